Background: an optimization exercise with open tools, aiming at small area. Do not read the settings as production practice. Where RTL was checked, it was by simulation tests only, not by an equivalence proof against the original. Order is by start time. A run may have started before the one above it ended, and the first run may already hold edits. Not every run is shown, and edits may drop behaviour that the tests do not exercise. For runs 12, 15, 19, 24 and 29, only the layout was checked, not whether the RTL still works.

**flow/design.v**
```verilog
`timescale 1ns / 1ps
`default_nettype none
module cordic #(
    parameter INPUT_DATA_WIDTH = 16,
    parameter ITERATIONS = 16
)(
    input wire i_clk,
    input wire i_resetn,
    input wire signed [INPUT_DATA_WIDTH - 1:0] i_xIn,
    input wire signed [INPUT_DATA_WIDTH - 1:0] i_yIn,
    input wire signed [31:0] i_angle,
    output reg signed [INPUT_DATA_WIDTH:0] o_xOut, 
    output reg signed [INPUT_DATA_WIDTH:0] o_yOut
);
localparam ANGLE_WIDTH = 32;  
reg signed [INPUT_DATA_WIDTH:0] r_x [ITERATIONS:0];
reg signed [INPUT_DATA_WIDTH:0] r_y [ITERATIONS:0];
reg signed [ANGLE_WIDTH - 1:0] r_angleErrors [ITERATIONS:0];
wire signed[30:0] w_cordicAngles [ANGLE_WIDTH - 1:0];
assign w_cordicAngles[00] = 32'b00100000000000000000000000000000;
assign w_cordicAngles[01] = 32'b00010010111001000000010100011110;
assign w_cordicAngles[02] = 32'b00001001111110110011100001011011;
assign w_cordicAngles[03] = 32'b00000101000100010001000111010100;
assign w_cordicAngles[04] = 32'b00000010100010110000110101000011;
assign w_cordicAngles[05] = 32'b00000001010001011101011111100001;
assign w_cordicAngles[06] = 32'b00000000101000101111011000011110;
assign w_cordicAngles[07] = 32'b00000000010100010111110001010101;
assign w_cordicAngles[08] = 32'b00000000001010001011111001010011;
assign w_cordicAngles[09] = 32'b00000000000101000101111100101111;
assign w_cordicAngles[10] = 32'b00000000000010100010111110011000;
assign w_cordicAngles[11] = 32'b00000000000001010001011111001100;
assign w_cordicAngles[12] = 32'b00000000000000101000101111100110;
assign w_cordicAngles[13] = 32'b00000000000000010100010111110011;
assign w_cordicAngles[14] = 32'b00000000000000001010001011111010;
assign w_cordicAngles[15] = 32'b00000000000000000101000101111101;
assign w_cordicAngles[16] = 32'b00000000000000000010100010111110;
assign w_cordicAngles[17] = 32'b00000000000000000001010001011111;
assign w_cordicAngles[18] = 32'b00000000000000000000101000110000;
assign w_cordicAngles[19] = 32'b00000000000000000000010100011000;
assign w_cordicAngles[20] = 32'b00000000000000000000001010001100;
assign w_cordicAngles[21] = 32'b00000000000000000000000101000110;
assign w_cordicAngles[22] = 32'b00000000000000000000000010100011;
assign w_cordicAngles[23] = 32'b00000000000000000000000001010001;
assign w_cordicAngles[24] = 32'b00000000000000000000000000101001;
assign w_cordicAngles[25] = 32'b00000000000000000000000000010100;
assign w_cordicAngles[26] = 32'b00000000000000000000000000001010;
assign w_cordicAngles[27] = 32'b00000000000000000000000000000101;
assign w_cordicAngles[28] = 32'b00000000000000000000000000000011;
assign w_cordicAngles[29] = 32'b00000000000000000000000000000001;
assign w_cordicAngles[30] = 32'b00000000000000000000000000000001;
always @(posedge i_clk or negedge i_resetn) begin
    if(~i_resetn) begin
        r_x[0] <= 0;
        r_y[0] <= 0;
        r_angleErrors[0] <= 0;
    end else begin
        case(i_angle[ANGLE_WIDTH - 1 -: 2])
            2'b00: begin
                r_x[0] <= i_xIn;
                r_y[0] <= i_yIn;
                r_angleErrors[0] <= i_angle;
            end
            2'b11: begin
                r_x[0] <= i_xIn;
                r_y[0] <= i_yIn;
                r_angleErrors[0] <= i_angle;
            end  
            2'b01: begin
                r_x[0] <= -i_yIn;
                r_y[0] <= i_xIn;
                r_angleErrors[0] <= {2'b00, i_angle[ANGLE_WIDTH - 3:0]};
            end
            2'b10: begin
                r_x[0] <= i_yIn;
                r_y[0] <= -i_xIn; 
                r_angleErrors[0] <= {2'b11, i_angle[ANGLE_WIDTH - 3:0]};
            end
        endcase
    end
end
genvar i;
generate
    for(i = 0; i < ITERATIONS; i = i + 1) begin
        always @(posedge i_clk) begin
            if(r_angleErrors[i] > 0) begin
                r_x[i+1] <= r_x[i] - (r_y[i] >>> i);
                r_y[i+1] <= r_y[i] + (r_x[i] >>> i);
                r_angleErrors[i+1] <= r_angleErrors[i] - w_cordicAngles[i];
            end else begin
                r_x[i+1] <= r_x[i] + (r_y[i] >>> i);
                r_y[i+1] <= r_y[i] - (r_x[i] >>> i);
                r_angleErrors[i+1] <= r_angleErrors[i] + w_cordicAngles[i];
            end
        end
    end
endgenerate
always @(posedge i_clk) begin
    o_xOut <= r_x[ITERATIONS];
    o_yOut <= r_y[ITERATIONS];
end
endmodule
```
**flow/run.sh**
```bash
#!/bin/bash
# synth_recipe.tcl (not shown) runs the flow's synth.tcl, then flattens the netlist and writes it again
# the make line also repeats each setting of config.mk as NAME=value (left out here)
make -C /OpenROAD-flow-scripts/flow DESIGN_CONFIG=/design/flow/config.mk WORK_HOME=/design/flow/orfs CLKGATE_MAP_FILE= SYNTH_SCRIPT=/design/flow/synth_recipe.tcl finish
```
**flow/config.mk**
```make
export PLATFORM = sky130hd
export DESIGN_NAME = cordic
export DESIGN_NICKNAME = cordic
export VERILOG_FILES = /design/flow/design.v
export SDC_FILE = /design/flow/constraint.sdc
export NUM_CORES = 4
export LEC_CHECK = 0
export CAP_MARGIN = 20
export CORE_MARGIN = 2
export CORE_UTILIZATION = 40
export SLEW_MARGIN = 20
```
**flow/constraint.sdc**
```tcl
create_clock -name core_clock -period 5.5 [get_ports {i_clk}]
set_input_delay 1.1000 -clock core_clock [delete_from_list [all_inputs] [get_ports {i_clk}]]
set_output_delay 1.1000 -clock core_clock [all_outputs]
set_load 0.01 [all_outputs]
```
==> impl_table.tex, run 1 <==
\begin{tabular}{lr}
\hline
Metric & Value \\
\hline
\multicolumn{2}{l}{\textbf{Timing}} \\
Fin crit period & $\sim$5000 ps \\
RSZ-0062 raised after global routing & false \\
Final TNS setup & 0 ps \\
Max-slew violation total from the final report & 0 \\
Endpoints failing setup & 0 \\
Count of final hold-check violations & 0 \\
Fraction of the cycle the final worst path needs & around 90\% \\
Final worst setup slack & between 500 and 600 ps \\
Worst slew margin relative to its limit & 36.65\% \\
Max Clock Freq & just over 200 MHz \\
Maximum clock skew at final layout & about 43 ps \\
Slew at the pin closest to its max-slew limit & $\sim$950 ps \\
\multicolumn{2}{l}{\textbf{Synthesis}} \\
Number of standard cells after synthesis & around 8800 \\
Simple-gate area share of the yosys netlist & between 15 and 20\% \\
Warnings from Yosys & 4 \\
Distinct cell type count of the synthesized netlist & approximately 110 \\
Share of flip-flops with an asynchronous set or reset after synthesis & between 5 and 6\% \\
Number of enable flip-flop cells after synthesis & 0 \\
Synth area leader & dfxtp\_1 \\
Number of synthesized register bits & $\sim$1100 \\
Synthesized-area fraction occupied by ao, oa, aoi and oai cells & 19.72\% \\
Primary FF master, synth & dfxtp\_1 \\
Largest cells by area after synthesis & dfxtp\_1 28\%, ha\_1 16\%, xnor2\_1 8.8\% \\
Multiplexer fraction of the synthesized cell area & less than 1\% \\
Share of synthesized area occupied by flip-flops and latches & between 30 and 40\% \\
Post-Syn Nets & a little under 10000 \\
Xor-xnor portion of the synthesized cell area & 11.78\% \\
Dominant combinational cell family by area after synthesis & compound AO/OA/AOI/OAI gates \\
Adder-cell area share of the yosys netlist & 17.13\% \\
Mapped Avg Cell Area & around 8.6 sq um \\
Fraction of post-synthesis cell area in the top cell type by area & 28.08\% \\
Cell area after synthesis & between 70000 and 80000 sq um \\
\multicolumn{2}{l}{\textbf{Final layout}} \\
Number of diodes added for antenna fixing & 0 \\
Nets & between 9000 and 10000 \\
Leading cell types in the layout, fill and taps excluded & 1057 x dfxtp\_1, 954 x ha\_1, 753 x xnor2\_1 \\
Syn-to-layout area delta & 11.29\% \\
Ratio of cells with drive above 1 in the final layout & 4.052\% \\
Commonest non-fill, non-tap cell in the layout & dfxtp\_1 \\
\multicolumn{2}{l}{\textbf{Route}} \\
Top Metal Used & met4 \\
Drt first pass iters & 6 \\
Routed length per placed instance & approximately 15 um \\
M1 WL & $\sim$78 mm \\
Total via count in the routed design & between 60000 and 70000 \\
Routed met3 length & a little over 5 mm \\
Via density per instance & $\sim$5.3 \\
Drt initial violations & 2842 \\
Met2 WL & roughly 87 mm \\
Count of antenna-violating nets left after detailed routing & 0 \\
Total routed wirelength & between 150 and 200 mm \\
Total DRC errors in the routed layout & 0 \\
\multicolumn{2}{l}{\textbf{Clock tree}} \\
Max H-tree Level & 4 \\
CTS tree & built \\
Root cell of the clock tree & clkbuf\_16 \\
TritonCTS buffer count & approximately 130 \\
Later-pin clock latency in the skew report & roughly 800 ps \\
Post-CTS setup buffers & 0 \\
Clock edge transition at the registers on the reported setup and hold paths & 60 ps \\
Buffer levels on the longest clock path & 3 \\
TritonCTS sink count & $\sim$1100 \\
Quantity of hold-fixing buffers added after cts & 0 \\
\multicolumn{2}{l}{\textbf{Worst hold path}} \\
Hold crit path type & register to register \\
\multicolumn{2}{l}{\textbf{Floorplanning}} \\
Core region area & $\sim$190000 sq um \\
Die span in x & 438.0 um \\
Die area & roughly 190000 sq um \\
Die boundary height & roughly 440 um \\
Number of top-level design ports & 100 \\
Std-Cell Rows & approximately 160 \\
Effective utilization at floorplan & a little over 40\% \\
\multicolumn{2}{l}{\textbf{Job}} \\
Max-cap violations & 0 \\
\multicolumn{2}{l}{\textbf{GRT}} \\
Number of antenna violations at the first check in global routing & 0 \\
Tot GR Track Use & between 10\% and 20\% \\
Via count of the first global-routing pass & 59830 \\
First-pass GRT wire length & slightly below 300 mm \\
Pin count of the biggest net entering global routing & 67 \\
Global route overflow & 0 \\
\multicolumn{2}{l}{\textbf{Worst setup path}} \\
Category of the worst setup path capture point & register \\
Class of the most critical setup path & register to register \\
Startpoint type of the worst setup path & register \\
Highest net fanout along the worst path & 18 \\
Data arrival time of the critical path & 5640 ps \\
Data required time at the worst endpoint & roughly 6200 ps \\
\multicolumn{2}{l}{\textbf{Run status}} \\
Status & no timing/DRC/antenna violations \\
\multicolumn{2}{l}{\textbf{Place}} \\
Post-placement worst setup slack & roughly 560 ps \\
Buffers added on ports & around 100 \\
DP HPWL & roughly 140 mm \\
Final estimated routing congestion in global placement & between 0.8 and 0.9 \\
\hline
\end{tabular}
==> sequential cells by signal (all words and copies together) (netlist names) <==
| signal | count |
|---|---|
| o_xOut | 17 |
| o_yOut | 17 |
| r_angleErrors | 512 |
| r_x | 288 |
| r_y | 289 |
==> kinds of logic after synthesis <==
kind of cell / count (synthesis)
XOR/XNOR: 1010
AO/OA/AOI/OAI: 2291
flip-flops: 1123
AND/OR/NAND/NOR: 2498
multiplexers: 42
buffers and inverters: 796
adder cells (fa/ha/maj): 1004
==> path summary, 6_finish.rpt <==
kind | startpoint | to | slack (ps) | depth (start not counted)
max | r_angleErrors[5][0] | r_angleErrors[6][30] | 550 | 17
min | r_x[16][9] | o_xOut[9] | 320 | 0
max reg2reg | r_angleErrors[5][0] | r_angleErrors[6][30] | 550 | 17
min reg2reg | r_x[16][9] | o_xOut[9] | 320 | 0
max in group asynchronous | i_resetn | r_angleErrors[0][17] | 4430 | 2
min in group asynchronous | i_resetn | r_y[0][16] | 520 | 2
==> metal layers <==
metal	track usage, %	vias up
met5	0	-
met4	5.534	0
met3	2.190	257
met2	32.73	869
met1	21.55	28280
li1	-	31670
==> through the flow <==
stage                     utilization [%]  hold WS (ps)  cell area, sq um  instances
after floorplan                         -         309.6             75360       8764
after global placement              42.28         311.8             79230      11260
after detailed placement            42.28         312.1             79230      11260
after CTS                           44.75         325.7             83860      11500
after global routing                44.75         329.4             83860      11500
final                               44.75         324.5             83860      11500
==> repair_timing <==
| action | in CTS | in global routing |
|---|---|---|
| gates resized for setup | 0 | 1 |
| endpoints found under the hold margin | 0 | 0 |
| endpoints found under the setup margin | 0 | 1 |
==> cells in the mapped netlist, drive strengths merged (25+ instances only) <==
cell and instances:
a21o 252, o41ai 37, nand2b 97, a311oi 29
mux2i 34, inv 642, o211ai 41, a31oi 70
and3 138, o21a 110, nor2b 104, xor2 255
or3 146, nand3b 25, xnor2 753, a211oi 108
o21bai 91, a21boi 58, or2 32, nand3 230
dfrtp 66, a21oi 635, clkbuf 108, dfxtp 1057
a211o 28, nor3 239, buf 40, nor2 616
o21ai 498, nor4 156, ha 954, fa 47
o31ai 110, and2 58, nand4 54, nand2 531
o2111ai 25
==> area by class of cell <==
class,count,area (sq um)
Clock buffer,178,3751
Multi-Input combinational cell,6845,49510
Sequential cell,1123,22810
Timing Repair Buffer,148,1354
Fill cell,18460,103500
Tap cell,2495,3122
Inverter,648,2435
Clock inverter,65,882.1
==> worst max-delay path: stages, from the launching register on <==
cell and delay, ps:
dfxtp_1 360, nor4_1 430, nand4_1 300, nor2_1 310, or2_2 180, inv_1 60, buf_4 210, fa_1 420
a21o_1 170, a21oi_1 270, o21a_1 180, o31ai_1 150, a311oi_1 510, o211ai_1 240, o41ai_2 390, o21ai_1 170
o41ai_1 350, xnor2_1 160
Power of run 1 is left out: the tool's default activity adds up to more than one toggle a clock period on the data nets, which glitch-free logic cannot reach.
==> run 2, diff against run 1 <==
==> flow/design.v (replaced) <==
`timescale 1ns / 1ps
`default_nettype none
module cordic #(
    parameter INPUT_DATA_WIDTH = 16,
    parameter ITERATIONS = 16
)(
    input wire i_clk,
    input wire i_resetn,
    input wire signed [INPUT_DATA_WIDTH - 1:0] i_xIn,
    input wire signed [INPUT_DATA_WIDTH - 1:0] i_yIn,
    input wire signed [31:0] i_angle,
    output reg signed [INPUT_DATA_WIDTH:0] o_xOut,
    output reg signed [INPUT_DATA_WIDTH:0] o_yOut
);
reg signed [15:0] r_xin, r_yin;
reg [31:0] r_ang;
always @(posedge i_clk or negedge i_resetn)
    if (~i_resetn) begin r_xin <= 0; r_yin <= 0; end
    else begin r_xin <= i_xIn; r_yin <= i_yIn; end
always @(posedge i_clk) r_ang <= i_angle;
wire [1:0] q = r_ang[31:30];
wire signed [16:0] xs = r_xin, ys = r_yin;
wire signed [16:0] x0 = (q == 2'b01) ? -ys : (q == 2'b10) ? ys : xs;
wire signed [16:0] y0 = (q == 2'b01) ? xs : (q == 2'b10) ? -xs : ys;
wire signed [30:0] a0 = {q[1], r_ang[29:0]};
reg signed [16:0] r_x1, r_y1;
reg signed [30:0] r_a1;
reg signed [16:0] r_x2, r_y2;
reg signed [29:0] r_a2;
reg signed [16:0] r_x3, r_y3;
reg signed [28:0] r_a3;
reg signed [16:0] r_x4, r_y4;
reg signed [27:0] r_a4;
reg signed [16:0] r_x5, r_y5;
reg signed [26:0] r_a5;
reg signed [16:0] r_x6, r_y6;
reg signed [25:0] r_a6;
reg signed [16:0] r_x7, r_y7;
reg signed [24:0] r_a7;
reg signed [16:0] r_x8, r_y8;
reg signed [23:0] r_a8;
reg signed [16:0] r_x9, r_y9;
reg signed [22:0] r_a9;
reg signed [16:0] r_x10, r_y10;
reg signed [21:0] r_a10;
reg signed [16:0] r_x11, r_y11;
reg signed [20:0] r_a11;
reg signed [16:0] r_x12, r_y12;
reg signed [19:0] r_a12;
reg signed [16:0] r_x13, r_y13;
reg signed [18:0] r_a13;
reg signed [16:0] r_x14, r_y14;
reg signed [17:0] r_a14;
reg signed [16:0] r_x15, r_y15;
reg signed [16:0] r_a15;
reg signed [16:0] r_x16, r_y16;
wire d0 = (a0 > 0);
always @(posedge i_clk) begin
    r_x1 <= d0 ? x0 - (y0 >>> 0) : x0 + (y0 >>> 0);
    r_y1 <= d0 ? y0 + (x0 >>> 0) : y0 - (x0 >>> 0);
    r_a1 <= d0 ? a0 - 31'sd536870912 : a0 + 31'sd536870912;
end
wire d1 = (r_a1 > 0);
always @(posedge i_clk) begin
    r_x2 <= d1 ? r_x1 - (r_y1 >>> 1) : r_x1 + (r_y1 >>> 1);
    r_y2 <= d1 ? r_y1 + (r_x1 >>> 1) : r_y1 - (r_x1 >>> 1);
    r_a2 <= d1 ? r_a1 - 31'sd316933406 : r_a1 + 31'sd316933406;
end
wire d2 = (r_a2 > 0);
always @(posedge i_clk) begin
    r_x3 <= d2 ? r_x2 - (r_y2 >>> 2) : r_x2 + (r_y2 >>> 2);
    r_y3 <= d2 ? r_y2 + (r_x2 >>> 2) : r_y2 - (r_x2 >>> 2);
    r_a3 <= d2 ? r_a2 - 30'sd167458907 : r_a2 + 30'sd167458907;
end
wire d3 = (r_a3 > 0);
always @(posedge i_clk) begin
    r_x4 <= d3 ? r_x3 - (r_y3 >>> 3) : r_x3 + (r_y3 >>> 3);
    r_y4 <= d3 ? r_y3 + (r_x3 >>> 3) : r_y3 - (r_x3 >>> 3);
    r_a4 <= d3 ? r_a3 - 29'sd85004756 : r_a3 + 29'sd85004756;
end
wire d4 = (r_a4 > 0);
always @(posedge i_clk) begin
    r_x5 <= d4 ? r_x4 - (r_y4 >>> 4) : r_x4 + (r_y4 >>> 4);
    r_y5 <= d4 ? r_y4 + (r_x4 >>> 4) : r_y4 - (r_x4 >>> 4);
    r_a5 <= d4 ? r_a4 - 28'sd42667331 : r_a4 + 28'sd42667331;
end
wire d5 = (r_a5 > 0);
always @(posedge i_clk) begin
    r_x6 <= d5 ? r_x5 - (r_y5 >>> 5) : r_x5 + (r_y5 >>> 5);
    r_y6 <= d5 ? r_y5 + (r_x5 >>> 5) : r_y5 - (r_x5 >>> 5);
    r_a6 <= d5 ? r_a5 - 27'sd21354465 : r_a5 + 27'sd21354465;
end
wire d6 = (r_a6 > 0);
always @(posedge i_clk) begin
    r_x7 <= d6 ? r_x6 - (r_y6 >>> 6) : r_x6 + (r_y6 >>> 6);
    r_y7 <= d6 ? r_y6 + (r_x6 >>> 6) : r_y6 - (r_x6 >>> 6);
    r_a7 <= d6 ? r_a6 - 26'sd10679838 : r_a6 + 26'sd10679838;
end
wire d7 = (r_a7 > 0);
always @(posedge i_clk) begin
    r_x8 <= d7 ? r_x7 - (r_y7 >>> 7) : r_x7 + (r_y7 >>> 7);
    r_y8 <= d7 ? r_y7 + (r_x7 >>> 7) : r_y7 - (r_x7 >>> 7);
    r_a8 <= d7 ? r_a7 - 25'sd5340245 : r_a7 + 25'sd5340245;
end
wire d8 = (r_a8 > 0);
always @(posedge i_clk) begin
    r_x9 <= d8 ? r_x8 - (r_y8 >>> 8) : r_x8 + (r_y8 >>> 8);
    r_y9 <= d8 ? r_y8 + (r_x8 >>> 8) : r_y8 - (r_x8 >>> 8);
    r_a9 <= d8 ? r_a8 - 24'sd2670163 : r_a8 + 24'sd2670163;
end
wire d9 = (r_a9 > 0);
always @(posedge i_clk) begin
    r_x10 <= d9 ? r_x9 - (r_y9 >>> 9) : r_x9 + (r_y9 >>> 9);
    r_y10 <= d9 ? r_y9 + (r_x9 >>> 9) : r_y9 - (r_x9 >>> 9);
    r_a10 <= d9 ? r_a9 - 23'sd1335087 : r_a9 + 23'sd1335087;
end
wire d10 = (r_a10 > 0);
always @(posedge i_clk) begin
    r_x11 <= d10 ? r_x10 - (r_y10 >>> 10) : r_x10 + (r_y10 >>> 10);
    r_y11 <= d10 ? r_y10 + (r_x10 >>> 10) : r_y10 - (r_x10 >>> 10);
    r_a11 <= d10 ? r_a10 - 22'sd667544 : r_a10 + 22'sd667544;
end
wire d11 = (r_a11 > 0);
always @(posedge i_clk) begin
    r_x12 <= d11 ? r_x11 - (r_y11 >>> 11) : r_x11 + (r_y11 >>> 11);
    r_y12 <= d11 ? r_y11 + (r_x11 >>> 11) : r_y11 - (r_x11 >>> 11);
    r_a12 <= d11 ? r_a11 - 21'sd333772 : r_a11 + 21'sd333772;
end
wire d12 = (r_a12 > 0);
always @(posedge i_clk) begin
    r_x13 <= d12 ? r_x12 - (r_y12 >>> 12) : r_x12 + (r_y12 >>> 12);
    r_y13 <= d12 ? r_y12 + (r_x12 >>> 12) : r_y12 - (r_x12 >>> 12);
    r_a13 <= d12 ? r_a12 - 20'sd166886 : r_a12 + 20'sd166886;
end
wire d13 = (r_a13 > 0);
always @(posedge i_clk) begin
    r_x14 <= d13 ? r_x13 - (r_y13 >>> 13) : r_x13 + (r_y13 >>> 13);
    r_y14 <= d13 ? r_y13 + (r_x13 >>> 13) : r_y13 - (r_x13 >>> 13);
    r_a14 <= d13 ? r_a13 - 19'sd83443 : r_a13 + 19'sd83443;
end
wire d14 = (r_a14 > 0);
always @(posedge i_clk) begin
    r_x15 <= d14 ? r_x14 - (r_y14 >>> 14) : r_x14 + (r_y14 >>> 14);
    r_y15 <= d14 ? r_y14 + (r_x14 >>> 14) : r_y14 - (r_x14 >>> 14);
    r_a15 <= d14 ? r_a14 - 18'sd41722 : r_a14 + 18'sd41722;
end
wire d15 = (r_a15 > 0);
always @(posedge i_clk) begin
    r_x16 <= d15 ? r_x15 - (r_y15 >>> 15) : r_x15 + (r_y15 >>> 15);
    r_y16 <= d15 ? r_y15 + (r_x15 >>> 15) : r_y15 - (r_x15 >>> 15);
end
always @(posedge i_clk) begin o_xOut <= r_x16; o_yOut <= r_y16; end
endmodule
==> run 2 against run 1 <==
Effect of this change:
- synthesized cell count fell by 12%
- flip-flop and latch count decreased by 122
- via count is 12% lower
- fmax rose by 0.74%
- sequential share of layout area rose by 0.059 points
- critical path type unchanged
- critical endpoint is now r_a6[24]
- highest routed layer unchanged
==> impl_table.tex, run 2 <==
\begin{tabular}{lr}
\hline
Metric & Value \\
\hline
\multicolumn{2}{l}{\textbf{Run status}} \\
Status & no timing/DRC/antenna violations (unchanged) \\
\multicolumn{2}{l}{\textbf{Worst setup path}} \\
Delay of the slowest cell on the worst path & 600 ps (was 510 ps) \\
Slowest library cell on the worst path & dfxtp\_1 (was a311oi\_1) \\
Ordered list of cells on the worst path & nor4\_1 > and4\_1 > a21oi\_4 > clkinv\_1 > xnor2\_1 > ha\_1 > nor2\_1 > nand2\_1 > a2111oi\_4 > o31ai\_2 > o41a\_1 > o21ai\_1 > o31ai\_1 > a221o\_1 > a311oi\_1 > xnor2\_1 (was nor4\_1 > nand4\_1 > nor2\_1 > or2\_2 > inv\_1 > buf\_4 > fa\_1 > a21o\_1 > a21oi\_1 > o21a\_1 > o31ai\_1 > a311oi\_1 > o211ai\_1 > o41ai\_2 > o21ai\_1 > o41ai\_1 > xnor2\_1) \\
CP dominant cell by count & xnor2\_1 \\
Data required time at the worst endpoint & 6170 ps (was 6190 ps) \\
Class of the most critical setup path & register to register (unchanged) \\
Data arrival time of the critical path & 5590 ps (was 5640 ps) \\
Highest net fanout along the worst path & 15 (was 18) \\
Category of the worst setup path capture point & register (unchanged) \\
Startpoint type of the worst setup path & register (unchanged) \\
\multicolumn{2}{l}{\textbf{Place}} \\
Final estimated routing congestion in global placement & 0.8801 (was 0.8628) \\
Post-placement worst setup slack & 656.5 ps (was 561.8 ps) \\
DP HPWL & 122.1 mm (was 139.6 mm) \\
Buffers added on ports & 99 (unchanged) \\
Total placed cells including tap cells & 9922 (was 11260) \\
\multicolumn{2}{l}{\textbf{Synthesis}} \\
Warnings from Yosys & 1 (was 4) \\
Cell area after synthesis & 66340 sq um (was 75360 sq um) \\
Largest cells by area after synthesis & dfxtp\_1 29\%, ha\_1 16\%, xnor2\_1 8.7\% (was dfxtp\_1 28\%, ha\_1 16\%, xnor2\_1 8.8\%) \\
Synth area leader & dfxtp\_1 (unchanged) \\
Mapped Avg Cell Area & 8.598 sq um (about the same) \\
Number of standard cells after synthesis & 7716 (was 8764) \\
Number of synthesized register bits & 1001 (was 1123) \\
Most frequent cells after synthesis & 969 x dfxtp\_1, 859 x ha\_1, 659 x xnor2\_1 (was 1057 x dfxtp\_1, 954 x ha\_1, 753 x xnor2\_1) \\
Post-Syn Nets & 8687 (was 9831) \\
Number of enable flip-flop cells after synthesis & 0 (unchanged) \\
Share of synthesized area occupied by flip-flops and latches & 30.45\% (was 30.27\%) \\
Primary FF master, synth & dfxtp\_1 (unchanged) \\
Share of flip-flops with an asynchronous set or reset after synthesis & 3.197\% (was 5.877\%) \\
Distinct cell type count of the synthesized netlist & 96 (was 108) \\
Fraction of post-synthesis cell area in the top cell type by area & 29.24\% (was 28.08\%) \\
Cell with the most instances after synthesis & dfxtp\_1 (unchanged) \\
\multicolumn{2}{l}{\textbf{Timing}} \\
Count of final hold-check violations & 0 (unchanged) \\
Final worst setup slack & 584.7 ps (was 548.2 ps) \\
Endpoints failing setup & 0 (unchanged) \\
Max Clock Freq & 203.4 MHz (was 201.9 MHz) \\
Slew at the pin closest to its max-slew limit & 1062 ps (was 950.2 ps) \\
Final TNS setup & 0 ps (unchanged) \\
Fin crit period & 4915 ps (was 4952 ps) \\
Worst slew margin relative to its limit & 29.17\% (was 36.65\%) \\
Max-slew violation total from the final report & 0 (unchanged) \\
Maximum clock skew at final layout & 44.78 ps (was 42.69 ps) \\
Fraction of the cycle the final worst path needs & 89.37\% (was 90.03\%) \\
RSZ-0062 raised after global routing & false (unchanged) \\
\multicolumn{2}{l}{\textbf{Route}} \\
Total routed wirelength & 153.0 mm (was 175.0 mm) \\
Count of antenna-violating nets left after detailed routing & 0 (unchanged) \\
Total DRC errors in the routed layout & 0 (unchanged) \\
Total via count in the routed design & 53680 (was 61070) \\
Via density per instance & 5.295 (was 5.310) \\
Routed length per placed instance & 15.09 um (was 15.22 um) \\
Drt initial violations & 2686 (was 2842) \\
Drt first pass iters & 8 (was 6) \\
\multicolumn{2}{l}{\textbf{Floorplanning}} \\
Die area & 169100 sq um (was 191900 sq um) \\
Die boundary height & 411.2 um (was 438.0 um) \\
Effective utilization at floorplan & 40.25\% (was 40.21\%) \\
Die span in x & 411.2 um (was 438.0 um) \\
Number of top-level design ports & 100 (unchanged) \\
Core region area & 164800 sq um (was 187400 sq um) \\
Std-Cell Rows & 149 (was 159) \\
\multicolumn{2}{l}{\textbf{Final layout}} \\
Ratio of cells with drive above 1 in the final layout & 4.302\% (was 4.052\%) \\
Number of diodes added for antenna fixing & 0 (unchanged) \\
Leading cell types in the layout, fill and taps excluded & 967 x dfxtp\_1, 859 x ha\_1, 659 x xnor2\_1 (was 1057 x dfxtp\_1, 954 x ha\_1, 753 x xnor2\_1) \\
Post-layout util & 44.97\% (was 44.75\%) \\
Number of flip-flops in the largest register & 32 (was 512) \\
Nets & 8821 (was 9967) \\
Commonest non-fill, non-tap cell in the layout & dfxtp\_1 (unchanged) \\
Area of combinational cells with multiple inputs & 43430 sq um (was 49510 sq um) \\
Final std cells w/o fill & 10140 (was 11500) \\
Filler cell count in the final layout & 16140 (was 18460) \\
Syn-to-layout area delta & 11.71\% (was 11.29\%) \\
Sequential cell area & 20200 sq um (was 22810 sq um) \\
Largest registers ranked by flip-flop count & r\_ang: 32 flops, r\_a1: 31 flops, r\_a2: 30 flops (was r\_angleErrors: 512 flops, r\_y: 289 flops, r\_x: 288 flops) \\
Register with the highest flop count & r\_ang (was r\_angleErrors) \\
\multicolumn{2}{l}{\textbf{GRT}} \\
Via count of the first global-routing pass & 52420 (was 59830) \\
Number of antenna violations at the first check in global routing & 0 (unchanged) \\
First-pass GRT wire length & 254.1 mm (was 290.6 mm) \\
Global route overflow & 0 (unchanged) \\
Tot GR Track Use & 17.74\% (was 17.86\%) \\
Pin count of the biggest net entering global routing & 66 (was 67) \\
\multicolumn{2}{l}{\textbf{Clock tree}} \\
Root cell of the clock tree & clkbuf\_16 (unchanged) \\
CTS tree & built (unchanged) \\
Post-CTS setup buffers & 0 (unchanged) \\
TritonCTS sink count & 1001 (was 1123) \\
Later-pin clock latency in the skew report & 760 ps (was 780 ps) \\
Clock edge transition at the registers on the reported setup and hold paths & 60 ps (about the same) \\
Post\_cts resized & 0 (unchanged) \\
Quantity of hold-fixing buffers added after cts & 0 (unchanged) \\
Buffer levels on the longest clock path & 3 (unchanged) \\
Max H-tree Level & 3 (was 4) \\
TritonCTS buffer count & 115 (was 134) \\
\multicolumn{2}{l}{\textbf{Job}} \\
Max-cap violations & 0 (unchanged) \\
\multicolumn{2}{l}{\textbf{Worst hold path}} \\
Hold crit path type & register to register (unchanged) \\
\hline
\end{tabular}
-- run 2: cell types whose count changed in the layout (fill, tap and decap cells not counted), sizes merged, moves of 39 or more --
cell / change
nor4: -40
ha: -95
dfxtp: -88
a21oi: -93
xnor2: -94
a21o: -51
o21ai: -75
inv: -39
nand2: -64
clkbuf: -40
-- run 2: cell families (layout without fill, tap and decap cells) --
group / count (synthesis) / in the layout / share of synthesized area, %
AOI/OAI and AO/OA: 1922 / 1922 / 18.73
xor gates and xnor gates: 911 / 911 / 12.07
adders and majority gates: 912 / 912 / 17.69
buffers and inverters: 736 / 969 / 4.196
DFF: 1001 / 1001 / 30.45
muxes: 44 / 44 / 0.7355
and+or+nand+nor: 2190 / 2190 / 16.12
-- run 2: path summary, 6_finish.rpt --
path                          start         to  slack, ps  cells after the start
max                         r_a5[8]   r_a6[24]        580                     16
min                        r_y16[3]  o_yOut[3]        320                      0
max reg2reg                 r_a5[8]   r_a6[24]        580                     16
min reg2reg                r_y16[3]  o_yOut[3]        320                      0
max in group asynchronous  i_resetn   r_xin[0]       4460                      2
min in group asynchronous  i_resetn  r_xin[15]        730                      2
-- run 2: critical path, delay by kind of cell (launching register included) --
family                     cells  cell delay [ps]
AOI/OAI and AO/OA              8             2380
xor gates and xnor gates       2              420
DFF                            1              600
and+or+nand+nor                4              680
adders and majority gates      1              240
buffers and inverters          1              510
-- run 2: stage by stage --
step	hold slack [ps]	area, sq um
global route	327.8	74110
floorplan	309.6	66340
finish	324.6	74110
global placement	310.7	69970
detailed placement	312.1	69970
CTS	325.1	74110
-- run 2: layout make-up --
type | instances | share of cell area (%)
clock buffers | 138 | 4.189
clock inverters | 78 | 1.395
inverters | 612 | 3.100
multi-input cells | 5979 | 58.60
flip-flops and latches | 1001 | 27.26
well taps | 2189 | 3.696
repair buffers | 141 | 1.763
-- run 2: layer usage --
metal  wire length (um)  GRT usage, %
met1              66560         20.82
met2              78050         33.48
met3               4696         2.314
met4               3652         4.724
met5                  0             0
Power of run 2 is left out for the same reason.
## Run 3: large edit since run 2, in outline
flow/design.v: 153 -> 2468 lines; modules unchanged: 0
  cordic: edited, 151 -> 2466 lines, shown in part
==> module cordic, changes in run 3, first 50 of 2591 lines <==
@@ -11,141 +11,2456 @@
     output reg signed [INPUT_DATA_WIDTH:0] o_yOut
 );
-reg signed [15:0] r_xin, r_yin;
-reg [31:0] r_ang;
+wire [1:0] q = i_angle[31:30];
+wire signed [16:0] xs = i_xIn, ys = i_yIn;
+wire signed [16:0] w_xpre = (q == 2'b01) ? -ys : (q == 2'b10) ? ys : xs;
+wire signed [16:0] w_ypre = (q == 2'b01) ? xs : (q == 2'b10) ? -xs : ys;
+wire w_nz29 = |i_angle[28:0];
+wire w_d0 = ~q[1] & (i_angle[29] | w_nz29);
+wire [1:0] w_t = {q[1], i_angle[29]};
+wire [1:0] w_t1 = w_d0 ? w_t - 2'd1 : w_t + 2'd1;
+wire w_d1 = (w_t1 == 2'b01) | ((w_t1 == 2'b00) & w_nz29);
+reg signed [16:0] r_x0, r_y0;
+reg [30:0] r_a1;
+reg r_d0, r_d1;
 always @(posedge i_clk or negedge i_resetn)
-    if (~i_resetn) begin r_xin <= 0; r_yin <= 0; end
-    else begin r_xin <= i_xIn; r_yin <= i_yIn; end
-always @(posedge i_clk) r_ang <= i_angle;
-wire [1:0] q = r_ang[31:30];
-wire signed [16:0] xs = r_xin, ys = r_yin;
-wire signed [16:0] x0 = (q == 2'b01) ? -ys : (q == 2'b10) ? ys : xs;
-wire signed [16:0] y0 = (q == 2'b01) ? xs : (q == 2'b10) ? -xs : ys;
-wire signed [30:0] a0 = {q[1], r_ang[29:0]};
-reg signed [16:0] r_x1, r_y1;
-reg signed [30:0] r_a1;
-reg signed [16:0] r_x2, r_y2;
-reg signed [29:0] r_a2;
-reg signed [16:0] r_x3, r_y3;
-reg signed [28:0] r_a3;
-reg signed [16:0] r_x4, r_y4;
-reg signed [27:0] r_a4;
-reg signed [16:0] r_x5, r_y5;
-reg signed [26:0] r_a5;
-reg signed [16:0] r_x6, r_y6;
-reg signed [25:0] r_a6;
-reg signed [16:0] r_x7, r_y7;
-reg signed [24:0] r_a7;
-reg signed [16:0] r_x8, r_y8;
-reg signed [23:0] r_a8;
-reg signed [16:0] r_x9, r_y9;
-reg signed [22:0] r_a9;
-reg signed [16:0] r_x10, r_y10;
-reg signed [21:0] r_a10;
-reg signed [16:0] r_x11, r_y11;
-reg signed [20:0] r_a11;
-reg signed [16:0] r_x12, r_y12;
-reg signed [19:0] r_a12;
==> run 3 against run 2 <==
Effect of this change:
- clock skew is 20 ps lower
- non-clock buffer count is 1 lower
- still clean
- via count is 52% lower
- design area is 24% lower
- cell count is 40% lower
- critical path depth is 2 lower
- worst hold slack better by 23 ps
- fmax is 2.2% lower
- flip-flop and latch count is 30 lower
- worst setup slack worse by 110 ps
- largest cell class unchanged
==> impl_table.tex, run 3 <==
\begin{tabular}{lr}
\hline
Metric & Value \\
\hline
\multicolumn{2}{l}{\textbf{Run status}} \\
Status & no timing/DRC/antenna violations (unchanged) \\
\multicolumn{2}{l}{\textbf{Synthesis}} \\
Number of synthesized register bits & 971 (was 1001) \\
Number of standard cells after synthesis & 4185 (was 7716) \\
Share of synthesized area occupied by flip-flops and latches & 39.35\% (was 30.45\%) \\
Multiplexer fraction of the synthesized cell area & 0.9164\% (was 0.7356\%) \\
Cell with the most instances after synthesis & dfxtp\_1 (unchanged) \\
Fraction of post-synthesis cell area in the top cell type by area & 37.64\% (was 29.24\%) \\
Mapped Avg Cell Area & 11.91 sq um (was 8.598 sq um) \\
Number of enable flip-flop cells after synthesis & 0 (unchanged) \\
Dominant combinational cell family by area after synthesis & adder cells (was compound AO/OA/AOI/OAI gates) \\
Share of flip-flops with an asynchronous set or reset after synthesis & 3.502\% (was 3.197\%) \\
Warnings from Yosys & 1 (unchanged) \\
Largest cells by area after synthesis & dfxtp\_1 38\%, fa\_1 26\%, xnor2\_1 8.6\% (was dfxtp\_1 29\%, ha\_1 16\%, xnor2\_1 8.7\%) \\
Most frequent cells after synthesis & 937 x dfxtp\_1, 691 x inv\_1, 658 x fa\_1 (was 969 x dfxtp\_1, 859 x ha\_1, 659 x xnor2\_1) \\
Synthesized-area fraction occupied by ao, oa, aoi and oai cells & 2.305\% (was 18.73\%) \\
Simple-gate area share of the yosys netlist & 5.961\% (was 16.12\%) \\
Xor-xnor portion of the synthesized cell area & 14.22\% (was 12.07\%) \\
Synth area leader & dfxtp\_1 (unchanged) \\
Cell area after synthesis & 49830 sq um (was 66340 sq um) \\
Adder-cell area share of the yosys netlist & 31.46\% (was 17.69\%) \\
Post-Syn Nets & 5109 (was 8687) \\
Primary FF master, synth & dfxtp\_1 (unchanged) \\
Distinct cell type count of the synthesized netlist & 75 (was 96) \\
\multicolumn{2}{l}{\textbf{Worst setup path}} \\
Class of the most critical setup path & register to register (unchanged) \\
CP dominant cell by count & fa\_1 (was xnor2\_1) \\
Category of the worst setup path capture point & register (unchanged) \\
Startpoint type of the worst setup path & register (unchanged) \\
Flop-to-flop setup slack & 470 ps (was 580 ps) \\
Ordered list of cells on the worst path & mux2\_2 > fa\_1 > fa\_1 > fa\_1 > fa\_1 > fa\_1 > fa\_1 > fa\_1 > inv\_1 > fa\_1 > nand3\_1 > or3\_1 > nor4\_1 > xnor2\_1 (was nor4\_1 > and4\_1 > a21oi\_4 > clkinv\_1 > xnor2\_1 > ha\_1 > nor2\_1 > nand2\_1 > a2111oi\_4 > o31ai\_2 > o41a\_1 > o21ai\_1 > o31ai\_1 > a221o\_1 > a311oi\_1 > xnor2\_1) \\
Slowest library cell on the worst path & fa\_1 (was dfxtp\_1) \\
Reg-to-reg endpoint & r\_yn16[16] (was r\_a6[24]) \\
Delay of the slowest cell on the worst path & 440 ps (was 600 ps) \\
Data required time at the worst endpoint & 6070 ps (was 6170 ps) \\
Data arrival time of the critical path & 5590 ps (about the same) \\
Start point of the critical path & r\_xn15[15] (was r\_a5[8]) \\
Worst reg2reg path depth & 14 (was 16) \\
Highest net fanout along the worst path & 5 (was 15) \\
Critical register-to-register path startpoint & r\_xn15[15] (was r\_a5[8]) \\
\multicolumn{2}{l}{\textbf{Route}} \\
Via density per instance & 4.243 (was 5.295) \\
Routed length per placed instance & 11.45 um (was 15.09 um) \\
Drt first pass iters & 4 (was 8) \\
Total routed wirelength & 69.58 mm (was 153.0 mm) \\
Drt initial violations & 701 (was 2686) \\
Total via count in the routed design & 25790 (was 53680) \\
Count of antenna-violating nets left after detailed routing & 0 (unchanged) \\
Total DRC errors in the routed layout & 0 (unchanged) \\
\multicolumn{2}{l}{\textbf{Floorplanning}} \\
Effective utilization at floorplan & 40.31\% (was 40.25\%) \\
Std-Cell Rows & 129 (was 149) \\
Die boundary height & 357.0 um (was 411.2 um) \\
Die area & 127400 sq um (was 169100 sq um) \\
Number of top-level design ports & 100 (unchanged) \\
Core region area & 123600 sq um (was 164800 sq um) \\
Die span in x & 357.0 um (was 411.2 um) \\
\multicolumn{2}{l}{\textbf{Place}} \\
DP HPWL & 56.93 mm (was 122.1 mm) \\
Buffers added on ports & 99 (unchanged) \\
Final estimated routing congestion in global placement & 0.8543 (was 0.8801) \\
\multicolumn{2}{l}{\textbf{Clock tree}} \\
Post\_cts resized & 0 (unchanged) \\
Clock edge transition at the registers on the reported setup and hold paths & 60 ps (about the same) \\
TritonCTS buffer count & 104 (was 115) \\
Buffer levels on the longest clock path & 3 (unchanged) \\
Quantity of hold-fixing buffers added after cts & 0 (unchanged) \\
Max H-tree Level & 3 (unchanged) \\
CTS tree & built (unchanged) \\
Root cell of the clock tree & clkbuf\_16 (unchanged) \\
TritonCTS sink count & 971 (was 1001) \\
Later-pin clock latency in the skew report & 690 ps (was 760 ps) \\
Post-CTS setup buffers & 0 (unchanged) \\
\multicolumn{2}{l}{\textbf{Final layout}} \\
Syn-to-layout area delta & 13.75\% (was 11.71\%) \\
Nets & 5278 (was 8821) \\
Largest registers ranked by flip-flop count & r\_a1: 30 flops, r\_bn2: 30 flops, r\_bn3: 29 flops (was r\_ang: 32 flops, r\_a1: 31 flops, r\_a2: 30 flops) \\
Number of diodes added for antenna fixing & 0 (unchanged) \\
Leading cell types in the layout, fill and taps excluded & 934 x dfxtp\_1, 691 x inv\_1, 658 x fa\_1 (was 967 x dfxtp\_1, 859 x ha\_1, 659 x xnor2\_1) \\
Commonest non-fill, non-tap cell in the layout & dfxtp\_1 (unchanged) \\
Filler cell count in the final layout & 11410 (was 16140) \\
Ratio of cells with drive above 1 in the final layout & 6.146\% (was 4.302\%) \\
\multicolumn{2}{l}{\textbf{Worst hold path}} \\
Hold Path Sink & o\_xOut[2] (was o\_yOut[3]) \\
Hold crit path type & register to register (unchanged) \\
Hold path startpoint & r\_xn16[2] (was r\_y16[3]) \\
Worst hold stages & 1 (was 0) \\
\multicolumn{2}{l}{\textbf{GRT}} \\
Tot GR Track Use & 11.72\% (was 17.74\%) \\
Global route overflow & 0 (unchanged) \\
Via count of the first global-routing pass & 27950 (was 52420) \\
Number of antenna violations at the first check in global routing & 0 (unchanged) \\
First-pass GRT wire length & 123.4 mm (was 254.1 mm) \\
Pin count of the biggest net entering global routing & 54 (was 66) \\
\multicolumn{2}{l}{\textbf{Timing}} \\
Maximum clock skew at final layout & 25.26 ps (was 44.78 ps) \\
Final TNS setup & 0 ps (unchanged) \\
Max-slew violation total from the final report & 0 (unchanged) \\
Slew at the pin closest to its max-slew limit & 1014 ps (was 1062 ps) \\
Max Clock Freq & 198.9 MHz (was 203.4 MHz) \\
RSZ-0062 raised after global routing & false (unchanged) \\
Worst slew margin relative to its limit & 32.37\% (was 29.17\%) \\
Fraction of the cycle the final worst path needs & 91.41\% (was 89.37\%) \\
Count of final hold-check violations & 0 (unchanged) \\
Endpoints failing setup & 0 (unchanged) \\
Fin crit period & 5027 ps (was 4915 ps) \\
\multicolumn{2}{l}{\textbf{Job}} \\
Max-cap violations & 0 (unchanged) \\
\hline
\end{tabular}
[run 3: cells by family (layout without fill, tap and decap cells)]
family,after synthesis,after routing
compound gates,174,174
xor+xnor,809,809
fa+ha+maj,858,858
buf+inv,769,1026
flops,971,971
mux,43,43
simple gates,561,561
[run 3: critical path: cells and delay by family, from the launching register on]
kind,cells,cell delay (ps)
XOR/XNOR,1,120
multiplexers,1,370
adder cells (fa/ha/maj),8,3160
AND/OR/NAND/NOR,3,790
flip-flops,1,390
buffers and inverters,1,90
[run 3: area by class of cell]
cell class / instances / area [sq um] / share of cell area, %
Clock inverter: 33 / 568.0 / 1.002
Sequential cell: 971 / 19610 / 34.60
Multi-Input combinational cell: 2445 / 27340 / 48.24
Timing Repair Buffer: 140 / 1294 / 2.282
Inverter: 692 / 2597 / 4.582
Clock buffer: 161 / 3219 / 5.680
Tap cell: 1637 / 2048 / 3.613
[run 3: per-stage QoR]
step / util [%] / hold WS, ps / std cells / cell area, sq um / worst slack [ps]
after floorplan: - / 309.6 / 4185 / 49830 / 164.2
after global placement: 42.78 / 339.5 / 5885 / 52900 / 409.1
after global routing: 45.85 / 366.9 / 6079 / 56680 / 143.2
final: 45.85 / 347.4 / 6079 / 56680 / 472.7
after detailed placement: 42.78 / 340.8 / 5885 / 52900 / 388.0
after CTS: 45.85 / 354.2 / 6079 / 56680 / 389.4
[run 3: how the worst max path moves through the flow]
| stage | depth (start not counted) | slack (ps) | endpoint |
|---|---|---|---|
| finish | 14 | 470 | r_yn16[16] |
| CTS | 14 | 390 | r_yn16[16] |
| detailed placement | 14 | 390 | r_yn16[16] |
| floorplan | 18 | 160 | r_xn3[16] |
| global route | 14 | 140 | r_yn16[16] |
| global placement | 14 | 410 | r_yn16[16] |
[run 3: routing by layer]
metal | track usage (%) | share of wire (%) | vias up | routed length [um]
met1 | 11.19 | 37 | 12140 | 25450
li1 | - | - | 13190 | -
met3 | 2.434 | 3.5 | 159 | 2464
met5 | 0 | 0 | - | 0
met4 | 4.580 | 3.5 | 0 | 2457
met2 | 23.90 | 56 | 302 | 39210
Power of run 3 is left out for the same reason.
==> run 4, diff against run 3 <==
--- a/flow/config.mk
+++ b/flow/config.mk
@@ -8,4 +8,5 @@
 export CAP_MARGIN = 20
 export CORE_MARGIN = 2
-export CORE_UTILIZATION = 40
+export CORE_UTILIZATION = 55
+export CTS_BUF_LIST = sky130_fd_sc_hd__clkbuf_8
 export SLEW_MARGIN = 20
==> run 4 against run 3 <==
Effect of this change:
- still clean
- synthesized area did not move
- worst setup slack got worse by 40 ps
- first-iteration DRC count rose by 6.6%
- core utilization rose by 16 points
- die area down 27%
- register-to-register slack got worse by 40 ps
- cell count shrank 5.7%
- critical path type unchanged
- flip-flop and latch count unchanged
- sequential share of layout area is 0.50 points higher
- non-clock buffer count increased by 6
- via count up 2.2%
==> impl_table.tex, run 4 <==
\begin{tabular}{lr}
\hline
Metric & Value \\
\hline
\multicolumn{2}{l}{\textbf{Worst hold path}} \\
Hold crit path type & register to register (unchanged) \\
\multicolumn{2}{l}{\textbf{Final layout}} \\
Largest registers ranked by flip-flop count & r\_a1: 30 flops, r\_bn2: 30 flops, r\_bn3: 29 flops (unchanged) \\
Post-route standard cell area excluding fillers & 55880 sq um (was 56680 sq um) \\
Commonest non-fill, non-tap cell in the layout & dfxtp\_1 (unchanged) \\
Final std cells w/o fill & 5735 (was 6079) \\
Area of combinational cells with multiple inputs & 27340 sq um (unchanged) \\
Syn-to-layout area delta & 12.13\% (was 13.75\%) \\
Ratio of cells with drive above 1 in the final layout & 7.679\% (was 6.146\%) \\
Nets & 5349 (was 5278) \\
Filler cell count in the final layout & 7321 (was 11410) \\
Leading cell types in the layout, fill and taps excluded & 934 x dfxtp\_1, 749 x inv\_1, 658 x fa\_1 (was 934 x dfxtp\_1, 691 x inv\_1, 658 x fa\_1) \\
Sequential cell area & 19610 sq um (unchanged) \\
\multicolumn{2}{l}{\textbf{Job}} \\
Max-cap violations & 0 (unchanged) \\
\multicolumn{2}{l}{\textbf{Synthesis}} \\
Xor-xnor portion of the synthesized cell area & 14.22\% (unchanged) \\
Share of synthesized area occupied by flip-flops and latches & 39.35\% (unchanged) \\
Cell with the most instances after synthesis & dfxtp\_1 (unchanged) \\
Fraction of post-synthesis cell area in the top cell type by area & 37.64\% (unchanged) \\
Synthesized-area fraction occupied by ao, oa, aoi and oai cells & 2.305\% (unchanged) \\
Dominant combinational cell family by area after synthesis & adder cells (unchanged) \\
Share of flip-flops with an asynchronous set or reset after synthesis & 3.502\% (unchanged) \\
Warnings from Yosys & 1 (unchanged) \\
Post-Syn Nets & 5109 (unchanged) \\
Most frequent cells after synthesis & 937 x dfxtp\_1, 691 x inv\_1, 658 x fa\_1 (unchanged) \\
Synth area leader & dfxtp\_1 (unchanged) \\
Number of enable flip-flop cells after synthesis & 0 (unchanged) \\
Multiplexer fraction of the synthesized cell area & 0.9164\% (unchanged) \\
Mapped Avg Cell Area & 11.91 sq um (unchanged) \\
Cell area after synthesis & 49830 sq um (unchanged) \\
Simple-gate area share of the yosys netlist & 5.961\% (unchanged) \\
Adder-cell area share of the yosys netlist & 31.46\% (unchanged) \\
Number of standard cells after synthesis & 4185 (unchanged) \\
Distinct cell type count of the synthesized netlist & 75 (unchanged) \\
Primary FF master, synth & dfxtp\_1 (unchanged) \\
Largest cells by area after synthesis & dfxtp\_1 38\%, fa\_1 26\%, xnor2\_1 8.6\% (unchanged) \\
Number of synthesized register bits & 971 (unchanged) \\
\multicolumn{2}{l}{\textbf{Place}} \\
Placed cell area & 52360 sq um (was 52900 sq um) \\
Buffers added on ports & 99 (unchanged) \\
DP HPWL & 61.16 mm (was 56.93 mm) \\
Total placed cells including tap cells & 5430 (was 5885) \\
Final estimated routing congestion in global placement & 0.8032 (was 0.8543) \\
\multicolumn{2}{l}{\textbf{Clock tree}} \\
CTS tree & built (unchanged) \\
Later-pin clock latency in the skew report & 830 ps (was 690 ps) \\
Post-CTS setup buffers & 0 (unchanged) \\
Post\_cts resized & 0 (unchanged) \\
Quantity of hold-fixing buffers added after cts & 0 (unchanged) \\
Clock edge transition at the registers on the reported setup and hold paths & 60 ps (about the same) \\
TritonCTS sink count & 971 (unchanged) \\
Max H-tree Level & 4 (was 3) \\
Buffer levels on the longest clock path & 3 (unchanged) \\
TritonCTS buffer count & 169 (was 104) \\
Root cell of the clock tree & clkbuf\_8 (was clkbuf\_16) \\
\multicolumn{2}{l}{\textbf{Timing}} \\
Endpoints failing setup & 0 (unchanged) \\
Slew at the pin closest to its max-slew limit & 1025 ps (was 1014 ps) \\
Max-slew violation total from the final report & 0 (unchanged) \\
RSZ-0062 raised after global routing & false (unchanged) \\
Worst hold margin & 352.6 ps (was 347.4 ps) \\
Max Clock Freq & 197.4 MHz (was 198.9 MHz) \\
Maximum clock skew at final layout & 35.45 ps (was 25.26 ps) \\
Final TNS setup & 0 ps (unchanged) \\
Count of final hold-check violations & 0 (unchanged) \\
Fraction of the cycle the final worst path needs & 92.13\% (was 91.41\%) \\
Fin crit period & 5067 ps (was 5027 ps) \\
Worst slew margin relative to its limit & 31.04\% (was 32.37\%) \\
\multicolumn{2}{l}{\textbf{Worst setup path}} \\
Data arrival time of the critical path & 5780 ps (was 5590 ps) \\
Category of the worst setup path capture point & register (unchanged) \\
Data required time at the worst endpoint & 6210 ps (was 6070 ps) \\
Class of the most critical setup path & register to register (unchanged) \\
Startpoint type of the worst setup path & register (unchanged) \\
Highest net fanout along the worst path & 5 (unchanged) \\
\multicolumn{2}{l}{\textbf{Route}} \\
Total via count in the routed design & 26350 (was 25790) \\
Met2 WL & 40.04 mm (was 39.21 mm) \\
Total routed wirelength & 75.55 mm (was 69.58 mm) \\
Total DRC errors in the routed layout & 0 (unchanged) \\
Top Metal Used & met4 (unchanged) \\
Via density per instance & 4.594 (was 4.243) \\
M1 WL & 30.92 mm (was 25.45 mm) \\
Drt initial violations & 747 (was 701) \\
Drt first pass iters & 5 (was 4) \\
Count of antenna-violating nets left after detailed routing & 0 (unchanged) \\
Routed met3 length & 2.757 mm (was 2.464 mm) \\
Routed length per placed instance & 13.17 um (was 11.45 um) \\
\multicolumn{2}{l}{\textbf{Floorplanning}} \\
Die area & 93030 sq um (was 127400 sq um) \\
Die boundary height & 305.0 um (was 357.0 um) \\
Effective utilization at floorplan & 55.45\% (was 40.31\%) \\
Die span in x & 305.0 um (was 357.0 um) \\
Core region area & 89870 sq um (was 123600 sq um) \\
Number of top-level design ports & 100 (unchanged) \\
Std-Cell Rows & 110 (was 129) \\
\multicolumn{2}{l}{\textbf{GRT}} \\
First-pass GRT wire length & 133.2 mm (was 123.4 mm) \\
Number of antenna violations at the first check in global routing & 1 (was 0) \\
Pin count of the biggest net entering global routing & 54 (unchanged) \\
Via count of the first global-routing pass & 28600 (was 27950) \\
Global route overflow & 0 (unchanged) \\
Tot GR Track Use & 17.73\% (was 11.72\%) \\
\multicolumn{2}{l}{\textbf{Run status}} \\
Status & no timing/DRC/antenna violations (unchanged) \\
\hline
\end{tabular}
[run 4: cell counts after synthesis]
Identical to the previous run, type by type.
[run 4: area by class of cell]
cell class,count,area share [%]
Inverter,692,4.649
Antenna cell,1,0.004478
Sequential cell,971,35.10
Multi-Input combinational cell,2445,48.94
Clock inverter,91,1.035
Timing Repair Buffer,146,2.396
Tap cell,1176,2.633
Clock buffer,213,5.247
[run 4: final timing paths]
kind	cells after the start	endpoint	start	slack, ps
setup / recovery	14	r_yn16[16]	r_xn15[15]	430
hold / removal	1	o_yOut[8]	r_yn16[8]	350
setup reg to reg	14	r_yn16[16]	r_xn15[15]	430
hold reg to reg	1	o_yOut[8]	r_yn16[8]	350
max in group asynchronous	2	r_y0[4]	i_resetn	4470
min in group asynchronous	2	r_y0[15]	i_resetn	690
[run 4: layer usage]
layer / vias up / GRT usage (%)
li1: 13310 / -
met1: 12540 / 19.94
met2: 347 / 33.31
met3: 151 / 3.428
met4: 0 / 6.010
met5: - / 0
[run 4: cell families after synthesis]
family / count (synthesis)
AND/OR/NAND/NOR: 561
AO/OA/AOI/OAI: 174
adder cells (fa/ha/maj): 858
multiplexers: 43
XOR/XNOR: 809
flip-flops: 971
buffers and inverters: 769
[run 4: stage by stage]
step	utilization [%]	setup slack, ps
5_1_grt	62.17	109.4
3_5_place_dp	58.26	399.4
6_report	62.17	433.0
3_3_place_gp	58.26	424.7
4_1_cts	62.17	385.3
2_1_floorplan	-	164.2
[run 4: worst max-delay path, stage by stage (launching register included)]
cell and delay, ps:
dfxtp_1 400, mux2_2 370, fa_1 420, fa_1 430, fa_1 420, fa_1 430
fa_1 450, fa_1 430, fa_1 400, inv_1 90, fa_1 200, nand3_1 120
or3_1 420, nor4_1 260, xnor2_1 110
Power of run 4 is left out for the same reason.
==> run 5, diff against run 4 <==
--- a/flow/config.mk
+++ b/flow/config.mk
@@ -8,5 +8,5 @@
 export CAP_MARGIN = 20
 export CORE_MARGIN = 2
-export CORE_UTILIZATION = 55
-export CTS_BUF_LIST = sky130_fd_sc_hd__clkbuf_8
+export CORE_UTILIZATION = 65
+export CTS_BUF_LIST = sky130_fd_sc_hd__clkbuf_4
 export SLEW_MARGIN = 20
==> run 5 against run 4 <==
Effect of this change:
- still clean on timing, DRC and antenna
- fmax shrank 0.69%
- clock-buffer cell count grew 174
- global-route usage grew 3.1 points
- first-iteration DRC count grew 9.9%
- cell count is essentially flat
- non-clock buffer count shrank 2
- highest routed layer unchanged
==> impl_table.tex, run 5 <==
\begin{tabular}{lr}
\hline
Metric & Value \\
\hline
\multicolumn{2}{l}{\textbf{Synthesis}} \\
Number of synthesized register bits & 971 (unchanged) \\
Share of synthesized area occupied by flip-flops and latches & 39.35\% (unchanged) \\
Number of standard cells after synthesis & 4185 (unchanged) \\
Number of enable flip-flop cells after synthesis & 0 (unchanged) \\
Synth area leader & dfxtp\_1 (unchanged) \\
Primary FF master, synth & dfxtp\_1 (unchanged) \\
Warnings from Yosys & 1 (unchanged) \\
Distinct cell type count of the synthesized netlist & 75 (unchanged) \\
Largest cells by area after synthesis & dfxtp\_1 38\%, fa\_1 26\%, xnor2\_1 8.6\% (unchanged) \\
Share of flip-flops with an asynchronous set or reset after synthesis & 3.502\% (unchanged) \\
Fraction of post-synthesis cell area in the top cell type by area & 37.64\% (unchanged) \\
Mapped Avg Cell Area & 11.91 sq um (unchanged) \\
Most frequent cells after synthesis & 937 x dfxtp\_1, 691 x inv\_1, 658 x fa\_1 (unchanged) \\
Cell area after synthesis & 49830 sq um (unchanged) \\
Cell with the most instances after synthesis & dfxtp\_1 (unchanged) \\
Post-Syn Nets & 5109 (unchanged) \\
\multicolumn{2}{l}{\textbf{Place}} \\
DP HPWL & 59.74 mm (was 61.16 mm) \\
Final estimated routing congestion in global placement & 0.8277 (was 0.8032) \\
Buffers added on ports & 99 (unchanged) \\
\multicolumn{2}{l}{\textbf{Timing}} \\
Max-slew violation total from the final report & 0 (unchanged) \\
RSZ-0062 raised after global routing & false (unchanged) \\
Endpoints failing setup & 0 (unchanged) \\
Fin crit period & 5102 ps (was 5067 ps) \\
Maximum clock skew at final layout & 92.87 ps (was 35.45 ps) \\
Worst slew margin relative to its limit & 30.35\% (was 31.04\%) \\
Max Clock Freq & 196.0 MHz (was 197.4 MHz) \\
Count of final hold-check violations & 0 (unchanged) \\
Fraction of the cycle the final worst path needs & 92.77\% (was 92.13\%) \\
Slew at the pin closest to its max-slew limit & 1045 ps (was 1025 ps) \\
Final TNS setup & 0 ps (unchanged) \\
\multicolumn{2}{l}{\textbf{Worst setup path}} \\
Data arrival time of the critical path & 6010 ps (was 5780 ps) \\
Slowest library cell on the worst path & fa\_1 (unchanged) \\
Critical register-to-register path startpoint & r\_xn15[15] (unchanged) \\
Class of the most critical setup path & register to register (unchanged) \\
Data required time at the worst endpoint & 6400 ps (was 6210 ps) \\
Delay of the slowest cell on the worst path & 450 ps (about the same) \\
CP dominant cell by count & fa\_1 (unchanged) \\
Highest net fanout along the worst path & 5 (unchanged) \\
Category of the worst setup path capture point & register (unchanged) \\
Ordered list of cells on the worst path & mux2\_2 > fa\_1 > fa\_1 > fa\_1 > fa\_1 > fa\_1 > fa\_1 > fa\_1 > inv\_1 > fa\_1 > nand3\_1 > or3\_1 > nor4\_1 > xnor2\_1 (unchanged) \\
Startpoint type of the worst setup path & register (unchanged) \\
Number of buffers and inverters on the critical path & 1 (unchanged) \\
Gate family responsible for the most delay along the worst path & adder cells (unchanged) \\
Start point of the critical path & r\_xn15[15] (unchanged) \\
\multicolumn{2}{l}{\textbf{Final layout}} \\
Sequential cell area & 19610 sq um (unchanged) \\
Largest registers ranked by flip-flop count & r\_a1: 30 flops, r\_bn2: 30 flops, r\_bn3: 29 flops (unchanged) \\
Area of combinational cells with multiple inputs & 27340 sq um (unchanged) \\
Filler cell count in the final layout & 5566 (was 7321) \\
Leading cell types in the layout, fill and taps excluded & 934 x dfxtp\_1, 691 x inv\_1, 658 x fa\_1 (was 934 x dfxtp\_1, 749 x inv\_1, 658 x fa\_1) \\
Syn-to-layout area delta & 11.36\% (was 12.13\%) \\
Ratio of cells with drive above 1 in the final layout & 10.88\% (was 7.679\%) \\
Nets & 5455 (was 5349) \\
Commonest non-fill, non-tap cell in the layout & dfxtp\_1 (unchanged) \\
\multicolumn{2}{l}{\textbf{Floorplanning}} \\
Die boundary height & 280.9 um (was 305.0 um) \\
Core region area & 75950 sq um (was 89870 sq um) \\
Std-Cell Rows & 101 (was 110) \\
Die span in x & 280.9 um (was 305.0 um) \\
Die area & 78900 sq um (was 93030 sq um) \\
Number of top-level design ports & 100 (unchanged) \\
Effective utilization at floorplan & 65.61\% (was 55.45\%) \\
\multicolumn{2}{l}{\textbf{Worst hold path}} \\
Hold crit path type & register to register (unchanged) \\
Hold path startpoint & r\_yn16[0] (was r\_yn16[8]) \\
\multicolumn{2}{l}{\textbf{Clock tree}} \\
Root cell of the clock tree & clkbuf\_4 (was clkbuf\_8) \\
TritonCTS sink count & 971 (unchanged) \\
Buffer levels on the longest clock path & 4 (was 3) \\
TritonCTS buffer count & 277 (was 169) \\
Quantity of hold-fixing buffers added after cts & 0 (unchanged) \\
Later-pin clock latency in the skew report & 1050 ps (was 830 ps) \\
Max H-tree Level & 5 (was 4) \\
Post-CTS setup buffers & 0 (unchanged) \\
Post\_cts resized & 0 (unchanged) \\
CTS tree & built (unchanged) \\
Clock edge transition at the registers on the reported setup and hold paths & 70 ps (was 60 ps) \\
\multicolumn{2}{l}{\textbf{Route}} \\
Routed length per placed instance & 12.97 um (was 13.17 um) \\
Total routed wirelength & 74.33 mm (was 75.55 mm) \\
Count of antenna-violating nets left after detailed routing & 0 (unchanged) \\
Drt initial violations & 821 (was 747) \\
Total via count in the routed design & 27240 (was 26350) \\
Drt first pass iters & 4 (was 5) \\
Via density per instance & 4.753 (was 4.594) \\
Total DRC errors in the routed layout & 0 (unchanged) \\
\multicolumn{2}{l}{\textbf{GRT}} \\
Number of antenna violations at the first check in global routing & 2 (was 1) \\
Tot GR Track Use & 20.83\% (was 17.73\%) \\
Via count of the first global-routing pass & 29530 (was 28600) \\
Pin count of the biggest net entering global routing & 54 (unchanged) \\
First-pass GRT wire length & 132.6 mm (was 133.2 mm) \\
Global route overflow & 0 (unchanged) \\
\multicolumn{2}{l}{\textbf{Run status}} \\
Status & no timing/DRC/antenna violations (unchanged) \\
\multicolumn{2}{l}{\textbf{Job}} \\
Max-cap violations & 0 (unchanged) \\
\hline
\end{tabular}
-- run 5: cell count changes in the layout (fill, tap and decap cells not counted), sizes merged --
| cell | change |
|---|---|
| clkbuf | +174 |
| bufinv | +3 |
| inv | -62 |
| clkinv | +27 |
| clkinvlp | -2 |
| buf | -2 |
| diode | +4 |
-- run 5: logic make-up after synthesis --
| kind of cell | count (synthesis) | synth area share, % |
|---|---|---|
| buffers and inverters | 769 | 5.795 |
| AND/OR/NAND/NOR | 561 | 5.961 |
| flip-flops | 971 | 39.35 |
| AO/OA/AOI/OAI | 174 | 2.305 |
| XOR/XNOR | 809 | 14.22 |
| adder cells (fa/ha/maj) | 858 | 31.46 |
| multiplexers | 43 | 0.9164 |
-- run 5: path summary, 6_finish.rpt --
kind	end	cells after the start	slack, ps
min in group asynchronous	r_x0[16]	2	470
worst min-delay path	o_yOut[0]	1	330
worst max-delay path	r_yn16[16]	14	400
worst max register to register	r_yn16[16]	14	400
worst min register to register	o_yOut[0]	1	330
max in group asynchronous	r_y0[6]	2	4640
-- run 5: routing by layer --
metal,vias to the layer above,track usage (%),wire (um)
met3,157,3.940,2475
li1,13660,-,-
met5,-,0,0
met2,383,38.65,39790
met1,13040,23.49,30210
met4,0,8.350,1859
-- run 5: area by class of cell --
type / instances / area share [%]
Tap cell: 1030 / 2.322
Sequential cell: 971 / 35.34
Multi-Input combinational cell: 2445 / 49.27
Clock buffer: 387 / 5.235
Clock inverter: 57 / 0.7373
Antenna cell: 5 / 0.02255
Timing Repair Buffer: 144 / 2.385
Inverter: 692 / 4.681
-- run 5: stage by stage --
stage               hold WS (ps)  instance area (sq um)  util (%)  cells  setup WS [ps]
floorplan                  309.6                  49830         -   4185          164.2
global placement           338.0                  52170     68.69   5282          409.6
detailed placement         341.5                  52170     68.69   5282          389.2
CTS                        341.1                  55480     73.05   5726          338.8
global route               362.1                  55490     73.07   5731          38.99
finish                     334.7                  55490     73.07   5731          397.9
Power of run 5 is left out for the same reason.
==> run 6, diff against run 5 <==
--- a/flow/config.mk
+++ b/flow/config.mk
@@ -8,5 +8,6 @@
 export CAP_MARGIN = 20
 export CORE_MARGIN = 2
-export CORE_UTILIZATION = 65
-export CTS_BUF_LIST = sky130_fd_sc_hd__clkbuf_4
+export CORE_UTILIZATION = 60
+export CTS_CLUSTER_DIAMETER = 60
+export CTS_CLUSTER_SIZE = 20
 export SLEW_MARGIN = 20
==> run 6 against run 5 <==
Effect of this change:
- highest routed layer unchanged
- first-iteration DRC count decreased by 19%
- via count down 4.5%
- worst hold slack gained 23 ps
- flip-flop and latch count stayed put
- critical path depth stayed put
- clock skew is 73 ps lower
- still clean
- critical path type unchanged
==> impl_table.tex, run 6 <==
\begin{tabular}{lr}
\hline
Metric & Value \\
\hline
\multicolumn{2}{l}{\textbf{Synthesis}} \\
Cell area after synthesis & 49830 sq um (unchanged) \\
Most frequent cells after synthesis & 937 x dfxtp\_1, 691 x inv\_1, 658 x fa\_1 (unchanged) \\
Cell with the most instances after synthesis & dfxtp\_1 (unchanged) \\
Post-Syn Nets & 5109 (unchanged) \\
Number of enable flip-flop cells after synthesis & 0 (unchanged) \\
Largest cells by area after synthesis & dfxtp\_1 38\%, fa\_1 26\%, xnor2\_1 8.6\% (unchanged) \\
Share of flip-flops with an asynchronous set or reset after synthesis & 3.502\% (unchanged) \\
Mapped Avg Cell Area & 11.91 sq um (unchanged) \\
Share of synthesized area occupied by flip-flops and latches & 39.35\% (unchanged) \\
Synth area leader & dfxtp\_1 (unchanged) \\
Primary FF master, synth & dfxtp\_1 (unchanged) \\
Distinct cell type count of the synthesized netlist & 75 (unchanged) \\
Number of synthesized register bits & 971 (unchanged) \\
Fraction of post-synthesis cell area in the top cell type by area & 37.64\% (unchanged) \\
Number of standard cells after synthesis & 4185 (unchanged) \\
Warnings from Yosys & 1 (unchanged) \\
\multicolumn{2}{l}{\textbf{Route}} \\
Routed length per placed instance & 13.58 um (was 12.97 um) \\
Drt initial violations & 664 (was 821) \\
Total routed wirelength & 74.16 mm (was 74.33 mm) \\
Via density per instance & 4.763 (was 4.753) \\
Drt first pass iters & 5 (was 4) \\
Count of antenna-violating nets left after detailed routing & 0 (unchanged) \\
Total via count in the routed design & 26010 (was 27240) \\
Total DRC errors in the routed layout & 0 (unchanged) \\
\multicolumn{2}{l}{\textbf{Floorplanning}} \\
Std-Cell Rows & 105 (was 101) \\
Effective utilization at floorplan & 60.69\% (was 65.61\%) \\
Die area & 85380 sq um (was 78900 sq um) \\
Die boundary height & 292.2 um (was 280.9 um) \\
Core region area & 82110 sq um (was 75950 sq um) \\
Number of top-level design ports & 100 (unchanged) \\
Die span in x & 292.2 um (was 280.9 um) \\
\multicolumn{2}{l}{\textbf{GRT}} \\
Global route overflow & 0 (unchanged) \\
Number of antenna violations at the first check in global routing & 0 (was 2) \\
Tot GR Track Use & 18.89\% (was 20.83\%) \\
Via count of the first global-routing pass & 27820 (was 29530) \\
First-pass GRT wire length & 130.4 mm (was 132.6 mm) \\
Pin count of the biggest net entering global routing & 44 (was 54) \\
\multicolumn{2}{l}{\textbf{Timing}} \\
Final worst setup slack & 415.2 ps (was 397.9 ps) \\
Max-slew violation total from the final report & 0 (unchanged) \\
Worst slew margin relative to its limit & 30.75\% (was 30.35\%) \\
RSZ-0062 raised after global routing & false (unchanged) \\
Count of final hold-check violations & 0 (unchanged) \\
Max Clock Freq & 196.7 MHz (was 196.0 MHz) \\
Slew at the pin closest to its max-slew limit & 1029 ps (was 1045 ps) \\
Fin crit period & 5085 ps (was 5102 ps) \\
Endpoints failing setup & 0 (unchanged) \\
Maximum clock skew at final layout & 19.78 ps (was 92.87 ps) \\
Fraction of the cycle the final worst path needs & 92.45\% (was 92.77\%) \\
Final TNS setup & 0 ps (unchanged) \\
\multicolumn{2}{l}{\textbf{Final layout}} \\
Largest registers ranked by flip-flop count & r\_a1: 30 flops, r\_bn2: 30 flops, r\_bn3: 29 flops (unchanged) \\
Leading cell types in the layout, fill and taps excluded & 934 x dfxtp\_1, 691 x inv\_1, 658 x fa\_1 (unchanged) \\
Sequential cell area & 19610 sq um (unchanged) \\
Number of diodes added for antenna fixing & 0 (was 5) \\
Filler cell count in the final layout & 6407 (was 5566) \\
Commonest non-fill, non-tap cell in the layout & dfxtp\_1 (unchanged) \\
Area of combinational cells with multiple inputs & 27340 sq um (unchanged) \\
Syn-to-layout area delta & 10.20\% (was 11.36\%) \\
Nets & 5256 (was 5455) \\
Ratio of cells with drive above 1 in the final layout & 5.376\% (was 10.88\%) \\
\multicolumn{2}{l}{\textbf{Worst hold path}} \\
Hold crit path type & register to register (unchanged) \\
Worst hold stages & 1 (unchanged) \\
Hold path startpoint & r\_yn16[7] (was r\_yn16[0]) \\
Hold Path Sink & o\_yOut[7] (was o\_yOut[0]) \\
\multicolumn{2}{l}{\textbf{Worst setup path}} \\
Flop-to-flop setup slack & 420 ps (was 400 ps) \\
Highest net fanout along the worst path & 5 (unchanged) \\
Start point of the critical path & r\_xn15[15] (unchanged) \\
Critical register-to-register path startpoint & r\_xn15[15] (unchanged) \\
Startpoint type of the worst setup path & register (unchanged) \\
Reg-to-reg endpoint & r\_yn16[16] (unchanged) \\
Worst reg2reg path depth & 14 (unchanged) \\
Data required time at the worst endpoint & 6000 ps (was 6400 ps) \\
Data arrival time of the critical path & 5590 ps (was 6010 ps) \\
Category of the worst setup path capture point & register (unchanged) \\
Class of the most critical setup path & register to register (unchanged) \\
\multicolumn{2}{l}{\textbf{Clock tree}} \\
TritonCTS sink count & 971 (unchanged) \\
Buffer levels on the longest clock path & 3 (was 4) \\
Post-CTS setup buffers & 0 (unchanged) \\
Root cell of the clock tree & clkbuf\_16 (was clkbuf\_4) \\
Clock edge transition at the registers on the reported setup and hold paths & 80 ps (was 70 ps) \\
Quantity of hold-fixing buffers added after cts & 0 (unchanged) \\
Later-pin clock latency in the skew report & 620 ps (was 1050 ps) \\
CTS tree & built (unchanged) \\
Max H-tree Level & 3 (was 5) \\
Post\_cts resized & 0 (unchanged) \\
TritonCTS buffer count & 77 (was 277) \\
\multicolumn{2}{l}{\textbf{Job}} \\
Max-cap violations & 0 (unchanged) \\
\multicolumn{2}{l}{\textbf{Place}} \\
Post-placement worst setup slack & 381.1 ps (was 389.2 ps) \\
Buffers added on ports & 99 (unchanged) \\
DP HPWL & 61.34 mm (was 59.74 mm) \\
Final estimated routing congestion in global placement & 0.8305 (was 0.8277) \\
\multicolumn{2}{l}{\textbf{Run status}} \\
Status & no timing/DRC/antenna violations (unchanged) \\
\hline
\end{tabular}
[run 6: changes by cell type in the layout (fill, tap and decap cells not counted), moves of 2 or more]
cell,change
clkbuf_4,-387
clkbuf_16,+81
clkinv_1,-35
inv_8,+11
inv_6,+8
clkinv_8,+6
inv_2,-6
diode_2,-5
clkbuf_1,+4
clkinv_4,+4
clkinvlp_4,+4
clkbuf_8,+2
clkinv_2,-2
inv_4,+2
[run 6: critical path, cell delays in order, from the launching register on]
cell     delay [ps]
dfxtp_1         410
mux2_2          370
fa_1            430
fa_1            440
fa_1            440
fa_1            430
fa_1            420
fa_1            450
fa_1            400
inv_1            80
fa_1            200
nand3_1         120
or3_1           410
nor4_1          260
xnor2_1         110
[run 6: cell type report]
type,instances,share of cell area [%]
clock buffer,87,3.769
clock inverter,50,1.130
inverter,692,4.730
multi-input combinational,2445,49.79
sequential,971,35.72
tap,1070,2.438
timing repair buffer,145,2.424
[run 6: worst max path at each step]
stage	endpoint	depth (start not counted)	slack [ps]
2_1_floorplan	r_xn3[16]	18	160
3_3_place_gp	r_yn16[16]	14	430
3_5_place_dp	r_yn16[16]	14	380
4_1_cts	r_yn16[16]	14	350
5_1_grt	r_yn16[16]	14	80
6_report	r_yn16[16]	14	420
[run 6: stage by stage]
stage	instance area, sq um	cells	util [%]	hold slack, ps
3_3_place_gp	52220	5323	63.60	338.3
5_1_grt	54910	5460	66.88	369.7
3_5_place_dp	52220	5323	63.60	341.5
6_report	54910	5460	66.88	357.5
4_1_cts	54910	5460	66.88	359.6
2_1_floorplan	49830	4185	-	309.6
[run 6: routing by layer]
metal	GRT usage, %	up-vias	wire length, um
li1	-	13100	-
met1	21.98	12510	30210
met2	36.03	281	39600
met3	2.991	120	2591
met4	4.664	0	1760
met5	0	-	0
[run 6: cell families after synthesis]
group	count (synthesis)	synth area share, %
muxes	43	0.9164
adders and majority gates	858	31.46
and+or+nand+nor	561	5.961
xor gates and xnor gates	809	14.22
DFF	971	39.35
AOI/OAI and AO/OA	174	2.305
buffers and inverters	769	5.795
Power of run 6 is left out for the same reason.
==> run 7, diff against run 6 <==
--- a/flow/config.mk
+++ b/flow/config.mk
@@ -9,5 +9,5 @@
 export CORE_MARGIN = 2
 export CORE_UTILIZATION = 60
-export CTS_CLUSTER_DIAMETER = 60
-export CTS_CLUSTER_SIZE = 20
+export CTS_CLUSTER_DIAMETER = 80
+export CTS_CLUSTER_SIZE = 25
 export SLEW_MARGIN = 20
==> run 7 against run 6 <==
Effect of this change:
- clock-buffer cell count down 31
- clock skew rose by 6.4 ps
- flip-flop and latch count unchanged
- design area is 1.9% lower
- worst setup slack got worse by 11 ps
- fmax is 0.21% lower
- critical endpoint unchanged
- sequential share of layout area grew 0.69 points
- largest cell class unchanged
- cell count shrank 1.1%
- synthesized cell count unchanged
==> impl_table.tex, run 7 <==
\begin{tabular}{lr}
\hline
Metric & Value \\
\hline
\multicolumn{2}{l}{\textbf{Floorplanning}} \\
Die span in x & 292.2 um (unchanged) \\
Number of top-level design ports & 100 (unchanged) \\
Die boundary height & 292.2 um (unchanged) \\
Die area & 85380 sq um (unchanged) \\
Core region area & 82110 sq um (unchanged) \\
Std-Cell Rows & 105 (unchanged) \\
Effective utilization at floorplan & 60.69\% (unchanged) \\
\multicolumn{2}{l}{\textbf{Clock tree}} \\
Clock edge transition at the registers on the reported setup and hold paths & 90 ps (was 80 ps) \\
CTS tree & built (unchanged) \\
Buffer levels on the longest clock path & 3 (unchanged) \\
TritonCTS sink count & 971 (unchanged) \\
Later-pin clock latency in the skew report & 640 ps (was 620 ps) \\
Post\_cts resized & 0 (unchanged) \\
Max H-tree Level & 2 (was 3) \\
Root cell of the clock tree & clkbuf\_16 (unchanged) \\
Post-CTS setup buffers & 0 (unchanged) \\
TritonCTS buffer count & 49 (was 77) \\
Quantity of hold-fixing buffers added after cts & 0 (unchanged) \\
\multicolumn{2}{l}{\textbf{Timing}} \\
Final TNS setup & 0 ps (unchanged) \\
Max-slew violation total from the final report & 0 (unchanged) \\
Fraction of the cycle the final worst path needs & 92.65\% (was 92.45\%) \\
Max Clock Freq & 196.2 MHz (was 196.7 MHz) \\
Count of final hold-check violations & 0 (unchanged) \\
RSZ-0062 raised after global routing & false (unchanged) \\
Fin crit period & 5096 ps (was 5085 ps) \\
Endpoints failing setup & 0 (unchanged) \\
Slew at the pin closest to its max-slew limit & 1007 ps (was 1029 ps) \\
Maximum clock skew at final layout & 26.20 ps (was 19.78 ps) \\
Worst slew margin relative to its limit & 32.25\% (was 30.75\%) \\
\multicolumn{2}{l}{\textbf{Synthesis}} \\
Primary FF master, synth & dfxtp\_1 (unchanged) \\
Synth area leader & dfxtp\_1 (unchanged) \\
Most frequent cells after synthesis & 937 x dfxtp\_1, 691 x inv\_1, 658 x fa\_1 (unchanged) \\
Number of synthesized register bits & 971 (unchanged) \\
Cell with the most instances after synthesis & dfxtp\_1 (unchanged) \\
Share of synthesized area occupied by flip-flops and latches & 39.35\% (unchanged) \\
Cell area after synthesis & 49830 sq um (unchanged) \\
Mapped Avg Cell Area & 11.91 sq um (unchanged) \\
Share of flip-flops with an asynchronous set or reset after synthesis & 3.502\% (unchanged) \\
Fraction of post-synthesis cell area in the top cell type by area & 37.64\% (unchanged) \\
Distinct cell type count of the synthesized netlist & 75 (unchanged) \\
Number of enable flip-flop cells after synthesis & 0 (unchanged) \\
Warnings from Yosys & 1 (unchanged) \\
Number of standard cells after synthesis & 4185 (unchanged) \\
Largest cells by area after synthesis & dfxtp\_1 38\%, fa\_1 26\%, xnor2\_1 8.6\% (unchanged) \\
Post-Syn Nets & 5109 (unchanged) \\
\multicolumn{2}{l}{\textbf{Route}} \\
Count of antenna-violating nets left after detailed routing & 0 (unchanged) \\
Via density per instance & 4.755 (was 4.763) \\
Total DRC errors in the routed layout & 0 (unchanged) \\
Drt initial violations & 675 (was 664) \\
Routed length per placed instance & 13.56 um (was 13.58 um) \\
Total routed wirelength & 73.22 mm (was 74.16 mm) \\
Drt first pass iters & 5 (unchanged) \\
Total via count in the routed design & 25670 (was 26010) \\
\multicolumn{2}{l}{\textbf{Final layout}} \\
Area of combinational cells with multiple inputs & 27340 sq um (unchanged) \\
Number of diodes added for antenna fixing & 0 (unchanged) \\
Ratio of cells with drive above 1 in the final layout & 4.067\% (was 5.376\%) \\
Leading cell types in the layout, fill and taps excluded & 934 x dfxtp\_1, 691 x inv\_1, 658 x fa\_1 (unchanged) \\
Sequential cell area & 19610 sq um (unchanged) \\
Largest registers ranked by flip-flop count & r\_a1: 30 flops, r\_bn2: 30 flops, r\_bn3: 29 flops (unchanged) \\
Nets & 5228 (was 5256) \\
Syn-to-layout area delta & 8.095\% (was 10.20\%) \\
Filler cell count in the final layout & 6531 (was 6407) \\
Commonest non-fill, non-tap cell in the layout & dfxtp\_1 (unchanged) \\
\multicolumn{2}{l}{\textbf{Job}} \\
Max-cap violations & 0 (unchanged) \\
\multicolumn{2}{l}{\textbf{GRT}} \\
Tot GR Track Use & 18.56\% (was 18.89\%) \\
Global route overflow & 0 (unchanged) \\
First-pass GRT wire length & 128.8 mm (was 130.4 mm) \\
Via count of the first global-routing pass & 27320 (was 27820) \\
Pin count of the biggest net entering global routing & 44 (unchanged) \\
Number of antenna violations at the first check in global routing & 0 (unchanged) \\
\multicolumn{2}{l}{\textbf{Worst setup path}} \\
Critical register-to-register path startpoint & r\_xn15[15] (unchanged) \\
Reg-to-reg endpoint & r\_yn16[16] (unchanged) \\
Highest net fanout along the worst path & 5 (unchanged) \\
Slowest library cell on the worst path & fa\_1 (unchanged) \\
CP dominant cell by count & fa\_1 (unchanged) \\
Worst reg2reg path depth & 14 (unchanged) \\
Ordered list of cells on the worst path & mux2\_2 > fa\_1 > fa\_1 > fa\_1 > fa\_1 > fa\_1 > fa\_1 > fa\_1 > inv\_1 > fa\_1 > nand3\_1 > or3\_1 > nor4\_1 > xnor2\_1 (unchanged) \\
Startpoint type of the worst setup path & register (unchanged) \\
Delay of the slowest cell on the worst path & 450 ps (about the same) \\
Data arrival time of the critical path & 5610 ps (was 5590 ps) \\
Class of the most critical setup path & register to register (unchanged) \\
Data required time at the worst endpoint & 6020 ps (was 6000 ps) \\
Flop-to-flop setup slack & 400 ps (was 420 ps) \\
Category of the worst setup path capture point & register (unchanged) \\
\multicolumn{2}{l}{\textbf{Place}} \\
Final estimated routing congestion in global placement & 0.8305 (unchanged) \\
DP HPWL & 61.34 mm (unchanged) \\
Buffers added on ports & 99 (unchanged) \\
\multicolumn{2}{l}{\textbf{Worst hold path}} \\
Hold Path Sink & o\_yOut[14] (was o\_yOut[7]) \\
Worst hold stages & 1 (unchanged) \\
Hold path startpoint & r\_yn16[14] (was r\_yn16[7]) \\
Hold crit path type & register to register (unchanged) \\
\multicolumn{2}{l}{\textbf{Run status}} \\
Status & no timing/DRC/antenna violations (unchanged) \\
\hline
\end{tabular}
==> run 7: logic make-up after synthesis <==
logic type      after synthesis  synth area share (%)
flops                       971                 39.35
fa+ha+maj                   858                 31.46
xor+xnor                    809                 14.22
buf+inv                     769                 5.795
simple gates                561                 5.961
compound gates              174                 2.305
mux                          43                0.9164
==> run 7: worst max path at each step <==
stage                           from          to  cells past startpoint
after floorplan                r_dd2   r_xn3[16]                     18
after global placement    r_xn15[15]  r_yn16[16]                     14
after detailed placement  r_xn15[15]  r_yn16[16]                     14
after CTS                 r_xn15[15]  r_yn16[16]                     14
after global routing      r_xn15[15]  r_yn16[16]                     14
final                     r_xn15[15]  r_yn16[16]                     14
==> run 7: critical path, delay by kind of cell (launching register included) <==
kind	cells	cell delay, ps
xor gates and xnor gates	1	110
muxes	1	370
DFF	1	410
adders and majority gates	8	3220
buffers and inverters	1	80
and+or+nand+nor	3	790
==> run 7: layer usage <==
| layer | vias to the layer above | GRT usage (%) | wire length [um] |
|---|---|---|---|
| met5 | - | 0 | 0 |
| met4 | 0 | 4.174 | 1447 |
| li1 | 12990 | - | - |
| met3 | 83 | 2.154 | 2090 |
| met2 | 233 | 35.69 | 39210 |
| met1 | 12360 | 22.06 | 30470 |
==> run 7: stage by stage <==
step	cell area, sq um	setup slack, ps	utilization, %	hold slack (ps)	cells
global route	53870	66.23	65.60	370.7	5398
finish	53870	404.3	65.60	356.7	5398
CTS	53870	338.6	65.60	360.0	5398
floorplan	49830	164.2	-	309.6	4185
detailed placement	52220	381.1	63.60	341.5	5323
global placement	52220	427.7	63.60	338.3	5323
==> run 7: layout make-up <==
| cell class | instances | share of cell area, % |
|---|---|---|
| Clock buffer | 56 | 2.460 |
| Clock inverter | 19 | 0.5900 |
| Inverter | 692 | 4.822 |
| Multi-Input combinational cell | 2445 | 50.76 |
| Sequential cell | 971 | 36.41 |
| Tap cell | 1070 | 2.485 |
| Timing Repair Buffer | 145 | 2.471 |
Power of run 7 is left out for the same reason.
--- run 8: outline of the changes from run 7 ---
flow/design.v: 2468 -> 2101 lines; modules unchanged: 0
  cordic: edited, 2466 -> 2099 lines, shown in part
==> module cordic, changes in run 8, first 24 of 2828 lines <==
@@ -41,8 +41,7 @@
 wire ax0_c8; assign ax0_s[7] = r_x0[7] ^ (r_y0[7] ^ r_d0) ^ ax0_c7; assign ax0_c8 = (r_x0[7] & (r_y0[7] ^ r_d0)) | (r_x0[7] & ax0_c7) | ((r_y0[7] ^ r_d0) & ax0_c7);
 wire ax0_c9; assign ax0_s[8] = r_x0[8] ^ (r_y0[8] ^ r_d0) ^ ax0_c8; assign ax0_c9 = (r_x0[8] & (r_y0[8] ^ r_d0)) | (r_x0[8] & ax0_c8) | ((r_y0[8] ^ r_d0) & ax0_c8);
-wire ax0_t9;
-wire ax0_l10; assign ax0_t9 = r_x0[9] ^ (r_y0[9] ^ r_d0); assign ax0_l10 = r_x0[9] & (r_y0[9] ^ r_d0);
+wire ax0_c10; assign ax0_s[9] = r_x0[9] ^ (r_y0[9] ^ r_d0) ^ ax0_c9; assign ax0_c10 = (r_x0[9] & (r_y0[9] ^ r_d0)) | (r_x0[9] & ax0_c9) | ((r_y0[9] ^ r_d0) & ax0_c9);
 wire ax0_t10;
-wire ax0_l11; assign ax0_t10 = r_x0[10] ^ (r_y0[10] ^ r_d0) ^ ax0_l10; assign ax0_l11 = (r_x0[10] & (r_y0[10] ^ r_d0)) | (r_x0[10] & ax0_l10) | ((r_y0[10] ^ r_d0) & ax0_l10);
+wire ax0_l11; assign ax0_t10 = r_x0[10] ^ (r_y0[10] ^ r_d0); assign ax0_l11 = r_x0[10] & (r_y0[10] ^ r_d0);
 wire ax0_t11;
 wire ax0_l12; assign ax0_t11 = r_x0[11] ^ (r_y0[11] ^ r_d0) ^ ax0_l11; assign ax0_l12 = (r_x0[11] & (r_y0[11] ^ r_d0)) | (r_x0[11] & ax0_l11) | ((r_y0[11] ^ r_d0) & ax0_l11);
@@ -56,19 +55,17 @@
 wire ax0_l16; assign ax0_t15 = r_x0[15] ^ (r_y0[15] ^ r_d0) ^ ax0_l15; assign ax0_l16 = (r_x0[15] & (r_y0[15] ^ r_d0)) | (r_x0[15] & ax0_l15) | ((r_y0[15] ^ r_d0) & ax0_l15);
 wire ax0_t16 = r_x0[16] ^ (r_y0[16] ^ r_d0) ^ ax0_l16;
-assign ax0_s[9] = ax0_t9 ^ ax0_c9;
-wire ax0_p10 = ax0_t9;
-assign ax0_s[10] = ax0_t10 ^ (ax0_c9 & ax0_p10);
-wire ax0_p11 = ax0_t10 & ax0_p10;
-assign ax0_s[11] = ax0_t11 ^ (ax0_c9 & ax0_p11);
+assign ax0_s[10] = ax0_t10 ^ ax0_c10;
+wire ax0_p11 = ax0_t10;
+assign ax0_s[11] = ax0_t11 ^ (ax0_c10 & ax0_p11);
 wire ax0_p12 = ax0_t11 & ax0_p11;
-assign ax0_s[12] = ax0_t12 ^ (ax0_c9 & ax0_p12);
==> run 8 against run 7 <==
Effect of this change:
- design area down 5.2%
- flip-flop and latch count is 15 lower
- via count is 0.42% lower
==> impl_table.tex, run 8 <==
\begin{tabular}{lr}
\hline
Metric & Value \\
\hline
\multicolumn{2}{l}{\textbf{Final layout}} \\
Syn-to-layout area delta & 8.138\% (was 8.095\%) \\
Nets & 4859 (was 5228) \\
Number of diodes added for antenna fixing & 0 (unchanged) \\
Commonest non-fill, non-tap cell in the layout & dfxtp\_1 (unchanged) \\
Post-layout util & 65.69\% (was 65.60\%) \\
Filler cell count in the final layout & 5948 (was 6531) \\
Largest registers ranked by flip-flop count & r\_a1: 30 flops, r\_bn2: 30 flops, r\_bn3: 29 flops (unchanged) \\
Ratio of cells with drive above 1 in the final layout & 4.987\% (was 4.067\%) \\
Leading cell types in the layout, fill and taps excluded & 914 x dfxtp\_1, 585 x fa\_1, 582 x inv\_1 (was 934 x dfxtp\_1, 691 x inv\_1, 658 x fa\_1) \\
\multicolumn{2}{l}{\textbf{Timing}} \\
Fin crit period & 5337 ps (was 5096 ps) \\
Worst slew margin relative to its limit & 27.36\% (was 32.25\%) \\
Endpoints failing setup & 0 (unchanged) \\
Max Clock Freq & 187.4 MHz (was 196.2 MHz) \\
RSZ-0062 raised after global routing & false (unchanged) \\
Fraction of the cycle the final worst path needs & 97.03\% (was 92.65\%) \\
Slew at the pin closest to its max-slew limit & 1082 ps (was 1007 ps) \\
Maximum clock skew at final layout & 28.46 ps (was 26.20 ps) \\
Final TNS setup & 0 ps (unchanged) \\
Worst hold margin & 356.5 ps (was 356.7 ps) \\
Max-slew violation total from the final report & 0 (unchanged) \\
Count of final hold-check violations & 0 (unchanged) \\
\multicolumn{2}{l}{\textbf{Synthesis}} \\
Number of synthesized register bits & 956 (was 971) \\
Distinct cell type count of the synthesized netlist & 77 (was 75) \\
Multiplexer fraction of the synthesized cell area & 1.460\% (was 0.9164\%) \\
Fraction of post-synthesis cell area in the top cell type by area & 39.09\% (was 37.64\%) \\
Cell area after synthesis & 47220 sq um (was 49830 sq um) \\
Simple-gate area share of the yosys netlist & 7.619\% (was 5.961\%) \\
Most frequent cells after synthesis & 922 x dfxtp\_1, 586 x fa\_1, 583 x inv\_1 (was 937 x dfxtp\_1, 691 x inv\_1, 658 x fa\_1) \\
Cell with the most instances after synthesis & dfxtp\_1 (unchanged) \\
Warnings from Yosys & 1 (unchanged) \\
Xor-xnor portion of the synthesized cell area & 14.51\% (was 14.22\%) \\
Mapped Avg Cell Area & 11.86 sq um (was 11.91 sq um) \\
Primary FF master, synth & dfxtp\_1 (unchanged) \\
Synth area leader & dfxtp\_1 (unchanged) \\
Largest cells by area after synthesis & dfxtp\_1 39\%, fa\_1 25\%, xnor2\_1 8.8\% (was dfxtp\_1 38\%, fa\_1 26\%, xnor2\_1 8.6\%) \\
Synthesized-area fraction occupied by ao, oa, aoi and oai cells & 2.639\% (was 2.305\%) \\
Adder-cell area share of the yosys netlist & 27.52\% (was 31.46\%) \\
Post-Syn Nets & 4735 (was 5109) \\
Number of enable flip-flop cells after synthesis & 0 (unchanged) \\
Share of synthesized area occupied by flip-flops and latches & 40.89\% (was 39.35\%) \\
Number of standard cells after synthesis & 3982 (was 4185) \\
Dominant combinational cell family by area after synthesis & adder cells (unchanged) \\
Share of flip-flops with an asynchronous set or reset after synthesis & 3.556\% (was 3.502\%) \\
\multicolumn{2}{l}{\textbf{Clock tree}} \\
Buffer levels on the longest clock path & 3 (unchanged) \\
CTS tree & built (unchanged) \\
Later-pin clock latency in the skew report & 630 ps (was 640 ps) \\
Max H-tree Level & 2 (unchanged) \\
TritonCTS sink count & 956 (was 971) \\
Clock edge transition at the registers on the reported setup and hold paths & 100 ps (was 90 ps) \\
Root cell of the clock tree & clkbuf\_16 (unchanged) \\
Post-CTS setup buffers & 0 (unchanged) \\
TritonCTS buffer count & 47 (was 49) \\
\multicolumn{2}{l}{\textbf{Route}} \\
Drt first pass iters & 5 (unchanged) \\
Total routed wirelength & 76.58 mm (was 73.22 mm) \\
Via density per instance & 4.943 (was 4.755) \\
Drt initial violations & 757 (was 675) \\
Total via count in the routed design & 25560 (was 25670) \\
Count of antenna-violating nets left after detailed routing & 0 (unchanged) \\
Total DRC errors in the routed layout & 0 (unchanged) \\
Routed length per placed instance & 14.81 um (was 13.56 um) \\
\multicolumn{2}{l}{\textbf{Worst setup path}} \\
CP dominant cell by count & fa\_1 (unchanged) \\
Ordered list of cells on the worst path & mux2\_2 > fa\_1 > fa\_1 > fa\_1 > fa\_1 > fa\_1 > fa\_1 > fa\_1 > fa\_1 > buf\_4 > or2\_2 > or3\_1 > o22ai\_1 > xor2\_1 (was mux2\_2 > fa\_1 > fa\_1 > fa\_1 > fa\_1 > fa\_1 > fa\_1 > fa\_1 > inv\_1 > fa\_1 > nand3\_1 > or3\_1 > nor4\_1 > xnor2\_1) \\
Delay of the slowest cell on the worst path & 450 ps (about the same) \\
Class of the most critical setup path & register to register (unchanged) \\
Slowest library cell on the worst path & fa\_1 (unchanged) \\
Data required time at the worst endpoint & 6060 ps (was 6020 ps) \\
Data arrival time of the critical path & 5900 ps (was 5610 ps) \\
Startpoint type of the worst setup path & register (unchanged) \\
Highest net fanout along the worst path & 5 (unchanged) \\
Worst reg2reg path depth & 14 (unchanged) \\
Category of the worst setup path capture point & register (unchanged) \\
\multicolumn{2}{l}{\textbf{Place}} \\
Final estimated routing congestion in global placement & 0.8881 (was 0.8305) \\
Buffers added on ports & 99 (unchanged) \\
DP HPWL & 62.74 mm (was 61.34 mm) \\
\multicolumn{2}{l}{\textbf{Run status}} \\
Status & no timing/DRC/antenna violations (unchanged) \\
\multicolumn{2}{l}{\textbf{GRT}} \\
Tot GR Track Use & 19.90\% (was 18.56\%) \\
Pin count of the biggest net entering global routing & 58 (was 44) \\
Number of antenna violations at the first check in global routing & 0 (unchanged) \\
First-pass GRT wire length & 132.8 mm (was 128.8 mm) \\
Global route overflow & 0 (unchanged) \\
Via count of the first global-routing pass & 27810 (was 27320) \\
\multicolumn{2}{l}{\textbf{Floorplanning}} \\
Std-Cell Rows & 102 (was 105) \\
Die span in x & 284.5 um (was 292.2 um) \\
Number of top-level design ports & 100 (unchanged) \\
Die boundary height & 284.5 um (was 292.2 um) \\
Die area & 80950 sq um (was 85380 sq um) \\
Effective utilization at floorplan & 60.75\% (was 60.69\%) \\
Core region area & 77720 sq um (was 82110 sq um) \\
\multicolumn{2}{l}{\textbf{Worst hold path}} \\
Worst hold stages & 0 (was 1) \\
Hold crit path type & register to register (unchanged) \\
\multicolumn{2}{l}{\textbf{Job}} \\
Max-cap violations & 0 (unchanged) \\
\hline
\end{tabular}
run 8: changes by cell type after synthesis, sizes merged, moves of 21 or more:
cell	previous run	this run
ha	200	101
fa	658	586
nand2b	55	28
and3	11	49
mux2i	22	43
inv	692	583
run 8: kinds of logic (layout without fill, tap and decap cells):
family / Yosys count / in the layout
flip-flops: 956 / 956
XOR/XNOR: 778 / 778
adder cells (fa/ha/maj): 687 / 687
buffers and inverters: 659 / 808
AND/OR/NAND/NOR: 637 / 637
AO/OA/AOI/OAI: 199 / 199
multiplexers: 66 / 66
run 8: final cells by class:
cell class / instances / area (sq um) / share of cell area, %
Tap cell: 1040 / 1301 / 2.549
Timing Repair Buffer: 151 / 1375 / 2.693
Clock inverter: 18 / 212.7 / 0.4166
Inverter: 583 / 2192 / 4.293
Sequential cell: 956 / 19320 / 37.84
Clock buffer: 56 / 1251 / 2.451
Multi-Input combinational cell: 2367 / 25410 / 49.76
run 8: through the flow:
stage / worst slack, ps / instance area [sq um] / std cells
floorplan: 11.81 / 47220 / 3982
global placement: 214.2 / 49560 / 5097
detailed placement: 159.0 / 49560 / 5097
CTS: 116.2 / 51030 / 5171
global route: 9.651 / 51060 / 5171
finish: 163.1 / 51060 / 5171
run 8: final timing paths:
| kind | from | to | slack, ps |
|---|---|---|---|
| setup reg to reg | r_xn14[14] | r_yn15[12] | 160 |
| max in group asynchronous | i_resetn | r_x0[14] | 4320 |
| setup / recovery | r_xn14[14] | r_yn15[12] | 160 |
| hold / removal | r_t15_0 | r_t15_13 | 360 |
| min in group asynchronous | i_resetn | r_x0[4] | 880 |
| hold reg to reg | r_t15_0 | r_t15_13 | 360 |
run 8: routing by layer:
metal  track usage [%]  wire length (um)  vias up
met5                 0                 0        -
met4             4.816              1632        0
met3             2.247              1769       97
met2             39.27             43290      266
met1             22.62             29890    12620
li1                  -                 -    12570
run 8: repair_timing:
action                                 4_1_cts  5_1_grt
hold buffers                                 0        0
endpoints found under the hold margin        0        0
setup endpoints to repair                    0        8
gates resized for setup                      0        7
run 8: critical path, delay by kind of cell (launching register included):
kind	cells	cell delay (ps)
adder cells (fa/ha/maj)	8	3440
AND/OR/NAND/NOR	2	620
flip-flops	1	350
multiplexers	1	350
AO/OA/AOI/OAI	1	180
buffers and inverters	1	170
XOR/XNOR	1	160
Power of run 8 is left out for the same reason.
==> run 9, diff against run 8 <==
==> flow/design.v: back to that of run 3 <==
--- a/flow/config.mk
+++ b/flow/config.mk
@@ -9,5 +9,5 @@
 export CORE_MARGIN = 2
 export CORE_UTILIZATION = 60
-export CTS_CLUSTER_DIAMETER = 80
-export CTS_CLUSTER_SIZE = 25
+export CTS_CLUSTER_DIAMETER = 100
+export CTS_CLUSTER_SIZE = 32
 export SLEW_MARGIN = 20
==> run 9 against run 8 <==
Effect of this change:
- clock skew grew 0.75 ps
- core utilization shrank 0.68 points
- highest routed layer unchanged
- clock-buffer cell count shrank 10
- register-to-register slack gained 250 ps
- cell count grew 4.0%
- die area grew 5.5%
- fmax grew 4.9%
==> impl_table.tex, run 9 <==
\begin{tabular}{lr}
\hline
Metric & Value \\
\hline
\multicolumn{2}{l}{\textbf{Run status}} \\
Status & no timing/DRC/antenna violations (unchanged) \\
\multicolumn{2}{l}{\textbf{Worst setup path}} \\
Startpoint type of the worst setup path & register (unchanged) \\
Data arrival time of the critical path & 5630 ps (was 5900 ps) \\
Category of the worst setup path capture point & register (unchanged) \\
Worst reg2reg path depth & 15 (was 14) \\
Critical register-to-register path startpoint & r\_dd15 (was r\_xn14[14]) \\
Data required time at the worst endpoint & 6050 ps (was 6060 ps) \\
Worst setup path end & r\_xn16[15] (was r\_yn15[12]) \\
Highest net fanout along the worst path & 5 (unchanged) \\
Flop-to-flop setup slack & 410 ps (was 160 ps) \\
Class of the most critical setup path & register to register (unchanged) \\
Start point of the critical path & r\_dd15 (was r\_xn14[14]) \\
Reg-to-reg endpoint & r\_xn16[15] (was r\_yn15[12]) \\
\multicolumn{2}{l}{\textbf{Final layout}} \\
Ratio of cells with drive above 1 in the final layout & 3.597\% (was 4.987\%) \\
Number of diodes added for antenna fixing & 0 (unchanged) \\
Commonest non-fill, non-tap cell in the layout & dfxtp\_1 (unchanged) \\
Nets & 5217 (was 4859) \\
Leading cell types in the layout, fill and taps excluded & 934 x dfxtp\_1, 691 x inv\_1, 658 x fa\_1 (was 914 x dfxtp\_1, 585 x fa\_1, 582 x inv\_1) \\
Final std cells w/o fill & 5379 (was 5171) \\
Syn-to-layout area delta & 7.121\% (was 8.138\%) \\
Largest registers ranked by flip-flop count & r\_a1: 30 flops, r\_bn2: 30 flops, r\_bn3: 29 flops (unchanged) \\
\multicolumn{2}{l}{\textbf{Timing}} \\
Max Clock Freq & 196.6 MHz (was 187.4 MHz) \\
Endpoints failing setup & 0 (unchanged) \\
RSZ-0062 raised after global routing & false (unchanged) \\
Final TNS setup & 0 ps (unchanged) \\
Worst slew margin relative to its limit & 34.16\% (was 27.36\%) \\
Fin crit period & 5085 ps (was 5337 ps) \\
Count of final hold-check violations & 0 (unchanged) \\
Max-slew violation total from the final report & 0 (unchanged) \\
Fraction of the cycle the final worst path needs & 92.46\% (was 97.03\%) \\
Slew at the pin closest to its max-slew limit & 978.5 ps (was 1082 ps) \\
Maximum clock skew at final layout & 29.20 ps (was 28.46 ps) \\
\multicolumn{2}{l}{\textbf{Clock tree}} \\
Max H-tree Level & 2 (unchanged) \\
Post\_cts resized & 0 (unchanged) \\
CTS tree & built (unchanged) \\
Buffer levels on the longest clock path & 3 (unchanged) \\
Later-pin clock latency in the skew report & 620 ps (was 630 ps) \\
Post-CTS setup buffers & 0 (unchanged) \\
TritonCTS buffer count & 38 (was 47) \\
TritonCTS sink count & 971 (was 956) \\
Clock edge transition at the registers on the reported setup and hold paths & 110 ps (was 100 ps) \\
Root cell of the clock tree & clkbuf\_16 (unchanged) \\
Quantity of hold-fixing buffers added after cts & 0 (unchanged) \\
\multicolumn{2}{l}{\textbf{GRT}} \\
First-pass GRT wire length & 128.0 mm (was 132.8 mm) \\
Global route overflow & 0 (unchanged) \\
Pin count of the biggest net entering global routing & 44 (was 58) \\
Tot GR Track Use & 18.44\% (was 19.90\%) \\
Number of antenna violations at the first check in global routing & 0 (unchanged) \\
Via count of the first global-routing pass & 27200 (was 27810) \\
\multicolumn{2}{l}{\textbf{Synthesis}} \\
Post-Syn Nets & 5109 (was 4735) \\
Distinct cell type count of the synthesized netlist & 75 (was 77) \\
Dominant combinational cell family by area after synthesis & adder cells (unchanged) \\
Multiplexer fraction of the synthesized cell area & 0.9164\% (was 1.460\%) \\
Largest cells by area after synthesis & dfxtp\_1 38\%, fa\_1 26\%, xnor2\_1 8.6\% (was dfxtp\_1 39\%, fa\_1 25\%, xnor2\_1 8.8\%) \\
Share of synthesized area occupied by flip-flops and latches & 39.35\% (was 40.89\%) \\
Synth area leader & dfxtp\_1 (unchanged) \\
Simple-gate area share of the yosys netlist & 5.961\% (was 7.619\%) \\
Xor-xnor portion of the synthesized cell area & 14.22\% (was 14.51\%) \\
Warnings from Yosys & 1 (unchanged) \\
Adder-cell area share of the yosys netlist & 31.46\% (was 27.52\%) \\
Cell with the most instances after synthesis & dfxtp\_1 (unchanged) \\
Number of standard cells after synthesis & 4185 (was 3982) \\
Number of enable flip-flop cells after synthesis & 0 (unchanged) \\
Most frequent cells after synthesis & 937 x dfxtp\_1, 691 x inv\_1, 658 x fa\_1 (was 922 x dfxtp\_1, 586 x fa\_1, 583 x inv\_1) \\
Cell area after synthesis & 49830 sq um (was 47220 sq um) \\
Synthesized-area fraction occupied by ao, oa, aoi and oai cells & 2.305\% (was 2.639\%) \\
Mapped Avg Cell Area & 11.91 sq um (was 11.86 sq um) \\
Number of synthesized register bits & 971 (was 956) \\
Primary FF master, synth & dfxtp\_1 (unchanged) \\
Fraction of post-synthesis cell area in the top cell type by area & 37.64\% (was 39.09\%) \\
Share of flip-flops with an asynchronous set or reset after synthesis & 3.502\% (was 3.556\%) \\
\multicolumn{2}{l}{\textbf{Route}} \\
Total routed wirelength & 72.78 mm (was 76.58 mm) \\
Total via count in the routed design & 25620 (was 25560) \\
Total DRC errors in the routed layout & 0 (unchanged) \\
Drt first pass iters & 5 (unchanged) \\
Via density per instance & 4.762 (was 4.943) \\
Drt initial violations & 779 (was 757) \\
Count of antenna-violating nets left after detailed routing & 0 (unchanged) \\
Routed length per placed instance & 13.53 um (was 14.81 um) \\
\multicolumn{2}{l}{\textbf{Job}} \\
Max-cap violations & 0 (unchanged) \\
\multicolumn{2}{l}{\textbf{Floorplanning}} \\
Core region area & 82110 sq um (was 77720 sq um) \\
Std-Cell Rows & 105 (was 102) \\
Die span in x & 292.2 um (was 284.5 um) \\
Die boundary height & 292.2 um (was 284.5 um) \\
Effective utilization at floorplan & 60.69\% (was 60.75\%) \\
Die area & 85380 sq um (was 80950 sq um) \\
Number of top-level design ports & 100 (unchanged) \\
\multicolumn{2}{l}{\textbf{Place}} \\
Final estimated routing congestion in global placement & 0.8305 (was 0.8881) \\
DP HPWL & 61.34 mm (was 62.74 mm) \\
Total placed cells including tap cells & 5323 (was 5097) \\
Buffers added on ports & 99 (unchanged) \\
\multicolumn{2}{l}{\textbf{Worst hold path}} \\
Hold crit path type & register to register (unchanged) \\
\hline
\end{tabular}
==> run 9: changes by cell type in the layout (fill, tap and decap cells not counted), sizes merged, moves of 15 or more <==
cell / delta
o21ai: +16
xor2: +17
fa: +72
ha: +99
mux2i: -21
nand2: -18
dfxtp: +15
inv: +107
and3: -38
nor2: +16
nand2b: +27
==> run 9: final cells by class <==
type	count	area, sq um
tap	1070	1339
clock buffer	46	1055
fill	6585	28730
timing repair buffer	145	1331
sequential	971	19610
clock inverter	10	102.6
inverter	692	2597
multi-input combinational	2445	27340
==> run 9: routing by layer <==
metal  global-route usage, %  share of wire, %  vias to the layer above
met4                   3.860               1.8                        0
met3                   2.055               2.7                       67
met1                   22.01                42                    12380
met2                   35.55                54                      220
met5                       0                 0                        -
li1                        -                 -                    12950
==> run 9: worst max-delay path, stage by stage (launching register included) <==
cell and delay [ps]:
dfxtp_1 370, xnor2_1 460, inv_1 170, fa_1 460, fa_1 410, fa_1 390, fa_1 390, fa_1 400
fa_1 390, fa_1 360, inv_1 80, fa_1 180, nand3_1 120, or3_1 410, nor3_1 270, xor2_1 170
==> run 9: cells by family after synthesis <==
family,count (synthesis)
mux,43
compound gates,174
buf+inv,769
fa+ha+maj,858
xor+xnor,809
simple gates,561
flops,971
==> run 9: how the worst min path moves through the flow <==
stage / depth (start not counted) / start / endpoint / slack [ps]
CTS: 0 / r_a1[0] / r_bn2[0] / 350
global placement: 1 / r_xn16[9] / o_xOut[9] / 340
global route: 0 / r_a1[0] / r_bn2[0] / 350
floorplan: 0 / r_bn15[16] / r_dd15 / 310
detailed placement: 1 / r_yn16[7] / o_yOut[7] / 340
finish: 0 / r_a1[0] / r_bn2[0] / 360
==> run 9: stage by stage <==
step | hold WS, ps | utilization (%) | cell area, sq um | worst slack, ps
after floorplan | 309.6 | - | 49830 | 164.2
after global placement | 338.3 | 63.60 | 52220 | 427.7
after detailed placement | 341.5 | 63.60 | 52220 | 381.1
after CTS | 353.7 | 65.01 | 53380 | 352.4
after global routing | 351.5 | 65.01 | 53380 | 96.21
final | 356.9 | 65.01 | 53380 | 414.6
Power of run 9 is left out for the same reason.
==> run 10, diff against run 9 <==
--- a/flow/config.mk
+++ b/flow/config.mk
@@ -9,5 +9,6 @@
 export CORE_MARGIN = 2
 export CORE_UTILIZATION = 60
-export CTS_CLUSTER_DIAMETER = 100
-export CTS_CLUSTER_SIZE = 32
+export CTS_CLUSTER_DIAMETER = 90
+export CTS_CLUSTER_SIZE = 28
+export GPL_TIMING_DRIVEN = 0
 export SLEW_MARGIN = 20
==> run 10 against run 9 <==
Effect of this change:
- still clean
- clock skew about the same
- global-route usage about the same
- critical path depth up 3
- synthesized area unchanged
- clock-buffer cell count up 3
- die area unchanged
- synthesized cell count unchanged
- design area up 0.62%
- via count up 0.59%
- worst hold slack worse by 22 ps
- cell count up 0.54%
- critical path type unchanged
==> impl_table.tex, run 10 <==
\begin{tabular}{lr}
\hline
Metric & Value \\
\hline
\multicolumn{2}{l}{\textbf{Timing}} \\
RSZ-0062 raised after global routing & false (unchanged) \\
Endpoints failing setup & 0 (unchanged) \\
Maximum clock skew at final layout & 29.06 ps (was 29.20 ps) \\
Slew at the pin closest to its max-slew limit & 996.4 ps (was 978.5 ps) \\
Max Clock Freq & 189.7 MHz (was 196.6 MHz) \\
Fraction of the cycle the final worst path needs & 95.83\% (was 92.46\%) \\
Worst slew margin relative to its limit & 33.49\% (was 34.16\%) \\
Max-slew violation total from the final report & 0 (unchanged) \\
Count of final hold-check violations & 0 (unchanged) \\
Fin crit period & 5271 ps (was 5085 ps) \\
\multicolumn{2}{l}{\textbf{Worst setup path}} \\
Number of buffers and inverters on the critical path & 5 (was 2) \\
Flop-to-flop setup slack & 230 ps (was 410 ps) \\
Category of the worst setup path capture point & register (unchanged) \\
Slowest library cell on the worst path & dfxtp\_1 (was xnor2\_1) \\
Startpoint type of the worst setup path & register (unchanged) \\
Worst reg2reg path depth & 18 (was 15) \\
Reg-to-reg endpoint & r\_xn3[15] (was r\_xn16[15]) \\
Data arrival time of the critical path & 5820 ps (was 5630 ps) \\
Critical register-to-register path startpoint & r\_dd2 (was r\_dd15) \\
Highest net fanout along the worst path & 10 (was 5) \\
CP dominant cell by count & fa\_1 (unchanged) \\
Class of the most critical setup path & register to register (unchanged) \\
Ordered list of cells on the worst path & clkbuf\_1 > buf\_6 > clkbuf\_8 > mux2i\_1 > fa\_1 > fa\_1 > fa\_1 > fa\_1 > fa\_1 > fa\_1 > fa\_1 > inv\_1 > fa\_1 > nand3\_1 > or3\_1 > clkbuf\_1 > nor3\_2 > xor2\_1 (was xnor2\_1 > inv\_1 > fa\_1 > fa\_1 > fa\_1 > fa\_1 > fa\_1 > fa\_1 > fa\_1 > inv\_1 > fa\_1 > nand3\_1 > or3\_1 > nor3\_1 > xor2\_1) \\
Data required time at the worst endpoint & 6050 ps (about the same) \\
Gate family responsible for the most delay along the worst path & adder cells (unchanged) \\
Delay of the slowest cell on the worst path & 430 ps (was 460 ps) \\
\multicolumn{2}{l}{\textbf{Floorplanning}} \\
Die span in x & 292.2 um (unchanged) \\
Effective utilization at floorplan & 60.69\% (unchanged) \\
Number of top-level design ports & 100 (unchanged) \\
Die area & 85380 sq um (unchanged) \\
Core region area & 82110 sq um (unchanged) \\
Die boundary height & 292.2 um (unchanged) \\
Std-Cell Rows & 105 (unchanged) \\
\multicolumn{2}{l}{\textbf{GRT}} \\
First-pass GRT wire length & 127.4 mm (was 128.0 mm) \\
Global route overflow & 0 (unchanged) \\
Number of antenna violations at the first check in global routing & 0 (unchanged) \\
M1 GR Usage & 19.36\% (was 22.01\%) \\
Grt met2 use & 38.22\% (was 35.55\%) \\
Tot GR Track Use & 18.42\% (was 18.44\%) \\
Layer carrying the most global-route usage & met2 (unchanged) \\
Global-route met3 utilization & 1.971\% (was 2.055\%) \\
Via count of the first global-routing pass & 27280 (was 27200) \\
Pin count of the biggest net entering global routing & 35 (was 44) \\
\multicolumn{2}{l}{\textbf{Final layout}} \\
Nets & 5246 (was 5217) \\
Area of combinational cells with multiple inputs & 27480 sq um (was 27340 sq um) \\
Number of diodes added for antenna fixing & 0 (unchanged) \\
Sequential cell area & 19650 sq um (was 19610 sq um) \\
Largest registers ranked by flip-flop count & r\_a1: 30 flops, r\_bn2: 30 flops, r\_bn3: 29 flops (unchanged) \\
Syn-to-layout area delta & 7.788\% (was 7.121\%) \\
Commonest non-fill, non-tap cell in the layout & dfxtp\_1 (unchanged) \\
Final std cells w/o fill & 5408 (was 5379) \\
Filler cell count in the final layout & 6476 (was 6585) \\
Ratio of cells with drive above 1 in the final layout & 4.172\% (was 3.597\%) \\
Leading cell types in the layout, fill and taps excluded & 918 x dfxtp\_1, 687 x inv\_1, 658 x fa\_1 (was 934 x dfxtp\_1, 691 x inv\_1, 658 x fa\_1) \\
\multicolumn{2}{l}{\textbf{Clock tree}} \\
TritonCTS sink count & 971 (unchanged) \\
Clock edge transition at the registers on the reported setup and hold paths & 100 ps (was 110 ps) \\
Later-pin clock latency in the skew report & 620 ps (about the same) \\
Root cell of the clock tree & clkbuf\_16 (unchanged) \\
Buffer levels on the longest clock path & 3 (unchanged) \\
TritonCTS buffer count & 43 (was 38) \\
CTS tree & built (unchanged) \\
Max H-tree Level & 2 (unchanged) \\
\multicolumn{2}{l}{\textbf{Route}} \\
Count of antenna-violating nets left after detailed routing & 0 (unchanged) \\
Total routed wirelength & 72.98 mm (was 72.78 mm) \\
Drt initial violations & 614 (was 779) \\
Via density per instance & 4.765 (was 4.762) \\
Total via count in the routed design & 25770 (was 25620) \\
Drt first pass iters & 4 (was 5) \\
Routed length per placed instance & 13.49 um (was 13.53 um) \\
Total DRC errors in the routed layout & 0 (unchanged) \\
\multicolumn{2}{l}{\textbf{Synthesis}} \\
Largest cells by area after synthesis & dfxtp\_1 38\%, fa\_1 26\%, xnor2\_1 8.6\% (unchanged) \\
Number of enable flip-flop cells after synthesis & 0 (unchanged) \\
Cell area after synthesis & 49830 sq um (unchanged) \\
Primary FF master, synth & dfxtp\_1 (unchanged) \\
Warnings from Yosys & 1 (unchanged) \\
Share of flip-flops with an asynchronous set or reset after synthesis & 3.502\% (unchanged) \\
Mapped Avg Cell Area & 11.91 sq um (unchanged) \\
Share of synthesized area occupied by flip-flops and latches & 39.35\% (unchanged) \\
Distinct cell type count of the synthesized netlist & 75 (unchanged) \\
Post-Syn Nets & 5109 (unchanged) \\
Most frequent cells after synthesis & 937 x dfxtp\_1, 691 x inv\_1, 658 x fa\_1 (unchanged) \\
Synth area leader & dfxtp\_1 (unchanged) \\
Number of standard cells after synthesis & 4185 (unchanged) \\
Fraction of post-synthesis cell area in the top cell type by area & 37.64\% (unchanged) \\
Cell with the most instances after synthesis & dfxtp\_1 (unchanged) \\
Number of synthesized register bits & 971 (unchanged) \\
\multicolumn{2}{l}{\textbf{Run status}} \\
Status & no timing/DRC/antenna violations (unchanged) \\
\multicolumn{2}{l}{\textbf{Worst hold path}} \\
Hold crit path type & register to register (unchanged) \\
Worst hold stages & 0 (unchanged) \\
Hold path startpoint & r\_bn15[16] (was r\_a1[0]) \\
Hold Path Sink & r\_dd15 (was r\_bn2[0]) \\
\multicolumn{2}{l}{\textbf{Job}} \\
Max-cap violations & 0 (unchanged) \\
\multicolumn{2}{l}{\textbf{Place}} \\
Total placed cells including tap cells & 5353 (was 5323) \\
Buffers added on ports & 95 (was 99) \\
DP HPWL & 60.71 mm (was 61.34 mm) \\
Final estimated routing congestion in global placement & 0.8272 (was 0.8305) \\
\hline
\end{tabular}
[run 10: changes by cell type in the layout (fill, tap and decap cells not counted), moves of 6 or more]
| cell | previous run | this run |
|---|---|---|
| clkbuf_1 | 4 | 44 |
| buf_4 | 46 | 7 |
| dfxtp_1 | 934 | 918 |
| dfxtp_2 | 3 | 14 |
| clkbuf_4 | 0 | 8 |
| xor2_1 | 318 | 311 |
| xor2_2 | 1 | 7 |
[run 10: stage by stage]
stage,setup slack (ps),util [%],hold WS (ps),instance area (sq um),TNS (ps)
floorplan,164.2,-,309.6,49830,0
global placement,-799.1,63.48,322.0,52120,-32140
detailed placement,-827.7,63.57,316.1,52200,-35900
CTS,4.034,65.27,340.3,53590,0
global route,1.824,65.42,348.3,53710,0
finish,229.2,65.42,334.7,53710,0
[run 10: cells by family after synthesis]
family / after synthesis / synth area share, %
multiplexers: 43 / 0.9164
flip-flops: 971 / 39.35
buffers and inverters: 769 / 5.795
adder cells (fa/ha/maj): 858 / 31.46
AND/OR/NAND/NOR: 561 / 5.961
XOR/XNOR: 809 / 14.22
AO/OA/AOI/OAI: 174 / 2.305
[run 10: per-layer routing]
metal / part of all wire (%) / vias to the layer above
met5: 0 / -
met4: 2.4 / 0
met3: 2.5 / 84
met2: 58 / 226
met1: 38 / 12420
li1: - / 13030
[run 10: area by class of cell]
type / count / share of cell area, %
Buffer: 66 / 0.5870
Clock buffer: 49 / 2.143
Clock inverter: 12 / 0.2469
Inverter: 692 / 4.866
Multi-Input combinational cell: 2445 / 51.16
Sequential cell: 971 / 36.57
Tap cell: 1070 / 2.492
Timing Repair Buffer: 103 / 1.926
[run 10: repair_timing]
item	CTS	global route
pin swaps	1	0
resized for setup	41	33
buffers inserted	4	1
endpoints found under the setup margin	124	77
hold buffers	0	0
[run 10: how the worst max path moves through the flow]
stage           start    endpoint  slack (ps)  depth (start not counted)
6_report        r_dd2   r_xn3[15]         230                         18
5_1_grt        r_dd10  r_xn11[16]           2                         16
4_1_cts         r_dd4   r_yn5[16]           4                         16
3_5_place_dp    r_dd2   r_xn3[16]        -830                         18
3_3_place_gp    r_dd2   r_xn3[16]        -800                         18
2_1_floorplan   r_dd2   r_xn3[16]         160                         18
[run 10: worst register-to-register path: cells and delay by family, from the launching register on]
| family | cells | cell delay [ps] |
|---|---|---|
| mux | 1 | 110 |
| simple gates | 3 | 640 |
| buf+inv | 5 | 920 |
| fa+ha+maj | 8 | 2980 |
| xor+xnor | 1 | 160 |
| flops | 1 | 430 |
Power of run 10 is left out for the same reason.
## Run 11: large edit since run 10, in outline
flow/design.v: 2468 -> 2590 lines; modules unchanged: 0
  cordic: edited, 2466 -> 2588 lines, shown in part
==> module cordic, changes in run 11, first 24 of 3416 lines <==
@@ -41,8 +41,7 @@
 wire ax0_c8; assign ax0_s[7] = r_x0[7] ^ (r_y0[7] ^ r_d0) ^ ax0_c7; assign ax0_c8 = (r_x0[7] & (r_y0[7] ^ r_d0)) | (r_x0[7] & ax0_c7) | ((r_y0[7] ^ r_d0) & ax0_c7);
 wire ax0_c9; assign ax0_s[8] = r_x0[8] ^ (r_y0[8] ^ r_d0) ^ ax0_c8; assign ax0_c9 = (r_x0[8] & (r_y0[8] ^ r_d0)) | (r_x0[8] & ax0_c8) | ((r_y0[8] ^ r_d0) & ax0_c8);
-wire ax0_t9;
-wire ax0_l10; assign ax0_t9 = r_x0[9] ^ (r_y0[9] ^ r_d0); assign ax0_l10 = r_x0[9] & (r_y0[9] ^ r_d0);
+wire ax0_c10; assign ax0_s[9] = r_x0[9] ^ (r_y0[9] ^ r_d0) ^ ax0_c9; assign ax0_c10 = (r_x0[9] & (r_y0[9] ^ r_d0)) | (r_x0[9] & ax0_c9) | ((r_y0[9] ^ r_d0) & ax0_c9);
 wire ax0_t10;
-wire ax0_l11; assign ax0_t10 = r_x0[10] ^ (r_y0[10] ^ r_d0) ^ ax0_l10; assign ax0_l11 = (r_x0[10] & (r_y0[10] ^ r_d0)) | (r_x0[10] & ax0_l10) | ((r_y0[10] ^ r_d0) & ax0_l10);
+wire ax0_l11; assign ax0_t10 = r_x0[10] ^ (r_y0[10] ^ r_d0); assign ax0_l11 = r_x0[10] & (r_y0[10] ^ r_d0);
 wire ax0_t11;
 wire ax0_l12; assign ax0_t11 = r_x0[11] ^ (r_y0[11] ^ r_d0) ^ ax0_l11; assign ax0_l12 = (r_x0[11] & (r_y0[11] ^ r_d0)) | (r_x0[11] & ax0_l11) | ((r_y0[11] ^ r_d0) & ax0_l11);
@@ -56,19 +55,17 @@
 wire ax0_l16; assign ax0_t15 = r_x0[15] ^ (r_y0[15] ^ r_d0) ^ ax0_l15; assign ax0_l16 = (r_x0[15] & (r_y0[15] ^ r_d0)) | (r_x0[15] & ax0_l15) | ((r_y0[15] ^ r_d0) & ax0_l15);
 wire ax0_t16 = r_x0[16] ^ (r_y0[16] ^ r_d0) ^ ax0_l16;
-assign ax0_s[9] = ax0_t9 ^ ax0_c9;
-wire ax0_p10 = ax0_t9;
-assign ax0_s[10] = ax0_t10 ^ (ax0_c9 & ax0_p10);
-wire ax0_p11 = ax0_t10 & ax0_p10;
-assign ax0_s[11] = ax0_t11 ^ (ax0_c9 & ax0_p11);
+assign ax0_s[10] = ax0_t10 ^ ax0_c10;
+wire ax0_p11 = ax0_t10;
+assign ax0_s[11] = ax0_t11 ^ (ax0_c10 & ax0_p11);
 wire ax0_p12 = ax0_t11 & ax0_p11;
-assign ax0_s[12] = ax0_t12 ^ (ax0_c9 & ax0_p12);
--- a/flow/config.mk
+++ b/flow/config.mk
@@ -11,4 +11,3 @@
 export CTS_CLUSTER_DIAMETER = 90
 export CTS_CLUSTER_SIZE = 28
-export GPL_TIMING_DRIVEN = 0
 export SLEW_MARGIN = 20
==> run 11 against run 10 <==
Effect of this change:
- still clean on timing, DRC and antenna
- synthesized cell count shrank 3.9%
- routed wire length is 7.9% higher
- clock skew up 1.9 ps
- global-route usage is 2.6 points higher
- via count decreased by 0.20%
- design area fell by 6.9%
==> impl_table.tex, run 11 <==
\begin{tabular}{lr}
\hline
Metric & Value \\
\hline
\multicolumn{2}{l}{\textbf{Synthesis}} \\
Cell with the most instances after synthesis & dfxtp\_1 (unchanged) \\
Share of flip-flops with an asynchronous set or reset after synthesis & 3.680\% (was 3.502\%) \\
Primary FF master, synth & dfxtp\_1 (unchanged) \\
Number of synthesized register bits & 924 (was 971) \\
Post-Syn Nets & 4736 (was 5109) \\
Mapped Avg Cell Area & 11.49 sq um (was 11.91 sq um) \\
Synth area leader & dfxtp\_1 (unchanged) \\
Number of enable flip-flop cells after synthesis & 0 (unchanged) \\
Most frequent cells after synthesis & 890 x dfxtp\_1, 556 x fa\_1, 542 x inv\_1 (was 937 x dfxtp\_1, 691 x inv\_1, 658 x fa\_1) \\
Share of synthesized area occupied by flip-flops and latches & 40.41\% (was 39.35\%) \\
Number of standard cells after synthesis & 4022 (was 4185) \\
Warnings from Yosys & 1 (unchanged) \\
Cell area after synthesis & 46190 sq um (was 49830 sq um) \\
Fraction of post-synthesis cell area in the top cell type by area & 38.57\% (was 37.64\%) \\
Distinct cell type count of the synthesized netlist & 79 (was 75) \\
Largest cells by area after synthesis & dfxtp\_1 39\%, fa\_1 24\%, xnor2\_1 9.2\% (was dfxtp\_1 38\%, fa\_1 26\%, xnor2\_1 8.6\%) \\
\multicolumn{2}{l}{\textbf{Final layout}} \\
Nets & 4836 (was 5246) \\
Commonest non-fill, non-tap cell in the layout & dfxtp\_1 (unchanged) \\
Filler cell count in the final layout & 5872 (was 6476) \\
Post-layout util & 65.71\% (was 65.42\%) \\
Area of combinational cells with multiple inputs & 25130 sq um (was 27480 sq um) \\
Ratio of cells with drive above 1 in the final layout & 5.338\% (was 4.172\%) \\
Largest registers ranked by flip-flop count & r\_a1: 30 flops, r\_bn2: 30 flops, r\_bn3: 29 flops (unchanged) \\
Syn-to-layout area delta & 8.213\% (was 7.788\%) \\
Sequential cell area & 18690 sq um (was 19650 sq um) \\
Leading cell types in the layout, fill and taps excluded & 877 x dfxtp\_1, 546 x fa\_1, 541 x inv\_1 (was 918 x dfxtp\_1, 687 x inv\_1, 658 x fa\_1) \\
\multicolumn{2}{l}{\textbf{Timing}} \\
RSZ-0062 raised after global routing & false (unchanged) \\
Maximum clock skew at final layout & 30.94 ps (was 29.06 ps) \\
Worst slew margin relative to its limit & 36.90\% (was 33.49\%) \\
Slew at the pin closest to its max-slew limit & 939.7 ps (was 996.4 ps) \\
Fraction of the cycle the final worst path needs & 95.68\% (was 95.83\%) \\
Final TNS setup & 0 ps (unchanged) \\
Count of final hold-check violations & 0 (unchanged) \\
Max Clock Freq & 190.0 MHz (was 189.7 MHz) \\
Max-slew violation total from the final report & 0 (unchanged) \\
Endpoints failing setup & 0 (unchanged) \\
Fin crit period & 5262 ps (was 5271 ps) \\
\multicolumn{2}{l}{\textbf{Worst setup path}} \\
Ordered list of cells on the worst path & mux2\_2 > fa\_1 > fa\_1 > fa\_1 > fa\_1 > fa\_1 > fa\_1 > fa\_1 > fa\_1 > or3\_1 > a21boi\_0 > o21ai\_0 > xnor2\_1 (was clkbuf\_1 > buf\_6 > clkbuf\_8 > mux2i\_1 > fa\_1 > fa\_1 > fa\_1 > fa\_1 > fa\_1 > fa\_1 > fa\_1 > inv\_1 > fa\_1 > nand3\_1 > or3\_1 > clkbuf\_1 > nor3\_2 > xor2\_1) \\
Startpoint type of the worst setup path & register (unchanged) \\
Data arrival time of the critical path & 5760 ps (was 5820 ps) \\
Gate family responsible for the most delay along the worst path & adder cells (unchanged) \\
Number of buffers and inverters on the critical path & 0 (was 5) \\
Class of the most critical setup path & register to register (unchanged) \\
CP dominant cell by count & fa\_1 (unchanged) \\
Category of the worst setup path capture point & register (unchanged) \\
Highest net fanout along the worst path & 5 (was 10) \\
Slowest library cell on the worst path & fa\_1 (was dfxtp\_1) \\
Delay of the slowest cell on the worst path & 460 ps (was 430 ps) \\
Data required time at the worst endpoint & 6000 ps (was 6050 ps) \\
\multicolumn{2}{l}{\textbf{Worst hold path}} \\
Hold crit path type & register to register (unchanged) \\
\multicolumn{2}{l}{\textbf{Clock tree}} \\
Root cell of the clock tree & clkbuf\_16 (unchanged) \\
Clock edge transition at the registers on the reported setup and hold paths & 100 ps (about the same) \\
Later-pin clock latency in the skew report & 610 ps (was 620 ps) \\
Max H-tree Level & 2 (unchanged) \\
TritonCTS buffer count & 42 (was 43) \\
CTS tree & built (unchanged) \\
TritonCTS sink count & 924 (was 971) \\
Buffer levels on the longest clock path & 3 (unchanged) \\
\multicolumn{2}{l}{\textbf{Route}} \\
Drt initial violations & 1041 (was 614) \\
Total routed wirelength & 78.73 mm (was 72.98 mm) \\
Total DRC errors in the routed layout & 0 (unchanged) \\
Drt first pass iters & 7 (was 4) \\
Routed length per placed instance & 15.22 um (was 13.49 um) \\
Count of antenna-violating nets left after detailed routing & 0 (unchanged) \\
Via density per instance & 4.972 (was 4.765) \\
Total via count in the routed design & 25720 (was 25770) \\
\multicolumn{2}{l}{\textbf{Floorplanning}} \\
Number of top-level design ports & 100 (unchanged) \\
Die span in x & 281.5 um (was 292.2 um) \\
Die area & 79220 sq um (was 85380 sq um) \\
Die boundary height & 281.5 um (was 292.2 um) \\
Std-Cell Rows & 101 (was 105) \\
Effective utilization at floorplan & 60.72\% (was 60.69\%) \\
Core region area & 76080 sq um (was 82110 sq um) \\
\multicolumn{2}{l}{\textbf{Job}} \\
Max-cap violations & 0 (unchanged) \\
\multicolumn{2}{l}{\textbf{Run status}} \\
Status & no timing/DRC/antenna violations (unchanged) \\
\multicolumn{2}{l}{\textbf{GRT}} \\
Global route overflow & 0 (unchanged) \\
Via count of the first global-routing pass & 28030 (was 27280) \\
Pin count of the biggest net entering global routing & 69 (was 35) \\
Number of antenna violations at the first check in global routing & 4 (was 0) \\
First-pass GRT wire length & 135.0 mm (was 127.4 mm) \\
Tot GR Track Use & 20.98\% (was 18.42\%) \\
\multicolumn{2}{l}{\textbf{Place}} \\
DP HPWL & 63.75 mm (was 60.71 mm) \\
Final estimated routing congestion in global placement & 0.8659 (was 0.8272) \\
Buffers added on ports & 99 (was 95) \\
\hline
\end{tabular}
## run 11: cell type report
cell class                 count  area share [%]
inverter                     542           4.077
timing repair buffer         167           3.004
sequential                   924           37.39
clock inverter                12          0.4080
antenna                        2         0.01001
tap                         1030           2.578
clock buffer                  50           2.268
multi-input combinational   2445           50.27
## run 11: worst register-to-register path, delay by kind of cell, from the launching register on
kind,cells,cell delay [ps]
AOI/OAI and AO/OA,2,560
and+or+nand+nor,1,360
adders and majority gates,8,3240
DFF,1,450
muxes,1,380
xor gates and xnor gates,1,160
## run 11: metal layers
| metal | vias up | track usage, % | share of wire (%) |
|---|---|---|---|
| met2 | 326 | 39.50 | 52 |
| li1 | 12730 | - | - |
| met1 | 12550 | 25.84 | 43 |
| met4 | 4 | 4.201 | 1.8 |
| met5 | - | 0 | 0.032 |
| met3 | 101 | 2.502 | 3.2 |
## run 11: cells by family (layout without fill, tap and decap cells)
logic type,after synthesis,in the layout,share of synthesized area (%)
and+or+nand+nor,671,671,7.500
adders and majority gates,648,648,26.59
xor gates and xnor gates,765,765,14.50
DFF,924,924,40.41
AOI/OAI and AO/OA,295,295,4.085
other,0,2,0
muxes,66,66,1.506
buffers and inverters,653,771,5.404
## run 11: path summary, 6_finish.rpt
| path | cells after the start | startpoint | slack [ps] | to |
|---|---|---|---|---|
| worst max register to register | 13 | r_xn13[13] | 240 | r_yn14[16] |
| worst min-delay path | 0 | r_t15_0 | 310 | r_t15_11 |
| max in group asynchronous | 2 | i_resetn | 4310 | r_y0[3] |
| worst min register to register | 0 | r_t15_0 | 310 | r_t15_11 |
| min in group asynchronous | 2 | i_resetn | 880 | r_y0[11] |
| worst max-delay path | 13 | r_xn13[13] | 240 | r_yn14[16] |
## run 11: timing repair
item                       4_1_cts  5_1_grt
gates resized for setup          0       23
hold buffers                     0        0
setup buffers                    0       15
setup endpoints to repair        0       23
## run 11: per-stage QoR
step / setup WS (ps) / cell area (sq um) / instances / hold slack (ps)
final: 237.8 / 49990 / 5172 / 312.2
after global routing: 0.4969 / 49990 / 5172 / 313.1
after CTS: 35.42 / 49790 / 5155 / 312.1
after detailed placement: 71.76 / 48450 / 5093 / 312.1
after global placement: 210.0 / 48450 / 5093 / 313.4
after floorplan: 20.06 / 46230 / 4022 / 309.6
Power of run 11 is left out for the same reason.
--- run 12: outline of the changes from run 11 ---
flow/design.v: 2590 -> 2460 lines; modules unchanged: 0
  cordic: edited, 2588 -> 2458 lines, shown in part
==> module cordic, changes in run 12, first 34 of 1196 lines <==
@@ -226,5 +226,4 @@
 wire ax1_t15;
 wire ax1_l16; assign ax1_t15 = r_x1[15] ^ (r_y1[16] ^ r_dd1) ^ ax1_l15; assign ax1_l16 = (r_x1[15] & (r_y1[16] ^ r_dd1)) | (r_x1[15] & ax1_l15) | ((r_y1[16] ^ r_dd1) & ax1_l15);
-wire ax1_t16 = r_x1[16] ^ (r_y1[16] ^ r_dd1) ^ ax1_l16;
 assign ax1_s[10] = ax1_t10 ^ ax1_c10;
 wire ax1_p11 = ax1_t10;
@@ -239,5 +238,7 @@
 assign ax1_s[15] = ax1_t15 ^ (ax1_c10 & ax1_p15);
 wire ax1_p16 = ax1_t15 & ax1_p15;
-assign ax1_s[16] = ax1_t16 ^ (ax1_c10 & ax1_p16);
+wire ax1_co16 = ax1_l16 | (ax1_c10 & ax1_p16);
+wire ax1_x16 = (r_y1[16] ^ r_dd1) ^ ax1_co16;
+assign ax1_s[16] = r_x1[16] ^ ax1_x16;
 wire [16:0] ay1_s;
 wire ay1_c1; assign ay1_s[0] = r_y1[0] ^ (r_x1[1] ^ ~r_dd1) ^ ~r_dd1; assign ay1_c1 = (r_y1[0] & (r_x1[1] ^ ~r_dd1)) | (r_y1[0] & ~r_dd1) | ((r_x1[1] ^ ~r_dd1) & ~r_dd1);
@@ -263,5 +264,4 @@
 wire ay1_t15;
 wire ay1_l16; assign ay1_t15 = r_y1[15] ^ (r_x1[16] ^ ~r_dd1) ^ ay1_l15; assign ay1_l16 = (r_y1[15] & (r_x1[16] ^ ~r_dd1)) | (r_y1[15] & ay1_l15) | ((r_x1[16] ^ ~r_dd1) & ay1_l15);
-wire ay1_t16 = r_y1[16] ^ (r_x1[16] ^ ~r_dd1) ^ ay1_l16;
 assign ay1_s[10] = ay1_t10 ^ ay1_c10;
 wire ay1_p11 = ay1_t10;
@@ -276,5 +276,7 @@
 assign ay1_s[15] = ay1_t15 ^ (ay1_c10 & ay1_p15);
 wire ay1_p16 = ay1_t15 & ay1_p15;
-assign ay1_s[16] = ay1_t16 ^ (ay1_c10 & ay1_p16);
+wire ay1_co16 = ay1_l16 | (ay1_c10 & ay1_p16);
+wire ay1_x16 = (r_x1[16] ^ ~r_dd1) ^ ay1_co16;
+assign ay1_s[16] = r_y1[16] ^ ay1_x16;
 reg [16:0] r_xn2, r_yn2;   
 wire [16:0] r_x2 = ~r_xn2, r_y2 = ~r_yn2;
@@ -393,7 +395,4 @@
 wire ax2_t14;
 wire ax2_l15; assign ax2_t14 = r_x2[14] ^ (r_y2[16] ^ r_dd2) ^ ax2_l14; assign ax2_l15 = (r_x2[14] & (r_y2[16] ^ r_dd2)) | (r_x2[14] & ax2_l14) | ((r_y2[16] ^ r_dd2) & ax2_l14);
-wire ax2_t15;
==> run 12 against run 11 <==
Effect of this change:
- synthesized cell count fell by 2.3%
- synthesized area down 1.9%
- clock-buffer cell count is the same
- design area decreased by 0.60%
- register-to-register slack got worse by 80 ps
- via count decreased by 1.4%
- global-route usage shrank 0.071 points
- routed wire length is 0.89% lower
- cell count down 2.4%
- worst setup slack worse by 83 ps
- die area shrank 1.9%
- core utilization increased by 0.92 points
- largest cell class unchanged
==> impl_table.tex, run 12 <==
\begin{tabular}{lr}
\hline
Metric & Value \\
\hline
\multicolumn{2}{l}{\textbf{Job}} \\
Max-cap violations & 0 (unchanged) \\
\multicolumn{2}{l}{\textbf{Synthesis}} \\
Distinct cell type count of the synthesized netlist & 96 (was 79) \\
Share of flip-flops with an asynchronous set or reset after synthesis & 3.680\% (unchanged) \\
Primary FF master, synth & dfxtp\_1 (unchanged) \\
Warnings from Yosys & 1 (unchanged) \\
Post-Syn Nets & 4608 (was 4736) \\
Number of synthesized register bits & 924 (unchanged) \\
Multiplexer fraction of the synthesized cell area & 1.511\% (was 1.506\%) \\
Largest cells by area after synthesis & dfxtp\_1 39\%, fa\_1 24\%, xnor2\_1 9.1\% (was dfxtp\_1 39\%, fa\_1 24\%, xnor2\_1 9.2\%) \\
Cell with the most instances after synthesis & dfxtp\_1 (unchanged) \\
Number of enable flip-flop cells after synthesis & 0 (unchanged) \\
Xor-xnor portion of the synthesized cell area & 14.38\% (was 14.50\%) \\
Cell area after synthesis & 45300 sq um (was 46190 sq um) \\
Synth area leader & dfxtp\_1 (unchanged) \\
Most frequent cells after synthesis & 890 x dfxtp\_1, 541 x fa\_1, 530 x inv\_1 (was 890 x dfxtp\_1, 556 x fa\_1, 542 x inv\_1) \\
Simple-gate area share of the yosys netlist & 7.261\% (was 7.500\%) \\
Synthesized-area fraction occupied by ao, oa, aoi and oai cells & 4.187\% (was 4.085\%) \\
Adder-cell area share of the yosys netlist & 25.92\% (was 26.59\%) \\
Share of synthesized area occupied by flip-flops and latches & 41.21\% (was 40.41\%) \\
Dominant combinational cell family by area after synthesis & adder cells (unchanged) \\
Mapped Avg Cell Area & 11.53 sq um (was 11.49 sq um) \\
Number of standard cells after synthesis & 3928 (was 4022) \\
Fraction of post-synthesis cell area in the top cell type by area & 39.33\% (was 38.57\%) \\
\multicolumn{2}{l}{\textbf{Timing}} \\
RSZ-0062 raised after global routing & true (was false) \\
Final worst setup slack & 154.8 ps (was 237.8 ps) \\
Slew at the pin closest to its max-slew limit & 1128 ps (was 939.7 ps) \\
Count of final hold-check violations & 0 (unchanged) \\
Maximum clock skew at final layout & 30.58 ps (was 30.94 ps) \\
Worst hold margin & 326.3 ps (was 312.2 ps) \\
Worst slew margin relative to its limit & 24.56\% (was 36.90\%) \\
Endpoints failing setup & 0 (unchanged) \\
Max-slew violation total from the final report & 0 (unchanged) \\
Fraction of the cycle the final worst path needs & 97.18\% (was 95.68\%) \\
Fin crit period & 5345 ps (was 5262 ps) \\
Max Clock Freq & 187.1 MHz (was 190.0 MHz) \\
\multicolumn{2}{l}{\textbf{Route}} \\
Drt initial violations & 940 (was 1041) \\
Routed length per placed instance & 15.46 um (was 15.22 um) \\
Count of antenna-violating nets left after detailed routing & 0 (unchanged) \\
Via density per instance & 5.022 (was 4.972) \\
Total via count in the routed design & 25350 (was 25720) \\
Total routed wirelength & 78.03 mm (was 78.73 mm) \\
Drt first pass iters & 5 (was 7) \\
Total DRC errors in the routed layout & 0 (unchanged) \\
\multicolumn{2}{l}{\textbf{Floorplanning}} \\
Core region area & 74570 sq um (was 76080 sq um) \\
Std-Cell Rows & 100 (was 101) \\
Die span in x & 278.8 um (was 281.5 um) \\
Die boundary height & 278.8 um (was 281.5 um) \\
Number of top-level design ports & 100 (unchanged) \\
Die area & 77720 sq um (was 79220 sq um) \\
Effective utilization at floorplan & 60.75\% (was 60.72\%) \\
\multicolumn{2}{l}{\textbf{Clock tree}} \\
Max H-tree Level & 2 (unchanged) \\
Root cell of the clock tree & clkbuf\_16 (unchanged) \\
CTS tree & built (unchanged) \\
TritonCTS buffer count & 40 (was 42) \\
Quantity of hold-fixing buffers added after cts & 0 (unchanged) \\
Later-pin clock latency in the skew report & 600 ps (was 610 ps) \\
Clock edge transition at the registers on the reported setup and hold paths & 100 ps (about the same) \\
TritonCTS sink count & 924 (unchanged) \\
Buffer levels on the longest clock path & 3 (unchanged) \\
\multicolumn{2}{l}{\textbf{Worst setup path}} \\
Worst reg2reg path depth & 15 (was 13) \\
Startpoint type of the worst setup path & register (unchanged) \\
Worst setup path end & r\_xn15[15] (was r\_yn14[16]) \\
Category of the worst setup path capture point & register (unchanged) \\
Data required time at the worst endpoint & 6040 ps (was 6000 ps) \\
Highest net fanout along the worst path & 5 (unchanged) \\
Start point of the critical path & r\_dd14 (was r\_xn13[13]) \\
Flop-to-flop setup slack & 150 ps (was 240 ps) \\
Reg-to-reg endpoint & r\_xn15[15] (was r\_yn14[16]) \\
Data arrival time of the critical path & 5890 ps (was 5760 ps) \\
Critical register-to-register path startpoint & r\_dd14 (was r\_xn13[13]) \\
Class of the most critical setup path & register to register (unchanged) \\
\multicolumn{2}{l}{\textbf{Place}} \\
DP HPWL & 63.50 mm (was 63.75 mm) \\
Post-placement worst setup slack & -52.82 ps (was 71.76 ps) \\
Placed cell area & 47850 sq um (was 48450 sq um) \\
Final estimated routing congestion in global placement & 0.8476 (was 0.8659) \\
Buffers added on ports & 99 (unchanged) \\
\multicolumn{2}{l}{\textbf{Run status}} \\
Status & no timing/DRC/antenna violations (unchanged) \\
\multicolumn{2}{l}{\textbf{GRT}} \\
Global route overflow & 0 (unchanged) \\
Number of antenna violations at the first check in global routing & 10 (was 4) \\
Via count of the first global-routing pass & 27390 (was 28030) \\
Pin count of the biggest net entering global routing & 57 (was 69) \\
First-pass GRT wire length & 131.8 mm (was 135.0 mm) \\
Tot GR Track Use & 20.91\% (was 20.98\%) \\
\multicolumn{2}{l}{\textbf{Final layout}} \\
Post-layout util & 66.63\% (was 65.71\%) \\
Ratio of cells with drive above 1 in the final layout & 9.720\% (was 5.338\%) \\
Nets & 4739 (was 4836) \\
Largest registers ranked by flip-flop count & r\_a1: 30 flops, r\_bn2: 30 flops, r\_bn3: 29 flops (unchanged) \\
Filler cell count in the final layout & 5719 (was 5872) \\
Post-route standard cell area excluding fillers & 49690 sq um (was 49990 sq um) \\
Leading cell types in the layout, fill and taps excluded & 851 x dfxtp\_1, 523 x inv\_1, 494 x fa\_1 (was 877 x dfxtp\_1, 546 x fa\_1, 541 x inv\_1) \\
Commonest non-fill, non-tap cell in the layout & dfxtp\_1 (unchanged) \\
Syn-to-layout area delta & 9.674\% (was 8.213\%) \\
\multicolumn{2}{l}{\textbf{Worst hold path}} \\
Hold crit path type & register to register (unchanged) \\
\hline
\end{tabular}
-- run 12: repair_timing --
| item | 4_1_cts | 5_1_grt |
|---|---|---|
| setup buffers | 0 | 9 |
| endpoints found under the setup margin | 13 | 89 |
| gates resized for setup | 12 | 155 |
| pin swaps | 2 | 22 |
-- run 12: worst min-delay path by stage --
stage / start / endpoint / slack, ps / depth (start not counted)
global placement: r_t15_12 / r_t15_13 / 310 / 0
floorplan: r_t12_0 / r_dd12 / 310 / 0
global route: r_t15_0 / r_t15_11 / 340 / 0
CTS: r_t15_0 / r_t15_11 / 330 / 0
detailed placement: r_t14_11 / r_t14_12 / 310 / 0
finish: r_t15_0 / r_t15_11 / 330 / 0
-- run 12: cell families after synthesis --
family / after synthesis
AO/OA/AOI/OAI: 289
XOR/XNOR: 743
adder cells (fa/ha/maj): 614
buffers and inverters: 652
flip-flops: 924
multiplexers: 65
AND/OR/NAND/NOR: 641
-- run 12: area by class of cell --
cell class,count,area [sq um],share of cell area [%]
flip-flops and latches,924,18740,37.71
repair buffers,209,1834,3.692
clock inverters,7,72.57,0.1461
well taps,969,1212,2.440
diodes,4,10.01,0.02015
inverters,532,2003,4.032
multi-input cells,2352,24700,49.71
clock buffers,50,1121,2.256
-- run 12: layer usage --
metal	vias up	global-route usage, %	share of wire, %
li1	12460	-	-
met5	-	0	0.047
met3	114	3.121	3.5
met1	12460	23.34	39
met2	314	40.93	55
met4	6	5.735	2.6
-- run 12: critical path, cell delays in order (launching register included) --
cell and delay, ps:
dfxtp_2 360, xor2_1 200, fa_1 440, fa_1 420, fa_1 400, fa_1 390
fa_1 400, fa_1 390, fa_1 390, fa_1 420, fa_2 390, or3_1 410
nor4_2 240, a41oi_2 110, nor2_1 170, xor2_1 140
-- run 12: metrics by stage --
stage	cells	TNS, ps
CTS	5034	0
global route	5046	-332.1
floorplan	3928	-94.48
finish	5047	0
detailed placement	4977	-247.9
global placement	4977	0
Power of run 12 is left out for the same reason.
==> run 13, diff against run 12 <==
--- a/flow/design.v
+++ b/flow/design.v
@@ -620,11 +620,16 @@
 wire aa4_c8; assign aa4_s[7] = r_b4[7] ^ w_d4 ^ aa4_c7; assign aa4_c8 = (r_b4[7] & w_d4) | (r_b4[7] & aa4_c7) | (w_d4 & aa4_c7);
 wire aa4_c9; assign aa4_s[8] = r_b4[8] ^ ~w_d4 ^ aa4_c8; assign aa4_c9 = (r_b4[8] & ~w_d4) | (r_b4[8] & aa4_c8) | (~w_d4 & aa4_c8);
-wire aa4_c10; assign aa4_s[9] = r_b4[9] ^ w_d4 ^ aa4_c9; assign aa4_c10 = (r_b4[9] & w_d4) | (r_b4[9] & aa4_c9) | (w_d4 & aa4_c9);
-wire aa4_c11; assign aa4_s[10] = r_b4[10] ^ ~w_d4 ^ aa4_c10; assign aa4_c11 = (r_b4[10] & ~w_d4) | (r_b4[10] & aa4_c10) | (~w_d4 & aa4_c10);
-wire aa4_c12; assign aa4_s[11] = r_b4[11] ^ ~w_d4 ^ aa4_c11; assign aa4_c12 = (r_b4[11] & ~w_d4) | (r_b4[11] & aa4_c11) | (~w_d4 & aa4_c11);
-wire aa4_c13; assign aa4_s[12] = r_b4[12] ^ w_d4 ^ aa4_c12; assign aa4_c13 = (r_b4[12] & w_d4) | (r_b4[12] & aa4_c12) | (w_d4 & aa4_c12);
-wire aa4_c14; assign aa4_s[13] = r_b4[13] ^ w_d4 ^ aa4_c13; assign aa4_c14 = (r_b4[13] & w_d4) | (r_b4[13] & aa4_c13) | (w_d4 & aa4_c13);
+wire aa4_t9;
+wire aa4_l10; assign aa4_t9 = r_b4[9] ^ w_d4; assign aa4_l10 = r_b4[9] & w_d4;
+wire aa4_t10;
+wire aa4_l11; assign aa4_t10 = r_b4[10] ^ ~w_d4 ^ aa4_l10; assign aa4_l11 = (r_b4[10] & ~w_d4) | (r_b4[10] & aa4_l10) | (~w_d4 & aa4_l10);
+wire aa4_t11;
+wire aa4_l12; assign aa4_t11 = r_b4[11] ^ ~w_d4 ^ aa4_l11; assign aa4_l12 = (r_b4[11] & ~w_d4) | (r_b4[11] & aa4_l11) | (~w_d4 & aa4_l11);
+wire aa4_t12;
+wire aa4_l13; assign aa4_t12 = r_b4[12] ^ w_d4 ^ aa4_l12; assign aa4_l13 = (r_b4[12] & w_d4) | (r_b4[12] & aa4_l12) | (w_d4 & aa4_l12);
+wire aa4_t13;
+wire aa4_l14; assign aa4_t13 = r_b4[13] ^ w_d4 ^ aa4_l13; assign aa4_l14 = (r_b4[13] & w_d4) | (r_b4[13] & aa4_l13) | (w_d4 & aa4_l13);
 wire aa4_t14;
-wire aa4_l15; assign aa4_t14 = r_b4[14] ^ w_d4; assign aa4_l15 = r_b4[14] & w_d4;
+wire aa4_l15; assign aa4_t14 = r_b4[14] ^ w_d4 ^ aa4_l14; assign aa4_l15 = (r_b4[14] & w_d4) | (r_b4[14] & aa4_l14) | (w_d4 & aa4_l14);
 wire aa4_t15;
 wire aa4_l16; assign aa4_t15 = r_b4[15] ^ w_d4 ^ aa4_l15; assign aa4_l16 = (r_b4[15] & w_d4) | (r_b4[15] & aa4_l15) | (w_d4 & aa4_l15);
@@ -633,6 +638,25 @@
 wire aa4_t17;
 wire aa4_l18; assign aa4_t17 = r_b4[17] ^ ~w_d4 ^ aa4_l17; assign aa4_l18 = (r_b4[17] & ~w_d4) | (r_b4[17] & aa4_l17) | (~w_d4 & aa4_l17);
+assign aa4_s[9] = aa4_t9 ^ aa4_c9;
+wire aa4_p10 = aa4_t9;
+assign aa4_s[10] = aa4_t10 ^ (aa4_c9 & aa4_p10);
+wire aa4_p11 = aa4_t10 & aa4_p10;
+assign aa4_s[11] = aa4_t11 ^ (aa4_c9 & aa4_p11);
+wire aa4_p12 = aa4_t11 & aa4_p11;
+assign aa4_s[12] = aa4_t12 ^ (aa4_c9 & aa4_p12);
+wire aa4_p13 = aa4_t12 & aa4_p12;
+assign aa4_s[13] = aa4_t13 ^ (aa4_c9 & aa4_p13);
+wire aa4_p14 = aa4_t13 & aa4_p13;
+assign aa4_s[14] = aa4_t14 ^ (aa4_c9 & aa4_p14);
+wire aa4_p15 = aa4_t14 & aa4_p14;
+assign aa4_s[15] = aa4_t15 ^ (aa4_c9 & aa4_p15);
+wire aa4_p16 = aa4_t15 & aa4_p15;
+assign aa4_s[16] = aa4_t16 ^ (aa4_c9 & aa4_p16);
+wire aa4_p17 = aa4_t16 & aa4_p16;
+assign aa4_s[17] = aa4_t17 ^ (aa4_c9 & aa4_p17);
+wire aa4_p18 = aa4_t17 & aa4_p17;
+wire aa4_co18 = aa4_l18 | (aa4_c9 & aa4_p18);
 wire aa4_t18;
-wire aa4_l19; assign aa4_t18 = r_b4[18] ^ w_d4 ^ aa4_l18; assign aa4_l19 = (r_b4[18] & w_d4) | (r_b4[18] & aa4_l18) | (w_d4 & aa4_l18);
+wire aa4_l19; assign aa4_t18 = r_b4[18] ^ w_d4; assign aa4_l19 = r_b4[18] & w_d4;
 wire aa4_t19;
 wire aa4_l20; assign aa4_t19 = r_b4[19] ^ ~w_d4 ^ aa4_l19; assign aa4_l20 = (r_b4[19] & ~w_d4) | (r_b4[19] & aa4_l19) | (~w_d4 & aa4_l19);
@@ -650,29 +674,21 @@
 wire aa4_l26; assign aa4_t25 = r_b4[25] ^ ~w_d4 ^ aa4_l25; assign aa4_l26 = (r_b4[25] & ~w_d4) | (r_b4[25] & aa4_l25) | (~w_d4 & aa4_l25);
 wire aa4_t26 = r_b4[26] ^ w_d4 ^ aa4_l26;
-assign aa4_s[14] = aa4_t14 ^ aa4_c14;
-wire aa4_p15 = aa4_t14;
-assign aa4_s[15] = aa4_t15 ^ (aa4_c14 & aa4_p15);
-wire aa4_p16 = aa4_t15 & aa4_p15;
-assign aa4_s[16] = aa4_t16 ^ (aa4_c14 & aa4_p16);
-wire aa4_p17 = aa4_t16 & aa4_p16;
-assign aa4_s[17] = aa4_t17 ^ (aa4_c14 & aa4_p17);
-wire aa4_p18 = aa4_t17 & aa4_p17;
-assign aa4_s[18] = aa4_t18 ^ (aa4_c14 & aa4_p18);
-wire aa4_p19 = aa4_t18 & aa4_p18;
-assign aa4_s[19] = aa4_t19 ^ (aa4_c14 & aa4_p19);
+assign aa4_s[18] = aa4_t18 ^ aa4_co18;
+wire aa4_p19 = aa4_t18;
+assign aa4_s[19] = aa4_t19 ^ (aa4_co18 & aa4_p19);
 wire aa4_p20 = aa4_t19 & aa4_p19;
-assign aa4_s[20] = aa4_t20 ^ (aa4_c14 & aa4_p20);
+assign aa4_s[20] = aa4_t20 ^ (aa4_co18 & aa4_p20);
 wire aa4_p21 = aa4_t20 & aa4_p20;
-assign aa4_s[21] = aa4_t21 ^ (aa4_c14 & aa4_p21);
+assign aa4_s[21] = aa4_t21 ^ (aa4_co18 & aa4_p21);
 wire aa4_p22 = aa4_t21 & aa4_p21;
-assign aa4_s[22] = aa4_t22 ^ (aa4_c14 & aa4_p22);
+assign aa4_s[22] = aa4_t22 ^ (aa4_co18 & aa4_p22);
 wire aa4_p23 = aa4_t22 & aa4_p22;
-assign aa4_s[23] = aa4_t23 ^ (aa4_c14 & aa4_p23);
+assign aa4_s[23] = aa4_t23 ^ (aa4_co18 & aa4_p23);
 wire aa4_p24 = aa4_t23 & aa4_p23;
-assign aa4_s[24] = aa4_t24 ^ (aa4_c14 & aa4_p24);
+assign aa4_s[24] = aa4_t24 ^ (aa4_co18 & aa4_p24);
 wire aa4_p25 = aa4_t24 & aa4_p24;
-assign aa4_s[25] = aa4_t25 ^ (aa4_c14 & aa4_p25);
+assign aa4_s[25] = aa4_t25 ^ (aa4_co18 & aa4_p25);
 wire aa4_p26 = aa4_t25 & aa4_p25;
-assign aa4_s[26] = aa4_t26 ^ (aa4_c14 & aa4_p26);
+assign aa4_s[26] = aa4_t26 ^ (aa4_co18 & aa4_p26);
 reg [26:0] r_bn5;   
 wire [26:0] r_b5 = ~r_bn5;
@@ -758,10 +774,14 @@
 wire aa5_c8; assign aa5_s[7] = r_b5[7] ^ ~w_d5 ^ aa5_c7; assign aa5_c8 = (r_b5[7] & ~w_d5) | (r_b5[7] & aa5_c7) | (~w_d5 & aa5_c7);
 wire aa5_c9; assign aa5_s[8] = r_b5[8] ^ ~w_d5 ^ aa5_c8; assign aa5_c9 = (r_b5[8] & ~w_d5) | (r_b5[8] & aa5_c8) | (~w_d5 & aa5_c8);
-wire aa5_c10; assign aa5_s[9] = r_b5[9] ^ ~w_d5 ^ aa5_c9; assign aa5_c10 = (r_b5[9] & ~w_d5) | (r_b5[9] & aa5_c9) | (~w_d5 & aa5_c9);
-wire aa5_c11; assign aa5_s[10] = r_b5[10] ^ ~w_d5 ^ aa5_c10; assign aa5_c11 = (r_b5[10] & ~w_d5) | (r_b5[10] & aa5_c10) | (~w_d5 & aa5_c10);
-wire aa5_c12; assign aa5_s[11] = r_b5[11] ^ w_d5 ^ aa5_c11; assign aa5_c12 = (r_b5[11] & w_d5) | (r_b5[11] & aa5_c11) | (w_d5 & aa5_c11);
-wire aa5_c13; assign aa5_s[12] = r_b5[12] ^ ~w_d5 ^ aa5_c12; assign aa5_c13 = (r_b5[12] & ~w_d5) | (r_b5[12] & aa5_c12) | (~w_d5 & aa5_c12);
+wire aa5_t9;
+wire aa5_l10; assign aa5_t9 = r_b5[9] ^ ~w_d5; assign aa5_l10 = r_b5[9] & ~w_d5;
+wire aa5_t10;
+wire aa5_l11; assign aa5_t10 = r_b5[10] ^ ~w_d5 ^ aa5_l10; assign aa5_l11 = (r_b5[10] & ~w_d5) | (r_b5[10] & aa5_l10) | (~w_d5 & aa5_l10);
+wire aa5_t11;
+wire aa5_l12; assign aa5_t11 = r_b5[11] ^ w_d5 ^ aa5_l11; assign aa5_l12 = (r_b5[11] & w_d5) | (r_b5[11] & aa5_l11) | (w_d5 & aa5_l11);
+wire aa5_t12;
+wire aa5_l13; assign aa5_t12 = r_b5[12] ^ ~w_d5 ^ aa5_l12; assign aa5_l13 = (r_b5[12] & ~w_d5) | (r_b5[12] & aa5_l12) | (~w_d5 & aa5_l12);
 wire aa5_t13;
-wire aa5_l14; assign aa5_t13 = r_b5[13] ^ w_d5; assign aa5_l14 = r_b5[13] & w_d5;
+wire aa5_l14; assign aa5_t13 = r_b5[13] ^ w_d5 ^ aa5_l13; assign aa5_l14 = (r_b5[13] & w_d5) | (r_b5[13] & aa5_l13) | (w_d5 & aa5_l13);
 wire aa5_t14;
 wire aa5_l15; assign aa5_t14 = r_b5[14] ^ ~w_d5 ^ aa5_l14; assign aa5_l15 = (r_b5[14] & ~w_d5) | (r_b5[14] & aa5_l14) | (~w_d5 & aa5_l14);
@@ -772,6 +792,25 @@
 wire aa5_t17;
 wire aa5_l18; assign aa5_t17 = r_b5[17] ^ w_d5 ^ aa5_l17; assign aa5_l18 = (r_b5[17] & w_d5) | (r_b5[17] & aa5_l17) | (w_d5 & aa5_l17);
+assign aa5_s[9] = aa5_t9 ^ aa5_c9;
+wire aa5_p10 = aa5_t9;
+assign aa5_s[10] = aa5_t10 ^ (aa5_c9 & aa5_p10);
+wire aa5_p11 = aa5_t10 & aa5_p10;
+assign aa5_s[11] = aa5_t11 ^ (aa5_c9 & aa5_p11);
+wire aa5_p12 = aa5_t11 & aa5_p11;
+assign aa5_s[12] = aa5_t12 ^ (aa5_c9 & aa5_p12);
+wire aa5_p13 = aa5_t12 & aa5_p12;
+assign aa5_s[13] = aa5_t13 ^ (aa5_c9 & aa5_p13);
+wire aa5_p14 = aa5_t13 & aa5_p13;
+assign aa5_s[14] = aa5_t14 ^ (aa5_c9 & aa5_p14);
+wire aa5_p15 = aa5_t14 & aa5_p14;
+assign aa5_s[15] = aa5_t15 ^ (aa5_c9 & aa5_p15);
+wire aa5_p16 = aa5_t15 & aa5_p15;
+assign aa5_s[16] = aa5_t16 ^ (aa5_c9 & aa5_p16);
+wire aa5_p17 = aa5_t16 & aa5_p16;
+assign aa5_s[17] = aa5_t17 ^ (aa5_c9 & aa5_p17);
+wire aa5_p18 = aa5_t17 & aa5_p17;
+wire aa5_co18 = aa5_l18 | (aa5_c9 & aa5_p18);
 wire aa5_t18;
-wire aa5_l19; assign aa5_t18 = r_b5[18] ^ ~w_d5 ^ aa5_l18; assign aa5_l19 = (r_b5[18] & ~w_d5) | (r_b5[18] & aa5_l18) | (~w_d5 & aa5_l18);
+wire aa5_l19; assign aa5_t18 = r_b5[18] ^ ~w_d5; assign aa5_l19 = r_b5[18] & ~w_d5;
 wire aa5_t19;
 wire aa5_l20; assign aa5_t19 = r_b5[19] ^ w_d5 ^ aa5_l19; assign aa5_l20 = (r_b5[19] & w_d5) | (r_b5[19] & aa5_l19) | (w_d5 & aa5_l19);
@@ -787,29 +826,19 @@
 wire aa5_l25; assign aa5_t24 = r_b5[24] ^ ~w_d5 ^ aa5_l24; assign aa5_l25 = (r_b5[24] & ~w_d5) | (r_b5[24] & aa5_l24) | (~w_d5 & aa5_l24);
 wire aa5_t25 = r_b5[25] ^ w_d5 ^ aa5_l25;
-assign aa5_s[13] = aa5_t13 ^ aa5_c13;
-wire aa5_p14 = aa5_t13;
-assign aa5_s[14] = aa5_t14 ^ (aa5_c13 & aa5_p14);
-wire aa5_p15 = aa5_t14 & aa5_p14;
-assign aa5_s[15] = aa5_t15 ^ (aa5_c13 & aa5_p15);
-wire aa5_p16 = aa5_t15 & aa5_p15;
-assign aa5_s[16] = aa5_t16 ^ (aa5_c13 & aa5_p16);
-wire aa5_p17 = aa5_t16 & aa5_p16;
-assign aa5_s[17] = aa5_t17 ^ (aa5_c13 & aa5_p17);
-wire aa5_p18 = aa5_t17 & aa5_p17;
-assign aa5_s[18] = aa5_t18 ^ (aa5_c13 & aa5_p18);
-wire aa5_p19 = aa5_t18 & aa5_p18;
-assign aa5_s[19] = aa5_t19 ^ (aa5_c13 & aa5_p19);
+assign aa5_s[18] = aa5_t18 ^ aa5_co18;
+wire aa5_p19 = aa5_t18;
+assign aa5_s[19] = aa5_t19 ^ (aa5_co18 & aa5_p19);
 wire aa5_p20 = aa5_t19 & aa5_p19;
-assign aa5_s[20] = aa5_t20 ^ (aa5_c13 & aa5_p20);
+assign aa5_s[20] = aa5_t20 ^ (aa5_co18 & aa5_p20);
 wire aa5_p21 = aa5_t20 & aa5_p20;
-assign aa5_s[21] = aa5_t21 ^ (aa5_c13 & aa5_p21);
+assign aa5_s[21] = aa5_t21 ^ (aa5_co18 & aa5_p21);
 wire aa5_p22 = aa5_t21 & aa5_p21;
-assign aa5_s[22] = aa5_t22 ^ (aa5_c13 & aa5_p22);
+assign aa5_s[22] = aa5_t22 ^ (aa5_co18 & aa5_p22);
 wire aa5_p23 = aa5_t22 & aa5_p22;
-assign aa5_s[23] = aa5_t23 ^ (aa5_c13 & aa5_p23);
+assign aa5_s[23] = aa5_t23 ^ (aa5_co18 & aa5_p23);
 wire aa5_p24 = aa5_t23 & aa5_p23;
-assign aa5_s[24] = aa5_t24 ^ (aa5_c13 & aa5_p24);
+assign aa5_s[24] = aa5_t24 ^ (aa5_co18 & aa5_p24);
 wire aa5_p25 = aa5_t24 & aa5_p24;
-assign aa5_s[25] = aa5_t25 ^ (aa5_c13 & aa5_p25);
+assign aa5_s[25] = aa5_t25 ^ (aa5_co18 & aa5_p25);
 reg [25:0] r_bn6;   
 wire [25:0] r_b6 = ~r_bn6;
@@ -891,10 +920,14 @@
 wire aa6_c8; assign aa6_s[7] = r_b6[7] ^ w_d6 ^ aa6_c7; assign aa6_c8 = (r_b6[7] & w_d6) | (r_b6[7] & aa6_c7) | (w_d6 & aa6_c7);
 wire aa6_c9; assign aa6_s[8] = r_b6[8] ^ w_d6 ^ aa6_c8; assign aa6_c9 = (r_b6[8] & w_d6) | (r_b6[8] & aa6_c8) | (w_d6 & aa6_c8);
-wire aa6_c10; assign aa6_s[9] = r_b6[9] ^ ~w_d6 ^ aa6_c9; assign aa6_c10 = (r_b6[9] & ~w_d6) | (r_b6[9] & aa6_c9) | (~w_d6 & aa6_c9);
-wire aa6_c11; assign aa6_s[10] = r_b6[10] ^ ~w_d6 ^ aa6_c10; assign aa6_c11 = (r_b6[10] & ~w_d6) | (r_b6[10] & aa6_c10) | (~w_d6 & aa6_c10);
-wire aa6_c12; assign aa6_s[11] = r_b6[11] ^ w_d6 ^ aa6_c11; assign aa6_c12 = (r_b6[11] & w_d6) | (r_b6[11] & aa6_c11) | (w_d6 & aa6_c11);
-wire aa6_c13; assign aa6_s[12] = r_b6[12] ^ ~w_d6 ^ aa6_c12; assign aa6_c13 = (r_b6[12] & ~w_d6) | (r_b6[12] & aa6_c12) | (~w_d6 & aa6_c12);
+wire aa6_t9;
+wire aa6_l10; assign aa6_t9 = r_b6[9] ^ ~w_d6; assign aa6_l10 = r_b6[9] & ~w_d6;
+wire aa6_t10;
+wire aa6_l11; assign aa6_t10 = r_b6[10] ^ ~w_d6 ^ aa6_l10; assign aa6_l11 = (r_b6[10] & ~w_d6) | (r_b6[10] & aa6_l10) | (~w_d6 & aa6_l10);
+wire aa6_t11;
+wire aa6_l12; assign aa6_t11 = r_b6[11] ^ w_d6 ^ aa6_l11; assign aa6_l12 = (r_b6[11] & w_d6) | (r_b6[11] & aa6_l11) | (w_d6 & aa6_l11);
+wire aa6_t12;
+wire aa6_l13; assign aa6_t12 = r_b6[12] ^ ~w_d6 ^ aa6_l12; assign aa6_l13 = (r_b6[12] & ~w_d6) | (r_b6[12] & aa6_l12) | (~w_d6 & aa6_l12);
 wire aa6_t13;
-wire aa6_l14; assign aa6_t13 = r_b6[13] ^ ~w_d6; assign aa6_l14 = r_b6[13] & ~w_d6;
+wire aa6_l14; assign aa6_t13 = r_b6[13] ^ ~w_d6 ^ aa6_l13; assign aa6_l14 = (r_b6[13] & ~w_d6) | (r_b6[13] & aa6_l13) | (~w_d6 & aa6_l13);
 wire aa6_t14;
 wire aa6_l15; assign aa6_t14 = r_b6[14] ^ ~w_d6 ^ aa6_l14; assign aa6_l15 = (r_b6[14] & ~w_d6) | (r_b6[14] & aa6_l14) | (~w_d6 & aa6_l14);
@@ -903,6 +936,23 @@
 wire aa6_t16;
 wire aa6_l17; assign aa6_t16 = r_b6[16] ^ w_d6 ^ aa6_l16; assign aa6_l17 = (r_b6[16] & w_d6) | (r_b6[16] & aa6_l16) | (w_d6 & aa6_l16);
+assign aa6_s[9] = aa6_t9 ^ aa6_c9;
+wire aa6_p10 = aa6_t9;
+assign aa6_s[10] = aa6_t10 ^ (aa6_c9 & aa6_p10);
+wire aa6_p11 = aa6_t10 & aa6_p10;
+assign aa6_s[11] = aa6_t11 ^ (aa6_c9 & aa6_p11);
+wire aa6_p12 = aa6_t11 & aa6_p11;
+assign aa6_s[12] = aa6_t12 ^ (aa6_c9 & aa6_p12);
+wire aa6_p13 = aa6_t12 & aa6_p12;
+assign aa6_s[13] = aa6_t13 ^ (aa6_c9 & aa6_p13);
+wire aa6_p14 = aa6_t13 & aa6_p13;
+assign aa6_s[14] = aa6_t14 ^ (aa6_c9 & aa6_p14);
+wire aa6_p15 = aa6_t14 & aa6_p14;
+assign aa6_s[15] = aa6_t15 ^ (aa6_c9 & aa6_p15);
+wire aa6_p16 = aa6_t15 & aa6_p15;
+assign aa6_s[16] = aa6_t16 ^ (aa6_c9 & aa6_p16);
+wire aa6_p17 = aa6_t16 & aa6_p16;
+wire aa6_co17 = aa6_l17 | (aa6_c9 & aa6_p17);
 wire aa6_t17;
-wire aa6_l18; assign aa6_t17 = r_b6[17] ^ ~w_d6 ^ aa6_l17; assign aa6_l18 = (r_b6[17] & ~w_d6) | (r_b6[17] & aa6_l17) | (~w_d6 & aa6_l17);
+wire aa6_l18; assign aa6_t17 = r_b6[17] ^ ~w_d6; assign aa6_l18 = r_b6[17] & ~w_d6;
 wire aa6_t18;
 wire aa6_l19; assign aa6_t18 = r_b6[18] ^ w_d6 ^ aa6_l18; assign aa6_l19 = (r_b6[18] & w_d6) | (r_b6[18] & aa6_l18) | (w_d6 & aa6_l18);
@@ -918,27 +968,19 @@
 wire aa6_l24; assign aa6_t23 = r_b6[23] ^ ~w_d6 ^ aa6_l23; assign aa6_l24 = (r_b6[23] & ~w_d6) | (r_b6[23] & aa6_l23) | (~w_d6 & aa6_l23);
 wire aa6_t24 = r_b6[24] ^ w_d6 ^ aa6_l24;
-assign aa6_s[13] = aa6_t13 ^ aa6_c13;
-wire aa6_p14 = aa6_t13;
-assign aa6_s[14] = aa6_t14 ^ (aa6_c13 & aa6_p14);
-wire aa6_p15 = aa6_t14 & aa6_p14;
-assign aa6_s[15] = aa6_t15 ^ (aa6_c13 & aa6_p15);
-wire aa6_p16 = aa6_t15 & aa6_p15;
-assign aa6_s[16] = aa6_t16 ^ (aa6_c13 & aa6_p16);
-wire aa6_p17 = aa6_t16 & aa6_p16;
-assign aa6_s[17] = aa6_t17 ^ (aa6_c13 & aa6_p17);
-wire aa6_p18 = aa6_t17 & aa6_p17;
-assign aa6_s[18] = aa6_t18 ^ (aa6_c13 & aa6_p18);
+assign aa6_s[17] = aa6_t17 ^ aa6_co17;
+wire aa6_p18 = aa6_t17;
+assign aa6_s[18] = aa6_t18 ^ (aa6_co17 & aa6_p18);
 wire aa6_p19 = aa6_t18 & aa6_p18;
-assign aa6_s[19] = aa6_t19 ^ (aa6_c13 & aa6_p19);
+assign aa6_s[19] = aa6_t19 ^ (aa6_co17 & aa6_p19);
 wire aa6_p20 = aa6_t19 & aa6_p19;
-assign aa6_s[20] = aa6_t20 ^ (aa6_c13 & aa6_p20);
+assign aa6_s[20] = aa6_t20 ^ (aa6_co17 & aa6_p20);
 wire aa6_p21 = aa6_t20 & aa6_p20;
-assign aa6_s[21] = aa6_t21 ^ (aa6_c13 & aa6_p21);
+assign aa6_s[21] = aa6_t21 ^ (aa6_co17 & aa6_p21);
 wire aa6_p22 = aa6_t21 & aa6_p21;
-assign aa6_s[22] = aa6_t22 ^ (aa6_c13 & aa6_p22);
+assign aa6_s[22] = aa6_t22 ^ (aa6_co17 & aa6_p22);
 wire aa6_p23 = aa6_t22 & aa6_p22;
-assign aa6_s[23] = aa6_t23 ^ (aa6_c13 & aa6_p23);
+assign aa6_s[23] = aa6_t23 ^ (aa6_co17 & aa6_p23);
 wire aa6_p24 = aa6_t23 & aa6_p23;
-assign aa6_s[24] = aa6_t24 ^ (aa6_c13 & aa6_p24);
+assign aa6_s[24] = aa6_t24 ^ (aa6_co17 & aa6_p24);
 reg [24:0] r_bn7;   
 wire [24:0] r_b7 = ~r_bn7;
==> flow/flow/run.sh (new file) <==
#!/bin/bash
set -euo pipefail
export BUFFER_PORTS_ARGS="-buffer_cell sky130_fd_sc_hd__buf_1"
bash standard.sh > standard_flow.log 2>&1
==> flow/standard.sh (new file) <==
#!/bin/bash
# synth_recipe.tcl (not shown) runs the flow's synth.tcl, then flattens the netlist and writes it again
# the make line also repeats each setting of config.mk as NAME=value (left out here)
make -C /OpenROAD-flow-scripts/flow DESIGN_CONFIG=/design/flow/config.mk WORK_HOME=/design/flow/orfs CLKGATE_MAP_FILE= SYNTH_SCRIPT=/design/flow/synth_recipe.tcl "${@:-finish}"
removed: flow/run.sh
==> run 13 against run 12 <==
Effect of this change:
- still clean
- first-iteration DRC count is 3.0% higher
- non-clock buffer count is 26 lower
- clock-buffer cell count down 4
==> impl_table.tex, run 13 <==
\begin{tabular}{lr}
\hline
Metric & Value \\
\hline
\multicolumn{2}{l}{\textbf{Run status}} \\
Status & no timing/DRC/antenna violations (unchanged) \\
\multicolumn{2}{l}{\textbf{Worst setup path}} \\
CP dominant cell by count & fa\_1 (unchanged) \\
Ordered list of cells on the worst path & mux2\_2 > fa\_1 > fa\_1 > fa\_1 > fa\_1 > fa\_1 > fa\_1 > fa\_1 > fa\_1 > fa\_1 > or4\_1 > nand2\_1 > o21ai\_0 > xnor2\_1 (was xor2\_1 > fa\_1 > fa\_1 > fa\_1 > fa\_1 > fa\_1 > fa\_1 > fa\_1 > fa\_1 > fa\_2 > or3\_1 > nor4\_2 > a41oi\_2 > nor2\_1 > xor2\_1) \\
Delay of the slowest cell on the worst path & 510 ps (was 440 ps) \\
Highest net fanout along the worst path & 4 (was 5) \\
Data required time at the worst endpoint & 6000 ps (was 6040 ps) \\
Startpoint type of the worst setup path & register (unchanged) \\
Class of the most critical setup path & register to register (unchanged) \\
Category of the worst setup path capture point & register (unchanged) \\
Data arrival time of the critical path & 5820 ps (was 5890 ps) \\
Slowest library cell on the worst path & or4\_1 (was fa\_1) \\
\multicolumn{2}{l}{\textbf{Final layout}} \\
Area of combinational cells with multiple inputs & 24680 sq um (was 24700 sq um) \\
Ratio of cells with drive above 1 in the final layout & 6.137\% (was 9.720\%) \\
Syn-to-layout area delta & 6.593\% (was 9.674\%) \\
Post-layout util & 64.46\% (was 66.63\%) \\
Leading cell types in the layout, fill and taps excluded & 876 x dfxtp\_1, 532 x fa\_1, 529 x inv\_1 (was 851 x dfxtp\_1, 523 x inv\_1, 494 x fa\_1) \\
Commonest non-fill, non-tap cell in the layout & dfxtp\_1 (unchanged) \\
Sequential cell area & 18690 sq um (was 18740 sq um) \\
Largest registers ranked by flip-flop count & r\_a1: 30 flops, r\_bn2: 30 flops, r\_bn3: 29 flops (unchanged) \\
Filler cell count in the final layout & 6139 (was 5719) \\
Nets & 4808 (was 4739) \\
\multicolumn{2}{l}{\textbf{Clock tree}} \\
Later-pin clock latency in the skew report & 600 ps (about the same) \\
Buffer levels on the longest clock path & 3 (unchanged) \\
Clock edge transition at the registers on the reported setup and hold paths & 100 ps (about the same) \\
TritonCTS buffer count & 41 (was 40) \\
TritonCTS sink count & 924 (unchanged) \\
Root cell of the clock tree & clkbuf\_16 (unchanged) \\
CTS tree & built (unchanged) \\
Max H-tree Level & 2 (unchanged) \\
\multicolumn{2}{l}{\textbf{Place}} \\
DP HPWL & 60.18 mm (was 63.50 mm) \\
Buffers added on ports & 99 (unchanged) \\
Final estimated routing congestion in global placement & 0.8577 (was 0.8476) \\
\multicolumn{2}{l}{\textbf{Route}} \\
Count of antenna-violating nets left after detailed routing & 0 (unchanged) \\
Drt first pass iters & 6 (was 5) \\
Via density per instance & 4.955 (was 5.022) \\
Total DRC errors in the routed layout & 0 (unchanged) \\
Total via count in the routed design & 25370 (was 25350) \\
Total routed wirelength & 73.87 mm (was 78.03 mm) \\
Routed length per placed instance & 14.43 um (was 15.46 um) \\
Drt initial violations & 968 (was 940) \\
\multicolumn{2}{l}{\textbf{Synthesis}} \\
Fraction of post-synthesis cell area in the top cell type by area & 38.92\% (was 39.33\%) \\
Share of flip-flops with an asynchronous set or reset after synthesis & 3.680\% (unchanged) \\
Distinct cell type count of the synthesized netlist & 90 (was 96) \\
Largest cells by area after synthesis & dfxtp\_1 39\%, fa\_1 24\%, xnor2\_1 9.3\% (was dfxtp\_1 39\%, fa\_1 24\%, xnor2\_1 9.1\%) \\
Primary FF master, synth & dfxtp\_1 (unchanged) \\
Synth area leader & dfxtp\_1 (unchanged) \\
Warnings from Yosys & 1 (unchanged) \\
Post-Syn Nets & 4712 (was 4608) \\
Mapped Avg Cell Area & 11.36 sq um (was 11.53 sq um) \\
Cell area after synthesis & 45780 sq um (was 45300 sq um) \\
Most frequent cells after synthesis & 890 x dfxtp\_1, 538 x fa\_1, 530 x inv\_1 (was 890 x dfxtp\_1, 541 x fa\_1, 530 x inv\_1) \\
Number of enable flip-flop cells after synthesis & 0 (unchanged) \\
Share of synthesized area occupied by flip-flops and latches & 40.78\% (was 41.21\%) \\
Number of synthesized register bits & 924 (unchanged) \\
Cell with the most instances after synthesis & dfxtp\_1 (unchanged) \\
Number of standard cells after synthesis & 4028 (was 3928) \\
\multicolumn{2}{l}{\textbf{GRT}} \\
First-pass GRT wire length & 125.7 mm (was 131.8 mm) \\
Number of antenna violations at the first check in global routing & 5 (was 10) \\
Pin count of the biggest net entering global routing & 57 (unchanged) \\
Via count of the first global-routing pass & 25880 (was 27390) \\
Global route overflow & 0 (unchanged) \\
Tot GR Track Use & 19.85\% (was 20.91\%) \\
\multicolumn{2}{l}{\textbf{Timing}} \\
Fraction of the cycle the final worst path needs & 96.67\% (was 97.18\%) \\
Endpoints failing setup & 0 (unchanged) \\
Worst slew margin relative to its limit & 34.11\% (was 24.56\%) \\
Slew at the pin closest to its max-slew limit & 988.4 ps (was 1128 ps) \\
Count of final hold-check violations & 0 (unchanged) \\
Maximum clock skew at final layout & 25.88 ps (was 30.58 ps) \\
Max Clock Freq & 188.1 MHz (was 187.1 MHz) \\
Max-slew violation total from the final report & 0 (unchanged) \\
Fin crit period & 5317 ps (was 5345 ps) \\
\multicolumn{2}{l}{\textbf{Floorplanning}} \\
Die span in x & 280.2 um (was 278.8 um) \\
Std-Cell Rows & 101 (was 100) \\
Die boundary height & 280.2 um (was 278.8 um) \\
Core region area & 75700 sq um (was 74570 sq um) \\
Number of top-level design ports & 100 (unchanged) \\
Die area & 78520 sq um (was 77720 sq um) \\
Effective utilization at floorplan & 60.47\% (was 60.75\%) \\
\multicolumn{2}{l}{\textbf{Worst hold path}} \\
Hold crit path type & register to register (unchanged) \\
\multicolumn{2}{l}{\textbf{Job}} \\
Max-cap violations & 0 (unchanged) \\
\hline
\end{tabular}
run 13: metal layers:
| metal | track usage, % | vias up | share of wire (%) |
|---|---|---|---|
| met1 | 23.52 | 12160 | 41 |
| li1 | - | 12770 | - |
| met5 | 0 | - | 0.050 |
| met2 | 37.63 | 310 | 53 |
| met4 | 5.156 | 6 | 2.6 |
| met3 | 2.648 | 119 | 3.0 |
run 13: kinds of logic (layout without fill, tap and decap cells):
kind of cell               count (synthesis)  in the layout  synth area share, %
DFF                                      924            924                40.78
xor gates and xnor gates                 734            734                14.04
and+or+nand+nor                          712            712                8.052
buffers and inverters                    660            771                5.543
adders and majority gates                618            618                25.71
AOI/OAI and AO/OA                        318            318                4.442
muxes                                     62             62                1.424
other                                      0              2                    0
run 13: timing repair:
item	4_1_cts	5_1_grt
buffers inserted	0	1
endpoints found under the setup margin	0	35
endpoints found under the hold margin	0	0
gates resized for setup	0	33
hold buffers	0	0
run 13: worst paths after layout:
check / start / end / slack (ps) / cells past startpoint
setup / recovery: r_xn12[12] / r_yn13[14] / 180 / 14
setup reg to reg: r_xn12[12] / r_yn13[14] / 180 / 14
min in group asynchronous: i_resetn / r_x0[10] / 580 / 1
hold reg to reg: r_t15_12 / r_t15_13 / 330 / 0
max in group asynchronous: i_resetn / r_y0[11] / 4420 / 1
hold / removal: r_t15_12 / r_t15_13 / 330 / 0
run 13: worst max-delay path, delay by kind of cell, from the launching register on:
kind	cells	cell delay [ps]
xor gates and xnor gates	1	130
adders and majority gates	9	3600
DFF	1	350
and+or+nand+nor	2	670
AOI/OAI and AO/OA	1	120
muxes	1	350
run 13: area by class of cell:
type / count / area share (%)
repair buffers: 183 / 2.077
well taps: 978 / 2.508
diodes: 2 / 0.01026
flip-flops and latches: 924 / 38.30
clock inverters: 12 / 0.2385
clock buffers: 46 / 2.203
multi-input cells: 2444 / 50.58
inverters: 530 / 4.085
run 13: per-stage QoR:
stage          cells  worst slack (ps)  hold WS [ps]  TNS, ps  instance area [sq um]
2_1_floorplan   4028             19.52         309.6        0                  45810
3_3_place_gp    5058             137.7         310.6        0                  47470
3_5_place_dp    5058             65.95         312.1        0                  47470
4_1_cts         5116             22.90         334.0        0                  48660
5_1_grt         5118            -17.88         337.6   -26.23                  48790
6_report        5119             183.0         326.5        0                  48790
Power of run 13 is left out for the same reason.
==> run 14, diff against run 13 <==
==> flow/run.sh (new file) <==
#!/bin/bash
# synth_recipe.tcl (not shown) runs the flow's synth.tcl, then flattens the netlist and writes it again
# the make line also repeats each setting of config.mk as NAME=value (left out here)
make -C /OpenROAD-flow-scripts/flow DESIGN_CONFIG=/design/flow/config.mk WORK_HOME=/design/flow/orfs CLKGATE_MAP_FILE= SYNTH_SCRIPT=/design/flow/synth_recipe.tcl finish
removed: flow/flow/run.sh
removed: flow/standard.sh
==> run 14 against run 13 <==
Effect of this change:
- first-iteration DRC count rose by 15%
- clock skew is 0.85 ps higher
- fmax rose by 0.40%
- sequential share of layout area decreased by 0.52 points
- clock-buffer cell count fell by 2
- global-route usage up 0.18 points
- flip-flop and latch count stayed put
- largest cell class unchanged
- via count grew 0.16%
- worst setup slack improved by 21 ps
==> impl_table.tex, run 14 <==
\begin{tabular}{lr}
\hline
Metric & Value \\
\hline
\multicolumn{2}{l}{\textbf{Clock tree}} \\
Later-pin clock latency in the skew report & 620 ps (was 600 ps) \\
Clock edge transition at the registers on the reported setup and hold paths & 100 ps (about the same) \\
Root cell of the clock tree & clkbuf\_16 (unchanged) \\
Quantity of hold-fixing buffers added after cts & 0 (unchanged) \\
Max H-tree Level & 2 (unchanged) \\
TritonCTS sink count & 924 (unchanged) \\
Buffer levels on the longest clock path & 3 (unchanged) \\
CTS tree & built (unchanged) \\
TritonCTS buffer count & 40 (was 41) \\
\multicolumn{2}{l}{\textbf{Route}} \\
Drt initial violations & 1110 (was 968) \\
Drt first pass iters & 5 (was 6) \\
Routed length per placed instance & 14.42 um (was 14.43 um) \\
Total via count in the routed design & 25410 (was 25370) \\
Count of antenna-violating nets left after detailed routing & 0 (unchanged) \\
Total DRC errors in the routed layout & 0 (unchanged) \\
Via density per instance & 4.957 (was 4.955) \\
Total routed wirelength & 73.91 mm (was 73.87 mm) \\
\multicolumn{2}{l}{\textbf{Worst setup path}} \\
Highest net fanout along the worst path & 12 (was 4) \\
Number of buffers and inverters on the critical path & 2 (was 0) \\
Gate family responsible for the most delay along the worst path & adder cells (unchanged) \\
Category of the worst setup path capture point & register (unchanged) \\
Ordered list of cells on the worst path & buf\_4 > xor2\_1 > fa\_1 > fa\_1 > fa\_1 > fa\_1 > fa\_1 > fa\_1 > fa\_1 > fa\_1 > fa\_1 > inv\_1 > nor2\_1 > and3\_1 > o21ai\_0 > xnor2\_1 (was mux2\_2 > fa\_1 > fa\_1 > fa\_1 > fa\_1 > fa\_1 > fa\_1 > fa\_1 > fa\_1 > fa\_1 > or4\_1 > nand2\_1 > o21ai\_0 > xnor2\_1) \\
Data required time at the worst endpoint & 6050 ps (was 6000 ps) \\
Data arrival time of the critical path & 5850 ps (was 5820 ps) \\
Class of the most critical setup path & register to register (unchanged) \\
CP dominant cell by count & fa\_1 (unchanged) \\
Slowest library cell on the worst path & fa\_1 (was or4\_1) \\
Startpoint type of the worst setup path & register (unchanged) \\
Delay of the slowest cell on the worst path & 430 ps (was 510 ps) \\
\multicolumn{2}{l}{\textbf{Final layout}} \\
Commonest non-fill, non-tap cell in the layout & dfxtp\_1 (unchanged) \\
Ratio of cells with drive above 1 in the final layout & 6.347\% (was 6.137\%) \\
Area of combinational cells with multiple inputs & 24730 sq um (was 24680 sq um) \\
Leading cell types in the layout, fill and taps excluded & 873 x dfxtp\_1, 531 x fa\_1, 529 x inv\_1 (was 876 x dfxtp\_1, 532 x fa\_1, 529 x inv\_1) \\
Nets & 4815 (was 4808) \\
Largest registers ranked by flip-flop count & r\_a1: 30 flops, r\_bn2: 30 flops, r\_bn3: 29 flops (unchanged) \\
Filler cell count in the final layout & 6050 (was 6139) \\
Post-layout util & 65.37\% (was 64.46\%) \\
Syn-to-layout area delta & 8.102\% (was 6.593\%) \\
Sequential cell area & 18690 sq um (about the same) \\
\multicolumn{2}{l}{\textbf{GRT}} \\
Tot GR Track Use & 20.03\% (was 19.85\%) \\
Global route overflow & 0 (unchanged) \\
Number of antenna violations at the first check in global routing & 5 (unchanged) \\
Via count of the first global-routing pass & 26390 (was 25880) \\
Pin count of the biggest net entering global routing & 57 (unchanged) \\
First-pass GRT wire length & 126.8 mm (was 125.7 mm) \\
\multicolumn{2}{l}{\textbf{Synthesis}} \\
Largest cells by area after synthesis & dfxtp\_1 39\%, fa\_1 24\%, xnor2\_1 9.3\% (unchanged) \\
Most frequent cells after synthesis & 890 x dfxtp\_1, 538 x fa\_1, 530 x inv\_1 (unchanged) \\
Cell area after synthesis & 45780 sq um (unchanged) \\
Post-Syn Nets & 4712 (unchanged) \\
Number of standard cells after synthesis & 4028 (unchanged) \\
Primary FF master, synth & dfxtp\_1 (unchanged) \\
Cell with the most instances after synthesis & dfxtp\_1 (unchanged) \\
Number of enable flip-flop cells after synthesis & 0 (unchanged) \\
Warnings from Yosys & 1 (unchanged) \\
Distinct cell type count of the synthesized netlist & 90 (unchanged) \\
Fraction of post-synthesis cell area in the top cell type by area & 38.92\% (unchanged) \\
Synth area leader & dfxtp\_1 (unchanged) \\
Share of flip-flops with an asynchronous set or reset after synthesis & 3.680\% (unchanged) \\
Number of synthesized register bits & 924 (unchanged) \\
Mapped Avg Cell Area & 11.36 sq um (unchanged) \\
Share of synthesized area occupied by flip-flops and latches & 40.78\% (unchanged) \\
\multicolumn{2}{l}{\textbf{Timing}} \\
Endpoints failing setup & 0 (unchanged) \\
Max Clock Freq & 188.8 MHz (was 188.1 MHz) \\
Fraction of the cycle the final worst path needs & 96.29\% (was 96.67\%) \\
Count of final hold-check violations & 0 (unchanged) \\
Max-slew violation total from the final report & 0 (unchanged) \\
Slew at the pin closest to its max-slew limit & 896.2 ps (was 988.4 ps) \\
Worst slew margin relative to its limit & 40.25\% (was 34.11\%) \\
Maximum clock skew at final layout & 26.73 ps (was 25.88 ps) \\
Fin crit period & 5296 ps (was 5317 ps) \\
\multicolumn{2}{l}{\textbf{Floorplanning}} \\
Core region area & 75700 sq um (unchanged) \\
Std-Cell Rows & 101 (unchanged) \\
Number of top-level design ports & 100 (unchanged) \\
Die area & 78520 sq um (unchanged) \\
Die span in x & 280.2 um (unchanged) \\
Effective utilization at floorplan & 60.47\% (unchanged) \\
Die boundary height & 280.2 um (unchanged) \\
\multicolumn{2}{l}{\textbf{Run status}} \\
Status & no timing/DRC/antenna violations (unchanged) \\
\multicolumn{2}{l}{\textbf{Place}} \\
Buffers added on ports & 99 (unchanged) \\
DP HPWL & 60.28 mm (was 60.18 mm) \\
Final estimated routing congestion in global placement & 0.8736 (was 0.8577) \\
\multicolumn{2}{l}{\textbf{Job}} \\
Max-cap violations & 0 (unchanged) \\
\multicolumn{2}{l}{\textbf{Worst hold path}} \\
Hold crit path type & register to register (unchanged) \\
\hline
\end{tabular}
-- run 14: per-stage QoR --
stage	hold slack (ps)	instances	setup slack, ps	setup TNS [ps]	cell area (sq um)
floorplan	309.6	4028	19.52	0	45810
global placement	310.0	5064	158.4	0	48160
detailed placement	312.1	5064	95.31	0	48160
CTS	334.8	5119	61.04	0	49290
global route	343.6	5123	-8.708	-8.708	49480
finish	333.7	5125	204.2	0	49490
-- run 14: path summary, 6_finish.rpt --
| path | startpoint | to | slack, ps | depth (start not counted) |
|---|---|---|---|---|
| setup / recovery | r_dd10 | r_xn11[16] | 200 | 16 |
| setup reg to reg | r_dd10 | r_xn11[16] | 200 | 16 |
| hold reg to reg | r_t15_11 | r_t15_12 | 330 | 0 |
| hold / removal | r_t15_11 | r_t15_12 | 330 | 0 |
| min in group asynchronous | i_resetn | r_y0[15] | 880 | 2 |
| max in group asynchronous | i_resetn | r_x0[0] | 4310 | 2 |
-- run 14: layout make-up --
class,instances,area share [%]
repair buffers,191,3.469
clock buffers,44,2.096
clock inverters,11,0.1770
diodes,3,0.01517
inverters,530,4.028
well taps,978,2.473
flip-flops and latches,924,37.78
multi-input cells,2444,49.96
-- run 14: worst register-to-register path: cells and delay by family, from the launching register on --
family | cells | cell delay (ps)
XOR/XNOR | 2 | 280
adder cells (fa/ha/maj) | 9 | 3630
AO/OA/AOI/OAI | 1 | 330
AND/OR/NAND/NOR | 2 | 280
flip-flops | 1 | 380
buffers and inverters | 2 | 330
-- run 14: what timing repair did --
| action | CTS | global route |
|---|---|---|
| buffers inserted | 0 | 3 |
| setup endpoints to repair | 0 | 40 |
| resized for setup | 0 | 44 |
| endpoints found under the hold margin | 0 | 0 |
-- run 14: logic make-up (layout without fill, tap and decap cells) --
kind of cell | Yosys count | after routing | synth area share, %
mux | 62 | 62 | 1.424
buf+inv | 660 | 776 | 5.543
compound gates | 318 | 318 | 4.442
simple gates | 712 | 712 | 8.052
fa+ha+maj | 618 | 618 | 25.71
other cells | 0 | 3 | 0
xor+xnor | 734 | 734 | 14.04
flops | 924 | 924 | 40.78
-- run 14: routing by layer --
metal | track usage (%) | share of wire (%) | up-vias
li1 | - | - | 12790
met1 | 23.45 | 41 | 12160
met2 | 37.48 | 52 | 321
met3 | 3.056 | 3.3 | 133
met4 | 6.280 | 3.2 | 6
met5 | 0 | 0.062 | -
Power of run 14 is left out for the same reason.
## Run 15: large edit since run 14, in outline
flow/design.v: 2502 -> 2487 lines; modules unchanged: 0
  cordic: edited, 2500 -> 2485 lines, shown in part
==> module cordic as of run 15, first 36 of 2485 lines <==
module cordic #(
    parameter INPUT_DATA_WIDTH = 16,
    parameter ITERATIONS = 16
)(
    input wire i_clk,
    input wire i_resetn,
    input wire signed [INPUT_DATA_WIDTH - 1:0] i_xIn,
    input wire signed [INPUT_DATA_WIDTH - 1:0] i_yIn,
    input wire signed [31:0] i_angle,
    output reg signed [INPUT_DATA_WIDTH:0] o_xOut,
    output reg signed [INPUT_DATA_WIDTH:0] o_yOut
);
wire [1:0] q = i_angle[31:30];
wire signed [16:0] xs = i_xIn, ys = i_yIn;
wire signed [16:0] w_xpre = (q == 2'b01) ? -ys : (q == 2'b10) ? ys : xs;
wire signed [16:0] w_ypre = (q == 2'b01) ? xs : (q == 2'b10) ? -xs : ys;
wire w_nz29 = |i_angle[28:0];
wire w_d0 = ~q[1] & (i_angle[29] | w_nz29);
wire [1:0] w_t = {q[1], i_angle[29]};
wire [1:0] w_t1 = w_d0 ? w_t - 2'd1 : w_t + 2'd1;
wire w_d1 = (w_t1 == 2'b01) | ((w_t1 == 2'b00) & w_nz29);
reg signed [16:0] r_x0, r_y0;
reg [30:0] r_a1;
reg r_d0, r_d1;
always @(posedge i_clk or negedge i_resetn)
    if (~i_resetn) begin r_x0 <= 17'sd0; r_y0 <= 17'sd0; end
    else begin r_x0 <= w_xpre; r_y0 <= w_ypre; end
always @(posedge i_clk) begin
    r_a1 <= {w_t1, i_angle[28:0]};
    r_d0 <= w_d0;
    r_d1 <= w_d1;
end
wire [16:0] ax0_s;
wire ax0_c1; assign ax0_s[0] = r_x0[0] ^ (r_y0[0] ^ r_d0) ^ r_d0; assign ax0_c1 = (r_x0[0] & (r_y0[0] ^ r_d0)) | (r_x0[0] & r_d0) | ((r_y0[0] ^ r_d0) & r_d0);
wire ax0_c2; assign ax0_s[1] = r_x0[1] ^ (r_y0[1] ^ r_d0) ^ ax0_c1; assign ax0_c2 = (r_x0[1] & (r_y0[1] ^ r_d0)) | (r_x0[1] & ax0_c1) | ((r_y0[1] ^ r_d0) & ax0_c1);
wire ax0_c3; assign ax0_s[2] = r_x0[2] ^ (r_y0[2] ^ r_d0) ^ ax0_c2; assign ax0_c3 = (r_x0[2] & (r_y0[2] ^ r_d0)) | (r_x0[2] & ax0_c2) | ((r_y0[2] ^ r_d0) & ax0_c2);
==> run 15 against run 14 <==
Effect of this change:
- now fails the layout checks on negative setup slack
- design area shrank 8.6%
- routed wire length grew 1.7%
- worst setup slack lost 260 ps
- critical path type unchanged
==> impl_table.tex, run 15 <==
\begin{tabular}{lr}
\hline
Metric & Value \\
\hline
\multicolumn{2}{l}{\textbf{Worst setup path}} \\
Reg-to-reg endpoint & r\_bn5[26] (was r\_xn11[16]) \\
Class of the most critical setup path & register to register (unchanged) \\
Data arrival time of the critical path & 6070 ps (was 5850 ps) \\
Critical register-to-register path startpoint & r\_bn3[2] (was r\_dd10) \\
Delay of the slowest cell on the worst path & 460 ps (was 430 ps) \\
Start point of the critical path & r\_bn3[2] (was r\_dd10) \\
Category of the worst setup path capture point & register (unchanged) \\
Ordered list of cells on the worst path & o21ai\_2 > a21oi\_2 > o41ai\_2 > a21oi\_1 > o41ai\_2 > a21o\_1 > o2111ai\_2 > inv\_4 > ha\_4 > inv\_2 > fa\_2 > fa\_2 > fa\_2 > fa\_2 > fa\_2 > fa\_2 > o41ai\_4 > and3\_4 > nand2\_4 > nor4\_4 > a21oi\_2 > nor4\_2 > nor2b\_2 > xnor2\_1 (was buf\_4 > xor2\_1 > fa\_1 > fa\_1 > fa\_1 > fa\_1 > fa\_1 > fa\_1 > fa\_1 > fa\_1 > fa\_1 > inv\_1 > nor2\_1 > and3\_1 > o21ai\_0 > xnor2\_1) \\
Flop-to-flop setup slack & -50 ps (was 200 ps) \\
Worst setup path end & r\_bn5[26] (was r\_xn11[16]) \\
Slowest library cell on the worst path & fa\_2 (was fa\_1) \\
Worst reg2reg path depth & 24 (was 16) \\
CP dominant cell by count & fa\_2 (was fa\_1) \\
Gate family responsible for the most delay along the worst path & adder cells (unchanged) \\
Data required time at the worst endpoint & 6020 ps (was 6050 ps) \\
Highest net fanout along the worst path & 3 (was 12) \\
Startpoint type of the worst setup path & register (unchanged) \\
Number of buffers and inverters on the critical path & 2 (unchanged) \\
Total number of cells along the worst setup path & 24 (was 16) \\
\multicolumn{2}{l}{\textbf{Timing}} \\
RSZ-0062 raised after global routing & true \\
Max-slew violation total from the final report & 0 (unchanged) \\
Max Clock Freq & 180.1 MHz (was 188.8 MHz) \\
Maximum clock skew at final layout & 18.13 ps (was 26.73 ps) \\
Worst slew margin relative to its limit & 29.64\% (was 40.25\%) \\
Endpoints failing setup & 2 (was 0) \\
Fraction of the cycle the final worst path needs & 100.9\% (was 96.29\%) \\
Slew at the pin closest to its max-slew limit & 1055 ps (was 896.2 ps) \\
Final worst setup slack & -52.04 ps (was 204.2 ps) \\
Final TNS setup & -89.49 ps (was 0 ps) \\
Count of final hold-check violations & 0 (unchanged) \\
Fin crit period & 5552 ps (was 5296 ps) \\
\multicolumn{2}{l}{\textbf{Synthesis}} \\
Number of enable flip-flop cells after synthesis & 0 (unchanged) \\
Fraction of post-synthesis cell area in the top cell type by area & 40.49\% (was 38.92\%) \\
Number of standard cells after synthesis & 3525 (was 4028) \\
Mapped Avg Cell Area & 11.37 sq um (was 11.36 sq um) \\
Most frequent cells after synthesis & 811 x dfxtp\_1, 426 x fa\_1, 414 x xnor2\_1 (was 890 x dfxtp\_1, 538 x fa\_1, 530 x inv\_1) \\
Synth area leader & dfxtp\_1 (unchanged) \\
Warnings from Yosys & 1 (unchanged) \\
Cell with the most instances after synthesis & dfxtp\_1 (unchanged) \\
Distinct cell type count of the synthesized netlist & 66 (was 90) \\
Number of synthesized register bits & 845 (was 924) \\
Largest cells by area after synthesis & dfxtp\_1 40\%, fa\_1 21\%, xnor2\_1 9.0\% (was dfxtp\_1 39\%, fa\_1 24\%, xnor2\_1 9.3\%) \\
Share of flip-flops with an asynchronous set or reset after synthesis & 4.024\% (was 3.680\%) \\
Cell area after synthesis & 40090 sq um (was 45780 sq um) \\
Share of synthesized area occupied by flip-flops and latches & 42.62\% (was 40.78\%) \\
Primary FF master, synth & dfxtp\_1 (unchanged) \\
Post-Syn Nets & 4073 (was 4712) \\
\multicolumn{2}{l}{\textbf{Clock tree}} \\
TritonCTS sink count & 845 (was 924) \\
Buffer levels on the longest clock path & 3 (unchanged) \\
Quantity of hold-fixing buffers added after cts & 0 (unchanged) \\
TritonCTS buffer count & 37 (was 40) \\
Clock edge transition at the registers on the reported setup and hold paths & 100 ps (about the same) \\
Root cell of the clock tree & clkbuf\_16 (unchanged) \\
CTS tree & built (unchanged) \\
Later-pin clock latency in the skew report & 600 ps (was 620 ps) \\
Max H-tree Level & 2 (unchanged) \\
\multicolumn{2}{l}{\textbf{Run status}} \\
Layout check faults & negative setup slack \\
Status & failed layout checks (was no timing/DRC/antenna violations) \\
\multicolumn{2}{l}{\textbf{Route}} \\
Count of antenna-violating nets left after detailed routing & 0 (unchanged) \\
Drt initial violations & 828 (was 1110) \\
Via density per instance & 5.176 (was 4.957) \\
Drt first pass iters & 5 (unchanged) \\
Total DRC errors in the routed layout & 0 (unchanged) \\
Total routed wirelength & 75.17 mm (was 73.91 mm) \\
Routed length per placed instance & 16.31 um (was 14.42 um) \\
Total via count in the routed design & 23850 (was 25410) \\
\multicolumn{2}{l}{\textbf{GRT}} \\
First-pass GRT wire length & 125.8 mm (was 126.8 mm) \\
Via count of the first global-routing pass & 25670 (was 26390) \\
Tot GR Track Use & 22.38\% (was 20.03\%) \\
Global route overflow & 0 (unchanged) \\
Pin count of the biggest net entering global routing & 72 (was 57) \\
Number of antenna violations at the first check in global routing & 0 (was 5) \\
\multicolumn{2}{l}{\textbf{Floorplanning}} \\
Effective utilization at floorplan & 60.77\% (was 60.47\%) \\
Std-Cell Rows & 94 (was 101) \\
Number of top-level design ports & 100 (unchanged) \\
Core region area & 65980 sq um (was 75700 sq um) \\
Die boundary height & 262.5 um (was 280.2 um) \\
Die span in x & 262.5 um (was 280.2 um) \\
Die area & 68910 sq um (was 78520 sq um) \\
\multicolumn{2}{l}{\textbf{Final layout}} \\
Nets & 4280 (was 4815) \\
Number of flip-flops in the largest register & 31 \\
Number of diodes added for antenna fixing & 0 (was 3) \\
Register with the highest flop count & r\_a1 \\
Syn-to-layout area delta & 12.82\% (was 8.102\%) \\
Ratio of cells with drive above 1 in the final layout & 13.51\% (was 6.347\%) \\
Largest registers ranked by flip-flop count & r\_a1: 31 flops, r\_bn3: 29 flops, r\_bn5: 27 flops (was r\_a1: 30 flops, r\_bn2: 30 flops, r\_bn3: 29 flops) \\
Post-layout util & 68.56\% (was 65.37\%) \\
Commonest non-fill, non-tap cell in the layout & dfxtp\_1 (unchanged) \\
Leading cell types in the layout, fill and taps excluded & 767 x dfxtp\_1, 413 x xnor2\_1, 348 x fa\_1 (was 873 x dfxtp\_1, 531 x fa\_1, 529 x inv\_1) \\
\multicolumn{2}{l}{\textbf{Place}} \\
Final estimated routing congestion in global placement & 0.8827 (was 0.8736) \\
DP HPWL & 60.16 mm (was 60.28 mm) \\
Buffers added on ports & 99 (unchanged) \\
\multicolumn{2}{l}{\textbf{Worst hold path}} \\
Hold crit path type & register to register (unchanged) \\
\multicolumn{2}{l}{\textbf{Job}} \\
Max-cap violations & 0 (unchanged) \\
\hline
\end{tabular}
==> run 15: area by class of cell <==
class	count	area [sq um]
clock buffers	43	1021
clock inverters	8	67.56
fillers	4753	20740
inverters	337	1280
multi-input cells	2224	22210
flip-flops and latches	845	17150
well taps	864	1081
repair buffers	287	2426
==> run 15: through the flow <==
| step | instances | hold slack (ps) | worst slack, ps | instance area, sq um |
|---|---|---|---|---|
| after detailed placement | 4530 | 312.1 | -177.6 | 43120 |
| final | 4608 | 329.8 | -52.04 | 45240 |
| after global placement | 4530 | 311.0 | -90.01 | 43120 |
| after CTS | 4590 | 332.9 | -106.2 | 44410 |
| after floorplan | 3525 | 309.5 | -356.4 | 40350 |
| after global routing | 4608 | 336.4 | -367.4 | 45240 |
==> run 15: cells by family after synthesis <==
| logic type | synth area share (%) |
|---|---|
| flops | 42.62 |
| xor+xnor | 14.59 |
| simple gates | 8.273 |
| fa+ha+maj | 23.07 |
| buf+inv | 4.294 |
| compound gates | 5.427 |
| mux | 1.732 |
==> run 15: worst min path at each step <==
stage                         start   endpoint  slack (ps)  cells past startpoint
after floorplan           r_dl15_14  r_dl15_15         310                      0
after global placement    r_dl12_11  r_dl12_12         310                      0
after detailed placement   r_dl11_7   r_dl11_8         310                      0
after CTS                  r_dl11_7   r_dl11_8         330                      0
after global routing          r_t13   r_dl13_7         340                      0
final                       r_dl7_6    r_dl7_7         330                      0
==> run 15: timing repair <==
item | in CTS | in global routing
endpoints found under the setup margin | 34 | 89
setup buffers | 9 | 18
pin swaps | 10 | 53
gates resized for setup | 37 | 199
==> run 15: metal layers <==
layer / vias to the layer above / routed length (um) / global-route usage [%]
met5: - / 0 / 0
met4: 0 / 2773 / 8.093
met3: 146 / 2176 / 2.849
met2: 324 / 41050 / 43.13
met1: 11650 / 29170 / 25.11
li1: 11740 / - / -
Power of run 15 is left out for the same reason.
==> run 16, diff against run 15 <==
--- a/flow/design.v
+++ b/flow/design.v
@@ -182,8 +182,21 @@
 wire aa1_c3; assign aa1_s[2] = r_a1[2] ^ (r_d1 ? (w_d2 ? 1'b1 : 1'b1) : (w_d2 ? 1'b0 : 1'b0)) ^ aa1_c2; assign aa1_c3 = (r_a1[2] & (r_d1 ? (w_d2 ? 1'b1 : 1'b1) : (w_d2 ? 1'b0 : 1'b0))) | (r_a1[2] & aa1_c2) | ((r_d1 ? (w_d2 ? 1'b1 : 1'b1) : (w_d2 ? 1'b0 : 1'b0)) & aa1_c2);
 wire aa1_c4; assign aa1_s[3] = r_a1[3] ^ (r_d1 ? (w_d2 ? 1'b0 : 1'b1) : (w_d2 ? 1'b0 : 1'b1)) ^ aa1_c3; assign aa1_c4 = (r_a1[3] & (r_d1 ? (w_d2 ? 1'b0 : 1'b1) : (w_d2 ? 1'b0 : 1'b1))) | (r_a1[3] & aa1_c3) | ((r_d1 ? (w_d2 ? 1'b0 : 1'b1) : (w_d2 ? 1'b0 : 1'b1)) & aa1_c3);
-wire aa1_c5; assign aa1_s[4] = r_a1[4] ^ (r_d1 ? (w_d2 ? 1'b0 : 1'b1) : (w_d2 ? 1'b0 : 1'b1)) ^ aa1_c4; assign aa1_c5 = (r_a1[4] & (r_d1 ? (w_d2 ? 1'b0 : 1'b1) : (w_d2 ? 1'b0 : 1'b1))) | (r_a1[4] & aa1_c4) | ((r_d1 ? (w_d2 ? 1'b0 : 1'b1) : (w_d2 ? 1'b0 : 1'b1)) & aa1_c4);
-wire aa1_c6; assign aa1_s[5] = r_a1[5] ^ (r_d1 ? (w_d2 ? 1'b0 : 1'b1) : (w_d2 ? 1'b0 : 1'b1)) ^ aa1_c5; assign aa1_c6 = (r_a1[5] & (r_d1 ? (w_d2 ? 1'b0 : 1'b1) : (w_d2 ? 1'b0 : 1'b1))) | (r_a1[5] & aa1_c5) | ((r_d1 ? (w_d2 ? 1'b0 : 1'b1) : (w_d2 ? 1'b0 : 1'b1)) & aa1_c5);
-wire aa1_c7; assign aa1_s[6] = r_a1[6] ^ (r_d1 ? (w_d2 ? 1'b0 : 1'b0) : (w_d2 ? 1'b1 : 1'b1)) ^ aa1_c6; assign aa1_c7 = (r_a1[6] & (r_d1 ? (w_d2 ? 1'b0 : 1'b0) : (w_d2 ? 1'b1 : 1'b1))) | (r_a1[6] & aa1_c6) | ((r_d1 ? (w_d2 ? 1'b0 : 1'b0) : (w_d2 ? 1'b1 : 1'b1)) & aa1_c6);
-wire aa1_c8; assign aa1_s[7] = r_a1[7] ^ (r_d1 ? (w_d2 ? 1'b1 : 1'b0) : (w_d2 ? 1'b1 : 1'b0)) ^ aa1_c7; assign aa1_c8 = (r_a1[7] & (r_d1 ? (w_d2 ? 1'b1 : 1'b0) : (w_d2 ? 1'b1 : 1'b0))) | (r_a1[7] & aa1_c7) | ((r_d1 ? (w_d2 ? 1'b1 : 1'b0) : (w_d2 ? 1'b1 : 1'b0)) & aa1_c7);
+wire aa1_t4;
+wire aa1_l5; assign aa1_t4 = r_a1[4] ^ (r_d1 ? (w_d2 ? 1'b0 : 1'b1) : (w_d2 ? 1'b0 : 1'b1)); assign aa1_l5 = r_a1[4] & (r_d1 ? (w_d2 ? 1'b0 : 1'b1) : (w_d2 ? 1'b0 : 1'b1));
+wire aa1_t5;
+wire aa1_l6; assign aa1_t5 = r_a1[5] ^ (r_d1 ? (w_d2 ? 1'b0 : 1'b1) : (w_d2 ? 1'b0 : 1'b1)) ^ aa1_l5; assign aa1_l6 = (r_a1[5] & (r_d1 ? (w_d2 ? 1'b0 : 1'b1) : (w_d2 ? 1'b0 : 1'b1))) | (r_a1[5] & aa1_l5) | ((r_d1 ? (w_d2 ? 1'b0 : 1'b1) : (w_d2 ? 1'b0 : 1'b1)) & aa1_l5);
+wire aa1_t6;
+wire aa1_l7; assign aa1_t6 = r_a1[6] ^ (r_d1 ? (w_d2 ? 1'b0 : 1'b0) : (w_d2 ? 1'b1 : 1'b1)) ^ aa1_l6; assign aa1_l7 = (r_a1[6] & (r_d1 ? (w_d2 ? 1'b0 : 1'b0) : (w_d2 ? 1'b1 : 1'b1))) | (r_a1[6] & aa1_l6) | ((r_d1 ? (w_d2 ? 1'b0 : 1'b0) : (w_d2 ? 1'b1 : 1'b1)) & aa1_l6);
+wire aa1_t7;
+wire aa1_l8; assign aa1_t7 = r_a1[7] ^ (r_d1 ? (w_d2 ? 1'b1 : 1'b0) : (w_d2 ? 1'b1 : 1'b0)) ^ aa1_l7; assign aa1_l8 = (r_a1[7] & (r_d1 ? (w_d2 ? 1'b1 : 1'b0) : (w_d2 ? 1'b1 : 1'b0))) | (r_a1[7] & aa1_l7) | ((r_d1 ? (w_d2 ? 1'b1 : 1'b0) : (w_d2 ? 1'b1 : 1'b0)) & aa1_l7);
+assign aa1_s[4] = aa1_t4 ^ aa1_c4;
+wire aa1_p5 = aa1_t4;
+assign aa1_s[5] = aa1_t5 ^ (aa1_c4 & aa1_p5);
+wire aa1_p6 = aa1_t5 & aa1_p5;
+assign aa1_s[6] = aa1_t6 ^ (aa1_c4 & aa1_p6);
+wire aa1_p7 = aa1_t6 & aa1_p6;
+assign aa1_s[7] = aa1_t7 ^ (aa1_c4 & aa1_p7);
+wire aa1_p8 = aa1_t7 & aa1_p7;
+wire aa1_co8 = aa1_l8 | (aa1_c4 & aa1_p8);
 wire aa1_t8;
 wire aa1_l9; assign aa1_t8 = r_a1[8] ^ (r_d1 ? (w_d2 ? 1'b0 : 1'b1) : (w_d2 ? 1'b0 : 1'b1)); assign aa1_l9 = r_a1[8] & (r_d1 ? (w_d2 ? 1'b0 : 1'b1) : (w_d2 ? 1'b0 : 1'b1));
@@ -194,29 +207,32 @@
 wire aa1_t11;
 wire aa1_l12; assign aa1_t11 = r_a1[11] ^ (r_d1 ? (w_d2 ? 1'b0 : 1'b0) : (w_d2 ? 1'b1 : 1'b1)) ^ aa1_l11; assign aa1_l12 = (r_a1[11] & (r_d1 ? (w_d2 ? 1'b0 : 1'b0) : (w_d2 ? 1'b1 : 1'b1))) | (r_a1[11] & aa1_l11) | ((r_d1 ? (w_d2 ? 1'b0 : 1'b0) : (w_d2 ? 1'b1 : 1'b1)) & aa1_l11);
+assign aa1_s[8] = aa1_t8 ^ aa1_co8;
+wire aa1_p9 = aa1_t8;
+assign aa1_s[9] = aa1_t9 ^ (aa1_co8 & aa1_p9);
+wire aa1_p10 = aa1_t9 & aa1_p9;
+assign aa1_s[10] = aa1_t10 ^ (aa1_co8 & aa1_p10);
+wire aa1_p11 = aa1_t10 & aa1_p10;
+assign aa1_s[11] = aa1_t11 ^ (aa1_co8 & aa1_p11);
+wire aa1_p12 = aa1_t11 & aa1_p11;
+wire aa1_co12 = aa1_l12 | (aa1_co8 & aa1_p12);
 wire aa1_t12;
-wire aa1_l13; assign aa1_t12 = r_a1[12] ^ (r_d1 ? (w_d2 ? 1'b0 : 1'b1) : (w_d2 ? 1'b0 : 1'b1)) ^ aa1_l12; assign aa1_l13 = (r_a1[12] & (r_d1 ? (w_d2 ? 1'b0 : 1'b1) : (w_d2 ? 1'b0 : 1'b1))) | (r_a1[12] & aa1_l12) | ((r_d1 ? (w_d2 ? 1'b0 : 1'b1) : (w_d2 ? 1'b0 : 1'b1)) & aa1_l12);
+wire aa1_l13; assign aa1_t12 = r_a1[12] ^ (r_d1 ? (w_d2 ? 1'b0 : 1'b1) : (w_d2 ? 1'b0 : 1'b1)); assign aa1_l13 = r_a1[12] & (r_d1 ? (w_d2 ? 1'b0 : 1'b1) : (w_d2 ? 1'b0 : 1'b1));
 wire aa1_t13;
 wire aa1_l14; assign aa1_t13 = r_a1[13] ^ (r_d1 ? (w_d2 ? 1'b0 : 1'b1) : (w_d2 ? 1'b0 : 1'b1)) ^ aa1_l13; assign aa1_l14 = (r_a1[13] & (r_d1 ? (w_d2 ? 1'b0 : 1'b1) : (w_d2 ? 1'b0 : 1'b1))) | (r_a1[13] & aa1_l13) | ((r_d1 ? (w_d2 ? 1'b0 : 1'b1) : (w_d2 ? 1'b0 : 1'b1)) & aa1_l13);
 wire aa1_t14;
 wire aa1_l15; assign aa1_t14 = r_a1[14] ^ (r_d1 ? (w_d2 ? 1'b1 : 1'b0) : (w_d2 ? 1'b1 : 1'b0)) ^ aa1_l14; assign aa1_l15 = (r_a1[14] & (r_d1 ? (w_d2 ? 1'b1 : 1'b0) : (w_d2 ? 1'b1 : 1'b0))) | (r_a1[14] & aa1_l14) | ((r_d1 ? (w_d2 ? 1'b1 : 1'b0) : (w_d2 ? 1'b1 : 1'b0)) & aa1_l14);
-assign aa1_s[8] = aa1_t8 ^ aa1_c8;
-wire aa1_p9 = aa1_t8;
-assign aa1_s[9] = aa1_t9 ^ (aa1_c8 & aa1_p9);
-wire aa1_p10 = aa1_t9 & aa1_p9;
-assign aa1_s[10] = aa1_t10 ^ (aa1_c8 & aa1_p10);
-wire aa1_p11 = aa1_t10 & aa1_p10;
-assign aa1_s[11] = aa1_t11 ^ (aa1_c8 & aa1_p11);
-wire aa1_p12 = aa1_t11 & aa1_p11;
-assign aa1_s[12] = aa1_t12 ^ (aa1_c8 & aa1_p12);
-wire aa1_p13 = aa1_t12 & aa1_p12;
-assign aa1_s[13] = aa1_t13 ^ (aa1_c8 & aa1_p13);
+wire aa1_t15;
+wire aa1_l16; assign aa1_t15 = r_a1[15] ^ (r_d1 ? (w_d2 ? 1'b1 : 1'b0) : (w_d2 ? 1'b1 : 1'b0)) ^ aa1_l15; assign aa1_l16 = (r_a1[15] & (r_d1 ? (w_d2 ? 1'b1 : 1'b0) : (w_d2 ? 1'b1 : 1'b0))) | (r_a1[15] & aa1_l15) | ((r_d1 ? (w_d2 ? 1'b1 : 1'b0) : (w_d2 ? 1'b1 : 1'b0)) & aa1_l15);
+assign aa1_s[12] = aa1_t12 ^ aa1_co12;
+wire aa1_p13 = aa1_t12;
+assign aa1_s[13] = aa1_t13 ^ (aa1_co12 & aa1_p13);
 wire aa1_p14 = aa1_t13 & aa1_p13;
-assign aa1_s[14] = aa1_t14 ^ (aa1_c8 & aa1_p14);
+assign aa1_s[14] = aa1_t14 ^ (aa1_co12 & aa1_p14);
 wire aa1_p15 = aa1_t14 & aa1_p14;
-wire aa1_co15 = aa1_l15 | (aa1_c8 & aa1_p15);
-wire aa1_t15;
-wire aa1_l16; assign aa1_t15 = r_a1[15] ^ (r_d1 ? (w_d2 ? 1'b1 : 1'b0) : (w_d2 ? 1'b1 : 1'b0)); assign aa1_l16 = r_a1[15] & (r_d1 ? (w_d2 ? 1'b1 : 1'b0) : (w_d2 ? 1'b1 : 1'b0));
+assign aa1_s[15] = aa1_t15 ^ (aa1_co12 & aa1_p15);
+wire aa1_p16 = aa1_t15 & aa1_p15;
+wire aa1_co16 = aa1_l16 | (aa1_co12 & aa1_p16);
 wire aa1_t16;
-wire aa1_l17; assign aa1_t16 = r_a1[16] ^ (r_d1 ? (w_d2 ? 1'b0 : 1'b1) : (w_d2 ? 1'b0 : 1'b1)) ^ aa1_l16; assign aa1_l17 = (r_a1[16] & (r_d1 ? (w_d2 ? 1'b0 : 1'b1) : (w_d2 ? 1'b0 : 1'b1))) | (r_a1[16] & aa1_l16) | ((r_d1 ? (w_d2 ? 1'b0 : 1'b1) : (w_d2 ? 1'b0 : 1'b1)) & aa1_l16);
+wire aa1_l17; assign aa1_t16 = r_a1[16] ^ (r_d1 ? (w_d2 ? 1'b0 : 1'b1) : (w_d2 ? 1'b0 : 1'b1)); assign aa1_l17 = r_a1[16] & (r_d1 ? (w_d2 ? 1'b0 : 1'b1) : (w_d2 ? 1'b0 : 1'b1));
 wire aa1_t17;
 wire aa1_l18; assign aa1_t17 = r_a1[17] ^ (r_d1 ? (w_d2 ? 1'b0 : 1'b1) : (w_d2 ? 1'b0 : 1'b1)) ^ aa1_l17; assign aa1_l18 = (r_a1[17] & (r_d1 ? (w_d2 ? 1'b0 : 1'b1) : (w_d2 ? 1'b0 : 1'b1))) | (r_a1[17] & aa1_l17) | ((r_d1 ? (w_d2 ? 1'b0 : 1'b1) : (w_d2 ? 1'b0 : 1'b1)) & aa1_l17);
@@ -225,49 +241,49 @@
 wire aa1_t19;
 wire aa1_l20; assign aa1_t19 = r_a1[19] ^ (r_d1 ? (w_d2 ? 1'b0 : 1'b0) : (w_d2 ? 1'b1 : 1'b1)) ^ aa1_l19; assign aa1_l20 = (r_a1[19] & (r_d1 ? (w_d2 ? 1'b0 : 1'b0) : (w_d2 ? 1'b1 : 1'b1))) | (r_a1[19] & aa1_l19) | ((r_d1 ? (w_d2 ? 1'b0 : 1'b0) : (w_d2 ? 1'b1 : 1'b1)) & aa1_l19);
-wire aa1_t20;
-wire aa1_l21; assign aa1_t20 = r_a1[20] ^ (r_d1 ? (w_d2 ? 1'b0 : 1'b1) : (w_d2 ? 1'b0 : 1'b1)) ^ aa1_l20; assign aa1_l21 = (r_a1[20] & (r_d1 ? (w_d2 ? 1'b0 : 1'b1) : (w_d2 ? 1'b0 : 1'b1))) | (r_a1[20] & aa1_l20) | ((r_d1 ? (w_d2 ? 1'b0 : 1'b1) : (w_d2 ? 1'b0 : 1'b1)) & aa1_l20);
-wire aa1_t21;
-wire aa1_l22; assign aa1_t21 = r_a1[21] ^ (r_d1 ? (w_d2 ? 1'b1 : 1'b0) : (w_d2 ? 1'b1 : 1'b0)) ^ aa1_l21; assign aa1_l22 = (r_a1[21] & (r_d1 ? (w_d2 ? 1'b1 : 1'b0) : (w_d2 ? 1'b1 : 1'b0))) | (r_a1[21] & aa1_l21) | ((r_d1 ? (w_d2 ? 1'b1 : 1'b0) : (w_d2 ? 1'b1 : 1'b0)) & aa1_l21);
-assign aa1_s[15] = aa1_t15 ^ aa1_co15;
-wire aa1_p16 = aa1_t15;
-assign aa1_s[16] = aa1_t16 ^ (aa1_co15 & aa1_p16);
-wire aa1_p17 = aa1_t16 & aa1_p16;
-assign aa1_s[17] = aa1_t17 ^ (aa1_co15 & aa1_p17);
+assign aa1_s[16] = aa1_t16 ^ aa1_co16;
+wire aa1_p17 = aa1_t16;
+assign aa1_s[17] = aa1_t17 ^ (aa1_co16 & aa1_p17);
 wire aa1_p18 = aa1_t17 & aa1_p17;
-assign aa1_s[18] = aa1_t18 ^ (aa1_co15 & aa1_p18);
+assign aa1_s[18] = aa1_t18 ^ (aa1_co16 & aa1_p18);
 wire aa1_p19 = aa1_t18 & aa1_p18;
-assign aa1_s[19] = aa1_t19 ^ (aa1_co15 & aa1_p19);
+assign aa1_s[19] = aa1_t19 ^ (aa1_co16 & aa1_p19);
 wire aa1_p20 = aa1_t19 & aa1_p19;
-assign aa1_s[20] = aa1_t20 ^ (aa1_co15 & aa1_p20);
-wire aa1_p21 = aa1_t20 & aa1_p20;
-assign aa1_s[21] = aa1_t21 ^ (aa1_co15 & aa1_p21);
-wire aa1_p22 = aa1_t21 & aa1_p21;
-wire aa1_co22 = aa1_l22 | (aa1_co15 & aa1_p22);
+wire aa1_co20 = aa1_l20 | (aa1_co16 & aa1_p20);
+wire aa1_t20;
+wire aa1_l21; assign aa1_t20 = r_a1[20] ^ (r_d1 ? (w_d2 ? 1'b0 : 1'b1) : (w_d2 ? 1'b0 : 1'b1)); assign aa1_l21 = r_a1[20] & (r_d1 ? (w_d2 ? 1'b0 : 1'b1) : (w_d2 ? 1'b0 : 1'b1));
+wire aa1_t21;
+wire aa1_l22; assign aa1_t21 = r_a1[21] ^ (r_d1 ? (w_d2 ? 1'b1 : 1'b0) : (w_d2 ? 1'b1 : 1'b0)) ^ aa1_l21; assign aa1_l22 = (r_a1[21] & (r_d1 ? (w_d2 ? 1'b1 : 1'b0) : (w_d2 ? 1'b1 : 1'b0))) | (r_a1[21] & aa1_l21) | ((r_d1 ? (w_d2 ? 1'b1 : 1'b0) : (w_d2 ? 1'b1 : 1'b0)) & aa1_l21);
 wire aa1_t22;
-wire aa1_l23; assign aa1_t22 = r_a1[22] ^ (r_d1 ? (w_d2 ? 1'b0 : 1'b0) : (w_d2 ? 1'b1 : 1'b1)); assign aa1_l23 = r_a1[22] & (r_d1 ? (w_d2 ? 1'b0 : 1'b0) : (w_d2 ? 1'b1 : 1'b1));
+wire aa1_l23; assign aa1_t22 = r_a1[22] ^ (r_d1 ? (w_d2 ? 1'b0 : 1'b0) : (w_d2 ? 1'b1 : 1'b1)) ^ aa1_l22; assign aa1_l23 = (r_a1[22] & (r_d1 ? (w_d2 ? 1'b0 : 1'b0) : (w_d2 ? 1'b1 : 1'b1))) | (r_a1[22] & aa1_l22) | ((r_d1 ? (w_d2 ? 1'b0 : 1'b0) : (w_d2 ? 1'b1 : 1'b1)) & aa1_l22);
+assign aa1_s[20] = aa1_t20 ^ aa1_co20;
+wire aa1_p21 = aa1_t20;
+assign aa1_s[21] = aa1_t21 ^ (aa1_co20 & aa1_p21);
+wire aa1_p22 = aa1_t21 & aa1_p21;
+assign aa1_s[22] = aa1_t22 ^ (aa1_co20 & aa1_p22);
+wire aa1_p23 = aa1_t22 & aa1_p22;
+wire aa1_co23 = aa1_l23 | (aa1_co20 & aa1_p23);
 wire aa1_t23;
-wire aa1_l24; assign aa1_t23 = r_a1[23] ^ (r_d1 ? (w_d2 ? 1'b0 : 1'b0) : (w_d2 ? 1'b1 : 1'b1)) ^ aa1_l23; assign aa1_l24 = (r_a1[23] & (r_d1 ? (w_d2 ? 1'b0 : 1'b0) : (w_d2 ? 1'b1 : 1'b1))) | (r_a1[23] & aa1_l23) | ((r_d1 ? (w_d2 ? 1'b0 : 1'b0) : (w_d2 ? 1'b1 : 1'b1)) & aa1_l23);
+wire aa1_l24; assign aa1_t23 = r_a1[23] ^ (r_d1 ? (w_d2 ? 1'b0 : 1'b0) : (w_d2 ? 1'b1 : 1'b1)); assign aa1_l24 = r_a1[23] & (r_d1 ? (w_d2 ? 1'b0 : 1'b0) : (w_d2 ? 1'b1 : 1'b1));
 wire aa1_t24;
 wire aa1_l25; assign aa1_t24 = r_a1[24] ^ (r_d1 ? (w_d2 ? 1'b1 : 1'b1) : (w_d2 ? 1'b0 : 1'b0)) ^ aa1_l24; assign aa1_l25 = (r_a1[24] & (r_d1 ? (w_d2 ? 1'b1 : 1'b1) : (w_d2 ? 1'b0 : 1'b0))) | (r_a1[24] & aa1_l24) | ((r_d1 ? (w_d2 ? 1'b1 : 1'b1) : (w_d2 ? 1'b0 : 1'b0)) & aa1_l24);
 wire aa1_t25;
 wire aa1_l26; assign aa1_t25 = r_a1[25] ^ (r_d1 ? (w_d2 ? 1'b1 : 1'b1) : (w_d2 ? 1'b0 : 1'b0)) ^ aa1_l25; assign aa1_l26 = (r_a1[25] & (r_d1 ? (w_d2 ? 1'b1 : 1'b1) : (w_d2 ? 1'b0 : 1'b0))) | (r_a1[25] & aa1_l25) | ((r_d1 ? (w_d2 ? 1'b1 : 1'b1) : (w_d2 ? 1'b0 : 1'b0)) & aa1_l25);
+assign aa1_s[23] = aa1_t23 ^ aa1_co23;
+wire aa1_p24 = aa1_t23;
+assign aa1_s[24] = aa1_t24 ^ (aa1_co23 & aa1_p24);
+wire aa1_p25 = aa1_t24 & aa1_p24;
+assign aa1_s[25] = aa1_t25 ^ (aa1_co23 & aa1_p25);
+wire aa1_p26 = aa1_t25 & aa1_p25;
+wire aa1_co26 = aa1_l26 | (aa1_co23 & aa1_p26);
 wire aa1_t26;
-wire aa1_l27; assign aa1_t26 = r_a1[26] ^ (r_d1 ? (w_d2 ? 1'b0 : 1'b1) : (w_d2 ? 1'b0 : 1'b1)) ^ aa1_l26; assign aa1_l27 = (r_a1[26] & (r_d1 ? (w_d2 ? 1'b0 : 1'b1) : (w_d2 ? 1'b0 : 1'b1))) | (r_a1[26] & aa1_l26) | ((r_d1 ? (w_d2 ? 1'b0 : 1'b1) : (w_d2 ? 1'b0 : 1'b1)) & aa1_l26);
+wire aa1_l27; assign aa1_t26 = r_a1[26] ^ (r_d1 ? (w_d2 ? 1'b0 : 1'b1) : (w_d2 ? 1'b0 : 1'b1)); assign aa1_l27 = r_a1[26] & (r_d1 ? (w_d2 ? 1'b0 : 1'b1) : (w_d2 ? 1'b0 : 1'b1));
 wire aa1_t27;
 wire aa1_l28; assign aa1_t27 = r_a1[27] ^ (r_d1 ? (w_d2 ? 1'b0 : 1'b0) : (w_d2 ? 1'b1 : 1'b1)) ^ aa1_l27; assign aa1_l28 = (r_a1[27] & (r_d1 ? (w_d2 ? 1'b0 : 1'b0) : (w_d2 ? 1'b1 : 1'b1))) | (r_a1[27] & aa1_l27) | ((r_d1 ? (w_d2 ? 1'b0 : 1'b0) : (w_d2 ? 1'b1 : 1'b1)) & aa1_l27);
 wire aa1_t28 = r_a1[28] ^ (r_d1 ? (w_d2 ? 1'b0 : 1'b1) : (w_d2 ? 1'b0 : 1'b1)) ^ aa1_l28;
-assign aa1_s[22] = aa1_t22 ^ aa1_co22;
-wire aa1_p23 = aa1_t22;
-assign aa1_s[23] = aa1_t23 ^ (aa1_co22 & aa1_p23);
-wire aa1_p24 = aa1_t23 & aa1_p23;
-assign aa1_s[24] = aa1_t24 ^ (aa1_co22 & aa1_p24);
-wire aa1_p25 = aa1_t24 & aa1_p24;
-assign aa1_s[25] = aa1_t25 ^ (aa1_co22 & aa1_p25);
-wire aa1_p26 = aa1_t25 & aa1_p25;
-assign aa1_s[26] = aa1_t26 ^ (aa1_co22 & aa1_p26);
-wire aa1_p27 = aa1_t26 & aa1_p26;
-assign aa1_s[27] = aa1_t27 ^ (aa1_co22 & aa1_p27);
+assign aa1_s[26] = aa1_t26 ^ aa1_co26;
+wire aa1_p27 = aa1_t26;
+assign aa1_s[27] = aa1_t27 ^ (aa1_co26 & aa1_p27);
 wire aa1_p28 = aa1_t27 & aa1_p27;
-assign aa1_s[28] = aa1_t28 ^ (aa1_co22 & aa1_p28);
+assign aa1_s[28] = aa1_t28 ^ (aa1_co26 & aa1_p28);
 reg r_d2; always @(posedge i_clk) r_d2 <= w_d2;
 reg [28:0] r_bn3;   
@@ -419,11 +435,23 @@
 wire aa2_c3; assign aa2_s[2] = r_b3[2] ^ (w_d3 ? (w_d4 ? 1'b0 : 1'b1) : (w_d4 ? 1'b0 : 1'b1)) ^ aa2_c2; assign aa2_c3 = (r_b3[2] & (w_d3 ? (w_d4 ? 1'b0 : 1'b1) : (w_d4 ? 1'b0 : 1'b1))) | (r_b3[2] & aa2_c2) | ((w_d3 ? (w_d4 ? 1'b0 : 1'b1) : (w_d4 ? 1'b0 : 1'b1)) & aa2_c2);
 wire aa2_c4; assign aa2_s[3] = r_b3[3] ^ (w_d3 ? (w_d4 ? 1'b1 : 1'b1) : (w_d4 ? 1'b0 : 1'b0)) ^ aa2_c3; assign aa2_c4 = (r_b3[3] & (w_d3 ? (w_d4 ? 1'b1 : 1'b1) : (w_d4 ? 1'b0 : 1'b0))) | (r_b3[3] & aa2_c3) | ((w_d3 ? (w_d4 ? 1'b1 : 1'b1) : (w_d4 ? 1'b0 : 1'b0)) & aa2_c3);
-wire aa2_c5; assign aa2_s[4] = r_b3[4] ^ (w_d3 ? (w_d4 ? 1'b0 : 1'b0) : (w_d4 ? 1'b1 : 1'b1)) ^ aa2_c4; assign aa2_c5 = (r_b3[4] & (w_d3 ? (w_d4 ? 1'b0 : 1'b0) : (w_d4 ? 1'b1 : 1'b1))) | (r_b3[4] & aa2_c4) | ((w_d3 ? (w_d4 ? 1'b0 : 1'b0) : (w_d4 ? 1'b1 : 1'b1)) & aa2_c4);
-wire aa2_c6; assign aa2_s[5] = r_b3[5] ^ (w_d3 ? (w_d4 ? 1'b1 : 1'b1) : (w_d4 ? 1'b0 : 1'b0)) ^ aa2_c5; assign aa2_c6 = (r_b3[5] & (w_d3 ? (w_d4 ? 1'b1 : 1'b1) : (w_d4 ? 1'b0 : 1'b0))) | (r_b3[5] & aa2_c5) | ((w_d3 ? (w_d4 ? 1'b1 : 1'b1) : (w_d4 ? 1'b0 : 1'b0)) & aa2_c5);
-wire aa2_c7; assign aa2_s[6] = r_b3[6] ^ (w_d3 ? (w_d4 ? 1'b1 : 1'b1) : (w_d4 ? 1'b0 : 1'b0)) ^ aa2_c6; assign aa2_c7 = (r_b3[6] & (w_d3 ? (w_d4 ? 1'b1 : 1'b1) : (w_d4 ? 1'b0 : 1'b0))) | (r_b3[6] & aa2_c6) | ((w_d3 ? (w_d4 ? 1'b1 : 1'b1) : (w_d4 ? 1'b0 : 1'b0)) & aa2_c6);
+wire aa2_t4;
+wire aa2_l5; assign aa2_t4 = r_b3[4] ^ (w_d3 ? (w_d4 ? 1'b0 : 1'b0) : (w_d4 ? 1'b1 : 1'b1)); assign aa2_l5 = r_b3[4] & (w_d3 ? (w_d4 ? 1'b0 : 1'b0) : (w_d4 ? 1'b1 : 1'b1));
+wire aa2_t5;
+wire aa2_l6; assign aa2_t5 = r_b3[5] ^ (w_d3 ? (w_d4 ? 1'b1 : 1'b1) : (w_d4 ? 1'b0 : 1'b0)) ^ aa2_l5; assign aa2_l6 = (r_b3[5] & (w_d3 ? (w_d4 ? 1'b1 : 1'b1) : (w_d4 ? 1'b0 : 1'b0))) | (r_b3[5] & aa2_l5) | ((w_d3 ? (w_d4 ? 1'b1 : 1'b1) : (w_d4 ? 1'b0 : 1'b0)) & aa2_l5);
+wire aa2_t6;
+wire aa2_l7; assign aa2_t6 = r_b3[6] ^ (w_d3 ? (w_d4 ? 1'b1 : 1'b1) : (w_d4 ? 1'b0 : 1'b0)) ^ aa2_l6; assign aa2_l7 = (r_b3[6] & (w_d3 ? (w_d4 ? 1'b1 : 1'b1) : (w_d4 ? 1'b0 : 1'b0))) | (r_b3[6] & aa2_l6) | ((w_d3 ? (w_d4 ? 1'b1 : 1'b1) : (w_d4 ? 1'b0 : 1'b0)) & aa2_l6);
 wire aa2_t7;
-wire aa2_l8; assign aa2_t7 = r_b3[7] ^ (w_d3 ? (w_d4 ? 1'b1 : 1'b0) : (w_d4 ? 1'b1 : 1'b0)); assign aa2_l8 = r_b3[7] & (w_d3 ? (w_d4 ? 1'b1 : 1'b0) : (w_d4 ? 1'b1 : 1'b0));
+wire aa2_l8; assign aa2_t7 = r_b3[7] ^ (w_d3 ? (w_d4 ? 1'b1 : 1'b0) : (w_d4 ? 1'b1 : 1'b0)) ^ aa2_l7; assign aa2_l8 = (r_b3[7] & (w_d3 ? (w_d4 ? 1'b1 : 1'b0) : (w_d4 ? 1'b1 : 1'b0))) | (r_b3[7] & aa2_l7) | ((w_d3 ? (w_d4 ? 1'b1 : 1'b0) : (w_d4 ? 1'b1 : 1'b0)) & aa2_l7);
+assign aa2_s[4] = aa2_t4 ^ aa2_c4;
+wire aa2_p5 = aa2_t4;
+assign aa2_s[5] = aa2_t5 ^ (aa2_c4 & aa2_p5);
+wire aa2_p6 = aa2_t5 & aa2_p5;
+assign aa2_s[6] = aa2_t6 ^ (aa2_c4 & aa2_p6);
+wire aa2_p7 = aa2_t6 & aa2_p6;
+assign aa2_s[7] = aa2_t7 ^ (aa2_c4 & aa2_p7);
+wire aa2_p8 = aa2_t7 & aa2_p7;
+wire aa2_co8 = aa2_l8 | (aa2_c4 & aa2_p8);
 wire aa2_t8;
-wire aa2_l9; assign aa2_t8 = r_b3[8] ^ (w_d3 ? (w_d4 ? 1'b0 : 1'b1) : (w_d4 ? 1'b0 : 1'b1)) ^ aa2_l8; assign aa2_l9 = (r_b3[8] & (w_d3 ? (w_d4 ? 1'b0 : 1'b1) : (w_d4 ? 1'b0 : 1'b1))) | (r_b3[8] & aa2_l8) | ((w_d3 ? (w_d4 ? 1'b0 : 1'b1) : (w_d4 ? 1'b0 : 1'b1)) & aa2_l8);
+wire aa2_l9; assign aa2_t8 = r_b3[8] ^ (w_d3 ? (w_d4 ? 1'b0 : 1'b1) : (w_d4 ? 1'b0 : 1'b1)); assign aa2_l9 = r_b3[8] & (w_d3 ? (w_d4 ? 1'b0 : 1'b1) : (w_d4 ? 1'b0 : 1'b1));
 wire aa2_t9;
 wire aa2_l10; assign aa2_t9 = r_b3[9] ^ (w_d3 ? (w_d4 ? 1'b0 : 1'b1) : (w_d4 ? 1'b0 : 1'b1)) ^ aa2_l9; assign aa2_l10 = (r_b3[9] & (w_d3 ? (w_d4 ? 1'b0 : 1'b1) : (w_d4 ? 1'b0 : 1'b1))) | (r_b3[9] & aa2_l9) | ((w_d3 ? (w_d4 ? 1'b0 : 1'b1) : (w_d4 ? 1'b0 : 1'b1)) & aa2_l9);
@@ -432,29 +460,32 @@
 wire aa2_t11;
 wire aa2_l12; assign aa2_t11 = r_b3[11] ^ (w_d3 ? (w_d4 ? 1'b0 : 1'b1) : (w_d4 ? 1'b0 : 1'b1)) ^ aa2_l11; assign aa2_l12 = (r_b3[11] & (w_d3 ? (w_d4 ? 1'b0 : 1'b1) : (w_d4 ? 1'b0 : 1'b1))) | (r_b3[11] & aa2_l11) | ((w_d3 ? (w_d4 ? 1'b0 : 1'b1) : (w_d4 ? 1'b0 : 1'b1)) & aa2_l11);
-wire aa2_t12;
-wire aa2_l13; assign aa2_t12 = r_b3[12] ^ (w_d3 ? (w_d4 ? 1'b0 : 1'b1) : (w_d4 ? 1'b0 : 1'b1)) ^ aa2_l12; assign aa2_l13 = (r_b3[12] & (w_d3 ? (w_d4 ? 1'b0 : 1'b1) : (w_d4 ? 1'b0 : 1'b1))) | (r_b3[12] & aa2_l12) | ((w_d3 ? (w_d4 ? 1'b0 : 1'b1) : (w_d4 ? 1'b0 : 1'b1)) & aa2_l12);
-wire aa2_t13;
-wire aa2_l14; assign aa2_t13 = r_b3[13] ^ (w_d3 ? (w_d4 ? 1'b1 : 1'b1) : (w_d4 ? 1'b0 : 1'b0)) ^ aa2_l13; assign aa2_l14 = (r_b3[13] & (w_d3 ? (w_d4 ? 1'b1 : 1'b1) : (w_d4 ? 1'b0 : 1'b0))) | (r_b3[13] & aa2_l13) | ((w_d3 ? (w_d4 ? 1'b1 : 1'b1) : (w_d4 ? 1'b0 : 1'b0)) & aa2_l13);
-assign aa2_s[7] = aa2_t7 ^ aa2_c7;
-wire aa2_p8 = aa2_t7;
-assign aa2_s[8] = aa2_t8 ^ (aa2_c7 & aa2_p8);
-wire aa2_p9 = aa2_t8 & aa2_p8;
-assign aa2_s[9] = aa2_t9 ^ (aa2_c7 & aa2_p9);
+assign aa2_s[8] = aa2_t8 ^ aa2_co8;
+wire aa2_p9 = aa2_t8;
+assign aa2_s[9] = aa2_t9 ^ (aa2_co8 & aa2_p9);
 wire aa2_p10 = aa2_t9 & aa2_p9;
-assign aa2_s[10] = aa2_t10 ^ (aa2_c7 & aa2_p10);
+assign aa2_s[10] = aa2_t10 ^ (aa2_co8 & aa2_p10);
 wire aa2_p11 = aa2_t10 & aa2_p10;
-assign aa2_s[11] = aa2_t11 ^ (aa2_c7 & aa2_p11);
+assign aa2_s[11] = aa2_t11 ^ (aa2_co8 & aa2_p11);
 wire aa2_p12 = aa2_t11 & aa2_p11;
-assign aa2_s[12] = aa2_t12 ^ (aa2_c7 & aa2_p12);
-wire aa2_p13 = aa2_t12 & aa2_p12;
-assign aa2_s[13] = aa2_t13 ^ (aa2_c7 & aa2_p13);
-wire aa2_p14 = aa2_t13 & aa2_p13;
-wire aa2_co14 = aa2_l14 | (aa2_c7 & aa2_p14);
+wire aa2_co12 = aa2_l12 | (aa2_co8 & aa2_p12);
+wire aa2_t12;
+wire aa2_l13; assign aa2_t12 = r_b3[12] ^ (w_d3 ? (w_d4 ? 1'b0 : 1'b1) : (w_d4 ? 1'b0 : 1'b1)); assign aa2_l13 = r_b3[12] & (w_d3 ? (w_d4 ? 1'b0 : 1'b1) : (w_d4 ? 1'b0 : 1'b1));
+wire aa2_t13;
+wire aa2_l14; assign aa2_t13 = r_b3[13] ^ (w_d3 ? (w_d4 ? 1'b1 : 1'b1) : (w_d4 ? 1'b0 : 1'b0)) ^ aa2_l13; assign aa2_l14 = (r_b3[13] & (w_d3 ? (w_d4 ? 1'b1 : 1'b1) : (w_d4 ? 1'b0 : 1'b0))) | (r_b3[13] & aa2_l13) | ((w_d3 ? (w_d4 ? 1'b1 : 1'b1) : (w_d4 ? 1'b0 : 1'b0)) & aa2_l13);
 wire aa2_t14;
-wire aa2_l15; assign aa2_t14 = r_b3[14] ^ (w_d3 ? (w_d4 ? 1'b1 : 1'b1) : (w_d4 ? 1'b0 : 1'b0)); assign aa2_l15 = r_b3[14] & (w_d3 ? (w_d4 ? 1'b1 : 1'b1) : (w_d4 ? 1'b0 : 1'b0));
+wire aa2_l15; assign aa2_t14 = r_b3[14] ^ (w_d3 ? (w_d4 ? 1'b1 : 1'b1) : (w_d4 ? 1'b0 : 1'b0)) ^ aa2_l14; assign aa2_l15 = (r_b3[14] & (w_d3 ? (w_d4 ? 1'b1 : 1'b1) : (w_d4 ? 1'b0 : 1'b0))) | (r_b3[14] & aa2_l14) | ((w_d3 ? (w_d4 ? 1'b1 : 1'b1) : (w_d4 ? 1'b0 : 1'b0)) & aa2_l14);
 wire aa2_t15;
 wire aa2_l16; assign aa2_t15 = r_b3[15] ^ (w_d3 ? (w_d4 ? 1'b1 : 1'b1) : (w_d4 ? 1'b0 : 1'b0)) ^ aa2_l15; assign aa2_l16 = (r_b3[15] & (w_d3 ? (w_d4 ? 1'b1 : 1'b1) : (w_d4 ? 1'b0 : 1'b0))) | (r_b3[15] & aa2_l15) | ((w_d3 ? (w_d4 ? 1'b1 : 1'b1) : (w_d4 ? 1'b0 : 1'b0)) & aa2_l15);
+assign aa2_s[12] = aa2_t12 ^ aa2_co12;
+wire aa2_p13 = aa2_t12;
+assign aa2_s[13] = aa2_t13 ^ (aa2_co12 & aa2_p13);
+wire aa2_p14 = aa2_t13 & aa2_p13;
+assign aa2_s[14] = aa2_t14 ^ (aa2_co12 & aa2_p14);
+wire aa2_p15 = aa2_t14 & aa2_p14;
+assign aa2_s[15] = aa2_t15 ^ (aa2_co12 & aa2_p15);
+wire aa2_p16 = aa2_t15 & aa2_p15;
+wire aa2_co16 = aa2_l16 | (aa2_co12 & aa2_p16);
 wire aa2_t16;
-wire aa2_l17; assign aa2_t16 = r_b3[16] ^ (w_d3 ? (w_d4 ? 1'b1 : 1'b1) : (w_d4 ? 1'b0 : 1'b0)) ^ aa2_l16; assign aa2_l17 = (r_b3[16] & (w_d3 ? (w_d4 ? 1'b1 : 1'b1) : (w_d4 ? 1'b0 : 1'b0))) | (r_b3[16] & aa2_l16) | ((w_d3 ? (w_d4 ? 1'b1 : 1'b1) : (w_d4 ? 1'b0 : 1'b0)) & aa2_l16);
+wire aa2_l17; assign aa2_t16 = r_b3[16] ^ (w_d3 ? (w_d4 ? 1'b1 : 1'b1) : (w_d4 ? 1'b0 : 1'b0)); assign aa2_l17 = r_b3[16] & (w_d3 ? (w_d4 ? 1'b1 : 1'b1) : (w_d4 ? 1'b0 : 1'b0));
 wire aa2_t17;
 wire aa2_l18; assign aa2_t17 = r_b3[17] ^ (w_d3 ? (w_d4 ? 1'b1 : 1'b0) : (w_d4 ? 1'b1 : 1'b0)) ^ aa2_l17; assign aa2_l18 = (r_b3[17] & (w_d3 ? (w_d4 ? 1'b1 : 1'b0) : (w_d4 ? 1'b1 : 1'b0))) | (r_b3[17] & aa2_l17) | ((w_d3 ? (w_d4 ? 1'b1 : 1'b0) : (w_d4 ? 1'b1 : 1'b0)) & aa2_l17);
@@ -463,43 +494,40 @@
 wire aa2_t19;
 wire aa2_l20; assign aa2_t19 = r_b3[19] ^ (w_d3 ? (w_d4 ? 1'b0 : 1'b1) : (w_d4 ? 1'b0 : 1'b1)) ^ aa2_l19; assign aa2_l20 = (r_b3[19] & (w_d3 ? (w_d4 ? 1'b0 : 1'b1) : (w_d4 ? 1'b0 : 1'b1))) | (r_b3[19] & aa2_l19) | ((w_d3 ? (w_d4 ? 1'b0 : 1'b1) : (w_d4 ? 1'b0 : 1'b1)) & aa2_l19);
-wire aa2_t20;
-wire aa2_l21; assign aa2_t20 = r_b3[20] ^ (w_d3 ? (w_d4 ? 1'b0 : 1'b1) : (w_d4 ? 1'b0 : 1'b1)) ^ aa2_l20; assign aa2_l21 = (r_b3[20] & (w_d3 ? (w_d4 ? 1'b0 : 1'b1) : (w_d4 ? 1'b0 : 1'b1))) | (r_b3[20] & aa2_l20) | ((w_d3 ? (w_d4 ? 1'b0 : 1'b1) : (w_d4 ? 1'b0 : 1'b1)) & aa2_l20);
-assign aa2_s[14] = aa2_t14 ^ aa2_co14;
-wire aa2_p15 = aa2_t14;
-assign aa2_s[15] = aa2_t15 ^ (aa2_co14 & aa2_p15);
-wire aa2_p16 = aa2_t15 & aa2_p15;
-assign aa2_s[16] = aa2_t16 ^ (aa2_co14 & aa2_p16);
-wire aa2_p17 = aa2_t16 & aa2_p16;
-assign aa2_s[17] = aa2_t17 ^ (aa2_co14 & aa2_p17);
+assign aa2_s[16] = aa2_t16 ^ aa2_co16;
+wire aa2_p17 = aa2_t16;
+assign aa2_s[17] = aa2_t17 ^ (aa2_co16 & aa2_p17);
 wire aa2_p18 = aa2_t17 & aa2_p17;
-assign aa2_s[18] = aa2_t18 ^ (aa2_co14 & aa2_p18);
+assign aa2_s[18] = aa2_t18 ^ (aa2_co16 & aa2_p18);
 wire aa2_p19 = aa2_t18 & aa2_p18;
-assign aa2_s[19] = aa2_t19 ^ (aa2_co14 & aa2_p19);
+assign aa2_s[19] = aa2_t19 ^ (aa2_co16 & aa2_p19);
 wire aa2_p20 = aa2_t19 & aa2_p19;
-assign aa2_s[20] = aa2_t20 ^ (aa2_co14 & aa2_p20);
-wire aa2_p21 = aa2_t20 & aa2_p20;
-wire aa2_co21 = aa2_l21 | (aa2_co14 & aa2_p21);
+wire aa2_co20 = aa2_l20 | (aa2_co16 & aa2_p20);
+wire aa2_t20;
+wire aa2_l21; assign aa2_t20 = r_b3[20] ^ (w_d3 ? (w_d4 ? 1'b0 : 1'b1) : (w_d4 ? 1'b0 : 1'b1)); assign aa2_l21 = r_b3[20] & (w_d3 ? (w_d4 ? 1'b0 : 1'b1) : (w_d4 ? 1'b0 : 1'b1));
 wire aa2_t21;
-wire aa2_l22; assign aa2_t21 = r_b3[21] ^ (w_d3 ? (w_d4 ? 1'b1 : 1'b1) : (w_d4 ? 1'b0 : 1'b0)); assign aa2_l22 = r_b3[21] & (w_d3 ? (w_d4 ? 1'b1 : 1'b1) : (w_d4 ? 1'b0 : 1'b0));
+wire aa2_l22; assign aa2_t21 = r_b3[21] ^ (w_d3 ? (w_d4 ? 1'b1 : 1'b1) : (w_d4 ? 1'b0 : 1'b0)) ^ aa2_l21; assign aa2_l22 = (r_b3[21] & (w_d3 ? (w_d4 ? 1'b1 : 1'b1) : (w_d4 ? 1'b0 : 1'b0))) | (r_b3[21] & aa2_l21) | ((w_d3 ? (w_d4 ? 1'b1 : 1'b1) : (w_d4 ? 1'b0 : 1'b0)) & aa2_l21);
 wire aa2_t22;
 wire aa2_l23; assign aa2_t22 = r_b3[22] ^ (w_d3 ? (w_d4 ? 1'b1 : 1'b1) : (w_d4 ? 1'b0 : 1'b0)) ^ aa2_l22; assign aa2_l23 = (r_b3[22] & (w_d3 ? (w_d4 ? 1'b1 : 1'b1) : (w_d4 ? 1'b0 : 1'b0))) | (r_b3[22] & aa2_l22) | ((w_d3 ? (w_d4 ? 1'b1 : 1'b1) : (w_d4 ? 1'b0 : 1'b0)) & aa2_l22);
 wire aa2_t23;
 wire aa2_l24; assign aa2_t23 = r_b3[23] ^ (w_d3 ? (w_d4 ? 1'b0 : 1'b0) : (w_d4 ? 1'b1 : 1'b1)) ^ aa2_l23; assign aa2_l24 = (r_b3[23] & (w_d3 ? (w_d4 ? 1'b0 : 1'b0) : (w_d4 ? 1'b1 : 1'b1))) | (r_b3[23] & aa2_l23) | ((w_d3 ? (w_d4 ? 1'b0 : 1'b0) : (w_d4 ? 1'b1 : 1'b1)) & aa2_l23);
+assign aa2_s[20] = aa2_t20 ^ aa2_co20;
+wire aa2_p21 = aa2_t20;
+assign aa2_s[21] = aa2_t21 ^ (aa2_co20 & aa2_p21);
+wire aa2_p22 = aa2_t21 & aa2_p21;
+assign aa2_s[22] = aa2_t22 ^ (aa2_co20 & aa2_p22);
+wire aa2_p23 = aa2_t22 & aa2_p22;
+assign aa2_s[23] = aa2_t23 ^ (aa2_co20 & aa2_p23);
+wire aa2_p24 = aa2_t23 & aa2_p23;
+wire aa2_co24 = aa2_l24 | (aa2_co20 & aa2_p24);
 wire aa2_t24;
-wire aa2_l25; assign aa2_t24 = r_b3[24] ^ (w_d3 ? (w_d4 ? 1'b0 : 1'b1) : (w_d4 ? 1'b0 : 1'b1)) ^ aa2_l24; assign aa2_l25 = (r_b3[24] & (w_d3 ? (w_d4 ? 1'b0 : 1'b1) : (w_d4 ? 1'b0 : 1'b1))) | (r_b3[24] & aa2_l24) | ((w_d3 ? (w_d4 ? 1'b0 : 1'b1) : (w_d4 ? 1'b0 : 1'b1)) & aa2_l24);
+wire aa2_l25; assign aa2_t24 = r_b3[24] ^ (w_d3 ? (w_d4 ? 1'b0 : 1'b1) : (w_d4 ? 1'b0 : 1'b1)); assign aa2_l25 = r_b3[24] & (w_d3 ? (w_d4 ? 1'b0 : 1'b1) : (w_d4 ? 1'b0 : 1'b1));
 wire aa2_t25;
 wire aa2_l26; assign aa2_t25 = r_b3[25] ^ (w_d3 ? (w_d4 ? 1'b0 : 1'b0) : (w_d4 ? 1'b1 : 1'b1)) ^ aa2_l25; assign aa2_l26 = (r_b3[25] & (w_d3 ? (w_d4 ? 1'b0 : 1'b0) : (w_d4 ? 1'b1 : 1'b1))) | (r_b3[25] & aa2_l25) | ((w_d3 ? (w_d4 ? 1'b0 : 1'b0) : (w_d4 ? 1'b1 : 1'b1)) & aa2_l25);
 wire aa2_t26 = r_b3[26] ^ (w_d3 ? (w_d4 ? 1'b0 : 1'b1) : (w_d4 ? 1'b0 : 1'b1)) ^ aa2_l26;
-assign aa2_s[21] = aa2_t21 ^ aa2_co21;
-wire aa2_p22 = aa2_t21;
-assign aa2_s[22] = aa2_t22 ^ (aa2_co21 & aa2_p22);
-wire aa2_p23 = aa2_t22 & aa2_p22;
-assign aa2_s[23] = aa2_t23 ^ (aa2_co21 & aa2_p23);
-wire aa2_p24 = aa2_t23 & aa2_p23;
-assign aa2_s[24] = aa2_t24 ^ (aa2_co21 & aa2_p24);
-wire aa2_p25 = aa2_t24 & aa2_p24;
-assign aa2_s[25] = aa2_t25 ^ (aa2_co21 & aa2_p25);
+assign aa2_s[24] = aa2_t24 ^ aa2_co24;
+wire aa2_p25 = aa2_t24;
+assign aa2_s[25] = aa2_t25 ^ (aa2_co24 & aa2_p25);
 wire aa2_p26 = aa2_t25 & aa2_p25;
-assign aa2_s[26] = aa2_t26 ^ (aa2_co21 & aa2_p26);
+assign aa2_s[26] = aa2_t26 ^ (aa2_co24 & aa2_p26);
 reg r_d4; always @(posedge i_clk) r_d4 <= w_d4;
 reg [26:0] r_bn5;   
@@ -648,17 +676,40 @@
 wire aa3_c3; assign aa3_s[2] = r_b5[2] ^ (w_d5 ? (w_d6 ? 1'b0 : 1'b1) : (w_d6 ? 1'b0 : 1'b1)) ^ aa3_c2; assign aa3_c3 = (r_b5[2] & (w_d5 ? (w_d6 ? 1'b0 : 1'b1) : (w_d6 ? 1'b0 : 1'b1))) | (r_b5[2] & aa3_c2) | ((w_d5 ? (w_d6 ? 1'b0 : 1'b1) : (w_d6 ? 1'b0 : 1'b1)) & aa3_c2);
 wire aa3_c4; assign aa3_s[3] = r_b5[3] ^ (w_d5 ? (w_d6 ? 1'b0 : 1'b1) : (w_d6 ? 1'b0 : 1'b1)) ^ aa3_c3; assign aa3_c4 = (r_b5[3] & (w_d5 ? (w_d6 ? 1'b0 : 1'b1) : (w_d6 ? 1'b0 : 1'b1))) | (r_b5[3] & aa3_c3) | ((w_d5 ? (w_d6 ? 1'b0 : 1'b1) : (w_d6 ? 1'b0 : 1'b1)) & aa3_c3);
-wire aa3_c5; assign aa3_s[4] = r_b5[4] ^ (w_d5 ? (w_d6 ? 1'b0 : 1'b1) : (w_d6 ? 1'b0 : 1'b1)) ^ aa3_c4; assign aa3_c5 = (r_b5[4] & (w_d5 ? (w_d6 ? 1'b0 : 1'b1) : (w_d6 ? 1'b0 : 1'b1))) | (r_b5[4] & aa3_c4) | ((w_d5 ? (w_d6 ? 1'b0 : 1'b1) : (w_d6 ? 1'b0 : 1'b1)) & aa3_c4);
-wire aa3_c6; assign aa3_s[5] = r_b5[5] ^ (w_d5 ? (w_d6 ? 1'b0 : 1'b1) : (w_d6 ? 1'b0 : 1'b1)) ^ aa3_c5; assign aa3_c6 = (r_b5[5] & (w_d5 ? (w_d6 ? 1'b0 : 1'b1) : (w_d6 ? 1'b0 : 1'b1))) | (r_b5[5] & aa3_c5) | ((w_d5 ? (w_d6 ? 1'b0 : 1'b1) : (w_d6 ? 1'b0 : 1'b1)) & aa3_c5);
-wire aa3_c7; assign aa3_s[6] = r_b5[6] ^ (w_d5 ? (w_d6 ? 1'b0 : 1'b0) : (w_d6 ? 1'b1 : 1'b1)) ^ aa3_c6; assign aa3_c7 = (r_b5[6] & (w_d5 ? (w_d6 ? 1'b0 : 1'b0) : (w_d6 ? 1'b1 : 1'b1))) | (r_b5[6] & aa3_c6) | ((w_d5 ? (w_d6 ? 1'b0 : 1'b0) : (w_d6 ? 1'b1 : 1'b1)) & aa3_c6);
-wire aa3_c8; assign aa3_s[7] = r_b5[7] ^ (w_d5 ? (w_d6 ? 1'b0 : 1'b0) : (w_d6 ? 1'b1 : 1'b1)) ^ aa3_c7; assign aa3_c8 = (r_b5[7] & (w_d5 ? (w_d6 ? 1'b0 : 1'b0) : (w_d6 ? 1'b1 : 1'b1))) | (r_b5[7] & aa3_c7) | ((w_d5 ? (w_d6 ? 1'b0 : 1'b0) : (w_d6 ? 1'b1 : 1'b1)) & aa3_c7);
-wire aa3_c9; assign aa3_s[8] = r_b5[8] ^ (w_d5 ? (w_d6 ? 1'b0 : 1'b0) : (w_d6 ? 1'b1 : 1'b1)) ^ aa3_c8; assign aa3_c9 = (r_b5[8] & (w_d5 ? (w_d6 ? 1'b0 : 1'b0) : (w_d6 ? 1'b1 : 1'b1))) | (r_b5[8] & aa3_c8) | ((w_d5 ? (w_d6 ? 1'b0 : 1'b0) : (w_d6 ? 1'b1 : 1'b1)) & aa3_c8);
+wire aa3_t4;
+wire aa3_l5; assign aa3_t4 = r_b5[4] ^ (w_d5 ? (w_d6 ? 1'b0 : 1'b1) : (w_d6 ? 1'b0 : 1'b1)); assign aa3_l5 = r_b5[4] & (w_d5 ? (w_d6 ? 1'b0 : 1'b1) : (w_d6 ? 1'b0 : 1'b1));
+wire aa3_t5;
+wire aa3_l6; assign aa3_t5 = r_b5[5] ^ (w_d5 ? (w_d6 ? 1'b0 : 1'b1) : (w_d6 ? 1'b0 : 1'b1)) ^ aa3_l5; assign aa3_l6 = (r_b5[5] & (w_d5 ? (w_d6 ? 1'b0 : 1'b1) : (w_d6 ? 1'b0 : 1'b1))) | (r_b5[5] & aa3_l5) | ((w_d5 ? (w_d6 ? 1'b0 : 1'b1) : (w_d6 ? 1'b0 : 1'b1)) & aa3_l5);
+wire aa3_t6;
+wire aa3_l7; assign aa3_t6 = r_b5[6] ^ (w_d5 ? (w_d6 ? 1'b0 : 1'b0) : (w_d6 ? 1'b1 : 1'b1)) ^ aa3_l6; assign aa3_l7 = (r_b5[6] & (w_d5 ? (w_d6 ? 1'b0 : 1'b0) : (w_d6 ? 1'b1 : 1'b1))) | (r_b5[6] & aa3_l6) | ((w_d5 ? (w_d6 ? 1'b0 : 1'b0) : (w_d6 ? 1'b1 : 1'b1)) & aa3_l6);
+wire aa3_t7;
+wire aa3_l8; assign aa3_t7 = r_b5[7] ^ (w_d5 ? (w_d6 ? 1'b0 : 1'b0) : (w_d6 ? 1'b1 : 1'b1)) ^ aa3_l7; assign aa3_l8 = (r_b5[7] & (w_d5 ? (w_d6 ? 1'b0 : 1'b0) : (w_d6 ? 1'b1 : 1'b1))) | (r_b5[7] & aa3_l7) | ((w_d5 ? (w_d6 ? 1'b0 : 1'b0) : (w_d6 ? 1'b1 : 1'b1)) & aa3_l7);
+assign aa3_s[4] = aa3_t4 ^ aa3_c4;
+wire aa3_p5 = aa3_t4;
+assign aa3_s[5] = aa3_t5 ^ (aa3_c4 & aa3_p5);
+wire aa3_p6 = aa3_t5 & aa3_p5;
+assign aa3_s[6] = aa3_t6 ^ (aa3_c4 & aa3_p6);
+wire aa3_p7 = aa3_t6 & aa3_p6;
+assign aa3_s[7] = aa3_t7 ^ (aa3_c4 & aa3_p7);
+wire aa3_p8 = aa3_t7 & aa3_p7;
+wire aa3_co8 = aa3_l8 | (aa3_c4 & aa3_p8);
+wire aa3_t8;
+wire aa3_l9; assign aa3_t8 = r_b5[8] ^ (w_d5 ? (w_d6 ? 1'b0 : 1'b0) : (w_d6 ? 1'b1 : 1'b1)); assign aa3_l9 = r_b5[8] & (w_d5 ? (w_d6 ? 1'b0 : 1'b0) : (w_d6 ? 1'b1 : 1'b1));
 wire aa3_t9;
-wire aa3_l10; assign aa3_t9 = r_b5[9] ^ (w_d5 ? (w_d6 ? 1'b1 : 1'b1) : (w_d6 ? 1'b0 : 1'b0)); assign aa3_l10 = r_b5[9] & (w_d5 ? (w_d6 ? 1'b1 : 1'b1) : (w_d6 ? 1'b0 : 1'b0));
+wire aa3_l10; assign aa3_t9 = r_b5[9] ^ (w_d5 ? (w_d6 ? 1'b1 : 1'b1) : (w_d6 ? 1'b0 : 1'b0)) ^ aa3_l9; assign aa3_l10 = (r_b5[9] & (w_d5 ? (w_d6 ? 1'b1 : 1'b1) : (w_d6 ? 1'b0 : 1'b0))) | (r_b5[9] & aa3_l9) | ((w_d5 ? (w_d6 ? 1'b1 : 1'b1) : (w_d6 ? 1'b0 : 1'b0)) & aa3_l9);
 wire aa3_t10;
 wire aa3_l11; assign aa3_t10 = r_b5[10] ^ (w_d5 ? (w_d6 ? 1'b0 : 1'b1) : (w_d6 ? 1'b0 : 1'b1)) ^ aa3_l10; assign aa3_l11 = (r_b5[10] & (w_d5 ? (w_d6 ? 1'b0 : 1'b1) : (w_d6 ? 1'b0 : 1'b1))) | (r_b5[10] & aa3_l10) | ((w_d5 ? (w_d6 ? 1'b0 : 1'b1) : (w_d6 ? 1'b0 : 1'b1)) & aa3_l10);
 wire aa3_t11;
 wire aa3_l12; assign aa3_t11 = r_b5[11] ^ (w_d5 ? (w_d6 ? 1'b0 : 1'b1) : (w_d6 ? 1'b0 : 1'b1)) ^ aa3_l11; assign aa3_l12 = (r_b5[11] & (w_d5 ? (w_d6 ? 1'b0 : 1'b1) : (w_d6 ? 1'b0 : 1'b1))) | (r_b5[11] & aa3_l11) | ((w_d5 ? (w_d6 ? 1'b0 : 1'b1) : (w_d6 ? 1'b0 : 1'b1)) & aa3_l11);
+assign aa3_s[8] = aa3_t8 ^ aa3_co8;
+wire aa3_p9 = aa3_t8;
+assign aa3_s[9] = aa3_t9 ^ (aa3_co8 & aa3_p9);
+wire aa3_p10 = aa3_t9 & aa3_p9;
+assign aa3_s[10] = aa3_t10 ^ (aa3_co8 & aa3_p10);
+wire aa3_p11 = aa3_t10 & aa3_p10;
+assign aa3_s[11] = aa3_t11 ^ (aa3_co8 & aa3_p11);
+wire aa3_p12 = aa3_t11 & aa3_p11;
+wire aa3_co12 = aa3_l12 | (aa3_co8 & aa3_p12);
 wire aa3_t12;
-wire aa3_l13; assign aa3_t12 = r_b5[12] ^ (w_d5 ? (w_d6 ? 1'b1 : 1'b1) : (w_d6 ? 1'b0 : 1'b0)) ^ aa3_l12; assign aa3_l13 = (r_b5[12] & (w_d5 ? (w_d6 ? 1'b1 : 1'b1) : (w_d6 ? 1'b0 : 1'b0))) | (r_b5[12] & aa3_l12) | ((w_d5 ? (w_d6 ? 1'b1 : 1'b1) : (w_d6 ? 1'b0 : 1'b0)) & aa3_l12);
+wire aa3_l13; assign aa3_t12 = r_b5[12] ^ (w_d5 ? (w_d6 ? 1'b1 : 1'b1) : (w_d6 ? 1'b0 : 1'b0)); assign aa3_l13 = r_b5[12] & (w_d5 ? (w_d6 ? 1'b1 : 1'b1) : (w_d6 ? 1'b0 : 1'b0));
 wire aa3_t13;
 wire aa3_l14; assign aa3_t13 = r_b5[13] ^ (w_d5 ? (w_d6 ? 1'b1 : 1'b0) : (w_d6 ? 1'b1 : 1'b0)) ^ aa3_l13; assign aa3_l14 = (r_b5[13] & (w_d5 ? (w_d6 ? 1'b1 : 1'b0) : (w_d6 ? 1'b1 : 1'b0))) | (r_b5[13] & aa3_l13) | ((w_d5 ? (w_d6 ? 1'b1 : 1'b0) : (w_d6 ? 1'b1 : 1'b0)) & aa3_l13);
@@ -667,53 +718,49 @@
 wire aa3_t15;
 wire aa3_l16; assign aa3_t15 = r_b5[15] ^ (w_d5 ? (w_d6 ? 1'b0 : 1'b0) : (w_d6 ? 1'b1 : 1'b1)) ^ aa3_l15; assign aa3_l16 = (r_b5[15] & (w_d5 ? (w_d6 ? 1'b0 : 1'b0) : (w_d6 ? 1'b1 : 1'b1))) | (r_b5[15] & aa3_l15) | ((w_d5 ? (w_d6 ? 1'b0 : 1'b0) : (w_d6 ? 1'b1 : 1'b1)) & aa3_l15);
-wire aa3_t16;
-wire aa3_l17; assign aa3_t16 = r_b5[16] ^ (w_d5 ? (w_d6 ? 1'b1 : 1'b1) : (w_d6 ? 1'b0 : 1'b0)) ^ aa3_l16; assign aa3_l17 = (r_b5[16] & (w_d5 ? (w_d6 ? 1'b1 : 1'b1) : (w_d6 ? 1'b0 : 1'b0))) | (r_b5[16] & aa3_l16) | ((w_d5 ? (w_d6 ? 1'b1 : 1'b1) : (w_d6 ? 1'b0 : 1'b0)) & aa3_l16);
-assign aa3_s[9] = aa3_t9 ^ aa3_c9;
-wire aa3_p10 = aa3_t9;
-assign aa3_s[10] = aa3_t10 ^ (aa3_c9 & aa3_p10);
-wire aa3_p11 = aa3_t10 & aa3_p10;
-assign aa3_s[11] = aa3_t11 ^ (aa3_c9 & aa3_p11);
-wire aa3_p12 = aa3_t11 & aa3_p11;
-assign aa3_s[12] = aa3_t12 ^ (aa3_c9 & aa3_p12);
-wire aa3_p13 = aa3_t12 & aa3_p12;
-assign aa3_s[13] = aa3_t13 ^ (aa3_c9 & aa3_p13);
+assign aa3_s[12] = aa3_t12 ^ aa3_co12;
+wire aa3_p13 = aa3_t12;
+assign aa3_s[13] = aa3_t13 ^ (aa3_co12 & aa3_p13);
 wire aa3_p14 = aa3_t13 & aa3_p13;
-assign aa3_s[14] = aa3_t14 ^ (aa3_c9 & aa3_p14);
+assign aa3_s[14] = aa3_t14 ^ (aa3_co12 & aa3_p14);
 wire aa3_p15 = aa3_t14 & aa3_p14;
-assign aa3_s[15] = aa3_t15 ^ (aa3_c9 & aa3_p15);
+assign aa3_s[15] = aa3_t15 ^ (aa3_co12 & aa3_p15);
 wire aa3_p16 = aa3_t15 & aa3_p15;
-assign aa3_s[16] = aa3_t16 ^ (aa3_c9 & aa3_p16);
-wire aa3_p17 = aa3_t16 & aa3_p16;
-wire aa3_co17 = aa3_l17 | (aa3_c9 & aa3_p17);
+wire aa3_co16 = aa3_l16 | (aa3_co12 & aa3_p16);
+wire aa3_t16;
+wire aa3_l17; assign aa3_t16 = r_b5[16] ^ (w_d5 ? (w_d6 ? 1'b1 : 1'b1) : (w_d6 ? 1'b0 : 1'b0)); assign aa3_l17 = r_b5[16] & (w_d5 ? (w_d6 ? 1'b1 : 1'b1) : (w_d6 ? 1'b0 : 1'b0));
 wire aa3_t17;
-wire aa3_l18; assign aa3_t17 = r_b5[17] ^ (w_d5 ? (w_d6 ? 1'b1 : 1'b0) : (w_d6 ? 1'b1 : 1'b0)); assign aa3_l18 = r_b5[17] & (w_d5 ? (w_d6 ? 1'b1 : 1'b0) : (w_d6 ? 1'b1 : 1'b0));
+wire aa3_l18; assign aa3_t17 = r_b5[17] ^ (w_d5 ? (w_d6 ? 1'b1 : 1'b0) : (w_d6 ? 1'b1 : 1'b0)) ^ aa3_l17; assign aa3_l18 = (r_b5[17] & (w_d5 ? (w_d6 ? 1'b1 : 1'b0) : (w_d6 ? 1'b1 : 1'b0))) | (r_b5[17] & aa3_l17) | ((w_d5 ? (w_d6 ? 1'b1 : 1'b0) : (w_d6 ? 1'b1 : 1'b0)) & aa3_l17);
 wire aa3_t18;
 wire aa3_l19; assign aa3_t18 = r_b5[18] ^ (w_d5 ? (w_d6 ? 1'b1 : 1'b1) : (w_d6 ? 1'b0 : 1'b0)) ^ aa3_l18; assign aa3_l19 = (r_b5[18] & (w_d5 ? (w_d6 ? 1'b1 : 1'b1) : (w_d6 ? 1'b0 : 1'b0))) | (r_b5[18] & aa3_l18) | ((w_d5 ? (w_d6 ? 1'b1 : 1'b1) : (w_d6 ? 1'b0 : 1'b0)) & aa3_l18);
+assign aa3_s[16] = aa3_t16 ^ aa3_co16;
+wire aa3_p17 = aa3_t16;
+assign aa3_s[17] = aa3_t17 ^ (aa3_co16 & aa3_p17);
+wire aa3_p18 = aa3_t17 & aa3_p17;
+assign aa3_s[18] = aa3_t18 ^ (aa3_co16 & aa3_p18);
+wire aa3_p19 = aa3_t18 & aa3_p18;
+wire aa3_co19 = aa3_l19 | (aa3_co16 & aa3_p19);
 wire aa3_t19;
-wire aa3_l20; assign aa3_t19 = r_b5[19] ^ (w_d5 ? (w_d6 ? 1'b0 : 1'b1) : (w_d6 ? 1'b0 : 1'b1)) ^ aa3_l19; assign aa3_l20 = (r_b5[19] & (w_d5 ? (w_d6 ? 1'b0 : 1'b1) : (w_d6 ? 1'b0 : 1'b1))) | (r_b5[19] & aa3_l19) | ((w_d5 ? (w_d6 ? 1'b0 : 1'b1) : (w_d6 ? 1'b0 : 1'b1)) & aa3_l19);
+wire aa3_l20; assign aa3_t19 = r_b5[19] ^ (w_d5 ? (w_d6 ? 1'b0 : 1'b1) : (w_d6 ? 1'b0 : 1'b1)); assign aa3_l20 = r_b5[19] & (w_d5 ? (w_d6 ? 1'b0 : 1'b1) : (w_d6 ? 1'b0 : 1'b1));
 wire aa3_t20;
 wire aa3_l21; assign aa3_t20 = r_b5[20] ^ (w_d5 ? (w_d6 ? 1'b1 : 1'b1) : (w_d6 ? 1'b0 : 1'b0)) ^ aa3_l20; assign aa3_l21 = (r_b5[20] & (w_d5 ? (w_d6 ? 1'b1 : 1'b1) : (w_d6 ? 1'b0 : 1'b0))) | (r_b5[20] & aa3_l20) | ((w_d5 ? (w_d6 ? 1'b1 : 1'b1) : (w_d6 ? 1'b0 : 1'b0)) & aa3_l20);
 wire aa3_t21;
 wire aa3_l22; assign aa3_t21 = r_b5[21] ^ (w_d5 ? (w_d6 ? 1'b0 : 1'b0) : (w_d6 ? 1'b1 : 1'b1)) ^ aa3_l21; assign aa3_l22 = (r_b5[21] & (w_d5 ? (w_d6 ? 1'b0 : 1'b0) : (w_d6 ? 1'b1 : 1'b1))) | (r_b5[21] & aa3_l21) | ((w_d5 ? (w_d6 ? 1'b0 : 1'b0) : (w_d6 ? 1'b1 : 1'b1)) & aa3_l21);
+assign aa3_s[19] = aa3_t19 ^ aa3_co19;
+wire aa3_p20 = aa3_t19;
+assign aa3_s[20] = aa3_t20 ^ (aa3_co19 & aa3_p20);
+wire aa3_p21 = aa3_t20 & aa3_p20;
+assign aa3_s[21] = aa3_t21 ^ (aa3_co19 & aa3_p21);
+wire aa3_p22 = aa3_t21 & aa3_p21;
+wire aa3_co22 = aa3_l22 | (aa3_co19 & aa3_p22);
 wire aa3_t22;
-wire aa3_l23; assign aa3_t22 = r_b5[22] ^ (w_d5 ? (w_d6 ? 1'b0 : 1'b1) : (w_d6 ? 1'b0 : 1'b1)) ^ aa3_l22; assign aa3_l23 = (r_b5[22] & (w_d5 ? (w_d6 ? 1'b0 : 1'b1) : (w_d6 ? 1'b0 : 1'b1))) | (r_b5[22] & aa3_l22) | ((w_d5 ? (w_d6 ? 1'b0 : 1'b1) : (w_d6 ? 1'b0 : 1'b1)) & aa3_l22);
+wire aa3_l23; assign aa3_t22 = r_b5[22] ^ (w_d5 ? (w_d6 ? 1'b0 : 1'b1) : (w_d6 ? 1'b0 : 1'b1)); assign aa3_l23 = r_b5[22] & (w_d5 ? (w_d6 ? 1'b0 : 1'b1) : (w_d6 ? 1'b0 : 1'b1));
 wire aa3_t23;
 wire aa3_l24; assign aa3_t23 = r_b5[23] ^ (w_d5 ? (w_d6 ? 1'b0 : 1'b0) : (w_d6 ? 1'b1 : 1'b1)) ^ aa3_l23; assign aa3_l24 = (r_b5[23] & (w_d5 ? (w_d6 ? 1'b0 : 1'b0) : (w_d6 ? 1'b1 : 1'b1))) | (r_b5[23] & aa3_l23) | ((w_d5 ? (w_d6 ? 1'b0 : 1'b0) : (w_d6 ? 1'b1 : 1'b1)) & aa3_l23);
 wire aa3_t24 = r_b5[24] ^ (w_d5 ? (w_d6 ? 1'b0 : 1'b1) : (w_d6 ? 1'b0 : 1'b1)) ^ aa3_l24;
-assign aa3_s[17] = aa3_t17 ^ aa3_co17;
-wire aa3_p18 = aa3_t17;
-assign aa3_s[18] = aa3_t18 ^ (aa3_co17 & aa3_p18);
-wire aa3_p19 = aa3_t18 & aa3_p18;
-assign aa3_s[19] = aa3_t19 ^ (aa3_co17 & aa3_p19);
-wire aa3_p20 = aa3_t19 & aa3_p19;
-assign aa3_s[20] = aa3_t20 ^ (aa3_co17 & aa3_p20);
-wire aa3_p21 = aa3_t20 & aa3_p20;
-assign aa3_s[21] = aa3_t21 ^ (aa3_co17 & aa3_p21);
-wire aa3_p22 = aa3_t21 & aa3_p21;
-assign aa3_s[22] = aa3_t22 ^ (aa3_co17 & aa3_p22);
-wire aa3_p23 = aa3_t22 & aa3_p22;
-assign aa3_s[23] = aa3_t23 ^ (aa3_co17 & aa3_p23);
+assign aa3_s[22] = aa3_t22 ^ aa3_co22;
+wire aa3_p23 = aa3_t22;
+assign aa3_s[23] = aa3_t23 ^ (aa3_co22 & aa3_p23);
 wire aa3_p24 = aa3_t23 & aa3_p23;
-assign aa3_s[24] = aa3_t24 ^ (aa3_co17 & aa3_p24);
+assign aa3_s[24] = aa3_t24 ^ (aa3_co22 & aa3_p24);
 reg r_d6; always @(posedge i_clk) r_d6 <= w_d6;
 reg [24:0] r_bn7;   
@@ -855,8 +902,21 @@
 wire aa4_c3; assign aa4_s[2] = r_b7[2] ^ (w_d7 ? (w_d8 ? 1'b0 : 1'b1) : (w_d8 ? 1'b0 : 1'b0)) ^ aa4_c2; assign aa4_c3 = (r_b7[2] & (w_d7 ? (w_d8 ? 1'b0 : 1'b1) : (w_d8 ? 1'b0 : 1'b0))) | (r_b7[2] & aa4_c2) | ((w_d7 ? (w_d8 ? 1'b0 : 1'b1) : (w_d8 ? 1'b0 : 1'b0)) & aa4_c2);
 wire aa4_c4; assign aa4_s[3] = r_b7[3] ^ (w_d7 ? (w_d8 ? 1'b1 : 1'b1) : (w_d8 ? 1'b0 : 1'b1)) ^ aa4_c3; assign aa4_c4 = (r_b7[3] & (w_d7 ? (w_d8 ? 1'b1 : 1'b1) : (w_d8 ? 1'b0 : 1'b1))) | (r_b7[3] & aa4_c3) | ((w_d7 ? (w_d8 ? 1'b1 : 1'b1) : (w_d8 ? 1'b0 : 1'b1)) & aa4_c3);
-wire aa4_c5; assign aa4_s[4] = r_b7[4] ^ (w_d7 ? (w_d8 ? 1'b1 : 1'b1) : (w_d8 ? 1'b0 : 1'b0)) ^ aa4_c4; assign aa4_c5 = (r_b7[4] & (w_d7 ? (w_d8 ? 1'b1 : 1'b1) : (w_d8 ? 1'b0 : 1'b0))) | (r_b7[4] & aa4_c4) | ((w_d7 ? (w_d8 ? 1'b1 : 1'b1) : (w_d8 ? 1'b0 : 1'b0)) & aa4_c4);
-wire aa4_c6; assign aa4_s[5] = r_b7[5] ^ (w_d7 ? (w_d8 ? 1'b0 : 1'b1) : (w_d8 ? 1'b0 : 1'b1)) ^ aa4_c5; assign aa4_c6 = (r_b7[5] & (w_d7 ? (w_d8 ? 1'b0 : 1'b1) : (w_d8 ? 1'b0 : 1'b1))) | (r_b7[5] & aa4_c5) | ((w_d7 ? (w_d8 ? 1'b0 : 1'b1) : (w_d8 ? 1'b0 : 1'b1)) & aa4_c5);
-wire aa4_c7; assign aa4_s[6] = r_b7[6] ^ (w_d7 ? (w_d8 ? 1'b1 : 1'b1) : (w_d8 ? 1'b0 : 1'b0)) ^ aa4_c6; assign aa4_c7 = (r_b7[6] & (w_d7 ? (w_d8 ? 1'b1 : 1'b1) : (w_d8 ? 1'b0 : 1'b0))) | (r_b7[6] & aa4_c6) | ((w_d7 ? (w_d8 ? 1'b1 : 1'b1) : (w_d8 ? 1'b0 : 1'b0)) & aa4_c6);
-wire aa4_c8; assign aa4_s[7] = r_b7[7] ^ (w_d7 ? (w_d8 ? 1'b0 : 1'b1) : (w_d8 ? 1'b0 : 1'b1)) ^ aa4_c7; assign aa4_c8 = (r_b7[7] & (w_d7 ? (w_d8 ? 1'b0 : 1'b1) : (w_d8 ? 1'b0 : 1'b1))) | (r_b7[7] & aa4_c7) | ((w_d7 ? (w_d8 ? 1'b0 : 1'b1) : (w_d8 ? 1'b0 : 1'b1)) & aa4_c7);
+wire aa4_t4;
+wire aa4_l5; assign aa4_t4 = r_b7[4] ^ (w_d7 ? (w_d8 ? 1'b1 : 1'b1) : (w_d8 ? 1'b0 : 1'b0)); assign aa4_l5 = r_b7[4] & (w_d7 ? (w_d8 ? 1'b1 : 1'b1) : (w_d8 ? 1'b0 : 1'b0));
+wire aa4_t5;
+wire aa4_l6; assign aa4_t5 = r_b7[5] ^ (w_d7 ? (w_d8 ? 1'b0 : 1'b1) : (w_d8 ? 1'b0 : 1'b1)) ^ aa4_l5; assign aa4_l6 = (r_b7[5] & (w_d7 ? (w_d8 ? 1'b0 : 1'b1) : (w_d8 ? 1'b0 : 1'b1))) | (r_b7[5] & aa4_l5) | ((w_d7 ? (w_d8 ? 1'b0 : 1'b1) : (w_d8 ? 1'b0 : 1'b1)) & aa4_l5);
+wire aa4_t6;
+wire aa4_l7; assign aa4_t6 = r_b7[6] ^ (w_d7 ? (w_d8 ? 1'b1 : 1'b1) : (w_d8 ? 1'b0 : 1'b0)) ^ aa4_l6; assign aa4_l7 = (r_b7[6] & (w_d7 ? (w_d8 ? 1'b1 : 1'b1) : (w_d8 ? 1'b0 : 1'b0))) | (r_b7[6] & aa4_l6) | ((w_d7 ? (w_d8 ? 1'b1 : 1'b1) : (w_d8 ? 1'b0 : 1'b0)) & aa4_l6);
+wire aa4_t7;
+wire aa4_l8; assign aa4_t7 = r_b7[7] ^ (w_d7 ? (w_d8 ? 1'b0 : 1'b1) : (w_d8 ? 1'b0 : 1'b1)) ^ aa4_l7; assign aa4_l8 = (r_b7[7] & (w_d7 ? (w_d8 ? 1'b0 : 1'b1) : (w_d8 ? 1'b0 : 1'b1))) | (r_b7[7] & aa4_l7) | ((w_d7 ? (w_d8 ? 1'b0 : 1'b1) : (w_d8 ? 1'b0 : 1'b1)) & aa4_l7);
+assign aa4_s[4] = aa4_t4 ^ aa4_c4;
+wire aa4_p5 = aa4_t4;
+assign aa4_s[5] = aa4_t5 ^ (aa4_c4 & aa4_p5);
+wire aa4_p6 = aa4_t5 & aa4_p5;
+assign aa4_s[6] = aa4_t6 ^ (aa4_c4 & aa4_p6);
+wire aa4_p7 = aa4_t6 & aa4_p6;
+assign aa4_s[7] = aa4_t7 ^ (aa4_c4 & aa4_p7);
+wire aa4_p8 = aa4_t7 & aa4_p7;
+wire aa4_co8 = aa4_l8 | (aa4_c4 & aa4_p8);
 wire aa4_t8;
 wire aa4_l9; assign aa4_t8 = r_b7[8] ^ (w_d7 ? (w_d8 ? 1'b1 : 1'b1) : (w_d8 ? 1'b0 : 1'b0)); assign aa4_l9 = r_b7[8] & (w_d7 ? (w_d8 ? 1'b1 : 1'b1) : (w_d8 ? 1'b0 : 1'b0));
@@ -867,6 +927,15 @@
 wire aa4_t11;
 wire aa4_l12; assign aa4_t11 = r_b7[11] ^ (w_d7 ? (w_d8 ? 1'b0 : 1'b0) : (w_d8 ? 1'b1 : 1'b1)) ^ aa4_l11; assign aa4_l12 = (r_b7[11] & (w_d7 ? (w_d8 ? 1'b0 : 1'b0) : (w_d8 ? 1'b1 : 1'b1))) | (r_b7[11] & aa4_l11) | ((w_d7 ? (w_d8 ? 1'b0 : 1'b0) : (w_d8 ? 1'b1 : 1'b1)) & aa4_l11);
+assign aa4_s[8] = aa4_t8 ^ aa4_co8;
+wire aa4_p9 = aa4_t8;
+assign aa4_s[9] = aa4_t9 ^ (aa4_co8 & aa4_p9);
+wire aa4_p10 = aa4_t9 & aa4_p9;
+assign aa4_s[10] = aa4_t10 ^ (aa4_co8 & aa4_p10);
+wire aa4_p11 = aa4_t10 & aa4_p10;
+assign aa4_s[11] = aa4_t11 ^ (aa4_co8 & aa4_p11);
+wire aa4_p12 = aa4_t11 & aa4_p11;
+wire aa4_co12 = aa4_l12 | (aa4_co8 & aa4_p12);
 wire aa4_t12;
-wire aa4_l13; assign aa4_t12 = r_b7[12] ^ (w_d7 ? (w_d8 ? 1'b0 : 1'b0) : (w_d8 ? 1'b1 : 1'b1)) ^ aa4_l12; assign aa4_l13 = (r_b7[12] & (w_d7 ? (w_d8 ? 1'b0 : 1'b0) : (w_d8 ? 1'b1 : 1'b1))) | (r_b7[12] & aa4_l12) | ((w_d7 ? (w_d8 ? 1'b0 : 1'b0) : (w_d8 ? 1'b1 : 1'b1)) & aa4_l12);
+wire aa4_l13; assign aa4_t12 = r_b7[12] ^ (w_d7 ? (w_d8 ? 1'b0 : 1'b0) : (w_d8 ? 1'b1 : 1'b1)); assign aa4_l13 = r_b7[12] & (w_d7 ? (w_d8 ? 1'b0 : 1'b0) : (w_d8 ? 1'b1 : 1'b1));
 wire aa4_t13;
 wire aa4_l14; assign aa4_t13 = r_b7[13] ^ (w_d7 ? (w_d8 ? 1'b0 : 1'b0) : (w_d8 ? 1'b1 : 1'b1)) ^ aa4_l13; assign aa4_l14 = (r_b7[13] & (w_d7 ? (w_d8 ? 1'b0 : 1'b0) : (w_d8 ? 1'b1 : 1'b1))) | (r_b7[13] & aa4_l13) | ((w_d7 ? (w_d8 ? 1'b0 : 1'b0) : (w_d8 ? 1'b1 : 1'b1)) & aa4_l13);
@@ -875,21 +944,13 @@
 wire aa4_t15;
 wire aa4_l16; assign aa4_t15 = r_b7[15] ^ (w_d7 ? (w_d8 ? 1'b1 : 1'b0) : (w_d8 ? 1'b1 : 1'b0)) ^ aa4_l15; assign aa4_l16 = (r_b7[15] & (w_d7 ? (w_d8 ? 1'b1 : 1'b0) : (w_d8 ? 1'b1 : 1'b0))) | (r_b7[15] & aa4_l15) | ((w_d7 ? (w_d8 ? 1'b1 : 1'b0) : (w_d8 ? 1'b1 : 1'b0)) & aa4_l15);
-assign aa4_s[8] = aa4_t8 ^ aa4_c8;
-wire aa4_p9 = aa4_t8;
-assign aa4_s[9] = aa4_t9 ^ (aa4_c8 & aa4_p9);
-wire aa4_p10 = aa4_t9 & aa4_p9;
-assign aa4_s[10] = aa4_t10 ^ (aa4_c8 & aa4_p10);
-wire aa4_p11 = aa4_t10 & aa4_p10;
-assign aa4_s[11] = aa4_t11 ^ (aa4_c8 & aa4_p11);
-wire aa4_p12 = aa4_t11 & aa4_p11;
-assign aa4_s[12] = aa4_t12 ^ (aa4_c8 & aa4_p12);
-wire aa4_p13 = aa4_t12 & aa4_p12;
-assign aa4_s[13] = aa4_t13 ^ (aa4_c8 & aa4_p13);
+assign aa4_s[12] = aa4_t12 ^ aa4_co12;
+wire aa4_p13 = aa4_t12;
+assign aa4_s[13] = aa4_t13 ^ (aa4_co12 & aa4_p13);
 wire aa4_p14 = aa4_t13 & aa4_p13;
-assign aa4_s[14] = aa4_t14 ^ (aa4_c8 & aa4_p14);
+assign aa4_s[14] = aa4_t14 ^ (aa4_co12 & aa4_p14);
 wire aa4_p15 = aa4_t14 & aa4_p14;
-assign aa4_s[15] = aa4_t15 ^ (aa4_c8 & aa4_p15);
+assign aa4_s[15] = aa4_t15 ^ (aa4_co12 & aa4_p15);
 wire aa4_p16 = aa4_t15 & aa4_p15;
-wire aa4_co16 = aa4_l16 | (aa4_c8 & aa4_p16);
+wire aa4_co16 = aa4_l16 | (aa4_co12 & aa4_p16);
 wire aa4_t16;
 wire aa4_l17; assign aa4_t16 = r_b7[16] ^ (w_d7 ? (w_d8 ? 1'b1 : 1'b1) : (w_d8 ? 1'b0 : 1'b0)); assign aa4_l17 = r_b7[16] & (w_d7 ? (w_d8 ? 1'b1 : 1'b1) : (w_d8 ? 1'b0 : 1'b0));
@@ -900,9 +961,4 @@
 wire aa4_t19;
 wire aa4_l20; assign aa4_t19 = r_b7[19] ^ (w_d7 ? (w_d8 ? 1'b0 : 1'b0) : (w_d8 ? 1'b1 : 1'b1)) ^ aa4_l19; assign aa4_l20 = (r_b7[19] & (w_d7 ? (w_d8 ? 1'b0 : 1'b0) : (w_d8 ? 1'b1 : 1'b1))) | (r_b7[19] & aa4_l19) | ((w_d7 ? (w_d8 ? 1'b0 : 1'b0) : (w_d8 ? 1'b1 : 1'b1)) & aa4_l19);
-wire aa4_t20;
-wire aa4_l21; assign aa4_t20 = r_b7[20] ^ (w_d7 ? (w_d8 ? 1'b0 : 1'b1) : (w_d8 ? 1'b0 : 1'b1)) ^ aa4_l20; assign aa4_l21 = (r_b7[20] & (w_d7 ? (w_d8 ? 1'b0 : 1'b1) : (w_d8 ? 1'b0 : 1'b1))) | (r_b7[20] & aa4_l20) | ((w_d7 ? (w_d8 ? 1'b0 : 1'b1) : (w_d8 ? 1'b0 : 1'b1)) & aa4_l20);
-wire aa4_t21;
-wire aa4_l22; assign aa4_t21 = r_b7[21] ^ (w_d7 ? (w_d8 ? 1'b0 : 1'b0) : (w_d8 ? 1'b1 : 1'b1)) ^ aa4_l21; assign aa4_l22 = (r_b7[21] & (w_d7 ? (w_d8 ? 1'b0 : 1'b0) : (w_d8 ? 1'b1 : 1'b1))) | (r_b7[21] & aa4_l21) | ((w_d7 ? (w_d8 ? 1'b0 : 1'b0) : (w_d8 ? 1'b1 : 1'b1)) & aa4_l21);
-wire aa4_t22 = r_b7[22] ^ (w_d7 ? (w_d8 ? 1'b0 : 1'b1) : (w_d8 ? 1'b0 : 1'b1)) ^ aa4_l22;
 assign aa4_s[16] = aa4_t16 ^ aa4_co16;
 wire aa4_p17 = aa4_t16;
@@ -913,9 +969,15 @@
 assign aa4_s[19] = aa4_t19 ^ (aa4_co16 & aa4_p19);
 wire aa4_p20 = aa4_t19 & aa4_p19;
-assign aa4_s[20] = aa4_t20 ^ (aa4_co16 & aa4_p20);
-wire aa4_p21 = aa4_t20 & aa4_p20;
-assign aa4_s[21] = aa4_t21 ^ (aa4_co16 & aa4_p21);
+wire aa4_co20 = aa4_l20 | (aa4_co16 & aa4_p20);
+wire aa4_t20;
+wire aa4_l21; assign aa4_t20 = r_b7[20] ^ (w_d7 ? (w_d8 ? 1'b0 : 1'b1) : (w_d8 ? 1'b0 : 1'b1)); assign aa4_l21 = r_b7[20] & (w_d7 ? (w_d8 ? 1'b0 : 1'b1) : (w_d8 ? 1'b0 : 1'b1));
+wire aa4_t21;
+wire aa4_l22; assign aa4_t21 = r_b7[21] ^ (w_d7 ? (w_d8 ? 1'b0 : 1'b0) : (w_d8 ? 1'b1 : 1'b1)) ^ aa4_l21; assign aa4_l22 = (r_b7[21] & (w_d7 ? (w_d8 ? 1'b0 : 1'b0) : (w_d8 ? 1'b1 : 1'b1))) | (r_b7[21] & aa4_l21) | ((w_d7 ? (w_d8 ? 1'b0 : 1'b0) : (w_d8 ? 1'b1 : 1'b1)) & aa4_l21);
+wire aa4_t22 = r_b7[22] ^ (w_d7 ? (w_d8 ? 1'b0 : 1'b1) : (w_d8 ? 1'b0 : 1'b1)) ^ aa4_l22;
+assign aa4_s[20] = aa4_t20 ^ aa4_co20;
+wire aa4_p21 = aa4_t20;
+assign aa4_s[21] = aa4_t21 ^ (aa4_co20 & aa4_p21);
 wire aa4_p22 = aa4_t21 & aa4_p21;
-assign aa4_s[22] = aa4_t22 ^ (aa4_co16 & aa4_p22);
+assign aa4_s[22] = aa4_t22 ^ (aa4_co20 & aa4_p22);
 reg r_d8; always @(posedge i_clk) r_d8 <= w_d8;
 reg [22:0] r_bn9;   
@@ -1050,11 +1112,23 @@
 wire aa5_c3; assign aa5_s[2] = r_b9[2] ^ (w_d9 ? (w_d10 ? 1'b0 : 1'b0) : (w_d10 ? 1'b1 : 1'b1)) ^ aa5_c2; assign aa5_c3 = (r_b9[2] & (w_d9 ? (w_d10 ? 1'b0 : 1'b0) : (w_d10 ? 1'b1 : 1'b1))) | (r_b9[2] & aa5_c2) | ((w_d9 ? (w_d10 ? 1'b0 : 1'b0) : (w_d10 ? 1'b1 : 1'b1)) & aa5_c2);
 wire aa5_c4; assign aa5_s[3] = r_b9[3] ^ (w_d9 ? (w_d10 ? 1'b1 : 1'b1) : (w_d10 ? 1'b0 : 1'b0)) ^ aa5_c3; assign aa5_c4 = (r_b9[3] & (w_d9 ? (w_d10 ? 1'b1 : 1'b1) : (w_d10 ? 1'b0 : 1'b0))) | (r_b9[3] & aa5_c3) | ((w_d9 ? (w_d10 ? 1'b1 : 1'b1) : (w_d10 ? 1'b0 : 1'b0)) & aa5_c3);
-wire aa5_c5; assign aa5_s[4] = r_b9[4] ^ (w_d9 ? (w_d10 ? 1'b1 : 1'b0) : (w_d10 ? 1'b1 : 1'b0)) ^ aa5_c4; assign aa5_c5 = (r_b9[4] & (w_d9 ? (w_d10 ? 1'b1 : 1'b0) : (w_d10 ? 1'b1 : 1'b0))) | (r_b9[4] & aa5_c4) | ((w_d9 ? (w_d10 ? 1'b1 : 1'b0) : (w_d10 ? 1'b1 : 1'b0)) & aa5_c4);
-wire aa5_c6; assign aa5_s[5] = r_b9[5] ^ (w_d9 ? (w_d10 ? 1'b1 : 1'b1) : (w_d10 ? 1'b0 : 1'b0)) ^ aa5_c5; assign aa5_c6 = (r_b9[5] & (w_d9 ? (w_d10 ? 1'b1 : 1'b1) : (w_d10 ? 1'b0 : 1'b0))) | (r_b9[5] & aa5_c5) | ((w_d9 ? (w_d10 ? 1'b1 : 1'b1) : (w_d10 ? 1'b0 : 1'b0)) & aa5_c5);
-wire aa5_c7; assign aa5_s[6] = r_b9[6] ^ (w_d9 ? (w_d10 ? 1'b0 : 1'b1) : (w_d10 ? 1'b0 : 1'b1)) ^ aa5_c6; assign aa5_c7 = (r_b9[6] & (w_d9 ? (w_d10 ? 1'b0 : 1'b1) : (w_d10 ? 1'b0 : 1'b1))) | (r_b9[6] & aa5_c6) | ((w_d9 ? (w_d10 ? 1'b0 : 1'b1) : (w_d10 ? 1'b0 : 1'b1)) & aa5_c6);
+wire aa5_t4;
+wire aa5_l5; assign aa5_t4 = r_b9[4] ^ (w_d9 ? (w_d10 ? 1'b1 : 1'b0) : (w_d10 ? 1'b1 : 1'b0)); assign aa5_l5 = r_b9[4] & (w_d9 ? (w_d10 ? 1'b1 : 1'b0) : (w_d10 ? 1'b1 : 1'b0));
+wire aa5_t5;
+wire aa5_l6; assign aa5_t5 = r_b9[5] ^ (w_d9 ? (w_d10 ? 1'b1 : 1'b1) : (w_d10 ? 1'b0 : 1'b0)) ^ aa5_l5; assign aa5_l6 = (r_b9[5] & (w_d9 ? (w_d10 ? 1'b1 : 1'b1) : (w_d10 ? 1'b0 : 1'b0))) | (r_b9[5] & aa5_l5) | ((w_d9 ? (w_d10 ? 1'b1 : 1'b1) : (w_d10 ? 1'b0 : 1'b0)) & aa5_l5);
+wire aa5_t6;
+wire aa5_l7; assign aa5_t6 = r_b9[6] ^ (w_d9 ? (w_d10 ? 1'b0 : 1'b1) : (w_d10 ? 1'b0 : 1'b1)) ^ aa5_l6; assign aa5_l7 = (r_b9[6] & (w_d9 ? (w_d10 ? 1'b0 : 1'b1) : (w_d10 ? 1'b0 : 1'b1))) | (r_b9[6] & aa5_l6) | ((w_d9 ? (w_d10 ? 1'b0 : 1'b1) : (w_d10 ? 1'b0 : 1'b1)) & aa5_l6);
 wire aa5_t7;
-wire aa5_l8; assign aa5_t7 = r_b9[7] ^ (w_d9 ? (w_d10 ? 1'b0 : 1'b0) : (w_d10 ? 1'b1 : 1'b1)); assign aa5_l8 = r_b9[7] & (w_d9 ? (w_d10 ? 1'b0 : 1'b0) : (w_d10 ? 1'b1 : 1'b1));
+wire aa5_l8; assign aa5_t7 = r_b9[7] ^ (w_d9 ? (w_d10 ? 1'b0 : 1'b0) : (w_d10 ? 1'b1 : 1'b1)) ^ aa5_l7; assign aa5_l8 = (r_b9[7] & (w_d9 ? (w_d10 ? 1'b0 : 1'b0) : (w_d10 ? 1'b1 : 1'b1))) | (r_b9[7] & aa5_l7) | ((w_d9 ? (w_d10 ? 1'b0 : 1'b0) : (w_d10 ? 1'b1 : 1'b1)) & aa5_l7);
+assign aa5_s[4] = aa5_t4 ^ aa5_c4;
+wire aa5_p5 = aa5_t4;
+assign aa5_s[5] = aa5_t5 ^ (aa5_c4 & aa5_p5);
+wire aa5_p6 = aa5_t5 & aa5_p5;
+assign aa5_s[6] = aa5_t6 ^ (aa5_c4 & aa5_p6);
+wire aa5_p7 = aa5_t6 & aa5_p6;
+assign aa5_s[7] = aa5_t7 ^ (aa5_c4 & aa5_p7);
+wire aa5_p8 = aa5_t7 & aa5_p7;
+wire aa5_co8 = aa5_l8 | (aa5_c4 & aa5_p8);
 wire aa5_t8;
-wire aa5_l9; assign aa5_t8 = r_b9[8] ^ (w_d9 ? (w_d10 ? 1'b1 : 1'b0) : (w_d10 ? 1'b1 : 1'b0)) ^ aa5_l8; assign aa5_l9 = (r_b9[8] & (w_d9 ? (w_d10 ? 1'b1 : 1'b0) : (w_d10 ? 1'b1 : 1'b0))) | (r_b9[8] & aa5_l8) | ((w_d9 ? (w_d10 ? 1'b1 : 1'b0) : (w_d10 ? 1'b1 : 1'b0)) & aa5_l8);
+wire aa5_l9; assign aa5_t8 = r_b9[8] ^ (w_d9 ? (w_d10 ? 1'b1 : 1'b0) : (w_d10 ? 1'b1 : 1'b0)); assign aa5_l9 = r_b9[8] & (w_d9 ? (w_d10 ? 1'b1 : 1'b0) : (w_d10 ? 1'b1 : 1'b0));
 wire aa5_t9;
 wire aa5_l10; assign aa5_t9 = r_b9[9] ^ (w_d9 ? (w_d10 ? 1'b0 : 1'b0) : (w_d10 ? 1'b1 : 1'b1)) ^ aa5_l9; assign aa5_l10 = (r_b9[9] & (w_d9 ? (w_d10 ? 1'b0 : 1'b0) : (w_d10 ? 1'b1 : 1'b1))) | (r_b9[9] & aa5_l9) | ((w_d9 ? (w_d10 ? 1'b0 : 1'b0) : (w_d10 ? 1'b1 : 1'b1)) & aa5_l9);
@@ -1063,49 +1137,49 @@
 wire aa5_t11;
 wire aa5_l12; assign aa5_t11 = r_b9[11] ^ (w_d9 ? (w_d10 ? 1'b0 : 1'b0) : (w_d10 ? 1'b1 : 1'b1)) ^ aa5_l11; assign aa5_l12 = (r_b9[11] & (w_d9 ? (w_d10 ? 1'b0 : 1'b0) : (w_d10 ? 1'b1 : 1'b1))) | (r_b9[11] & aa5_l11) | ((w_d9 ? (w_d10 ? 1'b0 : 1'b0) : (w_d10 ? 1'b1 : 1'b1)) & aa5_l11);
-wire aa5_t12;
-wire aa5_l13; assign aa5_t12 = r_b9[12] ^ (w_d9 ? (w_d10 ? 1'b1 : 1'b1) : (w_d10 ? 1'b0 : 1'b0)) ^ aa5_l12; assign aa5_l13 = (r_b9[12] & (w_d9 ? (w_d10 ? 1'b1 : 1'b1) : (w_d10 ? 1'b0 : 1'b0))) | (r_b9[12] & aa5_l12) | ((w_d9 ? (w_d10 ? 1'b1 : 1'b1) : (w_d10 ? 1'b0 : 1'b0)) & aa5_l12);
-wire aa5_t13;
-wire aa5_l14; assign aa5_t13 = r_b9[13] ^ (w_d9 ? (w_d10 ? 1'b1 : 1'b0) : (w_d10 ? 1'b1 : 1'b0)) ^ aa5_l13; assign aa5_l14 = (r_b9[13] & (w_d9 ? (w_d10 ? 1'b1 : 1'b0) : (w_d10 ? 1'b1 : 1'b0))) | (r_b9[13] & aa5_l13) | ((w_d9 ? (w_d10 ? 1'b1 : 1'b0) : (w_d10 ? 1'b1 : 1'b0)) & aa5_l13);
-assign aa5_s[7] = aa5_t7 ^ aa5_c7;
-wire aa5_p8 = aa5_t7;
-assign aa5_s[8] = aa5_t8 ^ (aa5_c7 & aa5_p8);
-wire aa5_p9 = aa5_t8 & aa5_p8;
-assign aa5_s[9] = aa5_t9 ^ (aa5_c7 & aa5_p9);
+assign aa5_s[8] = aa5_t8 ^ aa5_co8;
+wire aa5_p9 = aa5_t8;
+assign aa5_s[9] = aa5_t9 ^ (aa5_co8 & aa5_p9);
 wire aa5_p10 = aa5_t9 & aa5_p9;
-assign aa5_s[10] = aa5_t10 ^ (aa5_c7 & aa5_p10);
+assign aa5_s[10] = aa5_t10 ^ (aa5_co8 & aa5_p10);
 wire aa5_p11 = aa5_t10 & aa5_p10;
-assign aa5_s[11] = aa5_t11 ^ (aa5_c7 & aa5_p11);
+assign aa5_s[11] = aa5_t11 ^ (aa5_co8 & aa5_p11);
 wire aa5_p12 = aa5_t11 & aa5_p11;
-assign aa5_s[12] = aa5_t12 ^ (aa5_c7 & aa5_p12);
-wire aa5_p13 = aa5_t12 & aa5_p12;
-assign aa5_s[13] = aa5_t13 ^ (aa5_c7 & aa5_p13);
-wire aa5_p14 = aa5_t13 & aa5_p13;
-wire aa5_co14 = aa5_l14 | (aa5_c7 & aa5_p14);
+wire aa5_co12 = aa5_l12 | (aa5_co8 & aa5_p12);
+wire aa5_t12;
+wire aa5_l13; assign aa5_t12 = r_b9[12] ^ (w_d9 ? (w_d10 ? 1'b1 : 1'b1) : (w_d10 ? 1'b0 : 1'b0)); assign aa5_l13 = r_b9[12] & (w_d9 ? (w_d10 ? 1'b1 : 1'b1) : (w_d10 ? 1'b0 : 1'b0));
+wire aa5_t13;
+wire aa5_l14; assign aa5_t13 = r_b9[13] ^ (w_d9 ? (w_d10 ? 1'b1 : 1'b0) : (w_d10 ? 1'b1 : 1'b0)) ^ aa5_l13; assign aa5_l14 = (r_b9[13] & (w_d9 ? (w_d10 ? 1'b1 : 1'b0) : (w_d10 ? 1'b1 : 1'b0))) | (r_b9[13] & aa5_l13) | ((w_d9 ? (w_d10 ? 1'b1 : 1'b0) : (w_d10 ? 1'b1 : 1'b0)) & aa5_l13);
 wire aa5_t14;
-wire aa5_l15; assign aa5_t14 = r_b9[14] ^ (w_d9 ? (w_d10 ? 1'b1 : 1'b1) : (w_d10 ? 1'b0 : 1'b0)); assign aa5_l15 = r_b9[14] & (w_d9 ? (w_d10 ? 1'b1 : 1'b1) : (w_d10 ? 1'b0 : 1'b0));
+wire aa5_l15; assign aa5_t14 = r_b9[14] ^ (w_d9 ? (w_d10 ? 1'b1 : 1'b1) : (w_d10 ? 1'b0 : 1'b0)) ^ aa5_l14; assign aa5_l15 = (r_b9[14] & (w_d9 ? (w_d10 ? 1'b1 : 1'b1) : (w_d10 ? 1'b0 : 1'b0))) | (r_b9[14] & aa5_l14) | ((w_d9 ? (w_d10 ? 1'b1 : 1'b1) : (w_d10 ? 1'b0 : 1'b0)) & aa5_l14);
+assign aa5_s[12] = aa5_t12 ^ aa5_co12;
+wire aa5_p13 = aa5_t12;
+assign aa5_s[13] = aa5_t13 ^ (aa5_co12 & aa5_p13);
+wire aa5_p14 = aa5_t13 & aa5_p13;
+assign aa5_s[14] = aa5_t14 ^ (aa5_co12 & aa5_p14);
+wire aa5_p15 = aa5_t14 & aa5_p14;
+wire aa5_co15 = aa5_l15 | (aa5_co12 & aa5_p15);
 wire aa5_t15;
-wire aa5_l16; assign aa5_t15 = r_b9[15] ^ (w_d9 ? (w_d10 ? 1'b0 : 1'b1) : (w_d10 ? 1'b0 : 1'b1)) ^ aa5_l15; assign aa5_l16 = (r_b9[15] & (w_d9 ? (w_d10 ? 1'b0 : 1'b1) : (w_d10 ? 1'b0 : 1'b1))) | (r_b9[15] & aa5_l15) | ((w_d9 ? (w_d10 ? 1'b0 : 1'b1) : (w_d10 ? 1'b0 : 1'b1)) & aa5_l15);
+wire aa5_l16; assign aa5_t15 = r_b9[15] ^ (w_d9 ? (w_d10 ? 1'b0 : 1'b1) : (w_d10 ? 1'b0 : 1'b1)); assign aa5_l16 = r_b9[15] & (w_d9 ? (w_d10 ? 1'b0 : 1'b1) : (w_d10 ? 1'b0 : 1'b1));
 wire aa5_t16;
 wire aa5_l17; assign aa5_t16 = r_b9[16] ^ (w_d9 ? (w_d10 ? 1'b1 : 1'b1) : (w_d10 ? 1'b0 : 1'b0)) ^ aa5_l16; assign aa5_l17 = (r_b9[16] & (w_d9 ? (w_d10 ? 1'b1 : 1'b1) : (w_d10 ? 1'b0 : 1'b0))) | (r_b9[16] & aa5_l16) | ((w_d9 ? (w_d10 ? 1'b1 : 1'b1) : (w_d10 ? 1'b0 : 1'b0)) & aa5_l16);
 wire aa5_t17;
 wire aa5_l18; assign aa5_t17 = r_b9[17] ^ (w_d9 ? (w_d10 ? 1'b0 : 1'b0) : (w_d10 ? 1'b1 : 1'b1)) ^ aa5_l17; assign aa5_l18 = (r_b9[17] & (w_d9 ? (w_d10 ? 1'b0 : 1'b0) : (w_d10 ? 1'b1 : 1'b1))) | (r_b9[17] & aa5_l17) | ((w_d9 ? (w_d10 ? 1'b0 : 1'b0) : (w_d10 ? 1'b1 : 1'b1)) & aa5_l17);
+assign aa5_s[15] = aa5_t15 ^ aa5_co15;
+wire aa5_p16 = aa5_t15;
+assign aa5_s[16] = aa5_t16 ^ (aa5_co15 & aa5_p16);
+wire aa5_p17 = aa5_t16 & aa5_p16;
+assign aa5_s[17] = aa5_t17 ^ (aa5_co15 & aa5_p17);
+wire aa5_p18 = aa5_t17 & aa5_p17;
+wire aa5_co18 = aa5_l18 | (aa5_co15 & aa5_p18);
 wire aa5_t18;
-wire aa5_l19; assign aa5_t18 = r_b9[18] ^ (w_d9 ? (w_d10 ? 1'b0 : 1'b1) : (w_d10 ? 1'b0 : 1'b1)) ^ aa5_l18; assign aa5_l19 = (r_b9[18] & (w_d9 ? (w_d10 ? 1'b0 : 1'b1) : (w_d10 ? 1'b0 : 1'b1))) | (r_b9[18] & aa5_l18) | ((w_d9 ? (w_d10 ? 1'b0 : 1'b1) : (w_d10 ? 1'b0 : 1'b1)) & aa5_l18);
+wire aa5_l19; assign aa5_t18 = r_b9[18] ^ (w_d9 ? (w_d10 ? 1'b0 : 1'b1) : (w_d10 ? 1'b0 : 1'b1)); assign aa5_l19 = r_b9[18] & (w_d9 ? (w_d10 ? 1'b0 : 1'b1) : (w_d10 ? 1'b0 : 1'b1));
 wire aa5_t19;
 wire aa5_l20; assign aa5_t19 = r_b9[19] ^ (w_d9 ? (w_d10 ? 1'b0 : 1'b0) : (w_d10 ? 1'b1 : 1'b1)) ^ aa5_l19; assign aa5_l20 = (r_b9[19] & (w_d9 ? (w_d10 ? 1'b0 : 1'b0) : (w_d10 ? 1'b1 : 1'b1))) | (r_b9[19] & aa5_l19) | ((w_d9 ? (w_d10 ? 1'b0 : 1'b0) : (w_d10 ? 1'b1 : 1'b1)) & aa5_l19);
 wire aa5_t20 = r_b9[20] ^ (w_d9 ? (w_d10 ? 1'b0 : 1'b1) : (w_d10 ? 1'b0 : 1'b1)) ^ aa5_l20;
-assign aa5_s[14] = aa5_t14 ^ aa5_co14;
-wire aa5_p15 = aa5_t14;
-assign aa5_s[15] = aa5_t15 ^ (aa5_co14 & aa5_p15);
-wire aa5_p16 = aa5_t15 & aa5_p15;
-assign aa5_s[16] = aa5_t16 ^ (aa5_co14 & aa5_p16);
-wire aa5_p17 = aa5_t16 & aa5_p16;
-assign aa5_s[17] = aa5_t17 ^ (aa5_co14 & aa5_p17);
-wire aa5_p18 = aa5_t17 & aa5_p17;
-assign aa5_s[18] = aa5_t18 ^ (aa5_co14 & aa5_p18);
-wire aa5_p19 = aa5_t18 & aa5_p18;
-assign aa5_s[19] = aa5_t19 ^ (aa5_co14 & aa5_p19);
+assign aa5_s[18] = aa5_t18 ^ aa5_co18;
+wire aa5_p19 = aa5_t18;
+assign aa5_s[19] = aa5_t19 ^ (aa5_co18 & aa5_p19);
 wire aa5_p20 = aa5_t19 & aa5_p19;
-assign aa5_s[20] = aa5_t20 ^ (aa5_co14 & aa5_p20);
+assign aa5_s[20] = aa5_t20 ^ (aa5_co18 & aa5_p20);
 reg r_d10; always @(posedge i_clk) r_d10 <= w_d10;
 reg [20:0] r_bn11;   
==> run 16 against run 15 <==
Effect of this change:
- now clean on timing, DRC and antenna
- register-to-register slack better by 200 ps
- cell count is 0.69% lower
- routed wire length is 2.8% higher
- fmax grew 3.7%
- global-route usage grew 0.23 points
- synthesized cell count grew 1.8%
- via count is 1.0% higher
- synthesized area rose by 1.5%
- largest cell class unchanged
- highest routed layer unchanged
==> impl_table.tex, run 16 <==
\begin{tabular}{lr}
\hline
Metric & Value \\
\hline
\multicolumn{2}{l}{\textbf{Run status}} \\
Status & no timing/DRC/antenna violations (was failed layout checks) \\
\multicolumn{2}{l}{\textbf{Synthesis}} \\
Distinct cell type count of the synthesized netlist & 88 (was 66) \\
Number of enable flip-flop cells after synthesis & 0 (unchanged) \\
Number of synthesized register bits & 845 (unchanged) \\
Warnings from Yosys & 1 (unchanged) \\
Fraction of post-synthesis cell area in the top cell type by area & 39.88\% (was 40.49\%) \\
Most frequent cells after synthesis & 811 x dfxtp\_1, 410 x xnor2\_1, 408 x fa\_1 (was 811 x dfxtp\_1, 426 x fa\_1, 414 x xnor2\_1) \\
Synth area leader & dfxtp\_1 (unchanged) \\
Primary FF master, synth & dfxtp\_1 (unchanged) \\
Share of flip-flops with an asynchronous set or reset after synthesis & 4.024\% (unchanged) \\
Cell area after synthesis & 40710 sq um (was 40090 sq um) \\
Number of standard cells after synthesis & 3590 (was 3525) \\
Cell with the most instances after synthesis & dfxtp\_1 (unchanged) \\
Mapped Avg Cell Area & 11.34 sq um (was 11.37 sq um) \\
Largest cells by area after synthesis & dfxtp\_1 40\%, fa\_1 20\%, xnor2\_1 8.8\% (was dfxtp\_1 40\%, fa\_1 21\%, xnor2\_1 9.0\%) \\
Share of synthesized area occupied by flip-flops and latches & 41.97\% (was 42.62\%) \\
Post-Syn Nets & 4159 (was 4073) \\
\multicolumn{2}{l}{\textbf{Route}} \\
Total via count in the routed design & 24100 (was 23850) \\
Drt initial violations & 1135 (was 828) \\
Count of antenna-violating nets left after detailed routing & 0 (unchanged) \\
Via density per instance & 5.267 (was 5.176) \\
Total routed wirelength & 77.27 mm (was 75.17 mm) \\
Routed length per placed instance & 16.89 um (was 16.31 um) \\
Drt first pass iters & 5 (unchanged) \\
Total DRC errors in the routed layout & 0 (unchanged) \\
\multicolumn{2}{l}{\textbf{Final layout}} \\
Leading cell types in the layout, fill and taps excluded & 783 x dfxtp\_1, 408 x xnor2\_1, 373 x inv\_1, 373 x fa\_1, 263 x xor2\_1 (was 767 x dfxtp\_1, 413 x xnor2\_1, 348 x fa\_1) \\
Number of diodes added for antenna fixing & 0 (unchanged) \\
Syn-to-layout area delta & 9.263\% (was 12.82\%) \\
Commonest non-fill, non-tap cell in the layout & dfxtp\_1 (unchanged) \\
Register with the highest flop count & r\_a1 (unchanged) \\
Largest registers ranked by flip-flop count & r\_a1: 31 flops, r\_bn3: 29 flops, r\_bn5: 27 flops (unchanged) \\
Filler cell count in the final layout & 5158 (was 4753) \\
Sequential cell area & 17120 sq um (was 17150 sq um) \\
Area of combinational cells with multiple inputs & 22140 sq um (was 22210 sq um) \\
Ratio of cells with drive above 1 in the final layout & 8.183\% (was 13.51\%) \\
Nets & 4262 (was 4280) \\
Number of flip-flops in the largest register & 31 (unchanged) \\
\multicolumn{2}{l}{\textbf{GRT}} \\
Global route overflow & 0 (unchanged) \\
Via count of the first global-routing pass & 25480 (was 25670) \\
Number of antenna violations at the first check in global routing & 0 (unchanged) \\
Pin count of the biggest net entering global routing & 71 (was 72) \\
Tot GR Track Use & 22.61\% (was 22.38\%) \\
First-pass GRT wire length & 129.0 mm (was 125.8 mm) \\
\multicolumn{2}{l}{\textbf{Job}} \\
Max-cap violations & 0 (unchanged) \\
\multicolumn{2}{l}{\textbf{Clock tree}} \\
Buffer levels on the longest clock path & 3 (unchanged) \\
CTS tree & built (unchanged) \\
Root cell of the clock tree & clkbuf\_16 (unchanged) \\
Max H-tree Level & 2 (unchanged) \\
Later-pin clock latency in the skew report & 600 ps (about the same) \\
TritonCTS sink count & 845 (unchanged) \\
TritonCTS buffer count & 37 (unchanged) \\
Clock edge transition at the registers on the reported setup and hold paths & 100 ps (about the same) \\
\multicolumn{2}{l}{\textbf{Worst setup path}} \\
Ordered list of cells on the worst path & mux2\_2 > fa\_1 > fa\_1 > fa\_1 > fa\_1 > fa\_1 > fa\_2 > fa\_1 > fa\_1 > inv\_1 > fa\_2 > nand3\_1 > or2\_2 > o31ai\_1 > buf\_4 > nor2\_1 > a21oi\_2 > xnor2\_1 (was o21ai\_2 > a21oi\_2 > o41ai\_2 > a21oi\_1 > o41ai\_2 > a21o\_1 > o2111ai\_2 > inv\_4 > ha\_4 > inv\_2 > fa\_2 > fa\_2 > fa\_2 > fa\_2 > fa\_2 > fa\_2 > o41ai\_4 > and3\_4 > nand2\_4 > nor4\_4 > a21oi\_2 > nor4\_2 > nor2b\_2 > xnor2\_1) \\
Number of buffers and inverters on the critical path & 2 (unchanged) \\
Flop-to-flop setup slack & 150 ps (was -50 ps) \\
Worst reg2reg path depth & 18 (was 24) \\
Total number of cells along the worst setup path & 18 (was 24) \\
Delay of the slowest cell on the worst path & 410 ps (was 460 ps) \\
Critical register-to-register path startpoint & r\_xn2[2] (was r\_bn3[2]) \\
Reg-to-reg endpoint & r\_yn3[16] (was r\_bn5[26]) \\
Highest net fanout along the worst path & 3 (unchanged) \\
Gate family responsible for the most delay along the worst path & adder cells (unchanged) \\
Slowest library cell on the worst path & fa\_1 (was fa\_2) \\
Class of the most critical setup path & register to register (unchanged) \\
Category of the worst setup path capture point & register (unchanged) \\
Startpoint type of the worst setup path & register (unchanged) \\
Data arrival time of the critical path & 5880 ps (was 6070 ps) \\
Start point of the critical path & r\_xn2[2] (was r\_bn3[2]) \\
CP dominant cell by count & fa\_1 (was fa\_2) \\
Data required time at the worst endpoint & 6020 ps (about the same) \\
Worst setup path end & r\_yn3[16] (was r\_bn5[26]) \\
\multicolumn{2}{l}{\textbf{Floorplanning}} \\
Std-Cell Rows & 95 (was 94) \\
Die span in x & 264.5 um (was 262.5 um) \\
Core region area & 67160 sq um (was 65980 sq um) \\
Die boundary height & 264.5 um (was 262.5 um) \\
Effective utilization at floorplan & 60.62\% (was 60.77\%) \\
Number of top-level design ports & 100 (unchanged) \\
Die area & 69960 sq um (was 68910 sq um) \\
\multicolumn{2}{l}{\textbf{Timing}} \\
Worst hold margin & 328.1 ps (was 329.8 ps) \\
Max-slew violation total from the final report & 0 (unchanged) \\
Fin crit period & 5352 ps (was 5552 ps) \\
Maximum clock skew at final layout & 21.05 ps (was 18.13 ps) \\
Fraction of the cycle the final worst path needs & 97.30\% (was 100.9\%) \\
Worst slew margin relative to its limit & 32.39\% (was 29.64\%) \\
Slew at the pin closest to its max-slew limit & 1014 ps (was 1055 ps) \\
Max Clock Freq & 186.9 MHz (was 180.1 MHz) \\
Count of final hold-check violations & 0 (unchanged) \\
Final TNS setup & 0 ps (was -89.49 ps) \\
Endpoints failing setup & 0 (was 2) \\
\multicolumn{2}{l}{\textbf{Place}} \\
DP HPWL & 61.22 mm (was 60.16 mm) \\
Buffers added on ports & 99 (unchanged) \\
Final estimated routing congestion in global placement & 0.8906 (was 0.8827) \\
\multicolumn{2}{l}{\textbf{Worst hold path}} \\
Hold crit path type & register to register (unchanged) \\
\hline
\end{tabular}
-- run 16: stage by stage --
step	utilization, %	area [sq um]	setup WS [ps]	std cells
2_1_floorplan	-	40800	-47.21	3590
3_3_place_gp	63.92	42920	114.0	4521
3_5_place_dp	63.92	42920	-30.45	4521
4_1_cts	65.55	44020	0.2593	4570
5_1_grt	66.24	44490	-47.50	4576
6_report	66.24	44490	148.3	4576
-- run 16: final cells by class --
cell class | count | area share (%)
Clock buffer | 44 | 2.259
Inverter | 376 | 3.178
Sequential cell | 845 | 38.49
Clock inverter | 5 | 0.1406
Timing Repair Buffer | 187 | 3.707
Tap cell | 873 | 2.455
Multi-Input combinational cell | 2246 | 49.77
-- run 16: metal layers --
metal / vias up / GRT usage [%] / share of wire, %
met5: - / 0 / 0
met4: 0 / 4.714 / 1.8
met3: 92 / 2.239 / 2.9
met2: 379 / 40.43 / 51
met1: 11880 / 29.93 / 45
li1: 11750 / - / -
-- run 16: logic make-up (layout without fill, tap and decap cells) --
group	count (synthesis)	after routing	synth area share, %
xor gates and xnor gates	675	675	14.55
adders and majority gates	503	503	22.98
muxes	64	64	1.653
AOI/OAI and AO/OA	377	377	6.140
and+or+nand+nor	627	627	7.959
DFF	845	845	41.97
buffers and inverters	499	612	4.745
-- run 16: how the worst min path moves through the flow --
stage | start | endpoint | cells past startpoint
floorplan | r_dl10_9 | r_dl10_10 | 0
global placement | r_dl12_7 | r_dl12_8 | 0
detailed placement | r_t14 | r_dl14_7 | 0
CTS | r_t15 | r_dl15_7 | 0
global route | r_dl10_7 | r_dl10_8 | 0
finish | r_t15 | r_dl15_7 | 0
-- run 16: repair_timing --
item	CTS	global route
endpoints found under the setup margin	6	67
endpoints found under the hold margin	0	0
buffers inserted	0	6
pin swaps	1	19
resized for setup	8	118
gates cloned	0	0
hold buffers	0	0
Power of run 16 is left out for the same reason.
==> run 17, diff against run 16 <==
==> flow/flow/run.sh (new file) <==
#!/bin/bash
# The standard layout (standard.sh: standard synthesis and the ORFS flow), with one change:
# the buffers that placement puts on the input and output ports are the smallest buffer cell,
# sky130_fd_sc_hd__buf_1, instead of the flow's default choice. The make output (every tool's
# output, in order) goes to standard_flow.log here; ORFS keeps each step's own log under orfs/logs.
set -euo pipefail
export BUFFER_PORTS_ARGS="-buffer_cell sky130_fd_sc_hd__buf_1"
bash standard.sh > standard_flow.log 2>&1
==> flow/standard.sh (new file) <==
#!/bin/bash
# synth_recipe.tcl (not shown) runs the flow's synth.tcl, then flattens the netlist and writes it again
# the make line also repeats each setting of config.mk as NAME=value (left out here)
make -C /OpenROAD-flow-scripts/flow DESIGN_CONFIG=/design/flow/config.mk WORK_HOME=/design/flow/orfs CLKGATE_MAP_FILE= SYNTH_SCRIPT=/design/flow/synth_recipe.tcl "${@:-finish}"
removed: flow/run.sh
==> run 17 against run 16 <==
Effect of this change:
- still clean on timing, DRC and antenna
- clock skew up 20 ps
- register-to-register slack lost 20 ps
- routed wire length shrank 1.5%
- synthesized cell count unchanged
- via count shrank 0.31%
- largest cell class unchanged
- fmax down 0.37%
- global-route usage fell by 0.42 points
- core utilization fell by 0.89 points
==> impl_table.tex, run 17 <==
\begin{tabular}{lr}
\hline
Metric & Value \\
\hline
\multicolumn{2}{l}{\textbf{Worst setup path}} \\
Data required time at the worst endpoint & 6040 ps (was 6020 ps) \\
Number of buffers and inverters on the critical path & 0 (was 2) \\
Gate family responsible for the most delay along the worst path & adder cells (unchanged) \\
Delay of the slowest cell on the worst path & 430 ps (was 410 ps) \\
Flop-to-flop setup slack & 130 ps (was 150 ps) \\
Data arrival time of the critical path & 5910 ps (was 5880 ps) \\
Class of the most critical setup path & register to register (unchanged) \\
Startpoint type of the worst setup path & register (unchanged) \\
Slowest library cell on the worst path & fa\_1 (unchanged) \\
CP dominant cell by count & fa\_1 (unchanged) \\
Worst reg2reg path depth & 15 (was 18) \\
Category of the worst setup path capture point & register (unchanged) \\
Reg-to-reg endpoint & r\_xn15[16] (was r\_yn3[16]) \\
Ordered list of cells on the worst path & xor2\_1 > fa\_1 > fa\_1 > fa\_1 > fa\_1 > fa\_1 > fa\_1 > fa\_1 > fa\_1 > fa\_2 > or3\_1 > nor4\_2 > a41oi\_2 > a21oi\_2 > xor2\_1 (was mux2\_2 > fa\_1 > fa\_1 > fa\_1 > fa\_1 > fa\_1 > fa\_2 > fa\_1 > fa\_1 > inv\_1 > fa\_2 > nand3\_1 > or2\_2 > o31ai\_1 > buf\_4 > nor2\_1 > a21oi\_2 > xnor2\_1) \\
Highest net fanout along the worst path & 6 (was 3) \\
Critical register-to-register path startpoint & r\_dl14\_14 (was r\_xn2[2]) \\
\multicolumn{2}{l}{\textbf{Synthesis}} \\
Primary FF master, synth & dfxtp\_1 (unchanged) \\
Distinct cell type count of the synthesized netlist & 88 (unchanged) \\
Number of enable flip-flop cells after synthesis & 0 (unchanged) \\
Fraction of post-synthesis cell area in the top cell type by area & 39.88\% (unchanged) \\
Share of synthesized area occupied by flip-flops and latches & 41.97\% (unchanged) \\
Cell area after synthesis & 40710 sq um (unchanged) \\
Cell with the most instances after synthesis & dfxtp\_1 (unchanged) \\
Number of standard cells after synthesis & 3590 (unchanged) \\
Mapped Avg Cell Area & 11.34 sq um (unchanged) \\
Number of synthesized register bits & 845 (unchanged) \\
Largest cells by area after synthesis & dfxtp\_1 40\%, fa\_1 20\%, xnor2\_1 8.8\% (unchanged) \\
Share of flip-flops with an asynchronous set or reset after synthesis & 4.024\% (unchanged) \\
Synth area leader & dfxtp\_1 (unchanged) \\
Most frequent cells after synthesis & 811 x dfxtp\_1, 410 x xnor2\_1, 408 x fa\_1 (unchanged) \\
Post-Syn Nets & 4159 (unchanged) \\
Warnings from Yosys & 1 (unchanged) \\
\multicolumn{2}{l}{\textbf{Route}} \\
Total DRC errors in the routed layout & 0 (unchanged) \\
Total via count in the routed design & 24030 (was 24100) \\
Routed length per placed instance & 16.62 um (was 16.89 um) \\
Via density per instance & 5.246 (was 5.267) \\
Count of antenna-violating nets left after detailed routing & 0 (unchanged) \\
Total routed wirelength & 76.12 mm (was 77.27 mm) \\
Drt initial violations & 1130 (was 1135) \\
Drt first pass iters & 5 (unchanged) \\
\multicolumn{2}{l}{\textbf{Floorplanning}} \\
Die span in x & 264.5 um (unchanged) \\
Effective utilization at floorplan & 60.62\% (unchanged) \\
Die boundary height & 264.5 um (unchanged) \\
Core region area & 67160 sq um (unchanged) \\
Std-Cell Rows & 95 (unchanged) \\
Die area & 69960 sq um (unchanged) \\
Number of top-level design ports & 100 (unchanged) \\
\multicolumn{2}{l}{\textbf{Place}} \\
DP HPWL & 60.71 mm (was 61.22 mm) \\
Final estimated routing congestion in global placement & 0.9153 (was 0.8906) \\
Buffers added on ports & 99 (unchanged) \\
Total placed cells including tap cells & 4521 (unchanged) \\
\multicolumn{2}{l}{\textbf{Timing}} \\
Fin crit period & 5371 ps (was 5352 ps) \\
Maximum clock skew at final layout & 41.33 ps (was 21.05 ps) \\
Fraction of the cycle the final worst path needs & 97.66\% (was 97.30\%) \\
Max Clock Freq & 186.2 MHz (was 186.9 MHz) \\
Endpoints failing setup & 0 (unchanged) \\
Max-slew violation total from the final report & 0 (unchanged) \\
Worst hold margin & 325.8 ps (was 328.1 ps) \\
Worst slew margin relative to its limit & 28.67\% (was 32.39\%) \\
Slew at the pin closest to its max-slew limit & 1066 ps (was 1014 ps) \\
Final TNS setup & 0 ps (unchanged) \\
Count of final hold-check violations & 0 (unchanged) \\
\multicolumn{2}{l}{\textbf{Final layout}} \\
Post-layout util & 65.35\% (was 66.24\%) \\
Final std cells w/o fill & 4580 (was 4576) \\
Number of diodes added for antenna fixing & 0 (unchanged) \\
Syn-to-layout area delta & 7.794\% (was 9.263\%) \\
Nets & 4261 (was 4262) \\
Leading cell types in the layout, fill and taps excluded & 784 x dfxtp\_1, 409 x xnor2\_1, 374 x fa\_1 (was 783 x dfxtp\_1, 408 x xnor2\_1, 373 x inv\_1, 373 x fa\_1, 263 x xor2\_1) \\
Register with the highest flop count & r\_a1 (unchanged) \\
Filler cell count in the final layout & 5209 (was 5158) \\
Number of flip-flops in the largest register & 31 (unchanged) \\
Largest registers ranked by flip-flop count & r\_a1: 31 flops, r\_bn3: 29 flops, r\_bn5: 27 flops (unchanged) \\
Ratio of cells with drive above 1 in the final layout & 8.282\% (was 8.183\%) \\
Commonest non-fill, non-tap cell in the layout & dfxtp\_1 (unchanged) \\
\multicolumn{2}{l}{\textbf{Worst hold path}} \\
Worst hold stages & 0 (unchanged) \\
Hold path startpoint & r\_dl13\_11 (was r\_t15) \\
Hold crit path type & register to register (unchanged) \\
Hold Path Sink & r\_dl13\_12 (was r\_dl15\_7) \\
\multicolumn{2}{l}{\textbf{Clock tree}} \\
Max H-tree Level & 2 (unchanged) \\
Clock edge transition at the registers on the reported setup and hold paths & 100 ps (about the same) \\
CTS tree & built (unchanged) \\
Buffer levels on the longest clock path & 3 (unchanged) \\
TritonCTS buffer count & 38 (was 37) \\
Later-pin clock latency in the skew report & 610 ps (was 600 ps) \\
Root cell of the clock tree & clkbuf\_16 (unchanged) \\
TritonCTS sink count & 845 (unchanged) \\
\multicolumn{2}{l}{\textbf{GRT}} \\
Via count of the first global-routing pass & 25040 (was 25480) \\
Global route overflow & 0 (unchanged) \\
Tot GR Track Use & 22.18\% (was 22.61\%) \\
Number of antenna violations at the first check in global routing & 0 (unchanged) \\
First-pass GRT wire length & 126.4 mm (was 129.0 mm) \\
Pin count of the biggest net entering global routing & 71 (unchanged) \\
\multicolumn{2}{l}{\textbf{Run status}} \\
Status & no timing/DRC/antenna violations (unchanged) \\
\multicolumn{2}{l}{\textbf{Job}} \\
Max-cap violations & 0 (unchanged) \\
\hline
\end{tabular}
run 17: what timing repair did:
| action | in CTS | in global routing |
|---|---|---|
| setup endpoints to repair | 9 | 67 |
| gates resized for setup | 8 | 116 |
| buffers inserted | 0 | 4 |
| pin swaps | 1 | 16 |
| endpoints found under the hold margin | 0 | 0 |
| hold buffers | 0 | 0 |
run 17: final cells by class:
cell class                      instances  area [sq um]  share of cell area [%]
Multi-Input combinational cell       2246         22090                   50.33
Sequential cell                       845         17130                   39.03
Inverter                              376          1414                   3.222
Tap cell                              873          1092                   2.489
Timing Repair Buffer                  185          1032                   2.352
Clock buffer                           42         997.2                   2.272
Clock inverter                         13         132.6                  0.3022
run 17: cells by family after synthesis:
group	after synthesis	share of synthesized area [%]
DFF	845	41.97
xor gates and xnor gates	675	14.55
and+or+nand+nor	627	7.959
adders and majority gates	503	22.98
buffers and inverters	499	4.745
AOI/OAI and AO/OA	377	6.140
muxes	64	1.653
run 17: how the worst max path moves through the flow:
stage / start / to / slack (ps) / depth (start not counted)
2_1_floorplan: r_dl6_6 / r_yn7[16] / -50 / 20
3_3_place_gp: r_dl10_10 / r_yn11[16] / 110 / 15
3_5_place_dp: r_dl13_13 / r_xn14[15] / -40 / 15
4_1_cts: r_dl14_14 / r_xn15[16] / 10 / 15
5_1_grt: r_dl14_14 / r_xn15[16] / -90 / 15
6_report: r_dl14_14 / r_xn15[16] / 130 / 15
run 17: metrics by stage:
step | area [sq um] | setup slack, ps
after floorplan | 40800 | -47.21
after global placement | 42320 | 107.4
after detailed placement | 42320 | -40.61
after CTS | 43490 | 13.69
after global routing | 43890 | -92.15
final | 43890 | 128.6
run 17: worst reg2reg max path, stage by stage (launching register included):
cell and delay [ps]:
dfxtp_2 370, xor2_1 210, fa_1 430, fa_1 400, fa_1 390, fa_1 390, fa_1 400, fa_1 390
fa_1 390, fa_1 390, fa_2 390, or3_1 430, nor4_2 240, a41oi_2 130, a21oi_2 200, xor2_1 140
run 17: per-layer routing:
metal / up-vias / GRT usage (%) / share of wire (%)
li1: 11760 / - / -
met1: 11780 / 29.13 / 44
met2: 392 / 39.42 / 51
met3: 100 / 2.620 / 3.6
met4: 0 / 5.052 / 1.9
met5: - / 0 / 0
Power of run 17 is left out for the same reason.
==> run 18: too many edits to list; what changed since run 17 <==
flow/design.v: 2561 -> 2260 lines; modules unchanged: 0
  cordic: edited, 2559 -> 2258 lines, shown in part
==> module cordic, changes in run 18, first 50 of 2442 lines <==
@@ -174,18 +174,150 @@
 wire ge2_c32 = (r_a1[30] & ge2_c31);
 wire ge2 = ~(r_a1[30] ^ ge2_c32);
-wire w_d2 = r_d1 ? ge1 : ge2;
-wire [28:0] aa1_s;
+wire w_m1_1_r = r_d1 ? ge1 : ge2;
+wire w_d2 = w_m1_1_r;
+reg r_d2; always @(posedge i_clk) r_d2 <= w_d2;
+wire ge3_c2 = r_a1[1];
+wire ge3_c3 = (r_a1[2] | ge3_c2);
+wire ge3_c4 = (r_a1[3] & ge3_c3);
+wire ge3_c5 = (r_a1[4] & ge3_c4);
+wire ge3_c6 = (r_a1[5] & ge3_c5);
+wire ge3_c7 = (r_a1[6] & ge3_c6);
+wire ge3_c8 = (r_a1[7] | ge3_c7);
+wire ge3_c9 = (r_a1[8] & ge3_c8);
+wire ge3_c10 = (r_a1[9] | ge3_c9);
+wire ge3_c11 = (r_a1[10] & ge3_c10);
+wire ge3_c12 = (r_a1[11] & ge3_c11);
+wire ge3_c13 = (r_a1[12] & ge3_c12);
+wire ge3_c14 = (r_a1[13] & ge3_c13);
+wire ge3_c15 = (r_a1[14] | ge3_c14);
+wire ge3_c16 = (r_a1[15] | ge3_c15);
+wire ge3_c17 = (r_a1[16] & ge3_c16);
+wire ge3_c18 = (r_a1[17] & ge3_c17);
+wire ge3_c19 = (r_a1[18] & ge3_c18);
+wire ge3_c20 = (r_a1[19] & ge3_c19);
+wire ge3_c21 = (r_a1[20] & ge3_c20);
+wire ge3_c22 = (r_a1[21] | ge3_c21);
+wire ge3_c23 = (r_a1[22] & ge3_c22);
+wire ge3_c24 = (r_a1[23] & ge3_c23);
+wire ge3_c25 = (r_a1[24] | ge3_c24);
+wire ge3_c26 = (r_a1[25] | ge3_c25);
+wire ge3_c27 = (r_a1[26] & ge3_c26);
+wire ge3_c28 = (r_a1[27] & ge3_c27);
+wire ge3_c29 = (r_a1[28] & ge3_c28);
+wire ge3_c30 = (r_a1[29] | ge3_c29);
+wire ge3_c31 = (r_a1[30] | ge3_c30);
+wire ge3_c32 = (r_a1[30] | ge3_c31);
+wire ge3 = ~(~r_a1[30] ^ ge3_c32);
+wire ge4_c3 = r_a1[2];
+wire ge4_c4 = (r_a1[3] | ge4_c3);
+wire ge4_c5 = (r_a1[4] | ge4_c4);
+wire ge4_c6 = (r_a1[5] | ge4_c5);
+wire ge4_c7 = (r_a1[6] & ge4_c6);
+wire ge4_c8 = (r_a1[7] & ge4_c7);
+wire ge4_c9 = (r_a1[8] | ge4_c8);
+wire ge4_c10 = (r_a1[9] | ge4_c9);
+wire ge4_c11 = (r_a1[10] & ge4_c10);
+wire ge4_c12 = (r_a1[11] & ge4_c11);
==> run 18 against run 17 <==
Effect of this change:
- die area shrank 3.4%
- highest routed layer unchanged
- via count shrank 4.0%
- critical endpoint is now r_yn12[16]
- core utilization grew 0.73 points
==> impl_table.tex, run 18 <==
\begin{tabular}{lr}
\hline
Metric & Value \\
\hline
\multicolumn{2}{l}{\textbf{Final layout}} \\
Final std cells w/o fill & 4439 (was 4580) \\
Sequential cell area & 16810 sq um (was 17130 sq um) \\
Number of diodes added for antenna fixing & 0 (unchanged) \\
Commonest non-fill, non-tap cell in the layout & dfxtp\_1 (unchanged) \\
Filler cell count in the final layout & 4940 (was 5209) \\
Leading cell types in the layout, fill and taps excluded & 768 x dfxtp\_1, 393 x xnor2\_1, 346 x fa\_1 (was 784 x dfxtp\_1, 409 x xnor2\_1, 374 x fa\_1) \\
Nets & 4121 (was 4261) \\
Largest registers ranked by flip-flop count & r\_a1: 31 flops, r\_bn4: 28 flops, r\_bn7: 25 flops (was r\_a1: 31 flops, r\_bn3: 29 flops, r\_bn5: 27 flops) \\
Ratio of cells with drive above 1 in the final layout & 9.096\% (was 8.282\%) \\
Register with the highest flop count & r\_a1 (unchanged) \\
Number of flip-flops in the largest register & 31 (unchanged) \\
Area of combinational cells with multiple inputs & 21280 sq um (was 22090 sq um) \\
Syn-to-layout area delta & 8.517\% (was 7.794\%) \\
\multicolumn{2}{l}{\textbf{Clock tree}} \\
Root cell of the clock tree & clkbuf\_16 (unchanged) \\
Clock edge transition at the registers on the reported setup and hold paths & 100 ps (about the same) \\
CTS tree & built (unchanged) \\
TritonCTS sink count & 829 (was 845) \\
Buffer levels on the longest clock path & 3 (unchanged) \\
Max H-tree Level & 2 (unchanged) \\
TritonCTS buffer count & 38 (unchanged) \\
Later-pin clock latency in the skew report & 610 ps (about the same) \\
Quantity of hold-fixing buffers added after cts & 0 (unchanged) \\
\multicolumn{2}{l}{\textbf{Synthesis}} \\
Warnings from Yosys & 1 (unchanged) \\
Primary FF master, synth & dfxtp\_1 (unchanged) \\
Post-Syn Nets & 3984 (was 4159) \\
Number of enable flip-flop cells after synthesis & 0 (unchanged) \\
Most frequent cells after synthesis & 795 x dfxtp\_1, 394 x xnor2\_1, 386 x fa\_1 (was 811 x dfxtp\_1, 410 x xnor2\_1, 408 x fa\_1) \\
Share of flip-flops with an asynchronous set or reset after synthesis & 4.101\% (was 4.024\%) \\
Largest cells by area after synthesis & dfxtp\_1 40\%, fa\_1 20\%, xnor2\_1 8.8\% (unchanged) \\
Share of synthesized area occupied by flip-flops and latches & 42.63\% (was 41.97\%) \\
Cell area after synthesis & 39330 sq um (was 40710 sq um) \\
Number of synthesized register bits & 829 (was 845) \\
Cell with the most instances after synthesis & dfxtp\_1 (unchanged) \\
Number of standard cells after synthesis & 3433 (was 3590) \\
Distinct cell type count of the synthesized netlist & 88 (unchanged) \\
Fraction of post-synthesis cell area in the top cell type by area & 40.47\% (was 39.88\%) \\
Synth area leader & dfxtp\_1 (unchanged) \\
Mapped Avg Cell Area & 11.46 sq um (was 11.34 sq um) \\
\multicolumn{2}{l}{\textbf{Floorplanning}} \\
Core region area & 64580 sq um (was 67160 sq um) \\
Effective utilization at floorplan & 60.89\% (was 60.62\%) \\
Std-Cell Rows & 93 (was 95) \\
Die area & 67610 sq um (was 69960 sq um) \\
Number of top-level design ports & 100 (unchanged) \\
Die boundary height & 260.0 um (was 264.5 um) \\
Die span in x & 260.0 um (was 264.5 um) \\
\multicolumn{2}{l}{\textbf{GRT}} \\
Via count of the first global-routing pass & 24380 (was 25040) \\
First-pass GRT wire length & 123.8 mm (was 126.4 mm) \\
Global route overflow & 0 (unchanged) \\
Number of antenna violations at the first check in global routing & 0 (unchanged) \\
Pin count of the biggest net entering global routing & 69 (was 71) \\
Tot GR Track Use & 22.82\% (was 22.18\%) \\
\multicolumn{2}{l}{\textbf{Timing}} \\
Max-slew violation total from the final report & 0 (unchanged) \\
Maximum clock skew at final layout & 28.18 ps (was 41.33 ps) \\
Max Clock Freq & 186.2 MHz (about the same) \\
Count of final hold-check violations & 0 (unchanged) \\
Final worst setup slack & 130.8 ps (was 128.6 ps) \\
Endpoints failing setup & 0 (unchanged) \\
Fraction of the cycle the final worst path needs & 97.62\% (was 97.66\%) \\
Worst slew margin relative to its limit & 33.30\% (was 28.67\%) \\
Fin crit period & 5369 ps (was 5371 ps) \\
Slew at the pin closest to its max-slew limit & 1000 ps (was 1066 ps) \\
\multicolumn{2}{l}{\textbf{Route}} \\
Via density per instance & 5.194 (was 5.246) \\
Total routed wirelength & 74.59 mm (was 76.12 mm) \\
Total via count in the routed design & 23060 (was 24030) \\
Total DRC errors in the routed layout & 0 (unchanged) \\
Routed length per placed instance & 16.80 um (was 16.62 um) \\
Count of antenna-violating nets left after detailed routing & 0 (unchanged) \\
Drt first pass iters & 5 (unchanged) \\
Drt initial violations & 854 (was 1130) \\
\multicolumn{2}{l}{\textbf{Worst setup path}} \\
Highest net fanout along the worst path & 3 (was 6) \\
Startpoint type of the worst setup path & register (unchanged) \\
Ordered list of cells on the worst path & mux2\_2 > fa\_1 > fa\_2 > fa\_2 > fa\_1 > fa\_2 > fa\_1 > fa\_2 > fa\_2 > fa\_2 > or3\_4 > nor4\_4 > a41oi\_2 > nor2\_2 > nand2\_1 > xnor2\_1 (was xor2\_1 > fa\_1 > fa\_1 > fa\_1 > fa\_1 > fa\_1 > fa\_1 > fa\_1 > fa\_1 > fa\_2 > or3\_1 > nor4\_2 > a41oi\_2 > a21oi\_2 > xor2\_1) \\
Class of the most critical setup path & register to register (unchanged) \\
Category of the worst setup path capture point & register (unchanged) \\
Worst reg2reg path depth & 16 (was 15) \\
CP dominant cell by count & fa\_2 (was fa\_1) \\
Slowest library cell on the worst path & fa\_2 (was fa\_1) \\
Data arrival time of the critical path & 5890 ps (was 5910 ps) \\
Data required time at the worst endpoint & 6020 ps (was 6040 ps) \\
Delay of the slowest cell on the worst path & 430 ps (about the same) \\
\multicolumn{2}{l}{\textbf{Place}} \\
Final estimated routing congestion in global placement & 0.8854 (was 0.9153) \\
Buffers added on ports & 99 (unchanged) \\
DP HPWL & 60.32 mm (was 60.71 mm) \\
Post-placement worst setup slack & -67.12 ps (was -40.61 ps) \\
Total placed cells including tap cells & 4383 (was 4521) \\
\multicolumn{2}{l}{\textbf{Worst hold path}} \\
Worst hold stages & 0 (unchanged) \\
Hold crit path type & register to register (unchanged) \\
\multicolumn{2}{l}{\textbf{Run status}} \\
Status & no timing/DRC/antenna violations (unchanged) \\
\multicolumn{2}{l}{\textbf{Job}} \\
Max-cap violations & 0 (unchanged) \\
\hline
\end{tabular}
==> run 18: changes by cell type in the layout (fill, tap and decap cells not counted), moves of 16 or more <==
| cell | before | now |
|---|---|---|
| dfxtp_1 | 784 | 768 |
| fa_1 | 374 | 346 |
| inv_1 | 373 | 338 |
| nor2_1 | 152 | 170 |
| o21ai_0 | 74 | 56 |
| xnor2_1 | 409 | 393 |
==> run 18: final cells by class <==
cell class	instances	share of cell area, %
sequential	829	39.39
clock inverter	12	0.3460
inverter	341	2.999
tap	855	2.507
timing repair buffer	187	2.507
clock buffer	42	2.387
multi-input combinational	2173	49.86
==> run 18: logic make-up (layout without fill, tap and decap cells) <==
| kind of cell | count (synthesis) | in the layout | synth area share [%] |
|---|---|---|---|
| AOI/OAI and AO/OA | 356 | 356 | 6.064 |
| DFF | 829 | 829 | 42.63 |
| xor gates and xnor gates | 656 | 656 | 14.73 |
| muxes | 64 | 64 | 1.715 |
| adders and majority gates | 485 | 485 | 22.80 |
| and+or+nand+nor | 612 | 612 | 7.865 |
| buffers and inverters | 431 | 582 | 4.187 |
==> run 18: through the flow <==
step	util [%]	setup TNS, ps	hold slack, ps	area [sq um]
after floorplan	-	-27.49	309.6	39360
after global placement	63.59	0	311.0	41060
after detailed placement	63.59	-123.0	312.1	41060
after CTS	65.43	0	334.0	42260
after global routing	66.08	-87.73	333.1	42670
final	66.08	0	330.8	42670
==> run 18: critical path, delay by kind of cell (launching register included) <==
| family | cells | cell delay (ps) |
|---|---|---|
| adder cells (fa/ha/maj) | 9 | 3420 |
| AND/OR/NAND/NOR | 4 | 940 |
| flip-flops | 1 | 350 |
| multiplexers | 1 | 340 |
| XOR/XNOR | 1 | 170 |
| AO/OA/AOI/OAI | 1 | 90 |
==> run 18: final timing paths <==
kind / end / slack, ps / from
setup / recovery: r_yn12[16] / 130 / r_xn11[11]
hold / removal: r_dl12_7 / 330 / r_dl12_6
max in group asynchronous: r_y0[3] / 4460 / i_resetn
min in group asynchronous: r_y0[12] / 570 / i_resetn
setup reg to reg: r_yn12[16] / 130 / r_xn11[11]
hold reg to reg: r_dl12_7 / 330 / r_dl12_6
==> run 18: what timing repair did <==
action	4_1_cts	5_1_grt
setup buffers	0	1
resized for setup	10	115
pin swaps	2	19
cloned	0	1
endpoints found under the setup margin	8	79
==> run 18: layer usage <==
metal  up-vias  GRT usage (%)  part of all wire, %  routed length (um)
li1      11350              -                    -                   -
met1     11310          28.78                   43               31910
met2       311          42.18                   53               39310
met3        88          2.290                  2.6                1952
met4         0          5.077                  1.9                1419
met5         -              0                    0                   0
Power of run 18 is left out for the same reason.
==> run 19, diff against run 18 <==
--- a/flow/design.v
+++ b/flow/design.v
@@ -314,104 +314,99 @@
 wire aa1_c3; assign aa1_s[2] = r_a1[2] ^ (r_d1 ? 1'b0 : 1'b1) ^ aa1_c2; assign aa1_c3 = (r_a1[2] & (r_d1 ? 1'b0 : 1'b1)) | (r_a1[2] & aa1_c2) | ((r_d1 ? 1'b0 : 1'b1) & aa1_c2);
 wire aa1_c4; assign aa1_s[3] = r_a1[3] ^ (r_d1 ? (w_d2 ? (w_d3 ? 1'b0 : 1'b1) : (w_d3 ? 1'b1 : 1'b0)) : (w_d2 ? (w_d3 ? 1'b1 : 1'b0) : (w_d3 ? 1'b0 : 1'b1))) ^ aa1_c3; assign aa1_c4 = (r_a1[3] & (r_d1 ? (w_d2 ? (w_d3 ? 1'b0 : 1'b1) : (w_d3 ? 1'b1 : 1'b0)) : (w_d2 ? (w_d3 ? 1'b1 : 1'b0) : (w_d3 ? 1'b0 : 1'b1)))) | (r_a1[3] & aa1_c3) | ((r_d1 ? (w_d2 ? (w_d3 ? 1'b0 : 1'b1) : (w_d3 ? 1'b1 : 1'b0)) : (w_d2 ? (w_d3 ? 1'b1 : 1'b0) : (w_d3 ? 1'b0 : 1'b1))) & aa1_c3);
-wire aa1_t4;
-wire aa1_l5; assign aa1_t4 = r_a1[4] ^ (r_d1 ? (w_d2 ? 1'b1 : (w_d3 ? 1'b0 : 1'b1)) : (w_d2 ? (w_d3 ? 1'b0 : 1'b1) : 1'b0)); assign aa1_l5 = r_a1[4] & (r_d1 ? (w_d2 ? 1'b1 : (w_d3 ? 1'b0 : 1'b1)) : (w_d2 ? (w_d3 ? 1'b0 : 1'b1) : 1'b0));
+wire aa1_c5; assign aa1_s[4] = r_a1[4] ^ (r_d1 ? (w_d2 ? 1'b1 : (w_d3 ? 1'b0 : 1'b1)) : (w_d2 ? (w_d3 ? 1'b0 : 1'b1) : 1'b0)) ^ aa1_c4; assign aa1_c5 = (r_a1[4] & (r_d1 ? (w_d2 ? 1'b1 : (w_d3 ? 1'b0 : 1'b1)) : (w_d2 ? (w_d3 ? 1'b0 : 1'b1) : 1'b0))) | (r_a1[4] & aa1_c4) | ((r_d1 ? (w_d2 ? 1'b1 : (w_d3 ? 1'b0 : 1'b1)) : (w_d2 ? (w_d3 ? 1'b0 : 1'b1) : 1'b0)) & aa1_c4);
 wire aa1_t5;
-wire aa1_l6; assign aa1_t5 = r_a1[5] ^ (w_d3 ? 1'b1 : 1'b0) ^ aa1_l5; assign aa1_l6 = (r_a1[5] & (w_d3 ? 1'b1 : 1'b0)) | (r_a1[5] & aa1_l5) | ((w_d3 ? 1'b1 : 1'b0) & aa1_l5);
+wire aa1_l6; assign aa1_t5 = r_a1[5] ^ (w_d3 ? 1'b1 : 1'b0); assign aa1_l6 = r_a1[5] & (w_d3 ? 1'b1 : 1'b0);
 wire aa1_t6;
 wire aa1_l7; assign aa1_t6 = r_a1[6] ^ (r_d1 ? (w_d2 ? (w_d3 ? 1'b0 : 1'b1) : (w_d3 ? 1'b1 : 1'b0)) : (w_d2 ? (w_d3 ? 1'b1 : 1'b0) : (w_d3 ? 1'b0 : 1'b1))) ^ aa1_l6; assign aa1_l7 = (r_a1[6] & (r_d1 ? (w_d2 ? (w_d3 ? 1'b0 : 1'b1) : (w_d3 ? 1'b1 : 1'b0)) : (w_d2 ? (w_d3 ? 1'b1 : 1'b0) : (w_d3 ? 1'b0 : 1'b1)))) | (r_a1[6] & aa1_l6) | ((r_d1 ? (w_d2 ? (w_d3 ? 1'b0 : 1'b1) : (w_d3 ? 1'b1 : 1'b0)) : (w_d2 ? (w_d3 ? 1'b1 : 1'b0) : (w_d3 ? 1'b0 : 1'b1))) & aa1_l6);
 wire aa1_t7;
 wire aa1_l8; assign aa1_t7 = r_a1[7] ^ (r_d1 ? (w_d2 ? (w_d3 ? 1'b1 : 1'b0) : 1'b0) : (w_d2 ? 1'b1 : (w_d3 ? 1'b1 : 1'b0))) ^ aa1_l7; assign aa1_l8 = (r_a1[7] & (r_d1 ? (w_d2 ? (w_d3 ? 1'b1 : 1'b0) : 1'b0) : (w_d2 ? 1'b1 : (w_d3 ? 1'b1 : 1'b0)))) | (r_a1[7] & aa1_l7) | ((r_d1 ? (w_d2 ? (w_d3 ? 1'b1 : 1'b0) : 1'b0) : (w_d2 ? 1'b1 : (w_d3 ? 1'b1 : 1'b0))) & aa1_l7);
-assign aa1_s[4] = aa1_t4 ^ aa1_c4;
-wire aa1_p5 = aa1_t4;
-assign aa1_s[5] = aa1_t5 ^ (aa1_c4 & aa1_p5);
-wire aa1_p6 = aa1_t5 & aa1_p5;
-assign aa1_s[6] = aa1_t6 ^ (aa1_c4 & aa1_p6);
-wire aa1_p7 = aa1_t6 & aa1_p6;
-assign aa1_s[7] = aa1_t7 ^ (aa1_c4 & aa1_p7);
-wire aa1_p8 = aa1_t7 & aa1_p7;
-wire aa1_co8 = aa1_l8 | (aa1_c4 & aa1_p8);
 wire aa1_t8;
-wire aa1_l9; assign aa1_t8 = r_a1[8] ^ (w_d2 ? 1'b0 : 1'b1); assign aa1_l9 = r_a1[8] & (w_d2 ? 1'b0 : 1'b1);
+wire aa1_l9; assign aa1_t8 = r_a1[8] ^ (w_d2 ? 1'b0 : 1'b1) ^ aa1_l8; assign aa1_l9 = (r_a1[8] & (w_d2 ? 1'b0 : 1'b1)) | (r_a1[8] & aa1_l8) | ((w_d2 ? 1'b0 : 1'b1) & aa1_l8);
 wire aa1_t9;
 wire aa1_l10; assign aa1_t9 = r_a1[9] ^ (r_d1 ? 1'b0 : 1'b1) ^ aa1_l9; assign aa1_l10 = (r_a1[9] & (r_d1 ? 1'b0 : 1'b1)) | (r_a1[9] & aa1_l9) | ((r_d1 ? 1'b0 : 1'b1) & aa1_l9);
+assign aa1_s[5] = aa1_t5 ^ aa1_c5;
+wire aa1_p6 = aa1_t5;
+assign aa1_s[6] = aa1_t6 ^ (aa1_c5 & aa1_p6);
+wire aa1_p7 = aa1_t6 & aa1_p6;
+assign aa1_s[7] = aa1_t7 ^ (aa1_c5 & aa1_p7);
+wire aa1_p8 = aa1_t7 & aa1_p7;
+assign aa1_s[8] = aa1_t8 ^ (aa1_c5 & aa1_p8);
+wire aa1_p9 = aa1_t8 & aa1_p8;
+assign aa1_s[9] = aa1_t9 ^ (aa1_c5 & aa1_p9);
+wire aa1_p10 = aa1_t9 & aa1_p9;
+wire aa1_co10 = aa1_l10 | (aa1_c5 & aa1_p10);
 wire aa1_t10;
-wire aa1_l11; assign aa1_t10 = r_a1[10] ^ (w_d3 ? 1'b0 : 1'b1) ^ aa1_l10; assign aa1_l11 = (r_a1[10] & (w_d3 ? 1'b0 : 1'b1)) | (r_a1[10] & aa1_l10) | ((w_d3 ? 1'b0 : 1'b1) & aa1_l10);
+wire aa1_l11; assign aa1_t10 = r_a1[10] ^ (w_d3 ? 1'b0 : 1'b1); assign aa1_l11 = r_a1[10] & (w_d3 ? 1'b0 : 1'b1);
 wire aa1_t11;
 wire aa1_l12; assign aa1_t11 = r_a1[11] ^ (r_d1 ? 1'b0 : 1'b1) ^ aa1_l11; assign aa1_l12 = (r_a1[11] & (r_d1 ? 1'b0 : 1'b1)) | (r_a1[11] & aa1_l11) | ((r_d1 ? 1'b0 : 1'b1) & aa1_l11);
-assign aa1_s[8] = aa1_t8 ^ aa1_co8;
-wire aa1_p9 = aa1_t8;
-assign aa1_s[9] = aa1_t9 ^ (aa1_co8 & aa1_p9);
-wire aa1_p10 = aa1_t9 & aa1_p9;
-assign aa1_s[10] = aa1_t10 ^ (aa1_co8 & aa1_p10);
-wire aa1_p11 = aa1_t10 & aa1_p10;
-assign aa1_s[11] = aa1_t11 ^ (aa1_co8 & aa1_p11);
-wire aa1_p12 = aa1_t11 & aa1_p11;
-wire aa1_co12 = aa1_l12 | (aa1_co8 & aa1_p12);
 wire aa1_t12;
-wire aa1_l13; assign aa1_t12 = r_a1[12] ^ (w_d2 ? 1'b1 : 1'b0); assign aa1_l13 = r_a1[12] & (w_d2 ? 1'b1 : 1'b0);
+wire aa1_l13; assign aa1_t12 = r_a1[12] ^ (w_d2 ? 1'b1 : 1'b0) ^ aa1_l12; assign aa1_l13 = (r_a1[12] & (w_d2 ? 1'b1 : 1'b0)) | (r_a1[12] & aa1_l12) | ((w_d2 ? 1'b1 : 1'b0) & aa1_l12);
 wire aa1_t13;
 wire aa1_l14; assign aa1_t13 = r_a1[13] ^ (w_d3 ? 1'b1 : 1'b0) ^ aa1_l13; assign aa1_l14 = (r_a1[13] & (w_d3 ? 1'b1 : 1'b0)) | (r_a1[13] & aa1_l13) | ((w_d3 ? 1'b1 : 1'b0) & aa1_l13);
 wire aa1_t14;
 wire aa1_l15; assign aa1_t14 = r_a1[14] ^ (w_d3 ? 1'b0 : 1'b1) ^ aa1_l14; assign aa1_l15 = (r_a1[14] & (w_d3 ? 1'b0 : 1'b1)) | (r_a1[14] & aa1_l14) | ((w_d3 ? 1'b0 : 1'b1) & aa1_l14);
-wire aa1_t15;
-wire aa1_l16; assign aa1_t15 = r_a1[15] ^ (w_d2 ? 1'b1 : 1'b0) ^ aa1_l15; assign aa1_l16 = (r_a1[15] & (w_d2 ? 1'b1 : 1'b0)) | (r_a1[15] & aa1_l15) | ((w_d2 ? 1'b1 : 1'b0) & aa1_l15);
-assign aa1_s[12] = aa1_t12 ^ aa1_co12;
-wire aa1_p13 = aa1_t12;
-assign aa1_s[13] = aa1_t13 ^ (aa1_co12 & aa1_p13);
+assign aa1_s[10] = aa1_t10 ^ aa1_co10;
+wire aa1_p11 = aa1_t10;
+assign aa1_s[11] = aa1_t11 ^ (aa1_co10 & aa1_p11);
+wire aa1_p12 = aa1_t11 & aa1_p11;
+assign aa1_s[12] = aa1_t12 ^ (aa1_co10 & aa1_p12);
+wire aa1_p13 = aa1_t12 & aa1_p12;
+assign aa1_s[13] = aa1_t13 ^ (aa1_co10 & aa1_p13);
 wire aa1_p14 = aa1_t13 & aa1_p13;
-assign aa1_s[14] = aa1_t14 ^ (aa1_co12 & aa1_p14);
+assign aa1_s[14] = aa1_t14 ^ (aa1_co10 & aa1_p14);
 wire aa1_p15 = aa1_t14 & aa1_p14;
-assign aa1_s[15] = aa1_t15 ^ (aa1_co12 & aa1_p15);
-wire aa1_p16 = aa1_t15 & aa1_p15;
-wire aa1_co16 = aa1_l16 | (aa1_co12 & aa1_p16);
+wire aa1_co15 = aa1_l15 | (aa1_co10 & aa1_p15);
+wire aa1_t15;
+wire aa1_l16; assign aa1_t15 = r_a1[15] ^ (w_d2 ? 1'b1 : 1'b0); assign aa1_l16 = r_a1[15] & (w_d2 ? 1'b1 : 1'b0);
 wire aa1_t16;
-wire aa1_l17; assign aa1_t16 = r_a1[16] ^ (w_d2 ? 1'b1 : 1'b0); assign aa1_l17 = r_a1[16] & (w_d2 ? 1'b1 : 1'b0);
+wire aa1_l17; assign aa1_t16 = r_a1[16] ^ (w_d2 ? 1'b1 : 1'b0) ^ aa1_l16; assign aa1_l17 = (r_a1[16] & (w_d2 ? 1'b1 : 1'b0)) | (r_a1[16] & aa1_l16) | ((w_d2 ? 1'b1 : 1'b0) & aa1_l16);
 wire aa1_t17;
 wire aa1_l18; assign aa1_t17 = r_a1[17] ^ (w_d3 ? 1'b1 : 1'b0) ^ aa1_l17; assign aa1_l18 = (r_a1[17] & (w_d3 ? 1'b1 : 1'b0)) | (r_a1[17] & aa1_l17) | ((w_d3 ? 1'b1 : 1'b0) & aa1_l17);
 wire aa1_t18;
 wire aa1_l19; assign aa1_t18 = r_a1[18] ^ (w_d3 ? 1'b1 : 1'b0) ^ aa1_l18; assign aa1_l19 = (r_a1[18] & (w_d3 ? 1'b1 : 1'b0)) | (r_a1[18] & aa1_l18) | ((w_d3 ? 1'b1 : 1'b0) & aa1_l18);
-assign aa1_s[16] = aa1_t16 ^ aa1_co16;
-wire aa1_p17 = aa1_t16;
-assign aa1_s[17] = aa1_t17 ^ (aa1_co16 & aa1_p17);
+wire aa1_t19;
+wire aa1_l20; assign aa1_t19 = r_a1[19] ^ (r_d1 ? (w_d2 ? (w_d3 ? 1'b1 : 1'b0) : (w_d3 ? 1'b0 : 1'b1)) : (w_d2 ? (w_d3 ? 1'b0 : 1'b1) : (w_d3 ? 1'b1 : 1'b0))) ^ aa1_l19; assign aa1_l20 = (r_a1[19] & (r_d1 ? (w_d2 ? (w_d3 ? 1'b1 : 1'b0) : (w_d3 ? 1'b0 : 1'b1)) : (w_d2 ? (w_d3 ? 1'b0 : 1'b1) : (w_d3 ? 1'b1 : 1'b0)))) | (r_a1[19] & aa1_l19) | ((r_d1 ? (w_d2 ? (w_d3 ? 1'b1 : 1'b0) : (w_d3 ? 1'b0 : 1'b1)) : (w_d2 ? (w_d3 ? 1'b0 : 1'b1) : (w_d3 ? 1'b1 : 1'b0))) & aa1_l19);
+assign aa1_s[15] = aa1_t15 ^ aa1_co15;
+wire aa1_p16 = aa1_t15;
+assign aa1_s[16] = aa1_t16 ^ (aa1_co15 & aa1_p16);
+wire aa1_p17 = aa1_t16 & aa1_p16;
+assign aa1_s[17] = aa1_t17 ^ (aa1_co15 & aa1_p17);
 wire aa1_p18 = aa1_t17 & aa1_p17;
-assign aa1_s[18] = aa1_t18 ^ (aa1_co16 & aa1_p18);
+assign aa1_s[18] = aa1_t18 ^ (aa1_co15 & aa1_p18);
 wire aa1_p19 = aa1_t18 & aa1_p18;
-wire aa1_co19 = aa1_l19 | (aa1_co16 & aa1_p19);
-wire aa1_t19;
-wire aa1_l20; assign aa1_t19 = r_a1[19] ^ (r_d1 ? (w_d2 ? (w_d3 ? 1'b1 : 1'b0) : (w_d3 ? 1'b0 : 1'b1)) : (w_d2 ? (w_d3 ? 1'b0 : 1'b1) : (w_d3 ? 1'b1 : 1'b0))); assign aa1_l20 = r_a1[19] & (r_d1 ? (w_d2 ? (w_d3 ? 1'b1 : 1'b0) : (w_d3 ? 1'b0 : 1'b1)) : (w_d2 ? (w_d3 ? 1'b0 : 1'b1) : (w_d3 ? 1'b1 : 1'b0)));
+assign aa1_s[19] = aa1_t19 ^ (aa1_co15 & aa1_p19);
+wire aa1_p20 = aa1_t19 & aa1_p19;
+wire aa1_co20 = aa1_l20 | (aa1_co15 & aa1_p20);
 wire aa1_t20;
-wire aa1_l21; assign aa1_t20 = r_a1[20] ^ (r_d1 ? (w_d2 ? (w_d3 ? 1'b0 : 1'b1) : 1'b0) : (w_d2 ? 1'b1 : (w_d3 ? 1'b0 : 1'b1))) ^ aa1_l20; assign aa1_l21 = (r_a1[20] & (r_d1 ? (w_d2 ? (w_d3 ? 1'b0 : 1'b1) : 1'b0) : (w_d2 ? 1'b1 : (w_d3 ? 1'b0 : 1'b1)))) | (r_a1[20] & aa1_l20) | ((r_d1 ? (w_d2 ? (w_d3 ? 1'b0 : 1'b1) : 1'b0) : (w_d2 ? 1'b1 : (w_d3 ? 1'b0 : 1'b1))) & aa1_l20);
+wire aa1_l21; assign aa1_t20 = r_a1[20] ^ (r_d1 ? (w_d2 ? (w_d3 ? 1'b0 : 1'b1) : 1'b0) : (w_d2 ? 1'b1 : (w_d3 ? 1'b0 : 1'b1))); assign aa1_l21 = r_a1[20] & (r_d1 ? (w_d2 ? (w_d3 ? 1'b0 : 1'b1) : 1'b0) : (w_d2 ? 1'b1 : (w_d3 ? 1'b0 : 1'b1)));
 wire aa1_t21;
 wire aa1_l22; assign aa1_t21 = r_a1[21] ^ (w_d3 ? 1'b0 : 1'b1) ^ aa1_l21; assign aa1_l22 = (r_a1[21] & (w_d3 ? 1'b0 : 1'b1)) | (r_a1[21] & aa1_l21) | ((w_d3 ? 1'b0 : 1'b1) & aa1_l21);
-assign aa1_s[19] = aa1_t19 ^ aa1_co19;
-wire aa1_p20 = aa1_t19;
-assign aa1_s[20] = aa1_t20 ^ (aa1_co19 & aa1_p20);
-wire aa1_p21 = aa1_t20 & aa1_p20;
-assign aa1_s[21] = aa1_t21 ^ (aa1_co19 & aa1_p21);
-wire aa1_p22 = aa1_t21 & aa1_p21;
-wire aa1_co22 = aa1_l22 | (aa1_co19 & aa1_p22);
 wire aa1_t22;
-wire aa1_l23; assign aa1_t22 = r_a1[22] ^ (r_d1 ? 1'b0 : 1'b1); assign aa1_l23 = r_a1[22] & (r_d1 ? 1'b0 : 1'b1);
+wire aa1_l23; assign aa1_t22 = r_a1[22] ^ (r_d1 ? 1'b0 : 1'b1) ^ aa1_l22; assign aa1_l23 = (r_a1[22] & (r_d1 ? 1'b0 : 1'b1)) | (r_a1[22] & aa1_l22) | ((r_d1 ? 1'b0 : 1'b1) & aa1_l22);
 wire aa1_t23;
 wire aa1_l24; assign aa1_t23 = r_a1[23] ^ (r_d1 ? 1'b0 : 1'b1) ^ aa1_l23; assign aa1_l24 = (r_a1[23] & (r_d1 ? 1'b0 : 1'b1)) | (r_a1[23] & aa1_l23) | ((r_d1 ? 1'b0 : 1'b1) & aa1_l23);
-wire aa1_t24;
-wire aa1_l25; assign aa1_t24 = r_a1[24] ^ (r_d1 ? 1'b0 : 1'b1) ^ aa1_l24; assign aa1_l25 = (r_a1[24] & (r_d1 ? 1'b0 : 1'b1)) | (r_a1[24] & aa1_l24) | ((r_d1 ? 1'b0 : 1'b1) & aa1_l24);
-assign aa1_s[22] = aa1_t22 ^ aa1_co22;
-wire aa1_p23 = aa1_t22;
-assign aa1_s[23] = aa1_t23 ^ (aa1_co22 & aa1_p23);
+assign aa1_s[20] = aa1_t20 ^ aa1_co20;
+wire aa1_p21 = aa1_t20;
+assign aa1_s[21] = aa1_t21 ^ (aa1_co20 & aa1_p21);
+wire aa1_p22 = aa1_t21 & aa1_p21;
+assign aa1_s[22] = aa1_t22 ^ (aa1_co20 & aa1_p22);
+wire aa1_p23 = aa1_t22 & aa1_p22;
+assign aa1_s[23] = aa1_t23 ^ (aa1_co20 & aa1_p23);
 wire aa1_p24 = aa1_t23 & aa1_p23;
-assign aa1_s[24] = aa1_t24 ^ (aa1_co22 & aa1_p24);
-wire aa1_p25 = aa1_t24 & aa1_p24;
-wire aa1_co25 = aa1_l25 | (aa1_co22 & aa1_p25);
+wire aa1_co24 = aa1_l24 | (aa1_co20 & aa1_p24);
+wire aa1_t24;
+wire aa1_l25; assign aa1_t24 = r_a1[24] ^ (r_d1 ? 1'b0 : 1'b1); assign aa1_l25 = r_a1[24] & (r_d1 ? 1'b0 : 1'b1);
 wire aa1_t25;
-wire aa1_l26; assign aa1_t25 = r_a1[25] ^ (w_d3 ? 1'b1 : 1'b0); assign aa1_l26 = r_a1[25] & (w_d3 ? 1'b1 : 1'b0);
+wire aa1_l26; assign aa1_t25 = r_a1[25] ^ (w_d3 ? 1'b1 : 1'b0) ^ aa1_l25; assign aa1_l26 = (r_a1[25] & (w_d3 ? 1'b1 : 1'b0)) | (r_a1[25] & aa1_l25) | ((w_d3 ? 1'b1 : 1'b0) & aa1_l25);
 wire aa1_t26;
 wire aa1_l27; assign aa1_t26 = r_a1[26] ^ (r_d1 ? (w_d2 ? (w_d3 ? 1'b1 : 1'b0) : (w_d3 ? 1'b0 : 1'b1)) : (w_d2 ? (w_d3 ? 1'b0 : 1'b1) : (w_d3 ? 1'b1 : 1'b0))) ^ aa1_l26; assign aa1_l27 = (r_a1[26] & (r_d1 ? (w_d2 ? (w_d3 ? 1'b1 : 1'b0) : (w_d3 ? 1'b0 : 1'b1)) : (w_d2 ? (w_d3 ? 1'b0 : 1'b1) : (w_d3 ? 1'b1 : 1'b0)))) | (r_a1[26] & aa1_l26) | ((r_d1 ? (w_d2 ? (w_d3 ? 1'b1 : 1'b0) : (w_d3 ? 1'b0 : 1'b1)) : (w_d2 ? (w_d3 ? 1'b0 : 1'b1) : (w_d3 ? 1'b1 : 1'b0))) & aa1_l26);
 wire aa1_t27 = r_a1[27] ^ (r_d1 ? (w_d2 ? 1'b1 : (w_d3 ? 1'b0 : 1'b1)) : (w_d2 ? (w_d3 ? 1'b0 : 1'b1) : 1'b0)) ^ aa1_l27;
-assign aa1_s[25] = aa1_t25 ^ aa1_co25;
-wire aa1_p26 = aa1_t25;
-assign aa1_s[26] = aa1_t26 ^ (aa1_co25 & aa1_p26);
+assign aa1_s[24] = aa1_t24 ^ aa1_co24;
+wire aa1_p25 = aa1_t24;
+assign aa1_s[25] = aa1_t25 ^ (aa1_co24 & aa1_p25);
+wire aa1_p26 = aa1_t25 & aa1_p25;
+assign aa1_s[26] = aa1_t26 ^ (aa1_co24 & aa1_p26);
 wire aa1_p27 = aa1_t26 & aa1_p26;
-assign aa1_s[27] = aa1_t27 ^ (aa1_co25 & aa1_p27);
+assign aa1_s[27] = aa1_t27 ^ (aa1_co24 & aa1_p27);
 reg [27:0] r_bn4;   
 wire [27:0] r_b4 = ~r_bn4;
@@ -685,43 +680,39 @@
 wire aa2_c3; assign aa2_s[2] = r_b4[2] ^ (w_d4 ? (w_d5 ? (w_d6 ? 1'b1 : 1'b0) : (w_d6 ? 1'b0 : 1'b1)) : (w_d6 ? 1'b1 : 1'b0)) ^ aa2_c2; assign aa2_c3 = (r_b4[2] & (w_d4 ? (w_d5 ? (w_d6 ? 1'b1 : 1'b0) : (w_d6 ? 1'b0 : 1'b1)) : (w_d6 ? 1'b1 : 1'b0))) | (r_b4[2] & aa2_c2) | ((w_d4 ? (w_d5 ? (w_d6 ? 1'b1 : 1'b0) : (w_d6 ? 1'b0 : 1'b1)) : (w_d6 ? 1'b1 : 1'b0)) & aa2_c2);
 wire aa2_c4; assign aa2_s[3] = r_b4[3] ^ (w_d4 ? (w_d5 ? 1'b1 : (w_d6 ? 1'b0 : 1'b1)) : 1'b0) ^ aa2_c3; assign aa2_c4 = (r_b4[3] & (w_d4 ? (w_d5 ? 1'b1 : (w_d6 ? 1'b0 : 1'b1)) : 1'b0)) | (r_b4[3] & aa2_c3) | ((w_d4 ? (w_d5 ? 1'b1 : (w_d6 ? 1'b0 : 1'b1)) : 1'b0) & aa2_c3);
-wire aa2_t4;
-wire aa2_l5; assign aa2_t4 = r_b4[4] ^ (w_d4 ? (w_d5 ? 1'b1 : (w_d6 ? 1'b0 : 1'b1)) : 1'b0); assign aa2_l5 = r_b4[4] & (w_d4 ? (w_d5 ? 1'b1 : (w_d6 ? 1'b0 : 1'b1)) : 1'b0);
+wire aa2_c5; assign aa2_s[4] = r_b4[4] ^ (w_d4 ? (w_d5 ? 1'b1 : (w_d6 ? 1'b0 : 1'b1)) : 1'b0) ^ aa2_c4; assign aa2_c5 = (r_b4[4] & (w_d4 ? (w_d5 ? 1'b1 : (w_d6 ? 1'b0 : 1'b1)) : 1'b0)) | (r_b4[4] & aa2_c4) | ((w_d4 ? (w_d5 ? 1'b1 : (w_d6 ? 1'b0 : 1'b1)) : 1'b0) & aa2_c4);
 wire aa2_t5;
-wire aa2_l6; assign aa2_t5 = r_b4[5] ^ (w_d4 ? (w_d5 ? 1'b1 : (w_d6 ? 1'b0 : 1'b1)) : 1'b0) ^ aa2_l5; assign aa2_l6 = (r_b4[5] & (w_d4 ? (w_d5 ? 1'b1 : (w_d6 ? 1'b0 : 1'b1)) : 1'b0)) | (r_b4[5] & aa2_l5) | ((w_d4 ? (w_d5 ? 1'b1 : (w_d6 ? 1'b0 : 1'b1)) : 1'b0) & aa2_l5);
+wire aa2_l6; assign aa2_t5 = r_b4[5] ^ (w_d4 ? (w_d5 ? 1'b1 : (w_d6 ? 1'b0 : 1'b1)) : 1'b0); assign aa2_l6 = r_b4[5] & (w_d4 ? (w_d5 ? 1'b1 : (w_d6 ? 1'b0 : 1'b1)) : 1'b0);
 wire aa2_t6;
 wire aa2_l7; assign aa2_t6 = r_b4[6] ^ (w_d4 ? (w_d5 ? (w_d6 ? 1'b0 : 1'b1) : 1'b0) : (w_d5 ? (w_d6 ? 1'b1 : 1'b0) : (w_d6 ? 1'b0 : 1'b1))) ^ aa2_l6; assign aa2_l7 = (r_b4[6] & (w_d4 ? (w_d5 ? (w_d6 ? 1'b0 : 1'b1) : 1'b0) : (w_d5 ? (w_d6 ? 1'b1 : 1'b0) : (w_d6 ? 1'b0 : 1'b1)))) | (r_b4[6] & aa2_l6) | ((w_d4 ? (w_d5 ? (w_d6 ? 1'b0 : 1'b1) : 1'b0) : (w_d5 ? (w_d6 ? 1'b1 : 1'b0) : (w_d6 ? 1'b0 : 1'b1))) & aa2_l6);
-assign aa2_s[4] = aa2_t4 ^ aa2_c4;
-wire aa2_p5 = aa2_t4;
-assign aa2_s[5] = aa2_t5 ^ (aa2_c4 & aa2_p5);
-wire aa2_p6 = aa2_t5 & aa2_p5;
-assign aa2_s[6] = aa2_t6 ^ (aa2_c4 & aa2_p6);
-wire aa2_p7 = aa2_t6 & aa2_p6;
-wire aa2_co7 = aa2_l7 | (aa2_c4 & aa2_p7);
 wire aa2_t7;
-wire aa2_l8; assign aa2_t7 = r_b4[7] ^ (w_d4 ? 1'b1 : (w_d5 ? (w_d6 ? 1'b0 : 1'b1) : 1'b0)); assign aa2_l8 = r_b4[7] & (w_d4 ? 1'b1 : (w_d5 ? (w_d6 ? 1'b0 : 1'b1) : 1'b0));
+wire aa2_l8; assign aa2_t7 = r_b4[7] ^ (w_d4 ? 1'b1 : (w_d5 ? (w_d6 ? 1'b0 : 1'b1) : 1'b0)) ^ aa2_l7; assign aa2_l8 = (r_b4[7] & (w_d4 ? 1'b1 : (w_d5 ? (w_d6 ? 1'b0 : 1'b1) : 1'b0))) | (r_b4[7] & aa2_l7) | ((w_d4 ? 1'b1 : (w_d5 ? (w_d6 ? 1'b0 : 1'b1) : 1'b0)) & aa2_l7);
 wire aa2_t8;
 wire aa2_l9; assign aa2_t8 = r_b4[8] ^ (w_d4 ? 1'b0 : 1'b1) ^ aa2_l8; assign aa2_l9 = (r_b4[8] & (w_d4 ? 1'b0 : 1'b1)) | (r_b4[8] & aa2_l8) | ((w_d4 ? 1'b0 : 1'b1) & aa2_l8);
-wire aa2_t9;
-wire aa2_l10; assign aa2_t9 = r_b4[9] ^ (w_d4 ? 1'b0 : 1'b1) ^ aa2_l9; assign aa2_l10 = (r_b4[9] & (w_d4 ? 1'b0 : 1'b1)) | (r_b4[9] & aa2_l9) | ((w_d4 ? 1'b0 : 1'b1) & aa2_l9);
-assign aa2_s[7] = aa2_t7 ^ aa2_co7;
-wire aa2_p8 = aa2_t7;
-assign aa2_s[8] = aa2_t8 ^ (aa2_co7 & aa2_p8);
+assign aa2_s[5] = aa2_t5 ^ aa2_c5;
+wire aa2_p6 = aa2_t5;
+assign aa2_s[6] = aa2_t6 ^ (aa2_c5 & aa2_p6);
+wire aa2_p7 = aa2_t6 & aa2_p6;
+assign aa2_s[7] = aa2_t7 ^ (aa2_c5 & aa2_p7);
+wire aa2_p8 = aa2_t7 & aa2_p7;
+assign aa2_s[8] = aa2_t8 ^ (aa2_c5 & aa2_p8);
 wire aa2_p9 = aa2_t8 & aa2_p8;
-assign aa2_s[9] = aa2_t9 ^ (aa2_co7 & aa2_p9);
-wire aa2_p10 = aa2_t9 & aa2_p9;
-wire aa2_co10 = aa2_l10 | (aa2_co7 & aa2_p10);
+wire aa2_co9 = aa2_l9 | (aa2_c5 & aa2_p9);
+wire aa2_t9;
+wire aa2_l10; assign aa2_t9 = r_b4[9] ^ (w_d4 ? 1'b0 : 1'b1); assign aa2_l10 = r_b4[9] & (w_d4 ? 1'b0 : 1'b1);
 wire aa2_t10;
-wire aa2_l11; assign aa2_t10 = r_b4[10] ^ (w_d6 ? 1'b1 : 1'b0); assign aa2_l11 = r_b4[10] & (w_d6 ? 1'b1 : 1'b0);
+wire aa2_l11; assign aa2_t10 = r_b4[10] ^ (w_d6 ? 1'b1 : 1'b0) ^ aa2_l10; assign aa2_l11 = (r_b4[10] & (w_d6 ? 1'b1 : 1'b0)) | (r_b4[10] & aa2_l10) | ((w_d6 ? 1'b1 : 1'b0) & aa2_l10);
 wire aa2_t11;
 wire aa2_l12; assign aa2_t11 = r_b4[11] ^ (w_d4 ? 1'b0 : 1'b1) ^ aa2_l11; assign aa2_l12 = (r_b4[11] & (w_d4 ? 1'b0 : 1'b1)) | (r_b4[11] & aa2_l11) | ((w_d4 ? 1'b0 : 1'b1) & aa2_l11);
 wire aa2_t12;
 wire aa2_l13; assign aa2_t12 = r_b4[12] ^ (w_d4 ? (w_d5 ? (w_d6 ? 1'b0 : 1'b1) : (w_d6 ? 1'b1 : 1'b0)) : (w_d5 ? (w_d6 ? 1'b1 : 1'b0) : (w_d6 ? 1'b0 : 1'b1))) ^ aa2_l12; assign aa2_l13 = (r_b4[12] & (w_d4 ? (w_d5 ? (w_d6 ? 1'b0 : 1'b1) : (w_d6 ? 1'b1 : 1'b0)) : (w_d5 ? (w_d6 ? 1'b1 : 1'b0) : (w_d6 ? 1'b0 : 1'b1)))) | (r_b4[12] & aa2_l12) | ((w_d4 ? (w_d5 ? (w_d6 ? 1'b0 : 1'b1) : (w_d6 ? 1'b1 : 1'b0)) : (w_d5 ? (w_d6 ? 1'b1 : 1'b0) : (w_d6 ? 1'b0 : 1'b1))) & aa2_l12);
-assign aa2_s[10] = aa2_t10 ^ aa2_co10;
-wire aa2_p11 = aa2_t10;
-assign aa2_s[11] = aa2_t11 ^ (aa2_co10 & aa2_p11);
+assign aa2_s[9] = aa2_t9 ^ aa2_co9;
+wire aa2_p10 = aa2_t9;
+assign aa2_s[10] = aa2_t10 ^ (aa2_co9 & aa2_p10);
+wire aa2_p11 = aa2_t10 & aa2_p10;
+assign aa2_s[11] = aa2_t11 ^ (aa2_co9 & aa2_p11);
 wire aa2_p12 = aa2_t11 & aa2_p11;
-assign aa2_s[12] = aa2_t12 ^ (aa2_co10 & aa2_p12);
+assign aa2_s[12] = aa2_t12 ^ (aa2_co9 & aa2_p12);
 wire aa2_p13 = aa2_t12 & aa2_p12;
-wire aa2_co13 = aa2_l13 | (aa2_co10 & aa2_p13);
+wire aa2_co13 = aa2_l13 | (aa2_co9 & aa2_p13);
 wire aa2_t13;
 wire aa2_l14; assign aa2_t13 = r_b4[13] ^ (w_d4 ? (w_d5 ? (w_d6 ? 1'b1 : 1'b0) : 1'b0) : (w_d5 ? 1'b1 : (w_d6 ? 1'b1 : 1'b0))); assign aa2_l14 = r_b4[13] & (w_d4 ? (w_d5 ? (w_d6 ? 1'b1 : 1'b0) : 1'b0) : (w_d5 ? 1'b1 : (w_d6 ? 1'b1 : 1'b0)));
@@ -730,4 +721,6 @@
 wire aa2_t15;
 wire aa2_l16; assign aa2_t15 = r_b4[15] ^ (w_d5 ? 1'b0 : 1'b1) ^ aa2_l15; assign aa2_l16 = (r_b4[15] & (w_d5 ? 1'b0 : 1'b1)) | (r_b4[15] & aa2_l15) | ((w_d5 ? 1'b0 : 1'b1) & aa2_l15);
+wire aa2_t16;
+wire aa2_l17; assign aa2_t16 = r_b4[16] ^ (w_d5 ? 1'b0 : 1'b1) ^ aa2_l16; assign aa2_l17 = (r_b4[16] & (w_d5 ? 1'b0 : 1'b1)) | (r_b4[16] & aa2_l16) | ((w_d5 ? 1'b0 : 1'b1) & aa2_l16);
 assign aa2_s[13] = aa2_t13 ^ aa2_co13;
 wire aa2_p14 = aa2_t13;
@@ -736,41 +729,38 @@
 assign aa2_s[15] = aa2_t15 ^ (aa2_co13 & aa2_p15);
 wire aa2_p16 = aa2_t15 & aa2_p15;
-wire aa2_co16 = aa2_l16 | (aa2_co13 & aa2_p16);
-wire aa2_t16;
-wire aa2_l17; assign aa2_t16 = r_b4[16] ^ (w_d5 ? 1'b0 : 1'b1); assign aa2_l17 = r_b4[16] & (w_d5 ? 1'b0 : 1'b1);
+assign aa2_s[16] = aa2_t16 ^ (aa2_co13 & aa2_p16);
+wire aa2_p17 = aa2_t16 & aa2_p16;
+wire aa2_co17 = aa2_l17 | (aa2_co13 & aa2_p17);
 wire aa2_t17;
-wire aa2_l18; assign aa2_t17 = r_b4[17] ^ (w_d4 ? (w_d5 ? (w_d6 ? 1'b0 : 1'b1) : (w_d6 ? 1'b1 : 1'b0)) : (w_d5 ? (w_d6 ? 1'b1 : 1'b0) : (w_d6 ? 1'b0 : 1'b1))) ^ aa2_l17; assign aa2_l18 = (r_b4[17] & (w_d4 ? (w_d5 ? (w_d6 ? 1'b0 : 1'b1) : (w_d6 ? 1'b1 : 1'b0)) : (w_d5 ? (w_d6 ? 1'b1 : 1'b0) : (w_d6 ? 1'b0 : 1'b1)))) | (r_b4[17] & aa2_l17) | ((w_d4 ? (w_d5 ? (w_d6 ? 1'b0 : 1'b1) : (w_d6 ? 1'b1 : 1'b0)) : (w_d5 ? (w_d6 ? 1'b1 : 1'b0) : (w_d6 ? 1'b0 : 1'b1))) & aa2_l17);
+wire aa2_l18; assign aa2_t17 = r_b4[17] ^ (w_d4 ? (w_d5 ? (w_d6 ? 1'b0 : 1'b1) : (w_d6 ? 1'b1 : 1'b0)) : (w_d5 ? (w_d6 ? 1'b1 : 1'b0) : (w_d6 ? 1'b0 : 1'b1))); assign aa2_l18 = r_b4[17] & (w_d4 ? (w_d5 ? (w_d6 ? 1'b0 : 1'b1) : (w_d6 ? 1'b1 : 1'b0)) : (w_d5 ? (w_d6 ? 1'b1 : 1'b0) : (w_d6 ? 1'b0 : 1'b1)));
 wire aa2_t18;
 wire aa2_l19; assign aa2_t18 = r_b4[18] ^ (w_d4 ? (w_d5 ? (w_d6 ? 1'b1 : 1'b0) : 1'b1) : (w_d5 ? 1'b0 : (w_d6 ? 1'b1 : 1'b0))) ^ aa2_l18; assign aa2_l19 = (r_b4[18] & (w_d4 ? (w_d5 ? (w_d6 ? 1'b1 : 1'b0) : 1'b1) : (w_d5 ? 1'b0 : (w_d6 ? 1'b1 : 1'b0)))) | (r_b4[18] & aa2_l18) | ((w_d4 ? (w_d5 ? (w_d6 ? 1'b1 : 1'b0) : 1'b1) : (w_d5 ? 1'b0 : (w_d6 ? 1'b1 : 1'b0))) & aa2_l18);
-assign aa2_s[16] = aa2_t16 ^ aa2_co16;
-wire aa2_p17 = aa2_t16;
-assign aa2_s[17] = aa2_t17 ^ (aa2_co16 & aa2_p17);
-wire aa2_p18 = aa2_t17 & aa2_p17;
-assign aa2_s[18] = aa2_t18 ^ (aa2_co16 & aa2_p18);
-wire aa2_p19 = aa2_t18 & aa2_p18;
-wire aa2_co19 = aa2_l19 | (aa2_co16 & aa2_p19);
 wire aa2_t19;
-wire aa2_l20; assign aa2_t19 = r_b4[19] ^ (w_d4 ? (w_d5 ? (w_d6 ? 1'b1 : 1'b0) : (w_d6 ? 1'b0 : 1'b1)) : (w_d5 ? (w_d6 ? 1'b0 : 1'b1) : (w_d6 ? 1'b1 : 1'b0))); assign aa2_l20 = r_b4[19] & (w_d4 ? (w_d5 ? (w_d6 ? 1'b1 : 1'b0) : (w_d6 ? 1'b0 : 1'b1)) : (w_d5 ? (w_d6 ? 1'b0 : 1'b1) : (w_d6 ? 1'b1 : 1'b0)));
+wire aa2_l20; assign aa2_t19 = r_b4[19] ^ (w_d4 ? (w_d5 ? (w_d6 ? 1'b1 : 1'b0) : (w_d6 ? 1'b0 : 1'b1)) : (w_d5 ? (w_d6 ? 1'b0 : 1'b1) : (w_d6 ? 1'b1 : 1'b0))) ^ aa2_l19; assign aa2_l20 = (r_b4[19] & (w_d4 ? (w_d5 ? (w_d6 ? 1'b1 : 1'b0) : (w_d6 ? 1'b0 : 1'b1)) : (w_d5 ? (w_d6 ? 1'b0 : 1'b1) : (w_d6 ? 1'b1 : 1'b0)))) | (r_b4[19] & aa2_l19) | ((w_d4 ? (w_d5 ? (w_d6 ? 1'b1 : 1'b0) : (w_d6 ? 1'b0 : 1'b1)) : (w_d5 ? (w_d6 ? 1'b0 : 1'b1) : (w_d6 ? 1'b1 : 1'b0))) & aa2_l19);
 wire aa2_t20;
 wire aa2_l21; assign aa2_t20 = r_b4[20] ^ (w_d4 ? (w_d5 ? (w_d6 ? 1'b0 : 1'b1) : 1'b1) : (w_d5 ? 1'b0 : (w_d6 ? 1'b0 : 1'b1))) ^ aa2_l20; assign aa2_l21 = (r_b4[20] & (w_d4 ? (w_d5 ? (w_d6 ? 1'b0 : 1'b1) : 1'b1) : (w_d5 ? 1'b0 : (w_d6 ? 1'b0 : 1'b1)))) | (r_b4[20] & aa2_l20) | ((w_d4 ? (w_d5 ? (w_d6 ? 1'b0 : 1'b1) : 1'b1) : (w_d5 ? 1'b0 : (w_d6 ? 1'b0 : 1'b1))) & aa2_l20);
-wire aa2_t21;
-wire aa2_l22; assign aa2_t21 = r_b4[21] ^ (w_d4 ? 1'b0 : 1'b1) ^ aa2_l21; assign aa2_l22 = (r_b4[21] & (w_d4 ? 1'b0 : 1'b1)) | (r_b4[21] & aa2_l21) | ((w_d4 ? 1'b0 : 1'b1) & aa2_l21);
-assign aa2_s[19] = aa2_t19 ^ aa2_co19;
-wire aa2_p20 = aa2_t19;
-assign aa2_s[20] = aa2_t20 ^ (aa2_co19 & aa2_p20);
+assign aa2_s[17] = aa2_t17 ^ aa2_co17;
+wire aa2_p18 = aa2_t17;
+assign aa2_s[18] = aa2_t18 ^ (aa2_co17 & aa2_p18);
+wire aa2_p19 = aa2_t18 & aa2_p18;
+assign aa2_s[19] = aa2_t19 ^ (aa2_co17 & aa2_p19);
+wire aa2_p20 = aa2_t19 & aa2_p19;
+assign aa2_s[20] = aa2_t20 ^ (aa2_co17 & aa2_p20);
 wire aa2_p21 = aa2_t20 & aa2_p20;
-assign aa2_s[21] = aa2_t21 ^ (aa2_co19 & aa2_p21);
-wire aa2_p22 = aa2_t21 & aa2_p21;
-wire aa2_co22 = aa2_l22 | (aa2_co19 & aa2_p22);
+wire aa2_co21 = aa2_l21 | (aa2_co17 & aa2_p21);
+wire aa2_t21;
+wire aa2_l22; assign aa2_t21 = r_b4[21] ^ (w_d4 ? 1'b0 : 1'b1); assign aa2_l22 = r_b4[21] & (w_d4 ? 1'b0 : 1'b1);
 wire aa2_t22;
-wire aa2_l23; assign aa2_t22 = r_b4[22] ^ (w_d6 ? 1'b0 : 1'b1); assign aa2_l23 = r_b4[22] & (w_d6 ? 1'b0 : 1'b1);
+wire aa2_l23; assign aa2_t22 = r_b4[22] ^ (w_d6 ? 1'b0 : 1'b1) ^ aa2_l22; assign aa2_l23 = (r_b4[22] & (w_d6 ? 1'b0 : 1'b1)) | (r_b4[22] & aa2_l22) | ((w_d6 ? 1'b0 : 1'b1) & aa2_l22);
 wire aa2_t23;
 wire aa2_l24; assign aa2_t23 = r_b4[23] ^ (w_d5 ? 1'b1 : 1'b0) ^ aa2_l23; assign aa2_l24 = (r_b4[23] & (w_d5 ? 1'b1 : 1'b0)) | (r_b4[23] & aa2_l23) | ((w_d5 ? 1'b1 : 1'b0) & aa2_l23);
 wire aa2_t24 = r_b4[24] ^ (w_d4 ? (w_d5 ? (w_d6 ? 1'b1 : 1'b0) : (w_d6 ? 1'b0 : 1'b1)) : (w_d5 ? (w_d6 ? 1'b0 : 1'b1) : (w_d6 ? 1'b1 : 1'b0))) ^ aa2_l24;
-assign aa2_s[22] = aa2_t22 ^ aa2_co22;
-wire aa2_p23 = aa2_t22;
-assign aa2_s[23] = aa2_t23 ^ (aa2_co22 & aa2_p23);
+assign aa2_s[21] = aa2_t21 ^ aa2_co21;
+wire aa2_p22 = aa2_t21;
+assign aa2_s[22] = aa2_t22 ^ (aa2_co21 & aa2_p22);
+wire aa2_p23 = aa2_t22 & aa2_p22;
+assign aa2_s[23] = aa2_t23 ^ (aa2_co21 & aa2_p23);
 wire aa2_p24 = aa2_t23 & aa2_p23;
-assign aa2_s[24] = aa2_t24 ^ (aa2_co22 & aa2_p24);
+assign aa2_s[24] = aa2_t24 ^ (aa2_co21 & aa2_p24);
 reg [24:0] r_bn7;   
 wire [24:0] r_b7 = ~r_bn7;
@@ -1022,30 +1012,26 @@
 wire aa3_c3; assign aa3_s[2] = r_b7[2] ^ (w_d7 ? (w_d8 ? (w_d9 ? 1'b0 : 1'b1) : 1'b1) : (w_d8 ? 1'b0 : (w_d9 ? 1'b0 : 1'b1))) ^ aa3_c2; assign aa3_c3 = (r_b7[2] & (w_d7 ? (w_d8 ? (w_d9 ? 1'b0 : 1'b1) : 1'b1) : (w_d8 ? 1'b0 : (w_d9 ? 1'b0 : 1'b1)))) | (r_b7[2] & aa3_c2) | ((w_d7 ? (w_d8 ? (w_d9 ? 1'b0 : 1'b1) : 1'b1) : (w_d8 ? 1'b0 : (w_d9 ? 1'b0 : 1'b1))) & aa3_c2);
 wire aa3_c4; assign aa3_s[3] = r_b7[3] ^ (w_d7 ? (w_d8 ? (w_d9 ? 1'b1 : 1'b0) : 1'b1) : (w_d8 ? 1'b0 : (w_d9 ? 1'b1 : 1'b0))) ^ aa3_c3; assign aa3_c4 = (r_b7[3] & (w_d7 ? (w_d8 ? (w_d9 ? 1'b1 : 1'b0) : 1'b1) : (w_d8 ? 1'b0 : (w_d9 ? 1'b1 : 1'b0)))) | (r_b7[3] & aa3_c3) | ((w_d7 ? (w_d8 ? (w_d9 ? 1'b1 : 1'b0) : 1'b1) : (w_d8 ? 1'b0 : (w_d9 ? 1'b1 : 1'b0))) & aa3_c3);
-wire aa3_t4;
-wire aa3_l5; assign aa3_t4 = r_b7[4] ^ (w_d7 ? 1'b0 : 1'b1); assign aa3_l5 = r_b7[4] & (w_d7 ? 1'b0 : 1'b1);
+wire aa3_c5; assign aa3_s[4] = r_b7[4] ^ (w_d7 ? 1'b0 : 1'b1) ^ aa3_c4; assign aa3_c5 = (r_b7[4] & (w_d7 ? 1'b0 : 1'b1)) | (r_b7[4] & aa3_c4) | ((w_d7 ? 1'b0 : 1'b1) & aa3_c4);
 wire aa3_t5;
-wire aa3_l6; assign aa3_t5 = r_b7[5] ^ (w_d7 ? (w_d8 ? (w_d9 ? 1'b1 : 1'b0) : (w_d9 ? 1'b0 : 1'b1)) : (w_d8 ? (w_d9 ? 1'b0 : 1'b1) : (w_d9 ? 1'b1 : 1'b0))) ^ aa3_l5; assign aa3_l6 = (r_b7[5] & (w_d7 ? (w_d8 ? (w_d9 ? 1'b1 : 1'b0) : (w_d9 ? 1'b0 : 1'b1)) : (w_d8 ? (w_d9 ? 1'b0 : 1'b1) : (w_d9 ? 1'b1 : 1'b0)))) | (r_b7[5] & aa3_l5) | ((w_d7 ? (w_d8 ? (w_d9 ? 1'b1 : 1'b0) : (w_d9 ? 1'b0 : 1'b1)) : (w_d8 ? (w_d9 ? 1'b0 : 1'b1) : (w_d9 ? 1'b1 : 1'b0))) & aa3_l5);
+wire aa3_l6; assign aa3_t5 = r_b7[5] ^ (w_d7 ? (w_d8 ? (w_d9 ? 1'b1 : 1'b0) : (w_d9 ? 1'b0 : 1'b1)) : (w_d8 ? (w_d9 ? 1'b0 : 1'b1) : (w_d9 ? 1'b1 : 1'b0))); assign aa3_l6 = r_b7[5] & (w_d7 ? (w_d8 ? (w_d9 ? 1'b1 : 1'b0) : (w_d9 ? 1'b0 : 1'b1)) : (w_d8 ? (w_d9 ? 1'b0 : 1'b1) : (w_d9 ? 1'b1 : 1'b0)));
 wire aa3_t6;
 wire aa3_l7; assign aa3_t6 = r_b7[6] ^ (w_d7 ? (w_d8 ? 1'b0 : (w_d9 ? 1'b1 : 1'b0)) : (w_d8 ? (w_d9 ? 1'b1 : 1'b0) : 1'b1)) ^ aa3_l6; assign aa3_l7 = (r_b7[6] & (w_d7 ? (w_d8 ? 1'b0 : (w_d9 ? 1'b1 : 1'b0)) : (w_d8 ? (w_d9 ? 1'b1 : 1'b0) : 1'b1))) | (r_b7[6] & aa3_l6) | ((w_d7 ? (w_d8 ? 1'b0 : (w_d9 ? 1'b1 : 1'b0)) : (w_d8 ? (w_d9 ? 1'b1 : 1'b0) : 1'b1)) & aa3_l6);
-assign aa3_s[4] = aa3_t4 ^ aa3_c4;
-wire aa3_p5 = aa3_t4;
-assign aa3_s[5] = aa3_t5 ^ (aa3_c4 & aa3_p5);
-wire aa3_p6 = aa3_t5 & aa3_p5;
-assign aa3_s[6] = aa3_t6 ^ (aa3_c4 & aa3_p6);
-wire aa3_p7 = aa3_t6 & aa3_p6;
-wire aa3_co7 = aa3_l7 | (aa3_c4 & aa3_p7);
 wire aa3_t7;
-wire aa3_l8; assign aa3_t7 = r_b7[7] ^ (w_d7 ? (w_d8 ? (w_d9 ? 1'b0 : 1'b1) : (w_d9 ? 1'b1 : 1'b0)) : (w_d8 ? (w_d9 ? 1'b1 : 1'b0) : (w_d9 ? 1'b0 : 1'b1))); assign aa3_l8 = r_b7[7] & (w_d7 ? (w_d8 ? (w_d9 ? 1'b0 : 1'b1) : (w_d9 ? 1'b1 : 1'b0)) : (w_d8 ? (w_d9 ? 1'b1 : 1'b0) : (w_d9 ? 1'b0 : 1'b1)));
+wire aa3_l8; assign aa3_t7 = r_b7[7] ^ (w_d7 ? (w_d8 ? (w_d9 ? 1'b0 : 1'b1) : (w_d9 ? 1'b1 : 1'b0)) : (w_d8 ? (w_d9 ? 1'b1 : 1'b0) : (w_d9 ? 1'b0 : 1'b1))) ^ aa3_l7; assign aa3_l8 = (r_b7[7] & (w_d7 ? (w_d8 ? (w_d9 ? 1'b0 : 1'b1) : (w_d9 ? 1'b1 : 1'b0)) : (w_d8 ? (w_d9 ? 1'b1 : 1'b0) : (w_d9 ? 1'b0 : 1'b1)))) | (r_b7[7] & aa3_l7) | ((w_d7 ? (w_d8 ? (w_d9 ? 1'b0 : 1'b1) : (w_d9 ? 1'b1 : 1'b0)) : (w_d8 ? (w_d9 ? 1'b1 : 1'b0) : (w_d9 ? 1'b0 : 1'b1))) & aa3_l7);
 wire aa3_t8;
 wire aa3_l9; assign aa3_t8 = r_b7[8] ^ (w_d7 ? (w_d8 ? 1'b0 : (w_d9 ? 1'b0 : 1'b1)) : (w_d8 ? (w_d9 ? 1'b0 : 1'b1) : 1'b1)) ^ aa3_l8; assign aa3_l9 = (r_b7[8] & (w_d7 ? (w_d8 ? 1'b0 : (w_d9 ? 1'b0 : 1'b1)) : (w_d8 ? (w_d9 ? 1'b0 : 1'b1) : 1'b1))) | (r_b7[8] & aa3_l8) | ((w_d7 ? (w_d8 ? 1'b0 : (w_d9 ? 1'b0 : 1'b1)) : (w_d8 ? (w_d9 ? 1'b0 : 1'b1) : 1'b1)) & aa3_l8);
 wire aa3_t9;
 wire aa3_l10; assign aa3_t9 = r_b7[9] ^ (w_d9 ? 1'b1 : 1'b0) ^ aa3_l9; assign aa3_l10 = (r_b7[9] & (w_d9 ? 1'b1 : 1'b0)) | (r_b7[9] & aa3_l9) | ((w_d9 ? 1'b1 : 1'b0) & aa3_l9);
-assign aa3_s[7] = aa3_t7 ^ aa3_co7;
-wire aa3_p8 = aa3_t7;
-assign aa3_s[8] = aa3_t8 ^ (aa3_co7 & aa3_p8);
+assign aa3_s[5] = aa3_t5 ^ aa3_c5;
+wire aa3_p6 = aa3_t5;
+assign aa3_s[6] = aa3_t6 ^ (aa3_c5 & aa3_p6);
+wire aa3_p7 = aa3_t6 & aa3_p6;
+assign aa3_s[7] = aa3_t7 ^ (aa3_c5 & aa3_p7);
+wire aa3_p8 = aa3_t7 & aa3_p7;
+assign aa3_s[8] = aa3_t8 ^ (aa3_c5 & aa3_p8);
 wire aa3_p9 = aa3_t8 & aa3_p8;
-assign aa3_s[9] = aa3_t9 ^ (aa3_co7 & aa3_p9);
+assign aa3_s[9] = aa3_t9 ^ (aa3_c5 & aa3_p9);
 wire aa3_p10 = aa3_t9 & aa3_p9;
-wire aa3_co10 = aa3_l10 | (aa3_co7 & aa3_p10);
+wire aa3_co10 = aa3_l10 | (aa3_c5 & aa3_p10);
 wire aa3_t10;
 wire aa3_l11; assign aa3_t10 = r_b7[10] ^ (w_d8 ? 1'b1 : 1'b0); assign aa3_l11 = r_b7[10] & (w_d8 ? 1'b1 : 1'b0);
@@ -1054,4 +1040,6 @@
 wire aa3_t12;
 wire aa3_l13; assign aa3_t12 = r_b7[12] ^ (w_d7 ? 1'b0 : 1'b1) ^ aa3_l12; assign aa3_l13 = (r_b7[12] & (w_d7 ? 1'b0 : 1'b1)) | (r_b7[12] & aa3_l12) | ((w_d7 ? 1'b0 : 1'b1) & aa3_l12);
+wire aa3_t13;
+wire aa3_l14; assign aa3_t13 = r_b7[13] ^ (w_d7 ? 1'b1 : 1'b0) ^ aa3_l13; assign aa3_l14 = (r_b7[13] & (w_d7 ? 1'b1 : 1'b0)) | (r_b7[13] & aa3_l13) | ((w_d7 ? 1'b1 : 1'b0) & aa3_l13);
 assign aa3_s[10] = aa3_t10 ^ aa3_co10;
 wire aa3_p11 = aa3_t10;
@@ -1060,41 +1048,38 @@
 assign aa3_s[12] = aa3_t12 ^ (aa3_co10 & aa3_p12);
 wire aa3_p13 = aa3_t12 & aa3_p12;
-wire aa3_co13 = aa3_l13 | (aa3_co10 & aa3_p13);
-wire aa3_t13;
-wire aa3_l14; assign aa3_t13 = r_b7[13] ^ (w_d7 ? 1'b1 : 1'b0); assign aa3_l14 = r_b7[13] & (w_d7 ? 1'b1 : 1'b0);
+assign aa3_s[13] = aa3_t13 ^ (aa3_co10 & aa3_p13);
+wire aa3_p14 = aa3_t13 & aa3_p13;
+wire aa3_co14 = aa3_l14 | (aa3_co10 & aa3_p14);
 wire aa3_t14;
-wire aa3_l15; assign aa3_t14 = r_b7[14] ^ (w_d9 ? 1'b1 : 1'b0) ^ aa3_l14; assign aa3_l15 = (r_b7[14] & (w_d9 ? 1'b1 : 1'b0)) | (r_b7[14] & aa3_l14) | ((w_d9 ? 1'b1 : 1'b0) & aa3_l14);
+wire aa3_l15; assign aa3_t14 = r_b7[14] ^ (w_d9 ? 1'b1 : 1'b0); assign aa3_l15 = r_b7[14] & (w_d9 ? 1'b1 : 1'b0);
 wire aa3_t15;
 wire aa3_l16; assign aa3_t15 = r_b7[15] ^ (w_d8 ? 1'b0 : 1'b1) ^ aa3_l15; assign aa3_l16 = (r_b7[15] & (w_d8 ? 1'b0 : 1'b1)) | (r_b7[15] & aa3_l15) | ((w_d8 ? 1'b0 : 1'b1) & aa3_l15);
-assign aa3_s[13] = aa3_t13 ^ aa3_co13;
-wire aa3_p14 = aa3_t13;
-assign aa3_s[14] = aa3_t14 ^ (aa3_co13 & aa3_p14);
-wire aa3_p15 = aa3_t14 & aa3_p14;
-assign aa3_s[15] = aa3_t15 ^ (aa3_co13 & aa3_p15);
-wire aa3_p16 = aa3_t15 & aa3_p15;
-wire aa3_co16 = aa3_l16 | (aa3_co13 & aa3_p16);
 wire aa3_t16;
-wire aa3_l17; assign aa3_t16 = r_b7[16] ^ (w_d7 ? (w_d8 ? (w_d9 ? 1'b1 : 1'b0) : (w_d9 ? 1'b0 : 1'b1)) : (w_d8 ? (w_d9 ? 1'b0 : 1'b1) : (w_d9 ? 1'b1 : 1'b0))); assign aa3_l17 = r_b7[16] & (w_d7 ? (w_d8 ? (w_d9 ? 1'b1 : 1'b0) : (w_d9 ? 1'b0 : 1'b1)) : (w_d8 ? (w_d9 ? 1'b0 : 1'b1) : (w_d9 ? 1'b1 : 1'b0)));
+wire aa3_l17; assign aa3_t16 = r_b7[16] ^ (w_d7 ? (w_d8 ? (w_d9 ? 1'b1 : 1'b0) : (w_d9 ? 1'b0 : 1'b1)) : (w_d8 ? (w_d9 ? 1'b0 : 1'b1) : (w_d9 ? 1'b1 : 1'b0))) ^ aa3_l16; assign aa3_l17 = (r_b7[16] & (w_d7 ? (w_d8 ? (w_d9 ? 1'b1 : 1'b0) : (w_d9 ? 1'b0 : 1'b1)) : (w_d8 ? (w_d9 ? 1'b0 : 1'b1) : (w_d9 ? 1'b1 : 1'b0)))) | (r_b7[16] & aa3_l16) | ((w_d7 ? (w_d8 ? (w_d9 ? 1'b1 : 1'b0) : (w_d9 ? 1'b0 : 1'b1)) : (w_d8 ? (w_d9 ? 1'b0 : 1'b1) : (w_d9 ? 1'b1 : 1'b0))) & aa3_l16);
 wire aa3_t17;
 wire aa3_l18; assign aa3_t17 = r_b7[17] ^ (w_d7 ? (w_d8 ? (w_d9 ? 1'b0 : 1'b1) : 1'b1) : (w_d8 ? 1'b0 : (w_d9 ? 1'b0 : 1'b1))) ^ aa3_l17; assign aa3_l18 = (r_b7[17] & (w_d7 ? (w_d8 ? (w_d9 ? 1'b0 : 1'b1) : 1'b1) : (w_d8 ? 1'b0 : (w_d9 ? 1'b0 : 1'b1)))) | (r_b7[17] & aa3_l17) | ((w_d7 ? (w_d8 ? (w_d9 ? 1'b0 : 1'b1) : 1'b1) : (w_d8 ? 1'b0 : (w_d9 ? 1'b0 : 1'b1))) & aa3_l17);
-wire aa3_t18;
-wire aa3_l19; assign aa3_t18 = r_b7[18] ^ (w_d7 ? 1'b0 : 1'b1) ^ aa3_l18; assign aa3_l19 = (r_b7[18] & (w_d7 ? 1'b0 : 1'b1)) | (r_b7[18] & aa3_l18) | ((w_d7 ? 1'b0 : 1'b1) & aa3_l18);
-assign aa3_s[16] = aa3_t16 ^ aa3_co16;
-wire aa3_p17 = aa3_t16;
-assign aa3_s[17] = aa3_t17 ^ (aa3_co16 & aa3_p17);
+assign aa3_s[14] = aa3_t14 ^ aa3_co14;
+wire aa3_p15 = aa3_t14;
+assign aa3_s[15] = aa3_t15 ^ (aa3_co14 & aa3_p15);
+wire aa3_p16 = aa3_t15 & aa3_p15;
+assign aa3_s[16] = aa3_t16 ^ (aa3_co14 & aa3_p16);
+wire aa3_p17 = aa3_t16 & aa3_p16;
+assign aa3_s[17] = aa3_t17 ^ (aa3_co14 & aa3_p17);
 wire aa3_p18 = aa3_t17 & aa3_p17;
-assign aa3_s[18] = aa3_t18 ^ (aa3_co16 & aa3_p18);
-wire aa3_p19 = aa3_t18 & aa3_p18;
-wire aa3_co19 = aa3_l19 | (aa3_co16 & aa3_p19);
+wire aa3_co18 = aa3_l18 | (aa3_co14 & aa3_p18);
+wire aa3_t18;
+wire aa3_l19; assign aa3_t18 = r_b7[18] ^ (w_d7 ? 1'b0 : 1'b1); assign aa3_l19 = r_b7[18] & (w_d7 ? 1'b0 : 1'b1);
 wire aa3_t19;
-wire aa3_l20; assign aa3_t19 = r_b7[19] ^ (w_d9 ? 1'b0 : 1'b1); assign aa3_l20 = r_b7[19] & (w_d9 ? 1'b0 : 1'b1);
+wire aa3_l20; assign aa3_t19 = r_b7[19] ^ (w_d9 ? 1'b0 : 1'b1) ^ aa3_l19; assign aa3_l20 = (r_b7[19] & (w_d9 ? 1'b0 : 1'b1)) | (r_b7[19] & aa3_l19) | ((w_d9 ? 1'b0 : 1'b1) & aa3_l19);
 wire aa3_t20;
 wire aa3_l21; assign aa3_t20 = r_b7[20] ^ (w_d8 ? 1'b1 : 1'b0) ^ aa3_l20; assign aa3_l21 = (r_b7[20] & (w_d8 ? 1'b1 : 1'b0)) | (r_b7[20] & aa3_l20) | ((w_d8 ? 1'b1 : 1'b0) & aa3_l20);
 wire aa3_t21 = r_b7[21] ^ (w_d7 ? (w_d8 ? (w_d9 ? 1'b1 : 1'b0) : (w_d9 ? 1'b0 : 1'b1)) : (w_d8 ? (w_d9 ? 1'b0 : 1'b1) : (w_d9 ? 1'b1 : 1'b0))) ^ aa3_l21;
-assign aa3_s[19] = aa3_t19 ^ aa3_co19;
-wire aa3_p20 = aa3_t19;
-assign aa3_s[20] = aa3_t20 ^ (aa3_co19 & aa3_p20);
+assign aa3_s[18] = aa3_t18 ^ aa3_co18;
+wire aa3_p19 = aa3_t18;
+assign aa3_s[19] = aa3_t19 ^ (aa3_co18 & aa3_p19);
+wire aa3_p20 = aa3_t19 & aa3_p19;
+assign aa3_s[20] = aa3_t20 ^ (aa3_co18 & aa3_p20);
 wire aa3_p21 = aa3_t20 & aa3_p20;
-assign aa3_s[21] = aa3_t21 ^ (aa3_co19 & aa3_p21);
+assign aa3_s[21] = aa3_t21 ^ (aa3_co18 & aa3_p21);
 reg [21:0] r_bn10;   
 wire [21:0] r_b10 = ~r_bn10;
@@ -1326,4 +1311,6 @@
 wire aa4_t6;
 wire aa4_l7; assign aa4_t6 = r_b10[6] ^ (w_d10 ? (w_d11 ? 1'b0 : (w_d12 ? 1'b1 : 1'b0)) : (w_d11 ? (w_d12 ? 1'b1 : 1'b0) : 1'b1)) ^ aa4_l6; assign aa4_l7 = (r_b10[6] & (w_d10 ? (w_d11 ? 1'b0 : (w_d12 ? 1'b1 : 1'b0)) : (w_d11 ? (w_d12 ? 1'b1 : 1'b0) : 1'b1))) | (r_b10[6] & aa4_l6) | ((w_d10 ? (w_d11 ? 1'b0 : (w_d12 ? 1'b1 : 1'b0)) : (w_d11 ? (w_d12 ? 1'b1 : 1'b0) : 1'b1)) & aa4_l6);
+wire aa4_t7;
+wire aa4_l8; assign aa4_t7 = r_b10[7] ^ (w_d11 ? 1'b1 : 1'b0) ^ aa4_l7; assign aa4_l8 = (r_b10[7] & (w_d11 ? 1'b1 : 1'b0)) | (r_b10[7] & aa4_l7) | ((w_d11 ? 1'b1 : 1'b0) & aa4_l7);
 assign aa4_s[4] = aa4_t4 ^ aa4_c4;
 wire aa4_p5 = aa4_t4;
@@ -1332,44 +1319,41 @@
 assign aa4_s[6] = aa4_t6 ^ (aa4_c4 & aa4_p6);
 wire aa4_p7 = aa4_t6 & aa4_p6;
-wire aa4_co7 = aa4_l7 | (aa4_c4 & aa4_p7);
-wire aa4_t7;
-wire aa4_l8; assign aa4_t7 = r_b10[7] ^ (w_d11 ? 1'b1 : 1'b0); assign aa4_l8 = r_b10[7] & (w_d11 ? 1'b1 : 1'b0);
+assign aa4_s[7] = aa4_t7 ^ (aa4_c4 & aa4_p7);
+wire aa4_p8 = aa4_t7 & aa4_p7;
+wire aa4_co8 = aa4_l8 | (aa4_c4 & aa4_p8);
 wire aa4_t8;
-wire aa4_l9; assign aa4_t8 = r_b10[8] ^ (w_d10 ? 1'b0 : 1'b1) ^ aa4_l8; assign aa4_l9 = (r_b10[8] & (w_d10 ? 1'b0 : 1'b1)) | (r_b10[8] & aa4_l8) | ((w_d10 ? 1'b0 : 1'b1) & aa4_l8);
+wire aa4_l9; assign aa4_t8 = r_b10[8] ^ (w_d10 ? 1'b0 : 1'b1); assign aa4_l9 = r_b10[8] & (w_d10 ? 1'b0 : 1'b1);
 wire aa4_t9;
 wire aa4_l10; assign aa4_t9 = r_b10[9] ^ (w_d10 ? 1'b0 : 1'b1) ^ aa4_l9; assign aa4_l10 = (r_b10[9] & (w_d10 ? 1'b0 : 1'b1)) | (r_b10[9] & aa4_l9) | ((w_d10 ? 1'b0 : 1'b1) & aa4_l9);
-assign aa4_s[7] = aa4_t7 ^ aa4_co7;
-wire aa4_p8 = aa4_t7;
-assign aa4_s[8] = aa4_t8 ^ (aa4_co7 & aa4_p8);
-wire aa4_p9 = aa4_t8 & aa4_p8;
-assign aa4_s[9] = aa4_t9 ^ (aa4_co7 & aa4_p9);
-wire aa4_p10 = aa4_t9 & aa4_p9;
-wire aa4_co10 = aa4_l10 | (aa4_co7 & aa4_p10);
 wire aa4_t10;
-wire aa4_l11; assign aa4_t10 = r_b10[10] ^ (w_d10 ? 1'b1 : 1'b0); assign aa4_l11 = r_b10[10] & (w_d10 ? 1'b1 : 1'b0);
+wire aa4_l11; assign aa4_t10 = r_b10[10] ^ (w_d10 ? 1'b1 : 1'b0) ^ aa4_l10; assign aa4_l11 = (r_b10[10] & (w_d10 ? 1'b1 : 1'b0)) | (r_b10[10] & aa4_l10) | ((w_d10 ? 1'b1 : 1'b0) & aa4_l10);
 wire aa4_t11;
 wire aa4_l12; assign aa4_t11 = r_b10[11] ^ (w_d12 ? 1'b1 : 1'b0) ^ aa4_l11; assign aa4_l12 = (r_b10[11] & (w_d12 ? 1'b1 : 1'b0)) | (r_b10[11] & aa4_l11) | ((w_d12 ? 1'b1 : 1'b0) & aa4_l11);
-wire aa4_t12;
-wire aa4_l13; assign aa4_t12 = r_b10[12] ^ (w_d11 ? 1'b0 : 1'b1) ^ aa4_l12; assign aa4_l13 = (r_b10[12] & (w_d11 ? 1'b0 : 1'b1)) | (r_b10[12] & aa4_l12) | ((w_d11 ? 1'b0 : 1'b1) & aa4_l12);
-assign aa4_s[10] = aa4_t10 ^ aa4_co10;
-wire aa4_p11 = aa4_t10;
-assign aa4_s[11] = aa4_t11 ^ (aa4_co10 & aa4_p11);
+assign aa4_s[8] = aa4_t8 ^ aa4_co8;
+wire aa4_p9 = aa4_t8;
+assign aa4_s[9] = aa4_t9 ^ (aa4_co8 & aa4_p9);
+wire aa4_p10 = aa4_t9 & aa4_p9;
+assign aa4_s[10] = aa4_t10 ^ (aa4_co8 & aa4_p10);
+wire aa4_p11 = aa4_t10 & aa4_p10;
+assign aa4_s[11] = aa4_t11 ^ (aa4_co8 & aa4_p11);
 wire aa4_p12 = aa4_t11 & aa4_p11;
-assign aa4_s[12] = aa4_t12 ^ (aa4_co10 & aa4_p12);
-wire aa4_p13 = aa4_t12 & aa4_p12;
-wire aa4_co13 = aa4_l13 | (aa4_co10 & aa4_p13);
+wire aa4_co12 = aa4_l12 | (aa4_co8 & aa4_p12);
+wire aa4_t12;
+wire aa4_l13; assign aa4_t12 = r_b10[12] ^ (w_d11 ? 1'b0 : 1'b1); assign aa4_l13 = r_b10[12] & (w_d11 ? 1'b0 : 1'b1);
 wire aa4_t13;
-wire aa4_l14; assign aa4_t13 = r_b10[13] ^ (w_d10 ? (w_d11 ? (w_d12 ? 1'b1 : 1'b0) : (w_d12 ? 1'b0 : 1'b1)) : (w_d11 ? (w_d12 ? 1'b0 : 1'b1) : (w_d12 ? 1'b1 : 1'b0))); assign aa4_l14 = r_b10[13] & (w_d10 ? (w_d11 ? (w_d12 ? 1'b1 : 1'b0) : (w_d12 ? 1'b0 : 1'b1)) : (w_d11 ? (w_d12 ? 1'b0 : 1'b1) : (w_d12 ? 1'b1 : 1'b0)));
+wire aa4_l14; assign aa4_t13 = r_b10[13] ^ (w_d10 ? (w_d11 ? (w_d12 ? 1'b1 : 1'b0) : (w_d12 ? 1'b0 : 1'b1)) : (w_d11 ? (w_d12 ? 1'b0 : 1'b1) : (w_d12 ? 1'b1 : 1'b0))) ^ aa4_l13; assign aa4_l14 = (r_b10[13] & (w_d10 ? (w_d11 ? (w_d12 ? 1'b1 : 1'b0) : (w_d12 ? 1'b0 : 1'b1)) : (w_d11 ? (w_d12 ? 1'b0 : 1'b1) : (w_d12 ? 1'b1 : 1'b0)))) | (r_b10[13] & aa4_l13) | ((w_d10 ? (w_d11 ? (w_d12 ? 1'b1 : 1'b0) : (w_d12 ? 1'b0 : 1'b1)) : (w_d11 ? (w_d12 ? 1'b0 : 1'b1) : (w_d12 ? 1'b1 : 1'b0))) & aa4_l13);
 wire aa4_t14;
 wire aa4_l15; assign aa4_t14 = r_b10[14] ^ (w_d10 ? (w_d11 ? (w_d12 ? 1'b0 : 1'b1) : 1'b1) : (w_d11 ? 1'b0 : (w_d12 ? 1'b0 : 1'b1))) ^ aa4_l14; assign aa4_l15 = (r_b10[14] & (w_d10 ? (w_d11 ? (w_d12 ? 1'b0 : 1'b1) : 1'b1) : (w_d11 ? 1'b0 : (w_d12 ? 1'b0 : 1'b1)))) | (r_b10[14] & aa4_l14) | ((w_d10 ? (w_d11 ? (w_d12 ? 1'b0 : 1'b1) : 1'b1) : (w_d11 ? 1'b0 : (w_d12 ? 1'b0 : 1'b1))) & aa4_l14);
 wire aa4_t15;
 wire aa4_l16; assign aa4_t15 = r_b10[15] ^ (w_d10 ? 1'b0 : 1'b1) ^ aa4_l15; assign aa4_l16 = (r_b10[15] & (w_d10 ? 1'b0 : 1'b1)) | (r_b10[15] & aa4_l15) | ((w_d10 ? 1'b0 : 1'b1) & aa4_l15);
-assign aa4_s[13] = aa4_t13 ^ aa4_co13;
-wire aa4_p14 = aa4_t13;
-assign aa4_s[14] = aa4_t14 ^ (aa4_co13 & aa4_p14);
+assign aa4_s[12] = aa4_t12 ^ aa4_co12;
+wire aa4_p13 = aa4_t12;
+assign aa4_s[13] = aa4_t13 ^ (aa4_co12 & aa4_p13);
+wire aa4_p14 = aa4_t13 & aa4_p13;
+assign aa4_s[14] = aa4_t14 ^ (aa4_co12 & aa4_p14);
 wire aa4_p15 = aa4_t14 & aa4_p14;
-assign aa4_s[15] = aa4_t15 ^ (aa4_co13 & aa4_p15);
+assign aa4_s[15] = aa4_t15 ^ (aa4_co12 & aa4_p15);
 wire aa4_p16 = aa4_t15 & aa4_p15;
-wire aa4_co16 = aa4_l16 | (aa4_co13 & aa4_p16);
+wire aa4_co16 = aa4_l16 | (aa4_co12 & aa4_p16);
 wire aa4_t16;
 wire aa4_l17; assign aa4_t16 = r_b10[16] ^ (w_d12 ? 1'b0 : 1'b1); assign aa4_l17 = r_b10[16] & (w_d12 ? 1'b0 : 1'b1);
==> run 19 against run 18 <==
Effect of this change:
- still clean
- sequential share of layout area down 0.25 points
- worst hold slack got worse by 5.3 ps
- clock-buffer cell count increased by 2
- register-to-register slack better by 30 ps
- critical path depth fell by 2
- global-route usage down 0.069 points
- first-iteration DRC count is 31% higher
- cell count grew 0.45%
- flip-flop and latch count is the same
==> impl_table.tex, run 19 <==
\begin{tabular}{lr}
\hline
Metric & Value \\
\hline
\multicolumn{2}{l}{\textbf{Run status}} \\
Status & no timing/DRC/antenna violations (unchanged) \\
\multicolumn{2}{l}{\textbf{Place}} \\
DP HPWL & 60.04 mm (was 60.32 mm) \\
Buffers added on ports & 99 (unchanged) \\
Placed cell area & 41110 sq um (was 41060 sq um) \\
Final estimated routing congestion in global placement & 0.9171 (was 0.8854) \\
Total placed cells including tap cells & 4392 (was 4383) \\
\multicolumn{2}{l}{\textbf{Route}} \\
Via density per instance & 5.286 (was 5.194) \\
Total DRC errors in the routed layout & 0 (unchanged) \\
Total via count in the routed design & 23570 (was 23060) \\
Count of antenna-violating nets left after detailed routing & 0 (unchanged) \\
Total routed wirelength & 75.23 mm (was 74.59 mm) \\
Drt initial violations & 1123 (was 854) \\
Drt first pass iters & 8 (was 5) \\
Routed length per placed instance & 16.87 um (was 16.80 um) \\
\multicolumn{2}{l}{\textbf{Timing}} \\
Worst slew margin relative to its limit & 31.48\% (was 33.30\%) \\
Endpoints failing setup & 0 (unchanged) \\
Count of final hold-check violations & 0 (unchanged) \\
Max-slew violation total from the final report & 0 (unchanged) \\
Worst hold margin & 325.5 ps (was 330.8 ps) \\
Maximum clock skew at final layout & 36.01 ps (was 28.18 ps) \\
Slew at the pin closest to its max-slew limit & 1024 ps (was 1000 ps) \\
Final TNS setup & 0 ps (unchanged) \\
Max Clock Freq & 187.4 MHz (was 186.2 MHz) \\
Fin crit period & 5335 ps (was 5369 ps) \\
Fraction of the cycle the final worst path needs & 97.01\% (was 97.62\%) \\
\multicolumn{2}{l}{\textbf{Synthesis}} \\
Cell area after synthesis & 39260 sq um (was 39330 sq um) \\
Number of synthesized register bits & 829 (unchanged) \\
Post-Syn Nets & 3984 (unchanged) \\
Share of flip-flops with an asynchronous set or reset after synthesis & 4.101\% (unchanged) \\
Most frequent cells after synthesis & 795 x dfxtp\_1, 396 x xnor2\_1, 393 x fa\_1 (was 795 x dfxtp\_1, 394 x xnor2\_1, 386 x fa\_1) \\
Number of standard cells after synthesis & 3439 (was 3433) \\
Mapped Avg Cell Area & 11.42 sq um (was 11.46 sq um) \\
Largest cells by area after synthesis & dfxtp\_1 41\%, fa\_1 20\%, xnor2\_1 8.8\% (was dfxtp\_1 40\%, fa\_1 20\%, xnor2\_1 8.8\%) \\
Synth area leader & dfxtp\_1 (unchanged) \\
Warnings from Yosys & 1 (unchanged) \\
Distinct cell type count of the synthesized netlist & 77 (was 88) \\
Fraction of post-synthesis cell area in the top cell type by area & 40.54\% (was 40.47\%) \\
Number of enable flip-flop cells after synthesis & 0 (unchanged) \\
Share of synthesized area occupied by flip-flops and latches & 42.70\% (was 42.63\%) \\
Primary FF master, synth & dfxtp\_1 (unchanged) \\
Cell with the most instances after synthesis & dfxtp\_1 (unchanged) \\
\multicolumn{2}{l}{\textbf{Worst setup path}} \\
Reg-to-reg endpoint & r\_yn11[14] (was r\_yn12[16]) \\
Data required time at the worst endpoint & 6040 ps (was 6020 ps) \\
Startpoint type of the worst setup path & register (unchanged) \\
Data arrival time of the critical path & 5870 ps (was 5890 ps) \\
Highest net fanout along the worst path & 3 (unchanged) \\
Worst reg2reg path depth & 14 (was 16) \\
CP dominant cell by count & fa\_1 (was fa\_2) \\
Gate family responsible for the most delay along the worst path & adder cells (unchanged) \\
Number of buffers and inverters on the critical path & 1 (was 0) \\
Flop-to-flop setup slack & 160 ps (was 130 ps) \\
Delay of the slowest cell on the worst path & 510 ps (was 430 ps) \\
Critical register-to-register path startpoint & r\_xn10[10] (was r\_xn11[11]) \\
Category of the worst setup path capture point & register (unchanged) \\
Slowest library cell on the worst path & or4\_4 (was fa\_2) \\
Ordered list of cells on the worst path & mux2\_2 > fa\_1 > fa\_2 > fa\_1 > fa\_1 > fa\_1 > fa\_1 > fa\_1 > fa\_1 > fa\_2 > or4\_4 > o31ai\_4 > buf\_4 > xor2\_1 (was mux2\_2 > fa\_1 > fa\_2 > fa\_2 > fa\_1 > fa\_2 > fa\_1 > fa\_2 > fa\_2 > fa\_2 > or3\_4 > nor4\_4 > a41oi\_2 > nor2\_2 > nand2\_1 > xnor2\_1) \\
Class of the most critical setup path & register to register (unchanged) \\
\multicolumn{2}{l}{\textbf{Floorplanning}} \\
Die boundary height & 259.8 um (was 260.0 um) \\
Die area & 67500 sq um (was 67610 sq um) \\
Die span in x & 259.8 um (was 260.0 um) \\
Number of top-level design ports & 100 (unchanged) \\
Std-Cell Rows & 93 (unchanged) \\
Core region area & 64580 sq um (unchanged) \\
Effective utilization at floorplan & 60.79\% (was 60.89\%) \\
\multicolumn{2}{l}{\textbf{Final layout}} \\
Final std cells w/o fill & 4459 (was 4439) \\
Post-route standard cell area excluding fillers & 42950 sq um (was 42670 sq um) \\
Number of flip-flops in the largest register & 31 (unchanged) \\
Register with the highest flop count & r\_a1 (unchanged) \\
Leading cell types in the layout, fill and taps excluded & 765 x dfxtp\_1, 392 x xnor2\_1, 369 x fa\_1 (was 768 x dfxtp\_1, 393 x xnor2\_1, 346 x fa\_1) \\
Syn-to-layout area delta & 9.401\% (was 8.517\%) \\
Largest registers ranked by flip-flop count & r\_a1: 31 flops, r\_bn4: 28 flops, r\_bn7: 25 flops (unchanged) \\
Commonest non-fill, non-tap cell in the layout & dfxtp\_1 (unchanged) \\
Nets & 4127 (was 4121) \\
Filler cell count in the final layout & 4891 (was 4940) \\
Ratio of cells with drive above 1 in the final layout & 9.326\% (was 9.096\%) \\
\multicolumn{2}{l}{\textbf{GRT}} \\
Tot GR Track Use & 22.75\% (was 22.82\%) \\
Number of antenna violations at the first check in global routing & 0 (unchanged) \\
Via count of the first global-routing pass & 24970 (was 24380) \\
Pin count of the biggest net entering global routing & 51 (was 69) \\
Global route overflow & 0 (unchanged) \\
First-pass GRT wire length & 124.4 mm (was 123.8 mm) \\
\multicolumn{2}{l}{\textbf{Clock tree}} \\
TritonCTS buffer count & 39 (was 38) \\
Max H-tree Level & 2 (unchanged) \\
Root cell of the clock tree & clkbuf\_16 (unchanged) \\
Clock edge transition at the registers on the reported setup and hold paths & 100 ps (about the same) \\
Later-pin clock latency in the skew report & 600 ps (was 610 ps) \\
CTS tree & built (unchanged) \\
TritonCTS sink count & 829 (unchanged) \\
Buffer levels on the longest clock path & 3 (unchanged) \\
\multicolumn{2}{l}{\textbf{Worst hold path}} \\
Hold Path Sink & r\_dl6\_4 (was r\_dl12\_7) \\
Hold path startpoint & r\_dl6\_3 (was r\_dl12\_6) \\
Hold crit path type & register to register (unchanged) \\
Worst hold stages & 0 (unchanged) \\
\multicolumn{2}{l}{\textbf{Job}} \\
Max-cap violations & 0 (unchanged) \\
\hline
\end{tabular}
[run 19: cell count changes after synthesis, sizes merged, moves of 14 or more]
cell and change:
nor3 +14, a21oi -15, nor2 -25, inv -22
clkbuf +26, nand4 +15, nor4 -16
[run 19: final cells by class]
cell class / count / area (sq um) / area share [%]
multi-input cells: 2187 / 21430 / 49.88
flip-flops and latches: 829 / 16810 / 39.14
inverters: 320 / 1204 / 2.802
repair buffers: 205 / 1182 / 2.753
well taps: 855 / 1070 / 2.491
clock buffers: 44 / 1046 / 2.435
clock inverters: 18 / 210.2 / 0.4894
diodes: 1 / 2.502 / 0.005826
[run 19: per-stage QoR]
| step | utilization, % | worst slack [ps] |
|---|---|---|
| after global routing | 66.51 | -26.93 |
| after floorplan | - | -40.86 |
| final | 66.51 | 164.6 |
| after detailed placement | 63.66 | -75.78 |
| after CTS | 65.69 | 17.32 |
| after global placement | 63.66 | 130.0 |
[run 19: cells by family (layout without fill, tap and decap cells)]
family | after synthesis | count (layout) | share of synthesized area (%)
AO/OA/AOI/OAI | 349 | 349 | 5.717
XOR/XNOR | 655 | 655 | 14.61
adder cells (fa/ha/maj) | 479 | 479 | 22.78
buffers and inverters | 423 | 587 | 4.082
flip-flops | 829 | 829 | 42.70
multiplexers | 62 | 62 | 1.660
other | 0 | 1 | 0
AND/OR/NAND/NOR | 642 | 642 | 8.445
[run 19: metal layers]
| layer | global-route usage (%) | routed length, um | vias to the layer above |
|---|---|---|---|
| li1 | - | - | 11420 |
| met1 | 28.87 | 32400 | 11590 |
| met2 | 40.87 | 38540 | 421 |
| met3 | 2.573 | 2356 | 134 |
| met4 | 6.753 | 1930 | 0 |
| met5 | 0 | 0 | - |
[run 19: how the worst max path moves through the flow]
stage               startpoint          to  slack (ps)  cells after the start
floorplan            r_dl15_15  r_yn16[16]         -40                     15
global placement       r_dl9_9  r_xn10[16]         130                     15
detailed placement   r_dl15_15  r_xn16[16]         -80                     17
CTS                  r_dl15_15  r_xn16[16]          20                     17
global route        r_xn13[13]  r_yn14[16]         -30                     15
finish              r_xn10[10]  r_yn11[14]         160                     14
[run 19: repair_timing]
| action | CTS | global route |
|---|---|---|
| hold buffers | 0 | 0 |
| buffers inserted | 0 | 4 |
| gates resized for setup | 13 | 128 |
| endpoints found under the setup margin | 10 | 92 |
| pin swaps | 0 | 16 |
Power of run 19 is left out for the same reason.
==> run 20, diff against run 19 <==
==> flow/design.v: back to that of run 18 <==
--- a/flow/config.mk
+++ b/flow/config.mk
@@ -8,5 +8,5 @@
 export CAP_MARGIN = 20
 export CORE_MARGIN = 2
-export CORE_UTILIZATION = 60
+export CORE_UTILIZATION = 70
 export CTS_CLUSTER_DIAMETER = 90
 export CTS_CLUSTER_SIZE = 28
==> run 20 against run 19 <==
Effect of this change:
- via count shrank 0.31%
- still clean on timing, DRC and antenna
- sequential share of layout area grew 0.31 points
- non-clock buffer count fell by 10
- routed wire length rose by 2.7%
- register-to-register slack got worse by 20 ps
- worst hold slack got worse by 9.7 ps
- critical path depth rose by 1
- first-iteration DRC count is 14% higher
==> impl_table.tex, run 20 <==
\begin{tabular}{lr}
\hline
Metric & Value \\
\hline
\multicolumn{2}{l}{\textbf{Run status}} \\
Status & no timing/DRC/antenna violations (unchanged) \\
\multicolumn{2}{l}{\textbf{Clock tree}} \\
Root cell of the clock tree & clkbuf\_16 (unchanged) \\
Quantity of hold-fixing buffers added after cts & 0 (unchanged) \\
Buffer levels on the longest clock path & 3 (unchanged) \\
CTS tree & built (unchanged) \\
Clock edge transition at the registers on the reported setup and hold paths & 100 ps (about the same) \\
Later-pin clock latency in the skew report & 610 ps (was 600 ps) \\
Max H-tree Level & 2 (unchanged) \\
TritonCTS buffer count & 37 (was 39) \\
TritonCTS sink count & 829 (unchanged) \\
\multicolumn{2}{l}{\textbf{Final layout}} \\
Post-route standard cell area excluding fillers & 42620 sq um (was 42950 sq um) \\
Syn-to-layout area delta & 8.371\% (was 9.401\%) \\
Largest registers ranked by flip-flop count & r\_a1: 31 flops, r\_bn4: 28 flops, r\_bn7: 25 flops (unchanged) \\
Nets & 4128 (was 4127) \\
Ratio of cells with drive above 1 in the final layout & 9.418\% (was 9.326\%) \\
Commonest non-fill, non-tap cell in the layout & dfxtp\_1 (unchanged) \\
Leading cell types in the layout, fill and taps excluded & 769 x dfxtp\_1, 392 x xnor2\_1, 346 x fa\_1 (was 765 x dfxtp\_1, 392 x xnor2\_1, 369 x fa\_1) \\
Number of flip-flops in the largest register & 31 (unchanged) \\
Register with the highest flop count & r\_a1 (unchanged) \\
\multicolumn{2}{l}{\textbf{Worst setup path}} \\
Class of the most critical setup path & register to register (unchanged) \\
Category of the worst setup path capture point & register (unchanged) \\
Data arrival time of the critical path & 5890 ps (was 5870 ps) \\
Data required time at the worst endpoint & 6030 ps (was 6040 ps) \\
Startpoint type of the worst setup path & register (unchanged) \\
Highest net fanout along the worst path & 6 (was 3) \\
\multicolumn{2}{l}{\textbf{Synthesis}} \\
Number of standard cells after synthesis & 3433 (was 3439) \\
Share of flip-flops with an asynchronous set or reset after synthesis & 4.101\% (unchanged) \\
Largest cells by area after synthesis & dfxtp\_1 40\%, fa\_1 20\%, xnor2\_1 8.8\% (was dfxtp\_1 41\%, fa\_1 20\%, xnor2\_1 8.8\%) \\
Cell with the most instances after synthesis & dfxtp\_1 (unchanged) \\
Number of synthesized register bits & 829 (unchanged) \\
Post-Syn Nets & 3984 (unchanged) \\
Mapped Avg Cell Area & 11.46 sq um (was 11.42 sq um) \\
Primary FF master, synth & dfxtp\_1 (unchanged) \\
Number of enable flip-flop cells after synthesis & 0 (unchanged) \\
Warnings from Yosys & 1 (unchanged) \\
Distinct cell type count of the synthesized netlist & 88 (was 77) \\
Share of synthesized area occupied by flip-flops and latches & 42.63\% (was 42.70\%) \\
Synth area leader & dfxtp\_1 (unchanged) \\
Most frequent cells after synthesis & 795 x dfxtp\_1, 394 x xnor2\_1, 386 x fa\_1 (was 795 x dfxtp\_1, 396 x xnor2\_1, 393 x fa\_1) \\
Cell area after synthesis & 39330 sq um (was 39260 sq um) \\
Fraction of post-synthesis cell area in the top cell type by area & 40.47\% (was 40.54\%) \\
\multicolumn{2}{l}{\textbf{Timing}} \\
Slew at the pin closest to its max-slew limit & 1004 ps (was 1024 ps) \\
Worst slew margin relative to its limit & 33.09\% (was 31.48\%) \\
Worst hold margin & 315.8 ps (was 325.5 ps) \\
Max-slew violation total from the final report & 0 (unchanged) \\
Maximum clock skew at final layout & 30.97 ps (was 36.01 ps) \\
Fin crit period & 5359 ps (was 5335 ps) \\
Endpoints failing setup & 0 (unchanged) \\
Fraction of the cycle the final worst path needs & 97.44\% (was 97.01\%) \\
Max Clock Freq & 186.6 MHz (was 187.4 MHz) \\
Count of final hold-check violations & 0 (unchanged) \\
\multicolumn{2}{l}{\textbf{Route}} \\
Routed length per placed instance & 17.81 um (was 16.87 um) \\
Drt first pass iters & 5 (was 8) \\
Total routed wirelength & 77.29 mm (was 75.23 mm) \\
Via density per instance & 5.416 (was 5.286) \\
Total via count in the routed design & 23500 (was 23570) \\
Count of antenna-violating nets left after detailed routing & 0 (unchanged) \\
Drt initial violations & 1275 (was 1123) \\
Total DRC errors in the routed layout & 0 (unchanged) \\
\multicolumn{2}{l}{\textbf{GRT}} \\
Via count of the first global-routing pass & 24870 (was 24970) \\
Tot GR Track Use & 27.19\% (was 22.75\%) \\
Pin count of the biggest net entering global routing & 64 (was 51) \\
Number of antenna violations at the first check in global routing & 3 (was 0) \\
Global route overflow & 0 (unchanged) \\
First-pass GRT wire length & 125.6 mm (was 124.4 mm) \\
\multicolumn{2}{l}{\textbf{Place}} \\
DP HPWL & 59.95 mm (was 60.04 mm) \\
Placed cell area & 40930 sq um (was 41110 sq um) \\
Final estimated routing congestion in global placement & 0.8963 (was 0.9171) \\
Buffers added on ports & 99 (unchanged) \\
\multicolumn{2}{l}{\textbf{Floorplanning}} \\
Std-Cell Rows & 86 (was 93) \\
Die area & 58090 sq um (was 67500 sq um) \\
Number of top-level design ports & 100 (unchanged) \\
Core region area & 55310 sq um (was 64580 sq um) \\
Die span in x & 241.0 um (was 259.8 um) \\
Die boundary height & 241.0 um (was 259.8 um) \\
Effective utilization at floorplan & 71.10\% (was 60.79\%) \\
\multicolumn{2}{l}{\textbf{Worst hold path}} \\
Hold crit path type & register to register (unchanged) \\
\multicolumn{2}{l}{\textbf{Job}} \\
Max-cap violations & 0 (unchanged) \\
\hline
\end{tabular}
-- run 20: changes by cell type in the layout (fill, tap and decap cells not counted), sizes merged, moves of 14 or more --
| cell | before | now |
|---|---|---|
| nand4 | 34 | 19 |
| nor3 | 74 | 60 |
| nor4 | 37 | 53 |
| inv | 322 | 344 |
| a21oi | 91 | 106 |
| nor2 | 147 | 172 |
-- run 20: kinds of logic after synthesis --
kind of cell               after synthesis  synth area share, %
xor gates and xnor gates               656                14.73
DFF                                    829                42.63
adders and majority gates              485                22.80
muxes                                   64                1.715
buffers and inverters                  431                4.187
and+or+nand+nor                        612                7.865
AOI/OAI and AO/OA                      356                6.064
-- run 20: timing repair --
action / in CTS / in global routing
pin swaps: 1 / 21
resized for setup: 18 / 120
buffers inserted: 0 / 10
setup endpoints to repair: 18 / 79
-- run 20: stage by stage --
stage | TNS, ps | utilization [%] | cells | setup slack (ps)
global route | -281.4 | 77.05 | 4337 | -89.72
finish | 0 | 77.05 | 4339 | 141.0
global placement | 0 | 74.00 | 4276 | 68.19
detailed placement | -252.1 | 74.00 | 4276 | -95.46
floorplan | -27.49 | - | 3433 | -27.49
CTS | 0 | 76.09 | 4327 | 7.940
-- run 20: routing by layer --
| layer | wire (um) | share of wire (%) | track usage, % | vias to the layer above |
|---|---|---|---|---|
| met5 | 0 | 0 | 0 | - |
| met2 | 40420 | 52 | 49.66 | 433 |
| li1 | - | - | - | 11370 |
| met4 | 1604 | 2.1 | 6.902 | 0 |
| met3 | 2580 | 3.3 | 2.894 | 101 |
| met1 | 32680 | 42 | 34.58 | 11600 |
-- run 20: critical path, stage by stage, from the launching register on --
cell,delay (ps)
dfxtp_2,370
xor2_1,180
fa_1,410
fa_1,390
fa_1,410
fa_1,390
fa_1,380
fa_1,390
fa_1,390
fa_1,420
fa_2,410
or3_1,430
nor4_2,190
a41oi_1,130
nor2_1,200
xor2_1,180
-- run 20: cell type report --
type,count,area (sq um)
multi-input combinational,2173,21370
sequential,829,16810
fill,3513,12690
inverter,341,1280
timing repair buffer,195,1104
clock buffer,42,997.2
tap,748,935.9
clock inverter,9,111.4
antenna,2,5.005
-- run 20: final timing paths --
check	cells past startpoint	slack [ps]	start	endpoint
setup / recovery	15	140	r_dl10_10	r_xn11[15]
hold / removal	0	320	r_dl8_4	r_dl8_5
setup reg to reg	15	140	r_dl10_10	r_xn11[15]
hold reg to reg	0	320	r_dl8_4	r_dl8_5
max in group asynchronous	1	4470	i_resetn	r_y0[2]
min in group asynchronous	1	550	i_resetn	r_y0[15]
Power of run 20 is left out for the same reason.
==> run 21, diff against run 20 <==
--- a/flow/config.mk
+++ b/flow/config.mk
@@ -8,5 +8,5 @@
 export CAP_MARGIN = 20
 export CORE_MARGIN = 2
-export CORE_UTILIZATION = 70
+export CORE_UTILIZATION = 50
 export CTS_CLUSTER_DIAMETER = 90
 export CTS_CLUSTER_SIZE = 28
==> run 21 against run 20 <==
Effect of this change:
- synthesized cell count unchanged
- fmax up 0.48%
- highest routed layer is now met5
- critical path depth up 1
- register-to-register slack better by 30 ps
- critical endpoint is now r_yn10[16]
- routed wire length down 7.9%
- clock-buffer cell count down 5
- design area up 0.48%
- synthesized area unchanged
==> impl_table.tex, run 21 <==
\begin{tabular}{lr}
\hline
Metric & Value \\
\hline
\multicolumn{2}{l}{\textbf{Clock tree}} \\
Root cell of the clock tree & clkbuf\_16 (unchanged) \\
Clock edge transition at the registers on the reported setup and hold paths & 110 ps (was 100 ps) \\
Max H-tree Level & 2 (unchanged) \\
Later-pin clock latency in the skew report & 600 ps (was 610 ps) \\
Quantity of hold-fixing buffers added after cts & 0 (unchanged) \\
TritonCTS sink count & 829 (unchanged) \\
Buffer levels on the longest clock path & 3 (unchanged) \\
CTS tree & built (unchanged) \\
TritonCTS buffer count & 37 (unchanged) \\
\multicolumn{2}{l}{\textbf{Synthesis}} \\
Share of synthesized area occupied by flip-flops and latches & 42.63\% (unchanged) \\
Number of enable flip-flop cells after synthesis & 0 (unchanged) \\
Mapped Avg Cell Area & 11.46 sq um (unchanged) \\
Share of flip-flops with an asynchronous set or reset after synthesis & 4.101\% (unchanged) \\
Largest cells by area after synthesis & dfxtp\_1 40\%, fa\_1 20\%, xnor2\_1 8.8\% (unchanged) \\
Post-Syn Nets & 3984 (unchanged) \\
Warnings from Yosys & 1 (unchanged) \\
Synth area leader & dfxtp\_1 (unchanged) \\
Primary FF master, synth & dfxtp\_1 (unchanged) \\
Cell area after synthesis & 39330 sq um (unchanged) \\
Distinct cell type count of the synthesized netlist & 88 (unchanged) \\
Number of synthesized register bits & 829 (unchanged) \\
Number of standard cells after synthesis & 3433 (unchanged) \\
Fraction of post-synthesis cell area in the top cell type by area & 40.47\% (unchanged) \\
Cell with the most instances after synthesis & dfxtp\_1 (unchanged) \\
Most frequent cells after synthesis & 795 x dfxtp\_1, 394 x xnor2\_1, 386 x fa\_1 (unchanged) \\
\multicolumn{2}{l}{\textbf{Worst setup path}} \\
Flop-to-flop setup slack & 170 ps (was 140 ps) \\
Ordered list of cells on the worst path & mux2\_2 > fa\_1 > fa\_1 > fa\_1 > fa\_1 > fa\_1 > fa\_1 > fa\_1 > fa\_2 > fa\_2 > and3\_1 > and2\_1 > mux2\_2 > nand2\_1 > nor2\_1 > xor2\_1 (was xor2\_1 > fa\_1 > fa\_1 > fa\_1 > fa\_1 > fa\_1 > fa\_1 > fa\_1 > fa\_1 > fa\_2 > or3\_1 > nor4\_2 > a41oi\_1 > nor2\_1 > xor2\_1) \\
Critical register-to-register path startpoint & r\_xn9[9] (was r\_dl10\_10) \\
Data arrival time of the critical path & 5830 ps (was 5890 ps) \\
Slowest library cell on the worst path & fa\_2 (was or3\_1) \\
Data required time at the worst endpoint & 6000 ps (was 6030 ps) \\
CP dominant cell by count & fa\_1 (unchanged) \\
Highest net fanout along the worst path & 4 (was 6) \\
Worst reg2reg path depth & 16 (was 15) \\
Delay of the slowest cell on the worst path & 450 ps (was 430 ps) \\
Class of the most critical setup path & register to register (unchanged) \\
Startpoint type of the worst setup path & register (unchanged) \\
Category of the worst setup path capture point & register (unchanged) \\
Reg-to-reg endpoint & r\_yn10[16] (was r\_xn11[15]) \\
\multicolumn{2}{l}{\textbf{Timing}} \\
Worst slew margin relative to its limit & 42.09\% (was 33.09\%) \\
Max-slew violation total from the final report & 0 (unchanged) \\
Fin crit period & 5334 ps (was 5359 ps) \\
Endpoints failing setup & 0 (unchanged) \\
Max Clock Freq & 187.5 MHz (was 186.6 MHz) \\
Slew at the pin closest to its max-slew limit & 865.7 ps (was 1004 ps) \\
Count of final hold-check violations & 0 (unchanged) \\
Maximum clock skew at final layout & 27.50 ps (was 30.97 ps) \\
Worst hold margin & 321.1 ps (was 315.8 ps) \\
Final worst setup slack & 166.5 ps (was 141.0 ps) \\
Fraction of the cycle the final worst path needs & 96.97\% (was 97.44\%) \\
\multicolumn{2}{l}{\textbf{Route}} \\
Count of antenna-violating nets left after detailed routing & 0 (unchanged) \\
Total DRC errors in the routed layout & 0 (unchanged) \\
Drt first pass iters & 5 (unchanged) \\
Routed length per placed instance & 15.40 um (was 17.81 um) \\
Via density per instance & 4.957 (was 5.416) \\
Total routed wirelength & 71.18 mm (was 77.29 mm) \\
Drt initial violations & 1041 (was 1275) \\
Total via count in the routed design & 22910 (was 23500) \\
\multicolumn{2}{l}{\textbf{Final layout}} \\
Leading cell types in the layout, fill and taps excluded & 769 x dfxtp\_1, 393 x xnor2\_1, 364 x fa\_1 (was 769 x dfxtp\_1, 392 x xnor2\_1, 346 x fa\_1) \\
Register with the highest flop count & r\_a1 (unchanged) \\
Post-route standard cell area excluding fillers & 42820 sq um (was 42620 sq um) \\
Nets & 4118 (was 4128) \\
Post-layout util & 55.09\% (was 77.05\%) \\
Number of flip-flops in the largest register & 31 (unchanged) \\
Filler cell count in the final layout & 6656 (was 3513) \\
Largest registers ranked by flip-flop count & r\_a1: 31 flops, r\_bn4: 28 flops, r\_bn7: 25 flops (unchanged) \\
Commonest non-fill, non-tap cell in the layout & dfxtp\_1 (unchanged) \\
Syn-to-layout area delta & 8.886\% (was 8.371\%) \\
Ratio of cells with drive above 1 in the final layout & 8.776\% (was 9.418\%) \\
\multicolumn{2}{l}{\textbf{Floorplanning}} \\
Die boundary height & 284.4 um (was 241.0 um) \\
Die area & 80910 sq um (was 58090 sq um) \\
Core region area & 77720 sq um (was 55310 sq um) \\
Number of top-level design ports & 100 (unchanged) \\
Die span in x & 284.4 um (was 241.0 um) \\
Effective utilization at floorplan & 50.60\% (was 71.10\%) \\
Std-Cell Rows & 102 (was 86) \\
\multicolumn{2}{l}{\textbf{Worst hold path}} \\
Worst hold stages & 0 (unchanged) \\
Hold path startpoint & r\_dl8\_5 (was r\_dl8\_4) \\
Hold Path Sink & r\_dl8\_6 (was r\_dl8\_5) \\
Hold crit path type & register to register (unchanged) \\
\multicolumn{2}{l}{\textbf{Place}} \\
Placed cell area & 41260 sq um (was 40930 sq um) \\
DP HPWL & 58.29 mm (was 59.95 mm) \\
Final estimated routing congestion in global placement & 0.8471 (was 0.8963) \\
Buffers added on ports & 99 (unchanged) \\
Post-placement worst setup slack & -56.60 ps (was -95.46 ps) \\
\multicolumn{2}{l}{\textbf{GRT}} \\
Via count of the first global-routing pass & 24490 (was 24870) \\
Number of antenna violations at the first check in global routing & 5 (was 3) \\
First-pass GRT wire length & 120.6 mm (was 125.6 mm) \\
Tot GR Track Use & 18.07\% (was 27.19\%) \\
Global route overflow & 0 (unchanged) \\
Pin count of the biggest net entering global routing & 69 (was 64) \\
\multicolumn{2}{l}{\textbf{Job}} \\
Max-cap violations & 0 (unchanged) \\
\multicolumn{2}{l}{\textbf{Run status}} \\
Status & no timing/DRC/antenna violations (unchanged) \\
\hline
\end{tabular}
-- run 21: cell types whose count changed in the layout (fill, tap and decap cells not counted), sizes merged --
| cell | previous run | this run |
|---|---|---|
| buf | 193 | 182 |
| clkbuf | 44 | 40 |
| clkinv | 5 | 7 |
| diode | 2 | 4 |
| inv | 344 | 346 |
-- run 21: worst max path at each step --
stage,start,endpoint,slack (ps),cells past startpoint
2_1_floorplan,r_dl15_15,r_yn16[16],-30,15
3_3_place_gp,r_dl6_6,r_yn7[16],-20,18
3_5_place_dp,r_dl6_6,r_yn7[16],-60,18
4_1_cts,r_dl6_6,r_yn7[16],-5,18
5_1_grt,r_dl15_15,r_xn16[16],-70,16
6_report,r_xn9[9],r_yn10[16],170,16
-- run 21: per-layer routing --
layer | GRT usage, % | vias to the layer above | wire length (um)
met4 | 5.355 | 2 | 1933
li1 | - | 11360 | -
met2 | 32.90 | 343 | 36420
met5 | 0 | - | 13
met3 | 2.063 | 105 | 2130
met1 | 22.45 | 11110 | 30680
-- run 21: through the flow --
step           setup TNS [ps]  instances
3_5_place_dp           -231.7       4563
5_1_grt                -221.6       4622
4_1_cts                -4.962       4613
6_report                    0       4622
2_1_floorplan          -27.49       3433
3_3_place_gp           -16.41       4563
-- run 21: cell type report --
| type | count | area (sq um) | area share [%] |
|---|---|---|---|
| multi-input cells | 2173 | 21330 | 49.82 |
| clock buffers | 37 | 925.9 | 2.162 |
| well taps | 1040 | 1301 | 3.039 |
| inverters | 341 | 1280 | 2.989 |
| diodes | 4 | 10.01 | 0.02338 |
| repair buffers | 185 | 1060 | 2.475 |
| clock inverters | 13 | 107.6 | 0.2513 |
| flip-flops and latches | 829 | 16800 | 39.24 |
-- run 21: cells by family after synthesis --
family | Yosys count | synth area share [%]
buffers and inverters | 431 | 4.187
multiplexers | 64 | 1.715
AND/OR/NAND/NOR | 612 | 7.865
adder cells (fa/ha/maj) | 485 | 22.80
flip-flops | 829 | 42.63
XOR/XNOR | 656 | 14.73
AO/OA/AOI/OAI | 356 | 6.064
-- run 21: worst max-delay path: cells and delay by family (launching register included) --
family / cells / cell delay [ps]
and+or+nand+nor: 4 / 540
muxes: 2 / 630
adders and majority gates: 9 / 3560
xor gates and xnor gates: 1 / 140
DFF: 1 / 350
-- run 21: timing repair --
item / CTS / global route
gates resized for setup: 7 / 119
setup buffers: 0 / 5
pin swaps: 0 / 13
endpoints found under the setup margin: 11 / 86
Power of run 21 is left out for the same reason.
==> run 22, diff against run 21 <==
==> flow/run.sh (new file) <==
#!/bin/bash
# synth_recipe.tcl (not shown) runs the flow's synth.tcl, then flattens the netlist and writes it again
# the make line also repeats each setting of config.mk as NAME=value (left out here)
make -C /OpenROAD-flow-scripts/flow DESIGN_CONFIG=/design/flow/config.mk WORK_HOME=/design/flow/orfs CLKGATE_MAP_FILE= SYNTH_SCRIPT=/design/flow/synth_recipe.tcl finish
--- a/flow/config.mk
+++ b/flow/config.mk
@@ -8,5 +8,5 @@
 export CAP_MARGIN = 20
 export CORE_MARGIN = 2
-export CORE_UTILIZATION = 50
+export CORE_UTILIZATION = 60
 export CTS_CLUSTER_DIAMETER = 90
 export CTS_CLUSTER_SIZE = 28
removed: flow/flow/run.sh
removed: flow/standard.sh
==> run 22 against run 21 <==
Effect of this change:
- routed wire length is 5.7% higher
- clock-buffer cell count is 8 higher
- core utilization is 12 points higher
- flip-flop and latch count stayed put
- critical endpoint unchanged
==> impl_table.tex, run 22 <==
\begin{tabular}{lr}
\hline
Metric & Value \\
\hline
\multicolumn{2}{l}{\textbf{Run status}} \\
Status & no timing/DRC/antenna violations (unchanged) \\
\multicolumn{2}{l}{\textbf{Timing}} \\
Maximum clock skew at final layout & 34.34 ps (was 27.50 ps) \\
Final TNS setup & 0 ps (unchanged) \\
Endpoints failing setup & 0 (unchanged) \\
Max Clock Freq & 188.5 MHz (was 187.5 MHz) \\
Fin crit period & 5305 ps (was 5334 ps) \\
Count of final hold-check violations & 0 (unchanged) \\
Fraction of the cycle the final worst path needs & 96.45\% (was 96.97\%) \\
Max-slew violation total from the final report & 0 (unchanged) \\
Worst slew margin relative to its limit & 33.31\% (was 42.09\%) \\
Slew at the pin closest to its max-slew limit & 1000 ps (was 865.7 ps) \\
\multicolumn{2}{l}{\textbf{Floorplanning}} \\
Std-Cell Rows & 93 (was 102) \\
Core region area & 64580 sq um (was 77720 sq um) \\
Effective utilization at floorplan & 60.89\% (was 50.60\%) \\
Die boundary height & 260.0 um (was 284.4 um) \\
Die area & 67610 sq um (was 80910 sq um) \\
Die span in x & 260.0 um (was 284.4 um) \\
Number of top-level design ports & 100 (unchanged) \\
\multicolumn{2}{l}{\textbf{Synthesis}} \\
Largest cells by area after synthesis & dfxtp\_1 40\%, fa\_1 20\%, xnor2\_1 8.8\% (unchanged) \\
Distinct cell type count of the synthesized netlist & 88 (unchanged) \\
Post-Syn Nets & 3984 (unchanged) \\
Number of standard cells after synthesis & 3433 (unchanged) \\
Most frequent cells after synthesis & 795 x dfxtp\_1, 394 x xnor2\_1, 386 x fa\_1 (unchanged) \\
Cell area after synthesis & 39330 sq um (unchanged) \\
Share of synthesized area occupied by flip-flops and latches & 42.63\% (unchanged) \\
Warnings from Yosys & 1 (unchanged) \\
Primary FF master, synth & dfxtp\_1 (unchanged) \\
Number of enable flip-flop cells after synthesis & 0 (unchanged) \\
Share of flip-flops with an asynchronous set or reset after synthesis & 4.101\% (unchanged) \\
Number of synthesized register bits & 829 (unchanged) \\
Fraction of post-synthesis cell area in the top cell type by area & 40.47\% (unchanged) \\
Mapped Avg Cell Area & 11.46 sq um (unchanged) \\
Cell with the most instances after synthesis & dfxtp\_1 (unchanged) \\
Synth area leader & dfxtp\_1 (unchanged) \\
\multicolumn{2}{l}{\textbf{Worst setup path}} \\
Category of the worst setup path capture point & register (unchanged) \\
Reg-to-reg endpoint & r\_yn10[16] (unchanged) \\
Highest net fanout along the worst path & 3 (was 4) \\
Flop-to-flop setup slack & 200 ps (was 170 ps) \\
Data required time at the worst endpoint & 5990 ps (was 6000 ps) \\
Start point of the critical path & r\_xn9[9] (unchanged) \\
Startpoint type of the worst setup path & register (unchanged) \\
Critical register-to-register path startpoint & r\_xn9[9] (unchanged) \\
Worst reg2reg path depth & 16 (unchanged) \\
Data arrival time of the critical path & 5800 ps (was 5830 ps) \\
Worst setup path end & r\_yn10[16] (unchanged) \\
Class of the most critical setup path & register to register (unchanged) \\
\multicolumn{2}{l}{\textbf{Place}} \\
Buffers added on ports & 99 (unchanged) \\
Final estimated routing congestion in global placement & 0.8859 (was 0.8471) \\
DP HPWL & 60.58 mm (was 58.29 mm) \\
\multicolumn{2}{l}{\textbf{Final layout}} \\
Register with the highest flop count & r\_a1 (unchanged) \\
Leading cell types in the layout, fill and taps excluded & 765 x dfxtp\_1, 392 x xnor2\_1, 349 x fa\_1 (was 769 x dfxtp\_1, 393 x xnor2\_1, 364 x fa\_1) \\
Ratio of cells with drive above 1 in the final layout & 9.126\% (was 8.776\%) \\
Syn-to-layout area delta & 10.28\% (was 8.886\%) \\
Commonest non-fill, non-tap cell in the layout & dfxtp\_1 (unchanged) \\
Largest registers ranked by flip-flop count & r\_a1: 31 flops, r\_bn4: 28 flops, r\_bn7: 25 flops (unchanged) \\
Number of diodes added for antenna fixing & 0 (was 4) \\
Number of flip-flops in the largest register & 31 (unchanged) \\
Nets & 4116 (was 4118) \\
\multicolumn{2}{l}{\textbf{Route}} \\
Routed length per placed instance & 16.95 um (was 15.40 um) \\
Total DRC errors in the routed layout & 0 (unchanged) \\
Drt initial violations & 908 (was 1041) \\
Total routed wirelength & 75.22 mm (was 71.18 mm) \\
Count of antenna-violating nets left after detailed routing & 0 (unchanged) \\
Total via count in the routed design & 23060 (was 22910) \\
Via density per instance & 5.196 (was 4.957) \\
Drt first pass iters & 4 (was 5) \\
\multicolumn{2}{l}{\textbf{GRT}} \\
Global-route met3 utilization & 2.290\% (was 2.063\%) \\
Global route overflow & 0 (unchanged) \\
Tot GR Track Use & 22.85\% (was 18.07\%) \\
M1 GR Usage & 28.60\% (was 22.45\%) \\
First-pass GRT wire length & 123.5 mm (was 120.6 mm) \\
Layer carrying the most global-route usage & met2 (unchanged) \\
Via count of the first global-routing pass & 24300 (was 24490) \\
Grt met2 use & 42.00\% (was 32.90\%) \\
Pin count of the biggest net entering global routing & 69 (unchanged) \\
Number of antenna violations at the first check in global routing & 0 (was 5) \\
\multicolumn{2}{l}{\textbf{Clock tree}} \\
Quantity of hold-fixing buffers added after cts & 0 (unchanged) \\
Clock edge transition at the registers on the reported setup and hold paths & 100 ps (was 110 ps) \\
Max H-tree Level & 2 (unchanged) \\
CTS tree & built (unchanged) \\
TritonCTS sink count & 829 (unchanged) \\
Buffer levels on the longest clock path & 3 (unchanged) \\
Post-CTS setup buffers & 0 (unchanged) \\
TritonCTS buffer count & 39 (was 37) \\
Later-pin clock latency in the skew report & 600 ps (about the same) \\
Root cell of the clock tree & clkbuf\_16 (unchanged) \\
\multicolumn{2}{l}{\textbf{Worst hold path}} \\
Hold crit path type & register to register (unchanged) \\
\multicolumn{2}{l}{\textbf{Job}} \\
Max-cap violations & 0 (unchanged) \\
\hline
\end{tabular}
-- run 22: changes by cell type in the layout (fill, tap and decap cells not counted), sizes merged --
cell and change:
clkinv -1, diode -4, buf -99, clkdlybuf4s50 +97
bufinv +2, clkinvlp +1, clkbuf +6, inv -1
-- run 22: layout make-up --
class                      instances  area (sq um)
clock buffer                      45          1040
clock inverter                    14         220.2
fill                            4835         21210
inverter                         341          1280
multi-input combinational       2173         21300
sequential                       829         16820
tap                              855          1070
timing repair buffer             181          1634
-- run 22: what timing repair did --
item | CTS | global route
endpoints found under the setup margin | 11 | 78
pin swaps | 2 | 18
endpoints found under the hold margin | 0 | 0
cloned | 0 | 1
resized for setup | 13 | 123
-- run 22: logic make-up (layout without fill, tap and decap cells) --
group / after synthesis / after routing / share of synthesized area [%]
AOI/OAI and AO/OA: 356 / 356 / 6.064
xor gates and xnor gates: 656 / 656 / 14.73
adders and majority gates: 485 / 485 / 22.80
buffers and inverters: 431 / 581 / 4.187
DFF: 829 / 829 / 42.63
muxes: 64 / 64 / 1.715
and+or+nand+nor: 612 / 612 / 7.865
-- run 22: stage by stage --
step	hold slack (ps)	util, %	worst slack (ps)	instances	area, sq um
2_1_floorplan	309.6	-	-27.49	3433	39360
3_3_place_gp	309.6	64.47	80.57	4378	41630
3_5_place_dp	312.1	64.47	-45.28	4378	41630
4_1_cts	325.3	66.47	8.938	4437	42930
5_1_grt	336.7	67.15	-54.99	4438	43370
6_report	320.8	67.15	195.1	4438	43370
-- run 22: layer usage --
layer	share of wire, %	vias to the layer above
met5	0	-
met4	2.5	0
met3	2.5	110
met2	52	318
met1	43	11290
li1	-	11350
-- run 22: critical path: stages (launching register included) --
cell	delay [ps]
dfxtp_4	380
mux2_2	340
fa_1	400
fa_2	370
fa_1	400
fa_1	420
fa_1	400
fa_1	400
fa_1	390
fa_1	390
fa_2	370
and3_1	190
and2_1	180
mux2_2	280
nand2_1	90
nor2_1	60
xor2_1	130
-- run 22: worst min path at each step --
stage	start	to	slack, ps	depth (start not counted)
floorplan	r_bn10[0]	r_bn13[0]	310	0
detailed placement	r_dl13_7	r_dl13_8	310	0
finish	r_dl7_4	r_dl7_5	320	0
global placement	r_dl12_8	r_dl12_9	310	0
CTS	r_dl7_4	r_dl7_5	330	0
global route	r_dl11_9	r_dl11_10	340	0
Power of run 22 is left out for the same reason.
==> run 23, diff against run 22 <==
==> flow/flow/run.sh (new file) <==
#!/bin/bash
# The standard layout (standard.sh: standard synthesis and the ORFS flow), with one change:
# the buffers that placement puts on the input and output ports are the smallest buffer cell,
# sky130_fd_sc_hd__buf_1, instead of the flow's default choice. The make output (every tool's
# output, in order) goes to standard_flow.log here; ORFS keeps each step's own log under orfs/logs.
set -euo pipefail
export BUFFER_PORTS_ARGS="-buffer_cell sky130_fd_sc_hd__buf_1"
bash standard.sh > standard_flow.log 2>&1
==> flow/standard.sh (new file) <==
#!/bin/bash
# synth_recipe.tcl (not shown) runs the flow's synth.tcl, then flattens the netlist and writes it again
# the make line also repeats each setting of config.mk as NAME=value (left out here)
make -C /OpenROAD-flow-scripts/flow DESIGN_CONFIG=/design/flow/config.mk WORK_HOME=/design/flow/orfs CLKGATE_MAP_FILE= SYNTH_SCRIPT=/design/flow/synth_recipe.tcl "${@:-finish}"
--- a/flow/config.mk
+++ b/flow/config.mk
@@ -8,6 +8,6 @@
 export CAP_MARGIN = 20
 export CORE_MARGIN = 2
-export CORE_UTILIZATION = 60
-export CTS_CLUSTER_DIAMETER = 90
-export CTS_CLUSTER_SIZE = 28
+export CORE_UTILIZATION = 50
+export CTS_CLUSTER_DIAMETER = 95
+export CTS_CLUSTER_SIZE = 32
 export SLEW_MARGIN = 20
removed: flow/run.sh
==> run 23 against run 22 <==
Effect of this change:
- worst setup slack got worse by 54 ps
- synthesized area unchanged
- register-to-register slack got worse by 50 ps
- synthesized cell count unchanged
- routed wire length decreased by 5.3%
- worst hold slack improved by 9.6 ps
- clock-buffer cell count decreased by 3
- critical path depth unchanged
- first-iteration DRC count increased by 14%
- flip-flop and latch count unchanged
- non-clock buffer count increased by 5
==> impl_table.tex, run 23 <==
\begin{tabular}{lr}
\hline
Metric & Value \\
\hline
\multicolumn{2}{l}{\textbf{Timing}} \\
Maximum clock skew at final layout & 21.57 ps (was 34.34 ps) \\
Max Clock Freq & 186.6 MHz (was 188.5 MHz) \\
Fin crit period & 5359 ps (was 5305 ps) \\
Slew at the pin closest to its max-slew limit & 865.8 ps (was 1000 ps) \\
Endpoints failing setup & 0 (unchanged) \\
Count of final hold-check violations & 0 (unchanged) \\
Final worst setup slack & 141.0 ps (was 195.1 ps) \\
Fraction of the cycle the final worst path needs & 97.44\% (was 96.45\%) \\
Worst hold margin & 330.4 ps (was 320.8 ps) \\
Worst slew margin relative to its limit & 42.09\% (was 33.31\%) \\
Max-slew violation total from the final report & 0 (unchanged) \\
\multicolumn{2}{l}{\textbf{Clock tree}} \\
TritonCTS sink count & 829 (unchanged) \\
CTS tree & built (unchanged) \\
Root cell of the clock tree & clkbuf\_16 (unchanged) \\
Buffer levels on the longest clock path & 3 (unchanged) \\
TritonCTS buffer count & 36 (was 39) \\
Clock edge transition at the registers on the reported setup and hold paths & 110 ps (was 100 ps) \\
Max H-tree Level & 2 (unchanged) \\
Later-pin clock latency in the skew report & 600 ps (about the same) \\
\multicolumn{2}{l}{\textbf{Synthesis}} \\
Number of enable flip-flop cells after synthesis & 0 (unchanged) \\
Largest cells by area after synthesis & dfxtp\_1 40\%, fa\_1 20\%, xnor2\_1 8.8\% (unchanged) \\
Cell area after synthesis & 39330 sq um (unchanged) \\
Number of synthesized register bits & 829 (unchanged) \\
Synth area leader & dfxtp\_1 (unchanged) \\
Cell with the most instances after synthesis & dfxtp\_1 (unchanged) \\
Share of synthesized area occupied by flip-flops and latches & 42.63\% (unchanged) \\
Number of standard cells after synthesis & 3433 (unchanged) \\
Warnings from Yosys & 1 (unchanged) \\
Most frequent cells after synthesis & 795 x dfxtp\_1, 394 x xnor2\_1, 386 x fa\_1 (unchanged) \\
Post-Syn Nets & 3984 (unchanged) \\
Mapped Avg Cell Area & 11.46 sq um (unchanged) \\
Share of flip-flops with an asynchronous set or reset after synthesis & 4.101\% (unchanged) \\
Distinct cell type count of the synthesized netlist & 88 (unchanged) \\
Primary FF master, synth & dfxtp\_1 (unchanged) \\
Fraction of post-synthesis cell area in the top cell type by area & 40.47\% (unchanged) \\
\multicolumn{2}{l}{\textbf{Final layout}} \\
Post-route standard cell area excluding fillers & 43000 sq um (was 43370 sq um) \\
Largest registers ranked by flip-flop count & r\_a1: 31 flops, r\_bn4: 28 flops, r\_bn7: 25 flops (unchanged) \\
Nets & 4118 (was 4116) \\
Register with the highest flop count & r\_a1 (unchanged) \\
Ratio of cells with drive above 1 in the final layout & 9.192\% (was 9.126\%) \\
Commonest non-fill, non-tap cell in the layout & dfxtp\_1 (unchanged) \\
Syn-to-layout area delta & 9.351\% (was 10.28\%) \\
Number of flip-flops in the largest register & 31 (unchanged) \\
Post-layout util & 55.33\% (was 67.15\%) \\
Leading cell types in the layout, fill and taps excluded & 768 x dfxtp\_1, 393 x xnor2\_1, 361 x fa\_1 (was 765 x dfxtp\_1, 392 x xnor2\_1, 349 x fa\_1) \\
\multicolumn{2}{l}{\textbf{Floorplanning}} \\
Std-Cell Rows & 102 (was 93) \\
Effective utilization at floorplan & 50.60\% (was 60.89\%) \\
Die boundary height & 284.4 um (was 260.0 um) \\
Die span in x & 284.4 um (was 260.0 um) \\
Core region area & 77720 sq um (was 64580 sq um) \\
Die area & 80910 sq um (was 67610 sq um) \\
Number of top-level design ports & 100 (unchanged) \\
\multicolumn{2}{l}{\textbf{GRT}} \\
Number of antenna violations at the first check in global routing & 6 (was 0) \\
Pin count of the biggest net entering global routing & 69 (unchanged) \\
Global route overflow & 0 (unchanged) \\
Tot GR Track Use & 18.07\% (was 22.85\%) \\
Via count of the first global-routing pass & 24530 (was 24300) \\
First-pass GRT wire length & 120.6 mm (was 123.5 mm) \\
\multicolumn{2}{l}{\textbf{Worst setup path}} \\
Worst setup path end & r\_yn10[16] (unchanged) \\
Startpoint type of the worst setup path & register (unchanged) \\
Start point of the critical path & r\_xn9[9] (unchanged) \\
Category of the worst setup path capture point & register (unchanged) \\
Class of the most critical setup path & register to register (unchanged) \\
Flop-to-flop setup slack & 140 ps (was 200 ps) \\
Highest net fanout along the worst path & 4 (was 3) \\
Worst reg2reg path depth & 16 (unchanged) \\
Critical register-to-register path startpoint & r\_xn9[9] (unchanged) \\
Reg-to-reg endpoint & r\_yn10[16] (unchanged) \\
Data arrival time of the critical path & 5860 ps (was 5800 ps) \\
Data required time at the worst endpoint & 6000 ps (was 5990 ps) \\
\multicolumn{2}{l}{\textbf{Job}} \\
Max-cap violations & 0 (unchanged) \\
\multicolumn{2}{l}{\textbf{Place}} \\
Post-placement worst setup slack & -56.60 ps (was -45.28 ps) \\
Buffers added on ports & 99 (unchanged) \\
Placed cell area & 41260 sq um (was 41630 sq um) \\
Final estimated routing congestion in global placement & 0.8471 (was 0.8859) \\
DP HPWL & 58.29 mm (was 60.58 mm) \\
\multicolumn{2}{l}{\textbf{Route}} \\
Total DRC errors in the routed layout & 0 (unchanged) \\
Routed length per placed instance & 15.36 um (was 16.95 um) \\
Drt first pass iters & 5 (was 4) \\
Count of antenna-violating nets left after detailed routing & 0 (unchanged) \\
Total via count in the routed design & 22960 (was 23060) \\
Drt initial violations & 1035 (was 908) \\
Via density per instance & 4.953 (was 5.196) \\
Total routed wirelength & 71.20 mm (was 75.22 mm) \\
\multicolumn{2}{l}{\textbf{Run status}} \\
Status & no timing/DRC/antenna violations (unchanged) \\
\multicolumn{2}{l}{\textbf{Worst hold path}} \\
Hold crit path type & register to register (unchanged) \\
\hline
\end{tabular}
-- run 23: cell counts after synthesis --
Identical to the previous run, type by type.
-- run 23: through the flow --
| step | setup TNS [ps] | instances |
|---|---|---|
| floorplan | -27.49 | 3433 |
| global placement | -16.41 | 4563 |
| detailed placement | -231.7 | 4563 |
| CTS | 0 | 4624 |
| global route | -249.0 | 4635 |
| finish | 0 | 4635 |
-- run 23: logic make-up after synthesis --
logic type | count (synthesis) | share of synthesized area (%)
DFF | 829 | 42.63
xor gates and xnor gates | 656 | 14.73
and+or+nand+nor | 612 | 7.865
adders and majority gates | 485 | 22.80
buffers and inverters | 431 | 4.187
AOI/OAI and AO/OA | 356 | 6.064
muxes | 64 | 1.715
-- run 23: layer usage --
metal	part of all wire [%]	routed length [um]	GRT usage [%]	vias up
met4	2.6	1880	5.342	2
met2	51	36380	32.84	333
met5	0.018	13	0	-
li1	-	-	-	11370
met3	3.0	2164	2.303	107
met1	43	30770	22.37	11140
-- run 23: layout make-up --
type / instances / area [sq um]
repair buffers: 186 / 1067
well taps: 1040 / 1301
clock inverters: 19 / 212.7
diodes: 5 / 12.51
flip-flops and latches: 829 / 16810
inverters: 341 / 1280
clock buffers: 42 / 964.7
fillers: 6631 / 34720
multi-input cells: 2173 / 21360
-- run 23: critical path, stage by stage, from the launching register on --
cell and delay (ps):
dfxtp_2 350, mux2_2 350, fa_1 380, fa_1 380
fa_1 400, fa_1 400, fa_1 420, fa_1 400
fa_1 390, fa_2 360, fa_2 450, and3_1 200
and2_1 180, mux2_2 290, nand2_1 100, nor2_1 60
xor2_1 140
-- run 23: how the worst min path moves through the flow --
stage,slack [ps],startpoint,cells after the start,end
CTS,330,r_dl7_4,0,r_dl7_5
floorplan,310,r_bn10[0],0,r_bn13[0]
detailed placement,310,r_dl13_9,0,r_dl13_10
global placement,310,r_dl15_8,0,r_dl15_9
global route,320,r_d6,0,r_dl6_3
finish,330,r_d6,0,r_dl6_3
-- run 23: timing repair --
action	in CTS	in global routing
pin swaps	0	16
hold buffers	0	0
setup endpoints to repair	11	82
cloned	0	0
buffers inserted	0	6
gates resized for setup	8	128
endpoints found under the hold margin	0	0
Power of run 23 is left out for the same reason.
==> run 24: too many edits to list; what changed since run 23 <==
flow/design.v: 2260 -> 2198 lines; modules unchanged: 0
  cordic: edited, 2258 -> 2196 lines, shown in part
==> module cordic, changes in run 24, first 24 of 884 lines <==
@@ -42,8 +42,7 @@
 wire ax0_c9; assign ax0_s[8] = r_x0[8] ^ (r_y0[8] ^ r_d0) ^ ax0_c8; assign ax0_c9 = (r_x0[8] & (r_y0[8] ^ r_d0)) | (r_x0[8] & ax0_c8) | ((r_y0[8] ^ r_d0) & ax0_c8);
 wire ax0_c10; assign ax0_s[9] = r_x0[9] ^ (r_y0[9] ^ r_d0) ^ ax0_c9; assign ax0_c10 = (r_x0[9] & (r_y0[9] ^ r_d0)) | (r_x0[9] & ax0_c9) | ((r_y0[9] ^ r_d0) & ax0_c9);
-wire ax0_t10;
-wire ax0_l11; assign ax0_t10 = r_x0[10] ^ (r_y0[10] ^ r_d0); assign ax0_l11 = r_x0[10] & (r_y0[10] ^ r_d0);
+wire ax0_c11; assign ax0_s[10] = r_x0[10] ^ (r_y0[10] ^ r_d0) ^ ax0_c10; assign ax0_c11 = (r_x0[10] & (r_y0[10] ^ r_d0)) | (r_x0[10] & ax0_c10) | ((r_y0[10] ^ r_d0) & ax0_c10);
 wire ax0_t11;
-wire ax0_l12; assign ax0_t11 = r_x0[11] ^ (r_y0[11] ^ r_d0) ^ ax0_l11; assign ax0_l12 = (r_x0[11] & (r_y0[11] ^ r_d0)) | (r_x0[11] & ax0_l11) | ((r_y0[11] ^ r_d0) & ax0_l11);
+wire ax0_l12; assign ax0_t11 = r_x0[11] ^ (r_y0[11] ^ r_d0); assign ax0_l12 = r_x0[11] & (r_y0[11] ^ r_d0);
 wire ax0_t12;
 wire ax0_l13; assign ax0_t12 = r_x0[12] ^ (r_y0[12] ^ r_d0) ^ ax0_l12; assign ax0_l13 = (r_x0[12] & (r_y0[12] ^ r_d0)) | (r_x0[12] & ax0_l12) | ((r_y0[12] ^ r_d0) & ax0_l12);
@@ -55,17 +54,15 @@
 wire ax0_l16; assign ax0_t15 = r_x0[15] ^ (r_y0[15] ^ r_d0) ^ ax0_l15; assign ax0_l16 = (r_x0[15] & (r_y0[15] ^ r_d0)) | (r_x0[15] & ax0_l15) | ((r_y0[15] ^ r_d0) & ax0_l15);
 wire ax0_t16 = r_x0[16] ^ (r_y0[16] ^ r_d0) ^ ax0_l16;
-assign ax0_s[10] = ax0_t10 ^ ax0_c10;
-wire ax0_p11 = ax0_t10;
-assign ax0_s[11] = ax0_t11 ^ (ax0_c10 & ax0_p11);
-wire ax0_p12 = ax0_t11 & ax0_p11;
-assign ax0_s[12] = ax0_t12 ^ (ax0_c10 & ax0_p12);
+assign ax0_s[11] = ax0_t11 ^ ax0_c11;
+wire ax0_p12 = ax0_t11;
+assign ax0_s[12] = ax0_t12 ^ (ax0_c11 & ax0_p12);
 wire ax0_p13 = ax0_t12 & ax0_p12;
-assign ax0_s[13] = ax0_t13 ^ (ax0_c10 & ax0_p13);
--- a/flow/config.mk
+++ b/flow/config.mk
@@ -8,6 +8,6 @@
 export CAP_MARGIN = 20
 export CORE_MARGIN = 2
-export CORE_UTILIZATION = 50
-export CTS_CLUSTER_DIAMETER = 95
-export CTS_CLUSTER_SIZE = 32
+export CORE_UTILIZATION = 60
+export CTS_CLUSTER_DIAMETER = 90
+export CTS_CLUSTER_SIZE = 28
 export SLEW_MARGIN = 20
==> run 24 against run 23 <==
Effect of this change:
- cell count shrank 5.1%
- register-to-register slack hardly changed
- via count shrank 1.7%
- synthesized cell count down 3.5%
- synthesized area fell by 1.4%
- fmax is 0.20% lower
- first-iteration DRC count decreased by 21%
- critical path type unchanged
- largest cell class unchanged
- highest routed layer is now met4
==> impl_table.tex, run 24 <==
\begin{tabular}{lr}
\hline
Metric & Value \\
\hline
\multicolumn{2}{l}{\textbf{Route}} \\
Routed length per placed instance & 15.89 um (was 15.36 um) \\
Total via count in the routed design & 22570 (was 22960) \\
M1 WL & 27.47 mm (was 30.77 mm) \\
Count of antenna-violating nets left after detailed routing & 0 (unchanged) \\
Drt first pass iters & 5 (unchanged) \\
Total DRC errors in the routed layout & 0 (unchanged) \\
Via density per instance & 5.132 (was 4.953) \\
Met2 WL & 38.50 mm (was 36.38 mm) \\
Total routed wirelength & 69.89 mm (was 71.20 mm) \\
Top Metal Used & met4 (was met5) \\
Drt initial violations & 822 (was 1035) \\
Routed met3 length & 1.815 mm (was 2.164 mm) \\
\multicolumn{2}{l}{\textbf{Final layout}} \\
Largest registers ranked by flip-flop count & r\_a1: 31 flops, r\_bn4: 28 flops, r\_bn7: 25 flops (unchanged) \\
Register with the highest flop count & r\_a1 (unchanged) \\
Final std cells w/o fill & 4399 (was 4635) \\
Post-layout util & 67.29\% (was 55.33\%) \\
Nets & 4094 (was 4118) \\
Syn-to-layout area delta & 11.29\% (was 9.351\%) \\
Number of flip-flops in the largest register & 31 (unchanged) \\
Post-route standard cell area excluding fillers & 43140 sq um (was 43000 sq um) \\
Leading cell types in the layout, fill and taps excluded & 764 x dfxtp\_1, 390 x xnor2\_1, 306 x inv\_1 (was 768 x dfxtp\_1, 393 x xnor2\_1, 361 x fa\_1) \\
Number of diodes added for antenna fixing & 0 (was 5) \\
Commonest non-fill, non-tap cell in the layout & dfxtp\_1 (unchanged) \\
Ratio of cells with drive above 1 in the final layout & 14.00\% (was 9.192\%) \\
\multicolumn{2}{l}{\textbf{GRT}} \\
Tot GR Track Use & 21.61\% (was 18.07\%) \\
Pin count of the biggest net entering global routing & 55 (was 69) \\
Via count of the first global-routing pass & 24220 (was 24530) \\
Number of antenna violations at the first check in global routing & 1 (was 6) \\
Global route overflow & 0 (unchanged) \\
First-pass GRT wire length & 116.8 mm (was 120.6 mm) \\
\multicolumn{2}{l}{\textbf{Synthesis}} \\
Largest cells by area after synthesis & dfxtp\_1 41\%, fa\_1 21\%, xnor2\_1 8.9\% (was dfxtp\_1 40\%, fa\_1 20\%, xnor2\_1 8.8\%) \\
Mapped Avg Cell Area & 11.70 sq um (was 11.46 sq um) \\
Number of synthesized register bits & 829 (unchanged) \\
Share of flip-flops with an asynchronous set or reset after synthesis & 4.101\% (unchanged) \\
Number of standard cells after synthesis & 3312 (was 3433) \\
Distinct cell type count of the synthesized netlist & 70 (was 88) \\
Number of enable flip-flop cells after synthesis & 0 (unchanged) \\
Post-Syn Nets & 3879 (was 3984) \\
Synth area leader & dfxtp\_1 (unchanged) \\
Cell with the most instances after synthesis & dfxtp\_1 (unchanged) \\
Primary FF master, synth & dfxtp\_1 (unchanged) \\
Warnings from Yosys & 1 (unchanged) \\
Fraction of post-synthesis cell area in the top cell type by area & 41.05\% (was 40.47\%) \\
Cell area after synthesis & 38770 sq um (was 39330 sq um) \\
Most frequent cells after synthesis & 795 x dfxtp\_1, 406 x fa\_1, 394 x xnor2\_1 (was 795 x dfxtp\_1, 394 x xnor2\_1, 386 x fa\_1) \\
Share of synthesized area occupied by flip-flops and latches & 43.25\% (was 42.63\%) \\
\multicolumn{2}{l}{\textbf{Timing}} \\
Final TNS setup & 0 ps (unchanged) \\
Endpoints failing setup & 0 (unchanged) \\
Max-slew violation total from the final report & 0 (unchanged) \\
Count of final hold-check violations & 0 (unchanged) \\
Fin crit period & 5370 ps (was 5359 ps) \\
Maximum clock skew at final layout & 22.14 ps (was 21.57 ps) \\
Max Clock Freq & 186.2 MHz (was 186.6 MHz) \\
Fraction of the cycle the final worst path needs & 97.63\% (was 97.44\%) \\
Slew at the pin closest to its max-slew limit & 990.4 ps (was 865.8 ps) \\
Worst slew margin relative to its limit & 33.98\% (was 42.09\%) \\
\multicolumn{2}{l}{\textbf{Worst hold path}} \\
Hold crit path type & register to register (unchanged) \\
\multicolumn{2}{l}{\textbf{Floorplanning}} \\
Die area & 66660 sq um (was 80910 sq um) \\
Effective utilization at floorplan & 60.46\% (was 50.60\%) \\
Core region area & 64120 sq um (was 77720 sq um) \\
Std-Cell Rows & 93 (was 102) \\
Die boundary height & 258.2 um (was 284.4 um) \\
Die span in x & 258.2 um (was 284.4 um) \\
Number of top-level design ports & 100 (unchanged) \\
\multicolumn{2}{l}{\textbf{Clock tree}} \\
Quantity of hold-fixing buffers added after cts & 0 (unchanged) \\
Clock edge transition at the registers on the reported setup and hold paths & 100 ps (was 110 ps) \\
Root cell of the clock tree & clkbuf\_16 (unchanged) \\
Buffer levels on the longest clock path & 3 (unchanged) \\
TritonCTS buffer count & 37 (was 36) \\
CTS tree & built (unchanged) \\
TritonCTS sink count & 829 (unchanged) \\
Max H-tree Level & 2 (unchanged) \\
Later-pin clock latency in the skew report & 610 ps (was 600 ps) \\
\multicolumn{2}{l}{\textbf{Place}} \\
Placed cell area & 41180 sq um (was 41260 sq um) \\
Buffers added on ports & 99 (unchanged) \\
DP HPWL & 56.73 mm (was 58.29 mm) \\
Final estimated routing congestion in global placement & 0.8715 (was 0.8471) \\
Total placed cells including tap cells & 4332 (was 4563) \\
\multicolumn{2}{l}{\textbf{Job}} \\
Max-cap violations & 0 (unchanged) \\
\multicolumn{2}{l}{\textbf{Worst setup path}} \\
Category of the worst setup path capture point & register (unchanged) \\
Data required time at the worst endpoint & 6030 ps (was 6000 ps) \\
Startpoint type of the worst setup path & register (unchanged) \\
Class of the most critical setup path & register to register (unchanged) \\
Highest net fanout along the worst path & 7 (was 4) \\
Data arrival time of the critical path & 5900 ps (was 5860 ps) \\
\multicolumn{2}{l}{\textbf{Run status}} \\
Status & no timing/DRC/antenna violations (unchanged) \\
\hline
\end{tabular}
## run 24: timing repair
action                     in CTS  in global routing
setup endpoints to repair      46                113
gates resized for setup        68                170
pin swaps                      17                 51
setup buffers                   1                 10
## run 24: final timing paths
kind	slack (ps)	to	cells past startpoint	startpoint
setup / recovery	130	r_xn9[16]	16	r_dl8_8
hold reg to reg	320	r_dl7_4	0	r_dl7_3
max in group asynchronous	4450	r_x0[7]	1	i_resetn
setup reg to reg	130	r_xn9[16]	16	r_dl8_8
hold / removal	320	r_dl7_4	0	r_dl7_3
min in group asynchronous	570	r_y0[10]	1	i_resetn
## run 24: kinds of logic (layout without fill, tap and decap cells)
logic type                 after synthesis  count (layout)  synth area share (%)
and+or+nand+nor                        568             568                 7.482
buffers and inverters                  388             620                 3.780
AOI/OAI and AO/OA                      337             337                 5.590
adders and majority gates              501             501                 24.03
muxes                                   63              63                 1.724
xor gates and xnor gates               626             626                 14.14
DFF                                    829             829                 43.25
## run 24: area by class of cell
| cell class | count | area (sq um) |
|---|---|---|
| Multi-Input combinational cell | 2095 | 21390 |
| Fill cell | 4746 | 20970 |
| Sequential cell | 829 | 16820 |
| Timing Repair Buffer | 252 | 1548 |
| Inverter | 312 | 1176 |
| Tap cell | 855 | 1070 |
| Clock buffer | 46 | 1021 |
| Clock inverter | 10 | 111.4 |
## run 24: worst max-delay path: stages, from the launching register on
cell     delay (ps)
dfxtp_4         390
xor2_1          180
fa_1            410
fa_1            390
fa_2            350
fa_2            350
fa_2            350
fa_2            360
fa_2            370
fa_2            360
fa_2            360
fa_2            390
or4_4           560
nor3_2          110
a31oi_1          80
nor2_1          130
xor2_1          160
## run 24: through the flow
step	worst slack [ps]	hold slack (ps)
2_1_floorplan	-73.33	309.5
6_report	130.5	317.6
3_3_place_gp	-110.4	310.1
5_1_grt	-14.19	331.0
4_1_cts	4.463	314.4
3_5_place_dp	-219.7	312.1
## run 24: layer usage
| metal | global-route usage, % | vias to the layer above |
|---|---|---|
| met5 | 0 | - |
| met4 | 7.065 | 0 |
| met3 | 2.336 | 114 |
| met2 | 42.24 | 325 |
| met1 | 24.29 | 11010 |
| li1 | - | 11120 |
Power of run 24 is left out for the same reason.
==> run 25, diff against run 24 <==
==> flow/design.v: back to that of run 18 <==
--- a/flow/config.mk
+++ b/flow/config.mk
@@ -6,4 +6,5 @@
 export NUM_CORES = 4
 export LEC_CHECK = 0
+export ABC_CLOCK_PERIOD_IN_PS = 6500
 export CAP_MARGIN = 20
 export CORE_MARGIN = 2
==> run 25 against run 24 <==
Effect of this change:
- register-to-register slack hardly changed
- via count increased by 2.1%
- fmax about the same
- synthesized cell count is 3.7% higher
- design area down 1.1%
- worst hold slack better by 13 ps
- still clean on timing, DRC and antenna
- worst setup slack about the same
- global-route usage grew 1.2 points
- flip-flop and latch count is the same
==> impl_table.tex, run 25 <==
\begin{tabular}{lr}
\hline
Metric & Value \\
\hline
\multicolumn{2}{l}{\textbf{Job}} \\
Max-cap violations & 0 (unchanged) \\
\multicolumn{2}{l}{\textbf{Worst setup path}} \\
Data required time at the worst endpoint & 6020 ps (was 6030 ps) \\
Class of the most critical setup path & register to register (unchanged) \\
Ordered list of cells on the worst path & mux2\_2 > fa\_1 > fa\_2 > fa\_2 > fa\_1 > fa\_2 > fa\_1 > fa\_2 > fa\_2 > fa\_2 > or3\_4 > nor4\_4 > a41oi\_2 > nor2\_2 > nand2\_1 > xnor2\_1 (was xor2\_1 > fa\_1 > fa\_1 > fa\_2 > fa\_2 > fa\_2 > fa\_2 > fa\_2 > fa\_2 > fa\_2 > fa\_2 > or4\_4 > nor3\_2 > a31oi\_1 > nor2\_1 > xor2\_1) \\
Highest net fanout along the worst path & 3 (was 7) \\
Delay of the slowest cell on the worst path & 430 ps (was 560 ps) \\
Gate family responsible for the most delay along the worst path & adder cells (unchanged) \\
CP dominant cell by count & fa\_2 (unchanged) \\
Number of buffers and inverters on the critical path & 0 (unchanged) \\
Data arrival time of the critical path & 5890 ps (was 5900 ps) \\
Slowest library cell on the worst path & fa\_2 (was or4\_4) \\
Category of the worst setup path capture point & register (unchanged) \\
Startpoint type of the worst setup path & register (unchanged) \\
\multicolumn{2}{l}{\textbf{Synthesis}} \\
Share of synthesized area occupied by flip-flops and latches & 42.63\% (was 43.25\%) \\
Share of flip-flops with an asynchronous set or reset after synthesis & 4.101\% (unchanged) \\
Primary FF master, synth & dfxtp\_1 (unchanged) \\
Cell area after synthesis & 39330 sq um (was 38770 sq um) \\
Most frequent cells after synthesis & 795 x dfxtp\_1, 394 x xnor2\_1, 386 x fa\_1 (was 795 x dfxtp\_1, 406 x fa\_1, 394 x xnor2\_1) \\
Post-Syn Nets & 3984 (was 3879) \\
Distinct cell type count of the synthesized netlist & 88 (was 70) \\
Synth area leader & dfxtp\_1 (unchanged) \\
Fraction of post-synthesis cell area in the top cell type by area & 40.47\% (was 41.05\%) \\
Number of standard cells after synthesis & 3433 (was 3312) \\
Cell with the most instances after synthesis & dfxtp\_1 (unchanged) \\
Number of synthesized register bits & 829 (unchanged) \\
Largest cells by area after synthesis & dfxtp\_1 40\%, fa\_1 20\%, xnor2\_1 8.8\% (was dfxtp\_1 41\%, fa\_1 21\%, xnor2\_1 8.9\%) \\
Number of enable flip-flop cells after synthesis & 0 (unchanged) \\
Warnings from Yosys & 1 (unchanged) \\
Mapped Avg Cell Area & 11.46 sq um (was 11.70 sq um) \\
\multicolumn{2}{l}{\textbf{Final layout}} \\
Register with the highest flop count & r\_a1 (unchanged) \\
Commonest non-fill, non-tap cell in the layout & dfxtp\_1 (unchanged) \\
Post-layout util & 66.08\% (was 67.29\%) \\
Largest registers ranked by flip-flop count & r\_a1: 31 flops, r\_bn4: 28 flops, r\_bn7: 25 flops (unchanged) \\
Post-route standard cell area excluding fillers & 42670 sq um (was 43140 sq um) \\
Number of diodes added for antenna fixing & 0 (unchanged) \\
Ratio of cells with drive above 1 in the final layout & 9.096\% (was 14.00\%) \\
Nets & 4121 (was 4094) \\
Leading cell types in the layout, fill and taps excluded & 768 x dfxtp\_1, 393 x xnor2\_1, 346 x fa\_1 (was 764 x dfxtp\_1, 390 x xnor2\_1, 306 x inv\_1) \\
Filler cell count in the final layout & 4940 (was 4746) \\
Syn-to-layout area delta & 8.517\% (was 11.29\%) \\
Number of flip-flops in the largest register & 31 (unchanged) \\
\multicolumn{2}{l}{\textbf{Route}} \\
Total DRC errors in the routed layout & 0 (unchanged) \\
Drt initial violations & 854 (was 822) \\
Drt first pass iters & 5 (unchanged) \\
Via density per instance & 5.194 (was 5.132) \\
Total via count in the routed design & 23060 (was 22570) \\
Count of antenna-violating nets left after detailed routing & 0 (unchanged) \\
Total routed wirelength & 74.59 mm (was 69.89 mm) \\
Routed length per placed instance & 16.80 um (was 15.89 um) \\
\multicolumn{2}{l}{\textbf{GRT}} \\
First-pass GRT wire length & 123.8 mm (was 116.8 mm) \\
Tot GR Track Use & 22.82\% (was 21.61\%) \\
Global route overflow & 0 (unchanged) \\
Via count of the first global-routing pass & 24380 (was 24220) \\
Pin count of the biggest net entering global routing & 69 (was 55) \\
Number of antenna violations at the first check in global routing & 0 (was 1) \\
\multicolumn{2}{l}{\textbf{Floorplanning}} \\
Number of top-level design ports & 100 (unchanged) \\
Die span in x & 260.0 um (was 258.2 um) \\
Std-Cell Rows & 93 (unchanged) \\
Core region area & 64580 sq um (was 64120 sq um) \\
Effective utilization at floorplan & 60.89\% (was 60.46\%) \\
Die boundary height & 260.0 um (was 258.2 um) \\
Die area & 67610 sq um (was 66660 sq um) \\
\multicolumn{2}{l}{\textbf{Clock tree}} \\
Later-pin clock latency in the skew report & 610 ps (about the same) \\
CTS tree & built (unchanged) \\
Root cell of the clock tree & clkbuf\_16 (unchanged) \\
Quantity of hold-fixing buffers added after cts & 0 (unchanged) \\
TritonCTS sink count & 829 (unchanged) \\
Buffer levels on the longest clock path & 3 (unchanged) \\
Clock edge transition at the registers on the reported setup and hold paths & 100 ps (about the same) \\
Max H-tree Level & 2 (unchanged) \\
TritonCTS buffer count & 38 (was 37) \\
\multicolumn{2}{l}{\textbf{Timing}} \\
Max Clock Freq & 186.2 MHz (about the same) \\
Max-slew violation total from the final report & 0 (unchanged) \\
Count of final hold-check violations & 0 (unchanged) \\
Fraction of the cycle the final worst path needs & 97.62\% (was 97.63\%) \\
Fin crit period & 5369 ps (was 5370 ps) \\
Slew at the pin closest to its max-slew limit & 1000 ps (was 990.4 ps) \\
Endpoints failing setup & 0 (unchanged) \\
Worst slew margin relative to its limit & 33.30\% (was 33.98\%) \\
Maximum clock skew at final layout & 28.18 ps (was 22.14 ps) \\
\multicolumn{2}{l}{\textbf{Place}} \\
DP HPWL & 60.32 mm (was 56.73 mm) \\
Buffers added on ports & 99 (unchanged) \\
Placed cell area & 41060 sq um (was 41180 sq um) \\
Final estimated routing congestion in global placement & 0.8854 (was 0.8715) \\
\multicolumn{2}{l}{\textbf{Worst hold path}} \\
Hold crit path type & register to register (unchanged) \\
\multicolumn{2}{l}{\textbf{Run status}} \\
Status & no timing/DRC/antenna violations (unchanged) \\
\hline
\end{tabular}
[run 25: cell type report]
class	instances	area [sq um]	area share, %
clock buffers	42	1018	2.387
clock inverters	12	147.6	0.3460
inverters	341	1280	2.999
multi-input cells	2173	21280	49.86
flip-flops and latches	829	16810	39.39
well taps	855	1070	2.507
repair buffers	187	1070	2.507
[run 25: per-stage QoR]
stage	cells	worst slack, ps	hold slack (ps)	setup TNS [ps]
after floorplan	3433	-27.49	309.6	-27.49
after global placement	4383	46.53	311.0	0
after detailed placement	4383	-67.12	312.1	-123.0
after CTS	4437	6.486	334.0	0
after global routing	4439	-32.07	333.1	-87.73
final	4439	130.8	330.8	0
[run 25: final timing paths]
| path | start | end | slack (ps) | depth (start not counted) |
|---|---|---|---|---|
| max | r_xn11[11] | r_yn12[16] | 130 | 16 |
| max in group asynchronous | i_resetn | r_y0[3] | 4460 | 1 |
| min in group asynchronous | i_resetn | r_y0[12] | 570 | 1 |
| min reg2reg | r_dl12_6 | r_dl12_7 | 330 | 0 |
| max reg2reg | r_xn11[11] | r_yn12[16] | 130 | 16 |
| min | r_dl12_6 | r_dl12_7 | 330 | 0 |
[run 25: metal layers]
metal / global-route usage, % / wire length (um) / up-vias
met5: 0 / 0 / -
met4: 5.077 / 1419 / 0
met3: 2.290 / 1952 / 88
met2: 42.18 / 39310 / 311
met1: 28.78 / 31910 / 11310
li1: - / - / 11350
[run 25: logic make-up after synthesis]
group / count (synthesis) / synth area share (%)
compound gates: 356 / 6.064
xor+xnor: 656 / 14.73
buf+inv: 431 / 4.187
flops: 829 / 42.63
simple gates: 612 / 7.865
mux: 64 / 1.715
fa+ha+maj: 485 / 22.80
[run 25: timing repair]
action | 4_1_cts | 5_1_grt
buffers inserted | 0 | 1
endpoints found under the hold margin | 0 | 0
resized for setup | 10 | 115
pin swaps | 2 | 19
gates cloned | 0 | 1
endpoints found under the setup margin | 8 | 79
Power of run 25 is left out for the same reason.
==> run 26, diff against run 25 <==
--- a/flow/config.mk
+++ b/flow/config.mk
@@ -6,9 +6,8 @@
 export NUM_CORES = 4
 export LEC_CHECK = 0
-export ABC_CLOCK_PERIOD_IN_PS = 6500
-export CAP_MARGIN = 20
+export CAP_MARGIN = 10
 export CORE_MARGIN = 2
 export CORE_UTILIZATION = 60
 export CTS_CLUSTER_DIAMETER = 90
 export CTS_CLUSTER_SIZE = 28
-export SLEW_MARGIN = 20
+export SLEW_MARGIN = 10
==> run 26 against run 25 <==
Effect of this change:
- still clean
- flip-flop and latch count unchanged
- global-route usage unchanged
- cell count unchanged
- worst hold slack unchanged
- synthesized area unchanged
- clock skew about the same
- via count unchanged
- first-iteration DRC count unchanged
- worst setup slack unchanged
- critical path depth unchanged
- register-to-register slack about the same
- non-clock buffer count unchanged
- critical path type unchanged
- largest cell class unchanged
- highest routed layer unchanged
==> impl_table.tex, run 26 <==
\begin{tabular}{lr}
\hline
Metric & Value \\
\hline
\multicolumn{2}{l}{\textbf{Final layout}} \\
Filler cell count in the final layout & 4940 (unchanged) \\
Final std cells w/o fill & 4439 (unchanged) \\
Area of combinational cells with multiple inputs & 21280 sq um (unchanged) \\
Nets & 4121 (unchanged) \\
Syn-to-layout area delta & 8.517\% (unchanged) \\
Ratio of cells with drive above 1 in the final layout & 9.096\% (unchanged) \\
Leading cell types in the layout, fill and taps excluded & 768 x dfxtp\_1, 393 x xnor2\_1, 346 x fa\_1 (unchanged) \\
Post-layout util & 66.08\% (unchanged) \\
Register with the highest flop count & r\_a1 (unchanged) \\
Sequential cell area & 16810 sq um (unchanged) \\
Largest registers ranked by flip-flop count & r\_a1: 31 flops, r\_bn4: 28 flops, r\_bn7: 25 flops (unchanged) \\
Commonest non-fill, non-tap cell in the layout & dfxtp\_1 (unchanged) \\
Number of diodes added for antenna fixing & 0 (unchanged) \\
Number of flip-flops in the largest register & 31 (unchanged) \\
\multicolumn{2}{l}{\textbf{Timing}} \\
Final worst setup slack & 130.8 ps (unchanged) \\
Endpoints failing setup & 0 (unchanged) \\
Slew at the pin closest to its max-slew limit & 1117 ps (was 1000 ps) \\
Worst slew margin relative to its limit & 25.56\% (was 33.30\%) \\
Max Clock Freq & 186.2 MHz (unchanged) \\
Fin crit period & 5369 ps (unchanged) \\
Max-slew violation total from the final report & 0 (unchanged) \\
Fraction of the cycle the final worst path needs & 97.62\% (unchanged) \\
Count of final hold-check violations & 0 (unchanged) \\
Maximum clock skew at final layout & 28.18 ps (about the same) \\
\multicolumn{2}{l}{\textbf{GRT}} \\
Pin count of the biggest net entering global routing & 69 (unchanged) \\
Number of antenna violations at the first check in global routing & 0 (unchanged) \\
Tot GR Track Use & 22.82\% (unchanged) \\
First-pass GRT wire length & 123.8 mm (unchanged) \\
Via count of the first global-routing pass & 24380 (unchanged) \\
Global route overflow & 0 (unchanged) \\
\multicolumn{2}{l}{\textbf{Floorplanning}} \\
Die area & 67610 sq um (unchanged) \\
Core region area & 64580 sq um (unchanged) \\
Std-Cell Rows & 93 (unchanged) \\
Die boundary height & 260.0 um (unchanged) \\
Effective utilization at floorplan & 60.89\% (unchanged) \\
Number of top-level design ports & 100 (unchanged) \\
Die span in x & 260.0 um (unchanged) \\
\multicolumn{2}{l}{\textbf{Place}} \\
Post-placement worst setup slack & -67.12 ps (unchanged) \\
Total placed cells including tap cells & 4383 (unchanged) \\
Buffers added on ports & 99 (unchanged) \\
Final estimated routing congestion in global placement & 0.8854 (unchanged) \\
DP HPWL & 60.32 mm (unchanged) \\
\multicolumn{2}{l}{\textbf{Route}} \\
Total DRC errors in the routed layout & 0 (unchanged) \\
Total routed wirelength & 74.59 mm (about the same) \\
Drt initial violations & 854 (unchanged) \\
Drt first pass iters & 5 (unchanged) \\
Routed length per placed instance & 16.80 um (about the same) \\
Count of antenna-violating nets left after detailed routing & 0 (unchanged) \\
Via density per instance & 5.194 (unchanged) \\
Total via count in the routed design & 23060 (unchanged) \\
\multicolumn{2}{l}{\textbf{Clock tree}} \\
Quantity of hold-fixing buffers added after cts & 0 (unchanged) \\
Clock edge transition at the registers on the reported setup and hold paths & 100 ps (about the same) \\
Buffer levels on the longest clock path & 3 (unchanged) \\
Root cell of the clock tree & clkbuf\_16 (unchanged) \\
TritonCTS buffer count & 38 (unchanged) \\
CTS tree & built (unchanged) \\
Max H-tree Level & 2 (unchanged) \\
Later-pin clock latency in the skew report & 610 ps (about the same) \\
TritonCTS sink count & 829 (unchanged) \\
\multicolumn{2}{l}{\textbf{Worst setup path}} \\
Class of the most critical setup path & register to register (unchanged) \\
Worst reg2reg path depth & 16 (unchanged) \\
Highest net fanout along the worst path & 3 (unchanged) \\
Data required time at the worst endpoint & 6020 ps (about the same) \\
Startpoint type of the worst setup path & register (unchanged) \\
Category of the worst setup path capture point & register (unchanged) \\
Data arrival time of the critical path & 5890 ps (about the same) \\
\multicolumn{2}{l}{\textbf{Synthesis}} \\
Mapped Avg Cell Area & 11.46 sq um (unchanged) \\
Number of synthesized register bits & 829 (unchanged) \\
Share of flip-flops with an asynchronous set or reset after synthesis & 4.101\% (unchanged) \\
Adder-cell area share of the yosys netlist & 22.80\% (unchanged) \\
Number of enable flip-flop cells after synthesis & 0 (unchanged) \\
Distinct cell type count of the synthesized netlist & 88 (unchanged) \\
Primary FF master, synth & dfxtp\_1 (unchanged) \\
Simple-gate area share of the yosys netlist & 7.865\% (unchanged) \\
Post-Syn Nets & 3984 (unchanged) \\
Number of standard cells after synthesis & 3433 (unchanged) \\
Cell area after synthesis & 39330 sq um (unchanged) \\
Largest cells by area after synthesis & dfxtp\_1 40\%, fa\_1 20\%, xnor2\_1 8.8\% (unchanged) \\
Share of synthesized area occupied by flip-flops and latches & 42.63\% (unchanged) \\
Xor-xnor portion of the synthesized cell area & 14.73\% (unchanged) \\
Most frequent cells after synthesis & 795 x dfxtp\_1, 394 x xnor2\_1, 386 x fa\_1 (unchanged) \\
Synthesized-area fraction occupied by ao, oa, aoi and oai cells & 6.064\% (unchanged) \\
Synth area leader & dfxtp\_1 (unchanged) \\
Fraction of post-synthesis cell area in the top cell type by area & 40.47\% (unchanged) \\
Cell with the most instances after synthesis & dfxtp\_1 (unchanged) \\
Warnings from Yosys & 1 (unchanged) \\
Dominant combinational cell family by area after synthesis & adder cells (unchanged) \\
Multiplexer fraction of the synthesized cell area & 1.715\% (unchanged) \\
\multicolumn{2}{l}{\textbf{Job}} \\
Max-cap violations & 0 (unchanged) \\
\multicolumn{2}{l}{\textbf{Run status}} \\
Status & no timing/DRC/antenna violations (unchanged) \\
\multicolumn{2}{l}{\textbf{Worst hold path}} \\
Hold crit path type & register to register (unchanged) \\
Worst hold stages & 0 (unchanged) \\
\hline
\end{tabular}
## run 26: cell types whose count changed in the layout (fill, tap and decap cells not counted), sizes merged
cell / previous run / this run
clkbuf: 45 / 46
buf: 184 / 183
## run 26: final timing paths
path	from	end	slack, ps
max	r_xn11[11]	r_yn12[16]	130
min	r_dl12_6	r_dl12_7	330
max reg2reg	r_xn11[11]	r_yn12[16]	130
min reg2reg	r_dl12_6	r_dl12_7	330
max in group asynchronous	i_resetn	r_y0[3]	4460
min in group asynchronous	i_resetn	r_y0[12]	570
## run 26: cell type report
| type | instances | share of cell area (%) |
|---|---|---|
| Clock buffer | 42 | 2.387 |
| Sequential cell | 829 | 39.39 |
| Clock inverter | 12 | 0.3460 |
| Timing Repair Buffer | 187 | 2.507 |
| Inverter | 341 | 2.999 |
| Tap cell | 855 | 2.507 |
| Multi-Input combinational cell | 2173 | 49.86 |
## run 26: critical path, stage by stage, from the launching register on
cell and delay (ps):
dfxtp_2 350, mux2_2 340, fa_1 390, fa_2 370, fa_2 360, fa_1 400
fa_2 360, fa_1 390, fa_2 360, fa_2 360, fa_2 430, or3_4 400
nor4_4 270, a41oi_2 90, nor2_2 190, nand2_1 80, xnor2_1 170
## run 26: timing repair
action | CTS | global route
buffers inserted | 0 | 1
pin swaps | 2 | 19
resized for setup | 10 | 115
cloned | 0 | 1
setup endpoints to repair | 8 | 79
## run 26: routing by layer
layer	vias up	global-route usage, %	share of wire [%]
li1	11350	-	-
met1	11300	28.78	43
met2	315	42.18	53
met3	88	2.290	2.6
met4	0	5.077	1.9
met5	-	0	0
## run 26: per-stage QoR
stage	TNS, ps	instance area [sq um]	hold WS (ps)
2_1_floorplan	-27.49	39360	309.6
3_3_place_gp	0	41060	311.0
4_1_cts	0	42260	334.0
3_5_place_dp	-123.0	41060	312.1
5_1_grt	-87.73	42670	333.1
6_report	0	42670	330.8
## run 26: cell families after synthesis
logic type | Yosys count
AO/OA/AOI/OAI | 356
multiplexers | 64
buffers and inverters | 431
XOR/XNOR | 656
adder cells (fa/ha/maj) | 485
flip-flops | 829
AND/OR/NAND/NOR | 612
Power of run 26 is left out for the same reason.
==> run 27, diff against run 26 <==
--- a/flow/config.mk
+++ b/flow/config.mk
@@ -6,8 +6,8 @@
 export NUM_CORES = 4
 export LEC_CHECK = 0
-export CAP_MARGIN = 10
+export CAP_MARGIN = 0
 export CORE_MARGIN = 2
 export CORE_UTILIZATION = 60
 export CTS_CLUSTER_DIAMETER = 90
 export CTS_CLUSTER_SIZE = 28
-export SLEW_MARGIN = 10
+export SLEW_MARGIN = 0
==> run 27 against run 26 <==
Effect of this change:
- clock skew is the same
- register-to-register slack is essentially flat
- still clean on timing, DRC and antenna
- sequential share of layout area unchanged
- fmax did not move
- worst setup slack unchanged
- routed wire length is the same
- first-iteration DRC count did not move
- clock-buffer cell count is the same
- flip-flop and latch count is the same
- design area did not move
- cell count stayed put
==> impl_table.tex, run 27 <==
\begin{tabular}{lr}
\hline
Metric & Value \\
\hline
\multicolumn{2}{l}{\textbf{Place}} \\
DP HPWL & 60.32 mm (unchanged) \\
Buffers added on ports & 99 (unchanged) \\
Final estimated routing congestion in global placement & 0.8854 (unchanged) \\
\multicolumn{2}{l}{\textbf{Worst setup path}} \\
Startpoint type of the worst setup path & register (unchanged) \\
Start point of the critical path & r\_xn11[11] (unchanged) \\
Ordered list of cells on the worst path & mux2\_2 > fa\_1 > fa\_2 > fa\_2 > fa\_1 > fa\_2 > fa\_1 > fa\_2 > fa\_2 > fa\_2 > or3\_4 > nor4\_4 > a41oi\_2 > nor2\_2 > nand2\_1 > xnor2\_1 (unchanged) \\
Gate family responsible for the most delay along the worst path & adder cells (unchanged) \\
Category of the worst setup path capture point & register (unchanged) \\
Data arrival time of the critical path & 5890 ps (about the same) \\
Flop-to-flop setup slack & 130 ps (about the same) \\
Total number of cells along the worst setup path & 16 (unchanged) \\
Reg-to-reg endpoint & r\_yn12[16] (unchanged) \\
Delay of the slowest cell on the worst path & 430 ps (about the same) \\
Critical register-to-register path startpoint & r\_xn11[11] (unchanged) \\
CP dominant cell by count & fa\_2 (unchanged) \\
Highest net fanout along the worst path & 3 (unchanged) \\
Slowest library cell on the worst path & fa\_2 (unchanged) \\
Class of the most critical setup path & register to register (unchanged) \\
Number of buffers and inverters on the critical path & 0 (unchanged) \\
Worst reg2reg path depth & 16 (unchanged) \\
Data required time at the worst endpoint & 6020 ps (about the same) \\
\multicolumn{2}{l}{\textbf{Synthesis}} \\
Synthesized-area fraction occupied by ao, oa, aoi and oai cells & 6.064\% (unchanged) \\
Share of synthesized area occupied by flip-flops and latches & 42.63\% (unchanged) \\
Xor-xnor portion of the synthesized cell area & 14.73\% (unchanged) \\
Largest cells by area after synthesis & dfxtp\_1 40\%, fa\_1 20\%, xnor2\_1 8.8\% (unchanged) \\
Number of synthesized register bits & 829 (unchanged) \\
Multiplexer fraction of the synthesized cell area & 1.715\% (unchanged) \\
Most frequent cells after synthesis & 795 x dfxtp\_1, 394 x xnor2\_1, 386 x fa\_1 (unchanged) \\
Mapped Avg Cell Area & 11.46 sq um (unchanged) \\
Number of standard cells after synthesis & 3433 (unchanged) \\
Post-Syn Nets & 3984 (unchanged) \\
Adder-cell area share of the yosys netlist & 22.80\% (unchanged) \\
Share of flip-flops with an asynchronous set or reset after synthesis & 4.101\% (unchanged) \\
Synth area leader & dfxtp\_1 (unchanged) \\
Number of enable flip-flop cells after synthesis & 0 (unchanged) \\
Fraction of post-synthesis cell area in the top cell type by area & 40.47\% (unchanged) \\
Simple-gate area share of the yosys netlist & 7.865\% (unchanged) \\
Dominant combinational cell family by area after synthesis & adder cells (unchanged) \\
Cell area after synthesis & 39330 sq um (unchanged) \\
Cell with the most instances after synthesis & dfxtp\_1 (unchanged) \\
Warnings from Yosys & 1 (unchanged) \\
Distinct cell type count of the synthesized netlist & 88 (unchanged) \\
Primary FF master, synth & dfxtp\_1 (unchanged) \\
\multicolumn{2}{l}{\textbf{GRT}} \\
Via count of the first global-routing pass & 24380 (unchanged) \\
Global route overflow & 0 (unchanged) \\
First-pass GRT wire length & 123.8 mm (unchanged) \\
Pin count of the biggest net entering global routing & 69 (unchanged) \\
Number of antenna violations at the first check in global routing & 0 (unchanged) \\
Tot GR Track Use & 22.82\% (unchanged) \\
\multicolumn{2}{l}{\textbf{Final layout}} \\
Leading cell types in the layout, fill and taps excluded & 768 x dfxtp\_1, 393 x xnor2\_1, 346 x fa\_1 (unchanged) \\
Nets & 4121 (unchanged) \\
Largest registers ranked by flip-flop count & r\_a1: 31 flops, r\_bn4: 28 flops, r\_bn7: 25 flops (unchanged) \\
Filler cell count in the final layout & 4940 (unchanged) \\
Syn-to-layout area delta & 8.517\% (unchanged) \\
Commonest non-fill, non-tap cell in the layout & dfxtp\_1 (unchanged) \\
Ratio of cells with drive above 1 in the final layout & 9.096\% (unchanged) \\
Number of diodes added for antenna fixing & 0 (unchanged) \\
Number of flip-flops in the largest register & 31 (unchanged) \\
Post-layout util & 66.08\% (unchanged) \\
Register with the highest flop count & r\_a1 (unchanged) \\
\multicolumn{2}{l}{\textbf{Floorplanning}} \\
Std-Cell Rows & 93 (unchanged) \\
Number of top-level design ports & 100 (unchanged) \\
Core region area & 64580 sq um (unchanged) \\
Die span in x & 260.0 um (unchanged) \\
Die boundary height & 260.0 um (unchanged) \\
Effective utilization at floorplan & 60.89\% (unchanged) \\
Die area & 67610 sq um (unchanged) \\
\multicolumn{2}{l}{\textbf{Clock tree}} \\
Root cell of the clock tree & clkbuf\_16 (unchanged) \\
CTS tree & built (unchanged) \\
Buffer levels on the longest clock path & 3 (unchanged) \\
TritonCTS buffer count & 38 (unchanged) \\
Later-pin clock latency in the skew report & 610 ps (about the same) \\
Max H-tree Level & 2 (unchanged) \\
Quantity of hold-fixing buffers added after cts & 0 (unchanged) \\
Clock edge transition at the registers on the reported setup and hold paths & 100 ps (about the same) \\
TritonCTS sink count & 829 (unchanged) \\
\multicolumn{2}{l}{\textbf{Route}} \\
Total via count in the routed design & 23060 (unchanged) \\
Routed length per placed instance & 16.80 um (unchanged) \\
Count of antenna-violating nets left after detailed routing & 0 (unchanged) \\
Total DRC errors in the routed layout & 0 (unchanged) \\
Drt initial violations & 854 (unchanged) \\
Via density per instance & 5.194 (unchanged) \\
Total routed wirelength & 74.59 mm (unchanged) \\
Drt first pass iters & 5 (unchanged) \\
\multicolumn{2}{l}{\textbf{Run status}} \\
Status & no timing/DRC/antenna violations (unchanged) \\
\multicolumn{2}{l}{\textbf{Timing}} \\
Maximum clock skew at final layout & 28.18 ps (unchanged) \\
Fraction of the cycle the final worst path needs & 97.62\% (unchanged) \\
Slew at the pin closest to its max-slew limit & 1117 ps (unchanged) \\
Count of final hold-check violations & 0 (unchanged) \\
Max Clock Freq & 186.2 MHz (unchanged) \\
Worst slew margin relative to its limit & 25.56\% (unchanged) \\
Max-slew violation total from the final report & 0 (unchanged) \\
Endpoints failing setup & 0 (unchanged) \\
Fin crit period & 5369 ps (unchanged) \\
\multicolumn{2}{l}{\textbf{Job}} \\
Max-cap violations & 0 (unchanged) \\
\multicolumn{2}{l}{\textbf{Worst hold path}} \\
Hold Path Sink & r\_dl12\_7 (unchanged) \\
Worst hold stages & 0 (unchanged) \\
Hold path startpoint & r\_dl12\_6 (unchanged) \\
Hold crit path type & register to register (unchanged) \\
\hline
\end{tabular}
[run 27: per-stage QoR]
step                      setup TNS (ps)  cell area [sq um]  setup slack (ps)  hold slack (ps)  cells
after global placement                 0              41060             46.53            311.0   4383
after CTS                              0              42260             6.486            334.0   4437
after detailed placement          -123.0              41060            -67.12            312.1   4383
after floorplan                   -27.49              39360            -27.49            309.6   3433
after global routing              -87.73              42670            -32.07            333.1   4439
final                                  0              42670             130.8            330.8   4439
[run 27: timing repair]
item	4_1_cts	5_1_grt
endpoints found under the setup margin	8	79
gates resized for setup	10	115
setup buffers	0	1
cloned	0	1
hold endpoints to repair	0	0
pin swaps	2	19
[run 27: cell type report]
type / instances / area [sq um] / share of cell area (%)
multi-input combinational: 2173 / 21280 / 49.86
sequential: 829 / 16810 / 39.39
inverter: 341 / 1280 / 2.999
timing repair buffer: 187 / 1070 / 2.507
tap: 855 / 1070 / 2.507
clock buffer: 42 / 1018 / 2.387
clock inverter: 12 / 147.6 / 0.3460
[run 27: cells by family after synthesis]
family,Yosys count
xor+xnor,656
compound gates,356
mux,64
buf+inv,431
fa+ha+maj,485
flops,829
simple gates,612
[run 27: routing by layer]
layer	part of all wire (%)	vias to the layer above	global-route usage [%]
li1	-	11350	-
met1	43	11300	28.78
met5	0	-	0
met3	2.6	88	2.290
met4	1.9	0	5.077
met2	53	315	42.18
[run 27: worst max path at each step]
stage | endpoint | slack, ps
5_1_grt | r_yn4[16] | -30
2_1_floorplan | r_yn16[16] | -30
3_5_place_dp | r_yn15[16] | -70
3_3_place_gp | r_yn4[16] | 50
6_report | r_yn12[16] | 130
4_1_cts | r_yn15[16] | 6
Power of run 27 is left out for the same reason.
==> run 28, diff against run 27 <==
--- a/flow/config.mk
+++ b/flow/config.mk
@@ -6,8 +6,9 @@
 export NUM_CORES = 4
 export LEC_CHECK = 0
-export CAP_MARGIN = 0
+export CAP_MARGIN = 20
 export CORE_MARGIN = 2
 export CORE_UTILIZATION = 60
 export CTS_CLUSTER_DIAMETER = 90
 export CTS_CLUSTER_SIZE = 28
-export SLEW_MARGIN = 0
+export GPL_TIMING_DRIVEN = 0
+export SLEW_MARGIN = 20
==> run 28 against run 27 <==
Effect of this change:
- still clean on timing, DRC and antenna
- critical path depth rose by 2
- fmax is 0.13% higher
- first-iteration DRC count increased by 37%
- die area unchanged
- worst setup slack improved by 7.1 ps
- global-route usage is 0.56 points higher
- clock skew up 10 ps
- flip-flop and latch count did not move
- worst hold slack got worse by 33 ps
- synthesized cell count stayed put
- clock-buffer cell count rose by 1
==> impl_table.tex, run 28 <==
\begin{tabular}{lr}
\hline
Metric & Value \\
\hline
\multicolumn{2}{l}{\textbf{Run status}} \\
Status & no timing/DRC/antenna violations (unchanged) \\
\multicolumn{2}{l}{\textbf{Clock tree}} \\
TritonCTS sink count & 829 (unchanged) \\
Buffer levels on the longest clock path & 3 (unchanged) \\
Root cell of the clock tree & clkbuf\_16 (unchanged) \\
Clock edge transition at the registers on the reported setup and hold paths & 100 ps (about the same) \\
TritonCTS buffer count & 38 (unchanged) \\
Max H-tree Level & 2 (unchanged) \\
Quantity of hold-fixing buffers added after cts & 0 (unchanged) \\
Later-pin clock latency in the skew report & 590 ps (was 610 ps) \\
CTS tree & built (unchanged) \\
\multicolumn{2}{l}{\textbf{Place}} \\
DP HPWL & 61.18 mm (was 60.32 mm) \\
Final estimated routing congestion in global placement & 0.9193 (was 0.8854) \\
Buffers added on ports & 96 (was 99) \\
\multicolumn{2}{l}{\textbf{Synthesis}} \\
Fraction of post-synthesis cell area in the top cell type by area & 40.47\% (unchanged) \\
Share of flip-flops with an asynchronous set or reset after synthesis & 4.101\% (unchanged) \\
Primary FF master, synth & dfxtp\_1 (unchanged) \\
Most frequent cells after synthesis & 795 x dfxtp\_1, 394 x xnor2\_1, 386 x fa\_1 (unchanged) \\
Cell area after synthesis & 39330 sq um (unchanged) \\
Number of enable flip-flop cells after synthesis & 0 (unchanged) \\
Number of synthesized register bits & 829 (unchanged) \\
Cell with the most instances after synthesis & dfxtp\_1 (unchanged) \\
Largest cells by area after synthesis & dfxtp\_1 40\%, fa\_1 20\%, xnor2\_1 8.8\% (unchanged) \\
Distinct cell type count of the synthesized netlist & 88 (unchanged) \\
Number of standard cells after synthesis & 3433 (unchanged) \\
Share of synthesized area occupied by flip-flops and latches & 42.63\% (unchanged) \\
Post-Syn Nets & 3984 (unchanged) \\
Mapped Avg Cell Area & 11.46 sq um (unchanged) \\
Warnings from Yosys & 1 (unchanged) \\
Synth area leader & dfxtp\_1 (unchanged) \\
\multicolumn{2}{l}{\textbf{Timing}} \\
Fin crit period & 5362 ps (was 5369 ps) \\
Worst slew margin relative to its limit & 42.95\% (was 25.56\%) \\
Final TNS setup & 0 ps (unchanged) \\
Max Clock Freq & 186.5 MHz (was 186.2 MHz) \\
Worst hold margin & 297.4 ps (was 330.8 ps) \\
Endpoints failing setup & 0 (unchanged) \\
Maximum clock skew at final layout & 38.22 ps (was 28.18 ps) \\
Max-slew violation total from the final report & 0 (unchanged) \\
Count of final hold-check violations & 0 (unchanged) \\
Slew at the pin closest to its max-slew limit & 849.6 ps (was 1117 ps) \\
Fraction of the cycle the final worst path needs & 97.49\% (was 97.62\%) \\
RSZ-0062 raised after global routing & true \\
\multicolumn{2}{l}{\textbf{GRT}} \\
Via count of the first global-routing pass & 24670 (was 24380) \\
Number of antenna violations at the first check in global routing & 1 (was 0) \\
Global route overflow & 0 (unchanged) \\
First-pass GRT wire length & 127.0 mm (was 123.8 mm) \\
Tot GR Track Use & 23.38\% (was 22.82\%) \\
Pin count of the biggest net entering global routing & 35 (was 69) \\
\multicolumn{2}{l}{\textbf{Final layout}} \\
Number of diodes added for antenna fixing & 0 (unchanged) \\
Commonest non-fill, non-tap cell in the layout & dfxtp\_1 (unchanged) \\
Nets & 4145 (was 4121) \\
Ratio of cells with drive above 1 in the final layout & 11.25\% (was 9.096\%) \\
Leading cell types in the layout, fill and taps excluded & 771 x dfxtp\_1, 390 x xnor2\_1, 336 x inv\_1 (was 768 x dfxtp\_1, 393 x xnor2\_1, 346 x fa\_1) \\
Syn-to-layout area delta & 10.27\% (was 8.517\%) \\
Register with the highest flop count & r\_a1 (unchanged) \\
Filler cell count in the final layout & 4876 (was 4940) \\
Number of flip-flops in the largest register & 31 (unchanged) \\
Largest registers ranked by flip-flop count & r\_a1: 31 flops, r\_bn4: 28 flops, r\_bn7: 25 flops (unchanged) \\
\multicolumn{2}{l}{\textbf{Worst setup path}} \\
Ordered list of cells on the worst path & buf\_6 > buf\_12 > xnor2\_1 > fa\_2 > fa\_1 > fa\_2 > fa\_1 > fa\_1 > fa\_1 > fa\_1 > fa\_2 > fa\_2 > and3\_1 > and2\_1 > mux2\_2 > nand2\_1 > nor2\_1 > xor2\_1 (was mux2\_2 > fa\_1 > fa\_2 > fa\_2 > fa\_1 > fa\_2 > fa\_1 > fa\_2 > fa\_2 > fa\_2 > or3\_4 > nor4\_4 > a41oi\_2 > nor2\_2 > nand2\_1 > xnor2\_1) \\
Startpoint type of the worst setup path & register (unchanged) \\
Flop-to-flop setup slack & 140 ps (was 130 ps) \\
Data required time at the worst endpoint & 5990 ps (was 6020 ps) \\
Critical register-to-register path startpoint & r\_dl9\_9 (was r\_xn11[11]) \\
Slowest library cell on the worst path & fa\_1 (was fa\_2) \\
Category of the worst setup path capture point & register (unchanged) \\
Reg-to-reg endpoint & r\_yn10[16] (was r\_yn12[16]) \\
Worst reg2reg path depth & 18 (was 16) \\
Highest net fanout along the worst path & 10 (was 3) \\
Start point of the critical path & r\_dl9\_9 (was r\_xn11[11]) \\
Data arrival time of the critical path & 5850 ps (was 5890 ps) \\
CP dominant cell by count & fa\_1 (was fa\_2) \\
Class of the most critical setup path & register to register (unchanged) \\
Worst setup path end & r\_yn10[16] (was r\_yn12[16]) \\
Delay of the slowest cell on the worst path & 410 ps (was 430 ps) \\
\multicolumn{2}{l}{\textbf{Route}} \\
Via density per instance & 5.243 (was 5.194) \\
Total routed wirelength & 77.45 mm (was 74.59 mm) \\
Total via count in the routed design & 23410 (was 23060) \\
Routed length per placed instance & 17.35 um (was 16.80 um) \\
Count of antenna-violating nets left after detailed routing & 0 (unchanged) \\
Drt first pass iters & 5 (unchanged) \\
Drt initial violations & 1173 (was 854) \\
Total DRC errors in the routed layout & 0 (unchanged) \\
\multicolumn{2}{l}{\textbf{Floorplanning}} \\
Die boundary height & 260.0 um (unchanged) \\
Die area & 67610 sq um (unchanged) \\
Number of top-level design ports & 100 (unchanged) \\
Die span in x & 260.0 um (unchanged) \\
Std-Cell Rows & 93 (unchanged) \\
Effective utilization at floorplan & 60.89\% (unchanged) \\
Core region area & 64580 sq um (unchanged) \\
\multicolumn{2}{l}{\textbf{Worst hold path}} \\
Hold crit path type & register to register (unchanged) \\
\multicolumn{2}{l}{\textbf{Job}} \\
Max-cap violations & 0 (unchanged) \\
\hline
\end{tabular}
-- run 28: what timing repair did --
action / CTS / global route
gates resized for setup: 176 / 153
pin swaps: 14 / 39
setup buffers: 9 / 27
endpoints found under the setup margin: 127 / 98
endpoints found under the hold margin: 0 / 0
-- run 28: metrics by stage --
stage / util [%] / worst slack, ps / area, sq um / std cells
6_report: 67.15 / 138.0 / 43360 / 4465
5_1_grt: 67.15 / -32.29 / 43360 / 4465
4_1_cts: 66.07 / 0.2158 / 42670 / 4442
3_5_place_dp: 63.16 / -597.9 / 40790 / 4384
3_3_place_gp: 63.16 / -496.4 / 40790 / 4384
2_1_floorplan: - / -27.49 / 39360 / 3433
-- run 28: worst min path at each step --
stage | start | to | slack [ps] | depth (start not counted)
final | r_dl6_3 | r_dl6_4 | 300 | 0
after global routing | r_dl6_3 | r_dl6_4 | 290 | 0
after CTS | r_dl6_3 | r_dl6_4 | 300 | 0
after detailed placement | r_dl11_6 | r_dl11_7 | 310 | 0
after global placement | r_dl6_3 | r_dl6_4 | 310 | 0
after floorplan | r_bn10[0] | r_bn13[0] | 310 | 0
-- run 28: area by class of cell --
cell class	count	area [sq um]	area share (%)
clock buffers	43	1011	2.331
clock inverters	13	171.4	0.3953
inverters	341	1297	2.992
multi-input cells	2173	21790	50.25
repair buffers	132	631.9	1.457
well taps	855	1070	2.467
plain buffers	79	581.8	1.342
flip-flops and latches	829	16810	38.76
-- run 28: cells by family (layout without fill, tap and decap cells) --
logic type / Yosys count / after routing / synth area share (%)
buf+inv: 431 / 608 / 4.187
mux: 64 / 64 / 1.715
xor+xnor: 656 / 656 / 14.73
fa+ha+maj: 485 / 485 / 22.80
flops: 829 / 829 / 42.63
simple gates: 612 / 612 / 7.865
compound gates: 356 / 356 / 6.064
-- run 28: layer usage --
metal | track usage (%) | wire length, um | vias up
li1 | - | - | 11400
met1 | 30.86 | 34530 | 11520
met2 | 41.66 | 39340 | 400
met3 | 2.378 | 2243 | 88
met4 | 5.140 | 1336 | 0
met5 | 0 | 0 | -
-- run 28: critical path: cells and delay by family (launching register included) --
kind	cells	cell delay (ps)
xor gates and xnor gates	2	290
adders and majority gates	9	3560
buffers and inverters	2	280
DFF	1	320
muxes	1	270
and+or+nand+nor	4	550
Power of run 28 is left out for the same reason.
## Run 29: large edit since run 28, in outline
flow/design.v: 2260 -> 2326 lines; modules unchanged: 0
  cordic: edited, 2258 -> 2324 lines, shown in part
==> module cordic, changes in run 29, first 24 of 960 lines <==
@@ -41,7 +41,8 @@
 wire ax0_c8; assign ax0_s[7] = r_x0[7] ^ (r_y0[7] ^ r_d0) ^ ax0_c7; assign ax0_c8 = (r_x0[7] & (r_y0[7] ^ r_d0)) | (r_x0[7] & ax0_c7) | ((r_y0[7] ^ r_d0) & ax0_c7);
 wire ax0_c9; assign ax0_s[8] = r_x0[8] ^ (r_y0[8] ^ r_d0) ^ ax0_c8; assign ax0_c9 = (r_x0[8] & (r_y0[8] ^ r_d0)) | (r_x0[8] & ax0_c8) | ((r_y0[8] ^ r_d0) & ax0_c8);
-wire ax0_c10; assign ax0_s[9] = r_x0[9] ^ (r_y0[9] ^ r_d0) ^ ax0_c9; assign ax0_c10 = (r_x0[9] & (r_y0[9] ^ r_d0)) | (r_x0[9] & ax0_c9) | ((r_y0[9] ^ r_d0) & ax0_c9);
+wire ax0_t9;
+wire ax0_l10; assign ax0_t9 = r_x0[9] ^ (r_y0[9] ^ r_d0); assign ax0_l10 = r_x0[9] & (r_y0[9] ^ r_d0);
 wire ax0_t10;
-wire ax0_l11; assign ax0_t10 = r_x0[10] ^ (r_y0[10] ^ r_d0); assign ax0_l11 = r_x0[10] & (r_y0[10] ^ r_d0);
+wire ax0_l11; assign ax0_t10 = r_x0[10] ^ (r_y0[10] ^ r_d0) ^ ax0_l10; assign ax0_l11 = (r_x0[10] & (r_y0[10] ^ r_d0)) | (r_x0[10] & ax0_l10) | ((r_y0[10] ^ r_d0) & ax0_l10);
 wire ax0_t11;
 wire ax0_l12; assign ax0_t11 = r_x0[11] ^ (r_y0[11] ^ r_d0) ^ ax0_l11; assign ax0_l12 = (r_x0[11] & (r_y0[11] ^ r_d0)) | (r_x0[11] & ax0_l11) | ((r_y0[11] ^ r_d0) & ax0_l11);
@@ -55,17 +56,19 @@
 wire ax0_l16; assign ax0_t15 = r_x0[15] ^ (r_y0[15] ^ r_d0) ^ ax0_l15; assign ax0_l16 = (r_x0[15] & (r_y0[15] ^ r_d0)) | (r_x0[15] & ax0_l15) | ((r_y0[15] ^ r_d0) & ax0_l15);
 wire ax0_t16 = r_x0[16] ^ (r_y0[16] ^ r_d0) ^ ax0_l16;
-assign ax0_s[10] = ax0_t10 ^ ax0_c10;
-wire ax0_p11 = ax0_t10;
-assign ax0_s[11] = ax0_t11 ^ (ax0_c10 & ax0_p11);
+assign ax0_s[9] = ax0_t9 ^ ax0_c9;
+wire ax0_p10 = ax0_t9;
+assign ax0_s[10] = ax0_t10 ^ (ax0_c9 & ax0_p10);
+wire ax0_p11 = ax0_t10 & ax0_p10;
+assign ax0_s[11] = ax0_t11 ^ (ax0_c9 & ax0_p11);
 wire ax0_p12 = ax0_t11 & ax0_p11;
-assign ax0_s[12] = ax0_t12 ^ (ax0_c10 & ax0_p12);
==> run 29 against run 28 <==
Effect of this change:
- still clean
- synthesized area increased by 1.4%
- synthesized cell count rose by 4.2%
- worst hold slack improved by 25 ps
- worst setup slack improved by 28 ps
- via count grew 3.5%
- flip-flop and latch count did not move
- core utilization down 1.3 points
- critical path depth is 2 lower
- sequential share of layout area rose by 0.12 points
- clock-buffer cell count up 1
- global-route usage is 0.40 points lower
- design area is 0.23% lower
- critical path type unchanged
- critical endpoint is now r_yn12[16]
- largest cell class unchanged
==> impl_table.tex, run 29 <==
\begin{tabular}{lr}
\hline
Metric & Value \\
\hline
\multicolumn{2}{l}{\textbf{Synthesis}} \\
Number of standard cells after synthesis & 3577 (was 3433) \\
Multiplexer fraction of the synthesized cell area & 1.810\% (was 1.715\%) \\
Primary FF master, synth & dfxtp\_1 (unchanged) \\
Post-Syn Nets & 4114 (was 3984) \\
Mapped Avg Cell Area & 11.15 sq um (was 11.46 sq um) \\
Distinct cell type count of the synthesized netlist & 76 (was 88) \\
Share of flip-flops with an asynchronous set or reset after synthesis & 4.101\% (unchanged) \\
Simple-gate area share of the yosys netlist & 8.878\% (was 7.865\%) \\
Most frequent cells after synthesis & 795 x dfxtp\_1, 422 x xnor2\_1, 368 x fa\_1 (was 795 x dfxtp\_1, 394 x xnor2\_1, 386 x fa\_1) \\
Largest cells by area after synthesis & dfxtp\_1 40\%, fa\_1 18\%, xnor2\_1 9.3\% (was dfxtp\_1 40\%, fa\_1 20\%, xnor2\_1 8.8\%) \\
Cell area after synthesis & 39880 sq um (was 39330 sq um) \\
Dominant combinational cell family by area after synthesis & adder cells (unchanged) \\
Cell with the most instances after synthesis & dfxtp\_1 (unchanged) \\
Number of synthesized register bits & 829 (unchanged) \\
Warnings from Yosys & 1 (unchanged) \\
Fraction of post-synthesis cell area in the top cell type by area & 39.90\% (was 40.47\%) \\
Number of enable flip-flop cells after synthesis & 0 (unchanged) \\
Xor-xnor portion of the synthesized cell area & 14.93\% (was 14.73\%) \\
Share of synthesized area occupied by flip-flops and latches & 42.04\% (was 42.63\%) \\
Adder-cell area share of the yosys netlist & 21.70\% (was 22.80\%) \\
Synthesized-area fraction occupied by ao, oa, aoi and oai cells & 6.475\% (was 6.064\%) \\
Synth area leader & dfxtp\_1 (unchanged) \\
\multicolumn{2}{l}{\textbf{Timing}} \\
Fin crit period & 5334 ps (was 5362 ps) \\
Max-slew violation total from the final report & 0 (unchanged) \\
Worst slew margin relative to its limit & 34.92\% (was 42.95\%) \\
Endpoints failing setup & 0 (unchanged) \\
Max Clock Freq & 187.5 MHz (was 186.5 MHz) \\
Slew at the pin closest to its max-slew limit & 967.3 ps (was 849.6 ps) \\
Count of final hold-check violations & 0 (unchanged) \\
Fraction of the cycle the final worst path needs & 96.98\% (was 97.49\%) \\
Maximum clock skew at final layout & 24.80 ps (was 38.22 ps) \\
\multicolumn{2}{l}{\textbf{GRT}} \\
Global route overflow & 0 (unchanged) \\
Pin count of the biggest net entering global routing & 35 (unchanged) \\
Number of antenna violations at the first check in global routing & 0 (was 1) \\
Tot GR Track Use & 22.98\% (was 23.38\%) \\
Via count of the first global-routing pass & 25010 (was 24670) \\
First-pass GRT wire length & 126.4 mm (was 127.0 mm) \\
\multicolumn{2}{l}{\textbf{Floorplanning}} \\
Die area & 68550 sq um (was 67610 sq um) \\
Die span in x & 261.8 um (was 260.0 um) \\
Number of top-level design ports & 100 (unchanged) \\
Die boundary height & 261.8 um (was 260.0 um) \\
Core region area & 65750 sq um (was 64580 sq um) \\
Std-Cell Rows & 94 (was 93) \\
Effective utilization at floorplan & 60.66\% (was 60.89\%) \\
\multicolumn{2}{l}{\textbf{Worst hold path}} \\
Hold crit path type & register to register (unchanged) \\
\multicolumn{2}{l}{\textbf{Final layout}} \\
Post-route standard cell area excluding fillers & 43260 sq um (was 43360 sq um) \\
Register with the highest flop count & r\_a1 (unchanged) \\
Largest registers ranked by flip-flop count & r\_a1: 31 flops, r\_bn4: 28 flops, r\_bn7: 25 flops (unchanged) \\
Commonest non-fill, non-tap cell in the layout & dfxtp\_1 (unchanged) \\
Number of flip-flops in the largest register & 31 (unchanged) \\
Nets & 4267 (was 4145) \\
Number of diodes added for antenna fixing & 0 (unchanged) \\
Ratio of cells with drive above 1 in the final layout & 6.912\% (was 11.25\%) \\
Syn-to-layout area delta & 8.477\% (was 10.27\%) \\
Leading cell types in the layout, fill and taps excluded & 769 x dfxtp\_1, 420 x xnor2\_1, 363 x fa\_1 (was 771 x dfxtp\_1, 390 x xnor2\_1, 336 x inv\_1) \\
\multicolumn{2}{l}{\textbf{Clock tree}} \\
Later-pin clock latency in the skew report & 610 ps (was 590 ps) \\
Max H-tree Level & 2 (unchanged) \\
TritonCTS buffer count & 38 (unchanged) \\
TritonCTS sink count & 829 (unchanged) \\
Buffer levels on the longest clock path & 3 (unchanged) \\
Root cell of the clock tree & clkbuf\_16 (unchanged) \\
Clock edge transition at the registers on the reported setup and hold paths & 100 ps (about the same) \\
Quantity of hold-fixing buffers added after cts & 0 (unchanged) \\
CTS tree & built (unchanged) \\
\multicolumn{2}{l}{\textbf{Route}} \\
Total via count in the routed design & 24220 (was 23410) \\
Drt first pass iters & 5 (unchanged) \\
Via density per instance & 5.254 (was 5.243) \\
Total DRC errors in the routed layout & 0 (unchanged) \\
Drt initial violations & 1102 (was 1173) \\
Total routed wirelength & 77.19 mm (was 77.45 mm) \\
Count of antenna-violating nets left after detailed routing & 0 (unchanged) \\
Routed length per placed instance & 16.74 um (was 17.35 um) \\
\multicolumn{2}{l}{\textbf{Place}} \\
Buffers added on ports & 97 (was 96) \\
Final estimated routing congestion in global placement & 0.9087 (was 0.9193) \\
DP HPWL & 62.05 mm (was 61.18 mm) \\
Placed cell area & 41340 sq um (was 40790 sq um) \\
\multicolumn{2}{l}{\textbf{Worst setup path}} \\
Category of the worst setup path capture point & register (unchanged) \\
Class of the most critical setup path & register to register (unchanged) \\
Data arrival time of the critical path & 5830 ps (was 5850 ps) \\
Startpoint type of the worst setup path & register (unchanged) \\
Flop-to-flop setup slack & 170 ps (was 140 ps) \\
Data required time at the worst endpoint & 5990 ps (about the same) \\
Highest net fanout along the worst path & 10 (unchanged) \\
\multicolumn{2}{l}{\textbf{Run status}} \\
Status & no timing/DRC/antenna violations (unchanged) \\
\multicolumn{2}{l}{\textbf{Job}} \\
Max-cap violations & 0 (unchanged) \\
\hline
\end{tabular}
## run 29: stage by stage
step	setup WS [ps]	setup TNS, ps	hold WS [ps]	util [%]	std cells
detailed placement	-781.0	-36150	312.1	62.88	4539
global route	-32.78	-149.1	323.9	65.81	4611
floorplan	87.97	0	309.6	-	3577
global placement	-731.8	-23870	309.5	62.86	4538
CTS	-77.17	-77.17	325.3	65.11	4599
finish	165.9	0	322.9	65.81	4611
## run 29: worst paths after layout
kind | start | end | cells past startpoint
max reg2reg | r_dl11_11 | r_yn12[16] | 16
min | r_dl15_8 | r_dl15_9 | 0
min in group asynchronous | i_resetn | r_x0[13] | 1
min reg2reg | r_dl15_8 | r_dl15_9 | 0
max | r_dl11_11 | r_yn12[16] | 16
max in group asynchronous | i_resetn | r_x0[2] | 1
## run 29: cell type report
cell class	instances	area, sq um
Buffer	80	416.7
Clock buffer	44	1025
Clock inverter	13	170.2
Fill cell	5103	22480
Inverter	349	1321
Multi-Input combinational cell	2306	21840
Sequential cell	829	16820
Tap cell	864	1081
Timing Repair Buffer	126	586.8
## run 29: cell families after synthesis
kind of cell,Yosys count
AOI/OAI and AO/OA,398
xor gates and xnor gates,680
adders and majority gates,471
buffers and inverters,442
DFF,829
muxes,69
and+or+nand+nor,688
## run 29: layer usage
metal	share of wire (%)	up-vias	GRT usage (%)
li1	-	11930	-
met1	45	11850	30.30
met2	50	354	40.62
met3	2.8	97	2.267
met4	2.4	0	6.061
met5	0	-	0
## run 29: worst max-delay path, stage by stage (launching register included)
cell     delay [ps]
dfxtp_2         400
buf_4           220
mux2_2          280
fa_1            400
fa_1            430
fa_2            390
fa_1            410
fa_1            400
fa_1            390
fa_1            390
fa_1            440
or3_1           350
nor3_1          130
a31oi_1          80
a21oi_2         200
o21ai_0         160
xnor2_1         160
## run 29: repair_timing
item | CTS | global route
buffers inserted | 10 | 18
pin swaps | 13 | 16
cloned | 0 | 0
setup endpoints to repair | 128 | 88
resized for setup | 91 | 98
Power of run 29 is left out for the same reason.

## re-timing with driven ports
Ports are ideal in the flow. The routed layouts listed here were re-timed in OpenROAD.
Step 1: set_driving_cell puts a clkbuf_16 on i_clk and a buf_2 on each other input, an assumption about the parent block.
Step 2 times the ports against the registers' clock, not the clock port: input delays grow and output delays shrink by t, the midpoint of the rising clock arrivals with the driver on.
Slacks: ideal ports / drivers / drivers and shift; pairs: ideal ports / drivers.
run | shift t [ns] | slack for setup (ns) | worst setup path at the end
run 1 | 0.841 | 0.548 / 0.548 / 0.548 | register to register
run 2 | 0.823 | 0.585 / 0.585 / 0.585 | register to register
run 3 | 0.750 | 0.473 / 0.473 / 0.473 | register to register
run 4 | 0.877 | 0.433 / 0.433 / 0.433 | register to register
run 5 | 1.075 | 0.398 / 0.398 / 0.398 | register to register
run 6 | 0.683 | 0.415 / 0.415 / 0.415 | register to register
run 7 | 0.689 | 0.404 / 0.404 / 0.404 | register to register
run 8 | 0.679 | 0.163 / 0.163 / 0.163 | register to register
run 9 | 0.669 | 0.415 / 0.415 / 0.415 | register to register
run 10 | 0.675 | 0.229 / 0.229 / 0.229 | register to register
run 11 | 0.661 | 0.238 / 0.238 / 0.238 | register to register
run 12 | 0.653 | 0.155 / 0.155 / 0.155 | register to register
run 13 | 0.651 | 0.183 / 0.183 / 0.183 | register to register
run 14 | 0.672 | 0.204 / 0.204 / 0.204 | register to register
run 15 | 0.650 | -0.052 / -0.052 / -0.052 | register to register
run 16 | 0.646 | 0.148 / 0.148 / 0.148 | register to register
run 17 | 0.655 | 0.129 / 0.129 / 0.129 | register to register
run 18 | 0.657 | 0.131 / 0.131 / 0.131 | register to register
run 19 | 0.651 | 0.165 / 0.165 / 0.165 | register to register
run 20 | 0.660 | 0.141 / 0.141 / 0.141 | register to register
run 21 | 0.655 | 0.166 / 0.166 / 0.166 | register to register
run 22 | 0.646 | 0.195 / 0.195 / 0.195 | register to register
run 23 | 0.657 | 0.141 / 0.141 / 0.141 | register to register
run 24 | 0.660 | 0.130 / 0.130 / 0.130 | register to register
run 25 | 0.657 | 0.131 / 0.131 / 0.131 | register to register
run 26 | 0.657 | 0.131 / 0.131 / 0.131 | register to register
run 27 | 0.657 | 0.131 / 0.131 / 0.131 | register to register
run 28 | 0.649 | 0.138 / 0.138 / 0.138 | register to register
run 29 | 0.657 | 0.166 / 0.166 / 0.166 | register to register
